Source: an optimization exercise on an open RTL-to-GDS flow (aim: small area). Production flows keep margins and buffers that such runs may drop.
At most, simulation tests tie the RTL to the original design; equivalence was not proved.
Runs are listed by start time; runs that overlapped did not see each other's results, and the first one shown may already differ from the original design.
Not every run is shown, and edits may drop behaviour that the tests do not exercise.
No functional check of the RTL was part of run 8.
No activity file was given, so power comes from the tool's default toggle rates.

<file path="flow/config.mk">
export PLATFORM = sky130hd
export DESIGN_NAME = case2mod_new
export DESIGN_NICKNAME = case2mod_new
export VERILOG_FILES = /design/flow/design.v
export SDC_FILE = /design/flow/constraint.sdc
export NUM_CORES = 4
export LEC_CHECK = 0
export CAP_MARGIN = 20
export CORE_MARGIN = 2
export CORE_UTILIZATION = 40
export SLEW_MARGIN = 20
</file>
<file path="flow/constraint.sdc">
create_clock -name core_clock -period 10.0 [get_ports {clk}]
set_input_delay 2.0000 -clock core_clock [delete_from_list [all_inputs] [get_ports {clk}]]
set_output_delay 2.0000 -clock core_clock [all_outputs]
set_load 0.01 [all_outputs]
</file>
<file path="flow/design.v">
`timescale 1 ns / 1 ns
module node_aut
          (
           clk,
           reset,
           enb,
           inActive,
           Trest_def,
           Active,
           state,
           path_timer
          );
  input   clk;
  input   reset;
  input   enb;
  input   inActive;
  input   [15:0] Trest_def;   
  output  Active;
  output  [7:0] state;   
  output  [15:0] path_timer;   
  parameter [15:0] TRRP_def = 100;   
  parameter [15:0] TERP_defs = 200;   
  parameter [15:0] TERP_s = 200;   
  parameter [15:0] TRRP_s = 100;   
  parameter [15:0] Trest_s = 300;   
  parameter [15:0] Terp_min = 200;   
  parameter [15:0] Terp_max = 200;   
  parameter is_NodeAutomaton_IN_ERP = 2'd0, is_NodeAutomaton_IN_RRP = 2'd1, is_NodeAutomaton_IN_Rest = 2'd2;
  reg [1:0] is_NodeAutomaton;   
  reg [15:0] TERP_cur;   
  reg [15:0] TRRP_cur;   
  reg [15:0] Trest_cur;   
  reg [15:0] TERP_def;   
  reg  Active_reg;
  reg [7:0] state_reg;   
  reg [15:0] path_timer_reg;   
  reg [1:0] is_NodeAutomaton_next;   
  reg [15:0] TERP_cur_next;   
  reg [15:0] TRRP_cur_next;   
  reg [15:0] Trest_cur_next;   
  reg [15:0] TERP_def_next;   
  reg  Active_reg_next;
  reg [7:0] state_reg_next;   
  reg [15:0] path_timer_reg_next;   
  always @(posedge clk or posedge reset)
    begin : SimpleModeling_c4_suxpossEf4V4iz8hNpPGGHH_node_aut_process
      if (reset == 1'b1) begin
        state_reg <= 8'd0;
        Active_reg <= 1'b0;
        Trest_cur <= Trest_s;
        TERP_def <= TERP_defs;
        TERP_cur <= TERP_s;
        TRRP_cur <= TRRP_s;
        path_timer_reg <= 16'd0;
        is_NodeAutomaton <= is_NodeAutomaton_IN_Rest;
      end
      else begin
        if (enb) begin
          is_NodeAutomaton <= is_NodeAutomaton_next;
          TERP_cur <= TERP_cur_next;
          TRRP_cur <= TRRP_cur_next;
          Trest_cur <= Trest_cur_next;
          TERP_def <= TERP_def_next;
          Active_reg <= Active_reg_next;
          state_reg <= state_reg_next;
          path_timer_reg <= path_timer_reg_next;
        end
      end
    end
  always @(is_NodeAutomaton, TERP_cur, TRRP_cur, Trest_cur, inActive, Trest_def, TERP_def,
       Active_reg, state_reg, path_timer_reg) begin
    TERP_def_next = TERP_def;
    Active_reg_next = Active_reg;
    state_reg_next = state_reg;
    path_timer_reg_next = path_timer_reg;
    is_NodeAutomaton_next = is_NodeAutomaton;
    TERP_cur_next = TERP_cur;
    TRRP_cur_next = TRRP_cur;
    Trest_cur_next = Trest_cur;
    case ( is_NodeAutomaton)
      is_NodeAutomaton_IN_ERP :
        begin
          if (inActive) begin
            TERP_cur_next = Terp_min;
            TERP_def_next = Terp_min;
            path_timer_reg_next = 16'd3;
            Active_reg_next = 1'b0;
            is_NodeAutomaton_next = is_NodeAutomaton_IN_ERP;
          end
          else if ( ! inActive && (TERP_cur == 16'b0000000000000000)) begin
            TERP_cur_next = TERP_def;
            path_timer_reg_next = 16'd0;
            Active_reg_next = 1'b0;
            is_NodeAutomaton_next = is_NodeAutomaton_IN_RRP;
          end
          else begin
            TERP_cur_next = TERP_cur - 16'd1;
            path_timer_reg_next = 16'd0;
            Active_reg_next = 1'b0;
            state_reg_next = 8'd2;
          end
        end
      is_NodeAutomaton_IN_RRP :
        begin
          if (inActive) begin
            TERP_def_next = Terp_min;
            path_timer_reg_next = 16'd3;
            TERP_cur_next = Terp_min;
            TRRP_cur_next = TRRP_def;
            is_NodeAutomaton_next = is_NodeAutomaton_IN_ERP;
          end
          else if ( ! inActive && (TRRP_cur == 16'b0000000000000000)) begin
            TRRP_cur_next = TRRP_def;
            path_timer_reg_next = 16'd0;
            is_NodeAutomaton_next = is_NodeAutomaton_IN_Rest;
          end
          else begin
            TRRP_cur_next = TRRP_cur - 16'd1;
            state_reg_next = 8'd3;
          end
        end
      default :
        begin
          if ( ! inActive && (Trest_cur == 16'b0000000000000000)) begin
            Trest_cur_next = Trest_def;
            Active_reg_next = 1'b1;
            path_timer_reg_next = 16'd0;
            is_NodeAutomaton_next = is_NodeAutomaton_IN_ERP;
          end
          else if (inActive) begin
            Trest_cur_next = Trest_def;
            TERP_def_next = Terp_max;
            TERP_cur_next = Terp_max;
            path_timer_reg_next = 16'd1;
            is_NodeAutomaton_next = is_NodeAutomaton_IN_ERP;
          end
          else begin
            Trest_cur_next = Trest_cur - 16'd1;
            state_reg_next = 8'd1;
          end
        end
    endcase
  end
  assign Active = Active_reg_next;
  assign state = state_reg_next;
  assign path_timer = path_timer_reg_next;
endmodule   
`timescale 1 ns / 1 ns
module node_aut_block
          (
           clk,
           reset,
           enb,
           inActive,
           Trest_def,
           Active,
           state,
           path_timer
          );
  input   clk;
  input   reset;
  input   enb;
  input   inActive;
  input   [15:0] Trest_def;   
  output  Active;
  output  [7:0] state;   
  output  [15:0] path_timer;   
  parameter [15:0] TRRP_def = 100;   
  parameter [15:0] TERP_defs = 200;   
  parameter [15:0] TERP_s = 200;   
  parameter [15:0] TRRP_s = 100;   
  parameter [15:0] Trest_s = 9999;   
  parameter [15:0] Terp_min = 200;   
  parameter [15:0] Terp_max = 200;   
  parameter is_NodeAutomaton1_IN_ERP = 2'd0, is_NodeAutomaton1_IN_RRP = 2'd1, is_NodeAutomaton1_IN_Rest = 2'd2;
  reg [1:0] is_NodeAutomaton;   
  reg [15:0] TERP_cur;   
  reg [15:0] TRRP_cur;   
  reg [15:0] Trest_cur;   
  reg [15:0] TERP_def;   
  reg  Active_reg;
  reg [7:0] state_reg;   
  reg [15:0] path_timer_reg;   
  reg [1:0] is_NodeAutomaton_next;   
  reg [15:0] TERP_cur_next;   
  reg [15:0] TRRP_cur_next;   
  reg [15:0] Trest_cur_next;   
  reg [15:0] TERP_def_next;   
  reg  Active_reg_next;
  reg [7:0] state_reg_next;   
  reg [15:0] path_timer_reg_next;   
  always @(posedge clk or posedge reset)
    begin : SimpleModeling_c4_s1xDqgOO5UWpFPid2aCOBUB_node_aut_process
      if (reset == 1'b1) begin
        state_reg <= 8'd0;
        Active_reg <= 1'b0;
        Trest_cur <= Trest_s;
        TERP_def <= TERP_defs;
        TERP_cur <= TERP_s;
        TRRP_cur <= TRRP_s;
        path_timer_reg <= 16'd0;
        is_NodeAutomaton <= is_NodeAutomaton1_IN_Rest;
      end
      else begin
        if (enb) begin
          is_NodeAutomaton <= is_NodeAutomaton_next;
          TERP_cur <= TERP_cur_next;
          TRRP_cur <= TRRP_cur_next;
          Trest_cur <= Trest_cur_next;
          TERP_def <= TERP_def_next;
          Active_reg <= Active_reg_next;
          state_reg <= state_reg_next;
          path_timer_reg <= path_timer_reg_next;
        end
      end
    end
  always @(is_NodeAutomaton, TERP_cur, TRRP_cur, Trest_cur, inActive, Trest_def, TERP_def,
       Active_reg, state_reg, path_timer_reg) begin
    TERP_def_next = TERP_def;
    Active_reg_next = Active_reg;
    state_reg_next = state_reg;
    path_timer_reg_next = path_timer_reg;
    is_NodeAutomaton_next = is_NodeAutomaton;
    TERP_cur_next = TERP_cur;
    TRRP_cur_next = TRRP_cur;
    Trest_cur_next = Trest_cur;
    case ( is_NodeAutomaton)
      is_NodeAutomaton1_IN_ERP :
        begin
          if (inActive) begin
            TERP_cur_next = Terp_min;
            TERP_def_next = Terp_min;
            path_timer_reg_next = 16'd3;
            Active_reg_next = 1'b0;
            is_NodeAutomaton_next = is_NodeAutomaton1_IN_ERP;
          end
          else if ( ! inActive && (TERP_cur == 16'b0000000000000000)) begin
            TERP_cur_next = TERP_def;
            path_timer_reg_next = 16'd0;
            Active_reg_next = 1'b0;
            is_NodeAutomaton_next = is_NodeAutomaton1_IN_RRP;
          end
          else begin
            TERP_cur_next = TERP_cur - 16'd1;
            path_timer_reg_next = 16'd0;
            Active_reg_next = 1'b0;
            state_reg_next = 8'd2;
          end
        end
      is_NodeAutomaton1_IN_RRP :
        begin
          if (inActive) begin
            TERP_def_next = Terp_min;
            path_timer_reg_next = 16'd3;
            TERP_cur_next = Terp_min;
            TRRP_cur_next = TRRP_def;
            is_NodeAutomaton_next = is_NodeAutomaton1_IN_ERP;
          end
          else if ( ! inActive && (TRRP_cur == 16'b0000000000000000)) begin
            TRRP_cur_next = TRRP_def;
            path_timer_reg_next = 16'd0;
            is_NodeAutomaton_next = is_NodeAutomaton1_IN_Rest;
          end
          else begin
            TRRP_cur_next = TRRP_cur - 16'd1;
            state_reg_next = 8'd3;
          end
        end
      default :
        begin
          if ( ! inActive && (Trest_cur == 16'b0000000000000000)) begin
            Trest_cur_next = Trest_def;
            Active_reg_next = 1'b1;
            path_timer_reg_next = 16'd0;
            is_NodeAutomaton_next = is_NodeAutomaton1_IN_ERP;
          end
          else if (inActive) begin
            Trest_cur_next = Trest_def;
            TERP_def_next = Terp_max;
            TERP_cur_next = Terp_max;
            path_timer_reg_next = 16'd1;
            is_NodeAutomaton_next = is_NodeAutomaton1_IN_ERP;
          end
          else begin
            Trest_cur_next = Trest_cur - 16'd1;
            state_reg_next = 8'd1;
          end
        end
    endcase
  end
  assign Active = Active_reg_next;
  assign state = state_reg_next;
  assign path_timer = path_timer_reg_next;
endmodule   
`timescale 1 ns / 1 ns
module node_aut_block1
          (
           clk,
           reset,
           enb,
           inActive,
           Trest_def,
           Active,
           state,
           path_timer
          );
  input   clk;
  input   reset;
  input   enb;
  input   inActive;
  input   [15:0] Trest_def;   
  output  Active;
  output  [7:0] state;   
  output  [15:0] path_timer;   
  parameter [15:0] TRRP_def = 100;   
  parameter [15:0] TERP_defs = 250;   
  parameter [15:0] TERP_s = 250;   
  parameter [15:0] TRRP_s = 100;   
  parameter [15:0] Trest_s = 9999;   
  parameter [15:0] Terp_min = 250;   
  parameter [15:0] Terp_max = 250;   
  parameter is_NodeAutomaton2_IN_ERP = 2'd0, is_NodeAutomaton2_IN_RRP = 2'd1, is_NodeAutomaton2_IN_Rest = 2'd2;
  reg [1:0] is_NodeAutomaton;   
  reg [15:0] TERP_cur;   
  reg [15:0] TRRP_cur;   
  reg [15:0] Trest_cur;   
  reg [15:0] TERP_def;   
  reg  Active_reg;
  reg [7:0] state_reg;   
  reg [15:0] path_timer_reg;   
  reg [1:0] is_NodeAutomaton_next;   
  reg [15:0] TERP_cur_next;   
  reg [15:0] TRRP_cur_next;   
  reg [15:0] Trest_cur_next;   
  reg [15:0] TERP_def_next;   
  reg  Active_reg_next;
  reg [7:0] state_reg_next;   
  reg [15:0] path_timer_reg_next;   
  always @(posedge clk or posedge reset)
    begin : SimpleModeling_c4_szWf5iSuTCoRpi5BMejntzB_node_aut_process
      if (reset == 1'b1) begin
        state_reg <= 8'd0;
        Active_reg <= 1'b0;
        Trest_cur <= Trest_s;
        TERP_def <= TERP_defs;
        TERP_cur <= TERP_s;
        TRRP_cur <= TRRP_s;
        path_timer_reg <= 16'd0;
        is_NodeAutomaton <= is_NodeAutomaton2_IN_Rest;
      end
      else begin
        if (enb) begin
          is_NodeAutomaton <= is_NodeAutomaton_next;
          TERP_cur <= TERP_cur_next;
          TRRP_cur <= TRRP_cur_next;
          Trest_cur <= Trest_cur_next;
          TERP_def <= TERP_def_next;
          Active_reg <= Active_reg_next;
          state_reg <= state_reg_next;
          path_timer_reg <= path_timer_reg_next;
        end
      end
    end
  always @(is_NodeAutomaton, TERP_cur, TRRP_cur, Trest_cur, inActive, Trest_def, TERP_def,
       Active_reg, state_reg, path_timer_reg) begin
    TERP_def_next = TERP_def;
    Active_reg_next = Active_reg;
    state_reg_next = state_reg;
    path_timer_reg_next = path_timer_reg;
    is_NodeAutomaton_next = is_NodeAutomaton;
    TERP_cur_next = TERP_cur;
    TRRP_cur_next = TRRP_cur;
    Trest_cur_next = Trest_cur;
    case ( is_NodeAutomaton)
      is_NodeAutomaton2_IN_ERP :
        begin
          if (inActive) begin
            TERP_cur_next = Terp_min;
            TERP_def_next = Terp_min;
            path_timer_reg_next = 16'd3;
            Active_reg_next = 1'b0;
            is_NodeAutomaton_next = is_NodeAutomaton2_IN_ERP;
          end
          else if ( ! inActive && (TERP_cur == 16'b0000000000000000)) begin
            TERP_cur_next = TERP_def;
            path_timer_reg_next = 16'd0;
            Active_reg_next = 1'b0;
            is_NodeAutomaton_next = is_NodeAutomaton2_IN_RRP;
          end
          else begin
            TERP_cur_next = TERP_cur - 16'd1;
            path_timer_reg_next = 16'd0;
            Active_reg_next = 1'b0;
            state_reg_next = 8'd2;
          end
        end
      is_NodeAutomaton2_IN_RRP :
        begin
          if (inActive) begin
            TERP_def_next = Terp_min;
            path_timer_reg_next = 16'd3;
            TERP_cur_next = Terp_min;
            TRRP_cur_next = TRRP_def;
            is_NodeAutomaton_next = is_NodeAutomaton2_IN_ERP;
          end
          else if ( ! inActive && (TRRP_cur == 16'b0000000000000000)) begin
            TRRP_cur_next = TRRP_def;
            path_timer_reg_next = 16'd0;
            is_NodeAutomaton_next = is_NodeAutomaton2_IN_Rest;
          end
          else begin
            TRRP_cur_next = TRRP_cur - 16'd1;
            state_reg_next = 8'd3;
          end
        end
      default :
        begin
          if ( ! inActive && (Trest_cur == 16'b0000000000000000)) begin
            Trest_cur_next = Trest_def;
            Active_reg_next = 1'b1;
            path_timer_reg_next = 16'd0;
            is_NodeAutomaton_next = is_NodeAutomaton2_IN_ERP;
          end
          else if (inActive) begin
            Trest_cur_next = Trest_def;
            TERP_def_next = Terp_max;
            TERP_cur_next = Terp_max;
            path_timer_reg_next = 16'd1;
            is_NodeAutomaton_next = is_NodeAutomaton2_IN_ERP;
          end
          else begin
            Trest_cur_next = Trest_cur - 16'd1;
            state_reg_next = 8'd1;
          end
        end
    endcase
  end
  assign Active = Active_reg_next;
  assign state = state_reg_next;
  assign path_timer = path_timer_reg_next;
endmodule   
`timescale 1 ns / 1 ns
module node_aut_block2
          (
           clk,
           reset,
           enb,
           inActive,
           Trest_def,
           Active,
           state,
           path_timer
          );
  input   clk;
  input   reset;
  input   enb;
  input   inActive;
  input   [15:0] Trest_def;   
  output  Active;
  output  [7:0] state;   
  output  [15:0] path_timer;   
  parameter [15:0] TRRP_def = 100;   
  parameter [15:0] TERP_defs = 150;   
  parameter [15:0] TERP_s = 150;   
  parameter [15:0] TRRP_s = 100;   
  parameter [15:0] Trest_s = 9999;   
  parameter [15:0] Terp_min = 150;   
  parameter [15:0] Terp_max = 150;   
  parameter is_NodeAutomaton3_IN_ERP = 2'd0, is_NodeAutomaton3_IN_RRP = 2'd1, is_NodeAutomaton3_IN_Rest = 2'd2;
  reg [1:0] is_NodeAutomaton;   
  reg [15:0] TERP_cur;   
  reg [15:0] TRRP_cur;   
  reg [15:0] Trest_cur;   
  reg [15:0] TERP_def;   
  reg  Active_reg;
  reg [7:0] state_reg;   
  reg [15:0] path_timer_reg;   
  reg [1:0] is_NodeAutomaton_next;   
  reg [15:0] TERP_cur_next;   
  reg [15:0] TRRP_cur_next;   
  reg [15:0] Trest_cur_next;   
  reg [15:0] TERP_def_next;   
  reg  Active_reg_next;
  reg [7:0] state_reg_next;   
  reg [15:0] path_timer_reg_next;   
  always @(posedge clk or posedge reset)
    begin : SimpleModeling_c4_sesaJgFT16oseWqniFKQeBD_node_aut_process
      if (reset == 1'b1) begin
        state_reg <= 8'd0;
        Active_reg <= 1'b0;
        Trest_cur <= Trest_s;
        TERP_def <= TERP_defs;
        TERP_cur <= TERP_s;
        TRRP_cur <= TRRP_s;
        path_timer_reg <= 16'd0;
        is_NodeAutomaton <= is_NodeAutomaton3_IN_Rest;
      end
      else begin
        if (enb) begin
          is_NodeAutomaton <= is_NodeAutomaton_next;
          TERP_cur <= TERP_cur_next;
          TRRP_cur <= TRRP_cur_next;
          Trest_cur <= Trest_cur_next;
          TERP_def <= TERP_def_next;
          Active_reg <= Active_reg_next;
          state_reg <= state_reg_next;
          path_timer_reg <= path_timer_reg_next;
        end
      end
    end
  always @(is_NodeAutomaton, TERP_cur, TRRP_cur, Trest_cur, inActive, Trest_def, TERP_def,
       Active_reg, state_reg, path_timer_reg) begin
    TERP_def_next = TERP_def;
    Active_reg_next = Active_reg;
    state_reg_next = state_reg;
    path_timer_reg_next = path_timer_reg;
    is_NodeAutomaton_next = is_NodeAutomaton;
    TERP_cur_next = TERP_cur;
    TRRP_cur_next = TRRP_cur;
    Trest_cur_next = Trest_cur;
    case ( is_NodeAutomaton)
      is_NodeAutomaton3_IN_ERP :
        begin
          if (inActive) begin
            TERP_cur_next = Terp_min;
            TERP_def_next = Terp_min;
            path_timer_reg_next = 16'd3;
            Active_reg_next = 1'b0;
            is_NodeAutomaton_next = is_NodeAutomaton3_IN_ERP;
          end
          else if ( ! inActive && (TERP_cur == 16'b0000000000000000)) begin
            TERP_cur_next = TERP_def;
            path_timer_reg_next = 16'd0;
            Active_reg_next = 1'b0;
            is_NodeAutomaton_next = is_NodeAutomaton3_IN_RRP;
          end
          else begin
            TERP_cur_next = TERP_cur - 16'd1;
            path_timer_reg_next = 16'd0;
            Active_reg_next = 1'b0;
            state_reg_next = 8'd2;
          end
        end
      is_NodeAutomaton3_IN_RRP :
        begin
          if (inActive) begin
            TERP_def_next = Terp_min;
            path_timer_reg_next = 16'd3;
            TERP_cur_next = Terp_min;
            TRRP_cur_next = TRRP_def;
            is_NodeAutomaton_next = is_NodeAutomaton3_IN_ERP;
          end
          else if ( ! inActive && (TRRP_cur == 16'b0000000000000000)) begin
            TRRP_cur_next = TRRP_def;
            path_timer_reg_next = 16'd0;
            is_NodeAutomaton_next = is_NodeAutomaton3_IN_Rest;
          end
          else begin
            TRRP_cur_next = TRRP_cur - 16'd1;
            state_reg_next = 8'd3;
          end
        end
      default :
        begin
          if ( ! inActive && (Trest_cur == 16'b0000000000000000)) begin
            Trest_cur_next = Trest_def;
            Active_reg_next = 1'b1;
            path_timer_reg_next = 16'd0;
            is_NodeAutomaton_next = is_NodeAutomaton3_IN_ERP;
          end
          else if (inActive) begin
            Trest_cur_next = Trest_def;
            TERP_def_next = Terp_max;
            TERP_cur_next = Terp_max;
            path_timer_reg_next = 16'd1;
            is_NodeAutomaton_next = is_NodeAutomaton3_IN_ERP;
          end
          else begin
            Trest_cur_next = Trest_cur - 16'd1;
            state_reg_next = 8'd1;
          end
        end
    endcase
  end
  assign Active = Active_reg_next;
  assign state = state_reg_next;
  assign path_timer = path_timer_reg_next;
endmodule   
`timescale 1 ns / 1 ns
module path_aut
          (
           clk,
           reset,
           enb,
           inActive1,
           inActive2,
           forw_param,
           pathTimerEn,
           pathTimerEx,
           outActive1,
           outActive2,
           state
          );
  input   clk;
  input   reset;
  input   enb;
  input   inActive1;
  input   inActive2;
  input   [15:0] forw_param;   
  input   [15:0] pathTimerEn;   
  input   [15:0] pathTimerEx;   
  output  outActive1;
  output  outActive2;
  output  [7:0] state;   
  parameter [15:0] bck_param = 132;   
  parameter is_PathAutomaton_IN_AntegradeConduction = 3'd0, is_PathAutomaton_IN_Conflict = 3'd1, is_PathAutomaton_IN_Double = 3'd2, is_PathAutomaton_IN_Idle = 3'd3, is_PathAutomaton_IN_RetrogradeConduction = 3'd4;
  reg [2:0] is_PathAutomaton;   
  reg [15:0] forw_timer_cur;   
  reg [15:0] bck_timer_cur;   
  reg [15:0] bck_timer_def;   
  reg [15:0] forw_timer_def;   
  reg  idle_st;
  reg  outActive1_reg;
  reg  outActive2_reg;
  reg [7:0] state_reg;   
  reg [2:0] is_PathAutomaton_next;   
  reg [15:0] forw_timer_cur_next;   
  reg [15:0] bck_timer_cur_next;   
  reg [15:0] bck_timer_def_next;   
  reg [15:0] forw_timer_def_next;   
  reg  idle_st_next;
  reg  outActive1_reg_next;
  reg  outActive2_reg_next;
  reg [7:0] state_reg_next;   
  reg [15:0] forw_timer_cur_temp;   
  reg [15:0] bck_timer_cur_temp;   
  reg [15:0] bck_timer_def_temp;   
  reg [15:0] forw_timer_def_temp;   
  reg [31:0] mul_temp;   
  reg signed [31:0] cast;   
  reg [31:0] mul_temp_0;   
  reg signed [31:0] cast_0;   
  reg [31:0] mul_temp_1;   
  reg [31:0] mul_temp_2;   
  always @(posedge clk or posedge reset)
    begin : SimpleModeling_c5_syHRalblCJibqLyxg4M5rt_path_aut_process
      if (reset == 1'b1) begin
        forw_timer_cur <= 16'd0;
        bck_timer_cur <= 16'd0;
        bck_timer_def <= 16'd0;
        forw_timer_def <= 16'd0;
        state_reg <= 8'd0;
        outActive1_reg <= 1'b0;
        outActive2_reg <= 1'b0;
        is_PathAutomaton <= is_PathAutomaton_IN_Idle;
        idle_st <= 1'b1;
      end
      else begin
        if (enb) begin
          is_PathAutomaton <= is_PathAutomaton_next;
          forw_timer_cur <= forw_timer_cur_next;
          bck_timer_cur <= bck_timer_cur_next;
          bck_timer_def <= bck_timer_def_next;
          forw_timer_def <= forw_timer_def_next;
          idle_st <= idle_st_next;
          outActive1_reg <= outActive1_reg_next;
          outActive2_reg <= outActive2_reg_next;
          state_reg <= state_reg_next;
        end
      end
    end
  always @(is_PathAutomaton, forw_timer_cur, bck_timer_cur, inActive1, inActive2,
       bck_timer_def, forw_timer_def, forw_param, idle_st, pathTimerEn,
       pathTimerEx, outActive1_reg, outActive2_reg, state_reg) begin
    forw_timer_cur_temp = forw_timer_cur;
    bck_timer_cur_temp = bck_timer_cur;
    bck_timer_def_temp = bck_timer_def;
    forw_timer_def_temp = forw_timer_def;
    outActive1_reg_next = outActive1_reg;
    outActive2_reg_next = outActive2_reg;
    state_reg_next = state_reg;
    is_PathAutomaton_next = is_PathAutomaton;
    idle_st_next = idle_st;
    if ((pathTimerEn > 16'b0000000000000000) && idle_st) begin
      mul_temp = forw_param * pathTimerEn;
      cast = mul_temp;
      forw_timer_def_temp = cast[15:0];
      forw_timer_cur_temp = forw_timer_def_temp;
    end
    else if ((pathTimerEn > 16'b0000000000000000) &&  ! idle_st) begin
      mul_temp_0 = forw_param * pathTimerEn;
      cast_0 = mul_temp_0;
      forw_timer_def_temp = cast_0[15:0];
    end
    if ((pathTimerEx > 16'b0000000000000000) && idle_st) begin
      mul_temp_1 = bck_param * pathTimerEx;
      bck_timer_def_temp = mul_temp_1[15:0];
      bck_timer_cur_temp = bck_timer_def_temp;
    end
    else if ((pathTimerEx > 16'b0000000000000000) &&  ! idle_st) begin
      mul_temp_2 = bck_param * pathTimerEx;
      bck_timer_def_temp = mul_temp_2[15:0];
    end
    case ( is_PathAutomaton)
      is_PathAutomaton_IN_AntegradeConduction :
        begin
          if (inActive2) begin
            is_PathAutomaton_next = is_PathAutomaton_IN_Double;
          end
          else if ((forw_timer_cur_temp == 16'b0000000000000000) &&  ! inActive2) begin
            forw_timer_cur_temp = forw_timer_def_temp;
            outActive2_reg_next = 1'b1;
            is_PathAutomaton_next = is_PathAutomaton_IN_Conflict;
          end
          else begin
            forw_timer_cur_temp = forw_timer_cur_temp - 16'd1;
            outActive1_reg_next = 1'b0;
            idle_st_next = 1'b0;
            state_reg_next = 8'd2;
          end
        end
      is_PathAutomaton_IN_Conflict :
        begin
          outActive2_reg_next = 1'b0;
          outActive1_reg_next = 1'b0;
          is_PathAutomaton_next = is_PathAutomaton_IN_Idle;
          idle_st_next = 1'b1;
        end
      is_PathAutomaton_IN_Double :
        begin
          if (bck_timer_cur_temp == 16'b0000000000000000) begin
            bck_timer_cur_temp = bck_timer_def_temp;
            outActive1_reg_next = 1'b1;
            is_PathAutomaton_next = is_PathAutomaton_IN_AntegradeConduction;
          end
          else if ((forw_timer_cur_temp != 16'b0000000000000000) && (bck_timer_cur_temp != 16'b0000000000000000)) begin
            forw_timer_cur_temp = forw_timer_def_temp;
            bck_timer_cur_temp = bck_timer_def_temp;
            is_PathAutomaton_next = is_PathAutomaton_IN_Conflict;
          end
          else if (forw_timer_cur_temp == 16'b0000000000000000) begin
            forw_timer_cur_temp = forw_timer_def_temp;
            outActive2_reg_next = 1'b1;
            is_PathAutomaton_next = is_PathAutomaton_IN_RetrogradeConduction;
          end
          else begin
            forw_timer_cur_temp = forw_timer_cur_temp - 16'b0000000000000001;
            bck_timer_cur_temp = bck_timer_cur_temp - 16'b0000000000000001;
            state_reg_next = 8'd5;
          end
        end
      is_PathAutomaton_IN_Idle :
        begin
          if (inActive1) begin
            is_PathAutomaton_next = is_PathAutomaton_IN_AntegradeConduction;
          end
          else if (( ! inActive1) && inActive2) begin
            is_PathAutomaton_next = is_PathAutomaton_IN_RetrogradeConduction;
          end
          else begin
            state_reg_next = 8'd1;
          end
        end
      default :
        begin
          if ((bck_timer_cur_temp == 16'b0000000000000000) &&  ! inActive1) begin
            bck_timer_cur_temp = bck_timer_def_temp;
            outActive1_reg_next = 1'b1;
            is_PathAutomaton_next = is_PathAutomaton_IN_Conflict;
          end
          else if (inActive1) begin
            is_PathAutomaton_next = is_PathAutomaton_IN_Double;
          end
          else begin
            bck_timer_cur_temp = bck_timer_cur_temp - 16'd1;
            outActive2_reg_next = 1'b0;
            state_reg_next = 8'd3;
          end
        end
    endcase
    forw_timer_cur_next = forw_timer_cur_temp;
    bck_timer_cur_next = bck_timer_cur_temp;
    bck_timer_def_next = bck_timer_def_temp;
    forw_timer_def_next = forw_timer_def_temp;
  end
  assign outActive1 = outActive1_reg_next;
  assign outActive2 = outActive2_reg_next;
  assign state = state_reg_next;
endmodule   
`timescale 1 ns / 1 ns
module path_aut_block
          (
           clk,
           reset,
           enb,
           inActive1,
           inActive2,
           forw_param,
           pathTimerEn,
           pathTimerEx,
           outActive1,
           outActive2,
           state
          );
  input   clk;
  input   reset;
  input   enb;
  input   inActive1;
  input   inActive2;
  input   [15:0] forw_param;   
  input   [15:0] pathTimerEn;   
  input   [15:0] pathTimerEx;   
  output  outActive1;
  output  outActive2;
  output  [7:0] state;   
  parameter [15:0] bck_param = 144;   
  parameter is_PathAutomaton1_IN_AntegradeConduction = 3'd0, is_PathAutomaton1_IN_Conflict = 3'd1, is_PathAutomaton1_IN_Double = 3'd2, is_PathAutomaton1_IN_Idle = 3'd3, is_PathAutomaton1_IN_RetrogradeConduction = 3'd4;
  reg [2:0] is_PathAutomaton;   
  reg [15:0] forw_timer_cur;   
  reg [15:0] bck_timer_cur;   
  reg [15:0] bck_timer_def;   
  reg [15:0] forw_timer_def;   
  reg  idle_st;
  reg  outActive1_reg;
  reg  outActive2_reg;
  reg [7:0] state_reg;   
  reg [2:0] is_PathAutomaton_next;   
  reg [15:0] forw_timer_cur_next;   
  reg [15:0] bck_timer_cur_next;   
  reg [15:0] bck_timer_def_next;   
  reg [15:0] forw_timer_def_next;   
  reg  idle_st_next;
  reg  outActive1_reg_next;
  reg  outActive2_reg_next;
  reg [7:0] state_reg_next;   
  reg [15:0] forw_timer_cur_temp;   
  reg [15:0] bck_timer_cur_temp;   
  reg [15:0] bck_timer_def_temp;   
  reg [15:0] forw_timer_def_temp;   
  reg [31:0] mul_temp;   
  reg signed [31:0] cast;   
  reg [31:0] mul_temp_0;   
  reg signed [31:0] cast_0;   
  reg [31:0] mul_temp_1;   
  reg [31:0] mul_temp_2;   
  always @(posedge clk or posedge reset)
    begin : SimpleModeling_c5_slkWgeU7GiIrmZhMENsvtbC_path_aut_process
      if (reset == 1'b1) begin
        forw_timer_cur <= 16'd0;
        bck_timer_cur <= 16'd0;
        bck_timer_def <= 16'd0;
        forw_timer_def <= 16'd0;
        state_reg <= 8'd0;
        outActive1_reg <= 1'b0;
        outActive2_reg <= 1'b0;
        is_PathAutomaton <= is_PathAutomaton1_IN_Idle;
        idle_st <= 1'b1;
      end
      else begin
        if (enb) begin
          is_PathAutomaton <= is_PathAutomaton_next;
          forw_timer_cur <= forw_timer_cur_next;
          bck_timer_cur <= bck_timer_cur_next;
          bck_timer_def <= bck_timer_def_next;
          forw_timer_def <= forw_timer_def_next;
          idle_st <= idle_st_next;
          outActive1_reg <= outActive1_reg_next;
          outActive2_reg <= outActive2_reg_next;
          state_reg <= state_reg_next;
        end
      end
    end
  always @(is_PathAutomaton, forw_timer_cur, bck_timer_cur, inActive1, inActive2,
       bck_timer_def, forw_timer_def, forw_param, idle_st, pathTimerEn,
       pathTimerEx, outActive1_reg, outActive2_reg, state_reg) begin
    forw_timer_cur_temp = forw_timer_cur;
    bck_timer_cur_temp = bck_timer_cur;
    bck_timer_def_temp = bck_timer_def;
    forw_timer_def_temp = forw_timer_def;
    outActive1_reg_next = outActive1_reg;
    outActive2_reg_next = outActive2_reg;
    state_reg_next = state_reg;
    is_PathAutomaton_next = is_PathAutomaton;
    idle_st_next = idle_st;
    if ((pathTimerEn > 16'b0000000000000000) && idle_st) begin
      mul_temp = forw_param * pathTimerEn;
      cast = mul_temp;
      forw_timer_def_temp = cast[15:0];
      forw_timer_cur_temp = forw_timer_def_temp;
    end
    else if ((pathTimerEn > 16'b0000000000000000) &&  ! idle_st) begin
      mul_temp_0 = forw_param * pathTimerEn;
      cast_0 = mul_temp_0;
      forw_timer_def_temp = cast_0[15:0];
    end
    if ((pathTimerEx > 16'b0000000000000000) && idle_st) begin
      mul_temp_1 = bck_param * pathTimerEx;
      bck_timer_def_temp = mul_temp_1[15:0];
      bck_timer_cur_temp = bck_timer_def_temp;
    end
    else if ((pathTimerEx > 16'b0000000000000000) &&  ! idle_st) begin
      mul_temp_2 = bck_param * pathTimerEx;
      bck_timer_def_temp = mul_temp_2[15:0];
    end
    case ( is_PathAutomaton)
      is_PathAutomaton1_IN_AntegradeConduction :
        begin
          if (inActive2) begin
            is_PathAutomaton_next = is_PathAutomaton1_IN_Double;
          end
          else if ((forw_timer_cur_temp == 16'b0000000000000000) &&  ! inActive2) begin
            forw_timer_cur_temp = forw_timer_def_temp;
            outActive2_reg_next = 1'b1;
            is_PathAutomaton_next = is_PathAutomaton1_IN_Conflict;
          end
          else begin
            forw_timer_cur_temp = forw_timer_cur_temp - 16'd1;
            outActive1_reg_next = 1'b0;
            idle_st_next = 1'b0;
            state_reg_next = 8'd2;
          end
        end
      is_PathAutomaton1_IN_Conflict :
        begin
          outActive2_reg_next = 1'b0;
          outActive1_reg_next = 1'b0;
          is_PathAutomaton_next = is_PathAutomaton1_IN_Idle;
          idle_st_next = 1'b1;
        end
      is_PathAutomaton1_IN_Double :
        begin
          if (bck_timer_cur_temp == 16'b0000000000000000) begin
            bck_timer_cur_temp = bck_timer_def_temp;
            outActive1_reg_next = 1'b1;
            is_PathAutomaton_next = is_PathAutomaton1_IN_AntegradeConduction;
          end
          else if ((forw_timer_cur_temp != 16'b0000000000000000) && (bck_timer_cur_temp != 16'b0000000000000000)) begin
            forw_timer_cur_temp = forw_timer_def_temp;
            bck_timer_cur_temp = bck_timer_def_temp;
            is_PathAutomaton_next = is_PathAutomaton1_IN_Conflict;
          end
          else if (forw_timer_cur_temp == 16'b0000000000000000) begin
            forw_timer_cur_temp = forw_timer_def_temp;
            outActive2_reg_next = 1'b1;
            is_PathAutomaton_next = is_PathAutomaton1_IN_RetrogradeConduction;
          end
          else begin
            forw_timer_cur_temp = forw_timer_cur_temp - 16'b0000000000000001;
            bck_timer_cur_temp = bck_timer_cur_temp - 16'b0000000000000001;
            state_reg_next = 8'd5;
          end
        end
      is_PathAutomaton1_IN_Idle :
        begin
          if (inActive1) begin
            is_PathAutomaton_next = is_PathAutomaton1_IN_AntegradeConduction;
          end
          else if (( ! inActive1) && inActive2) begin
            is_PathAutomaton_next = is_PathAutomaton1_IN_RetrogradeConduction;
          end
          else begin
            state_reg_next = 8'd1;
          end
        end
      default :
        begin
          if ((bck_timer_cur_temp == 16'b0000000000000000) &&  ! inActive1) begin
            bck_timer_cur_temp = bck_timer_def_temp;
            outActive1_reg_next = 1'b1;
            is_PathAutomaton_next = is_PathAutomaton1_IN_Conflict;
          end
          else if (inActive1) begin
            is_PathAutomaton_next = is_PathAutomaton1_IN_Double;
          end
          else begin
            bck_timer_cur_temp = bck_timer_cur_temp - 16'd1;
            outActive2_reg_next = 1'b0;
            state_reg_next = 8'd3;
          end
        end
    endcase
    forw_timer_cur_next = forw_timer_cur_temp;
    bck_timer_cur_next = bck_timer_cur_temp;
    bck_timer_def_next = bck_timer_def_temp;
    forw_timer_def_next = forw_timer_def_temp;
  end
  assign outActive1 = outActive1_reg_next;
  assign outActive2 = outActive2_reg_next;
  assign state = state_reg_next;
endmodule   
`timescale 1 ns / 1 ns
module path_aut_block1
          (
           clk,
           reset,
           enb,
           inActive1,
           inActive2,
           forw_param,
           pathTimerEn,
           pathTimerEx,
           outActive1,
           outActive2,
           state
          );
  input   clk;
  input   reset;
  input   enb;
  input   inActive1;
  input   inActive2;
  input   [15:0] forw_param;   
  input   [15:0] pathTimerEn;   
  input   [15:0] pathTimerEx;   
  output  outActive1;
  output  outActive2;
  output  [7:0] state;   
  parameter [15:0] bck_param = 32767;   
  parameter is_PathAutomaton2_IN_AntegradeConduction = 3'd0, is_PathAutomaton2_IN_Conflict = 3'd1, is_PathAutomaton2_IN_Double = 3'd2, is_PathAutomaton2_IN_Idle = 3'd3, is_PathAutomaton2_IN_RetrogradeConduction = 3'd4;
  reg [2:0] is_PathAutomaton;   
  reg [15:0] forw_timer_cur;   
  reg [15:0] bck_timer_cur;   
  reg [15:0] bck_timer_def;   
  reg [15:0] forw_timer_def;   
  reg  idle_st;
  reg  outActive1_reg;
  reg  outActive2_reg;
  reg [7:0] state_reg;   
  reg [2:0] is_PathAutomaton_next;   
  reg [15:0] forw_timer_cur_next;   
  reg [15:0] bck_timer_cur_next;   
  reg [15:0] bck_timer_def_next;   
  reg [15:0] forw_timer_def_next;   
  reg  idle_st_next;
  reg  outActive1_reg_next;
  reg  outActive2_reg_next;
  reg [7:0] state_reg_next;   
  reg [15:0] forw_timer_cur_temp;   
  reg [15:0] bck_timer_cur_temp;   
  reg [15:0] bck_timer_def_temp;   
  reg [15:0] forw_timer_def_temp;   
  reg [31:0] mul_temp;   
  reg signed [31:0] cast;   
  reg [31:0] mul_temp_0;   
  reg signed [31:0] cast_0;   
  reg [31:0] mul_temp_1;   
  reg [31:0] mul_temp_2;   
  always @(posedge clk or posedge reset)
    begin : SimpleModeling_c5_sfdxFIRurZ8Vejj6LPq2lUG_path_aut_process
      if (reset == 1'b1) begin
        forw_timer_cur <= 16'd0;
        bck_timer_cur <= 16'd0;
        bck_timer_def <= 16'd0;
        forw_timer_def <= 16'd0;
        state_reg <= 8'd0;
        outActive1_reg <= 1'b0;
        outActive2_reg <= 1'b0;
        is_PathAutomaton <= is_PathAutomaton2_IN_Idle;
        idle_st <= 1'b1;
      end
      else begin
        if (enb) begin
          is_PathAutomaton <= is_PathAutomaton_next;
          forw_timer_cur <= forw_timer_cur_next;
          bck_timer_cur <= bck_timer_cur_next;
          bck_timer_def <= bck_timer_def_next;
          forw_timer_def <= forw_timer_def_next;
          idle_st <= idle_st_next;
          outActive1_reg <= outActive1_reg_next;
          outActive2_reg <= outActive2_reg_next;
          state_reg <= state_reg_next;
        end
      end
    end
  always @(is_PathAutomaton, forw_timer_cur, bck_timer_cur, inActive1, inActive2,
       bck_timer_def, forw_timer_def, forw_param, idle_st, pathTimerEn,
       pathTimerEx, outActive1_reg, outActive2_reg, state_reg) begin
    forw_timer_cur_temp = forw_timer_cur;
    bck_timer_cur_temp = bck_timer_cur;
    bck_timer_def_temp = bck_timer_def;
    forw_timer_def_temp = forw_timer_def;
    outActive1_reg_next = outActive1_reg;
    outActive2_reg_next = outActive2_reg;
    state_reg_next = state_reg;
    is_PathAutomaton_next = is_PathAutomaton;
    idle_st_next = idle_st;
    if ((pathTimerEn > 16'b0000000000000000) && idle_st) begin
      mul_temp = forw_param * pathTimerEn;
      cast = mul_temp;
      forw_timer_def_temp = cast[15:0];
      forw_timer_cur_temp = forw_timer_def_temp;
    end
    else if ((pathTimerEn > 16'b0000000000000000) &&  ! idle_st) begin
      mul_temp_0 = forw_param * pathTimerEn;
      cast_0 = mul_temp_0;
      forw_timer_def_temp = cast_0[15:0];
    end
    if ((pathTimerEx > 16'b0000000000000000) && idle_st) begin
      mul_temp_1 = bck_param * pathTimerEx;
      bck_timer_def_temp = mul_temp_1[15:0];
      bck_timer_cur_temp = bck_timer_def_temp;
    end
    else if ((pathTimerEx > 16'b0000000000000000) &&  ! idle_st) begin
      mul_temp_2 = bck_param * pathTimerEx;
      bck_timer_def_temp = mul_temp_2[15:0];
    end
    case ( is_PathAutomaton)
      is_PathAutomaton2_IN_AntegradeConduction :
        begin
          if (inActive2) begin
            is_PathAutomaton_next = is_PathAutomaton2_IN_Double;
          end
          else if ((forw_timer_cur_temp == 16'b0000000000000000) &&  ! inActive2) begin
            forw_timer_cur_temp = forw_timer_def_temp;
            outActive2_reg_next = 1'b1;
            is_PathAutomaton_next = is_PathAutomaton2_IN_Conflict;
          end
          else begin
            forw_timer_cur_temp = forw_timer_cur_temp - 16'd1;
            outActive1_reg_next = 1'b0;
            idle_st_next = 1'b0;
            state_reg_next = 8'd2;
          end
        end
      is_PathAutomaton2_IN_Conflict :
        begin
          outActive2_reg_next = 1'b0;
          outActive1_reg_next = 1'b0;
          is_PathAutomaton_next = is_PathAutomaton2_IN_Idle;
          idle_st_next = 1'b1;
        end
      is_PathAutomaton2_IN_Double :
        begin
          if (bck_timer_cur_temp == 16'b0000000000000000) begin
            bck_timer_cur_temp = bck_timer_def_temp;
            outActive1_reg_next = 1'b1;
            is_PathAutomaton_next = is_PathAutomaton2_IN_AntegradeConduction;
          end
          else if ((forw_timer_cur_temp != 16'b0000000000000000) && (bck_timer_cur_temp != 16'b0000000000000000)) begin
            forw_timer_cur_temp = forw_timer_def_temp;
            bck_timer_cur_temp = bck_timer_def_temp;
            is_PathAutomaton_next = is_PathAutomaton2_IN_Conflict;
          end
          else if (forw_timer_cur_temp == 16'b0000000000000000) begin
            forw_timer_cur_temp = forw_timer_def_temp;
            outActive2_reg_next = 1'b1;
            is_PathAutomaton_next = is_PathAutomaton2_IN_RetrogradeConduction;
          end
          else begin
            forw_timer_cur_temp = forw_timer_cur_temp - 16'b0000000000000001;
            bck_timer_cur_temp = bck_timer_cur_temp - 16'b0000000000000001;
            state_reg_next = 8'd5;
          end
        end
      is_PathAutomaton2_IN_Idle :
        begin
          if (inActive1) begin
            is_PathAutomaton_next = is_PathAutomaton2_IN_AntegradeConduction;
          end
          else if (( ! inActive1) && inActive2) begin
            is_PathAutomaton_next = is_PathAutomaton2_IN_RetrogradeConduction;
          end
          else begin
            state_reg_next = 8'd1;
          end
        end
      default :
        begin
          if ((bck_timer_cur_temp == 16'b0000000000000000) &&  ! inActive1) begin
            bck_timer_cur_temp = bck_timer_def_temp;
            outActive1_reg_next = 1'b1;
            is_PathAutomaton_next = is_PathAutomaton2_IN_Conflict;
          end
          else if (inActive1) begin
            is_PathAutomaton_next = is_PathAutomaton2_IN_Double;
          end
          else begin
            bck_timer_cur_temp = bck_timer_cur_temp - 16'd1;
            outActive2_reg_next = 1'b0;
            state_reg_next = 8'd3;
          end
        end
    endcase
    forw_timer_cur_next = forw_timer_cur_temp;
    bck_timer_cur_next = bck_timer_cur_temp;
    bck_timer_def_next = bck_timer_def_temp;
    forw_timer_def_next = forw_timer_def_temp;
  end
  assign outActive1 = outActive1_reg_next;
  assign outActive2 = outActive2_reg_next;
  assign state = state_reg_next;
endmodule   
`timescale 1 ns / 1 ns
module path_aut_block2
          (
           clk,
           reset,
           enb,
           inActive1,
           inActive2,
           forw_param,
           pathTimerEn,
           pathTimerEx,
           outActive1,
           outActive2,
           state
          );
  input   clk;
  input   reset;
  input   enb;
  input   inActive1;
  input   inActive2;
  input   [15:0] forw_param;   
  input   [15:0] pathTimerEn;   
  input   [15:0] pathTimerEx;   
  output  outActive1;
  output  outActive2;
  output  [7:0] state;   
  parameter is_PathAutomaton3_IN_AntegradeConduction = 3'd0, is_PathAutomaton3_IN_Conflict = 3'd1, is_PathAutomaton3_IN_Double = 3'd2, is_PathAutomaton3_IN_Idle = 3'd3, is_PathAutomaton3_IN_RetrogradeConduction = 3'd4;
  reg [2:0] is_PathAutomaton;   
  reg [15:0] forw_timer_cur;   
  reg [15:0] bck_timer_cur;   
  reg [15:0] bck_timer_def;   
  reg [15:0] forw_timer_def;   
  reg  idle_st;
  reg  outActive1_reg;
  reg  outActive2_reg;
  reg [7:0] state_reg;   
  reg [2:0] is_PathAutomaton_next;   
  reg [15:0] forw_timer_cur_next;   
  reg [15:0] bck_timer_cur_next;   
  reg [15:0] bck_timer_def_next;   
  reg [15:0] forw_timer_def_next;   
  reg  idle_st_next;
  reg  outActive1_reg_next;
  reg  outActive2_reg_next;
  reg [7:0] state_reg_next;   
  reg [15:0] forw_timer_cur_temp;   
  reg [15:0] bck_timer_cur_temp;   
  reg [15:0] bck_timer_def_temp;   
  reg [15:0] forw_timer_def_temp;   
  reg [31:0] mul_temp;   
  reg signed [31:0] cast;   
  reg [31:0] mul_temp_0;   
  reg signed [31:0] cast_0;   
  reg [31:0] cast_1;   
  reg [31:0] cast_2;   
  always @(posedge clk or posedge reset)
    begin : SimpleModeling_c5_sXXf9G8yBl4H718z1OLmKvG_path_aut_process
      if (reset == 1'b1) begin
        forw_timer_cur <= 16'd0;
        bck_timer_cur <= 16'd0;
        bck_timer_def <= 16'd0;
        forw_timer_def <= 16'd0;
        state_reg <= 8'd0;
        outActive1_reg <= 1'b0;
        outActive2_reg <= 1'b0;
        is_PathAutomaton <= is_PathAutomaton3_IN_Idle;
        idle_st <= 1'b1;
      end
      else begin
        if (enb) begin
          is_PathAutomaton <= is_PathAutomaton_next;
          forw_timer_cur <= forw_timer_cur_next;
          bck_timer_cur <= bck_timer_cur_next;
          bck_timer_def <= bck_timer_def_next;
          forw_timer_def <= forw_timer_def_next;
          idle_st <= idle_st_next;
          outActive1_reg <= outActive1_reg_next;
          outActive2_reg <= outActive2_reg_next;
          state_reg <= state_reg_next;
        end
      end
    end
  always @(is_PathAutomaton, forw_timer_cur, bck_timer_cur, inActive1, inActive2,
       bck_timer_def, forw_timer_def, forw_param, idle_st, pathTimerEn,
       pathTimerEx, outActive1_reg, outActive2_reg, state_reg) begin
    forw_timer_cur_temp = forw_timer_cur;
    bck_timer_cur_temp = bck_timer_cur;
    bck_timer_def_temp = bck_timer_def;
    forw_timer_def_temp = forw_timer_def;
    outActive1_reg_next = outActive1_reg;
    outActive2_reg_next = outActive2_reg;
    state_reg_next = state_reg;
    is_PathAutomaton_next = is_PathAutomaton;
    idle_st_next = idle_st;
    if ((pathTimerEn > 16'b0000000000000000) && idle_st) begin
      mul_temp = forw_param * pathTimerEn;
      cast = mul_temp;
      forw_timer_def_temp = cast[15:0];
      forw_timer_cur_temp = forw_timer_def_temp;
    end
    else if ((pathTimerEn > 16'b0000000000000000) &&  ! idle_st) begin
      mul_temp_0 = forw_param * pathTimerEn;
      cast_0 = mul_temp_0;
      forw_timer_def_temp = cast_0[15:0];
    end
    if ((pathTimerEx > 16'b0000000000000000) && idle_st) begin
      cast_1 = {12'b0, {pathTimerEx, 4'b0000}};
      bck_timer_def_temp = cast_1[15:0];
      bck_timer_cur_temp = bck_timer_def_temp;
    end
    else if ((pathTimerEx > 16'b0000000000000000) &&  ! idle_st) begin
      cast_2 = {12'b0, {pathTimerEx, 4'b0000}};
      bck_timer_def_temp = cast_2[15:0];
    end
    case ( is_PathAutomaton)
      is_PathAutomaton3_IN_AntegradeConduction :
        begin
          if (inActive2) begin
            is_PathAutomaton_next = is_PathAutomaton3_IN_Double;
          end
          else if ((forw_timer_cur_temp == 16'b0000000000000000) &&  ! inActive2) begin
            forw_timer_cur_temp = forw_timer_def_temp;
            outActive2_reg_next = 1'b1;
            is_PathAutomaton_next = is_PathAutomaton3_IN_Conflict;
          end
          else begin
            forw_timer_cur_temp = forw_timer_cur_temp - 16'd1;
            outActive1_reg_next = 1'b0;
            idle_st_next = 1'b0;
            state_reg_next = 8'd2;
          end
        end
      is_PathAutomaton3_IN_Conflict :
        begin
          outActive2_reg_next = 1'b0;
          outActive1_reg_next = 1'b0;
          is_PathAutomaton_next = is_PathAutomaton3_IN_Idle;
          idle_st_next = 1'b1;
        end
      is_PathAutomaton3_IN_Double :
        begin
          if (bck_timer_cur_temp == 16'b0000000000000000) begin
            bck_timer_cur_temp = bck_timer_def_temp;
            outActive1_reg_next = 1'b1;
            is_PathAutomaton_next = is_PathAutomaton3_IN_AntegradeConduction;
          end
          else if ((forw_timer_cur_temp != 16'b0000000000000000) && (bck_timer_cur_temp != 16'b0000000000000000)) begin
            forw_timer_cur_temp = forw_timer_def_temp;
            bck_timer_cur_temp = bck_timer_def_temp;
            is_PathAutomaton_next = is_PathAutomaton3_IN_Conflict;
          end
          else if (forw_timer_cur_temp == 16'b0000000000000000) begin
            forw_timer_cur_temp = forw_timer_def_temp;
            outActive2_reg_next = 1'b1;
            is_PathAutomaton_next = is_PathAutomaton3_IN_RetrogradeConduction;
          end
          else begin
            forw_timer_cur_temp = forw_timer_cur_temp - 16'b0000000000000001;
            bck_timer_cur_temp = bck_timer_cur_temp - 16'b0000000000000001;
            state_reg_next = 8'd5;
          end
        end
      is_PathAutomaton3_IN_Idle :
        begin
          if (inActive1) begin
            is_PathAutomaton_next = is_PathAutomaton3_IN_AntegradeConduction;
          end
          else if (( ! inActive1) && inActive2) begin
            is_PathAutomaton_next = is_PathAutomaton3_IN_RetrogradeConduction;
          end
          else begin
            state_reg_next = 8'd1;
          end
        end
      default :
        begin
          if ((bck_timer_cur_temp == 16'b0000000000000000) &&  ! inActive1) begin
            bck_timer_cur_temp = bck_timer_def_temp;
            outActive1_reg_next = 1'b1;
            is_PathAutomaton_next = is_PathAutomaton3_IN_Conflict;
          end
          else if (inActive1) begin
            is_PathAutomaton_next = is_PathAutomaton3_IN_Double;
          end
          else begin
            bck_timer_cur_temp = bck_timer_cur_temp - 16'd1;
            outActive2_reg_next = 1'b0;
            state_reg_next = 8'd3;
          end
        end
    endcase
    forw_timer_cur_next = forw_timer_cur_temp;
    bck_timer_cur_next = bck_timer_cur_temp;
    bck_timer_def_next = bck_timer_def_temp;
    forw_timer_def_next = forw_timer_def_temp;
  end
  assign outActive1 = outActive1_reg_next;
  assign outActive2 = outActive2_reg_next;
  assign state = state_reg_next;
endmodule   
`timescale 1 ns / 1 ns
module path_aut_block3
          (
           clk,
           reset,
           enb,
           inActive1,
           inActive2,
           forw_param,
           pathTimerEn,
           pathTimerEx,
           outActive1,
           outActive2,
           state
          );
  input   clk;
  input   reset;
  input   enb;
  input   inActive1;
  input   inActive2;
  input   [15:0] forw_param;   
  input   [15:0] pathTimerEn;   
  input   [15:0] pathTimerEx;   
  output  outActive1;
  output  outActive2;
  output  [7:0] state;   
  parameter [15:0] bck_param = 20;   
  parameter is_PathAutomaton4_IN_AntegradeConduction = 3'd0, is_PathAutomaton4_IN_Conflict = 3'd1, is_PathAutomaton4_IN_Double = 3'd2, is_PathAutomaton4_IN_Idle = 3'd3, is_PathAutomaton4_IN_RetrogradeConduction = 3'd4;
  reg [2:0] is_PathAutomaton;   
  reg [15:0] forw_timer_cur;   
  reg [15:0] bck_timer_cur;   
  reg [15:0] bck_timer_def;   
  reg [15:0] forw_timer_def;   
  reg  idle_st;
  reg  outActive1_reg;
  reg  outActive2_reg;
  reg [7:0] state_reg;   
  reg [2:0] is_PathAutomaton_next;   
  reg [15:0] forw_timer_cur_next;   
  reg [15:0] bck_timer_cur_next;   
  reg [15:0] bck_timer_def_next;   
  reg [15:0] forw_timer_def_next;   
  reg  idle_st_next;
  reg  outActive1_reg_next;
  reg  outActive2_reg_next;
  reg [7:0] state_reg_next;   
  reg [15:0] forw_timer_cur_temp;   
  reg [15:0] bck_timer_cur_temp;   
  reg [15:0] bck_timer_def_temp;   
  reg [15:0] forw_timer_def_temp;   
  reg [31:0] mul_temp;   
  reg signed [31:0] cast;   
  reg [31:0] mul_temp_0;   
  reg signed [31:0] cast_0;   
  reg [31:0] mul_temp_1;   
  reg [31:0] mul_temp_2;   
  always @(posedge clk or posedge reset)
    begin : SimpleModeling_c5_s8JQpq20GP7s0xCFAG0H17G_path_aut_process
      if (reset == 1'b1) begin
        forw_timer_cur <= 16'd0;
        bck_timer_cur <= 16'd0;
        bck_timer_def <= 16'd0;
        forw_timer_def <= 16'd0;
        state_reg <= 8'd0;
        outActive1_reg <= 1'b0;
        outActive2_reg <= 1'b0;
        is_PathAutomaton <= is_PathAutomaton4_IN_Idle;
        idle_st <= 1'b1;
      end
      else begin
        if (enb) begin
          is_PathAutomaton <= is_PathAutomaton_next;
          forw_timer_cur <= forw_timer_cur_next;
          bck_timer_cur <= bck_timer_cur_next;
          bck_timer_def <= bck_timer_def_next;
          forw_timer_def <= forw_timer_def_next;
          idle_st <= idle_st_next;
          outActive1_reg <= outActive1_reg_next;
          outActive2_reg <= outActive2_reg_next;
          state_reg <= state_reg_next;
        end
      end
    end
  always @(is_PathAutomaton, forw_timer_cur, bck_timer_cur, inActive1, inActive2,
       bck_timer_def, forw_timer_def, forw_param, idle_st, pathTimerEn,
       pathTimerEx, outActive1_reg, outActive2_reg, state_reg) begin
    forw_timer_cur_temp = forw_timer_cur;
    bck_timer_cur_temp = bck_timer_cur;
    bck_timer_def_temp = bck_timer_def;
    forw_timer_def_temp = forw_timer_def;
    outActive1_reg_next = outActive1_reg;
    outActive2_reg_next = outActive2_reg;
    state_reg_next = state_reg;
    is_PathAutomaton_next = is_PathAutomaton;
    idle_st_next = idle_st;
    if ((pathTimerEn > 16'b0000000000000000) && idle_st) begin
      mul_temp = forw_param * pathTimerEn;
      cast = mul_temp;
      forw_timer_def_temp = cast[15:0];
      forw_timer_cur_temp = forw_timer_def_temp;
    end
    else if ((pathTimerEn > 16'b0000000000000000) &&  ! idle_st) begin
      mul_temp_0 = forw_param * pathTimerEn;
      cast_0 = mul_temp_0;
      forw_timer_def_temp = cast_0[15:0];
    end
    if ((pathTimerEx > 16'b0000000000000000) && idle_st) begin
      mul_temp_1 = bck_param * pathTimerEx;
      bck_timer_def_temp = mul_temp_1[15:0];
      bck_timer_cur_temp = bck_timer_def_temp;
    end
    else if ((pathTimerEx > 16'b0000000000000000) &&  ! idle_st) begin
      mul_temp_2 = bck_param * pathTimerEx;
      bck_timer_def_temp = mul_temp_2[15:0];
    end
    case ( is_PathAutomaton)
      is_PathAutomaton4_IN_AntegradeConduction :
        begin
          if (inActive2) begin
            is_PathAutomaton_next = is_PathAutomaton4_IN_Double;
          end
          else if ((forw_timer_cur_temp == 16'b0000000000000000) &&  ! inActive2) begin
            forw_timer_cur_temp = forw_timer_def_temp;
            outActive2_reg_next = 1'b1;
            is_PathAutomaton_next = is_PathAutomaton4_IN_Conflict;
          end
          else begin
            forw_timer_cur_temp = forw_timer_cur_temp - 16'd1;
            outActive1_reg_next = 1'b0;
            idle_st_next = 1'b0;
            state_reg_next = 8'd2;
          end
        end
      is_PathAutomaton4_IN_Conflict :
        begin
          outActive2_reg_next = 1'b0;
          outActive1_reg_next = 1'b0;
          is_PathAutomaton_next = is_PathAutomaton4_IN_Idle;
          idle_st_next = 1'b1;
        end
      is_PathAutomaton4_IN_Double :
        begin
          if (bck_timer_cur_temp == 16'b0000000000000000) begin
            bck_timer_cur_temp = bck_timer_def_temp;
            outActive1_reg_next = 1'b1;
            is_PathAutomaton_next = is_PathAutomaton4_IN_AntegradeConduction;
          end
          else if ((forw_timer_cur_temp != 16'b0000000000000000) && (bck_timer_cur_temp != 16'b0000000000000000)) begin
            forw_timer_cur_temp = forw_timer_def_temp;
            bck_timer_cur_temp = bck_timer_def_temp;
            is_PathAutomaton_next = is_PathAutomaton4_IN_Conflict;
          end
          else if (forw_timer_cur_temp == 16'b0000000000000000) begin
            forw_timer_cur_temp = forw_timer_def_temp;
            outActive2_reg_next = 1'b1;
            is_PathAutomaton_next = is_PathAutomaton4_IN_RetrogradeConduction;
          end
          else begin
            forw_timer_cur_temp = forw_timer_cur_temp - 16'b0000000000000001;
            bck_timer_cur_temp = bck_timer_cur_temp - 16'b0000000000000001;
            state_reg_next = 8'd5;
          end
        end
      is_PathAutomaton4_IN_Idle :
        begin
          if (inActive1) begin
            is_PathAutomaton_next = is_PathAutomaton4_IN_AntegradeConduction;
          end
          else if (( ! inActive1) && inActive2) begin
            is_PathAutomaton_next = is_PathAutomaton4_IN_RetrogradeConduction;
          end
          else begin
            state_reg_next = 8'd1;
          end
        end
      default :
        begin
          if ((bck_timer_cur_temp == 16'b0000000000000000) &&  ! inActive1) begin
            bck_timer_cur_temp = bck_timer_def_temp;
            outActive1_reg_next = 1'b1;
            is_PathAutomaton_next = is_PathAutomaton4_IN_Conflict;
          end
          else if (inActive1) begin
            is_PathAutomaton_next = is_PathAutomaton4_IN_Double;
          end
          else begin
            bck_timer_cur_temp = bck_timer_cur_temp - 16'd1;
            outActive2_reg_next = 1'b0;
            state_reg_next = 8'd3;
          end
        end
    endcase
    forw_timer_cur_next = forw_timer_cur_temp;
    bck_timer_cur_next = bck_timer_cur_temp;
    bck_timer_def_next = bck_timer_def_temp;
    forw_timer_def_next = forw_timer_def_temp;
  end
  assign outActive1 = outActive1_reg_next;
  assign outActive2 = outActive2_reg_next;
  assign state = state_reg_next;
endmodule   
`timescale 1 ns / 1 ns
module path_aut_block4
          (
           clk,
           reset,
           enb,
           inActive1,
           inActive2,
           forw_param,
           pathTimerEn,
           pathTimerEx,
           outActive1,
           outActive2,
           state
          );
  input   clk;
  input   reset;
  input   enb;
  input   inActive1;
  input   inActive2;
  input   [15:0] forw_param;   
  input   [15:0] pathTimerEn;   
  input   [15:0] pathTimerEx;   
  output  outActive1;
  output  outActive2;
  output  [7:0] state;   
  parameter [15:0] bck_param = 36;   
  parameter is_PathAutomaton5_IN_AntegradeConduction = 3'd0, is_PathAutomaton5_IN_Conflict = 3'd1, is_PathAutomaton5_IN_Double = 3'd2, is_PathAutomaton5_IN_Idle = 3'd3, is_PathAutomaton5_IN_RetrogradeConduction = 3'd4;
  reg [2:0] is_PathAutomaton;   
  reg [15:0] forw_timer_cur;   
  reg [15:0] bck_timer_cur;   
  reg [15:0] bck_timer_def;   
  reg [15:0] forw_timer_def;   
  reg  idle_st;
  reg  outActive1_reg;
  reg  outActive2_reg;
  reg [7:0] state_reg;   
  reg [2:0] is_PathAutomaton_next;   
  reg [15:0] forw_timer_cur_next;   
  reg [15:0] bck_timer_cur_next;   
  reg [15:0] bck_timer_def_next;   
  reg [15:0] forw_timer_def_next;   
  reg  idle_st_next;
  reg  outActive1_reg_next;
  reg  outActive2_reg_next;
  reg [7:0] state_reg_next;   
  reg [15:0] forw_timer_cur_temp;   
  reg [15:0] bck_timer_cur_temp;   
  reg [15:0] bck_timer_def_temp;   
  reg [15:0] forw_timer_def_temp;   
  reg [31:0] mul_temp;   
  reg signed [31:0] cast;   
  reg [31:0] mul_temp_0;   
  reg signed [31:0] cast_0;   
  reg [31:0] mul_temp_1;   
  reg [31:0] mul_temp_2;   
  always @(posedge clk or posedge reset)
    begin : SimpleModeling_c5_sJoVFldQ2OZoACM6qDrrS6E_path_aut_process
      if (reset == 1'b1) begin
        forw_timer_cur <= 16'd0;
        bck_timer_cur <= 16'd0;
        bck_timer_def <= 16'd0;
        forw_timer_def <= 16'd0;
        state_reg <= 8'd0;
        outActive1_reg <= 1'b0;
        outActive2_reg <= 1'b0;
        is_PathAutomaton <= is_PathAutomaton5_IN_Idle;
        idle_st <= 1'b1;
      end
      else begin
        if (enb) begin
          is_PathAutomaton <= is_PathAutomaton_next;
          forw_timer_cur <= forw_timer_cur_next;
          bck_timer_cur <= bck_timer_cur_next;
          bck_timer_def <= bck_timer_def_next;
          forw_timer_def <= forw_timer_def_next;
          idle_st <= idle_st_next;
          outActive1_reg <= outActive1_reg_next;
          outActive2_reg <= outActive2_reg_next;
          state_reg <= state_reg_next;
        end
      end
    end
  always @(is_PathAutomaton, forw_timer_cur, bck_timer_cur, inActive1, inActive2,
       bck_timer_def, forw_timer_def, forw_param, idle_st, pathTimerEn,
       pathTimerEx, outActive1_reg, outActive2_reg, state_reg) begin
    forw_timer_cur_temp = forw_timer_cur;
    bck_timer_cur_temp = bck_timer_cur;
    bck_timer_def_temp = bck_timer_def;
    forw_timer_def_temp = forw_timer_def;
    outActive1_reg_next = outActive1_reg;
    outActive2_reg_next = outActive2_reg;
    state_reg_next = state_reg;
    is_PathAutomaton_next = is_PathAutomaton;
    idle_st_next = idle_st;
    if ((pathTimerEn > 16'b0000000000000000) && idle_st) begin
      mul_temp = forw_param * pathTimerEn;
      cast = mul_temp;
      forw_timer_def_temp = cast[15:0];
      forw_timer_cur_temp = forw_timer_def_temp;
    end
    else if ((pathTimerEn > 16'b0000000000000000) &&  ! idle_st) begin
      mul_temp_0 = forw_param * pathTimerEn;
      cast_0 = mul_temp_0;
      forw_timer_def_temp = cast_0[15:0];
    end
    if ((pathTimerEx > 16'b0000000000000000) && idle_st) begin
      mul_temp_1 = bck_param * pathTimerEx;
      bck_timer_def_temp = mul_temp_1[15:0];
      bck_timer_cur_temp = bck_timer_def_temp;
    end
    else if ((pathTimerEx > 16'b0000000000000000) &&  ! idle_st) begin
      mul_temp_2 = bck_param * pathTimerEx;
      bck_timer_def_temp = mul_temp_2[15:0];
    end
    case ( is_PathAutomaton)
      is_PathAutomaton5_IN_AntegradeConduction :
        begin
          if (inActive2) begin
            is_PathAutomaton_next = is_PathAutomaton5_IN_Double;
          end
          else if ((forw_timer_cur_temp == 16'b0000000000000000) &&  ! inActive2) begin
            forw_timer_cur_temp = forw_timer_def_temp;
            outActive2_reg_next = 1'b1;
            is_PathAutomaton_next = is_PathAutomaton5_IN_Conflict;
          end
          else begin
            forw_timer_cur_temp = forw_timer_cur_temp - 16'd1;
            outActive1_reg_next = 1'b0;
            idle_st_next = 1'b0;
            state_reg_next = 8'd2;
          end
        end
      is_PathAutomaton5_IN_Conflict :
        begin
          outActive2_reg_next = 1'b0;
          outActive1_reg_next = 1'b0;
          is_PathAutomaton_next = is_PathAutomaton5_IN_Idle;
          idle_st_next = 1'b1;
        end
      is_PathAutomaton5_IN_Double :
        begin
          if (bck_timer_cur_temp == 16'b0000000000000000) begin
            bck_timer_cur_temp = bck_timer_def_temp;
            outActive1_reg_next = 1'b1;
            is_PathAutomaton_next = is_PathAutomaton5_IN_AntegradeConduction;
          end
          else if ((forw_timer_cur_temp != 16'b0000000000000000) && (bck_timer_cur_temp != 16'b0000000000000000)) begin
            forw_timer_cur_temp = forw_timer_def_temp;
            bck_timer_cur_temp = bck_timer_def_temp;
            is_PathAutomaton_next = is_PathAutomaton5_IN_Conflict;
          end
          else if (forw_timer_cur_temp == 16'b0000000000000000) begin
            forw_timer_cur_temp = forw_timer_def_temp;
            outActive2_reg_next = 1'b1;
            is_PathAutomaton_next = is_PathAutomaton5_IN_RetrogradeConduction;
          end
          else begin
            forw_timer_cur_temp = forw_timer_cur_temp - 16'b0000000000000001;
            bck_timer_cur_temp = bck_timer_cur_temp - 16'b0000000000000001;
            state_reg_next = 8'd5;
          end
        end
      is_PathAutomaton5_IN_Idle :
        begin
          if (inActive1) begin
            is_PathAutomaton_next = is_PathAutomaton5_IN_AntegradeConduction;
          end
          else if (( ! inActive1) && inActive2) begin
            is_PathAutomaton_next = is_PathAutomaton5_IN_RetrogradeConduction;
          end
          else begin
            state_reg_next = 8'd1;
          end
        end
      default :
        begin
          if ((bck_timer_cur_temp == 16'b0000000000000000) &&  ! inActive1) begin
            bck_timer_cur_temp = bck_timer_def_temp;
            outActive1_reg_next = 1'b1;
            is_PathAutomaton_next = is_PathAutomaton5_IN_Conflict;
          end
          else if (inActive1) begin
            is_PathAutomaton_next = is_PathAutomaton5_IN_Double;
          end
          else begin
            bck_timer_cur_temp = bck_timer_cur_temp - 16'd1;
            outActive2_reg_next = 1'b0;
            state_reg_next = 8'd3;
          end
        end
    endcase
    forw_timer_cur_next = forw_timer_cur_temp;
    bck_timer_cur_next = bck_timer_cur_temp;
    bck_timer_def_next = bck_timer_def_temp;
    forw_timer_def_next = forw_timer_def_temp;
  end
  assign outActive1 = outActive1_reg_next;
  assign outActive2 = outActive2_reg_next;
  assign state = state_reg_next;
endmodule   
`timescale 1 ns / 1 ns
module path_aut_block5
          (
           clk,
           reset,
           enb,
           inActive1,
           inActive2,
           forw_param,
           pathTimerEn,
           pathTimerEx,
           outActive1,
           outActive2,
           state
          );
  input   clk;
  input   reset;
  input   enb;
  input   inActive1;
  input   inActive2;
  input   [15:0] forw_param;   
  input   [15:0] pathTimerEn;   
  input   [15:0] pathTimerEx;   
  output  outActive1;
  output  outActive2;
  output  [7:0] state;   
  parameter [15:0] bck_param = 38;   
  parameter is_PathAutomaton6_IN_AntegradeConduction = 3'd0, is_PathAutomaton6_IN_Conflict = 3'd1, is_PathAutomaton6_IN_Double = 3'd2, is_PathAutomaton6_IN_Idle = 3'd3, is_PathAutomaton6_IN_RetrogradeConduction = 3'd4;
  reg [2:0] is_PathAutomaton;   
  reg [15:0] forw_timer_cur;   
  reg [15:0] bck_timer_cur;   
  reg [15:0] bck_timer_def;   
  reg [15:0] forw_timer_def;   
  reg  idle_st;
  reg  outActive1_reg;
  reg  outActive2_reg;
  reg [7:0] state_reg;   
  reg [2:0] is_PathAutomaton_next;   
  reg [15:0] forw_timer_cur_next;   
  reg [15:0] bck_timer_cur_next;   
  reg [15:0] bck_timer_def_next;   
  reg [15:0] forw_timer_def_next;   
  reg  idle_st_next;
  reg  outActive1_reg_next;
  reg  outActive2_reg_next;
  reg [7:0] state_reg_next;   
  reg [15:0] forw_timer_cur_temp;   
  reg [15:0] bck_timer_cur_temp;   
  reg [15:0] bck_timer_def_temp;   
  reg [15:0] forw_timer_def_temp;   
  reg [31:0] mul_temp;   
  reg signed [31:0] cast;   
  reg [31:0] mul_temp_0;   
  reg signed [31:0] cast_0;   
  reg [31:0] mul_temp_1;   
  reg [31:0] mul_temp_2;   
  always @(posedge clk or posedge reset)
    begin : SimpleModeling_c5_sgWaDJNI37SeTljw87P4QPF_path_aut_process
      if (reset == 1'b1) begin
        forw_timer_cur <= 16'd0;
        bck_timer_cur <= 16'd0;
        bck_timer_def <= 16'd0;
        forw_timer_def <= 16'd0;
        state_reg <= 8'd0;
        outActive1_reg <= 1'b0;
        outActive2_reg <= 1'b0;
        is_PathAutomaton <= is_PathAutomaton6_IN_Idle;
        idle_st <= 1'b1;
      end
      else begin
        if (enb) begin
          is_PathAutomaton <= is_PathAutomaton_next;
          forw_timer_cur <= forw_timer_cur_next;
          bck_timer_cur <= bck_timer_cur_next;
          bck_timer_def <= bck_timer_def_next;
          forw_timer_def <= forw_timer_def_next;
          idle_st <= idle_st_next;
          outActive1_reg <= outActive1_reg_next;
          outActive2_reg <= outActive2_reg_next;
          state_reg <= state_reg_next;
        end
      end
    end
  always @(is_PathAutomaton, forw_timer_cur, bck_timer_cur, inActive1, inActive2,
       bck_timer_def, forw_timer_def, forw_param, idle_st, pathTimerEn,
       pathTimerEx, outActive1_reg, outActive2_reg, state_reg) begin
    forw_timer_cur_temp = forw_timer_cur;
    bck_timer_cur_temp = bck_timer_cur;
    bck_timer_def_temp = bck_timer_def;
    forw_timer_def_temp = forw_timer_def;
    outActive1_reg_next = outActive1_reg;
    outActive2_reg_next = outActive2_reg;
    state_reg_next = state_reg;
    is_PathAutomaton_next = is_PathAutomaton;
    idle_st_next = idle_st;
    if ((pathTimerEn > 16'b0000000000000000) && idle_st) begin
      mul_temp = forw_param * pathTimerEn;
      cast = mul_temp;
      forw_timer_def_temp = cast[15:0];
      forw_timer_cur_temp = forw_timer_def_temp;
    end
    else if ((pathTimerEn > 16'b0000000000000000) &&  ! idle_st) begin
      mul_temp_0 = forw_param * pathTimerEn;
      cast_0 = mul_temp_0;
      forw_timer_def_temp = cast_0[15:0];
    end
    if ((pathTimerEx > 16'b0000000000000000) && idle_st) begin
      mul_temp_1 = bck_param * pathTimerEx;
      bck_timer_def_temp = mul_temp_1[15:0];
      bck_timer_cur_temp = bck_timer_def_temp;
    end
    else if ((pathTimerEx > 16'b0000000000000000) &&  ! idle_st) begin
      mul_temp_2 = bck_param * pathTimerEx;
      bck_timer_def_temp = mul_temp_2[15:0];
    end
    case ( is_PathAutomaton)
      is_PathAutomaton6_IN_AntegradeConduction :
        begin
          if (inActive2) begin
            is_PathAutomaton_next = is_PathAutomaton6_IN_Double;
          end
          else if ((forw_timer_cur_temp == 16'b0000000000000000) &&  ! inActive2) begin
            forw_timer_cur_temp = forw_timer_def_temp;
            outActive2_reg_next = 1'b1;
            is_PathAutomaton_next = is_PathAutomaton6_IN_Conflict;
          end
          else begin
            forw_timer_cur_temp = forw_timer_cur_temp - 16'd1;
            outActive1_reg_next = 1'b0;
            idle_st_next = 1'b0;
            state_reg_next = 8'd2;
          end
        end
      is_PathAutomaton6_IN_Conflict :
        begin
          outActive2_reg_next = 1'b0;
          outActive1_reg_next = 1'b0;
          is_PathAutomaton_next = is_PathAutomaton6_IN_Idle;
          idle_st_next = 1'b1;
        end
      is_PathAutomaton6_IN_Double :
        begin
          if (bck_timer_cur_temp == 16'b0000000000000000) begin
            bck_timer_cur_temp = bck_timer_def_temp;
            outActive1_reg_next = 1'b1;
            is_PathAutomaton_next = is_PathAutomaton6_IN_AntegradeConduction;
          end
          else if ((forw_timer_cur_temp != 16'b0000000000000000) && (bck_timer_cur_temp != 16'b0000000000000000)) begin
            forw_timer_cur_temp = forw_timer_def_temp;
            bck_timer_cur_temp = bck_timer_def_temp;
            is_PathAutomaton_next = is_PathAutomaton6_IN_Conflict;
          end
          else if (forw_timer_cur_temp == 16'b0000000000000000) begin
            forw_timer_cur_temp = forw_timer_def_temp;
            outActive2_reg_next = 1'b1;
            is_PathAutomaton_next = is_PathAutomaton6_IN_RetrogradeConduction;
          end
          else begin
            forw_timer_cur_temp = forw_timer_cur_temp - 16'b0000000000000001;
            bck_timer_cur_temp = bck_timer_cur_temp - 16'b0000000000000001;
            state_reg_next = 8'd5;
          end
        end
      is_PathAutomaton6_IN_Idle :
        begin
          if (inActive1) begin
            is_PathAutomaton_next = is_PathAutomaton6_IN_AntegradeConduction;
          end
          else if (( ! inActive1) && inActive2) begin
            is_PathAutomaton_next = is_PathAutomaton6_IN_RetrogradeConduction;
          end
          else begin
            state_reg_next = 8'd1;
          end
        end
      default :
        begin
          if ((bck_timer_cur_temp == 16'b0000000000000000) &&  ! inActive1) begin
            bck_timer_cur_temp = bck_timer_def_temp;
            outActive1_reg_next = 1'b1;
            is_PathAutomaton_next = is_PathAutomaton6_IN_Conflict;
          end
          else if (inActive1) begin
            is_PathAutomaton_next = is_PathAutomaton6_IN_Double;
          end
          else begin
            bck_timer_cur_temp = bck_timer_cur_temp - 16'd1;
            outActive2_reg_next = 1'b0;
            state_reg_next = 8'd3;
          end
        end
    endcase
    forw_timer_cur_next = forw_timer_cur_temp;
    bck_timer_cur_next = bck_timer_cur_temp;
    bck_timer_def_next = bck_timer_def_temp;
    forw_timer_def_next = forw_timer_def_temp;
  end
  assign outActive1 = outActive1_reg_next;
  assign outActive2 = outActive2_reg_next;
  assign state = state_reg_next;
endmodule   
`timescale 1 ns / 1 ns
module NA1_SA
          (
           clk,
           reset,
           enb,
           inActive,
           Trest_def,
           Active,
           State,
           path_timer
          );
  input   clk;
  input   reset;
  input   enb;
  input   inActive;
  input   [15:0] Trest_def;   
  output  Active;
  output  [7:0] State;   
  output  [15:0] path_timer;   
  reg  activeMem_out1;
  wire Logical_Operator1_out1;
  wire Active_1;
  wire [7:0] state_1;   
  wire [15:0] path_timer_1;   
  reg  inActiveMem_out1;
  reg [15:0] path_timer_2;   
  assign Logical_Operator1_out1 = activeMem_out1 | inActive;
  node_aut   u_node_aut   (.clk(clk),
                           .reset(reset),
                           .enb(enb),
                           .inActive(Logical_Operator1_out1),
                           .Trest_def(Trest_def),   
                           .Active(Active_1),
                           .state(state_1),   
                           .path_timer(path_timer_1)   
                           );
  always @(posedge clk or posedge reset)
    begin : activeMem_process
      if (reset == 1'b1) begin
        activeMem_out1 <= 1'b0;
      end
      else begin
        if (enb) begin
          activeMem_out1 <= Active_1;
        end
      end
    end
  always @(posedge clk or posedge reset)
    begin : inActiveMem_process
      if (reset == 1'b1) begin
        inActiveMem_out1 <= 1'b0;
      end
      else begin
        if (enb) begin
          inActiveMem_out1 <= inActive;
        end
      end
    end
  assign Active = activeMem_out1 | inActiveMem_out1;
  assign State = state_1;
  always @(posedge clk or posedge reset)
    begin : pathMem_process
      if (reset == 1'b1) begin
        path_timer_2 <= 16'b0000000000000000;
      end
      else begin
        if (enb) begin
          path_timer_2 <= path_timer_1;
        end
      end
    end
  assign path_timer = path_timer_2;
endmodule   
`timescale 1 ns / 1 ns
module NA2_AV
          (
           clk,
           reset,
           enb,
           inActive,
           Trest_def,
           Active,
           State,
           path_timer
          );
  input   clk;
  input   reset;
  input   enb;
  input   inActive;
  input   [15:0] Trest_def;   
  output  Active;
  output  [7:0] State;   
  output  [15:0] path_timer;   
  reg  activeMem_out1;
  wire Logical_Operator1_out1;
  wire Active_1;
  wire [7:0] state_1;   
  wire [15:0] path_timer_1;   
  reg  inActiveMem_out1;
  reg [15:0] path_timer_2;   
  assign Logical_Operator1_out1 = activeMem_out1 | inActive;
  node_aut_block   u_node_aut   (.clk(clk),
                                 .reset(reset),
                                 .enb(enb),
                                 .inActive(Logical_Operator1_out1),
                                 .Trest_def(Trest_def),   
                                 .Active(Active_1),
                                 .state(state_1),   
                                 .path_timer(path_timer_1)   
                                 );
  always @(posedge clk or posedge reset)
    begin : activeMem_process
      if (reset == 1'b1) begin
        activeMem_out1 <= 1'b0;
      end
      else begin
        if (enb) begin
          activeMem_out1 <= Active_1;
        end
      end
    end
  always @(posedge clk or posedge reset)
    begin : inActiveMem_process
      if (reset == 1'b1) begin
        inActiveMem_out1 <= 1'b0;
      end
      else begin
        if (enb) begin
          inActiveMem_out1 <= inActive;
        end
      end
    end
  assign Active = activeMem_out1 | inActiveMem_out1;
  assign State = state_1;
  always @(posedge clk or posedge reset)
    begin : pathMem_process
      if (reset == 1'b1) begin
        path_timer_2 <= 16'b0000000000000000;
      end
      else begin
        if (enb) begin
          path_timer_2 <= path_timer_1;
        end
      end
    end
  assign path_timer = path_timer_2;
endmodule   
`timescale 1 ns / 1 ns
module NA3_RV
          (
           clk,
           reset,
           enb,
           inActive,
           Trest_def,
           Active,
           State,
           path_timer
          );
  input   clk;
  input   reset;
  input   enb;
  input   inActive;
  input   [15:0] Trest_def;   
  output  Active;
  output  [7:0] State;   
  output  [15:0] path_timer;   
  reg  activeMem_out1;
  wire Logical_Operator1_out1;
  wire Active_1;
  wire [7:0] state_1;   
  wire [15:0] path_timer_1;   
  reg  inActiveMem_out1;
  reg [15:0] path_timer_2;   
  assign Logical_Operator1_out1 = activeMem_out1 | inActive;
  node_aut_block1   u_node_aut   (.clk(clk),
                                  .reset(reset),
                                  .enb(enb),
                                  .inActive(Logical_Operator1_out1),
                                  .Trest_def(Trest_def),   
                                  .Active(Active_1),
                                  .state(state_1),   
                                  .path_timer(path_timer_1)   
                                  );
  always @(posedge clk or posedge reset)
    begin : activeMem_process
      if (reset == 1'b1) begin
        activeMem_out1 <= 1'b0;
      end
      else begin
        if (enb) begin
          activeMem_out1 <= Active_1;
        end
      end
    end
  always @(posedge clk or posedge reset)
    begin : inActiveMem_process
      if (reset == 1'b1) begin
        inActiveMem_out1 <= 1'b0;
      end
      else begin
        if (enb) begin
          inActiveMem_out1 <= inActive;
        end
      end
    end
  assign Active = activeMem_out1 | inActiveMem_out1;
  assign State = state_1;
  always @(posedge clk or posedge reset)
    begin : pathMem_process
      if (reset == 1'b1) begin
        path_timer_2 <= 16'b0000000000000000;
      end
      else begin
        if (enb) begin
          path_timer_2 <= path_timer_1;
        end
      end
    end
  assign path_timer = path_timer_2;
endmodule   
`timescale 1 ns / 1 ns
module NA4_F1
          (
           clk,
           reset,
           enb,
           inActive,
           Trest_def,
           Active,
           State,
           path_timer
          );
  input   clk;
  input   reset;
  input   enb;
  input   inActive;
  input   [15:0] Trest_def;   
  output  Active;
  output  [7:0] State;   
  output  [15:0] path_timer;   
  reg  activeMem_out1;
  wire Logical_Operator1_out1;
  wire node_aut_out1;
  wire [7:0] node_aut_out2;   
  wire [15:0] node_aut_out3;   
  reg  inActiveMem_out1;
  reg [15:0] path_timer_1;   
  assign Logical_Operator1_out1 = activeMem_out1 | inActive;
  node_aut_block1   u_node_aut   (.clk(clk),
                                  .reset(reset),
                                  .enb(enb),
                                  .inActive(Logical_Operator1_out1),
                                  .Trest_def(Trest_def),   
                                  .Active(node_aut_out1),
                                  .state(node_aut_out2),   
                                  .path_timer(node_aut_out3)   
                                  );
  always @(posedge clk or posedge reset)
    begin : activeMem_process
      if (reset == 1'b1) begin
        activeMem_out1 <= 1'b0;
      end
      else begin
        if (enb) begin
          activeMem_out1 <= node_aut_out1;
        end
      end
    end
  always @(posedge clk or posedge reset)
    begin : inActiveMem_process
      if (reset == 1'b1) begin
        inActiveMem_out1 <= 1'b0;
      end
      else begin
        if (enb) begin
          inActiveMem_out1 <= inActive;
        end
      end
    end
  assign Active = activeMem_out1 | inActiveMem_out1;
  assign State = node_aut_out2;
  always @(posedge clk or posedge reset)
    begin : pathMem_process
      if (reset == 1'b1) begin
        path_timer_1 <= 16'b0000000000000000;
      end
      else begin
        if (enb) begin
          path_timer_1 <= node_aut_out3;
        end
      end
    end
  assign path_timer = path_timer_1;
endmodule   
`timescale 1 ns / 1 ns
module NA5_F2
          (
           clk,
           reset,
           enb,
           inActive,
           Trest_def,
           Active,
           State,
           path_timer
          );
  input   clk;
  input   reset;
  input   enb;
  input   inActive;
  input   [15:0] Trest_def;   
  output  Active;
  output  [7:0] State;   
  output  [15:0] path_timer;   
  reg  activeMem_out1;
  wire Logical_Operator1_out1;
  wire node_aut_out1;
  wire [7:0] node_aut_out2;   
  wire [15:0] node_aut_out3;   
  reg  inActiveMem_out1;
  reg [15:0] path_timer_1;   
  assign Logical_Operator1_out1 = activeMem_out1 | inActive;
  node_aut_block1   u_node_aut   (.clk(clk),
                                  .reset(reset),
                                  .enb(enb),
                                  .inActive(Logical_Operator1_out1),
                                  .Trest_def(Trest_def),   
                                  .Active(node_aut_out1),
                                  .state(node_aut_out2),   
                                  .path_timer(node_aut_out3)   
                                  );
  always @(posedge clk or posedge reset)
    begin : activeMem_process
      if (reset == 1'b1) begin
        activeMem_out1 <= 1'b0;
      end
      else begin
        if (enb) begin
          activeMem_out1 <= node_aut_out1;
        end
      end
    end
  always @(posedge clk or posedge reset)
    begin : inActiveMem_process
      if (reset == 1'b1) begin
        inActiveMem_out1 <= 1'b0;
      end
      else begin
        if (enb) begin
          inActiveMem_out1 <= inActive;
        end
      end
    end
  assign Active = activeMem_out1 | inActiveMem_out1;
  assign State = node_aut_out2;
  always @(posedge clk or posedge reset)
    begin : pathMem_process
      if (reset == 1'b1) begin
        path_timer_1 <= 16'b0000000000000000;
      end
      else begin
        if (enb) begin
          path_timer_1 <= node_aut_out3;
        end
      end
    end
  assign path_timer = path_timer_1;
endmodule   
`timescale 1 ns / 1 ns
module NA6_S1
          (
           clk,
           reset,
           enb,
           inActive,
           Trest_def,
           Active,
           State,
           path_timer
          );
  input   clk;
  input   reset;
  input   enb;
  input   inActive;
  input   [15:0] Trest_def;   
  output  Active;
  output  [7:0] State;   
  output  [15:0] path_timer;   
  reg  activeMem_out1;
  wire Logical_Operator1_out1;
  wire Active_1;
  wire [7:0] state_1;   
  wire [15:0] path_timer_1;   
  reg  inActiveMem_out1;
  reg [15:0] path_timer_2;   
  assign Logical_Operator1_out1 = activeMem_out1 | inActive;
  node_aut_block2   u_node_aut   (.clk(clk),
                                  .reset(reset),
                                  .enb(enb),
                                  .inActive(Logical_Operator1_out1),
                                  .Trest_def(Trest_def),   
                                  .Active(Active_1),
                                  .state(state_1),   
                                  .path_timer(path_timer_1)   
                                  );
  always @(posedge clk or posedge reset)
    begin : activeMem_process
      if (reset == 1'b1) begin
        activeMem_out1 <= 1'b0;
      end
      else begin
        if (enb) begin
          activeMem_out1 <= Active_1;
        end
      end
    end
  always @(posedge clk or posedge reset)
    begin : inActiveMem_process
      if (reset == 1'b1) begin
        inActiveMem_out1 <= 1'b0;
      end
      else begin
        if (enb) begin
          inActiveMem_out1 <= inActive;
        end
      end
    end
  assign Active = activeMem_out1 | inActiveMem_out1;
  assign State = state_1;
  always @(posedge clk or posedge reset)
    begin : pathMem_process
      if (reset == 1'b1) begin
        path_timer_2 <= 16'b0000000000000000;
      end
      else begin
        if (enb) begin
          path_timer_2 <= path_timer_1;
        end
      end
    end
  assign path_timer = path_timer_2;
endmodule   
`timescale 1 ns / 1 ns
module NA7_S2
          (
           clk,
           reset,
           enb,
           inActive,
           Trest_def,
           Active,
           State,
           path_timer
          );
  input   clk;
  input   reset;
  input   enb;
  input   inActive;
  input   [15:0] Trest_def;   
  output  Active;
  output  [7:0] State;   
  output  [15:0] path_timer;   
  reg  activeMem_out1;
  wire Logical_Operator1_out1;
  wire node_aut_out1;
  wire [7:0] node_aut_out2;   
  wire [15:0] node_aut_out3;   
  reg  inActiveMem_out1;
  reg [15:0] path_timer_1;   
  assign Logical_Operator1_out1 = activeMem_out1 | inActive;
  node_aut_block2   u_node_aut   (.clk(clk),
                                  .reset(reset),
                                  .enb(enb),
                                  .inActive(Logical_Operator1_out1),
                                  .Trest_def(Trest_def),   
                                  .Active(node_aut_out1),
                                  .state(node_aut_out2),   
                                  .path_timer(node_aut_out3)   
                                  );
  always @(posedge clk or posedge reset)
    begin : activeMem_process
      if (reset == 1'b1) begin
        activeMem_out1 <= 1'b0;
      end
      else begin
        if (enb) begin
          activeMem_out1 <= node_aut_out1;
        end
      end
    end
  always @(posedge clk or posedge reset)
    begin : inActiveMem_process
      if (reset == 1'b1) begin
        inActiveMem_out1 <= 1'b0;
      end
      else begin
        if (enb) begin
          inActiveMem_out1 <= inActive;
        end
      end
    end
  assign Active = activeMem_out1 | inActiveMem_out1;
  assign State = node_aut_out2;
  always @(posedge clk or posedge reset)
    begin : pathMem_process
      if (reset == 1'b1) begin
        path_timer_1 <= 16'b0000000000000000;
      end
      else begin
        if (enb) begin
          path_timer_1 <= node_aut_out3;
        end
      end
    end
  assign path_timer = path_timer_1;
endmodule   
`timescale 1 ns / 1 ns
module PA1_1to2
          (
           clk,
           reset,
           enb,
           inActive1,
           inActive2,
           pathTimerEn,
           pathTimerEx,
           forw_param,
           outActive1,
           outActive2,
           state
          );
  input   clk;
  input   reset;
  input   enb;
  input   inActive1;
  input   inActive2;
  input   [15:0] pathTimerEn;   
  input   [15:0] pathTimerEx;   
  input   [15:0] forw_param;   
  output  outActive1;
  output  outActive2;
  output  [7:0] state;   
  path_aut   u_path_aut   (.clk(clk),
                           .reset(reset),
                           .enb(enb),
                           .inActive1(inActive1),
                           .inActive2(inActive2),
                           .forw_param(forw_param),   
                           .pathTimerEn(pathTimerEn),   
                           .pathTimerEx(pathTimerEx),   
                           .outActive1(outActive1),
                           .outActive2(outActive2),
                           .state(state)   
                           );
endmodule   
`timescale 1 ns / 1 ns
module PA2_2to3
          (
           clk,
           reset,
           enb,
           inActive1,
           inActive2,
           pathTimerEn,
           pathTimerEx,
           forw_param,
           outActive1,
           outActive2,
           state
          );
  input   clk;
  input   reset;
  input   enb;
  input   inActive1;
  input   inActive2;
  input   [15:0] pathTimerEn;   
  input   [15:0] pathTimerEx;   
  input   [15:0] forw_param;   
  output  outActive1;
  output  outActive2;
  output  [7:0] state;   
  path_aut_block   u_path_aut   (.clk(clk),
                                 .reset(reset),
                                 .enb(enb),
                                 .inActive1(inActive1),
                                 .inActive2(inActive2),
                                 .forw_param(forw_param),   
                                 .pathTimerEn(pathTimerEn),   
                                 .pathTimerEx(pathTimerEx),   
                                 .outActive1(outActive1),
                                 .outActive2(outActive2),
                                 .state(state)   
                                 );
endmodule   
`timescale 1 ns / 1 ns
module PA3_1to4
          (
           clk,
           reset,
           enb,
           inActive1,
           inActive2,
           pathTimerEn,
           pathTimerEx,
           forw_param,
           outActive1,
           outActive2,
           state
          );
  input   clk;
  input   reset;
  input   enb;
  input   inActive1;
  input   inActive2;
  input   [15:0] pathTimerEn;   
  input   [15:0] pathTimerEx;   
  input   [15:0] forw_param;   
  output  outActive1;
  output  outActive2;
  output  [7:0] state;   
  path_aut_block1   u_path_aut   (.clk(clk),
                                  .reset(reset),
                                  .enb(enb),
                                  .inActive1(inActive1),
                                  .inActive2(inActive2),
                                  .forw_param(forw_param),   
                                  .pathTimerEn(pathTimerEn),   
                                  .pathTimerEx(pathTimerEx),   
                                  .outActive1(outActive1),
                                  .outActive2(outActive2),
                                  .state(state)   
                                  );
endmodule   
`timescale 1 ns / 1 ns
module PA4_1to6
          (
           clk,
           reset,
           enb,
           inActive1,
           inActive2,
           pathTimerEn,
           pathTimerEx,
           forw_param,
           outActive1,
           outActive2,
           state
          );
  input   clk;
  input   reset;
  input   enb;
  input   inActive1;
  input   inActive2;
  input   [15:0] pathTimerEn;   
  input   [15:0] pathTimerEx;   
  input   [15:0] forw_param;   
  output  outActive1;
  output  outActive2;
  output  [7:0] state;   
  path_aut_block2   u_path_aut   (.clk(clk),
                                  .reset(reset),
                                  .enb(enb),
                                  .inActive1(inActive1),
                                  .inActive2(inActive2),
                                  .forw_param(forw_param),   
                                  .pathTimerEn(pathTimerEn),   
                                  .pathTimerEx(pathTimerEx),   
                                  .outActive1(outActive1),
                                  .outActive2(outActive2),
                                  .state(state)   
                                  );
endmodule   
`timescale 1 ns / 1 ns
module PA5_4to5
          (
           clk,
           reset,
           enb,
           inActive1,
           inActive2,
           pathTimerEn,
           pathTimerEx,
           forw_param,
           outActive1,
           outActive2,
           state
          );
  input   clk;
  input   reset;
  input   enb;
  input   inActive1;
  input   inActive2;
  input   [15:0] pathTimerEn;   
  input   [15:0] pathTimerEx;   
  input   [15:0] forw_param;   
  output  outActive1;
  output  outActive2;
  output  [7:0] state;   
  path_aut_block3   u_path_aut   (.clk(clk),
                                  .reset(reset),
                                  .enb(enb),
                                  .inActive1(inActive1),
                                  .inActive2(inActive2),
                                  .forw_param(forw_param),   
                                  .pathTimerEn(pathTimerEn),   
                                  .pathTimerEx(pathTimerEx),   
                                  .outActive1(outActive1),
                                  .outActive2(outActive2),
                                  .state(state)   
                                  );
endmodule   
`timescale 1 ns / 1 ns
module PA6_6to7
          (
           clk,
           reset,
           enb,
           inActive1,
           inActive2,
           pathTimerEn,
           pathTimerEx,
           forw_param,
           outActive1,
           outActive2,
           state
          );
  input   clk;
  input   reset;
  input   enb;
  input   inActive1;
  input   inActive2;
  input   [15:0] pathTimerEn;   
  input   [15:0] pathTimerEx;   
  input   [15:0] forw_param;   
  output  outActive1;
  output  outActive2;
  output  [7:0] state;   
  path_aut_block4   u_path_aut   (.clk(clk),
                                  .reset(reset),
                                  .enb(enb),
                                  .inActive1(inActive1),
                                  .inActive2(inActive2),
                                  .forw_param(forw_param),   
                                  .pathTimerEn(pathTimerEn),   
                                  .pathTimerEx(pathTimerEx),   
                                  .outActive1(outActive1),
                                  .outActive2(outActive2),
                                  .state(state)   
                                  );
endmodule   
`timescale 1 ns / 1 ns
module PA7_5to7
          (
           clk,
           reset,
           enb,
           inActive1,
           inActive2,
           pathTimerEn,
           pathTimerEx,
           forw_param,
           outActive1,
           outActive2,
           state
          );
  input   clk;
  input   reset;
  input   enb;
  input   inActive1;
  input   inActive2;
  input   [15:0] pathTimerEn;   
  input   [15:0] pathTimerEx;   
  input   [15:0] forw_param;   
  output  outActive1;
  output  outActive2;
  output  [7:0] state;   
  path_aut_block5   u_path_aut   (.clk(clk),
                                  .reset(reset),
                                  .enb(enb),
                                  .inActive1(inActive1),
                                  .inActive2(inActive2),
                                  .forw_param(forw_param),   
                                  .pathTimerEn(pathTimerEn),   
                                  .pathTimerEx(pathTimerEx),   
                                  .outActive1(outActive1),
                                  .outActive2(outActive2),
                                  .state(state)   
                                  );
endmodule   
`timescale 1 ns / 1 ns
module PAC
          (
           clk,
           reset,
           enb,
           st_en,
           count_def,
           act,
           PVC
          );
  input   clk;
  input   reset;
  input   enb;
  input   st_en;
  input   [15:0] count_def;   
  input   act;
  output  PVC;
  parameter is_SimpleModeling_c8_PVC_IN_Count = 2'd0, is_SimpleModeling_c8_PVC_IN_Wait = 2'd1, is_SimpleModeling_c8_PVC_IN_start = 2'd2;
  reg [1:0] is_SimpleModeling_c8_PVC;   
  reg [15:0] count;   
  reg  PVC_reg;
  reg [1:0] is_SimpleModeling_c8_PVC_next;   
  reg [15:0] count_next;   
  reg  PVC_reg_next;
  always @(posedge clk or posedge reset)
    begin : SimpleModeling_c8_PVC_process
      if (reset == 1'b1) begin
        count <= 16'd0;
        PVC_reg <= 1'b0;
        is_SimpleModeling_c8_PVC <= is_SimpleModeling_c8_PVC_IN_Wait;
      end
      else begin
        if (enb) begin
          is_SimpleModeling_c8_PVC <= is_SimpleModeling_c8_PVC_next;
          count <= count_next;
          PVC_reg <= PVC_reg_next;
        end
      end
    end
  always @(is_SimpleModeling_c8_PVC, st_en, count_def, act, count, PVC_reg) begin
    PVC_reg_next = PVC_reg;
    is_SimpleModeling_c8_PVC_next = is_SimpleModeling_c8_PVC;
    count_next = count;
    case ( is_SimpleModeling_c8_PVC)
      is_SimpleModeling_c8_PVC_IN_Count :
        begin
          if (count == 16'b0000000000000000) begin
            PVC_reg_next = 1'b1;
            is_SimpleModeling_c8_PVC_next = is_SimpleModeling_c8_PVC_IN_Wait;
          end
          else begin
            PVC_reg_next = 1'b0;
            count_next = count - 16'd1;
          end
        end
      is_SimpleModeling_c8_PVC_IN_Wait :
        begin
          if (st_en) begin
            is_SimpleModeling_c8_PVC_next = is_SimpleModeling_c8_PVC_IN_start;
          end
          else begin
            PVC_reg_next = 1'b0;
          end
        end
      default :
        begin
          if (act) begin
            count_next = count_def;
            is_SimpleModeling_c8_PVC_next = is_SimpleModeling_c8_PVC_IN_Count;
          end
          else begin
            PVC_reg_next = 1'b0;
          end
        end
    endcase
  end
  assign PVC = PVC_reg_next;
endmodule   
`timescale 1 ns / 1 ns
module case2mod_new
          (
           clk,
           reset,
           clk_enable,
           AP,
           VP,
           SArest,
           AVforw,
           PAC_en,
           PVC_en,
           ce_out,
           NA1Out,
           NA2Out,
           NA3Out,
           NA4Out,
           NA5Out,
           NA6Out,
           NA7Out
          );
  input   clk;
  input   reset;
  input   clk_enable;
  input   AP;
  input   VP;
  input   [15:0] SArest;   
  input   [15:0] AVforw;   
  input   PAC_en;
  input   PVC_en;
  output  ce_out;
  output  NA1Out;
  output  NA2Out;
  output  NA3Out;
  output  NA4Out;
  output  NA5Out;
  output  NA6Out;
  output  NA7Out;
  wire [15:0] PVC_count_out1;   
  wire [15:0] NA3_tRest_out1;   
  wire [15:0] NA2_tRest_out1;   
  wire [15:0] PA1_forw_out1;   
  wire [15:0] PA4_forw_out1;   
  wire [15:0] NA6_tRest_out1;   
  wire [15:0] PA6_forw_out1;   
  wire [15:0] NA7_tRest_out1;   
  wire [15:0] PA7_forw_out1;   
  wire [15:0] NA5_tRest_out1;   
  wire [15:0] PA5_forw_out1;   
  wire [15:0] NA4_tRest_out1;   
  wire [15:0] PA3_forw_out1;   
  wire [15:0] PAC_count_out1;   
  wire Active;
  wire Active_1;
  wire PVC;
  wire PVC_1;
  wire outActive1;
  wire outActive1_1;
  wire [15:0] path_timer;   
  wire [15:0] path_timer_1;   
  wire [15:0] path_timer_2;   
  wire [15:0] path_timer_3;   
  wire outActive2;
  wire outActive2_1;
  wire [15:0] path_timer_4;   
  wire [15:0] path_timer_5;   
  wire [15:0] path_timer_6;   
  wire outActive2_2;
  wire outActive2_3;
  wire [15:0] path_timer_7;   
  wire [15:0] path_timer_8;   
  wire [15:0] path_timer_9;   
  wire outActive2_4;
  wire outActive2_5;
  wire [15:0] path_timer_10;   
  wire [15:0] path_timer_11;   
  wire [15:0] path_timer_12;   
  wire Active_2;
  wire Active_3;
  wire [15:0] path_timer_13;   
  wire [15:0] path_timer_14;   
  wire Active_4;
  wire Active_5;
  wire Active_6;
  wire outActive2_6;
  wire [7:0] state;   
  wire outActive2_7;
  wire outActive1_2;
  wire outActive1_3;
  wire NA6_OR_out1;
  wire [7:0] state_1;   
  wire Active_7;
  wire outActive2_8;
  wire [7:0] state_2;   
  wire outActive2_9;
  wire NA7_OR_out1;
  wire [7:0] state_3;   
  wire Active_8;
  wire Active_9;
  wire Active_10;
  wire outActive1_4;
  wire [7:0] state_4;   
  wire outActive1_5;
  wire NA5_OR_out1;
  wire [7:0] state_5;   
  wire Active_11;
  wire Active_12;
  wire Active_13;
  wire outActive1_6;
  wire [7:0] state_6;   
  wire outActive1_7;
  wire NA4_OR_out1;
  wire [7:0] state_7;   
  wire Active_14;
  wire Active_15;
  wire outActive1_8;
  wire [7:0] state_8;   
  wire outActive1_9;
  wire [15:0] path_timer_15;   
  wire [15:0] path_timer_16;   
  wire [15:0] path_timer_17;   
  wire outActive2_10;
  wire outActive2_11;
  wire [15:0] path_timer_18;   
  wire [15:0] path_timer_19;   
  wire [15:0] path_timer_20;   
  wire Active_16;
  wire Active_17;
  wire PVC_out1;
  wire PVC_2;
  wire outActive2_12;
  wire outActive2_13;
  wire NA3_OR_out1;
  wire [7:0] state_9;   
  wire Active_18;
  wire Active_19;
  wire Active_20;
  wire outActive1_10;
  wire [7:0] state_10;   
  wire outActive1_11;
  wire NA2_OR_out1;
  wire [7:0] state_11;   
  wire Active_21;
  wire Active_22;
  wire outActive1_12;
  wire [7:0] state_12;   
  wire outActive1_13;
  wire NA1_OR_out1;
  wire [7:0] state_13;   
  wire Active_23;
  wire Active_24;
  wire Active_25;
  wire Active_26;
  wire Active_27;
  wire Active_28;
  wire Active_29;
  assign PVC_count_out1 = 16'b0000000110010000;
  assign NA3_tRest_out1 = 16'b0010011100001111;
  assign NA2_tRest_out1 = 16'b0010011100001111;
  assign PA1_forw_out1 = 16'b0000000000010110;
  assign PA4_forw_out1 = 16'b0000000000010000;
  assign NA6_tRest_out1 = 16'b0010011100001111;
  assign PA6_forw_out1 = 16'b0000000000100100;
  assign NA7_tRest_out1 = 16'b0010011100001111;
  assign PA7_forw_out1 = 16'b0000000000100110;
  assign NA5_tRest_out1 = 16'b0010011100001111;
  assign PA5_forw_out1 = 16'b0000000000010100;
  assign NA4_tRest_out1 = 16'b0010011100001111;
  assign PA3_forw_out1 = 16'b0000000000101111;
  assign PAC_count_out1 = 16'b0000000011010010;
  assign Active_1 = Active;
  PAC   u_PAC   (.clk(clk),
                 .reset(reset),
                 .enb(clk_enable),
                 .st_en(PAC_en),
                 .count_def(PAC_count_out1),   
                 .act(Active_1),
                 .PVC(PVC)
                 );
  assign PVC_1 = PVC;
  assign outActive1_1 = outActive1;
  assign path_timer_1 = path_timer;
  assign path_timer_3 = path_timer_2;
  assign outActive2_1 = outActive2;
  assign path_timer_5 = path_timer_4;
  assign path_timer_6 = path_timer;
  assign outActive2_3 = outActive2_2;
  assign path_timer_8 = path_timer_7;
  assign path_timer_9 = path_timer_4;
  assign outActive2_5 = outActive2_4;
  assign path_timer_10 = path_timer_7;
  assign path_timer_12 = path_timer_11;
  assign Active_3 = Active_2;
  assign path_timer_13 = path_timer_11;
  assign path_timer_14 = path_timer_2;
  assign Active_5 = Active_4;
  assign Active_6 = Active;
  PA4_1to6   u_PA4_1to6   (.clk(clk),
                           .reset(reset),
                           .enb(clk_enable),
                           .inActive1(Active_6),
                           .inActive2(Active_5),
                           .pathTimerEn(path_timer_14),   
                           .pathTimerEx(path_timer_13),   
                           .forw_param(PA4_forw_out1),   
                           .outActive1(outActive1),
                           .outActive2(outActive2_6),
                           .state(state)   
                           );
  assign outActive2_7 = outActive2_6;
  assign outActive1_3 = outActive1_2;
  assign NA6_OR_out1 = outActive1_3 | outActive2_7;
  NA6_S1   u_NA6_S1   (.clk(clk),
                       .reset(reset),
                       .enb(clk_enable),
                       .inActive(NA6_OR_out1),
                       .Trest_def(NA6_tRest_out1),   
                       .Active(Active_4),
                       .State(state_1),   
                       .path_timer(path_timer_11)   
                       );
  assign Active_7 = Active_4;
  PA6_6to7   u_PA6_6to7   (.clk(clk),
                           .reset(reset),
                           .enb(clk_enable),
                           .inActive1(Active_7),
                           .inActive2(Active_3),
                           .pathTimerEn(path_timer_12),   
                           .pathTimerEx(path_timer_10),   
                           .forw_param(PA6_forw_out1),   
                           .outActive1(outActive1_2),
                           .outActive2(outActive2_8),
                           .state(state_2)   
                           );
  assign outActive2_9 = outActive2_8;
  assign NA7_OR_out1 = outActive2_9 | outActive2_5;
  NA7_S2   u_NA7_S2   (.clk(clk),
                       .reset(reset),
                       .enb(clk_enable),
                       .inActive(NA7_OR_out1),
                       .Trest_def(NA7_tRest_out1),   
                       .Active(Active_2),
                       .State(state_3),   
                       .path_timer(path_timer_7)   
                       );
  assign Active_8 = Active_2;
  assign Active_10 = Active_9;
  PA7_5to7   u_PA7_5to7   (.clk(clk),
                           .reset(reset),
                           .enb(clk_enable),
                           .inActive1(Active_10),
                           .inActive2(Active_8),
                           .pathTimerEn(path_timer_9),   
                           .pathTimerEx(path_timer_8),   
                           .forw_param(PA7_forw_out1),   
                           .outActive1(outActive1_4),
                           .outActive2(outActive2_4),
                           .state(state_4)   
                           );
  assign outActive1_5 = outActive1_4;
  assign NA5_OR_out1 = outActive1_5 | outActive2_3;
  NA5_F2   u_NA5_F2   (.clk(clk),
                       .reset(reset),
                       .enb(clk_enable),
                       .inActive(NA5_OR_out1),
                       .Trest_def(NA5_tRest_out1),   
                       .Active(Active_9),
                       .State(state_5),   
                       .path_timer(path_timer_4)   
                       );
  assign Active_11 = Active_9;
  assign Active_13 = Active_12;
  PA5_4to5   u_PA5_4to5   (.clk(clk),
                           .reset(reset),
                           .enb(clk_enable),
                           .inActive1(Active_13),
                           .inActive2(Active_11),
                           .pathTimerEn(path_timer_6),   
                           .pathTimerEx(path_timer_5),   
                           .forw_param(PA5_forw_out1),   
                           .outActive1(outActive1_6),
                           .outActive2(outActive2_2),
                           .state(state_6)   
                           );
  assign outActive1_7 = outActive1_6;
  assign NA4_OR_out1 = outActive1_7 | outActive2_1;
  NA4_F1   u_NA4_F1   (.clk(clk),
                       .reset(reset),
                       .enb(clk_enable),
                       .inActive(NA4_OR_out1),
                       .Trest_def(NA4_tRest_out1),   
                       .Active(Active_12),
                       .State(state_7),   
                       .path_timer(path_timer)   
                       );
  assign Active_14 = Active_12;
  assign Active_15 = Active;
  PA3_1to4   u_PA3_1to4   (.clk(clk),
                           .reset(reset),
                           .enb(clk_enable),
                           .inActive1(Active_15),
                           .inActive2(Active_14),
                           .pathTimerEn(path_timer_3),   
                           .pathTimerEx(path_timer_1),   
                           .forw_param(PA3_forw_out1),   
                           .outActive1(outActive1_8),
                           .outActive2(outActive2),
                           .state(state_8)   
                           );
  assign outActive1_9 = outActive1_8;
  assign path_timer_16 = path_timer_15;
  assign path_timer_17 = path_timer_2;
  assign outActive2_11 = outActive2_10;
  assign path_timer_19 = path_timer_18;
  assign path_timer_20 = path_timer_15;
  assign Active_17 = Active_16;
  PAC   u_PVC   (.clk(clk),
                 .reset(reset),
                 .enb(clk_enable),
                 .st_en(PVC_en),
                 .count_def(PVC_count_out1),   
                 .act(Active_17),
                 .PVC(PVC_out1)
                 );
  assign PVC_2 = PVC_out1;
  assign outActive2_13 = outActive2_12;
  assign NA3_OR_out1 = PVC_2 | (outActive2_13 | VP);
  NA3_RV   u_NA3_RV   (.clk(clk),
                       .reset(reset),
                       .enb(clk_enable),
                       .inActive(NA3_OR_out1),
                       .Trest_def(NA3_tRest_out1),   
                       .Active(Active_16),
                       .State(state_9),   
                       .path_timer(path_timer_18)   
                       );
  assign Active_18 = Active_16;
  assign Active_20 = Active_19;
  PA2_2to3   u_PA2_2to3   (.clk(clk),
                           .reset(reset),
                           .enb(clk_enable),
                           .inActive1(Active_20),
                           .inActive2(Active_18),
                           .pathTimerEn(path_timer_20),   
                           .pathTimerEx(path_timer_19),   
                           .forw_param(AVforw),   
                           .outActive1(outActive1_10),
                           .outActive2(outActive2_12),
                           .state(state_10)   
                           );
  assign outActive1_11 = outActive1_10;
  assign NA2_OR_out1 = outActive1_11 | outActive2_11;
  NA2_AV   u_NA2_AV   (.clk(clk),
                       .reset(reset),
                       .enb(clk_enable),
                       .inActive(NA2_OR_out1),
                       .Trest_def(NA2_tRest_out1),   
                       .Active(Active_19),
                       .State(state_11),   
                       .path_timer(path_timer_15)   
                       );
  assign Active_21 = Active_19;
  assign Active_22 = Active;
  PA1_1to2   u_PA1_1to2   (.clk(clk),
                           .reset(reset),
                           .enb(clk_enable),
                           .inActive1(Active_22),
                           .inActive2(Active_21),
                           .pathTimerEn(path_timer_17),   
                           .pathTimerEx(path_timer_16),   
                           .forw_param(PA1_forw_out1),   
                           .outActive1(outActive1_12),
                           .outActive2(outActive2_10),
                           .state(state_12)   
                           );
  assign outActive1_13 = outActive1_12;
  assign NA1_OR_out1 = PVC_1 | (AP | (outActive1_1 | (outActive1_13 | outActive1_9)));
  NA1_SA   u_NA1_SA   (.clk(clk),
                       .reset(reset),
                       .enb(clk_enable),
                       .inActive(NA1_OR_out1),
                       .Trest_def(SArest),   
                       .Active(Active),
                       .State(state_13),   
                       .path_timer(path_timer_2)   
                       );
  assign Active_23 = Active;
  assign NA1Out = Active_23;
  assign Active_24 = Active_19;
  assign NA2Out = Active_24;
  assign Active_25 = Active_16;
  assign NA3Out = Active_25;
  assign Active_26 = Active_12;
  assign NA4Out = Active_26;
  assign Active_27 = Active_9;
  assign NA5Out = Active_27;
  assign Active_28 = Active_4;
  assign NA6Out = Active_28;
  assign Active_29 = Active_2;
  assign NA7Out = Active_29;
  assign ce_out = clk_enable;
endmodule   
</file>
<file path="flow/run.sh">
#!/bin/bash
# synth_recipe.tcl (not shown) runs the flow's synth.tcl, then flattens the netlist and writes it again
# the make line also repeats each setting of config.mk as NAME=value (left out here)
make -C /OpenROAD-flow-scripts/flow DESIGN_CONFIG=/design/flow/config.mk WORK_HOME=/design/flow/orfs CLKGATE_MAP_FILE= SYNTH_SCRIPT=/design/flow/synth_recipe.tcl finish
</file>
==> reports/metrics.csv, run 1 <==
metric;value;unit
avgSynthCellArea;8.209;um^2
ys_top_cells_by_area;dfrtp_1 (36%), dfstp_2 (6.5%), nand2_1 (6.2%);
start_util;40.14;%
max-cap-violations;0;
end_kind;flip-flop;
rsz0062_at_grt;no;
grt.overflow.total;0;
cts_tree;done;
area.growth.synth_to_final;11.07;%
dieArea;138400;um^2
grt_use_total;20.70;%
required;10.62;ns
cts_buffer_depth;3;
clk_latency;0.73;ns
ys_types;89;
grt_pass1_wl;243000;um
crit_buf_inv;3;
num_rows;135;
drc;0;
cts_resized;0;
r2r-start;u_NA1_SA.u_node_aut.path_timer_reg[0];
worst_slack;3.193;ns
start_kind;primary input;
antenna_cells;0;
multiInputGateArea;29490;um^2
critPathTopFamily;compound AO/OA/AOI/OAI gates;
tns;0;ns
slowest_stage;o21ai_1;
seq_area;22840;um^2
crit_fanout;14;
antenna_found_initial;0;
hold_viol;0;
cts_sinks;906;
fillers;13210;
synth_top_area_cell;dfrtp_1;
critPathLaunch;AVforw[3];
ys_seq_area_share;42.16;%
min_period;6.807;ns
synth_nets;6742;
pre_cts_ws;2.449;ns
hpwl;94590;um
maxSlewViolCount;0;
crit_type;in2reg;
mostFrequentLayoutCell;nand2_1;
cp_slowest_stage_delay;0.71;ns
grt_pass1_vias;46970;
timing.slew.headroom;21.87;%
drtPass1Iterations;6;
vias_per_cell;5.810;
layout-drive-gt1-share;7.802;%
h-tree-depth;3;
ys_warn_count;19;
grt_max_degree;167;
die_y;372.0;um
synth_ff_type;dfrtp_1;
total_leakage_power;25.33;nW
drt_iter0_markers;4212;
io_buffers;46;
netlist.area_leader.share;35.61;%
cp.arrival;7.43;ns
ant_nets;0;
clock-skew-final;0.04300;ns
place_congestion;0.8630;
die_w;372.0;um
wl_per_cell;17.21;um
synth-edff-count;0;
status;no timing/DRC/antenna violations;
worstMarginPinSlew;1.161;ns
most-common-layout-cells;nand2_1 (888), nor2_1 (783), dfrtp_1 (771), o21ai_0 (621), a21oi_1 (502);
clock.fmax;146.9;MHz
synth-seq-cells;906;
nets;6651;
clockRootBuffer;clkbuf_16;
vdd_drop_max;0.1820;mV
syn_area;54170;um^2
hp-start;u_PA3_1to4.u_path_aut.forw_timer_def[3];
vias;48700;
ios;47;
power_density;271.5;nW/um^2
cp_cell_sequence;clkdlybuf4s50_1, and2_1, ha_1, ha_1, inv_1, fa_1, nand2b_1, a21boi_0, nor3_1, o31a_1, and3_1, o2111a_1, buf_4, o21ai_1, nand2_1, o21ai_0, mux2_2;
cts_setup_buffers;0;
path_clk_slew;0.06;ns
min_path_type;reg2reg;
min_period_over_period;68.07;%
core_area;135000;um^2
synthArstFlopShare;100.0;%
cp_common_cell;ha_1;
wirelength;144300;um
cts_buffers;105;
holdBufCountCts;0;
synthCells;6599;
setup_violations;0;
[worst register-to-register path, stage by stage, from the launching register on]
cell and delay [ns]:
dfrtp_1 0.53, inv_1 0.27, ha_2 0.21, buf_4 0.44, nand2b_1 0.71, nand2_1 0.24, ha_1 0.28, inv_1 0.13
nor4_4 0.09, a31oi_1 0.17, o21ai_0 0.09, buf_4 0.18, a221oi_1 0.93, nand4b_1 0.76, or2_2 0.66, nand2b_1 0.27
o41ai_1 0.27
[layer usage]
metal	global-route usage [%]	wire length [um]
met1	29.42	68600
met3	2.665	6899
met4	6.041	3248
met2	32.90	65510
met5	0	0
[kinds of logic after synthesis]
kind of cell    after synthesis  synth area share [%]
compound gates             1923                 21.89
xor+xnor                    222                 3.615
fa+ha+maj                   104                 2.416
buf+inv                     492                 3.464
flops                       906                 42.16
mux                          76                 1.478
simple gates               2876                 24.98
[where the power goes]
part / switching, mW / internal, mW / leakage (nW)
combinational: 4.36 / 2.39 / 12.0
clock: 1.69 / 2.54 / 1.88
sequential: 0.884 / 4.48 / 11.5
total: 6.93 / 9.40 / 25.3
[Yosys cell counts (all sizes together), types with 32 or more instances]
library cell  number
a211oi            33
a21o              32
a21oi            502
a22o              43
a22oi             63
a31oi            107
and2             196
and3              43
buf               32
clkbuf           294
dfrtp            771
dfstp            135
ha               103
inv              162
mux2i             47
nand2            889
nand2b            77
nand3            164
nand4             45
nor2             787
nor2b             51
nor3             251
nor4             119
o211ai            43
o21a              32
o21ai            636
o22ai             71
o31ai             64
o41ai             32
or2               37
or3               99
or4               50
xnor2            142
xor2              79
[final cells by class]
type                    instances  area share [%]
clock inverters                70           1.585
multi-input cells            5201           49.02
repair buffers                128           1.928
inverters                     166           1.050
flip-flops and latches        906           37.96
well taps                    1781           3.704
clock buffers                 130           4.756
[worst paths after layout]
check	endpoint	slack, ns	cells after the start
worst max-delay path	u_NA2_AV.u_node_aut.path_timer_reg[0]	3.19	17
worst min-delay path	u_PA3_1to4.u_path_aut.forw_timer_def[3]	0.46	2
worst max register to register	u_NA1_SA.u_node_aut.TERP_cur[15]	3.66	16
worst min register to register	u_PA3_1to4.u_path_aut.forw_timer_def[3]	0.46	2
max in group asynchronous	u_NA6_S1.u_node_aut.TERP_cur[5]	6.41	4
min in group asynchronous	u_PA2_2to3.u_path_aut.forw_timer_def[3]	1.61	2
[stage by stage]
step | hold WS, ns | utilization (%) | std cells | power [mW] | cell area, um^2
final | 0.4568 | 44.58 | 8382 | 16.34 | 60170
after global placement | 0.4383 | 41.75 | 8181 | 11.94 | 56340
after floorplan | 0.4146 | - | 6599 | 10.24 | 54180
after global routing | 0.4606 | 44.58 | 8382 | 17.56 | 60170
after detailed placement | 0.4378 | 41.75 | 8181 | 12.04 | 56340
after CTS | 0.4516 | 44.57 | 8381 | 16.37 | 60160
==> inputs of run 2 (changes only) <==
==> flow/design.v (replaced) <==
module node_fix
  #(parameter W = 14,
    parameter [W-1:0] TERP = 200,
    parameter [W-1:0] TRRP = 100,
    parameter [W-1:0] TREST = 9999)
  (input  clk,
   input  reset,
   input  enb,
   input  inExt,
   output Active,
   output pt_nz,
   output pt_3);
  localparam [1:0] S_REST = 2'd0, S_ERP = 2'd1, S_RRP = 2'd2;
  reg activeMem, inActiveMem, pm_nz, pm_3;
  reg [1:0] st;
  reg [W-1:0] c;
  wire node_in = activeMem | inExt;
  wire rest = (st == S_REST);
  wire cz = (c == {W{1'b0}});
  wire fire = rest & ~node_in & cz;
  always @(posedge clk or posedge reset)
    if (reset) begin
      activeMem   <= 1'b0;
      inActiveMem <= 1'b0;
      pm_nz       <= 1'b0;
      pm_3        <= 1'b0;
      st          <= S_REST;
      c           <= TREST;
    end else if (enb) begin
      activeMem   <= fire;
      inActiveMem <= inExt;
      pm_nz       <= node_in;
      pm_3        <= node_in & ~rest;
      if (node_in) begin
        st <= S_ERP;
        c  <= TERP;
      end else if (cz) begin
        case (st)
          S_ERP:   begin st <= S_RRP;  c <= TRRP;  end
          S_RRP:   begin st <= S_REST; c <= TREST; end
          default: begin st <= S_ERP;  c <= TERP;  end
        endcase
      end else begin
        c <= c - 1'b1;
      end
    end
  assign Active = activeMem | inActiveMem;
  assign pt_nz  = pm_nz;
  assign pt_3   = pm_3;
endmodule
module node_sa
  #(parameter [7:0] TERP = 200,
    parameter [7:0] TRRP = 100,
    parameter [15:0] TREST_INIT = 300)
  (input  clk,
   input  reset,
   input  enb,
   input  inExt,
   input  [15:0] Trest_def,
   output Active,
   output pt_nz,
   output pt_3);
  localparam [1:0] S_REST = 2'd0, S_ERP = 2'd1, S_RRP = 2'd2;
  reg activeMem, inActiveMem, pm_nz, pm_3;
  reg [1:0] st;
  reg [15:0] r;
  reg [7:0] e;
  wire node_in = activeMem | inExt;
  wire rest = (st == S_REST);
  wire rz = (r == 16'd0);
  wire ez = (e == 8'd0);
  wire fire = rest & ~node_in & rz;
  always @(posedge clk or posedge reset)
    if (reset) begin
      activeMem   <= 1'b0;
      inActiveMem <= 1'b0;
      pm_nz       <= 1'b0;
      pm_3        <= 1'b0;
      st          <= S_REST;
      r           <= TREST_INIT;
      e           <= TERP;
    end else if (enb) begin
      activeMem   <= fire;
      inActiveMem <= inExt;
      pm_nz       <= node_in;
      pm_3        <= node_in & ~rest;
      case (st)
        S_ERP: begin
          if (node_in) e <= TERP;
          else if (ez) begin st <= S_RRP; e <= TRRP; end
          else e <= e - 1'b1;
        end
        S_RRP: begin
          if (node_in) begin st <= S_ERP; e <= TERP; end
          else if (ez) st <= S_REST;
          else e <= e - 1'b1;
        end
        default: begin
          if (node_in | rz) begin
            st <= S_ERP;
            e  <= TERP;
            r  <= Trest_def;
          end else begin
            r <= r - 1'b1;
          end
        end
      endcase
    end
  assign Active = activeMem | inActiveMem;
  assign pt_nz  = pm_nz;
  assign pt_3   = pm_3;
endmodule
module path_aut
  #(parameter VARF = 0,
    parameter FW = 16,
    parameter [FW-1:0] F1 = 0,    
    parameter [FW-1:0] F3 = 0,    
    parameter BW = 16,
    parameter [BW-1:0] B1 = 0,
    parameter [BW-1:0] B3 = 0)
  (input  clk,
   input  reset,
   input  enb,
   input  in1,
   input  in2,
   input  en_nz,
   input  en_3,
   input  ex_nz,
   input  ex_3,
   input  [15:0] forw,
   output out1,
   output out2);
  localparam [2:0] S_ANTE = 3'd0, S_CONF = 3'd1, S_DBL = 3'd2, S_IDLE = 3'd3, S_RETRO = 3'd4;
  reg [2:0] st;
  reg idle, o1, o2;
  reg [FW-1:0] fcur;
  reg [BW-1:0] bcur;
  reg [1:0] bdef_c;
  reg [2:0] st_n;
  reg idle_n, o1_n, o2_n;
  reg [FW-1:0] fcur_n;
  reg [BW-1:0] bcur_n;
  wire [FW-1:0] fnew;
  wire [FW-1:0] fdef;
  generate
    if (VARF) begin : g_varf
      reg [FW-1:0] fdef_r;
      wire [FW-1:0] f1 = forw[FW-1:0];
      assign fnew = en_3 ? (f1 + {f1[FW-2:0], 1'b0}) : f1;
      always @(posedge clk or posedge reset)
        if (reset) fdef_r <= {FW{1'b0}};
        else if (enb & en_nz) fdef_r <= fnew;
      assign fdef = fdef_r;
    end else begin : g_constf
      reg [1:0] fdef_c;
      assign fnew = en_3 ? F3 : F1;
      always @(posedge clk or posedge reset)
        if (reset) fdef_c <= 2'b00;
        else if (enb & en_nz) fdef_c <= {1'b1, en_3};
      assign fdef = fdef_c[1] ? (fdef_c[0] ? F3 : F1) : {FW{1'b0}};
    end
  endgenerate
  wire [BW-1:0] bnew = ex_3 ? B3 : B1;
  wire [BW-1:0] bdef = bdef_c[1] ? (bdef_c[0] ? B3 : B1) : {BW{1'b0}};
  wire [FW-1:0] fdef_t = en_nz ? fnew : fdef;
  wire [FW-1:0] fcur_t = (en_nz & idle) ? fnew : fcur;
  wire [BW-1:0] bdef_t = ex_nz ? bnew : bdef;
  wire [BW-1:0] bcur_t = (ex_nz & idle) ? bnew : bcur;
  wire fz = (fcur_t == {FW{1'b0}});
  wire bz = (bcur_t == {BW{1'b0}});
  always @* begin
    st_n   = st;
    idle_n = idle;
    o1_n   = o1;
    o2_n   = o2;
    fcur_n = fcur_t;
    bcur_n = bcur_t;
    case (st)
      S_ANTE: begin
        if (in2) st_n = S_DBL;
        else if (fz) begin
          fcur_n = fdef_t;
          o2_n   = 1'b1;
          st_n   = S_CONF;
        end else begin
          fcur_n = fcur_t - 1'b1;
          o1_n   = 1'b0;
          idle_n = 1'b0;
        end
      end
      S_CONF: begin
        o1_n   = 1'b0;
        o2_n   = 1'b0;
        st_n   = S_IDLE;
        idle_n = 1'b1;
      end
      S_DBL: begin
        if (bz) begin
          bcur_n = bdef_t;
          o1_n   = 1'b1;
          st_n   = S_ANTE;
        end else if (!fz) begin
          fcur_n = fdef_t;
          bcur_n = bdef_t;
          st_n   = S_CONF;
        end else begin
          fcur_n = fdef_t;
          o2_n   = 1'b1;
          st_n   = S_RETRO;
        end
      end
      S_IDLE: begin
        if (in1) st_n = S_ANTE;
        else if (in2) st_n = S_RETRO;
      end
      default: begin
        if (bz & !in1) begin
          bcur_n = bdef_t;
          o1_n   = 1'b1;
          st_n   = S_CONF;
        end else if (in1) st_n = S_DBL;
        else begin
          bcur_n = bcur_t - 1'b1;
          o2_n   = 1'b0;
        end
      end
    endcase
  end
  always @(posedge clk or posedge reset)
    if (reset) begin
      st     <= S_IDLE;
      idle   <= 1'b1;
      o1     <= 1'b0;
      o2     <= 1'b0;
      fcur   <= {FW{1'b0}};
      bcur   <= {BW{1'b0}};
      bdef_c <= 2'b00;
    end else if (enb) begin
      st     <= st_n;
      idle   <= idle_n;
      o1     <= o1_n;
      o2     <= o2_n;
      fcur   <= fcur_n;
      bcur   <= bcur_n;
      if (ex_nz) bdef_c <= {1'b1, ex_3};
    end
  assign out1 = o1_n;
  assign out2 = o2_n;
endmodule
module PAC
  #(parameter W = 9,
    parameter [W-1:0] DEF = 210)
  (input  clk,
   input  reset,
   input  enb,
   input  st_en,
   input  act,
   output PVC);
  localparam [1:0] S_COUNT = 2'd0, S_WAIT = 2'd1, S_START = 2'd2;
  reg [1:0] st;
  reg [W-1:0] count;
  reg pvc;
  reg pvc_n;
  always @* begin
    pvc_n = pvc;
    case (st)
      S_COUNT: pvc_n = (count == {W{1'b0}});
      S_WAIT:  if (!st_en) pvc_n = 1'b0;
      default: if (!act) pvc_n = 1'b0;
    endcase
  end
  always @(posedge clk or posedge reset)
    if (reset) begin
      st    <= S_WAIT;
      count <= {W{1'b0}};
      pvc   <= 1'b0;
    end else if (enb) begin
      pvc <= pvc_n;
      case (st)
        S_COUNT:
          if (count == {W{1'b0}}) st <= S_WAIT;
          else count <= count - 1'b1;
        S_WAIT:
          if (st_en) st <= S_START;
        default:
          if (act) begin
            count <= DEF;
            st    <= S_COUNT;
          end
      endcase
    end
  assign PVC = pvc_n;
endmodule
`timescale 1 ns / 1 ns
module case2mod_new
  (input  clk,
   input  reset,
   input  clk_enable,
   input  AP,
   input  VP,
   input  [15:0] SArest,
   input  [15:0] AVforw,
   input  PAC_en,
   input  PVC_en,
   output ce_out,
   output NA1Out,
   output NA2Out,
   output NA3Out,
   output NA4Out,
   output NA5Out,
   output NA6Out,
   output NA7Out);
  wire enb = clk_enable;
  wire a1, a2, a3, a4, a5, a6, a7;                  
  wire n1, n2, n3, n4, n5, n6, n7;                  
  wire t1, t2, t3, t4, t5, t6, t7;                  
  wire p1o1, p1o2, p2o1, p2o2, p3o1, p3o2, p4o1, p4o2;
  wire p5o1, p5o2, p6o1, p6o2, p7o1, p7o2;
  wire pac, pvc;
  PAC #(.W(8), .DEF(8'd210)) u_PAC
    (.clk(clk), .reset(reset), .enb(enb), .st_en(PAC_en), .act(a1), .PVC(pac));
  PAC #(.W(9), .DEF(9'd400)) u_PVC
    (.clk(clk), .reset(reset), .enb(enb), .st_en(PVC_en), .act(a3), .PVC(pvc));
  node_sa #(.TERP(8'd200), .TRRP(8'd100), .TREST_INIT(16'd300)) u_NA1
    (.clk(clk), .reset(reset), .enb(enb),
     .inExt(pac | AP | p4o1 | p1o1 | p3o1), .Trest_def(SArest),
     .Active(a1), .pt_nz(n1), .pt_3(t1));
  node_fix #(.W(14), .TERP(14'd200), .TRRP(14'd100), .TREST(14'd9999)) u_NA2
    (.clk(clk), .reset(reset), .enb(enb), .inExt(p2o1 | p1o2),
     .Active(a2), .pt_nz(n2), .pt_3(t2));
  node_fix #(.W(14), .TERP(14'd250), .TRRP(14'd100), .TREST(14'd9999)) u_NA3
    (.clk(clk), .reset(reset), .enb(enb), .inExt(pvc | p2o2 | VP),
     .Active(a3), .pt_nz(n3), .pt_3(t3));
  node_fix #(.W(14), .TERP(14'd250), .TRRP(14'd100), .TREST(14'd9999)) u_NA4
    (.clk(clk), .reset(reset), .enb(enb), .inExt(p5o1 | p3o2),
     .Active(a4), .pt_nz(n4), .pt_3(t4));
  node_fix #(.W(14), .TERP(14'd250), .TRRP(14'd100), .TREST(14'd9999)) u_NA5
    (.clk(clk), .reset(reset), .enb(enb), .inExt(p7o1 | p5o2),
     .Active(a5), .pt_nz(n5), .pt_3(t5));
  node_fix #(.W(14), .TERP(14'd150), .TRRP(14'd100), .TREST(14'd9999)) u_NA6
    (.clk(clk), .reset(reset), .enb(enb), .inExt(p6o1 | p4o2),
     .Active(a6), .pt_nz(n6), .pt_3(t6));
  node_fix #(.W(14), .TERP(14'd150), .TRRP(14'd100), .TREST(14'd9999)) u_NA7
    (.clk(clk), .reset(reset), .enb(enb), .inExt(p6o2 | p7o2),
     .Active(a7), .pt_nz(n7), .pt_3(t7));
  path_aut #(.FW(7), .F1(7'd22), .F3(7'd66), .BW(9), .B1(9'd132), .B3(9'd396)) u_PA1
    (.clk(clk), .reset(reset), .enb(enb), .in1(a1), .in2(a2),
     .en_nz(n1), .en_3(t1), .ex_nz(n2), .ex_3(t2), .forw(16'd0),
     .out1(p1o1), .out2(p1o2));
  path_aut #(.VARF(1), .FW(16), .BW(9), .B1(9'd144), .B3(9'd432)) u_PA2
    (.clk(clk), .reset(reset), .enb(enb), .in1(a2), .in2(a3),
     .en_nz(n2), .en_3(t2), .ex_nz(n3), .ex_3(t3), .forw(AVforw),
     .out1(p2o1), .out2(p2o2));
  path_aut #(.FW(8), .F1(8'd47), .F3(8'd141), .BW(15), .B1(15'd32767), .B3(15'd32765)) u_PA3
    (.clk(clk), .reset(reset), .enb(enb), .in1(a1), .in2(a4),
     .en_nz(n1), .en_3(t1), .ex_nz(n4), .ex_3(t4), .forw(16'd0),
     .out1(p3o1), .out2(p3o2));
  path_aut #(.FW(6), .F1(6'd16), .F3(6'd48), .BW(6), .B1(6'd16), .B3(6'd48)) u_PA4
    (.clk(clk), .reset(reset), .enb(enb), .in1(a1), .in2(a6),
     .en_nz(n1), .en_3(t1), .ex_nz(n6), .ex_3(t6), .forw(16'd0),
     .out1(p4o1), .out2(p4o2));
  path_aut #(.FW(6), .F1(6'd20), .F3(6'd60), .BW(6), .B1(6'd20), .B3(6'd60)) u_PA5
    (.clk(clk), .reset(reset), .enb(enb), .in1(a4), .in2(a5),
     .en_nz(n4), .en_3(t4), .ex_nz(n5), .ex_3(t5), .forw(16'd0),
     .out1(p5o1), .out2(p5o2));
  path_aut #(.FW(7), .F1(7'd36), .F3(7'd108), .BW(7), .B1(7'd36), .B3(7'd108)) u_PA6
    (.clk(clk), .reset(reset), .enb(enb), .in1(a6), .in2(a7),
     .en_nz(n6), .en_3(t6), .ex_nz(n7), .ex_3(t7), .forw(16'd0),
     .out1(p6o1), .out2(p6o2));
  path_aut #(.FW(7), .F1(7'd38), .F3(7'd114), .BW(7), .B1(7'd38), .B3(7'd114)) u_PA7
    (.clk(clk), .reset(reset), .enb(enb), .in1(a5), .in2(a7),
     .en_nz(n5), .en_3(t5), .ex_nz(n7), .ex_3(t7), .forw(16'd0),
     .out1(p7o1), .out2(p7o2));
  assign NA1Out = a1;
  assign NA2Out = a2;
  assign NA3Out = a3;
  assign NA4Out = a4;
  assign NA5Out = a5;
  assign NA6Out = a6;
  assign NA7Out = a7;
  assign ce_out = clk_enable;
endmodule
==> run 2 against run 1 <==
Against the previous run:
- still clean on timing, DRC and antenna
- maximum frequency increased by 12%
- wire length decreased by 53%
- area after synthesis decreased by 55%
- global-route usage increased by 0.35 points
- sequential power decreased by about 50%
- combinational power decreased by 52%
- cell area decreased by 55%
- hold slack improved by 0.023 ns
- sequential share of layout area decreased by 4.4 points
- clock-buffer cell count decreased by 66
- core utilization increased by 0.39 points
- critical path type unchanged
- largest cell class unchanged
==> reports/metrics.csv, run 2 <==
metric;value;unit;change
synth-seq-cells;361;;was 906
die_y;252.2;um;was 372.0 um
cts_tree;done;;unchanged
tns;0;ns;unchanged
synthArstFlopShare;100.0;%;unchanged
start_util;40.67;%;was 40.14%
drc;0;;unchanged
rsz0062_at_grt;no;;unchanged
hpwl;45760;um;was 94,590 um
critPathLaunch;AVforw[0];;was AVforw[3]
h-tree-depth;2;;was 3
hold_viol;0;;unchanged
internal_power;4.382;mW;was 9.405 mW
mostFrequentLayoutCell;nand2_1;;unchanged
cts_buffers;45;;was 105
final_area;27250;um^2;was 60,170 um^2
vias;23420;;was 48,700
ys_top_cells_by_area;dfrtp_1 (29%), dfstp_2 (8.3%), nand2_1 (6.4%);;was dfrtp_1 (36%), dfstp_2 (6.5%), nand2_1 (6.2%)
ys_seq_area_share;37.06;%;was 42.16%
grt.overflow.total;0;;unchanged
cts_buffer_depth;3;;unchanged
p_sw;3.279;mW;was 6.932 mW
clock-skew-final;0.02939;ns;was 0.04300 ns
ios;47;;unchanged
start_kind;primary input;;unchanged
ys_types;92;;was 89
end_kind;flip-flop;;unchanged
cts_setup_buffers;0;;unchanged
io_buffers;46;;unchanged
place_area;25660;um^2;was 56,340 um^2
vdd_drop_max;0.1486;mV;was 0.1820 mV
wl_per_cell;17.40;um;was 17.21 um
cp_slowest_stage_delay;0.66;ns;was 0.71 ns
total_leakage_power;10.81;nW;was 25.33 nW
clock_power_share;22.6;%;was 25.9%
swShare;42.80;%;was 42.43%
drtPass1Iterations;6;;unchanged
r2r_end;u_PA2.st[2];;was u_NA1_SA.u_node_aut.TERP_cur[15]
vias_per_cell;6.031;;was 5.810
maxSlewViolCount;0;;unchanged
worstHoldPathCells;2;;unchanged
crit_type;in2reg;;unchanged
power;7.662;mW;was 16.34 mW
synthCells;3116;;was 6,599
final_util;44.98;%;was 44.58%
reg2regPathDepth;12;;was 16
netlist.area_leader.share;28.74;%;was 35.61%
power_density;281.2;nW/um^2;was 271.5 nW/um^2
reg2reg_slack;5.26;ns;was 3.66 ns
holdBufCountCts;0;;unchanged
max-cap-violations;0;;unchanged
status;no timing/DRC/antenna violations;;unchanged
worstMarginPinSlew;1.019;ns;was 1.161 ns
die_w;252.2;um;was 372.0 um
area.growth.synth_to_final;10.59;%;was 11.07%
cp.arrival;6.57;ns;was 7.43 ns
core_area;60580;um^2;was 135,000 um^2
setup_violations;0;;unchanged
dieArea;63600;um^2;was 138,400 um^2
crit_fanout;14;;unchanged
syn_area;24640;um^2;was 54,170 um^2
min_period;6.098;ns;was 6.807 ns
synth_top_area_cell;dfrtp_1;;unchanged
antenna_found_initial;0;;unchanged
hp-start;u_PA2.g_varf.fdef_r[10];;was u_PA3_1to4.u_path_aut.forw_timer_def[3]
clock.fmax;164.0;MHz;was 146.9 MHz
grt_max_degree;133;;was 167
cp_cell_sequence;clkdlybuf4s50_1, ha_1, inv_1, fa_1, nor2b_1, o21a_1, nor4_1, nor3_1, nand4bb_1, a2111oi_4, and3_1, nor2_1, nor2_1, mux2_2;;was clkdlybuf4s50_1, and2_1, ha_1, ha_1, inv_1, fa_1, nand2b_1, a21boi_0, nor3_1, o31a_1, and3_1, o2111a_1, buf_4, o21ai_1, nand2_1, o21ai_0, mux2_2
synth_nets;3219;;was 6,742
nets;3168;;was 6,651
wirelength;67570;um;was 144,300 um
slowest_stage;and3_1;;was o21ai_1
grt_pass1_wl;114100;um;was 243,000 um
synth_common_cells;nand2_1 (418), nor2_1 (310), o21ai_0 (301), a21oi_1 (296), dfrtp_1 (283);;was nand2_1 (889), nor2_1 (785), dfrtp_1 (771), o21ai_0 (625), a21oi_1 (502)
antenna_cells;0;;unchanged
min_path_type;reg2reg;;unchanged
clockRootBuffer;clkbuf_16;;unchanged
cp_common_cell;nor2_1;;was ha_1
num_rows;90;;was 135
ant_nets;0;;unchanged
r2r-start;u_NA2.pm_nz;;was u_NA1_SA.u_node_aut.path_timer_reg[0]
timing.slew.headroom;31.57;%;was 21.87%
top_regs;u_NA1.r (16), u_PA2.fcur (16), u_PA2.g_varf.fdef_r (16);;
layout-drive-gt1-share;8.285;%;was 7.802%
avgSynthCellArea;7.907;um^2;was 8.209 um^2
cts_resized;0;;unchanged
yosysMostFrequentCell;nand2_1;;unchanged
path_clk_slew;0.06;ns;about the same
hold-path-endpoint;u_PA2.g_varf.fdef_r[10];;was u_PA3_1to4.u_path_aut.forw_timer_def[3]
combPwrFrac;42.4;%;was 41.3%
p_seq_share;35.0;%;was 32.8%
required;10.47;ns;was 10.62 ns
synth_ff_type;dfrtp_1;;unchanged
grt_use_total;21.05;%;was 20.70%
cts_sinks;361;;was 906
synth-edff-count;0;;unchanged
place_congestion;0.8831;;was 0.8630
clk_latency;0.59;ns;was 0.73 ns
min_period_over_period;60.98;%;was 68.07%
grt_pass1_vias;22690;;was 46,970
most-common-layout-cells;nand2_1 (418), nor2_1 (308), o21ai_0 (301), a21oi_1 (296), dfrtp_1 (283);;was nand2_1 (888), nor2_1 (783), dfrtp_1 (771), o21ai_0 (621), a21oi_1 (502)
ys_warn_count;13;;was 19
drt_iter0_markers;1795;;was 4,212
==> run 2: changes by cell type in the layout (fill, tap and decap cells not counted), sizes merged, moves of 55 or more <==
cell,previous run,this run
dfstp,135,78
inv,166,99
or3,99,44
nand2,889,418
o21ai,636,308
a21oi,502,296
and2,196,34
dfrtp,771,283
xnor2,142,37
nand3,164,89
clkbuf,130,64
nor2,787,311
nor3,251,108
nor4,119,31
==> run 2: logic make-up after synthesis <==
| family | count (synthesis) | synth area share (%) |
|---|---|---|
| adder cells (fa/ha/maj) | 64 | 3.281 |
| AO/OA/AOI/OAI | 1066 | 27.34 |
| flip-flops | 361 | 37.06 |
| XOR/XNOR | 62 | 2.204 |
| buffers and inverters | 277 | 4.352 |
| AND/OR/NAND/NOR | 1239 | 23.74 |
| multiplexers | 47 | 2.026 |
==> run 2: worst max-delay path by stage <==
stage / endpoint / slack [ns] / cells past startpoint
after global placement: u_PA2.st[2] / 3.48 / 14
after detailed placement: u_PA2.st[2] / 3.36 / 14
after global routing: u_PA2.st[2] / 3.61 / 14
after CTS: u_PA2.st[2] / 3.97 / 14
after floorplan: u_NA1.activeMem / 3.22 / 1
final: u_PA2.st[2] / 3.90 / 14
==> run 2: power by group through the flow <==
stage / clock (mW) / combinational [mW] / sequential (mW)
2_1_floorplan: 0 / 2.68 / 2.37
3_3_place_gp: 0 / 3.12 / 2.65
3_5_place_dp: 0 / 3.21 / 2.67
4_1_cts: 1.78 / 3.23 / 2.66
5_1_grt: 1.85 / 3.67 / 2.77
6_report: 1.73 / 3.25 / 2.68
==> run 2: layout make-up <==
type / count / area [um^2]
inverter: 101 / 385.4
timing repair buffer: 78 / 718.2
multi-input combinational: 2478 / 14450
sequential: 361 / 9131
clock buffer: 64 / 1340
fill: 5953 / 33340
tap: 782 / 978.4
clock inverter: 20 / 244.0
==> run 2: stage by stage <==
step,setup WS (ns),hold WS (ns),instances
floorplan,3.223,0.4422,3116
global placement,3.481,0.4611,3800
detailed placement,3.362,0.4665,3800
CTS,3.974,0.4809,3884
global route,3.611,0.4929,3884
finish,3.902,0.4802,3884
==> run 2: per-layer routing <==
metal / wire (um) / track usage, % / share of wire [%] / vias up
met1: 31570 / 29.01 / 47 / 11420
li1: - / - / - / 11320
met2: 31740 / 35.06 / 47 / 594
met5: 0 / 0 / 0 / -
met4: 1229 / 5.275 / 1.8 / 0
met3: 3030 / 2.636 / 4.5 / 97
==> run 2: worst max-delay path: cells and delay by family <==
family          cells  cell delay [ns]
fa+ha+maj           2             0.65
simple gates        7             2.26
buf+inv             2             0.65
mux                 1             0.35
compound gates      2             0.63
==> inputs of run 3 (changes only) <==
==> flow/design.v (replaced) <==
module node_fix
  #(parameter W = 14,
    parameter [W-1:0] TAP = 0,
    parameter [W-1:0] SZ = 0,
    parameter [W-1:0] SERP = 0,
    parameter [W-1:0] SRRP = 0,
    parameter [W-1:0] SREST = 0)
  (input  clk,
   input  reset,
   input  enb,
   input  inExt,
   output Active,
   output pt_nz,
   output pt_3);
  localparam [2:0] S_REST = 3'b000, S_RRP = 3'b010, S_ERP = 3'b001,
                   S_FIRE = 3'b011, S_ERPS = 3'b101, S_ERP1 = 3'b111;
  reg inActiveMem;
  reg [2:0] st;
  reg [W-1:0] c;
  wire activeMem = (st == S_FIRE);
  wire node_in = activeMem | inExt;
  wire rest = (st == S_REST);
  wire cz = (c == SZ);
  always @(posedge clk or posedge reset)
    if (reset) begin
      inActiveMem <= 1'b0;
      st          <= S_REST;
      c           <= SREST;
    end else if (enb) begin
      inActiveMem <= inExt;
      if (node_in) begin
        st <= rest ? S_ERPS : S_ERP1;
        c  <= SERP;
      end else if (cz) begin
        if (st[0]) begin
          st <= S_RRP;
          c  <= SRRP;
        end else if (st[1]) begin
          st <= S_REST;
          c  <= SREST;
        end else begin
          st <= S_FIRE;
          c  <= SERP;
        end
      end else begin
        if (st[0]) st <= S_ERP;
        c <= {c[W-2:0], ^(c & TAP)};
      end
    end
  assign Active = activeMem | inActiveMem;
  assign pt_nz  = st[2];
  assign pt_3   = st[1];
endmodule
module node_sa
  #(parameter [7:0] TAP = 0,
    parameter [7:0] SZ = 0,
    parameter [7:0] SERP = 0,
    parameter [7:0] SRRP = 0,
    parameter [15:0] TREST_INIT = 300)
  (input  clk,
   input  reset,
   input  enb,
   input  inExt,
   input  [15:0] Trest_def,
   output Active,
   output pt_nz,
   output pt_3);
  localparam [2:0] S_REST = 3'b000, S_RRP = 3'b010, S_ERP = 3'b001,
                   S_FIRE = 3'b011, S_ERPS = 3'b101, S_ERP1 = 3'b111;
  reg inActiveMem;
  reg [2:0] st;
  reg [15:0] r;
  reg [7:0] e;
  wire activeMem = (st == S_FIRE);
  wire node_in = activeMem | inExt;
  wire rest = (st == S_REST);
  wire rz = (r == 16'd0);
  wire ez = (e == SZ);
  always @(posedge clk or posedge reset)
    if (reset) begin
      inActiveMem <= 1'b0;
      st          <= S_REST;
      r           <= TREST_INIT;
      e           <= SERP;
    end else if (enb) begin
      inActiveMem <= inExt;
      if (rest) begin
        if (node_in | rz) begin
          st <= node_in ? S_ERPS : S_FIRE;
          e  <= SERP;
          r  <= Trest_def;
        end else begin
          r <= r - 1'b1;
        end
      end else if (node_in) begin
        st <= S_ERP1;
        e  <= SERP;
      end else if (ez) begin
        st <= st[0] ? S_RRP : S_REST;
        e  <= SRRP;
      end else begin
        if (st[0]) st <= S_ERP;
        e <= {e[6:0], ^(e & TAP)};
      end
    end
  assign Active = activeMem | inActiveMem;
  assign pt_nz  = st[2];
  assign pt_3   = st[1];
endmodule
module path_aut
  #(parameter VARF = 0,
    parameter FW = 16,
    parameter [FW-1:0] FTAP = 0,
    parameter [FW-1:0] FZ = 0,
    parameter [FW-1:0] F1 = 0,
    parameter [FW-1:0] F3 = 0,
    parameter BW = 16,
    parameter [BW-1:0] BTAP = 0,
    parameter [BW-1:0] BZ = 0,
    parameter [BW-1:0] B1 = 0,
    parameter [BW-1:0] B3 = 0)
  (input  clk,
   input  reset,
   input  enb,
   input  in1,
   input  in2,
   input  en_nz,
   input  en_3,
   input  ex_nz,
   input  ex_3,
   input  [15:0] forw,
   output out1,
   output out2);
  localparam [2:0] S_ANTE = 3'd0, S_CONF = 3'd1, S_DBL = 3'd2, S_IDLE = 3'd3, S_RETRO = 3'd4;
  reg [2:0] st;
  reg idle, o1, o2;
  reg [FW-1:0] fcur;
  reg [BW-1:0] bcur;
  reg [1:0] bdef_c;
  reg [2:0] st_n;
  reg idle_n, o1_n, o2_n;
  reg [FW-1:0] fcur_n;
  reg [BW-1:0] bcur_n;
  wire [FW-1:0] fnew;
  wire [FW-1:0] fdef;
  generate
    if (VARF) begin : g_varf
      reg [FW-1:0] fdef_r;
      wire [FW-1:0] f1 = forw[FW-1:0];
      assign fnew = en_3 ? (f1 + {f1[FW-2:0], 1'b0}) : f1;
      always @(posedge clk or posedge reset)
        if (reset) fdef_r <= {FW{1'b0}};
        else if (enb & en_nz) fdef_r <= fnew;
      assign fdef = fdef_r;
    end else begin : g_constf
      reg [1:0] fdef_c;
      assign fnew = en_3 ? F3 : F1;
      always @(posedge clk or posedge reset)
        if (reset) fdef_c <= 2'b00;
        else if (enb & en_nz) fdef_c <= {1'b1, en_3};
      assign fdef = fdef_c[1] ? (fdef_c[0] ? F3 : F1) : FZ;
    end
  endgenerate
  wire [BW-1:0] bnew = ex_3 ? B3 : B1;
  wire [BW-1:0] bdef = bdef_c[1] ? (bdef_c[0] ? B3 : B1) : BZ;
  wire [FW-1:0] fdef_t = en_nz ? fnew : fdef;
  wire [FW-1:0] fcur_t = (en_nz & idle) ? fnew : fcur;
  wire [BW-1:0] bdef_t = ex_nz ? bnew : bdef;
  wire [BW-1:0] bcur_t = (ex_nz & idle) ? bnew : bcur;
  wire fz = (fcur_t == FZ);
  wire bz = (bcur_t == BZ);
  wire [FW-1:0] fcur_dec = VARF ? fcur_t - 1'b1 : {fcur_t[FW-2:0], ^(fcur_t & FTAP)};
  wire [BW-1:0] bcur_dec = {bcur_t[BW-2:0], ^(bcur_t & BTAP)};
  always @* begin
    st_n   = st;
    idle_n = idle;
    o1_n   = o1;
    o2_n   = o2;
    fcur_n = fcur_t;
    bcur_n = bcur_t;
    case (st)
      S_ANTE: begin
        if (in2) st_n = S_DBL;
        else if (fz) begin
          fcur_n = fdef_t;
          o2_n   = 1'b1;
          st_n   = S_CONF;
        end else begin
          fcur_n = fcur_dec;
          o1_n   = 1'b0;
          idle_n = 1'b0;
        end
      end
      S_CONF: begin
        o1_n   = 1'b0;
        o2_n   = 1'b0;
        st_n   = S_IDLE;
        idle_n = 1'b1;
      end
      S_DBL: begin
        if (bz) begin
          bcur_n = bdef_t;
          o1_n   = 1'b1;
          st_n   = S_ANTE;
        end else if (!fz) begin
          fcur_n = fdef_t;
          bcur_n = bdef_t;
          st_n   = S_CONF;
        end else begin
          fcur_n = fdef_t;
          o2_n   = 1'b1;
          st_n   = S_RETRO;
        end
      end
      S_IDLE: begin
        if (in1) st_n = S_ANTE;
        else if (in2) st_n = S_RETRO;
      end
      default: begin
        if (bz & !in1) begin
          bcur_n = bdef_t;
          o1_n   = 1'b1;
          st_n   = S_CONF;
        end else if (in1) st_n = S_DBL;
        else begin
          bcur_n = bcur_dec;
          o2_n   = 1'b0;
        end
      end
    endcase
  end
  always @(posedge clk or posedge reset)
    if (reset) begin
      st     <= S_IDLE;
      idle   <= 1'b1;
      o1     <= 1'b0;
      o2     <= 1'b0;
      fcur   <= FZ;
      bcur   <= BZ;
      bdef_c <= 2'b00;
    end else if (enb) begin
      st     <= st_n;
      idle   <= idle_n;
      o1     <= o1_n;
      o2     <= o2_n;
      fcur   <= fcur_n;
      bcur   <= bcur_n;
      if (ex_nz) bdef_c <= {1'b1, ex_3};
    end
  assign out1 = o1_n;
  assign out2 = o2_n;
endmodule
module PAC
  #(parameter W = 9,
    parameter [W-1:0] TAP = 0,
    parameter [W-1:0] SZ = 0,
    parameter [W-1:0] SDEF = 0)
  (input  clk,
   input  reset,
   input  enb,
   input  st_en,
   input  act,
   output PVC);
  localparam [1:0] S_COUNT = 2'd0, S_WAIT = 2'd1, S_START = 2'd2;
  reg [1:0] st;
  reg [W-1:0] count;
  reg pvc;
  reg pvc_n;
  wire cz = (count == SZ);
  always @* begin
    pvc_n = pvc;
    case (st)
      S_COUNT: pvc_n = cz;
      S_WAIT:  if (!st_en) pvc_n = 1'b0;
      default: if (!act) pvc_n = 1'b0;
    endcase
  end
  always @(posedge clk or posedge reset)
    if (reset) begin
      st    <= S_WAIT;
      count <= SZ;
      pvc   <= 1'b0;
    end else if (enb) begin
      pvc <= pvc_n;
      case (st)
        S_COUNT:
          if (cz) st <= S_WAIT;
          else count <= {count[W-2:0], ^(count & TAP)};
        S_WAIT:
          if (st_en) st <= S_START;
        default:
          if (act) begin
            count <= SDEF;
            st    <= S_COUNT;
          end
      endcase
    end
  assign PVC = pvc_n;
endmodule
`timescale 1 ns / 1 ns
module case2mod_new
  (input  clk,
   input  reset,
   input  clk_enable,
   input  AP,
   input  VP,
   input  [15:0] SArest,
   input  [15:0] AVforw,
   input  PAC_en,
   input  PVC_en,
   output ce_out,
   output NA1Out,
   output NA2Out,
   output NA3Out,
   output NA4Out,
   output NA5Out,
   output NA6Out,
   output NA7Out);
  wire enb = clk_enable;
  wire a1, a2, a3, a4, a5, a6, a7;                  
  wire n1, n2, n3, n4, n5, n6, n7;                  
  wire t1, t2, t3, t4, t5, t6, t7;                  
  wire p1o1, p1o2, p2o1, p2o2, p3o1, p3o2, p4o1, p4o2;
  wire p5o1, p5o2, p6o1, p6o2, p7o1, p7o2;
  wire pac, pvc;
  PAC #(.W(8), .TAP(8'b10111000), .SZ(8'b11111111), .SDEF(8'b10111000)) u_PAC
    (.clk(clk), .reset(reset), .enb(enb), .st_en(PAC_en), .act(a1), .PVC(pac));
  PAC #(.W(9), .TAP(9'b100010000), .SZ(9'b111111111), .SDEF(9'b111000100)) u_PVC
    (.clk(clk), .reset(reset), .enb(enb), .st_en(PVC_en), .act(a3), .PVC(pvc));
  node_sa #(.TAP(8'b10111000), .SZ(8'b11111111), .SERP(8'b01100100), .SRRP(8'b00101101),
            .TREST_INIT(16'd300)) u_NA1
    (.clk(clk), .reset(reset), .enb(enb),
     .inExt(pac | AP | p4o1 | p1o1 | p3o1), .Trest_def(SArest),
     .Active(a1), .pt_nz(n1), .pt_3(t1));
  node_fix #(.W(14), .TAP(14'b10000000010101), .SZ(14'b11111111111111),
             .SERP(14'b10011010001000), .SRRP(14'b00001110001011), .SREST(14'b11011000010011)) u_NA2
    (.clk(clk), .reset(reset), .enb(enb), .inExt(p2o1 | p1o2),
     .Active(a2), .pt_nz(n2), .pt_3(t2));
  node_fix #(.W(14), .TAP(14'b10000000010101), .SZ(14'b11111111111111),
             .SERP(14'b01101110110011), .SRRP(14'b00001110001011), .SREST(14'b11011000010011)) u_NA3
    (.clk(clk), .reset(reset), .enb(enb), .inExt(pvc | p2o2 | VP),
     .Active(a3), .pt_nz(n3), .pt_3(t3));
  node_fix #(.W(14), .TAP(14'b10000000010101), .SZ(14'b11111111111111),
             .SERP(14'b01101110110011), .SRRP(14'b00001110001011), .SREST(14'b11011000010011)) u_NA4
    (.clk(clk), .reset(reset), .enb(enb), .inExt(p5o1 | p3o2),
     .Active(a4), .pt_nz(n4), .pt_3(t4));
  node_fix #(.W(14), .TAP(14'b10000000010101), .SZ(14'b11111111111111),
             .SERP(14'b01101110110011), .SRRP(14'b00001110001011), .SREST(14'b11011000010011)) u_NA5
    (.clk(clk), .reset(reset), .enb(enb), .inExt(p7o1 | p5o2),
     .Active(a5), .pt_nz(n5), .pt_3(t5));
  node_fix #(.W(14), .TAP(14'b10000000010101), .SZ(14'b11111111111111),
             .SERP(14'b11001111110001), .SRRP(14'b00001110001011), .SREST(14'b11011000010011)) u_NA6
    (.clk(clk), .reset(reset), .enb(enb), .inExt(p6o1 | p4o2),
     .Active(a6), .pt_nz(n6), .pt_3(t6));
  node_fix #(.W(14), .TAP(14'b10000000010101), .SZ(14'b11111111111111),
             .SERP(14'b11001111110001), .SRRP(14'b00001110001011), .SREST(14'b11011000010011)) u_NA7
    (.clk(clk), .reset(reset), .enb(enb), .inExt(p6o2 | p7o2),
     .Active(a7), .pt_nz(n7), .pt_3(t7));
  path_aut #(.FW(7), .FTAP(7'b1100000), .FZ(7'b1111111), .F1(7'b0101110), .F3(7'b0100001),
             .BW(9), .BTAP(9'b100010000), .BZ(9'b111111111), .B1(9'b111010101), .B3(9'b001001100)) u_PA1
    (.clk(clk), .reset(reset), .enb(enb), .in1(a1), .in2(a2),
     .en_nz(n1), .en_3(t1), .ex_nz(n2), .ex_3(t2), .forw(16'd0),
     .out1(p1o1), .out2(p1o2));
  path_aut #(.VARF(1), .FW(16), .FZ(16'd0),
             .BW(9), .BTAP(9'b100010000), .BZ(9'b111111111), .B1(9'b000101101), .B3(9'b110001010)) u_PA2
    (.clk(clk), .reset(reset), .enb(enb), .in1(a2), .in2(a3),
     .en_nz(n2), .en_3(t2), .ex_nz(n3), .ex_3(t3), .forw(AVforw),
     .out1(p2o1), .out2(p2o2));
  path_aut #(.FW(8), .FTAP(8'b10111000), .FZ(8'b11111111), .F1(8'b11001101), .F3(8'b11101011),
             .BW(16), .BTAP(16'b1101000000001000), .BZ(16'b1111111111111111), .B1(16'b0101010100010001), .B3(16'b0101010001000101)) u_PA3
    (.clk(clk), .reset(reset), .enb(enb), .in1(a1), .in2(a4),
     .en_nz(n1), .en_3(t1), .ex_nz(n4), .ex_3(t4), .forw(16'd0),
     .out1(p3o1), .out2(p3o2));
  path_aut #(.FW(6), .FTAP(6'b110000), .FZ(6'b111111), .F1(6'b011101), .F3(6'b011000),
             .BW(6), .BTAP(6'b110000), .BZ(6'b111111), .B1(6'b011101), .B3(6'b011000)) u_PA4
    (.clk(clk), .reset(reset), .enb(enb), .in1(a1), .in2(a6),
     .en_nz(n1), .en_3(t1), .ex_nz(n6), .ex_3(t6), .forw(16'd0),
     .out1(p4o1), .out2(p4o2));
  path_aut #(.FW(6), .FTAP(6'b110000), .FZ(6'b111111), .F1(6'b101101), .F3(6'b111000),
             .BW(6), .BTAP(6'b110000), .BZ(6'b111111), .B1(6'b101101), .B3(6'b111000)) u_PA5
    (.clk(clk), .reset(reset), .enb(enb), .in1(a4), .in2(a5),
     .en_nz(n4), .en_3(t4), .ex_nz(n5), .ex_3(t5), .forw(16'd0),
     .out1(p5o1), .out2(p5o2));
  path_aut #(.FW(7), .FTAP(7'b1100000), .FZ(7'b1111111), .F1(7'b1110110), .F3(7'b1100001),
             .BW(7), .BTAP(7'b1100000), .BZ(7'b1111111), .B1(7'b1110110), .B3(7'b1100001)) u_PA6
    (.clk(clk), .reset(reset), .enb(enb), .in1(a6), .in2(a7),
     .en_nz(n6), .en_3(t6), .ex_nz(n7), .ex_3(t7), .forw(16'd0),
     .out1(p6o1), .out2(p6o2));
  path_aut #(.FW(7), .FTAP(7'b1100000), .FZ(7'b1111111), .F1(7'b0111101), .F3(7'b1000001),
             .BW(7), .BTAP(7'b1100000), .BZ(7'b1111111), .B1(7'b0111101), .B3(7'b1000001)) u_PA7
    (.clk(clk), .reset(reset), .enb(enb), .in1(a5), .in2(a7),
     .en_nz(n5), .en_3(t5), .ex_nz(n7), .ex_3(t7), .forw(16'd0),
     .out1(p7o1), .out2(p7o2));
  assign NA1Out = a1;
  assign NA2Out = a2;
  assign NA3Out = a3;
  assign NA4Out = a4;
  assign NA5Out = a5;
  assign NA6Out = a6;
  assign NA7Out = a7;
  assign ce_out = clk_enable;
endmodule
==> run 3 against run 2 <==
Against the previous run:
- via count is 11% lower
- still clean
- sequential power is 6% higher
- largest cell class unchanged
- final cell count is 10% lower
- critical path type unchanged
==> reports/metrics.csv, run 3 <==
metric;value;unit;change
total_leakage_power;9.495;nW;was 10.81 nW
grt_use_total;20.04;%;was 21.05%
power_density;328.5;nW/um^2;was 281.2 nW/um^2
reg2regPathDepth;12;;unchanged
start_util;40.48;%;was 40.67%
max-cap-violations;0;;unchanged
instances_no_fill;3497;;was 3,884
synth-edff-count;0;;unchanged
synth_top_area_cell;dfstp_2;;was dfrtp_1
antenna_found_initial;0;;unchanged
synth-seq-cells;348;;was 361
nets;2779;;was 3,168
cts_resized;0;;unchanged
hold-path-endpoint;u_PVC.count[0];;was u_PA2.g_varf.fdef_r[10]
min_path_type;reg2reg;;unchanged
clk_latency;0.57;ns;was 0.59 ns
vias_per_cell;5.937;;was 6.031
worst_slack;3.503;ns;was 3.902 ns
netlist.area_leader.share;22.39;%;was 28.74%
fillers;5443;;was 5,953
syn_area;22300;um^2;was 24,640 um^2
critPathTopFamily;simple AND/OR/NAND/NOR gates;;unchanged
crit_type;in2reg;;unchanged
end_kind;flip-flop;;unchanged
clockRootBuffer;clkbuf_16;;unchanged
grt.overflow.total;0;;unchanged
synth_ff_type;dfstp_2;;was dfrtp_1
r2r_end;u_PA2.fcur[3];;was u_PA2.st[2]
cts_buffer_depth;3;;unchanged
dp.cells;3418;;was 3,800
place_congestion;0.8934;;was 0.8831
clock-skew-final;0.02235;ns;was 0.02939 ns
cts_tree;done;;unchanged
reg2reg_slack;4.98;ns;was 5.26 ns
start_kind;primary input;;unchanged
hpwl;38330;um;was 45,760 um
ys_seq_area_share;40.12;%;was 37.06%
synth_nets;2852;;was 3,219
area.growth.synth_to_final;11.18;%;was 10.59%
ant_nets;0;;unchanged
tns;0;ns;unchanged
maxSlewViolCount;0;;unchanged
pre_cts_ws;2.945;ns;was 3.362 ns
min_period_over_period;64.97;%;was 60.98%
setup_violations;0;;unchanged
ys_top_cells_by_area;dfstp_2 (22%), dfrtp_1 (18%), a21oi_1 (7.2%);;was dfrtp_1 (29%), dfstp_2 (8.3%), nand2_1 (6.4%)
wl_per_cell;16.65;um;was 17.40 um
clock.fmax;153.9;MHz;was 164.0 MHz
worstMarginPinSlew;1.018;ns;was 1.019 ns
rsz0062_at_grt;no;;unchanged
io_buffers;46;;unchanged
final_area;24790;um^2;was 27,250 um^2
cts_setup_buffers;0;;unchanged
mostFrequentLayoutCell;nand2_1;;unchanged
most-common-layout-cells;nand2_1 (367), a21oi_1 (323), nor2_1 (287), o21ai_0 (283), dfstp_2 (190);;was nand2_1 (418), nor2_1 (308), o21ai_0 (301), a21oi_1 (296), dfrtp_1 (283)
grt_pass1_vias;19580;;was 22,690
synth_common_cells;nand2_1 (367), a21oi_1 (323), nor2_1 (287), o21ai_0 (283), dfstp_2 (190);;was nand2_1 (418), nor2_1 (310), o21ai_0 (301), a21oi_1 (296), dfrtp_1 (283)
ys_warn_count;13;;unchanged
avgSynthCellArea;7.998;um^2;was 7.907 um^2
vias;20760;;was 23,420
min_period;6.497;ns;was 6.098 ns
ios;47;;unchanged
drtPass1Iterations;8;;was 6
hp-start;u_PVC.count[0];;was u_PA2.g_varf.fdef_r[10]
vdd_drop_max;0.1381;mV;was 0.1486 mV
grt_max_degree;204;;was 133
wirelength;58220;um;was 67,570 um
synthArstFlopShare;100.0;%;unchanged
synthCells;2788;;was 3,116
cts_buffers;43;;was 45
r2r-start;u_NA2.st[2];;was u_NA2.pm_nz
cts_sinks;348;;was 361
core_area;55090;um^2;was 60,580 um^2
crit_buf_inv;3;;was 2
status;no timing/DRC/antenna violations;;unchanged
cp_slowest_stage_delay;0.70;ns;was 0.66 ns
holdBufCountCts;0;;unchanged
yosysMostFrequentCell;nand2_1;;unchanged
drc;0;;unchanged
ys_types;88;;was 92
final_util;45.00;%;was 44.98%
antenna_cells;0;;unchanged
required;10.40;ns;was 10.47 ns
dieArea;57650;um^2;was 63,600 um^2
whs;0.4570;ns;was 0.4802 ns
h-tree-depth;2;;unchanged
power;8.144;mW;was 7.662 mW
die_y;240.1;um;was 252.2 um
die_w;240.1;um;was 252.2 um
drt_iter0_markers;2050;;was 1,795
timing.slew.headroom;31.99;%;was 31.57%
place_area;23190;um^2;was 25,660 um^2
hold_viol;0;;unchanged
grt_pass1_wl;97870;um;was 114,100 um
cp_cell_sequence;clkdlybuf4s50_1, ha_1, inv_1, fa_1, nand2b_1, a211oi_2, o311ai_0, nor2_1, nand4_2, or4_4, or2_1, nor3_2, buf_4, o31ai_1, a222oi_1, o22ai_1;;was clkdlybuf4s50_1, ha_1, inv_1, fa_1, nor2b_1, o21a_1, nor4_1, nor3_1, nand4bb_1, a2111oi_4, and3_1, nor2_1, nor2_1, mux2_2
cp.arrival;6.89;ns;was 6.57 ns
path_clk_slew;0.06;ns;about the same
num_rows;86;;was 90
worstHoldPathCells;2;;unchanged
slowest_stage;nor3_2;;was and3_1
crit_fanout;12;;was 14
layout-drive-gt1-share;12.37;%;was 8.285%
-- run 3: changes by cell type after synthesis, sizes merged, moves of 17 or more --
cell / delta
dfstp: +112
a21oi: +28
dfrtp: -125
or3: -22
o31ai: -17
ha: -39
nor3: -42
inv: -29
nand2: -51
o21ai: -20
nor2: -24
clkbuf: +18
-- run 3: per-layer routing --
layer  vias to the layer above  share of wire (%)  global-route usage, %  wire length, um
li1                      10070                  -                      -                -
met1                     10000                 48                  28.05            27680
met2                       604                 46                  32.26            26600
met3                        92                4.6                  2.216             2703
met4                         0                2.1                  6.682             1238
met5                         -                  0                      0                0
-- run 3: kinds of logic after synthesis --
kind of cell | after synthesis | synth area share, %
AO/OA/AOI/OAI | 1024 | 28.55
XOR/XNOR | 39 | 1.532
adder cells (fa/ha/maj) | 25 | 1.436
buffers and inverters | 261 | 4.545
flip-flops | 348 | 40.12
multiplexers | 42 | 1.969
AND/OR/NAND/NOR | 1049 | 21.84
-- run 3: layout make-up --
| class | instances | area, um^2 | area share, % |
|---|---|---|---|
| Clock buffer | 62 | 1310 | 5.284 |
| Clock inverter | 17 | 287.8 | 1.161 |
| Inverter | 70 | 266.5 | 1.075 |
| Multi-Input combinational cell | 2179 | 12340 | 49.77 |
| Sequential cell | 348 | 8946 | 36.09 |
| Tap cell | 748 | 935.9 | 3.775 |
| Timing Repair Buffer | 73 | 705.7 | 2.846 |
-- run 3: worst max-delay path by stage --
stage | startpoint | to | slack (ns) | cells past startpoint
final | AVforw[0] | u_PA2.fcur[3] | 3.50 | 16
after global routing | AVforw[0] | u_PA2.fcur[3] | 3.12 | 16
after CTS | AVforw[0] | u_PA2.fcur[3] | 3.54 | 16
after detailed placement | AVforw[0] | u_PA2.fcur[3] | 2.95 | 16
after global placement | AVforw[1] | u_PA2.fcur[3] | 2.98 | 16
after floorplan | reset | u_NA1.e[0] | 3.50 | 1
-- run 3: worst register-to-register path: stages, from the launching register on --
cell and delay, ns:
dfrtp_1 0.72, and2_1 0.80, mux2i_1 0.25, o311ai_0 0.14
nor2_1 0.30, nand4_2 0.18, or4_4 0.59, or2_1 0.27
nor3_2 0.70, buf_4 0.32, o31ai_1 0.11, a222oi_1 0.35
o22ai_1 0.13
-- run 3: where the power goes --
group	internal [mW]	total (mW)	switching (mW)
clock	1.11	1.75	0.632
combinational	1.39	3.57	2.18
sequential	2.17	2.83	0.655
==> inputs of run 4 (changes only) <==
--- a/flow/config.mk
+++ b/flow/config.mk
@@ -8,4 +8,5 @@
 export CAP_MARGIN = 20
 export CORE_MARGIN = 2
 export CORE_UTILIZATION = 40
+export CTS_BUF_LIST = sky130_fd_sc_hd__clkbuf_4
 export SLEW_MARGIN = 20
==> run 4 against run 3 <==
Against the previous run:
- first-iteration DRC count fell by 4.1%
- area after synthesis did not move
- sequential share of layout area rose by 0.46 points
- flip-flop and latch count did not move
- sequential power barely moved
- maximum frequency rose by 4.3%
- hold slack improved by 0.0012 ns
- non-clock buffer count did not move
- synthesized cell count did not move
- wire length rose by 1.1%
- die area did not move
- final cell count rose by 3.1%
- largest power group unchanged
==> reports/metrics.csv, run 4 <==
metric;value;unit;change
status;no timing/DRC/antenna violations;;unchanged
timing.slew.headroom;26.85;%;was 31.99%
start_kind;primary input;;unchanged
ys_seq_area_share;40.12;%;unchanged
setup_violations;0;;unchanged
cts_resized;0;;unchanged
min_period_over_period;62.29;%;was 64.97%
vdd_drop_max;0.1040;mV;was 0.1381 mV
power;7.749;mW;was 8.144 mW
min_path_type;reg2reg;;unchanged
path_clk_slew;0.07;ns;was 0.06 ns
clk_latency;0.83;ns;was 0.57 ns
crit_type;in2reg;;unchanged
die_w;240.1;um;unchanged
place_congestion;0.8934;;unchanged
total_leakage_power;9.475;nW;was 9.495 nW
avgSynthCellArea;7.998;um^2;unchanged
io_buffers;46;;unchanged
synth-seq-cells;348;;unchanged
fillers;5539;;was 5,443
worstMarginPinSlew;1.097;ns;was 1.018 ns
grt_use_total;20.36;%;was 20.04%
internal_power;4.257;mW;was 4.674 mW
critPathLaunch;AVforw[0];;unchanged
ant_nets;0;;unchanged
cts_buffers;99;;was 43
combPwrFrac;46.2;%;was 43.8%
core_area;55090;um^2;unchanged
tns;0;ns;unchanged
cts_tree;done;;unchanged
min_period;6.229;ns;was 6.497 ns
ys_types;88;;unchanged
synthCells;2788;;unchanged
slowest_stage;nor3_2;;unchanged
yosysMostFrequentCell;nand2_1;;unchanged
vias_per_cell;5.887;;was 5.937
swShare;45.06;%;was 42.60%
start_util;40.48;%;unchanged
ios;47;;unchanged
layout-drive-gt1-share;14.85;%;was 12.37%
hpwl;38330;um;unchanged
clock.fmax;160.5;MHz;was 153.9 MHz
synth-edff-count;0;;unchanged
wl_per_cell;16.34;um;was 16.65 um
syn_area;22300;um^2;unchanged
cp.arrival;6.90;ns;was 6.89 ns
grt_pass1_vias;20130;;was 19,580
seq_area;8946;um^2;unchanged
power_density;316.6;nW/um^2;was 328.5 nW/um^2
cts_setup_buffers;0;;unchanged
hp-start;u_PVC.count[0];;unchanged
mostFrequentLayoutCell;nand2_1;;unchanged
synth_top_area_cell;dfstp_2;;unchanged
vias;21220;;was 20,760
p_sw;3.491;mW;was 3.469 mW
clockRootBuffer;clkbuf_4;;was clkbuf_16
netlist.area_leader.share;22.39;%;unchanged
synth_ff_type;dfstp_2;;unchanged
rsz0062_at_grt;no;;unchanged
synth_nets;2852;;unchanged
cts_sinks;348;;unchanged
maxSlewViolCount;0;;unchanged
wirelength;58880;um;was 58,220 um
ys_warn_count;13;;unchanged
drt_iter0_markers;1966;;was 2,050
grt.overflow.total;0;;unchanged
clock_power_share;17.3;%;was 21.4%
nets;2835;;was 2,779
synthArstFlopShare;100.0;%;unchanged
synth_common_cells;nand2_1 (367), a21oi_1 (323), nor2_1 (287), o21ai_0 (283), dfstp_2 (190);;unchanged
multiInputGateArea;12340;um^2;unchanged
cp_slowest_stage_delay;0.71;ns;was 0.70 ns
p_seq_share;36.5;%;was 34.7%
clock-skew-final;0.04489;ns;was 0.02235 ns
h-tree-depth;3;;was 2
cp_cell_sequence;clkdlybuf4s50_1, ha_1, inv_1, fa_1, nand2b_1, a211oi_2, o311ai_0, nor2_1, nand4_2, or4_4, or2_1, nor3_2, buf_4, o31ai_1, a222oi_1, o22ai_1;;unchanged
crit_fanout;12;;unchanged
drtPass1Iterations;6;;was 8
ys_top_cells_by_area;dfstp_2 (22%), dfrtp_1 (18%), a21oi_1 (7.2%);;unchanged
cts_buffer_depth;3;;unchanged
required;10.67;ns;was 10.40 ns
num_rows;86;;unchanged
grt_max_degree;204;;unchanged
dieArea;57650;um^2;unchanged
max-cap-violations;0;;unchanged
hold_viol;0;;unchanged
die_y;240.1;um;unchanged
holdBufCountCts;0;;unchanged
most-common-layout-cells;nand2_1 (367), a21oi_1 (323), nor2_1 (287), o21ai_0 (283), dfstp_2 (190);;unchanged
area.growth.synth_to_final;9.763;%;was 11.18%
drc;0;;unchanged
r2r-start;u_NA2.st[2];;unchanged
end_kind;flip-flop;;unchanged
antenna_found_initial;1;;was 0
grt_pass1_wl;99080;um;was 97,870 um
-- run 4: changes by cell type in the layout (fill, tap and decap cells not counted), sizes merged --
cell,change
clkinvlp,-1
clkinv,+28
diode,+1
clkbuf,+84
inv,+2
bufinv,-7
-- run 4: final timing paths --
| kind | endpoint | slack [ns] | cells after the start |
|---|---|---|---|
| min in group asynchronous | u_NA1.r[4] | 1.64 | 3 |
| min | u_PVC.count[0] | 0.46 | 2 |
| max reg2reg | u_PA2.fcur[3] | 5.03 | 12 |
| max in group asynchronous | u_PA3.o1 | 6.66 | 4 |
| min reg2reg | u_PVC.count[0] | 0.46 | 2 |
| max | u_PA2.fcur[3] | 3.77 | 16 |
-- run 4: final cells by class --
class	count	share of cell area, %
multi-input combinational	2179	50.41
antenna	1	0.01022
inverter	70	1.089
clock inverter	39	0.7515
clock buffer	146	4.478
timing repair buffer	73	2.883
tap	748	3.824
sequential	348	36.55
-- run 4: power groups by stage --
stage / clock network (mW) / registers, mW / logic [mW]
CTS: 1.40 / 2.81 / 3.55
global placement: 0 / 2.81 / 3.47
global route: 1.48 / 2.92 / 4.05
floorplan: 0 / 2.49 / 2.97
detailed placement: 0 / 2.82 / 3.53
finish: 1.34 / 2.83 / 3.58
-- run 4: critical path: cells and delay by family --
| family | cells | cell delay, ns |
|---|---|---|
| AOI/OAI and AO/OA | 5 | 1.15 |
| and+or+nand+nor | 6 | 2.22 |
| buffers and inverters | 3 | 0.91 |
| adders and majority gates | 2 | 0.59 |
-- run 4: cell families (layout without fill, tap and decap cells) --
group	count (synthesis)	in the layout	share of synthesized area [%]
adders and majority gates	25	25	1.436
DFF	348	348	40.12
and+or+nand+nor	1049	1049	21.84
muxes	42	42	1.969
AOI/OAI and AO/OA	1024	1024	28.55
other	0	1	0
buffers and inverters	261	328	4.545
xor gates and xnor gates	39	39	1.532
-- run 4: layer usage --
| layer | vias to the layer above | global-route usage, % | routed length (um) | share of wire (%) |
|---|---|---|---|---|
| met1 | 10150 | 27.91 | 27520 | 47 |
| met3 | 112 | 3.249 | 3326 | 5.6 |
| li1 | 10250 | - | - | - |
| met5 | - | 0 | 0 | 0 |
| met4 | 0 | 7.943 | 1299 | 2.2 |
| met2 | 703 | 32.18 | 26740 | 45 |
-- run 4: per-stage QoR --
step | setup WS, ns | hold slack (ns) | utilization (%) | cells | cell area (um^2)
floorplan | 3.497 | 0.4348 | - | 2788 | 22300
global placement | 2.983 | 0.4432 | 42.09 | 3417 | 23190
detailed placement | 2.945 | 0.4528 | 42.10 | 3418 | 23190
CTS | 3.844 | 0.4632 | 44.42 | 3603 | 24470
global route | 3.425 | 0.4825 | 44.43 | 3604 | 24480
finish | 3.771 | 0.4582 | 44.43 | 3604 | 24480
==> inputs of run 5 (changes only) <==
==> flow/design.v (replaced) <==
module node_fix
  #(parameter W = 14,
    parameter [W-1:0] TAP = 0,
    parameter [W-1:0] SZ = 0,
    parameter [W-1:0] SERP = 0,
    parameter [W-1:0] SRRP = 0,
    parameter [W-1:0] SREST = 0)
  (input  clk,
   input  reset,
   input  enb,
   input  inExt,
   output Active,
   output pt_nz,
   output pt_3);
  localparam [2:0] S_REST = 3'b000, S_RRP = 3'b010, S_ERP = 3'b001,
                   S_FIRE = 3'b011, S_ERPS = 3'b101, S_ERP1 = 3'b111;
  reg inActiveMem;
  reg [2:0] st;
  reg [W-1:0] c;
  wire activeMem = (st == S_FIRE);
  wire node_in = activeMem | inExt;
  wire rest = (st == S_REST);
  wire cz = (c == SZ);
  always @(posedge clk or posedge reset)
    if (reset) begin
      inActiveMem <= 1'b0;
      st          <= S_REST;
      c           <= SREST;
    end else if (enb) begin
      inActiveMem <= inExt;
      if (node_in) begin
        st <= rest ? S_ERPS : S_ERP1;
        c  <= SERP;
      end else if (cz) begin
        if (st[0]) begin
          st <= S_RRP;
          c  <= SRRP;
        end else if (st[1]) begin
          st <= S_REST;
          c  <= SREST;
        end else begin
          st <= S_FIRE;
          c  <= SERP;
        end
      end else begin
        if (st[0]) st <= S_ERP;
        c <= {c[W-2:0], ^(c & TAP)};
      end
    end
  assign Active = activeMem | inActiveMem;
  assign pt_nz  = st[2];
  assign pt_3   = st[1];
endmodule
module node_sa
  #(parameter [7:0] TAP = 0,
    parameter [7:0] SZ = 0,
    parameter [7:0] SERP = 0,
    parameter [7:0] SRRP = 0,
    parameter [15:0] TREST_INIT = 300)
  (input  clk,
   input  reset,
   input  enb,
   input  inExt,
   input  [15:0] Trest_def,
   output Active,
   output pt_nz,
   output pt_3);
  localparam [2:0] S_REST = 3'b000, S_RRP = 3'b010, S_ERP = 3'b001,
                   S_FIRE = 3'b011, S_ERPS = 3'b101, S_ERP1 = 3'b111;
  reg inActiveMem;
  reg [2:0] st;
  reg [15:0] r;
  reg [7:0] e;
  wire activeMem = (st == S_FIRE);
  wire node_in = activeMem | inExt;
  wire rest = (st == S_REST);
  wire rz = (r == 16'd0);
  wire ez = (e == SZ);
  always @(posedge clk or posedge reset)
    if (reset) begin
      inActiveMem <= 1'b0;
      st          <= S_REST;
      r           <= TREST_INIT;
    end else if (enb) begin
      inActiveMem <= inExt;
      if (rest) begin
        if (node_in | rz) begin
          st <= node_in ? S_ERPS : S_FIRE;
          r  <= Trest_def;
        end else begin
          r <= r - 1'b1;
        end
      end else if (node_in) begin
        st <= S_ERP1;
      end else if (ez) begin
        st <= st[0] ? S_RRP : S_REST;
      end else begin
        if (st[0]) st <= S_ERP;
      end
    end
  always @(posedge clk)
    if (enb) begin
      if (rest | node_in) e <= SERP;
      else if (ez) e <= SRRP;
      else e <= {e[6:0], ^(e & TAP)};
    end
  assign Active = activeMem | inActiveMem;
  assign pt_nz  = st[2];
  assign pt_3   = st[1];
endmodule
module path_aut
  #(parameter VARF = 0,
    parameter FW = 16,
    parameter [FW-1:0] FTAP = 0,
    parameter [FW-1:0] FZ = 0,
    parameter [FW-1:0] F1 = 0,
    parameter [FW-1:0] F3 = 0,
    parameter BW = 16,
    parameter [BW-1:0] BTAP = 0,
    parameter [BW-1:0] BZ = 0,
    parameter [BW-1:0] B1 = 0,
    parameter [BW-1:0] B3 = 0)
  (input  clk,
   input  reset,
   input  enb,
   input  in1,
   input  in2,
   input  en_nz,
   input  en_3,
   input  ex_nz,
   input  ex_3,
   input  [15:0] forw,
   output out1,
   output out2);
  reg sA, sC, sD, sR;
  reg idle, o1, o2;
  reg [FW-1:0] fcur;
  reg [BW-1:0] bcur;
  reg bdef3;
  wire sI = ~(sA | sC | sD | sR);
  wire [FW-1:0] fnew;
  wire [FW-1:0] fdef;
  generate
    if (VARF) begin : g_varf
      reg [FW-1:0] fdef_r;
      wire [FW-1:0] f1 = forw[FW-1:0];
      assign fnew = en_3 ? (f1 + {f1[FW-2:0], 1'b0}) : f1;
      always @(posedge clk)
        if (enb & en_nz) fdef_r <= fnew;
      assign fdef = fdef_r;
    end else begin : g_constf
      reg fdef3;
      assign fnew = en_3 ? F3 : F1;
      always @(posedge clk)
        if (enb & en_nz) fdef3 <= en_3;
      assign fdef = fdef3 ? F3 : F1;
    end
  endgenerate
  wire [BW-1:0] bnew = ex_3 ? B3 : B1;
  wire [BW-1:0] bdef = bdef3 ? B3 : B1;
  wire [FW-1:0] fdef_t = en_nz ? fnew : fdef;
  wire [FW-1:0] fcur_t = (en_nz & idle) ? fnew : fcur;
  wire [BW-1:0] bdef_t = ex_nz ? bnew : bdef;
  wire [BW-1:0] bcur_t = (ex_nz & idle) ? bnew : bcur;
  wire fz = (fcur_t == FZ);
  wire bz = (bcur_t == BZ);
  wire [FW-1:0] fcur_dec = VARF ? fcur_t - 1'b1 : {fcur_t[FW-2:0], ^(fcur_t & FTAP)};
  wire [BW-1:0] bcur_dec = {bcur_t[BW-2:0], ^(bcur_t & BTAP)};
  wire a_run  = sA & ~in2 & ~fz;        
  wire a_out  = sA & ~in2 & fz;         
  wire a_dbl  = sA & in2;
  wire d_ante = sD & bz;                
  wire d_conf = sD & ~bz & ~fz;
  wire d_ret  = sD & ~bz & fz;          
  wire r_out  = sR & bz & ~in1;         
  wire r_dbl  = sR & in1;
  wire r_run  = sR & ~in1 & ~bz;        
  wire i_ante = sI & in1;
  wire i_ret  = sI & ~in1 & in2;
  wire sA_n = a_run | d_ante | i_ante;
  wire sC_n = a_out | d_conf | r_out;
  wire sD_n = a_dbl | r_dbl;
  wire sR_n = d_ret | i_ret | r_run;
  wire idle_n = sC | (idle & ~a_run);
  wire o1_n = d_ante | r_out | (o1 & ~sC & ~a_run);
  wire o2_n = a_out | d_ret | (o2 & ~sC & ~r_run);
  wire [FW-1:0] fcur_n = (sD & ~bz) ? fdef_t : ((sA & ~in2) ? fcur_dec : fcur_t);
  wire [BW-1:0] bcur_n = (d_ante | d_conf | r_out) ? bdef_t : (r_run ? bcur_dec : bcur_t);
  always @(posedge clk or posedge reset)
    if (reset) begin
      sA   <= 1'b0;
      sC   <= 1'b0;
      sD   <= 1'b0;
      sR   <= 1'b0;
      idle <= 1'b1;
      o1   <= 1'b0;
      o2   <= 1'b0;
      bcur <= BZ;
    end else if (enb) begin
      sA   <= sA_n;
      sC   <= sC_n;
      sD   <= sD_n;
      sR   <= sR_n;
      idle <= idle_n;
      o1   <= o1_n;
      o2   <= o2_n;
      bcur <= bcur_n;
    end
  always @(posedge clk)
    if (enb) begin
      fcur <= fcur_n;
      if (ex_nz) bdef3 <= ex_3;
    end
  assign out1 = o1_n;
  assign out2 = o2_n;
endmodule
module PAC
  #(parameter W = 9,
    parameter [W-1:0] TAP = 0,
    parameter [W-1:0] SZ = 0,
    parameter [W-1:0] SDEF = 0)
  (input  clk,
   input  reset,
   input  enb,
   input  st_en,
   input  act,
   output PVC);
  localparam [1:0] S_COUNT = 2'd0, S_WAIT = 2'd1, S_START = 2'd2;
  reg [1:0] st;
  reg [W-1:0] count;
  reg pvc;
  reg pvc_n;
  wire cz = (count == SZ);
  always @* begin
    pvc_n = pvc;
    case (st)
      S_COUNT: pvc_n = cz;
      S_WAIT:  if (!st_en) pvc_n = 1'b0;
      default: if (!act) pvc_n = 1'b0;
    endcase
  end
  always @(posedge clk or posedge reset)
    if (reset) begin
      st    <= S_WAIT;
      pvc   <= 1'b0;
    end else if (enb) begin
      pvc <= pvc_n;
      case (st)
        S_COUNT: if (cz) st <= S_WAIT;
        S_WAIT:  if (st_en) st <= S_START;
        default: if (act) st <= S_COUNT;
      endcase
    end
  always @(posedge clk)
    if (enb) begin
      if (st == S_COUNT) count <= {count[W-2:0], ^(count & TAP)};
      else count <= SDEF;
    end
  assign PVC = pvc_n;
endmodule
`timescale 1 ns / 1 ns
module case2mod_new
  (input  clk,
   input  reset,
   input  clk_enable,
   input  AP,
   input  VP,
   input  [15:0] SArest,
   input  [15:0] AVforw,
   input  PAC_en,
   input  PVC_en,
   output ce_out,
   output NA1Out,
   output NA2Out,
   output NA3Out,
   output NA4Out,
   output NA5Out,
   output NA6Out,
   output NA7Out);
  wire enb = clk_enable;
  wire a1, a2, a3, a4, a5, a6, a7;                  
  wire n1, n2, n3, n4, n5, n6, n7;                  
  wire t1, t2, t3, t4, t5, t6, t7;                  
  wire p1o1, p1o2, p2o1, p2o2, p3o1, p3o2, p4o1, p4o2;
  wire p5o1, p5o2, p6o1, p6o2, p7o1, p7o2;
  wire pac, pvc;
  PAC #(.W(8), .TAP(8'b10111000), .SZ(8'b11111111), .SDEF(8'b10111000)) u_PAC
    (.clk(clk), .reset(reset), .enb(enb), .st_en(PAC_en), .act(a1), .PVC(pac));
  PAC #(.W(9), .TAP(9'b100010000), .SZ(9'b111111111), .SDEF(9'b111000100)) u_PVC
    (.clk(clk), .reset(reset), .enb(enb), .st_en(PVC_en), .act(a3), .PVC(pvc));
  node_sa #(.TAP(8'b10111000), .SZ(8'b00000111), .SERP(8'b01000000), .SRRP(8'b01000100),
            .TREST_INIT(16'd300)) u_NA1
    (.clk(clk), .reset(reset), .enb(enb),
     .inExt(pac | AP | p4o1 | p1o1 | p3o1), .Trest_def(SArest),
     .Active(a1), .pt_nz(n1), .pt_3(t1));
  node_fix #(.W(14), .TAP(14'b10000000010101), .SZ(14'b00110110000110),
             .SERP(14'b11110111001100), .SRRP(14'b11110110101100), .SREST(14'b11100111011100)) u_NA2
    (.clk(clk), .reset(reset), .enb(enb), .inExt(p2o1 | p1o2),
     .Active(a2), .pt_nz(n2), .pt_3(t2));
  node_fix #(.W(14), .TAP(14'b10000000010101), .SZ(14'b10100010110111),
             .SERP(14'b00001101011010), .SRRP(14'b00001010011000), .SREST(14'b00001110011000)) u_NA3
    (.clk(clk), .reset(reset), .enb(enb), .inExt(pvc | p2o2 | VP),
     .Active(a3), .pt_nz(n3), .pt_3(t3));
  node_fix #(.W(14), .TAP(14'b10000000010101), .SZ(14'b10100010110111),
             .SERP(14'b00001101011010), .SRRP(14'b00001010011000), .SREST(14'b00001110011000)) u_NA4
    (.clk(clk), .reset(reset), .enb(enb), .inExt(p5o1 | p3o2),
     .Active(a4), .pt_nz(n4), .pt_3(t4));
  node_fix #(.W(14), .TAP(14'b10000000010101), .SZ(14'b10100010110111),
             .SERP(14'b00001101011010), .SRRP(14'b00001010011000), .SREST(14'b00001110011000)) u_NA5
    (.clk(clk), .reset(reset), .enb(enb), .inExt(p7o1 | p5o2),
     .Active(a5), .pt_nz(n5), .pt_3(t5));
  node_fix #(.W(14), .TAP(14'b10000000010101), .SZ(14'b11011001111111),
             .SERP(14'b01110010001011), .SRRP(14'b11110010000011), .SREST(14'b01100010001001)) u_NA6
    (.clk(clk), .reset(reset), .enb(enb), .inExt(p6o1 | p4o2),
     .Active(a6), .pt_nz(n6), .pt_3(t6));
  node_fix #(.W(14), .TAP(14'b10000000010101), .SZ(14'b11011001111111),
             .SERP(14'b01110010001011), .SRRP(14'b11110010000011), .SREST(14'b01100010001001)) u_NA7
    (.clk(clk), .reset(reset), .enb(enb), .inExt(p6o2 | p7o2),
     .Active(a7), .pt_nz(n7), .pt_3(t7));
  path_aut #(.FW(7), .FTAP(7'b1100000), .FZ(7'b0101110), .F1(7'b1010110), .F3(7'b0010110),
             .BW(9), .BTAP(9'b100010000), .BZ(9'b000110110), .B1(9'b101111011), .B3(9'b111111011)) u_PA1
    (.clk(clk), .reset(reset), .enb(enb), .in1(a1), .in2(a2),
     .en_nz(n1), .en_3(t1), .ex_nz(n2), .ex_3(t2), .forw(16'd0),
     .out1(p1o1), .out2(p1o2));
  path_aut #(.VARF(1), .FW(16), .FZ(16'd0),
             .BW(9), .BTAP(9'b100010000), .BZ(9'b010010011), .B1(9'b111111101), .B3(9'b111111100)) u_PA2
    (.clk(clk), .reset(reset), .enb(enb), .in1(a2), .in2(a3),
     .en_nz(n2), .en_3(t2), .ex_nz(n3), .ex_3(t3), .forw(AVforw),
     .out1(p2o1), .out2(p2o2));
  path_aut #(.FW(8), .FTAP(8'b10111000), .FZ(8'b00011000), .F1(8'b10010101), .F3(8'b00010101),
             .BW(16), .BTAP(16'b1101000000001000), .BZ(16'b0000010000000101), .B1(16'b0000000000011111), .B3(16'b0000000001111111)) u_PA3
    (.clk(clk), .reset(reset), .enb(enb), .in1(a1), .in2(a4),
     .en_nz(n1), .en_3(t1), .ex_nz(n4), .ex_3(t4), .forw(16'd0),
     .out1(p3o1), .out2(p3o2));
  path_aut #(.FW(6), .FTAP(6'b110000), .FZ(6'b001101), .F1(6'b001001), .F3(6'b000001),
             .BW(6), .BTAP(6'b110000), .BZ(6'b001101), .B1(6'b001001), .B3(6'b000001)) u_PA4
    (.clk(clk), .reset(reset), .enb(enb), .in1(a1), .in2(a6),
     .en_nz(n1), .en_3(t1), .ex_nz(n6), .ex_3(t6), .forw(16'd0),
     .out1(p4o1), .out2(p4o2));
  path_aut #(.FW(6), .FTAP(6'b110000), .FZ(6'b000011), .F1(6'b011010), .F3(6'b011000),
             .BW(6), .BTAP(6'b110000), .BZ(6'b010000), .B1(6'b100110), .B3(6'b000110)) u_PA5
    (.clk(clk), .reset(reset), .enb(enb), .in1(a4), .in2(a5),
     .en_nz(n4), .en_3(t4), .ex_nz(n5), .ex_3(t5), .forw(16'd0),
     .out1(p5o1), .out2(p5o2));
  path_aut #(.FW(7), .FTAP(7'b1100000), .FZ(7'b0010001), .F1(7'b0111111), .F3(7'b0011111),
             .BW(7), .BTAP(7'b1100000), .BZ(7'b0010001), .B1(7'b0111111), .B3(7'b0011111)) u_PA6
    (.clk(clk), .reset(reset), .enb(enb), .in1(a6), .in2(a7),
     .en_nz(n6), .en_3(t6), .ex_nz(n7), .ex_3(t7), .forw(16'd0),
     .out1(p6o1), .out2(p6o2));
  path_aut #(.FW(7), .FTAP(7'b1100000), .FZ(7'b0000001), .F1(7'b1000110), .F3(7'b1000010),
             .BW(7), .BTAP(7'b1100000), .BZ(7'b0000001), .B1(7'b1000110), .B3(7'b1000010)) u_PA7
    (.clk(clk), .reset(reset), .enb(enb), .in1(a5), .in2(a7),
     .en_nz(n5), .en_3(t5), .ex_nz(n7), .ex_3(t7), .forw(16'd0),
     .out1(p7o1), .out2(p7o2));
  assign NA1Out = a1;
  assign NA2Out = a2;
  assign NA3Out = a3;
  assign NA4Out = a4;
  assign NA5Out = a5;
  assign NA6Out = a6;
  assign NA7Out = a7;
  assign ce_out = clk_enable;
endmodule
==> flow/flow/run.sh (new file) <==
#!/bin/bash
# The standard layout, with clock tree synthesis given its own sink clustering
# and buffer, and no dummy loads.
set -euo pipefail
export CTS_ARGS="-sink_clustering_enable -repair_clock_nets -dont_use_dummy_load -buf_list sky130_fd_sc_hd__clkbuf_16 -sink_clustering_size 30 -sink_clustering_max_diameter 100"
bash standard.sh > standard.log 2>&1
==> flow/standard.sh (new file) <==
#!/bin/bash
# synth_recipe.tcl (not shown) runs the flow's synth.tcl, then flattens the netlist and writes it again
# the make line also repeats each setting of config.mk as NAME=value (left out here)
make -C /OpenROAD-flow-scripts/flow DESIGN_CONFIG=/design/flow/config.mk WORK_HOME=/design/flow/orfs CLKGATE_MAP_FILE= SYNTH_SCRIPT=/design/flow/synth_recipe.tcl "${@:-finish}"
--- a/flow/config.mk
+++ b/flow/config.mk
@@ -8,5 +8,4 @@
 export CAP_MARGIN = 20
 export CORE_MARGIN = 2
 export CORE_UTILIZATION = 40
-export CTS_BUF_LIST = sky130_fd_sc_hd__clkbuf_4
 export SLEW_MARGIN = 20
removed: flow/run.sh
==> run 5 against run 4 <==
Against the previous run:
- still clean on timing, DRC and antenna
- hold slack improved by 0.017 ns
- clock power fell by 42%
- combinational power fell by 61%
- clock skew fell by 0.00061 ns
- setup slack improved by 0.12 ns
- global-route usage fell by 3.5 points
- wire length fell by 29%
- critical path depth fell by 3
- core utilization fell by 0.87 points
- critical path type unchanged
- critical endpoint is now u_PA2.bcur[8]
- largest cell class is now sequential cells
==> reports/metrics.csv, run 5 <==
metric;value;unit;change
most-common-layout-cells;nand2_1 (232), a21oi_1 (223), nor2_1 (196), dfrtp_1 (178), o21ai_0 (117);;was nand2_1 (367), a21oi_1 (323), nor2_1 (287), o21ai_0 (283), dfstp_2 (190)
cp.arrival;6.53;ns;was 6.90 ns
synthCells;2009;;was 2,788
vdd_drop_max;0.1177;mV;was 0.1040 mV
ys_top_cells_by_area;dfrtp_1 (24%), edfxtp_1 (17%), dfstp_2 (9.1%);;was dfstp_2 (22%), dfrtp_1 (18%), a21oi_1 (7.2%)
r2r_end;u_PA2.bcur[8];;was u_PA2.fcur[3]
antenna_found_initial;1;;unchanged
cts_buffers;18;;was 99
wirelength;41720;um;was 58,880 um
ios;47;;unchanged
nets;2054;;was 2,835
worst_slack;3.891;ns;was 3.771 ns
drt_iter0_markers;1114;;was 1,966
clockRootBuffer;clkbuf_16;;was clkbuf_4
ant_nets;0;;unchanged
synth_adder_area_share;1.699;%;was 1.436%
final_util;43.56;%;was 44.43%
num_rows;79;;was 86
grt_use_total;16.82;%;was 20.36%
dieArea;48880;um^2;was 57,650 um^2
rsz0062_at_grt;no;;unchanged
clock.fmax;163.7;MHz;was 160.5 MHz
drtPass1Iterations;5;;was 6
setup_violations;0;;unchanged
crit_fanout;7;;was 12
reg2regPathDepth;10;;was 12
grt_pass1_vias;14460;;was 20,130
yosys-mux-area-fraction;2.582;%;was 1.969%
dp.cells;2577;;was 3,418
total_leakage_power;7.730;nW;was 9.475 nW
synth_compound_area_share;21.21;%;was 28.55%
io_buffers;46;;unchanged
power_density;212.8;nW/um^2;was 316.6 nW/um^2
ys_types;80;;was 88
place_area;19820;um^2;was 23,190 um^2
vias_per_cell;5.785;;was 5.887
synth_common_cells;nand2_1 (232), a21oi_1 (223), nor2_1 (196), dfrtp_1 (178), o21ai_0 (117);;was nand2_1 (367), a21oi_1 (323), nor2_1 (287), o21ai_0 (283), dfstp_2 (190)
reg2reg_slack;5.68;ns;was 5.03 ns
syn_area;18850;um^2;was 22,300 um^2
grt_max_degree;208;;was 204
synth-seq-cells;348;;unchanged
drc;0;;unchanged
wl_per_cell;16.08;um;was 16.34 um
clk_latency;0.54;ns;was 0.83 ns
synth_ff_type;dfrtp_1;;was dfstp_2
start_util;40.49;%;was 40.48%
start_kind;primary input;;unchanged
antenna_cells;0;;was 1
fillers;4439;;was 5,539
maxSlewViolCount;0;;unchanged
grt_pass1_wl;71640;um;was 99,080 um
r2r-start;u_NA2.st[1];;was u_NA2.st[2]
holdBufCountCts;0;;unchanged
tns;0;ns;unchanged
clock-skew-final;0.04428;ns;was 0.04489 ns
place_congestion;0.8415;;was 0.8934
grt.overflow.total;0;;unchanged
cp_slowest_stage_delay;0.68;ns;was 0.71 ns
hold_viol;0;;unchanged
ys_warn_count;13;;unchanged
synth_nets;2073;;was 2,852
worstHoldPathCells;2;;unchanged
mostFrequentLayoutCell;nand2_1;;unchanged
p_seq_share;49.6;%;was 36.5%
clock_power_share;17.9;%;was 17.3%
avgSynthCellArea;9.384;um^2;was 7.998 um^2
swShare;36.27;%;was 45.06%
synth_xor_area_share;2.137;%;was 1.532%
synthArstFlopShare;69.83;%;was 100.0%
ys_seq_area_share;49.41;%;was 40.12%
hpwl;27660;um;was 38,330 um
p_sw;1.566;mW;was 3.491 mW
min_period;6.109;ns;was 6.229 ns
area.growth.synth_to_final;7.573;%;was 9.763%
max-cap-violations;0;;unchanged
layout-drive-gt1-share;6.590;%;was 14.85%
status;no timing/DRC/antenna violations;;unchanged
slowest_stage;o31ai_1;;was nor3_2
die_y;221.1;um;was 240.1 um
yosysMostFrequentCell;nand2_1;;unchanged
min_path_type;reg2reg;;unchanged
cts_sinks;348;;unchanged
critPathTopFamily;compound AO/OA/AOI/OAI gates;;was simple AND/OR/NAND/NOR gates
pre_cts_ws;3.411;ns;was 2.945 ns
cts_buffer_depth;3;;unchanged
instances_no_fill;2595;;was 3,604
synth_top_family_by_area;compound AO/OA/AOI/OAI gates;;unchanged
hold-path-endpoint;u_PA4.bcur[2];;was u_PVC.count[0]
h-tree-depth;1;;was 3
cts_resized;0;;unchanged
path_clk_slew;0.10;ns;was 0.07 ns
cp_cell_sequence;clkdlybuf4s50_1, ha_1, inv_1, fa_1, nor2b_1, o31ai_1, mux2i_1, or4_4, a221o_1, or4b_4, nor3_1, a211oi_1, o32a_1;;was clkdlybuf4s50_1, ha_1, inv_1, fa_1, nand2b_1, a211oi_2, o311ai_0, nor2_1, nand4_2, or4_4, or2_1, nor3_2, buf_4, o31ai_1, a222oi_1, o22ai_1
crit_buf_inv;2;;was 3
timing.slew.headroom;35.71;%;was 26.85%
crit_type;in2reg;;unchanged
synth_top_area_cell;dfrtp_1;;was dfstp_2
hp-start;u_PA4.bcur[2];;was u_PVC.count[0]
cts_tree;done;;unchanged
final_area;20280;um^2;was 24,480 um^2
end_kind;flip-flop;;unchanged
vias;15010;;was 21,220
netlist.area_leader.share;23.63;%;was 22.39%
synth-simple-area-share;19.48;%;was 21.84%
combPwrFrac;32.5;%;was 46.2%
internal_power;2.750;mW;was 4.257 mW
synth-edff-count;105;;was 0
cts_setup_buffers;0;;unchanged
die_w;221.1;um;was 240.1 um
core_area;46560;um^2;was 55,090 um^2
min_period_over_period;61.09;%;was 62.29%
worstMarginPinSlew;0.9643;ns;was 1.097 ns
required;10.42;ns;was 10.67 ns
## run 5: cell types whose count changed after synthesis, moves of 30 or more
cell / change
clkbuf_1: -77
nand3_1: -34
edfxtp_1: +105
nor2_1: -91
nand2_1: -135
dfstp_2: -125
a21oi_1: -100
o21ai_0: -166
a31oi_1: -30
## run 5: cell families (layout without fill, tap and decap cells)
family | count (synthesis) | after routing
flops | 348 | 348
compound gates | 620 | 620
buf+inv | 170 | 149
xor+xnor | 46 | 46
simple gates | 753 | 753
mux | 47 | 47
fa+ha+maj | 25 | 25
## run 5: tightest hold or removal path: stages (launching register included)
cell	delay, ns
dfstp_2	0.39
nand2_1	0.05
nand2_1	0.04
## run 5: worst max path at each step
| stage | depth (start not counted) | start | slack, ns | to |
|---|---|---|---|---|
| finish | 13 | AVforw[0] | 3.89 | u_PA2.bcur[8] |
| global route | 14 | AVforw[0] | 3.57 | u_NA2.st[1] |
| CTS | 13 | AVforw[0] | 3.96 | u_PA2.bcur[8] |
| detailed placement | 13 | AVforw[0] | 3.41 | u_PA2.bcur[8] |
| global placement | 14 | AVforw[0] | 3.49 | u_NA2.st[1] |
| floorplan | 1 | reset | 1.43 | u_NA1.inActiveMem |
## run 5: per-layer routing
| layer | share of wire, % | global-route usage [%] | up-vias |
|---|---|---|---|
| met4 | 1.6 | 3.919 | 0 |
| met3 | 3.2 | 1.567 | 40 |
| met5 | 0 | 0 | - |
| met1 | 47 | 23.19 | 7367 |
| li1 | - | - | 7348 |
| met2 | 48 | 28.66 | 257 |
## run 5: power groups by stage
stage | Sequential [mW] | Clock [mW] | Combinational [mW]
after floorplan | 2.05 | 0 | 1.14
after global placement | 2.16 | 0 | 1.37
after detailed placement | 2.16 | 0 | 1.40
after CTS | 2.14 | 0.808 | 1.41
after global routing | 2.19 | 0.851 | 1.59
final | 2.14 | 0.774 | 1.40
## run 5: cell type report
class                   instances  area [um^2]  share of cell area (%)
flip-flops and latches        348         9315                   45.93
multi-input cells            1491         8885                   43.81
well taps                     607        759.5                   3.745
repair buffers                 63        605.6                   2.986
clock buffers                  18        450.4                   2.221
inverters                      68        264.0                   1.302
## run 5: metrics by stage
stage / hold slack [ns] / power (mW)
floorplan: 0.4231 / 3.197
global placement: 0.4600 / 3.529
detailed placement: 0.4620 / 3.567
CTS: 0.4760 / 4.356
global route: 0.4994 / 4.631
finish: 0.4754 / 4.316
==> inputs of run 6 (changes only) <==
==> flow/flow/run.sh (replaced) <==
#!/bin/bash
# The standard layout, with clock tree synthesis given its own sink clustering
# and buffer, and no dummy loads.
set -euo pipefail
export CTS_ARGS="-sink_clustering_enable -repair_clock_nets -dont_use_dummy_load -buf_list sky130_fd_sc_hd__clkbuf_8 -sink_clustering_size 16 -sink_clustering_max_diameter 80"
bash standard.sh > standard.log 2>&1
==> run 6 against run 5 <==
Against the previous run:
- hold slack worse by 0.00082 ns
- core utilization is 0.20 points lower
- synthesized cell count stayed put
- register-to-register slack hardly changed
- clock power is 11% lower
- die area stayed put
==> reports/metrics.csv, run 6 <==
metric;value;unit;change
grt_use_total;16.95;%;was 16.82%
seq_area;9315;um^2;unchanged
ant_nets;0;;unchanged
die_y;221.1;um;unchanged
multiInputGateArea;8885;um^2;unchanged
hpwl;27660;um;unchanged
reg2reg_slack;5.68;ns;about the same
ys_warn_count;13;;unchanged
r2r-start;u_NA2.st[1];;unchanged
netlist.area_leader.share;23.63;%;unchanged
end_kind;flip-flop;;unchanged
required;10.50;ns;was 10.42 ns
avgSynthCellArea;9.384;um^2;unchanged
syn_area;18850;um^2;unchanged
dieArea;48880;um^2;unchanged
p_seq_share;50.6;%;was 49.6%
place_congestion;0.8415;;unchanged
swShare;37.12;%;was 36.27%
max-cap-violations;0;;unchanged
status;no timing/DRC/antenna violations;;unchanged
grt_pass1_vias;14520;;was 14,460
total_leakage_power;7.695;nW;was 7.730 nW
cts_sinks;348;;unchanged
cts_buffer_depth;3;;unchanged
cts_buffers;26;;was 18
tns;0;ns;unchanged
die_w;221.1;um;unchanged
synth_nets;2073;;unchanged
grt_max_degree;208;;unchanged
h-tree-depth;1;;unchanged
vdd_drop_max;0.1007;mV;was 0.1177 mV
worstMarginPinSlew;0.9571;ns;was 0.9643 ns
clock-skew-final;0.05161;ns;was 0.04428 ns
wl_per_cell;16.10;um;was 16.08 um
synthArstFlopShare;69.83;%;unchanged
antenna_found_initial;1;;unchanged
cts_resized;0;;unchanged
holdBufCountCts;0;;unchanged
maxSlewViolCount;0;;unchanged
synth-seq-cells;348;;unchanged
path_clk_slew;0.10;ns;about the same
crit_path_end;u_PA2.bcur[8];;unchanged
mostFrequentLayoutCell;nand2_1;;unchanged
ios;47;;unchanged
cts_setup_buffers;0;;unchanged
p_sw;1.569;mW;was 1.566 mW
grt_pass1_wl;72220;um;was 71,640 um
antenna_cells;0;;unchanged
cp.arrival;6.53;ns;about the same
ys_top_cells_by_area;dfrtp_1 (24%), edfxtp_1 (17%), dfstp_2 (9.1%);;unchanged
area.growth.synth_to_final;7.082;%;was 7.573%
min_period;6.027;ns;was 6.109 ns
crit_fanout;7;;unchanged
yosysMostFrequentCell;nand2_1;;unchanged
cts_tree;done;;unchanged
synthCells;2009;;unchanged
wirelength;41920;um;was 41,720 um
clk_latency;0.62;ns;was 0.54 ns
start_util;40.49;%;unchanged
clock_power_share;16.2;%;was 17.9%
final_util;43.36;%;was 43.56%
r2r_end;u_PA2.bcur[8];;unchanged
nets;2062;;was 2,054
hold_viol;0;;unchanged
min_period_over_period;60.27;%;was 61.09%
io_buffers;46;;unchanged
instances_no_fill;2603;;was 2,595
setup_violations;0;;unchanged
synth-edff-count;105;;unchanged
drt_iter0_markers;1082;;was 1,114
critPathLaunch;AVforw[0];;unchanged
most-common-layout-cells;nand2_1 (232), a21oi_1 (223), nor2_1 (196), dfrtp_1 (178), o21ai_0 (117);;unchanged
whs;0.4746;ns;was 0.4754 ns
synth_ff_type;dfrtp_1;;unchanged
grt.overflow.total;0;;unchanged
timing.slew.headroom;35.60;%;was 35.71%
pre_cts_ws;3.411;ns;unchanged
start_kind;primary input;;unchanged
drtPass1Iterations;5;;unchanged
vias_per_cell;5.769;;was 5.785
vias;15020;;was 15,010
crit_type;in2reg;;unchanged
layout-drive-gt1-share;6.964;%;was 6.590%
dp.cells;2577;;unchanged
power_density;209.4;nW/um^2;was 212.8 nW/um^2
clock.fmax;165.9;MHz;was 163.7 MHz
clockRootBuffer;clkbuf_8;;was clkbuf_16
min_path_type;reg2reg;;unchanged
worst_slack;3.973;ns;was 3.891 ns
ys_seq_area_share;49.41;%;unchanged
rsz0062_at_grt;no;;unchanged
ys_types;80;;unchanged
synth_common_cells;nand2_1 (232), a21oi_1 (223), nor2_1 (196), dfrtp_1 (178), o21ai_0 (117);;unchanged
synth_top_area_cell;dfrtp_1;;unchanged
num_rows;79;;unchanged
internal_power;2.658;mW;was 2.750 mW
reg2regPathDepth;10;;unchanged
combPwrFrac;33.2;%;was 32.5%
fillers;4448;;was 4,439
drc;0;;unchanged
core_area;46560;um^2;unchanged
## run 6: cell type report
class	instances	area share (%)
sequential	348	46.14
multi-input combinational	1491	44.01
tap	607	3.762
timing repair buffer	63	3.000
clock buffer	26	1.773
inverter	68	1.308
## run 6: cells by family after synthesis
logic type               share of synthesized area (%)
AO/OA/AOI/OAI                                    21.21
XOR/XNOR                                         2.137
adder cells (fa/ha/maj)                          1.699
buffers and inverters                            3.484
flip-flops                                       49.41
multiplexers                                     2.582
AND/OR/NAND/NOR                                  19.48
## run 6: how the worst min path moves through the flow
stage | start | endpoint | slack (ns) | cells after the start
floorplan | u_NA3.st[1] | u_PA2.bdef3 | 0.42 | 0
global placement | u_PA4.bcur[2] | u_PA4.bcur[2] | 0.46 | 2
detailed placement | u_PA4.bcur[2] | u_PA4.bcur[2] | 0.46 | 2
CTS | u_PA4.bcur[2] | u_PA4.bcur[2] | 0.48 | 2
global route | u_PA4.bcur[2] | u_PA4.bcur[2] | 0.50 | 2
finish | u_PA4.bcur[2] | u_PA4.bcur[2] | 0.47 | 2
## run 6: power groups by stage
stage                     Sequential, mW  Combinational [mW]  Clock, mW
after floorplan                     2.05                1.14          0
after global routing                2.19                1.59      0.771
after CTS                           2.14                1.41      0.727
after global placement              2.16                1.37          0
final                               2.14                1.40      0.686
after detailed placement            2.16                1.40          0
## run 6: per-stage QoR
stage | cell area, um^2 | power (mW)
6_report | 20190 | 4.228
5_1_grt | 20190 | 4.550
4_1_cts | 20180 | 4.274
3_5_place_dp | 19820 | 3.567
3_3_place_gp | 19820 | 3.529
2_1_floorplan | 18850 | 3.197
## run 6: layer usage
metal	share of wire, %	up-vias	GRT usage (%)	routed length (um)
met5	0	-	0	0
met4	1.8	0	3.616	753
met3	3.3	49	1.978	1392
met2	48	267	28.75	19990
met1	47	7353	23.37	19780
li1	-	7347	-	-
## run 6: critical path, stage by stage
cell and delay, ns:
clkdlybuf4s50_1 0.47, ha_1 0.26, inv_1 0.08, fa_1 0.21
nor2b_1 0.08, o31ai_1 0.68, mux2i_1 0.20, or4_4 0.52
a221o_1 0.36, or4b_4 0.58, nor3_1 0.39, a211oi_1 0.29
o32a_1 0.39
==> inputs of run 7 (changes only) <==
==> flow/run.sh (new file) <==
#!/bin/bash
# synth_recipe.tcl (not shown) runs the flow's synth.tcl, then flattens the netlist and writes it again
# the make line also repeats each setting of config.mk as NAME=value (left out here)
make -C /OpenROAD-flow-scripts/flow DESIGN_CONFIG=/design/flow/config.mk WORK_HOME=/design/flow/orfs CLKGATE_MAP_FILE= SYNTH_SCRIPT=/design/flow/synth_recipe.tcl finish
--- a/flow/config.mk
+++ b/flow/config.mk
@@ -8,4 +8,7 @@
 export CAP_MARGIN = 20
 export CORE_MARGIN = 2
 export CORE_UTILIZATION = 40
+export CTS_BUF_LIST = sky130_fd_sc_hd__clkbuf_8
+export CTS_CLUSTER_DIAMETER = 80
+export CTS_CLUSTER_SIZE = 16
 export SLEW_MARGIN = 20
removed: flow/flow/run.sh
removed: flow/standard.sh
==> run 7 against run 6 <==
Against the previous run:
- synthesized cell count did not move
- non-clock buffer count did not move
- via count rose by 0.13%
- global-route usage barely moved
- total power rose by 2.0%
- cell area rose by 0.66%
- critical path depth did not move
==> reports/metrics.csv, run 7 <==
metric;value;unit;change
setup_violations;0;;unchanged
num_rows;79;;unchanged
grt_pass1_vias;14520;;about the same
ios;47;;unchanged
cts_tree;done;;unchanged
ys_warn_count;13;;unchanged
multiInputGateArea;8885;um^2;unchanged
area.growth.synth_to_final;7.792;%;was 7.082%
drc;0;;unchanged
synth_ff_type;dfrtp_1;;unchanged
status;no timing/DRC/antenna violations;;unchanged
synth_top_area_cell;dfrtp_1;;unchanged
vias_per_cell;5.730;;was 5.769
reg2regPathDepth;10;;unchanged
met1_length;19840;um;was 19,780 um
ys_top_cells_by_area;dfrtp_1 (24%), edfxtp_1 (17%), dfstp_2 (9.1%);;unchanged
top_layer;met4;;unchanged
nets;2062;;unchanged
syn_area;18850;um^2;unchanged
synth-seq-cells;348;;unchanged
dr_wl_met2;20080;um;was 19,990 um
r2r-start;u_NA2.st[1];;unchanged
synth_compound_area_share;21.21;%;unchanged
yosysMostFrequentCell;nand2_1;;unchanged
hp-start;u_PA4.bcur[2];;unchanged
start_kind;primary input;;unchanged
grt_max_degree;208;;unchanged
synthArstFlopShare;69.83;%;unchanged
required;10.50;ns;about the same
whs;0.4757;ns;was 0.4746 ns
synth_xor_area_share;2.137;%;unchanged
power_density;212.1;nW/um^2;was 209.4 nW/um^2
synthCells;2009;;unchanged
wl_per_cell;16.00;um;was 16.10 um
grt_use_total;16.99;%;was 16.95%
io_buffers;46;;unchanged
end_kind;flip-flop;;unchanged
min_period;6.023;ns;was 6.027 ns
pre_cts_ws;3.411;ns;unchanged
die_y;221.1;um;unchanged
wl_met3;1282;um;was 1392 um
antenna_cells;0;;unchanged
timing.slew.headroom;35.10;%;was 35.60%
grt_pass1_wl;72330;um;was 72,220 um
mostFrequentLayoutCell;nand2_1;;unchanged
crit_type;in2reg;;unchanged
avgSynthCellArea;9.384;um^2;unchanged
layout-drive-gt1-share;7.139;%;was 6.964%
synth_top_family_by_area;compound AO/OA/AOI/OAI gates;;unchanged
core_area;46560;um^2;unchanged
drtPass1Iterations;5;;unchanged
antenna_found_initial;1;;unchanged
tns;0;ns;unchanged
critPathLaunch;AVforw[0];;unchanged
ys_seq_area_share;49.41;%;unchanged
cts_buffer_depth;3;;unchanged
synth_common_cells;nand2_1 (232), a21oi_1 (223), nor2_1 (196), dfrtp_1 (178), o21ai_0 (117);;unchanged
drt_iter0_markers;1082;;unchanged
cts_resized;0;;unchanged
synth_nets;2073;;unchanged
worstHoldPathCells;2;;unchanged
r2r_end;u_PA2.bcur[8];;unchanged
most-common-layout-cells;nand2_1 (232), a21oi_1 (223), nor2_1 (196), dfrtp_1 (178), o21ai_0 (117);;unchanged
dieArea;48880;um^2;unchanged
worst_slack;3.977;ns;was 3.973 ns
yosys-mux-area-fraction;2.582;%;unchanged
cts_buffers;26;;unchanged
h-tree-depth;1;;unchanged
clock.fmax;166.0;MHz;was 165.9 MHz
cts_setup_buffers;0;;unchanged
hold_viol;0;;unchanged
clock-skew-final;0.03504;ns;was 0.05161 ns
ant_nets;0;;unchanged
max-cap-violations;0;;unchanged
synth-edff-count;105;;unchanged
place_congestion;0.8415;;unchanged
synth_adder_area_share;1.699;%;unchanged
seq_area;9315;um^2;unchanged
vias;15040;;was 15,020
die_w;221.1;um;unchanged
path_clk_slew;0.10;ns;about the same
crit_fanout;7;;unchanged
reg2reg_slack;5.68;ns;about the same
hold-path-endpoint;u_PA4.bcur[2];;unchanged
fillers;4453;;was 4,448
hpwl;27660;um;unchanged
cts_sinks;348;;unchanged
holdBufCountCts;0;;unchanged
min_period_over_period;60.23;%;was 60.27%
clockRootBuffer;clkbuf_8;;unchanged
synth-simple-area-share;19.48;%;unchanged
clk_latency;0.63;ns;was 0.62 ns
min_path_type;reg2reg;;unchanged
start_util;40.49;%;unchanged
netlist.area_leader.share;23.63;%;unchanged
maxSlewViolCount;0;;unchanged
total_leakage_power;7.819;nW;was 7.695 nW
grt.overflow.total;0;;unchanged
rsz0062_at_grt;no;;unchanged
worstMarginPinSlew;0.9647;ns;was 0.9571 ns
wirelength;41990;um;was 41,920 um
ys_types;80;;unchanged
cp.arrival;6.52;ns;was 6.53 ns
vdd_drop_max;0.1018;mV;was 0.1007 mV
[run 7: kinds of logic (layout without fill, tap and decap cells)]
kind of cell	count (synthesis)	count (layout)
adders and majority gates	25	25
and+or+nand+nor	753	753
xor gates and xnor gates	46	46
DFF	348	348
muxes	47	47
AOI/OAI and AO/OA	620	620
buffers and inverters	170	178
[run 7: metal layers]
layer / up-vias / global-route usage (%)
li1: 7376 / -
met1: 7364 / 23.46
met2: 250 / 28.72
met3: 45 / 1.925
met4: 0 / 3.789
met5: - / 0
[run 7: per-stage QoR]
step,util (%),power [mW],cell area [um^2],cells
5_1_grt,43.65,4.638,20320,2624
3_3_place_gp,42.58,3.529,19820,2577
4_1_cts,43.64,4.358,20320,2624
3_5_place_dp,42.58,3.567,19820,2577
6_report,43.65,4.310,20320,2624
2_1_floorplan,-,3.197,18850,2009
[run 7: power breakdown]
part | internal (mW) | total [mW] | switching, mW
Combinational | 0.567 | 1.40 | 0.834
Sequential | 1.86 | 2.14 | 0.281
Clock | 0.288 | 0.769 | 0.482
Total | 2.71 | 4.31 | 1.60
[run 7: critical path: stages]
cell             delay [ns]
clkdlybuf4s50_1        0.47
ha_1                   0.26
inv_1                  0.08
fa_1                   0.21
nor2b_1                0.08
o31ai_1                0.70
mux2i_1                0.20
or4_4                  0.52
a221o_1                0.36
or4b_4                 0.58
nor3_1                 0.38
a211oi_1               0.28
o32a_1                 0.38
[run 7: final cells by class]
cell class / count / share of cell area, %
tap: 607 / 3.737
clock inverter: 19 / 0.5234
sequential: 348 / 45.84
clock buffer: 28 / 1.896
inverter: 68 / 1.299
multi-input combinational: 1491 / 43.72
timing repair buffer: 63 / 2.980
[run 7: how the worst max path moves through the flow]
stage | endpoint | depth (start not counted) | slack, ns
final | u_PA2.bcur[8] | 13 | 3.98
after global routing | u_NA2.st[1] | 14 | 3.68
after CTS | u_PA2.bcur[8] | 13 | 4.08
after detailed placement | u_PA2.bcur[8] | 13 | 3.41
after global placement | u_NA2.st[1] | 14 | 3.49
after floorplan | u_NA1.inActiveMem | 1 | 1.43
==> inputs of run 8 (changes only) <==
--- a/flow/design.v
+++ b/flow/design.v
@@ -133,11 +133,12 @@
    output out1,
    output out2);
   reg sA, sC, sD, sR;
-  reg idle, o1, o2;
+  reg nidle, o1, o2;        
   reg [FW-1:0] fcur;
   reg [BW-1:0] bcur;
   reg bdef3;
   wire sI = ~(sA | sC | sD | sR);
+  wire idle = ~nidle;
   wire [FW-1:0] fnew;
   wire [FW-1:0] fdef;
   generate
@@ -181,7 +182,7 @@
   wire sC_n = a_out | d_conf | r_out;
   wire sD_n = a_dbl | r_dbl;
   wire sR_n = d_ret | i_ret | r_run;
-  wire idle_n = sC | (idle & ~a_run);
+  wire nidle_n = ~sC & (nidle | a_run);
   wire o1_n = d_ante | r_out | (o1 & ~sC & ~a_run);
   wire o2_n = a_out | d_ret | (o2 & ~sC & ~r_run);
   wire [FW-1:0] fcur_n = (sD & ~bz) ? fdef_t : ((sA & ~in2) ? fcur_dec : fcur_t);
@@ -192,7 +193,7 @@
       sC   <= 1'b0;
       sD   <= 1'b0;
       sR   <= 1'b0;
-      idle <= 1'b1;
+      nidle <= 1'b0;
       o1   <= 1'b0;
       o2   <= 1'b0;
       bcur <= BZ;
@@ -201,7 +202,7 @@
       sC   <= sC_n;
       sD   <= sD_n;
       sR   <= sR_n;
-      idle <= idle_n;
+      nidle <= nidle_n;
       o1   <= o1_n;
       o2   <= o2_n;
       bcur <= bcur_n;
@@ -225,7 +226,7 @@
    input  st_en,
    input  act,
    output PVC);
-  localparam [1:0] S_COUNT = 2'd0, S_WAIT = 2'd1, S_START = 2'd2;
+  localparam [1:0] S_WAIT = 2'd0, S_COUNT = 2'd1, S_START = 2'd2;
   reg [1:0] st;
   reg [W-1:0] count;
   reg pvc;
==> flow/flow/run.sh (new file) <==
#!/bin/bash
# Own layout flow: the standard flow (standard.sh), with three changes:
#  1. after the standard synthesis, its combinational logic is mapped again
#     by ABC for area (flow/remap.abc); the flip-flops are kept as they are
#     (same instances, names and cells), and the new netlist is proved
#     equivalent to the standard one before it is used (else the standard
#     netlist is kept);
#  2. clock tree synthesis uses clkbuf_8 sink clusters and no dummy loads;
#  3. ports are buffered with buf_1 (every port still gets its own buffer).
# Each tool's output goes to a log file of its own in this folder.
set -euo pipefail
W=$(pwd)
K=$W/flow
R=$W/orfs/results/${FLOW_PLATFORM}/case2mod_new/base
LIB=$FLOW_HOME/platforms/${FLOW_PLATFORM}/lib/sky130_fd_sc_hd__tt_025C_1v80.lib
YOSYS=$(command -v yosys || echo "$FLOW_HOME/../tools/install/yosys/bin/yosys")

export CTS_ARGS="-sink_clustering_enable -repair_clock_nets -dont_use_dummy_load -buf_list sky130_fd_sc_hd__clkbuf_8 -sink_clustering_size 16 -sink_clustering_max_diameter 80"
export BUFFER_PORTS_ARGS="-buffer_cell sky130_fd_sc_hd__buf_1"

bash standard.sh synth > standard_synth.log 2>&1
cp "$R/1_2_yosys.v" "$W/std_netlist.v"

SEQ=$(tr '\n' ' ' < "$K/seq.txt")
DU=$(sed 's/^/-dont_use /' "$K/dont_use.txt" | tr '\n' ' ')
TOP=${FLOW_TOP}

cat > "$W/remap.ys" <<EOS
read_liberty -ignore_miss_func $LIB
blackbox $SEQ
read_verilog $W/std_netlist.v
hierarchy -check -top $TOP
flatten
opt_clean
abc -liberty $LIB -script $K/remap.abc $DU
opt_clean -purge
hilomap -singleton -hicell sky130_fd_sc_hd__conb_1 HI -locell sky130_fd_sc_hd__conb_1 LO
splitnets
opt_clean -purge
insbuf -buf sky130_fd_sc_hd__buf_4 A X
opt_clean -purge
stat -liberty $LIB
select -assert-none t:\$_*
write_verilog -noattr -nohex -nodec $W/remapped.v
EOS

# Equivalence of the two netlists: both read with the flip-flops as black
# boxes, every flip-flop instance turned into ports named after it (so the
# proof pairs flip-flops by instance name), then a SAT proof of the miter.
for x in gold gate; do
  if [[ $x == gold ]]; then f=$W/std_netlist.v; else f=$W/remapped.v; fi
  cat > "$W/eq_$x.ys" <<EOS
read_liberty -ignore_miss_func $LIB
blackbox $SEQ
read_verilog $f
hierarchy -check -top $TOP
flatten
delete t:\$scopeinfo
expose -evert -sep __ t:sky130_fd_sc_hd__*
opt_clean -purge
rename $TOP $x
write_verilog -noattr $W/eq_$x.v
EOS
done
cat > "$W/eq_miter.ys" <<EOS
read_liberty -ignore_miss_func $LIB
read_verilog $W/eq_gold.v $W/eq_gate.v
flatten
miter -equiv -flatten -make_assert gold gate miter
hierarchy -top miter
sat -verify -prove-asserts miter
EOS

use_remap=0
if timeout 1200 "$YOSYS" -s "$W/remap.ys" > "$W/remap.log" 2>&1; then
  if timeout 600 "$YOSYS" -s "$W/eq_gold.ys" > "$W/eq_gold.log" 2>&1 &&
     timeout 600 "$YOSYS" -s "$W/eq_gate.ys" > "$W/eq_gate.log" 2>&1 &&
     timeout 1200 "$YOSYS" -s "$W/eq_miter.ys" > "$W/eq_miter.log" 2>&1; then
    use_remap=1
  fi
fi
echo "use_remap=$use_remap" > "$W/remap_result.txt"
if [[ $use_remap == 1 ]]; then
  cp "$W/remapped.v" "$R/1_2_yosys.v"
  rm -f "$R/1_synth.odb" "$R/1_synth.sdc"
fi

bash standard.sh > standard.log 2>&1
==> flow/flow/dont_use.txt (new file) <==
sky130_fd_sc_hd__fill_1
sky130_fd_sc_hd__fill_2
sky130_fd_sc_hd__fill_4
sky130_fd_sc_hd__fill_8
sky130_fd_sc_hd__lpflow_bleeder_1
sky130_fd_sc_hd__lpflow_clkbufkapwr_1
sky130_fd_sc_hd__lpflow_clkbufkapwr_16
sky130_fd_sc_hd__lpflow_clkbufkapwr_2
sky130_fd_sc_hd__lpflow_clkbufkapwr_4
sky130_fd_sc_hd__lpflow_clkbufkapwr_8
sky130_fd_sc_hd__lpflow_clkinvkapwr_1
sky130_fd_sc_hd__lpflow_clkinvkapwr_16
sky130_fd_sc_hd__lpflow_clkinvkapwr_2
sky130_fd_sc_hd__lpflow_clkinvkapwr_4
sky130_fd_sc_hd__lpflow_clkinvkapwr_8
sky130_fd_sc_hd__lpflow_decapkapwr_12
sky130_fd_sc_hd__lpflow_decapkapwr_3
sky130_fd_sc_hd__lpflow_decapkapwr_4
sky130_fd_sc_hd__lpflow_decapkapwr_6
sky130_fd_sc_hd__lpflow_decapkapwr_8
sky130_fd_sc_hd__lpflow_inputiso0n_1
sky130_fd_sc_hd__lpflow_inputiso0p_1
sky130_fd_sc_hd__lpflow_inputiso1n_1
sky130_fd_sc_hd__lpflow_inputiso1p_1
sky130_fd_sc_hd__lpflow_inputisolatch_1
sky130_fd_sc_hd__lpflow_isobufsrc_1
sky130_fd_sc_hd__lpflow_isobufsrc_16
sky130_fd_sc_hd__lpflow_isobufsrc_2
sky130_fd_sc_hd__lpflow_isobufsrc_4
sky130_fd_sc_hd__lpflow_isobufsrc_8
sky130_fd_sc_hd__lpflow_isobufsrckapwr_16
sky130_fd_sc_hd__lpflow_lsbuf_lh_hl_isowell_tap_1
sky130_fd_sc_hd__lpflow_lsbuf_lh_hl_isowell_tap_2
sky130_fd_sc_hd__lpflow_lsbuf_lh_hl_isowell_tap_4
sky130_fd_sc_hd__lpflow_lsbuf_lh_isowell_4
sky130_fd_sc_hd__lpflow_lsbuf_lh_isowell_tap_1
sky130_fd_sc_hd__lpflow_lsbuf_lh_isowell_tap_2
sky130_fd_sc_hd__lpflow_lsbuf_lh_isowell_tap_4
sky130_fd_sc_hd__probe_p_8
sky130_fd_sc_hd__probec_p_8
==> flow/flow/remap.abc (new file) <==
strash
&get -n
&deepsyn -T 60
&put
dch -f
amap
topo
==> flow/flow/seq.txt (new file) <==
sky130_fd_sc_hd__dfbbn_1
sky130_fd_sc_hd__dfbbn_2
sky130_fd_sc_hd__dfbbp_1
sky130_fd_sc_hd__dfrbp_1
sky130_fd_sc_hd__dfrbp_2
sky130_fd_sc_hd__dfrtn_1
sky130_fd_sc_hd__dfrtp_1
sky130_fd_sc_hd__dfrtp_2
sky130_fd_sc_hd__dfrtp_4
sky130_fd_sc_hd__dfsbp_1
sky130_fd_sc_hd__dfsbp_2
sky130_fd_sc_hd__dfstp_1
sky130_fd_sc_hd__dfstp_2
sky130_fd_sc_hd__dfstp_4
sky130_fd_sc_hd__dfxbp_1
sky130_fd_sc_hd__dfxbp_2
sky130_fd_sc_hd__dfxtp_1
sky130_fd_sc_hd__dfxtp_2
sky130_fd_sc_hd__dfxtp_4
sky130_fd_sc_hd__dlclkp_1
sky130_fd_sc_hd__dlclkp_2
sky130_fd_sc_hd__dlclkp_4
sky130_fd_sc_hd__dlrbn_1
sky130_fd_sc_hd__dlrbn_2
sky130_fd_sc_hd__dlrbp_1
sky130_fd_sc_hd__dlrbp_2
sky130_fd_sc_hd__dlrtn_1
sky130_fd_sc_hd__dlrtn_2
sky130_fd_sc_hd__dlrtn_4
sky130_fd_sc_hd__dlrtp_1
sky130_fd_sc_hd__dlrtp_2
sky130_fd_sc_hd__dlrtp_4
sky130_fd_sc_hd__dlxbn_1
sky130_fd_sc_hd__dlxbn_2
sky130_fd_sc_hd__dlxbp_1
sky130_fd_sc_hd__dlxtn_1
sky130_fd_sc_hd__dlxtn_2
sky130_fd_sc_hd__dlxtn_4
sky130_fd_sc_hd__dlxtp_1
sky130_fd_sc_hd__edfxbp_1
sky130_fd_sc_hd__edfxtp_1
sky130_fd_sc_hd__lpflow_inputisolatch_1
sky130_fd_sc_hd__sdfbbn_1
sky130_fd_sc_hd__sdfbbn_2
sky130_fd_sc_hd__sdfbbp_1
sky130_fd_sc_hd__sdfrbp_1
sky130_fd_sc_hd__sdfrbp_2
sky130_fd_sc_hd__sdfrtn_1
sky130_fd_sc_hd__sdfrtp_1
sky130_fd_sc_hd__sdfrtp_2
sky130_fd_sc_hd__sdfrtp_4
sky130_fd_sc_hd__sdfsbp_1
sky130_fd_sc_hd__sdfsbp_2
sky130_fd_sc_hd__sdfstp_1
sky130_fd_sc_hd__sdfstp_2
sky130_fd_sc_hd__sdfstp_4
sky130_fd_sc_hd__sdfxbp_1
sky130_fd_sc_hd__sdfxbp_2
sky130_fd_sc_hd__sdfxtp_1
sky130_fd_sc_hd__sdfxtp_2
sky130_fd_sc_hd__sdfxtp_4
sky130_fd_sc_hd__sdlclkp_1
sky130_fd_sc_hd__sdlclkp_2
sky130_fd_sc_hd__sdlclkp_4
sky130_fd_sc_hd__sedfxbp_1
sky130_fd_sc_hd__sedfxbp_2
sky130_fd_sc_hd__sedfxtp_1
sky130_fd_sc_hd__sedfxtp_2
sky130_fd_sc_hd__sedfxtp_4
==> flow/standard.sh (new file) <==
#!/bin/bash
# synth_recipe.tcl (not shown) runs the flow's synth.tcl, then flattens the netlist and writes it again
# the make line also repeats each setting of config.mk as NAME=value (left out here)
make -C /OpenROAD-flow-scripts/flow DESIGN_CONFIG=/design/flow/config.mk WORK_HOME=/design/flow/orfs CLKGATE_MAP_FILE= SYNTH_SCRIPT=/design/flow/synth_recipe.tcl "${@:-finish}"
--- a/flow/config.mk
+++ b/flow/config.mk
@@ -8,7 +8,4 @@
 export CAP_MARGIN = 20
 export CORE_MARGIN = 2
 export CORE_UTILIZATION = 40
-export CTS_BUF_LIST = sky130_fd_sc_hd__clkbuf_8
-export CTS_CLUSTER_DIAMETER = 80
-export CTS_CLUSTER_SIZE = 16
 export SLEW_MARGIN = 20
removed: flow/run.sh
==> run 8 against run 7 <==
Against the previous run:
- hold slack gained 0.0059 ns
- synthesized cell count shrank 9.9%
- combinational power is essentially flat
- critical path depth grew 15
- clock power shrank 12%
==> reports/metrics.csv, run 8 <==
metric;value;unit;change
status;no timing/DRC/antenna violations;;unchanged
place_congestion;0.8304;;was 0.8415
rsz0062_at_grt;no;;unchanged
nets;1936;;was 2,062
cp_slowest_stage_delay;0.41;ns;was 0.70 ns
most-common-layout-cells;nor2_1 (292), clkinv_1 (289), dfrtp_1 (187), o21ai_0 (141), nand2_1 (132);;was nand2_1 (232), a21oi_1 (223), nor2_1 (196), dfrtp_1 (178), o21ai_0 (117)
layout-drive-gt1-share;5.172;%;was 7.139%
vias_per_cell;5.509;;was 5.730
grt.overflow.total;0;;unchanged
holdBufCountCts;0;;unchanged
min_period_over_period;59.26;%;was 60.23%
dieArea;43630;um^2;was 48,880 um^2
end_kind;flip-flop;;unchanged
max-cap-violations;0;;unchanged
clockRootBuffer;clkbuf_8;;unchanged
clock-skew-final;0.05975;ns;was 0.03504 ns
cts_buffers;26;;unchanged
timing.slew.headroom;35.33;%;was 35.10%
cp_common_cell;nor2_1;;
hold_viol;0;;unchanged
start_kind;primary input;;unchanged
clock.fmax;168.7;MHz;was 166.0 MHz
clk_latency;0.62;ns;was 0.63 ns
dp.cells;2408;;was 2,577
final_area;18100;um^2;was 20,320 um^2
area.growth.synth_to_final;7.803;%;was 7.792%
worstMarginPinSlew;0.9664;ns;was 0.9647 ns
syn_area;16790;um^2;was 18,850 um^2
met2_usage;27.54;%;was 28.72%
cts_buffer_depth;3;;unchanged
die_w;208.9;um;was 221.1 um
synthCells;1811;;was 2,009
grt_util_met3;2.465;%;was 1.925%
mostFrequentLayoutCell;nor2_1;;was nand2_1
cts_tree;done;;unchanged
power_density;233.0;nW/um^2;was 212.1 nW/um^2
busiest_layer;met2;;unchanged
crit_fanout;8;;was 7
crit_type;in2reg;;unchanged
instances_no_fill;2435;;was 2,624
crit_buf_inv;5;;was 2
setup_violations;0;;unchanged
ant_nets;0;;unchanged
cp.arrival;6.43;ns;was 6.52 ns
min_path_type;reg2reg;;unchanged
grt_use_met1;23.72;%;was 23.46%
io_buffers;46;;unchanged
grt_max_degree;143;;was 208
grt_use_total;16.95;%;was 16.99%
ios;47;;unchanged
drc;0;;unchanged
total_leakage_power;6.349;nW;was 7.819 nW
die_y;208.9;um;was 221.1 um
antenna_found_initial;1;;unchanged
grt_pass1_vias;13240;;was 14,520
drtPass1Iterations;5;;unchanged
maxSlewViolCount;0;;unchanged
start_util;40.30;%;was 40.49%
place_area;17740;um^2;was 19,820 um^2
grt_pass1_wl;63200;um;was 72,330 um
path_clk_slew;0.10;ns;about the same
min_period;5.926;ns;was 6.023 ns
cts_setup_buffers;0;;unchanged
hpwl;25480;um;was 27,660 um
power;4.218;mW;was 4.310 mW
critPathTopFamily;simple AND/OR/NAND/NOR gates;;was compound AO/OA/AOI/OAI gates
num_rows;75;;was 79
wl_per_cell;15.05;um;was 16.00 um
synth_nets;1850;;was 2,073
h-tree-depth;1;;unchanged
wirelength;36650;um;was 41,990 um
required;10.50;ns;about the same
drt_iter0_markers;864;;was 1,082
vias;13410;;was 15,040
cts_sinks;348;;unchanged
core_area;41670;um^2;was 46,560 um^2
vdd_drop_max;0.09952;mV;was 0.1018 mV
slowest_stage;nor2_1;;was o31ai_1
cts_resized;0;;unchanged
tns;0;ns;unchanged
ys_warn_count;13;;unchanged
avgSynthCellArea;9.271;um^2;was 9.384 um^2
==> run 8: final timing paths <==
| path | from | endpoint | cells after the start | slack [ns] |
|---|---|---|---|---|
| max | AVforw[2] | u_NA2.c[0] | 28 | 4.07 |
| min | u_NA2.c[0] | u_NA2.c[0] | 1 | 0.48 |
| max reg2reg | u_NA2.st[2] | u_NA1.r[9] | 21 | 4.58 |
| min reg2reg | u_NA2.c[0] | u_NA2.c[0] | 1 | 0.48 |
| max in group asynchronous | reset | u_NA7.c[2] | 3 | 7.01 |
| min in group asynchronous | reset | u_NA3.c[6] | 2 | 1.62 |
==> run 8: power breakdown <==
group	internal, mW	switching, mW	leakage (nW)
combinational	0.487	0.881	2.37
clock	0.233	0.446	0.187
sequential	1.92	0.247	3.80
==> run 8: routing by layer <==
layer | up-vias | wire (um)
li1 | 6686 | -
met5 | - | 0
met1 | 6447 | 17670
met4 | 0 | 814
met2 | 221 | 16720
met3 | 60 | 1449
==> run 8: through the flow <==
step	hold WS (ns)	setup WS, ns	utilization, %
floorplan	0.4433	3.618	-
global placement	0.4629	3.570	42.58
CTS	0.4859	4.131	43.44
finish	0.4815	4.074	43.44
global route	0.4995	3.437	43.44
detailed placement	0.4692	3.481	42.58
==> run 8: area by class of cell <==
| class | count | area (um^2) |
|---|---|---|
| diodes | 1 | 2.502 |
| inverters | 291 | 1101 |
| repair buffers | 59 | 274.0 |
| well taps | 539 | 674.4 |
| fillers | 4100 | 23570 |
| clock buffers | 26 | 357.8 |
| multi-input cells | 1171 | 6386 |
| flip-flops and latches | 348 | 9304 |
==> inputs of run 9 (changes only) <==
--- a/flow/design.v
+++ b/flow/design.v
@@ -9,12 +9,12 @@
    input  reset,
    input  enb,
    input  inExt,
+   input  inMem,
    output Active,
    output pt_nz,
    output pt_3);
   localparam [2:0] S_REST = 3'b000, S_RRP = 3'b010, S_ERP = 3'b001,
                    S_FIRE = 3'b011, S_ERPS = 3'b101, S_ERP1 = 3'b111;
-  reg inActiveMem;
   reg [2:0] st;
   reg [W-1:0] c;
   wire activeMem = (st == S_FIRE);
@@ -23,11 +23,9 @@
   wire cz = (c == SZ);
   always @(posedge clk or posedge reset)
     if (reset) begin
-      inActiveMem <= 1'b0;
       st          <= S_REST;
       c           <= SREST;
     end else if (enb) begin
-      inActiveMem <= inExt;
       if (node_in) begin
         st <= rest ? S_ERPS : S_ERP1;
         c  <= SERP;
@@ -47,7 +45,7 @@
         c <= {c[W-2:0], ^(c & TAP)};
       end
     end
-  assign Active = activeMem | inActiveMem;
+  assign Active = activeMem | inMem;
   assign pt_nz  = st[2];
   assign pt_3   = st[1];
 endmodule
@@ -61,13 +59,13 @@
    input  reset,
    input  enb,
    input  inExt,
+   input  inMem,
    input  [15:0] Trest_def,
    output Active,
    output pt_nz,
    output pt_3);
   localparam [2:0] S_REST = 3'b000, S_RRP = 3'b010, S_ERP = 3'b001,
                    S_FIRE = 3'b011, S_ERPS = 3'b101, S_ERP1 = 3'b111;
-  reg inActiveMem;
   reg [2:0] st;
   reg [15:0] r;
   reg [7:0] e;
@@ -78,11 +76,9 @@
   wire ez = (e == SZ);
   always @(posedge clk or posedge reset)
     if (reset) begin
-      inActiveMem <= 1'b0;
       st          <= S_REST;
       r           <= TREST_INIT;
     end else if (enb) begin
-      inActiveMem <= inExt;
       if (rest) begin
         if (node_in | rz) begin
           st <= node_in ? S_ERPS : S_FIRE;
@@ -104,7 +100,7 @@
       else if (ez) e <= SRRP;
       else e <= {e[6:0], ^(e & TAP)};
     end
-  assign Active = activeMem | inActiveMem;
+  assign Active = activeMem | inMem;
   assign pt_nz  = st[2];
   assign pt_3   = st[1];
 endmodule
@@ -131,7 +127,9 @@
    input  ex_3,
    input  [15:0] forw,
    output out1,
-   output out2);
+   output out2,
+   output out1_q,    
+   output out2_q);
   reg sA, sC, sD, sR;
   reg nidle, o1, o2;        
   reg [FW-1:0] fcur;
@@ -214,6 +212,8 @@
     end
   assign out1 = o1_n;
   assign out2 = o2_n;
+  assign out1_q = o1;
+  assign out2_q = o2;
 endmodule
 module PAC
   #(parameter W = 9,
@@ -225,7 +225,8 @@
    input  enb,
    input  st_en,
    input  act,
-   output PVC);
+   output PVC,
+   output PVC_q);
   localparam [1:0] S_WAIT = 2'd0, S_COUNT = 2'd1, S_START = 2'd2;
   reg [1:0] st;
   reg [W-1:0] count;
@@ -258,6 +259,7 @@
       else count <= SDEF;
     end
   assign PVC = pvc_n;
+  assign PVC_q = pvc;
 endmodule
 `timescale 1 ns / 1 ns
 module case2mod_new
@@ -285,74 +287,86 @@
   wire p1o1, p1o2, p2o1, p2o2, p3o1, p3o2, p4o1, p4o2;
   wire p5o1, p5o2, p6o1, p6o2, p7o1, p7o2;
   wire pac, pvc;
+  wire p1q1, p1q2, p2q1, p2q2, p3q1, p3q2, p4q1, p4q2;    
+  wire p5q1, p5q2, p6q1, p6q2, p7q1, p7q2;
+  wire pacq, pvcq;
+  reg APq, VPq;
+  always @(posedge clk or posedge reset)
+    if (reset) begin
+      APq <= 1'b0;
+      VPq <= 1'b0;
+    end else if (enb) begin
+      APq <= AP;
+      VPq <= VP;
+    end
   PAC #(.W(8), .TAP(8'b10111000), .SZ(8'b11111111), .SDEF(8'b10111000)) u_PAC
-    (.clk(clk), .reset(reset), .enb(enb), .st_en(PAC_en), .act(a1), .PVC(pac));
+    (.clk(clk), .reset(reset), .enb(enb), .st_en(PAC_en), .act(a1), .PVC(pac), .PVC_q(pacq));
   PAC #(.W(9), .TAP(9'b100010000), .SZ(9'b111111111), .SDEF(9'b111000100)) u_PVC
-    (.clk(clk), .reset(reset), .enb(enb), .st_en(PVC_en), .act(a3), .PVC(pvc));
+    (.clk(clk), .reset(reset), .enb(enb), .st_en(PVC_en), .act(a3), .PVC(pvc), .PVC_q(pvcq));
   node_sa #(.TAP(8'b10111000), .SZ(8'b00000111), .SERP(8'b01000000), .SRRP(8'b01000100),
             .TREST_INIT(16'd300)) u_NA1
     (.clk(clk), .reset(reset), .enb(enb),
-     .inExt(pac | AP | p4o1 | p1o1 | p3o1), .Trest_def(SArest),
+     .inExt(pac | AP | p4o1 | p1o1 | p3o1), .inMem(pacq | APq | p4q1 | p1q1 | p3q1), .Trest_def(SArest),
      .Active(a1), .pt_nz(n1), .pt_3(t1));
   node_fix #(.W(14), .TAP(14'b10000000010101), .SZ(14'b00110110000110),
              .SERP(14'b11110111001100), .SRRP(14'b11110110101100), .SREST(14'b11100111011100)) u_NA2
-    (.clk(clk), .reset(reset), .enb(enb), .inExt(p2o1 | p1o2),
+    (.clk(clk), .reset(reset), .enb(enb), .inExt(p2o1 | p1o2), .inMem(p2q1 | p1q2),
      .Active(a2), .pt_nz(n2), .pt_3(t2));
   node_fix #(.W(14), .TAP(14'b10000000010101), .SZ(14'b10100010110111),
              .SERP(14'b00001101011010), .SRRP(14'b00001010011000), .SREST(14'b00001110011000)) u_NA3
-    (.clk(clk), .reset(reset), .enb(enb), .inExt(pvc | p2o2 | VP),
+    (.clk(clk), .reset(reset), .enb(enb), .inExt(pvc | p2o2 | VP), .inMem(pvcq | p2q2 | VPq),
      .Active(a3), .pt_nz(n3), .pt_3(t3));
   node_fix #(.W(14), .TAP(14'b10000000010101), .SZ(14'b10100010110111),
              .SERP(14'b00001101011010), .SRRP(14'b00001010011000), .SREST(14'b00001110011000)) u_NA4
-    (.clk(clk), .reset(reset), .enb(enb), .inExt(p5o1 | p3o2),
+    (.clk(clk), .reset(reset), .enb(enb), .inExt(p5o1 | p3o2), .inMem(p5q1 | p3q2),
      .Active(a4), .pt_nz(n4), .pt_3(t4));
   node_fix #(.W(14), .TAP(14'b10000000010101), .SZ(14'b10100010110111),
              .SERP(14'b00001101011010), .SRRP(14'b00001010011000), .SREST(14'b00001110011000)) u_NA5
-    (.clk(clk), .reset(reset), .enb(enb), .inExt(p7o1 | p5o2),
+    (.clk(clk), .reset(reset), .enb(enb), .inExt(p7o1 | p5o2), .inMem(p7q1 | p5q2),
      .Active(a5), .pt_nz(n5), .pt_3(t5));
   node_fix #(.W(14), .TAP(14'b10000000010101), .SZ(14'b11011001111111),
              .SERP(14'b01110010001011), .SRRP(14'b11110010000011), .SREST(14'b01100010001001)) u_NA6
-    (.clk(clk), .reset(reset), .enb(enb), .inExt(p6o1 | p4o2),
+    (.clk(clk), .reset(reset), .enb(enb), .inExt(p6o1 | p4o2), .inMem(p6q1 | p4q2),
      .Active(a6), .pt_nz(n6), .pt_3(t6));
   node_fix #(.W(14), .TAP(14'b10000000010101), .SZ(14'b11011001111111),
              .SERP(14'b01110010001011), .SRRP(14'b11110010000011), .SREST(14'b01100010001001)) u_NA7
-    (.clk(clk), .reset(reset), .enb(enb), .inExt(p6o2 | p7o2),
+    (.clk(clk), .reset(reset), .enb(enb), .inExt(p6o2 | p7o2), .inMem(p6q2 | p7q2),
      .Active(a7), .pt_nz(n7), .pt_3(t7));
   path_aut #(.FW(7), .FTAP(7'b1100000), .FZ(7'b0101110), .F1(7'b1010110), .F3(7'b0010110),
              .BW(9), .BTAP(9'b100010000), .BZ(9'b000110110), .B1(9'b101111011), .B3(9'b111111011)) u_PA1
     (.clk(clk), .reset(reset), .enb(enb), .in1(a1), .in2(a2),
      .en_nz(n1), .en_3(t1), .ex_nz(n2), .ex_3(t2), .forw(16'd0),
-     .out1(p1o1), .out2(p1o2));
+     .out1(p1o1), .out2(p1o2), .out1_q(p1q1), .out2_q(p1q2));
   path_aut #(.VARF(1), .FW(16), .FZ(16'd0),
              .BW(9), .BTAP(9'b100010000), .BZ(9'b010010011), .B1(9'b111111101), .B3(9'b111111100)) u_PA2
     (.clk(clk), .reset(reset), .enb(enb), .in1(a2), .in2(a3),
      .en_nz(n2), .en_3(t2), .ex_nz(n3), .ex_3(t3), .forw(AVforw),
-     .out1(p2o1), .out2(p2o2));
+     .out1(p2o1), .out2(p2o2), .out1_q(p2q1), .out2_q(p2q2));
   path_aut #(.FW(8), .FTAP(8'b10111000), .FZ(8'b00011000), .F1(8'b10010101), .F3(8'b00010101),
              .BW(16), .BTAP(16'b1101000000001000), .BZ(16'b0000010000000101), .B1(16'b0000000000011111), .B3(16'b0000000001111111)) u_PA3
     (.clk(clk), .reset(reset), .enb(enb), .in1(a1), .in2(a4),
      .en_nz(n1), .en_3(t1), .ex_nz(n4), .ex_3(t4), .forw(16'd0),
-     .out1(p3o1), .out2(p3o2));
+     .out1(p3o1), .out2(p3o2), .out1_q(p3q1), .out2_q(p3q2));
   path_aut #(.FW(6), .FTAP(6'b110000), .FZ(6'b001101), .F1(6'b001001), .F3(6'b000001),
              .BW(6), .BTAP(6'b110000), .BZ(6'b001101), .B1(6'b001001), .B3(6'b000001)) u_PA4
     (.clk(clk), .reset(reset), .enb(enb), .in1(a1), .in2(a6),
      .en_nz(n1), .en_3(t1), .ex_nz(n6), .ex_3(t6), .forw(16'd0),
-     .out1(p4o1), .out2(p4o2));
+     .out1(p4o1), .out2(p4o2), .out1_q(p4q1), .out2_q(p4q2));
   path_aut #(.FW(6), .FTAP(6'b110000), .FZ(6'b000011), .F1(6'b011010), .F3(6'b011000),
              .BW(6), .BTAP(6'b110000), .BZ(6'b010000), .B1(6'b100110), .B3(6'b000110)) u_PA5
     (.clk(clk), .reset(reset), .enb(enb), .in1(a4), .in2(a5),
      .en_nz(n4), .en_3(t4), .ex_nz(n5), .ex_3(t5), .forw(16'd0),
-     .out1(p5o1), .out2(p5o2));
+     .out1(p5o1), .out2(p5o2), .out1_q(p5q1), .out2_q(p5q2));
   path_aut #(.FW(7), .FTAP(7'b1100000), .FZ(7'b0010001), .F1(7'b0111111), .F3(7'b0011111),
              .BW(7), .BTAP(7'b1100000), .BZ(7'b0010001), .B1(7'b0111111), .B3(7'b0011111)) u_PA6
     (.clk(clk), .reset(reset), .enb(enb), .in1(a6), .in2(a7),
      .en_nz(n6), .en_3(t6), .ex_nz(n7), .ex_3(t7), .forw(16'd0),
-     .out1(p6o1), .out2(p6o2));
+     .out1(p6o1), .out2(p6o2), .out1_q(p6q1), .out2_q(p6q2));
   path_aut #(.FW(7), .FTAP(7'b1100000), .FZ(7'b0000001), .F1(7'b1000110), .F3(7'b1000010),
              .BW(7), .BTAP(7'b1100000), .BZ(7'b0000001), .B1(7'b1000110), .B3(7'b1000010)) u_PA7
     (.clk(clk), .reset(reset), .enb(enb), .in1(a5), .in2(a7),
      .en_nz(n5), .en_3(t5), .ex_nz(n7), .ex_3(t7), .forw(16'd0),
-     .out1(p7o1), .out2(p7o2));
+     .out1(p7o1), .out2(p7o2), .out1_q(p7q1), .out2_q(p7q2));
   assign NA1Out = a1;
   assign NA2Out = a2;
   assign NA3Out = a3;
==> flow/flow/remap.abc (replaced) <==
strash
&get -n
&deepsyn -T 60
&put
dch -f
amap -F 5 -A 5
topo
==> run 9 against run 8 <==
Against the previous run:
- cell area down 1.9%
- synthesized cell count down 2.2%
- core utilization up 0.13 points
- clock skew up 0.029 ns
- flip-flop and latch count down 5
- largest cell class unchanged
==> reports/metrics.csv, run 9 <==
metric;value;unit;change
vdd_drop_max;0.09010;mV;was 0.09952 mV
nets;1894;;was 1,936
crit_fanout;10;;was 8
io_buffers;46;;unchanged
cts_sinks;343;;was 348
max-cap-violations;0;;unchanged
rsz0062_at_grt;no;;unchanged
holdBufCountCts;0;;unchanged
avgSynthCellArea;9.297;um^2;was 9.271 um^2
die_w;206.9;um;was 208.9 um
ios;47;;unchanged
drtPass1Iterations;5;;unchanged
grt_pass1_vias;12660;;was 13,240
hpwl;24330;um;was 25,480 um
required;10.50;ns;about the same
grt_max_degree;142;;was 143
cp.arrival;6.89;ns;was 6.43 ns
start_util;40.41;%;was 40.30%
total_leakage_power;6.225;nW;was 6.349 nW
setup_violations;0;;unchanged
antenna_cells;0;;was 1
drc;0;;unchanged
grt.overflow.total;0;;unchanged
path_clk_slew;0.10;ns;about the same
end_kind;flip-flop;;unchanged
cts_setup_buffers;0;;unchanged
grt_use_total;17.09;%;was 16.95%
wirelength;35850;um;was 36,650 um
syn_area;16460;um^2;was 16,790 um^2
start_kind;primary input;;unchanged
maxSlewViolCount;0;;unchanged
min_period_over_period;63.87;%;was 59.26%
clk_latency;0.61;ns;was 0.62 ns
vias;13190;;was 13,410
clockRootBuffer;clkbuf_8;;unchanged
power_density;244.4;nW/um^2;was 233.0 nW/um^2
r2r_end;u_NA2.c[10];;was u_NA1.r[9]
cts_buffers;26;;unchanged
r2r-start;u_NA2.st[2];;unchanged
antenna_found_initial;0;;was 1
layout-drive-gt1-share;5.181;%;was 5.172%
min_path_type;reg2reg;;unchanged
dieArea;42800;um^2;was 43,630 um^2
ys_warn_count;14;;was 13
num_rows;74;;was 75
vias_per_cell;5.532;;was 5.509
timing.slew.headroom;34.83;%;was 35.33%
ant_nets;0;;unchanged
most-common-layout-cells;clkinv_1 (318), nor2_1 (259), dfrtp_1 (182), o21ai_0 (142), o22ai_1 (111);;was nor2_1 (292), clkinv_1 (289), dfrtp_1 (187), o21ai_0 (141), nand2_1 (132)
min_period;6.387;ns;was 5.926 ns
worstMarginPinSlew;0.9775;ns;was 0.9664 ns
cts_resized;0;;unchanged
die_y;206.9;um;was 208.9 um
status;no timing/DRC/antenna violations;;unchanged
wl_per_cell;15.03;um;was 15.05 um
tns;0;ns;unchanged
critPathLaunch;AVforw[1];;was AVforw[2]
drt_iter0_markers;1026;;was 864
mostFrequentLayoutCell;clkinv_1;;was nor2_1
synth_nets;1810;;was 1,850
h-tree-depth;1;;unchanged
crit_path_end;u_NA2.c[10];;was u_NA2.c[0]
pre_cts_ws;3.058;ns;was 3.481 ns
clock-skew-final;0.08908;ns;was 0.05975 ns
cts_buffer_depth;3;;unchanged
hold_viol;0;;unchanged
final_util;43.57;%;was 43.44%
crit_type;in2reg;;unchanged
synthCells;1771;;was 1,811
place_congestion;0.8222;;was 0.8304
area.growth.synth_to_final;7.804;%;was 7.803%
core_area;40740;um^2;was 41,670 um^2
worst_slack;3.613;ns;was 4.074 ns
clock.fmax;156.6;MHz;was 168.7 MHz
grt_pass1_wl;61240;um;was 63,200 um
cts_tree;done;;unchanged
reg2regPathDepth;17;;was 21
reg2reg_slack;4.21;ns;was 4.58 ns
-- run 9: worst min-delay path by stage --
stage | from | end | slack [ns] | depth (start not counted)
floorplan | u_NA7.c[12] | u_NA7.c[12] | 0.45 | 2
global placement | u_NA2.c[8] | u_NA2.c[8] | 0.46 | 2
detailed placement | u_NA2.c[8] | u_NA2.c[8] | 0.46 | 2
CTS | u_NA4.c[9] | u_NA4.c[10] | 0.48 | 2
global route | u_NA2.c[8] | u_NA2.c[8] | 0.49 | 2
finish | u_NA4.c[9] | u_NA4.c[10] | 0.47 | 2
-- run 9: through the flow --
step                area [um^2]  cells  power [mW]  hold WS [ns]
global route              17750   2385       4.687        0.4929
floorplan                 16460   1771       3.270        0.4507
detailed placement        17390   2359       3.693        0.4646
global placement          17390   2359       3.659        0.4578
CTS                       17750   2385       4.376        0.4759
finish                    17750   2385       4.337        0.4687
-- run 9: metal layers --
layer  global-route usage [%]  wire length, um  vias up
li1                         -                -     6565
met1                    24.85            17460     6361
met2                    27.29            16370      235
met3                    2.214             1520       33
met4                    3.850              493        0
met5                        0                0        -
-- run 9: final cells by class --
type                       count  area, um^2
clock buffer                  26       357.8
tap                          532       665.6
sequential                   343        9179
fill                        3988       22990
timing repair buffer          57       259.0
inverter                     320        1211
multi-input combinational   1107        6077
-- run 9: report_power, final --
group	internal (mW)	leakage, nW	switching [mW]	total, mW
registers	1.92	3.78	0.256	2.17
clock network	0.233	0.187	0.438	0.671
logic	0.542	2.26	0.953	1.49
-- run 9: critical path: stages --
cell and delay [ns]:
buf_1 0.12, clkinv_1 0.15, o21ai_0 0.25, nor2b_1 0.20, nor2_1 0.07, nor2_1 0.13, nor2_1 0.07, nor2_1 0.12
nor2_1 0.07, nor2_1 0.13, nor2_1 0.08, nor3_1 0.24, a21oi_1 0.19, nor3_1 0.15, a21oi_1 0.10, or4_1 0.45
nor4bb_1 0.63, nor2_1 0.16, a211oi_1 0.30, o32ai_1 0.15, nor4_1 0.42, nand2_1 0.35, o22ai_1 0.25, o21ai_0 0.10
==> inputs of run 10 (changes only) <==
--- a/flow/design.v
+++ b/flow/design.v
@@ -4,7 +4,8 @@
     parameter [W-1:0] SZ = 0,
     parameter [W-1:0] SERP = 0,
     parameter [W-1:0] SRRP = 0,
-    parameter [W-1:0] SREST = 0)
+    parameter [W-1:0] SREST = 0,
+    parameter [W-1:0] MASK = 0)    
   (input  clk,
    input  reset,
    input  enb,
@@ -16,7 +17,9 @@
   localparam [2:0] S_REST = 3'b000, S_RRP = 3'b010, S_ERP = 3'b001,
                    S_FIRE = 3'b011, S_ERPS = 3'b101, S_ERP1 = 3'b111;
   reg [2:0] st;
-  reg [W-1:0] c;
+  reg [W-1:0] cm;                   
+  wire [W-1:0] c = cm ^ MASK;
+  reg [W-1:0] c_n;
   wire activeMem = (st == S_FIRE);
   wire node_in = activeMem | inExt;
   wire rest = (st == S_REST);
@@ -24,27 +27,27 @@
   always @(posedge clk or posedge reset)
     if (reset) begin
       st          <= S_REST;
-      c           <= SREST;
+      cm          <= SREST ^ MASK;
     end else if (enb) begin
+      cm <= c_n ^ MASK;
       if (node_in) begin
         st <= rest ? S_ERPS : S_ERP1;
-        c  <= SERP;
       end else if (cz) begin
-        if (st[0]) begin
-          st <= S_RRP;
-          c  <= SRRP;
-        end else if (st[1]) begin
-          st <= S_REST;
-          c  <= SREST;
-        end else begin
-          st <= S_FIRE;
-          c  <= SERP;
-        end
+        if (st[0]) st <= S_RRP;
+        else if (st[1]) st <= S_REST;
+        else st <= S_FIRE;
       end else begin
         if (st[0]) st <= S_ERP;
-        c <= {c[W-2:0], ^(c & TAP)};
       end
     end
+  always @* begin
+    if (node_in) c_n = SERP;
+    else if (cz) begin
+      if (st[0]) c_n = SRRP;
+      else if (st[1]) c_n = SREST;
+      else c_n = SERP;
+    end else c_n = {c[W-2:0], ^(c & TAP)};
+  end
   assign Active = activeMem | inMem;
   assign pt_nz  = st[2];
   assign pt_3   = st[1];
@@ -94,12 +97,10 @@
         if (st[0]) st <= S_ERP;
       end
     end
-  always @(posedge clk)
-    if (enb) begin
-      if (rest | node_in) e <= SERP;
-      else if (ez) e <= SRRP;
-      else e <= {e[6:0], ^(e & TAP)};
-    end
+  wire [7:0] e_n = (rest | node_in) ? SERP : (ez ? SRRP : {e[6:0], ^(e & TAP)});
+  always @(posedge clk or posedge reset)
+    if (reset) e <= 8'd0;
+    else e <= e ^ ((e ^ e_n) & {8{enb}});
   assign Active = activeMem | inMem;
   assign pt_nz  = st[2];
   assign pt_3   = st[1];
@@ -144,14 +145,18 @@
       reg [FW-1:0] fdef_r;
       wire [FW-1:0] f1 = forw[FW-1:0];
       assign fnew = en_3 ? (f1 + {f1[FW-2:0], 1'b0}) : f1;
-      always @(posedge clk)
-        if (enb & en_nz) fdef_r <= fnew;
+      wire we = enb & en_nz;
+      always @(posedge clk or posedge reset)
+        if (reset) fdef_r <= {FW{1'b0}};
+        else fdef_r <= fdef_r ^ ((fdef_r ^ fnew) & {FW{we}});
       assign fdef = fdef_r;
     end else begin : g_constf
       reg fdef3;
       assign fnew = en_3 ? F3 : F1;
-      always @(posedge clk)
-        if (enb & en_nz) fdef3 <= en_3;
+      wire we = enb & en_nz;
+      always @(posedge clk or posedge reset)
+        if (reset) fdef3 <= 1'b0;
+        else fdef3 <= fdef3 ^ ((fdef3 ^ en_3) & we);
       assign fdef = fdef3 ? F3 : F1;
     end
   endgenerate
@@ -205,11 +210,15 @@
       o2   <= o2_n;
       bcur <= bcur_n;
     end
-  always @(posedge clk)
-    if (enb) begin
-      fcur <= fcur_n;
-      if (ex_nz) bdef3 <= ex_3;
-    end
+  wire bwe = enb & ex_nz;
+  always @(posedge clk or posedge reset)
+    if (reset) begin
+      fcur <= {FW{1'b0}};
+      bdef3 <= 1'b0;
+    end else begin
+    fcur  <= fcur ^ ((fcur ^ fcur_n) & {FW{enb}});
+    bdef3 <= bdef3 ^ ((bdef3 ^ ex_3) & bwe);
+  end
   assign out1 = o1_n;
   assign out2 = o2_n;
   assign out1_q = o1;
@@ -253,11 +262,10 @@
         default: if (act) st <= S_COUNT;
       endcase
     end
-  always @(posedge clk)
-    if (enb) begin
-      if (st == S_COUNT) count <= {count[W-2:0], ^(count & TAP)};
-      else count <= SDEF;
-    end
+  wire [W-1:0] count_n = (st == S_COUNT) ? {count[W-2:0], ^(count & TAP)} : SDEF;
+  always @(posedge clk or posedge reset)
+    if (reset) count <= {W{1'b0}};
+    else count <= count ^ ((count ^ count_n) & {W{enb}});
   assign PVC = pvc_n;
   assign PVC_q = pvc;
 endmodule
@@ -309,27 +317,33 @@
      .inExt(pac | AP | p4o1 | p1o1 | p3o1), .inMem(pacq | APq | p4q1 | p1q1 | p3q1), .Trest_def(SArest),
      .Active(a1), .pt_nz(n1), .pt_3(t1));
   node_fix #(.W(14), .TAP(14'b10000000010101), .SZ(14'b00110110000110),
-             .SERP(14'b11110111001100), .SRRP(14'b11110110101100), .SREST(14'b11100111011100)) u_NA2
+             .SERP(14'b11110111001100), .SRRP(14'b11110110101100), .SREST(14'b11100111011100),
+             .MASK(14'b10101010101010)) u_NA2
     (.clk(clk), .reset(reset), .enb(enb), .inExt(p2o1 | p1o2), .inMem(p2q1 | p1q2),
      .Active(a2), .pt_nz(n2), .pt_3(t2));
   node_fix #(.W(14), .TAP(14'b10000000010101), .SZ(14'b10100010110111),
-             .SERP(14'b00001101011010), .SRRP(14'b00001010011000), .SREST(14'b00001110011000)) u_NA3
+             .SERP(14'b00001101011010), .SRRP(14'b00001010011000), .SREST(14'b00001110011000),
+             .MASK(14'b10101010101010)) u_NA3
     (.clk(clk), .reset(reset), .enb(enb), .inExt(pvc | p2o2 | VP), .inMem(pvcq | p2q2 | VPq),
      .Active(a3), .pt_nz(n3), .pt_3(t3));
   node_fix #(.W(14), .TAP(14'b10000000010101), .SZ(14'b10100010110111),
-             .SERP(14'b00001101011010), .SRRP(14'b00001010011000), .SREST(14'b00001110011000)) u_NA4
+             .SERP(14'b00001101011010), .SRRP(14'b00001010011000), .SREST(14'b00001110011000),
+             .MASK(14'b10101010101010)) u_NA4
     (.clk(clk), .reset(reset), .enb(enb), .inExt(p5o1 | p3o2), .inMem(p5q1 | p3q2),
      .Active(a4), .pt_nz(n4), .pt_3(t4));
   node_fix #(.W(14), .TAP(14'b10000000010101), .SZ(14'b10100010110111),
-             .SERP(14'b00001101011010), .SRRP(14'b00001010011000), .SREST(14'b00001110011000)) u_NA5
+             .SERP(14'b00001101011010), .SRRP(14'b00001010011000), .SREST(14'b00001110011000),
+             .MASK(14'b10101010101010)) u_NA5
     (.clk(clk), .reset(reset), .enb(enb), .inExt(p7o1 | p5o2), .inMem(p7q1 | p5q2),
      .Active(a5), .pt_nz(n5), .pt_3(t5));
   node_fix #(.W(14), .TAP(14'b10000000010101), .SZ(14'b11011001111111),
-             .SERP(14'b01110010001011), .SRRP(14'b11110010000011), .SREST(14'b01100010001001)) u_NA6
+             .SERP(14'b01110010001011), .SRRP(14'b11110010000011), .SREST(14'b01100010001001),
+             .MASK(14'b10101010101010)) u_NA6
     (.clk(clk), .reset(reset), .enb(enb), .inExt(p6o1 | p4o2), .inMem(p6q1 | p4q2),
      .Active(a6), .pt_nz(n6), .pt_3(t6));
   node_fix #(.W(14), .TAP(14'b10000000010101), .SZ(14'b11011001111111),
-             .SERP(14'b01110010001011), .SRRP(14'b11110010000011), .SREST(14'b01100010001001)) u_NA7
+             .SERP(14'b01110010001011), .SRRP(14'b11110010000011), .SREST(14'b01100010001001),
+             .MASK(14'b10101010101010)) u_NA7
     (.clk(clk), .reset(reset), .enb(enb), .inExt(p6o2 | p7o2), .inMem(p6q2 | p7q2),
      .Active(a7), .pt_nz(n7), .pt_3(t7));
   path_aut #(.FW(7), .FTAP(7'b1100000), .FZ(7'b0101110), .F1(7'b1010110), .F3(7'b0010110),
==> run 10 against run 9 <==
Against the previous run:
- still clean on timing, DRC and antenna
- global-route usage up 1.2 points
- combinational power grew 9%
- wire length up 4.0%
- maximum frequency grew 12%
- critical path type unchanged
- critical endpoint is now u_NA3.st[1]
- largest power group unchanged
- highest routed layer unchanged
==> reports/metrics.csv, run 10 <==
metric;value;unit;change
status;no timing/DRC/antenna violations;;unchanged
start_util;40.69;%;was 40.41%
holdBufCountCts;0;;unchanged
nets;1916;;was 1,894
reg2regPathDepth;22;;was 17
most-common-layout-cells;dfrtp_1 (283), clkinv_1 (283), nor2_1 (228), o21ai_0 (136);;was clkinv_1 (318), nor2_1 (259), dfrtp_1 (182), o21ai_0 (142), o22ai_1 (111)
drt_iter0_markers;930;;was 1,026
die_y;205.5;um;was 206.9 um
place_area;17180;um^2;was 17,390 um^2
cts_tree;done;;unchanged
dieArea;42230;um^2;was 42,800 um^2
start_kind;primary input;;unchanged
grt_use_total;18.24;%;was 17.09%
vias_per_cell;5.615;;was 5.532
worstMarginPinSlew;1.034;ns;was 0.9775 ns
end_kind;flip-flop;;unchanged
path_clk_slew;0.10;ns;about the same
antenna_found_initial;0;;unchanged
layout-drive-gt1-share;5.493;%;was 5.181%
r2r-start;u_NA2.st[2];;unchanged
ios;47;;unchanged
grt_use_met1;25.98;%;was 24.85%
hpwl;25670;um;was 24,330 um
r2r_end;u_NA3.st[1];;was u_NA2.c[10]
vdd_drop_max;0.1324;mV;was 0.09010 mV
crit_type;in2reg;;unchanged
instances_no_fill;2400;;was 2,385
power_density;256.2;nW/um^2;was 244.4 nW/um^2
worst_slack;4.292;ns;was 3.613 ns
die_w;205.5;um;was 206.9 um
cp.arrival;6.22;ns;was 6.89 ns
tns;0;ns;unchanged
critPathLaunch;AVforw[0];;was AVforw[1]
place_congestion;0.8646;;was 0.8222
min_period_over_period;57.08;%;was 63.87%
grt_util_met3;2.582;%;was 2.214%
num_rows;73;;was 74
maxSlewViolCount;0;;unchanged
power;4.494;mW;was 4.337 mW
wirelength;37290;um;was 35,850 um
cts_buffer_depth;3;;unchanged
core_area;39910;um^2;was 40,740 um^2
crit_fanout;4;;was 10
setup_violations;0;;unchanged
clk_latency;0.60;ns;was 0.61 ns
grt_max_degree;76;;was 142
synth_nets;1829;;was 1,810
met2_usage;29.68;%;was 27.29%
timing.slew.headroom;30.83;%;was 34.83%
vias;13480;;was 13,190
grt_pass1_vias;13280;;was 12,660
ys_warn_count;14;;unchanged
h-tree-depth;1;;unchanged
crit_path_end;u_NA3.st[1];;was u_NA2.c[10]
busiest_layer;met2;;unchanged
ant_nets;0;;unchanged
max-cap-violations;0;;unchanged
final_util;43.94;%;was 43.57%
reg2reg_slack;4.70;ns;was 4.21 ns
synthCells;1790;;was 1,771
pre_cts_ws;3.740;ns;was 3.058 ns
drc;0;;unchanged
grt.overflow.total;0;;unchanged
drtPass1Iterations;5;;unchanged
hold_viol;0;;unchanged
area.growth.synth_to_final;7.997;%;was 7.804%
whs;0.4393;ns;was 0.4687 ns
required;10.51;ns;was 10.50 ns
grt_pass1_wl;64780;um;was 61,240 um
antenna_cells;0;;unchanged
cts_resized;0;;unchanged
clockRootBuffer;clkbuf_8;;unchanged
io_buffers;46;;unchanged
cts_setup_buffers;0;;unchanged
cts_buffers;26;;unchanged
min_path_type;reg2reg;;unchanged
avgSynthCellArea;9.073;um^2;was 9.297 um^2
clock-skew-final;0.03608;ns;was 0.08908 ns
dp.cells;2374;;was 2,359
cts_sinks;343;;unchanged
min_period;5.708;ns;was 6.387 ns
clock.fmax;175.2;MHz;was 156.6 MHz
rsz0062_at_grt;no;;unchanged
total_leakage_power;6.553;nW;was 6.225 nW
wl_per_cell;15.54;um;was 15.03 um
syn_area;16240;um^2;was 16,460 um^2
final_area;17540;um^2;was 17,750 um^2
[run 10: per-layer routing]
layer / up-vias / part of all wire [%]
li1: 6681 / -
met1: 6551 / 49
met2: 203 / 46
met3: 41 / 3.5
met4: 0 / 1.7
met5: - / 0
[run 10: layout make-up]
cell class                 instances  area, um^2
tap                              525       656.9
multi-input combinational       1161        6505
timing repair buffer              60       281.5
inverter                         285        1080
clock buffer                      26       357.8
fill                            3886       22380
sequential                       343        8658
[run 10: how the worst min path moves through the flow]
| stage | start | endpoint | slack (ns) | cells after the start |
|---|---|---|---|---|
| final | u_NA2.cm[7] | u_NA2.cm[8] | 0.44 | 1 |
| after CTS | u_NA2.cm[7] | u_NA2.cm[8] | 0.44 | 1 |
| after global placement | u_NA2.cm[7] | u_NA2.cm[8] | 0.42 | 1 |
| after detailed placement | u_NA2.cm[7] | u_NA2.cm[8] | 0.42 | 1 |
| after floorplan | u_NA2.cm[7] | u_NA2.cm[8] | 0.39 | 1 |
| after global routing | u_NA2.cm[7] | u_NA2.cm[8] | 0.46 | 1 |
[run 10: report_power, final]
group          internal [mW]  total (mW)  switching, mW  leakage, nW
sequential              1.87        2.19          0.314         3.99
clock                  0.233       0.673          0.440        0.187
combinational          0.602        1.63           1.03         2.38
[run 10: critical path: stages]
cell	delay [ns]
buf_1	0.18
clkinv_1	0.19
o21ai_0	0.26
nor2b_1	0.20
nor2_1	0.08
nor3_1	0.19
o21ai_0	0.16
o22ai_1	0.22
clkinv_1	0.13
or4_1	0.52
or4_1	0.55
nor3_1	0.34
nand2_1	0.15
nor2_1	0.22
nor2_1	0.10
nand3_1	0.16
clkinv_1	0.13
nor2_1	0.14
clkinv_1	0.12
o21ai_0	0.16
==> inputs of run 11 (changes only) <==
--- a/flow/flow/run.sh
+++ b/flow/flow/run.sh
@@ -15,7 +15,7 @@
 LIB=$FLOW_HOME/platforms/${FLOW_PLATFORM}/lib/sky130_fd_sc_hd__tt_025C_1v80.lib
 YOSYS=$(command -v yosys || echo "$FLOW_HOME/../tools/install/yosys/bin/yosys")
 
-export CTS_ARGS="-sink_clustering_enable -repair_clock_nets -dont_use_dummy_load -buf_list sky130_fd_sc_hd__clkbuf_8 -sink_clustering_size 16 -sink_clustering_max_diameter 80"
+export CTS_ARGS="-sink_clustering_enable -repair_clock_nets -dont_use_dummy_load -buf_list sky130_fd_sc_hd__clkbuf_8 -sink_clustering_size 24 -sink_clustering_max_diameter 60"
 export BUFFER_PORTS_ARGS="-buffer_cell sky130_fd_sc_hd__buf_1"
 
 bash standard.sh synth > standard_synth.log 2>&1
==> run 11 against run 10 <==
Against the previous run:
- critical endpoint unchanged
- maximum frequency decreased by 2.7%
- via count increased by 0.88%
- core utilization increased by 0.39 points
- sequential share of layout area decreased by 0.43 points
==> reports/metrics.csv, run 11 <==
metric;value;unit;change
combPwrFrac;34.8;%;was 36.3%
internal_power;2.762;mW;was 2.709 mW
status;no timing/DRC/antenna violations;;unchanged
grt.overflow.total;0;;unchanged
power_density;254.7;nW/um^2;was 256.2 nW/um^2
critPathLaunch;AVforw[1];;was AVforw[0]
vias;13600;;was 13,480
met2_usage;28.64;%;was 29.68%
clockRootBuffer;clkbuf_8;;unchanged
die_y;205.6;um;was 205.5 um
wirelength;36810;um;was 37,290 um
drc;0;;unchanged
rsz0062_at_grt;no;;unchanged
area.growth.synth_to_final;8.785;%;was 7.997%
swShare;38.71;%;was 39.71%
maxSlewViolCount;0;;unchanged
grt_max_degree;124;;was 76
seq_area;8658;um^2;unchanged
path_clk_slew;0.09;ns;was 0.10 ns
cts_resized;0;;unchanged
start_kind;primary input;;unchanged
holdBufCountCts;0;;unchanged
worst_slack;4.132;ns;was 4.292 ns
timing.slew.headroom;30.95;%;was 30.83%
hp-start;u_NA2.cm[7];;unchanged
instances_no_fill;2426;;was 2,400
cts_tree;done;;unchanged
required;10.47;ns;was 10.51 ns
clock_power_share;16.9;%;was 15.0%
clock.fmax;170.4;MHz;was 175.2 MHz
cts_setup_buffers;0;;unchanged
cts_sinks;343;;unchanged
hold_viol;0;;unchanged
crit_type;in2reg;;unchanged
clk_latency;0.60;ns;about the same
grt_use_met1;25.55;%;was 25.98%
layout-drive-gt1-share;5.892;%;was 5.493%
antenna_found_initial;0;;unchanged
mostFrequentLayoutCell;clkinv_1;;
clock-skew-final;0.06631;ns;was 0.03608 ns
avgSynthCellArea;9.001;um^2;was 9.073 um^2
max-cap-violations;0;;unchanged
min_path_type;reg2reg;;unchanged
start_util;40.75;%;was 40.69%
cp.arrival;6.33;ns;was 6.22 ns
most-common-layout-cells;clkinv_1 (303), dfrtp_1 (283), nor2_1 (247), o22ai_1 (131), o21ai_0 (127);;was dfrtp_1 (283), clkinv_1 (283), nor2_1 (228), o21ai_0 (136)
p_sw;1.745;mW;was 1.785 mW
drt_iter0_markers;936;;was 930
hpwl;25230;um;was 25,670 um
ys_warn_count;14;;unchanged
wl_per_cell;15.17;um;was 15.54 um
h-tree-depth;2;;was 1
io_buffers;46;;unchanged
pre_cts_ws;3.607;ns;was 3.740 ns
r2r-start;u_NA3.st[0];;was u_NA2.st[2]
worstMarginPinSlew;1.032;ns;was 1.034 ns
syn_area;16260;um^2;was 16,240 um^2
grt_pass1_vias;13200;;was 13,280
busiest_layer;met2;;unchanged
p_seq_share;48.4;%;was 48.7%
drtPass1Iterations;6;;was 5
cts_buffers;34;;was 26
setup_violations;0;;unchanged
grt_use_total;18.10;%;was 18.24%
dieArea;42290;um^2;was 42,230 um^2
tns;0;ns;unchanged
vdd_drop_max;0.1023;mV;was 0.1324 mV
grt_pass1_wl;64050;um;was 64,780 um
place_congestion;0.8438;;was 0.8646
crit_fanout;9;;was 4
ant_nets;0;;unchanged
fillers;3923;;was 3,886
synthCells;1807;;was 1,790
min_period_over_period;58.68;%;was 57.08%
cts_buffer_depth;3;;unchanged
grt_util_met3;3.310;%;was 2.582%
min_period;5.868;ns;was 5.708 ns
num_rows;73;;unchanged
die_w;205.6;um;was 205.5 um
dp.cells;2392;;was 2,374
nets;1942;;was 1,916
ios;47;;unchanged
end_kind;flip-flop;;unchanged
total_leakage_power;6.684;nW;was 6.553 nW
core_area;39910;um^2;unchanged
synth_nets;1846;;was 1,829
multiInputGateArea;6454;um^2;was 6505 um^2
antenna_cells;0;;unchanged
vias_per_cell;5.604;;was 5.615
==> run 11: worst max-delay path, stage by stage <==
cell      delay, ns
buf_1          0.14
clkinv_1       0.16
o21ai_0        0.23
nor2b_1        0.19
nor2_1         0.07
nor2_1         0.13
nor2_1         0.08
nor2_1         0.12
nor2_1         0.07
nor2_1         0.12
nor2_1         0.07
nor2_1         0.12
nor2_1         0.07
nor3_1         0.18
nor2_1         0.07
a21oi_1        0.16
nor2_1         0.06
a21oi_1        0.21
nor4b_1        0.73
clkinv_1       0.27
nor2_1         0.25
nor4_1         0.08
buf_4          0.17
nand2_1        0.25
a21oi_1        0.14
nand2_1        0.09
o221ai_1       0.10
==> run 11: worst paths after layout <==
check / cells past startpoint / slack, ns / end
hold / removal: 1 / 0.43 / u_NA2.cm[8]
hold reg to reg: 1 / 0.43 / u_NA2.cm[8]
min in group asynchronous: 2 / 1.53 / u_PA7.bcur[1]
setup / recovery: 27 / 4.13 / u_NA3.st[1]
setup reg to reg: 29 / 4.90 / u_NA3.st[1]
max in group asynchronous: 4 / 6.49 / asynchronous set/reset pin
==> run 11: through the flow <==
stage	total power, mW	cell area [um^2]	hold slack [ns]	utilization (%)
finish	4.507	17690	0.4288	44.33
global placement	3.735	17230	0.4118	43.16
detailed placement	3.772	17230	0.4143	43.16
global route	4.891	17690	0.4539	44.33
floorplan	3.342	16260	0.3907	-
CTS	4.558	17690	0.4307	44.33
==> run 11: metal layers <==
metal,vias to the layer above,routed length (um)
li1,6735,-
met1,6582,17910
met2,231,16680
met3,47,1589
met4,0,628
met5,-,0
==> run 11: power by group through the flow <==
stage,logic (mW),clock network (mW),registers [mW]
floorplan,1.22,0,2.12
global placement,1.54,0,2.20
detailed placement,1.57,0,2.20
CTS,1.57,0.803,2.18
global route,1.79,0.852,2.25
finish,1.57,0.760,2.18
==> run 11: final cells by class <==
| cell class | count | share of cell area (%) |
|---|---|---|
| flip-flops and latches | 343 | 48.94 |
| well taps | 525 | 3.713 |
| repair buffers | 61 | 1.704 |
| inverters | 305 | 6.527 |
| clock buffers | 34 | 2.645 |
| multi-input cells | 1158 | 36.48 |
==> inputs of run 12 (changes only) <==
--- a/flow/flow/run.sh
+++ b/flow/flow/run.sh
@@ -15,7 +15,7 @@
 LIB=$FLOW_HOME/platforms/${FLOW_PLATFORM}/lib/sky130_fd_sc_hd__tt_025C_1v80.lib
 YOSYS=$(command -v yosys || echo "$FLOW_HOME/../tools/install/yosys/bin/yosys")
 
-export CTS_ARGS="-sink_clustering_enable -repair_clock_nets -dont_use_dummy_load -buf_list sky130_fd_sc_hd__clkbuf_8 -sink_clustering_size 24 -sink_clustering_max_diameter 60"
+export CTS_ARGS="-sink_clustering_enable -repair_clock_nets -dont_use_dummy_load -buf_list sky130_fd_sc_hd__clkbuf_4 -sink_clustering_size 10 -sink_clustering_max_diameter 50"
 export BUFFER_PORTS_ARGS="-buffer_cell sky130_fd_sc_hd__buf_1"
 
 bash standard.sh synth > standard_synth.log 2>&1
@@ -25,14 +25,18 @@
 DU=$(sed 's/^/-dont_use /' "$K/dont_use.txt" | tr '\n' ' ')
 TOP=${FLOW_TOP}
 
-cat > "$W/remap.ys" <<EOS
+# The remap is run with four ABC random seeds in parallel; the smallest
+# result that is proved equivalent is used.
+for S in 0 1 2 3; do
+  sed "s/-S 0/-S $S/" "$K/remap.abc" > "$W/remap_$S.abc"
+  cat > "$W/remap_$S.ys" <<EOS
 read_liberty -ignore_miss_func $LIB
 blackbox $SEQ
 read_verilog $W/std_netlist.v
 hierarchy -check -top $TOP
 flatten
 opt_clean
-abc -liberty $LIB -script $K/remap.abc $DU
+abc -liberty $LIB -script $W/remap_$S.abc $DU
 opt_clean -purge
 hilomap -singleton -hicell sky130_fd_sc_hd__conb_1 HI -locell sky130_fd_sc_hd__conb_1 LO
 splitnets
@@ -41,8 +45,19 @@
 opt_clean -purge
 stat -liberty $LIB
 select -assert-none t:\$_*
-write_verilog -noattr -nohex -nodec $W/remapped.v
+write_verilog -noattr -nohex -nodec $W/remapped_$S.v
 EOS
+  (timeout 1200 "$YOSYS" -s "$W/remap_$S.ys" > "$W/remap_$S.log" 2>&1 || rm -f "$W/remapped_$S.v") &
+done
+wait
+: > "$W/remap_areas.txt"
+for S in 0 1 2 3; do
+  if [[ -f "$W/remapped_$S.v" ]]; then
+    area=$(grep "Chip area" "$W/remap_$S.log" | tail -1 | awk '{print $NF}')
+    echo "$area $S" >> "$W/remap_areas.txt"
+  fi
+done
+sort -g "$W/remap_areas.txt" -o "$W/remap_areas.txt"
 
 # Equivalence of the two netlists: both read with the flip-flops as black
 # boxes, every flip-flop instance turned into ports named after it (so the
@@ -72,13 +87,16 @@
 EOS
 
 use_remap=0
-if timeout 1200 "$YOSYS" -s "$W/remap.ys" > "$W/remap.log" 2>&1; then
+while read -r area S; do
+  cp "$W/remapped_$S.v" "$W/remapped.v"
   if timeout 600 "$YOSYS" -s "$W/eq_gold.ys" > "$W/eq_gold.log" 2>&1 &&
      timeout 600 "$YOSYS" -s "$W/eq_gate.ys" > "$W/eq_gate.log" 2>&1 &&
      timeout 1200 "$YOSYS" -s "$W/eq_miter.ys" > "$W/eq_miter.log" 2>&1; then
     use_remap=1
+    echo "seed=$S area=$area" > "$W/remap_choice.txt"
+    break
   fi
-fi
+done < "$W/remap_areas.txt"
 echo "use_remap=$use_remap" > "$W/remap_result.txt"
 if [[ $use_remap == 1 ]]; then
   cp "$W/remapped.v" "$R/1_2_yosys.v"
==> flow/flow/remap.abc (replaced) <==
strash
&get -n
&deepsyn -T 60 -S 0
&put
dch -f
amap -F 5 -A 5
topo
==> run 12 against run 11 <==
Against the previous run:
- cell area decreased by 1.0%
- global-route usage increased by 0.70 points
- core utilization decreased by 0.44 points
- final cell count decreased by 0.70%
==> reports/metrics.csv, run 12 <==
metric;value;unit;change
status;no timing/DRC/antenna violations;;unchanged
place_congestion;0.8724;;was 0.8438
synthCells;1785;;was 1,807
avgSynthCellArea;9.107;um^2;was 9.001 um^2
grt.overflow.total;0;;unchanged
ys_warn_count;14;;unchanged
wl_per_cell;15.69;um;was 15.17 um
reg2regPathDepth;12;;was 29
grt_use_total;18.81;%;was 18.10%
combPwrFrac;35.0;%;was 34.8%
synth_nets;1824;;was 1,846
final_area;17520;um^2;was 17,690 um^2
tns;0;ns;unchanged
antenna_found_initial;2;;was 0
p_seq_share;50.0;%;was 48.4%
clockRootBuffer;clkbuf_4;;was clkbuf_8
io_buffers;46;;unchanged
final_util;43.89;%;was 44.33%
swShare;39.74;%;was 38.71%
die_w;205.6;um;about the same
rsz0062_at_grt;no;;unchanged
mostFrequentLayoutCell;dfrtp_1;;was clkinv_1
area.growth.synth_to_final;7.759;%;was 8.785%
clock.fmax;173.8;MHz;was 170.4 MHz
worstMarginPinSlew;0.9968;ns;was 1.032 ns
drc;0;;unchanged
p_sw;1.753;mW;was 1.745 mW
num_rows;73;;unchanged
maxSlewViolCount;0;;unchanged
hold_viol;0;;unchanged
clock-skew-final;0.04679;ns;was 0.06631 ns
nets;1924;;was 1,942
min_period_over_period;57.55;%;was 58.68%
required;10.67;ns;was 10.47 ns
dieArea;42270;um^2;was 42,290 um^2
drt_iter0_markers;880;;was 936
vdd_drop_max;0.1091;mV;was 0.1023 mV
reg2reg_slack;5.13;ns;was 4.90 ns
cp_common_cell;nor2_1;;unchanged
ant_nets;0;;unchanged
cp_slowest_stage_delay;0.62;ns;was 0.73 ns
cts_tree;done;;unchanged
hpwl;25590;um;was 25,230 um
cts_resized;0;;unchanged
max-cap-violations;0;;unchanged
drtPass1Iterations;5;;was 6
grt_pass1_wl;65980;um;was 64,050 um
internal_power;2.658;mW;was 2.762 mW
cts_buffer_depth;3;;unchanged
most-common-layout-cells;dfrtp_1 (283), clkinv_1 (282), nor2_1 (229), o21ai_0 (150), nand2_1 (123);;was clkinv_1 (303), dfrtp_1 (283), nor2_1 (247), o22ai_1 (131), o21ai_0 (127)
vias;13580;;was 13,600
min_period;5.755;ns;was 5.868 ns
vias_per_cell;5.636;;was 5.604
cts_sinks;343;;unchanged
start_kind;primary input;;unchanged
worstHoldPathCells;1;;unchanged
slowest_stage;nor4b_1;;unchanged
core_area;39910;um^2;unchanged
syn_area;16260;um^2;about the same
min_path_type;reg2reg;;unchanged
power_density;251.8;nW/um^2;was 254.7 nW/um^2
cts_setup_buffers;0;;unchanged
cts_buffers;45;;was 34
start_util;40.73;%;was 40.75%
place_area;17180;um^2;was 17,230 um^2
setup_violations;0;;unchanged
ios;47;;unchanged
cp.arrival;6.43;ns;was 6.33 ns
wirelength;37790;um;was 36,810 um
crit_fanout;6;;was 9
die_y;205.6;um;about the same
end_kind;flip-flop;;unchanged
holdBufCountCts;0;;unchanged
timing.slew.headroom;33.55;%;was 30.95%
crit_type;in2reg;;unchanged
whs;0.4363;ns;was 0.4288 ns
grt_pass1_vias;13620;;was 13,200
clk_latency;0.77;ns;was 0.60 ns
h-tree-depth;2;;unchanged
grt_max_degree;127;;was 124
total_leakage_power;6.507;nW;was 6.684 nW
path_clk_slew;0.11;ns;was 0.09 ns
clock_power_share;15.0;%;was 16.9%
layout-drive-gt1-share;6.160;%;was 5.892%
## run 12: worst paths after layout
check                              start                          to
setup / recovery               AVforw[1]                 u_NA2.cm[9]
hold / removal              u_NA3.cm[12]                u_NA3.cm[13]
setup reg to reg           u_PA3.bcur[6]                 u_NA1.r[15]
hold reg to reg             u_NA3.cm[12]                u_NA3.cm[13]
max in group asynchronous          reset  asynchronous set/reset pin
min in group asynchronous          reset                 u_NA5.cm[6]
## run 12: layer usage
metal	track usage, %	up-vias	share of wire (%)
met3	3.009	65	4.5
met2	30.24	269	46
met1	26.07	6488	48
li1	-	6752	-
met5	0	-	0.034
met4	5.884	2	2.0
## run 12: worst max-delay path, delay by kind of cell
family          cells  cell delay [ns]
compound gates      6             0.80
simple gates       18             2.76
buf+inv             4             0.88
## run 12: stage by stage
step                power (mW)  setup slack [ns]  std cells
finish                   4.411             4.245       2409
global route             4.808             3.733       2409
CTS                      4.461             4.413       2408
detailed placement       3.774             3.565       2363
global placement         3.739             3.642       2363
floorplan                3.342             1.702       1785
## run 12: layout make-up
cell class                 count  area (um^2)
timing repair buffer          54        261.5
multi-input combinational   1157         6524
antenna                        1        2.502
clock buffer                  45        337.8
tap                          525        656.9
fill                        3892        22400
sequential                   343         8658
inverter                     284         1076
## run 12: power by group through the flow
stage | Clock (mW) | Sequential, mW | Combinational, mW
final | 0.662 | 2.21 | 1.54
after global routing | 0.751 | 2.28 | 1.78
after CTS | 0.708 | 2.21 | 1.55
after detailed placement | 0 | 2.23 | 1.54
after global placement | 0 | 2.22 | 1.51
after floorplan | 0 | 2.14 | 1.20
==> inputs of run 13 (changes only) <==
--- a/flow/flow/run.sh
+++ b/flow/flow/run.sh
@@ -15,7 +15,7 @@
 LIB=$FLOW_HOME/platforms/${FLOW_PLATFORM}/lib/sky130_fd_sc_hd__tt_025C_1v80.lib
 YOSYS=$(command -v yosys || echo "$FLOW_HOME/../tools/install/yosys/bin/yosys")
 
-export CTS_ARGS="-sink_clustering_enable -repair_clock_nets -dont_use_dummy_load -buf_list sky130_fd_sc_hd__clkbuf_4 -sink_clustering_size 10 -sink_clustering_max_diameter 50"
+export CTS_ARGS="-sink_clustering_enable -repair_clock_nets -dont_use_dummy_load -buf_list {sky130_fd_sc_hd__clkbuf_4 sky130_fd_sc_hd__clkbuf_8} -sink_clustering_size 12 -sink_clustering_max_diameter 60"
 export BUFFER_PORTS_ARGS="-buffer_cell sky130_fd_sc_hd__buf_1"
 
 bash standard.sh synth > standard_synth.log 2>&1
==> run 13 against run 12 <==
Against the previous run:
- still clean
- global-route usage decreased by 0.13 points
- wire length decreased by 0.51%
- first-iteration DRC count decreased by 1.4%
- sequential share of layout area decreased by 0.59 points
- register-to-register slack got worse by 0.02 ns
- die area unchanged
- non-clock buffer count increased by 1
- combinational power about the same
- critical path type unchanged
==> reports/metrics.csv, run 13 <==
metric;value;unit;change
status;no timing/DRC/antenna violations;;unchanged
dp.cells;2363;;unchanged
grt_pass1_wl;65630;um;was 65,980 um
hold_viol;0;;unchanged
worstHoldPathCells;1;;unchanged
synthCells;1785;;unchanged
core_area;39910;um^2;unchanged
rsz0062_at_grt;no;;unchanged
antenna_cells;0;;was 1
clockRootBuffer;clkbuf_8;;was clkbuf_4
grt_use_total;18.67;%;was 18.81%
vdd_drop_max;0.1127;mV;was 0.1091 mV
cts_sinks;343;;unchanged
start_kind;primary input;;unchanged
nets;1918;;was 1,924
pre_cts_ws;3.565;ns;unchanged
critPathLaunch;AVforw[1];;unchanged
cts_tree;done;;unchanged
critPathTopFamily;simple AND/OR/NAND/NOR gates;;unchanged
place_congestion;0.8724;;unchanged
antenna_found_initial;0;;was 2
hold-path-endpoint;u_NA3.cm[13];;unchanged
end_kind;flip-flop;;unchanged
fillers;3871;;was 3,892
vias_per_cell;5.627;;was 5.636
instances_no_fill;2402;;was 2,409
vias;13520;;was 13,580
timing.slew.headroom;35.85;%;was 33.55%
grt_util_met3;2.677;%;was 3.009%
total_leakage_power;6.586;nW;was 6.507 nW
r2r_end;u_NA1.r[15];;unchanged
cts_resized;0;;unchanged
r2r-start;u_PA3.bcur[6];;unchanged
hp-start;u_NA3.cm[12];;unchanged
multiInputGateArea;6524;um^2;unchanged
ys_warn_count;14;;unchanged
max-cap-violations;0;;unchanged
ant_nets;0;;unchanged
power_density;257.0;nW/um^2;was 251.8 nW/um^2
crit_type;in2reg;;unchanged
drc;0;;unchanged
min_period;5.909;ns;was 5.755 ns
dieArea;42270;um^2;unchanged
crit_buf_inv;4;;unchanged
crit_fanout;6;;unchanged
clock.fmax;169.2;MHz;was 173.8 MHz
reg2reg_slack;5.11;ns;was 5.13 ns
syn_area;16260;um^2;unchanged
cts_buffers;38;;was 45
mostFrequentLayoutCell;dfrtp_1;;unchanged
worstMarginPinSlew;0.9548;ns;was 0.9968 ns
cp_common_cell;nor2_1;;unchanged
clk_latency;0.61;ns;was 0.77 ns
hpwl;25590;um;unchanged
seq_area;8658;um^2;unchanged
clock-skew-final;0.09253;ns;was 0.04679 ns
grt.overflow.total;0;;unchanged
start_util;40.73;%;unchanged
most-common-layout-cells;dfrtp_1 (283), clkinv_1 (282), nor2_1 (229), o21ai_0 (150), nand2_1 (123);;unchanged
reg2regPathDepth;12;;unchanged
layout-drive-gt1-share;5.860;%;was 6.160%
slowest_stage;nor4b_1;;unchanged
io_buffers;46;;unchanged
synth_nets;1824;;unchanged
met2_usage;29.97;%;was 30.24%
final_util;44.41;%;was 43.89%
cp.arrival;6.45;ns;was 6.43 ns
min_period_over_period;59.09;%;was 57.55%
h-tree-depth;2;;unchanged
cts_buffer_depth;3;;unchanged
grt_pass1_vias;13540;;was 13,620
cp_slowest_stage_delay;0.63;ns;was 0.62 ns
setup_violations;0;;unchanged
die_w;205.6;um;unchanged
num_rows;73;;unchanged
maxSlewViolCount;0;;unchanged
grt_max_degree;127;;unchanged
die_y;205.6;um;unchanged
tns;0;ns;unchanged
grt_use_met1;26.23;%;was 26.07%
path_clk_slew;0.08;ns;was 0.11 ns
required;10.54;ns;was 10.67 ns
area.growth.synth_to_final;9.052;%;was 7.759%
wl_per_cell;15.65;um;was 15.69 um
holdBufCountCts;0;;unchanged
cts_setup_buffers;0;;unchanged
min_path_type;reg2reg;;unchanged
drtPass1Iterations;5;;unchanged
worst_slack;4.091;ns;was 4.245 ns
wirelength;37600;um;was 37,790 um
drt_iter0_markers;868;;was 880
power;4.556;mW;was 4.411 mW
ios;47;;unchanged
busiest_layer;met2;;unchanged
avgSynthCellArea;9.107;um^2;unchanged
[run 13: final cells by class]
type / instances / share of cell area [%]
sequential: 343 / 48.84
multi-input combinational: 1157 / 36.80
inverter: 284 / 6.070
tap: 525 / 3.706
clock buffer: 38 / 2.950
timing repair buffer: 55 / 1.630
[run 13: how the worst max path moves through the flow]
stage	end	slack [ns]	cells after the start
final	u_NA2.cm[9]	4.09	28
after global routing	u_NA2.cm[9]	3.56	28
after CTS	u_NA2.cm[9]	4.22	28
after detailed placement	u_NA2.cm[9]	3.57	28
after global placement	u_NA2.cm[9]	3.64	28
after floorplan	APq	1.70	1
[run 13: power breakdown]
part           leakage (nW)  internal [mW]  total (mW)  switching (mW)
registers              3.99           1.88        2.21           0.330
logic                  2.32          0.577        1.55           0.968
clock network         0.273          0.339       0.803           0.464
total                  6.59           2.79        4.56            1.76
[run 13: through the flow]
| step | cell area [um^2] | hold slack, ns |
|---|---|---|
| 3_3_place_gp | 17180 | 0.4141 |
| 2_1_floorplan | 16260 | 0.3965 |
| 4_1_cts | 17700 | 0.4332 |
| 3_5_place_dp | 17180 | 0.4207 |
| 5_1_grt | 17730 | 0.4474 |
| 6_report | 17730 | 0.4298 |
[run 13: metal layers]
layer  up-vias  wire (um)  part of all wire, %
li1       6719          -                    -
met4         0        696                  1.9
met1      6509      18230                   48
met5         -          0                    0
met3        54       1413                  3.8
met2       234      17270                   46
==> inputs of run 14 (changes only) <==
--- a/flow/design.v
+++ b/flow/design.v
@@ -70,7 +70,8 @@
   localparam [2:0] S_REST = 3'b000, S_RRP = 3'b010, S_ERP = 3'b001,
                    S_FIRE = 3'b011, S_ERPS = 3'b101, S_ERP1 = 3'b111;
   reg [2:0] st;
-  reg [15:0] r;
+  reg [15:0] rm;            
+  wire [15:0] r = rm ^ TREST_INIT;
   reg [7:0] e;
   wire activeMem = (st == S_FIRE);
   wire node_in = activeMem | inExt;
@@ -80,14 +81,14 @@
   always @(posedge clk or posedge reset)
     if (reset) begin
       st          <= S_REST;
-      r           <= TREST_INIT;
+      rm          <= 16'd0;
     end else if (enb) begin
       if (rest) begin
         if (node_in | rz) begin
           st <= node_in ? S_ERPS : S_FIRE;
-          r  <= Trest_def;
+          rm <= Trest_def ^ TREST_INIT;
         end else begin
-          r <= r - 1'b1;
+          rm <= (r - 1'b1) ^ TREST_INIT;
         end
       end else if (node_in) begin
         st <= S_ERP1;
@@ -134,7 +135,8 @@
   reg sA, sC, sD, sR;
   reg nidle, o1, o2;        
   reg [FW-1:0] fcur;
-  reg [BW-1:0] bcur;
+  reg [BW-1:0] bcm;         
+  wire [BW-1:0] bcur = bcm ^ BZ;
   reg bdef3;
   wire sI = ~(sA | sC | sD | sR);
   wire idle = ~nidle;
@@ -199,7 +201,7 @@
       nidle <= 1'b0;
       o1   <= 1'b0;
       o2   <= 1'b0;
-      bcur <= BZ;
+      bcm  <= {BW{1'b0}};
     end else if (enb) begin
       sA   <= sA_n;
       sC   <= sC_n;
@@ -208,7 +210,7 @@
       nidle <= nidle_n;
       o1   <= o1_n;
       o2   <= o2_n;
-      bcur <= bcur_n;
+      bcm  <= bcur_n ^ BZ;
     end
   wire bwe = enb & ex_nz;
   always @(posedge clk or posedge reset)
@@ -318,32 +320,32 @@
      .Active(a1), .pt_nz(n1), .pt_3(t1));
   node_fix #(.W(14), .TAP(14'b10000000010101), .SZ(14'b00110110000110),
              .SERP(14'b11110111001100), .SRRP(14'b11110110101100), .SREST(14'b11100111011100),
-             .MASK(14'b10101010101010)) u_NA2
+             .MASK(14'b11100111011100)) u_NA2
     (.clk(clk), .reset(reset), .enb(enb), .inExt(p2o1 | p1o2), .inMem(p2q1 | p1q2),
      .Active(a2), .pt_nz(n2), .pt_3(t2));
   node_fix #(.W(14), .TAP(14'b10000000010101), .SZ(14'b10100010110111),
              .SERP(14'b00001101011010), .SRRP(14'b00001010011000), .SREST(14'b00001110011000),
-             .MASK(14'b10101010101010)) u_NA3
+             .MASK(14'b00001110011000)) u_NA3
     (.clk(clk), .reset(reset), .enb(enb), .inExt(pvc | p2o2 | VP), .inMem(pvcq | p2q2 | VPq),
      .Active(a3), .pt_nz(n3), .pt_3(t3));
   node_fix #(.W(14), .TAP(14'b10000000010101), .SZ(14'b10100010110111),
              .SERP(14'b00001101011010), .SRRP(14'b00001010011000), .SREST(14'b00001110011000),
-             .MASK(14'b10101010101010)) u_NA4
+             .MASK(14'b00001110011000)) u_NA4
     (.clk(clk), .reset(reset), .enb(enb), .inExt(p5o1 | p3o2), .inMem(p5q1 | p3q2),
      .Active(a4), .pt_nz(n4), .pt_3(t4));
   node_fix #(.W(14), .TAP(14'b10000000010101), .SZ(14'b10100010110111),
              .SERP(14'b00001101011010), .SRRP(14'b00001010011000), .SREST(14'b00001110011000),
-             .MASK(14'b10101010101010)) u_NA5
+             .MASK(14'b00001110011000)) u_NA5
     (.clk(clk), .reset(reset), .enb(enb), .inExt(p7o1 | p5o2), .inMem(p7q1 | p5q2),
      .Active(a5), .pt_nz(n5), .pt_3(t5));
   node_fix #(.W(14), .TAP(14'b10000000010101), .SZ(14'b11011001111111),
              .SERP(14'b01110010001011), .SRRP(14'b11110010000011), .SREST(14'b01100010001001),
-             .MASK(14'b10101010101010)) u_NA6
+             .MASK(14'b01100010001001)) u_NA6
     (.clk(clk), .reset(reset), .enb(enb), .inExt(p6o1 | p4o2), .inMem(p6q1 | p4q2),
      .Active(a6), .pt_nz(n6), .pt_3(t6));
   node_fix #(.W(14), .TAP(14'b10000000010101), .SZ(14'b11011001111111),
              .SERP(14'b01110010001011), .SRRP(14'b11110010000011), .SREST(14'b01100010001001),
-             .MASK(14'b10101010101010)) u_NA7
+             .MASK(14'b01100010001001)) u_NA7
     (.clk(clk), .reset(reset), .enb(enb), .inExt(p6o2 | p7o2), .inMem(p6q2 | p7q2),
      .Active(a7), .pt_nz(n7), .pt_3(t7));
   path_aut #(.FW(7), .FTAP(7'b1100000), .FZ(7'b0101110), .F1(7'b1010110), .F3(7'b0010110),
--- a/flow/flow/run.sh
+++ b/flow/flow/run.sh
@@ -15,7 +15,7 @@
 LIB=$FLOW_HOME/platforms/${FLOW_PLATFORM}/lib/sky130_fd_sc_hd__tt_025C_1v80.lib
 YOSYS=$(command -v yosys || echo "$FLOW_HOME/../tools/install/yosys/bin/yosys")
 
-export CTS_ARGS="-sink_clustering_enable -repair_clock_nets -dont_use_dummy_load -buf_list {sky130_fd_sc_hd__clkbuf_4 sky130_fd_sc_hd__clkbuf_8} -sink_clustering_size 12 -sink_clustering_max_diameter 60"
+export CTS_ARGS="-sink_clustering_enable -repair_clock_nets -dont_use_dummy_load -buf_list sky130_fd_sc_hd__clkbuf_8 -sink_clustering_size 16 -sink_clustering_max_diameter 80"
 export BUFFER_PORTS_ARGS="-buffer_cell sky130_fd_sc_hd__buf_1"
 
 bash standard.sh synth > standard_synth.log 2>&1
==> run 14 against run 13 <==
Against the previous run:
- final cell count grew 0.79%
- still clean
- core utilization down 0.64 points
- critical path depth shrank 3
==> reports/metrics.csv, run 14 <==
metric;value;unit;change
cts_buffer_depth;3;;unchanged
maxSlewViolCount;0;;unchanged
wl_per_cell;15.23;um;was 15.65 um
antenna_found_initial;0;;unchanged
drt_iter0_markers;893;;was 868
instances_no_fill;2421;;was 2,402
swShare;39.79;%;was 38.69%
holdBufCountCts;0;;unchanged
fillers;3896;;was 3,871
power;4.279;mW;was 4.556 mW
synth_nets;1853;;was 1,824
layout-drive-gt1-share;2.110;%;was 5.860%
total_leakage_power;6.571;nW;was 6.586 nW
vias;13470;;was 13,520
hold_viol;0;;unchanged
syn_area;16090;um^2;was 16,260 um^2
die_w;204.6;um;was 205.6 um
ys_warn_count;14;;unchanged
num_rows;73;;unchanged
max-cap-violations;0;;unchanged
seq_area;8583;um^2;was 8658 um^2
vias_per_cell;5.565;;was 5.627
internal_power;2.576;mW;was 2.794 mW
mostFrequentLayoutCell;dfrtp_1;;unchanged
combPwrFrac;35.4;%;was 33.9%
grt.overflow.total;0;;unchanged
start_kind;primary input;;unchanged
wirelength;36880;um;was 37,600 um
path_clk_slew;0.10;ns;was 0.08 ns
core_area;39730;um^2;was 39,910 um^2
min_period;5.742;ns;was 5.909 ns
cts_tree;done;;unchanged
clockRootBuffer;clkbuf_8;;unchanged
dieArea;41860;um^2;was 42,270 um^2
min_path_type;reg2reg;;unchanged
multiInputGateArea;6306;um^2;was 6524 um^2
h-tree-depth;1;;was 2
place_area;17030;um^2;was 17,180 um^2
grt_use_total;18.15;%;was 18.67%
die_y;204.6;um;was 205.6 um
rsz0062_at_grt;no;;unchanged
whs;0.4553;ns;was 0.4298 ns
dp.cells;2395;;was 2,363
drc;0;;unchanged
status;no timing/DRC/antenna violations;;unchanged
crit_fanout;27;;was 6
grt_pass1_wl;64170;um;was 65,630 um
cp.arrival;6.22;ns;was 6.45 ns
start_util;40.51;%;was 40.73%
end_kind;flip-flop;;unchanged
antenna_cells;0;;unchanged
ant_nets;0;;unchanged
p_sw;1.702;mW;was 1.763 mW
nets;1937;;was 1,918
cts_resized;0;;unchanged
grt_pass1_vias;13320;;was 13,540
timing.slew.headroom;38.73;%;was 35.85%
vdd_drop_max;0.08983;mV;was 0.1127 mV
worstMarginPinSlew;0.9157;ns;was 0.9548 ns
clock.fmax;174.1;MHz;was 169.2 MHz
synthCells;1814;;was 1,785
ios;47;;unchanged
avgSynthCellArea;8.872;um^2;was 9.107 um^2
setup_violations;0;;unchanged
area.growth.synth_to_final;8.054;%;was 9.052%
cts_sinks;343;;unchanged
clock-skew-final;0.04646;ns;was 0.09253 ns
power_density;246.0;nW/um^2;was 257.0 nW/um^2
p_seq_share;48.8;%;was 48.5%
drtPass1Iterations;5;;unchanged
most-common-layout-cells;dfrtp_1 (343), clkinv_1 (317), nor2_1 (237), o22ai_1 (164), o21ai_0 (132);;was dfrtp_1 (283), clkinv_1 (282), nor2_1 (229), o21ai_0 (150), nand2_1 (123)
final_area;17390;um^2;was 17,730 um^2
grt_max_degree;120;;was 127
clk_latency;0.61;ns;about the same
required;10.48;ns;was 10.54 ns
tns;0;ns;unchanged
cts_setup_buffers;0;;unchanged
min_period_over_period;57.42;%;was 59.09%
hpwl;25450;um;was 25,590 um
cts_buffers;26;;was 38
place_congestion;0.8295;;was 0.8724
clock_power_share;15.8;%;was 17.6%
io_buffers;46;;unchanged
crit_type;in2reg;;unchanged
==> run 14: cell count changes in the layout (fill, tap and decap cells not counted), moves of 12 or more <==
cell and change:
dfrtp_1 +60, dfstp_2 -60, o22ai_1 +53, o22a_1 -37, clkinv_1 +35, a21oi_1 +19, o21ai_0 -18, clkbuf_8 -12
nand3_1 -12
==> run 14: routing by layer <==
metal	GRT usage [%]	up-vias	share of wire [%]
li1	-	6706	-
met4	5.409	0	2.1
met3	2.259	58	3.8
met2	29.43	238	45
met1	25.46	6471	49
met5	0	-	0
==> run 14: stage by stage <==
stage	setup slack, ns	utilization (%)
floorplan	1.635	-
global placement	3.672	42.85
detailed placement	3.581	42.85
CTS	4.244	43.75
global route	3.525	43.77
finish	4.258	43.77
==> run 14: worst paths after layout <==
path / depth (start not counted) / endpoint / slack [ns] / from
max: 25 / u_NA1.rm[0] / 4.26 / clk_enable
min: 1 / u_PA4.nidle / 0.46 / u_PA4.sC
max reg2reg: 12 / u_NA1.rm[3] / 4.66 / u_NA2.st[1]
min reg2reg: 1 / u_PA4.nidle / 0.46 / u_PA4.sC
max in group asynchronous: 3 / asynchronous set/reset pin / 7.03 / reset
min in group asynchronous: 2 / u_NA6.cm[3] / 1.61 / reset
==> run 14: final cells by class <==
class	instances	area share, %
Clock buffer	26	2.058
Sequential cell	343	49.36
Timing Repair Buffer	57	1.604
Tap cell	525	3.777
Inverter	319	6.943
Multi-Input combinational cell	1151	36.26
==> run 14: power by group through the flow <==
stage	combinational, mW	sequential [mW]	clock [mW]
global route	1.74	2.15	0.755
global placement	1.49	2.11	0
detailed placement	1.51	2.11	0
floorplan	1.17	2.04	0
finish	1.51	2.09	0.675
CTS	1.52	2.09	0.704
==> run 14: worst max-delay path, stage by stage <==
cell and delay, ns:
clkbuf_4 0.35, nand4_1 0.25, nor2_1 0.19, clkinv_1 0.10
nor2_1 0.15, and2_0 0.21, nand2_1 0.10, nor2_1 0.17
nand2_1 0.11, nor2_1 0.14, clkinv_1 0.10, nor2_1 0.16
nand2_1 0.12, nor2_1 0.15, clkinv_1 0.10, nor2_1 0.14
clkinv_1 0.09, nor2_1 0.13, clkinv_1 0.10, nor2_1 0.20
nand2_1 0.11, nor2_1 0.16, o21ai_0 0.29, clkinv_1 0.43
o21ai_0 0.17
==> inputs of run 15 (changes only) <==
--- a/flow/config.mk
+++ b/flow/config.mk
@@ -7,5 +7,5 @@
 export LEC_CHECK = 0
 export CAP_MARGIN = 20
 export CORE_MARGIN = 2
-export CORE_UTILIZATION = 40
+export CORE_UTILIZATION = 65
 export SLEW_MARGIN = 20
==> run 15 against run 14 <==
Against the previous run:
- maximum frequency grew 1.9%
- sequential share of layout area grew 0.83 points
- first-iteration DRC count grew 41%
==> reports/metrics.csv, run 15 <==
metric;value;unit;change
die_y;161.4;um;was 204.6 um
most-common-layout-cells;dfrtp_1 (343), clkinv_1 (317), nor2_1 (237), o22ai_1 (164), o21ai_0 (132);;unchanged
io_buffers;46;;unchanged
clock_power_share;15.2;%;was 15.8%
r2r_end;u_NA3.cm[7];;was u_NA1.rm[3]
max-cap-violations;0;;unchanged
vdd_drop_max;0.1585;mV;was 0.08983 mV
core_area;24320;um^2;was 39,730 um^2
whs;0.4579;ns;was 0.4553 ns
antenna_found_initial;1;;was 0
mostFrequentLayoutCell;dfrtp_1;;unchanged
layout-drive-gt1-share;1.851;%;was 2.110%
power;4.262;mW;was 4.279 mW
path_clk_slew;0.10;ns;about the same
start_util;66.18;%;was 40.51%
internal_power;2.565;mW;was 2.576 mW
instances_no_fill;2216;;was 2,421
place_area;16760;um^2;was 17,030 um^2
r2r-start;u_NA2.st[2];;was u_NA2.st[1]
synth_nets;1853;;unchanged
timing.slew.headroom;33.12;%;was 38.73%
combPwrFrac;35.8;%;was 35.4%
grt_pass1_vias;13130;;was 13,320
reg2regPathDepth;15;;was 12
critPathLaunch;clk_enable;;unchanged
grt_use_total;27.67;%;was 18.15%
drt_iter0_markers;1260;;was 893
final_area;17100;um^2;was 17,390 um^2
clockRootBuffer;clkbuf_8;;unchanged
status;no timing/DRC/antenna violations;;unchanged
min_period_over_period;56.37;%;was 57.42%
wl_per_cell;16.00;um;was 15.23 um
cp_slowest_stage_delay;0.43;ns;about the same
place_congestion;0.8421;;was 0.8295
reg2reg_slack;4.50;ns;was 4.66 ns
drc;0;;unchanged
crit_type;in2reg;;unchanged
slowest_stage;clkinv_1;;unchanged
maxSlewViolCount;0;;unchanged
dieArea;26040;um^2;was 41,860 um^2
crit_fanout;23;;was 27
tns;0;ns;unchanged
syn_area;16090;um^2;unchanged
hold_viol;0;;unchanged
nets;1932;;was 1,937
start_kind;primary input;;unchanged
setup_violations;0;;unchanged
power_density;249.2;nW/um^2;was 246.0 nW/um^2
avgSynthCellArea;8.872;um^2;unchanged
p_sw;1.696;mW;was 1.702 mW
cts_buffers;25;;was 26
ios;47;;unchanged
rsz0062_at_grt;no;;unchanged
vias;13690;;was 13,470
min_path_type;reg2reg;;unchanged
final_util;70.32;%;was 43.77%
cts_resized;0;;unchanged
holdBufCountCts;0;;unchanged
synthCells;1814;;unchanged
clock-skew-final;0.04359;ns;was 0.04646 ns
wirelength;35460;um;was 36,880 um
h-tree-depth;1;;unchanged
end_kind;flip-flop;;unchanged
swShare;39.80;%;was 39.79%
die_w;161.4;um;was 204.6 um
grt_pass1_wl;61000;um;was 64,170 um
hpwl;24160;um;was 25,450 um
clock.fmax;177.4;MHz;was 174.1 MHz
ys_warn_count;14;;unchanged
worst_slack;4.363;ns;was 4.258 ns
cts_setup_buffers;0;;unchanged
drtPass1Iterations;5;;unchanged
grt_max_degree;179;;was 120
pre_cts_ws;3.728;ns;was 3.581 ns
ant_nets;0;;unchanged
grt.overflow.total;0;;unchanged
cts_tree;done;;unchanged
cp_common_cell;nor2_1;;unchanged
clk_latency;0.57;ns;was 0.61 ns
p_seq_share;49.1;%;was 48.8%
cts_buffer_depth;3;;unchanged
cp.arrival;6.08;ns;was 6.22 ns
total_leakage_power;6.546;nW;was 6.571 nW
area.growth.synth_to_final;6.266;%;was 8.054%
worstMarginPinSlew;0.9941;ns;was 0.9157 ns
dp.cells;2190;;was 2,395
num_rows;57;;was 73
vias_per_cell;6.177;;was 5.565
crit_path_end;u_NA1.rm[12];;was u_NA1.rm[0]
min_period;5.637;ns;was 5.742 ns
required;10.45;ns;was 10.48 ns
cts_sinks;343;;unchanged
[run 15: layer usage]
| metal | global-route usage [%] | part of all wire [%] | vias to the layer above |
|---|---|---|---|
| met3 | 2.825 | 4.8 | 62 |
| met5 | 0 | 0 | - |
| met4 | 7.792 | 2.4 | 0 |
| met1 | 40.11 | 46 | 6551 |
| met2 | 45.16 | 46 | 391 |
| li1 | - | - | 6684 |
[run 15: final cells by class]
type	count	area [um^2]
Antenna cell	1	2.502
Clock buffer	25	344.1
Fill cell	1937	7217
Inverter	319	1207
Multi-Input combinational cell	1151	6306
Sequential cell	343	8583
Tap cell	324	405.4
Timing Repair Buffer	53	254.0
[run 15: critical path: cells and delay by family]
| kind | cells | cell delay (ns) |
|---|---|---|
| buf+inv | 7 | 1.17 |
| compound gates | 2 | 0.45 |
| simple gates | 16 | 2.44 |
[run 15: how the worst min path moves through the flow]
stage,from,to,slack (ns),cells after the start
floorplan,u_PA3.sC,u_PA3.nidle,0.43,1
global placement,u_PA3.sC,u_PA3.nidle,0.44,1
detailed placement,u_PA3.sC,u_PA3.nidle,0.45,1
CTS,u_PA6.bcm[3],u_PA6.bcm[4],0.46,1
global route,u_PA6.bcm[3],u_PA6.bcm[4],0.48,1
finish,u_PA3.sC,u_PA3.nidle,0.46,1
[run 15: power by group through the flow]
stage	clock network (mW)	registers [mW]	logic (mW)
floorplan	0	2.04	1.17
detailed placement	0	2.11	1.51
global route	0.712	2.14	1.73
CTS	0.662	2.09	1.51
finish	0.646	2.09	1.52
global placement	0	2.10	1.46
==> inputs of run 16 (changes only) <==
--- a/flow/design.v
+++ b/flow/design.v
@@ -132,13 +132,17 @@
    output out2,
    output out1_q,    
    output out2_q);
-  reg sA, sC, sD, sR;
+  reg [2:0] st;
+  wire sA = (st == 3'b001);
+  wire sR = (st == 3'b010);
+  wire sD = (st == 3'b011);
+  wire sC = st[2];
   reg nidle, o1, o2;        
   reg [FW-1:0] fcur;
   reg [BW-1:0] bcm;         
   wire [BW-1:0] bcur = bcm ^ BZ;
   reg bdef3;
-  wire sI = ~(sA | sC | sD | sR);
+  wire sI = (st == 3'b000);
   wire idle = ~nidle;
   wire [FW-1:0] fnew;
   wire [FW-1:0] fdef;
@@ -194,19 +198,13 @@
   wire [BW-1:0] bcur_n = (d_ante | d_conf | r_out) ? bdef_t : (r_run ? bcur_dec : bcur_t);
   always @(posedge clk or posedge reset)
     if (reset) begin
-      sA   <= 1'b0;
-      sC   <= 1'b0;
-      sD   <= 1'b0;
-      sR   <= 1'b0;
+      st   <= 3'b000;
       nidle <= 1'b0;
       o1   <= 1'b0;
       o2   <= 1'b0;
       bcm  <= {BW{1'b0}};
     end else if (enb) begin
-      sA   <= sA_n;
-      sC   <= sC_n;
-      sD   <= sD_n;
-      sR   <= sR_n;
+      st   <= {sC_n, sR_n | sD_n, sA_n | sD_n};
       nidle <= nidle_n;
       o1   <= o1_n;
       o2   <= o2_n;
==> run 16 against run 15 <==
Against the previous run:
- hold slack gained 0.010 ns
- synthesized cell count is 2.3% lower
- first-iteration DRC count down 6.6%
- wire length down 5.0%
- critical endpoint is now u_NA1.rm[15]
==> reports/metrics.csv, run 16 <==
metric;value;unit;change
vias;13160;;was 13,690
timing.slew.headroom;32.43;%;was 33.12%
slowest_stage;nor4_1;;was clkinv_1
dieArea;25540;um^2;was 26,040 um^2
clk_latency;0.56;ns;was 0.57 ns
antenna_found_initial;0;;was 1
cp_common_cell;nor2_1;;unchanged
cts_sinks;336;;was 343
status;no timing/DRC/antenna violations;;unchanged
drt_iter0_markers;1177;;was 1,260
clock-skew-final;0.009147;ns;was 0.04359 ns
hold_viol;0;;unchanged
drtPass1Iterations;6;;was 5
clock.fmax;188.0;MHz;was 177.4 MHz
h-tree-depth;1;;unchanged
start_kind;primary input;;unchanged
maxSlewViolCount;0;;unchanged
io_buffers;46;;unchanged
power_density;246.2;nW/um^2;was 249.2 nW/um^2
total_leakage_power;6.429;nW;was 6.546 nW
antenna_cells;0;;was 1
cp.arrival;5.78;ns;was 6.08 ns
whs;0.4680;ns;was 0.4579 ns
min_path_type;reg2reg;;unchanged
min_period;5.320;ns;was 5.637 ns
core_area;24110;um^2;was 24,320 um^2
crit_type;in2reg;;unchanged
grt_pass1_vias;12480;;was 13,130
rsz0062_at_grt;no;;unchanged
holdBufCountCts;0;;unchanged
required;10.46;ns;was 10.45 ns
drc;0;;unchanged
setup_violations;0;;unchanged
ys_warn_count;14;;unchanged
end_kind;flip-flop;;unchanged
max-cap-violations;0;;unchanged
worstMarginPinSlew;1.014;ns;was 0.9941 ns
num_rows;57;;unchanged
syn_area;15780;um^2;was 16,090 um^2
cts_buffer_depth;3;;unchanged
cp_slowest_stage_delay;0.38;ns;was 0.43 ns
most-common-layout-cells;dfrtp_1 (336), clkinv_1 (301), nor2_1 (226), o22ai_1 (151), o21ai_0 (147);;was dfrtp_1 (343), clkinv_1 (317), nor2_1 (237), o22ai_1 (164), o21ai_0 (132)
ios;47;;unchanged
die_y;159.8;um;was 161.4 um
cts_buffers;24;;was 25
synth_nets;1811;;was 1,853
critPathTopFamily;simple AND/OR/NAND/NOR gates;;unchanged
die_w;159.8;um;was 161.4 um
path_clk_slew;0.10;ns;about the same
min_period_over_period;53.20;%;was 56.37%
vdd_drop_max;0.1747;mV;was 0.1585 mV
cp_cell_sequence;clkbuf_4, inv_4, nor4_1, clkinv_1, nor2_1, and3_1, nand2_1, nor2_1, nand2_1, nor2_1, clkinv_1, nor2_1, nand2_1, nor2_1, clkinv_1, nor2_1, clkinv_1, nor2_1, clkinv_1, nor3_1, a21oi_1, a22o_1;;
wirelength;33690;um;was 35,460 um
wl_per_cell;15.49;um;was 16.00 um
grt_pass1_wl;58550;um;was 61,000 um
tns;0;ns;unchanged
cts_resized;0;;unchanged
hpwl;23200;um;was 24,160 um
crit_buf_inv;7;;unchanged
clockRootBuffer;clkbuf_8;;unchanged
ant_nets;0;;unchanged
synthCells;1772;;was 1,814
start_util;65.46;%;was 66.18%
grt.overflow.total;0;;unchanged
area.growth.synth_to_final;6.589;%;was 6.266%
mostFrequentLayoutCell;dfrtp_1;;unchanged
cts_setup_buffers;0;;unchanged
cts_tree;done;;unchanged
nets;1892;;was 1,932
avgSynthCellArea;8.905;um^2;was 8.872 um^2
grt_use_total;26.79;%;was 27.67%
crit_fanout;21;;was 23
place_congestion;0.9051;;was 0.8421
layout-drive-gt1-share;2.053;%;was 1.851%
vias_per_cell;6.051;;was 6.177
grt_max_degree;190;;was 179
-- run 16: layout make-up --
| cell class | count | area [um^2] |
|---|---|---|
| Tap cell | 324 | 405.4 |
| Multi-Input combinational cell | 1132 | 6231 |
| Timing Repair Buffer | 56 | 296.5 |
| Fill cell | 1953 | 7287 |
| Clock buffer | 24 | 330.3 |
| Inverter | 303 | 1147 |
| Sequential cell | 336 | 8408 |
-- run 16: routing by layer --
layer,up-vias,track usage (%),wire length [um]
met4,0,6.757,679
met3,51,3.481,1642
met5,-,0,0
met2,313,41.97,15110
li1,6540,-,-
met1,6258,40.27,16260
-- run 16: path summary, 6_finish.rpt --
check | start | slack (ns) | depth (start not counted) | endpoint
max | clk_enable | 4.68 | 22 | u_NA1.rm[15]
min | u_PA3.bcm[9] | 0.47 | 1 | u_PA3.bcm[10]
max in group asynchronous | reset | 7.27 | 3 | u_NA4.cm[12]
max reg2reg | u_NA1.st[1] | 5.88 | 15 | u_NA1.rm[13]
min reg2reg | u_PA3.bcm[9] | 0.47 | 1 | u_PA3.bcm[10]
min in group asynchronous | reset | 1.45 | 2 | u_PA6.bcm[0]
-- run 16: worst register-to-register path, stage by stage (launching register included) --
cell and delay (ns):
dfrtp_1 0.46, clkinv_1 0.17, nor3_1 0.10, nor4_1 0.66
buf_4 0.28, nor2_1 0.07, clkinv_1 0.06, nand3_1 0.07
nor2_1 0.25, a31oi_1 0.15, o211ai_1 0.23, a311oi_1 0.12
nor2_1 0.57, buf_4 0.31, clkinv_1 0.26, o32a_1 0.25
-- run 16: power breakdown --
part	switching, mW	internal [mW]	leakage [nW]
clock network	0.412	0.216	0.173
logic	0.926	0.532	2.23
registers	0.295	1.76	4.03
total	1.63	2.51	6.43
-- run 16: stage by stage --
stage	cells	area [um^2]	util (%)	setup WS [ns]	power, mW
final	2175	16820	69.77	4.680	4.140
after global routing	2175	16820	69.77	4.112	4.463
after CTS	2174	16790	69.66	4.716	4.145
after detailed placement	2150	16460	68.29	4.139	3.522
after global placement	2150	16460	68.27	4.403	3.469
after floorplan	1772	15780	-	1.769	3.129
==> inputs of run 17 (changes only) <==
--- a/flow/flow/run.sh
+++ b/flow/flow/run.sh
@@ -15,7 +15,7 @@
 LIB=$FLOW_HOME/platforms/${FLOW_PLATFORM}/lib/sky130_fd_sc_hd__tt_025C_1v80.lib
 YOSYS=$(command -v yosys || echo "$FLOW_HOME/../tools/install/yosys/bin/yosys")
 
-export CTS_ARGS="-sink_clustering_enable -repair_clock_nets -dont_use_dummy_load -buf_list sky130_fd_sc_hd__clkbuf_8 -sink_clustering_size 16 -sink_clustering_max_diameter 80"
+export CTS_ARGS="-sink_clustering_enable -repair_clock_nets -dont_use_dummy_load -buf_list sky130_fd_sc_hd__clkbuf_4 -sink_clustering_size 10 -sink_clustering_max_diameter 50"
 export BUFFER_PORTS_ARGS="-buffer_cell sky130_fd_sc_hd__buf_1"
 
 bash standard.sh synth > standard_synth.log 2>&1
@@ -25,9 +25,9 @@
 DU=$(sed 's/^/-dont_use /' "$K/dont_use.txt" | tr '\n' ' ')
 TOP=${FLOW_TOP}
 
-# The remap is run with four ABC random seeds in parallel; the smallest
-# result that is proved equivalent is used.
-for S in 0 1 2 3; do
+# The remap is run with eight ABC random seeds, four at a time; the
+# smallest result that is proved equivalent is used.
+for S in 0 1 2 3 4 5 6 7; do
   sed "s/-S 0/-S $S/" "$K/remap.abc" > "$W/remap_$S.abc"
   cat > "$W/remap_$S.ys" <<EOS
 read_liberty -ignore_miss_func $LIB
@@ -48,10 +48,11 @@
 write_verilog -noattr -nohex -nodec $W/remapped_$S.v
 EOS
   (timeout 1200 "$YOSYS" -s "$W/remap_$S.ys" > "$W/remap_$S.log" 2>&1 || rm -f "$W/remapped_$S.v") &
+  if [[ $S == 3 ]]; then wait; fi
 done
 wait
 : > "$W/remap_areas.txt"
-for S in 0 1 2 3; do
+for S in 0 1 2 3 4 5 6 7; do
   if [[ -f "$W/remapped_$S.v" ]]; then
     area=$(grep "Chip area" "$W/remap_$S.log" | tail -1 | awk '{print $NF}')
     echo "$area $S" >> "$W/remap_areas.txt"
==> run 17 against run 16 <==
Against the previous run:
- still clean on timing, DRC and antenna
- area after synthesis is the same
- synthesized cell count is the same
- wire length grew 0.84%
- total power shrank 0.26%
- cell area shrank 0.12%
- critical path depth is the same
- global-route usage grew 0.50 points
==> reports/metrics.csv, run 17 <==
metric;value;unit;change
cts_resized;0;;unchanged
ys_warn_count;14;;unchanged
clock-skew-final;0.03583;ns;was 0.009147 ns
die_w;159.8;um;unchanged
place_area;16460;um^2;unchanged
cp.arrival;5.81;ns;was 5.78 ns
h-tree-depth;2;;was 1
required;10.55;ns;was 10.46 ns
min_period_over_period;52.64;%;was 53.20%
p_sw;1.649;mW;was 1.633 mW
dr_wl_met2;15080;um;was 15,110 um
cp_cell_sequence;clkbuf_4, inv_4, nor4_1, clkinv_1, nor2_1, and3_1, nand2_1, nor2_1, nand2_1, nor2_1, clkinv_1, nor2_1, nand2_1, nor2_1, clkinv_1, nor2_1, clkinv_1, nor2_1, clkinv_1, nor3_1, a21oi_1, a22o_1;;unchanged
drt_iter0_markers;1049;;was 1,177
worstMarginPinSlew;1.015;ns;was 1.014 ns
synthCells;1772;;unchanged
tns;0;ns;unchanged
grt_use_total;27.29;%;was 26.79%
clk_latency;0.68;ns;was 0.56 ns
reg2reg_slack;5.92;ns;was 5.88 ns
wl_per_cell;15.49;um;about the same
cp_common_cell;nor2_1;;unchanged
cts_tree;done;;unchanged
power_density;245.8;nW/um^2;was 246.2 nW/um^2
reg2regPathDepth;15;;unchanged
timing.slew.headroom;32.30;%;was 32.43%
wirelength;33970;um;was 33,690 um
whs;0.4745;ns;was 0.4680 ns
place_congestion;0.9051;;unchanged
syn_area;15780;um^2;unchanged
area.growth.synth_to_final;6.463;%;was 6.589%
rsz0062_at_grt;no;;unchanged
setup_violations;0;;unchanged
mostFrequentLayoutCell;dfrtp_1;;unchanged
crit_fanout;21;;unchanged
clockRootBuffer;clkbuf_4;;was clkbuf_8
start_util;65.46;%;unchanged
cts_buffers;41;;was 24
cts_sinks;336;;unchanged
internal_power;2.480;mW;was 2.507 mW
cp_slowest_stage_delay;0.40;ns;was 0.38 ns
most-common-layout-cells;dfrtp_1 (336), clkinv_1 (301), nor2_1 (226), o22ai_1 (151), o21ai_0 (147);;unchanged
min_period;5.264;ns;was 5.320 ns
slowest_stage;nor4_1;;unchanged
vias_per_cell;6.047;;was 6.051
die_y;159.8;um;unchanged
path_clk_slew;0.10;ns;about the same
start_kind;primary input;;unchanged
grt_pass1_wl;59150;um;was 58,550 um
antenna_found_initial;2;;was 0
hold_viol;0;;unchanged
combPwrFrac;35.3;%;was 35.2%
top_layer;met5;;was met4
drc;0;;unchanged
status;no timing/DRC/antenna violations;;unchanged
clock.fmax;190.0;MHz;was 188.0 MHz
dieArea;25540;um^2;unchanged
max-cap-violations;0;;unchanged
ant_nets;0;;unchanged
grt_max_degree;190;;unchanged
io_buffers;46;;unchanged
cts_buffer_depth;3;;unchanged
worstHoldPathCells;2;;was 1
maxSlewViolCount;0;;unchanged
grt.overflow.total;0;;unchanged
layout-drive-gt1-share;2.944;%;was 2.053%
core_area;24110;um^2;unchanged
end_kind;flip-flop;;unchanged
cts_setup_buffers;0;;unchanged
r2r-start;u_NA1.st[1];;unchanged
wl_met3;1784;um;was 1642 um
clock_power_share;15.0;%;was 15.2%
met1_length;16300;um;was 16,260 um
swShare;39.94;%;was 39.45%
vias;13260;;was 13,160
holdBufCountCts;0;;unchanged
ios;47;;unchanged
drtPass1Iterations;5;;was 6
p_seq_share;49.7;%;was 49.6%
total_leakage_power;6.445;nW;was 6.429 nW
nets;1909;;was 1,892
vdd_drop_max;0.1377;mV;was 0.1747 mV
crit_buf_inv;7;;unchanged
final_area;16800;um^2;was 16,820 um^2
synth_nets;1811;;unchanged
min_path_type;reg2reg;;unchanged
final_util;69.69;%;was 69.77%
r2r_end;u_NA1.rm[13];;unchanged
hpwl;23200;um;unchanged
critPathTopFamily;simple AND/OR/NAND/NOR gates;;unchanged
grt_pass1_vias;12600;;was 12,480
num_rows;57;;unchanged
avgSynthCellArea;8.905;um^2;unchanged
crit_type;in2reg;;unchanged
==> run 17: changes by cell type in the layout (fill, tap and decap cells not counted), sizes merged <==
cell | previous run | this run
clkbuf | 25 | 42
diode | 0 | 1
==> run 17: metal layers <==
| metal | vias to the layer above | global-route usage, % |
|---|---|---|
| met4 | 2 | 7.862 |
| met1 | 6256 | 40.54 |
| met2 | 349 | 42.15 |
| li1 | 6584 | - |
| met3 | 71 | 4.442 |
| met5 | - | 0 |
==> run 17: worst max-delay path by stage <==
stage / from / endpoint / slack, ns / cells past startpoint
2_1_floorplan: reset / APq / 1.77 / 1
3_3_place_gp: clk_enable / u_NA1.rm[15] / 4.40 / 22
3_5_place_dp: clk_enable / u_NA1.rm[15] / 4.14 / 22
4_1_cts: clk_enable / u_NA1.rm[15] / 4.87 / 22
5_1_grt: clk_enable / u_NA1.rm[14] / 4.26 / 23
6_report: clk_enable / u_NA1.rm[15] / 4.74 / 22
==> run 17: worst min-delay path, cell delays in order (launching register included) <==
cell	delay, ns
dfrtp_1	0.33
nand2_1	0.05
nand2_1	0.07
==> run 17: power by group through the flow <==
stage               logic (mW)  registers [mW]  clock network, mW
floorplan                 1.12            2.01                  0
global placement          1.40            2.07                  0
detailed placement        1.44            2.08                  0
CTS                       1.45            2.05              0.638
global route              1.66            2.11              0.693
finish                    1.46            2.05              0.619
==> run 17: stage by stage <==
step           std cells  setup WS [ns]  total power, mW
3_5_place_dp        2150          4.139            3.522
5_1_grt             2193          4.262            4.465
4_1_cts             2191          4.867            4.139
6_report            2193          4.736            4.130
2_1_floorplan       1772          1.769            3.129
3_3_place_gp        2150          4.403            3.469
==> run 17: final cells by class <==
| type | instances | area (um^2) |
|---|---|---|
| fillers | 1963 | 7307 |
| multi-input cells | 1132 | 6231 |
| repair buffers | 56 | 296.5 |
| clock buffers | 41 | 307.8 |
| well taps | 324 | 405.4 |
| diodes | 1 | 2.502 |
| flip-flops and latches | 336 | 8408 |
| inverters | 303 | 1147 |
==> inputs of run 18 (changes only) <==
--- a/flow/flow/run.sh
+++ b/flow/flow/run.sh
@@ -15,7 +15,7 @@
 LIB=$FLOW_HOME/platforms/${FLOW_PLATFORM}/lib/sky130_fd_sc_hd__tt_025C_1v80.lib
 YOSYS=$(command -v yosys || echo "$FLOW_HOME/../tools/install/yosys/bin/yosys")
 
-export CTS_ARGS="-sink_clustering_enable -repair_clock_nets -dont_use_dummy_load -buf_list sky130_fd_sc_hd__clkbuf_4 -sink_clustering_size 10 -sink_clustering_max_diameter 50"
+export CTS_ARGS="-sink_clustering_enable -repair_clock_nets -dont_use_dummy_load -buf_list sky130_fd_sc_hd__clkbuf_8 -sink_clustering_size 16 -sink_clustering_max_diameter 80"
 export BUFFER_PORTS_ARGS="-buffer_cell sky130_fd_sc_hd__buf_1"
 
 bash standard.sh synth > standard_synth.log 2>&1
==> run 18 against run 17 <==
Against the previous run:
- still clean on timing, DRC and antenna
- combinational power about the same
- clock power is 1% higher
- critical path depth did not move
- sequential power about the same
==> reports/metrics.csv, run 18 <==
metric;value;unit;change
synth_nets;1811;;unchanged
grt_pass1_vias;12480;;was 12,600
io_buffers;46;;unchanged
min_period_over_period;53.20;%;was 52.64%
fillers;1953;;was 1,963
cts_buffers;24;;was 41
required;10.46;ns;was 10.55 ns
swShare;39.45;%;was 39.94%
drt_iter0_markers;1177;;was 1,049
timing.slew.headroom;32.43;%;was 32.30%
core_area;24110;um^2;unchanged
synthCells;1772;;unchanged
clk_latency;0.56;ns;was 0.68 ns
whs;0.4680;ns;was 0.4745 ns
mostFrequentLayoutCell;dfrtp_1;;unchanged
hpwl;23200;um;unchanged
antenna_cells;0;;was 1
ys_warn_count;14;;unchanged
vias;13160;;was 13,260
ios;47;;unchanged
combPwrFrac;35.2;%;was 35.3%
vdd_drop_max;0.1747;mV;was 0.1377 mV
slowest_stage;nor4_1;;unchanged
grt_pass1_wl;58550;um;was 59,150 um
cp_slowest_stage_delay;0.38;ns;was 0.40 ns
setup_violations;0;;unchanged
clock-skew-final;0.009147;ns;was 0.03583 ns
crit_type;in2reg;;unchanged
grt_use_total;26.79;%;was 27.29%
cp_common_cell;nor2_1;;unchanged
die_w;159.8;um;unchanged
wl_per_cell;15.49;um;about the same
p_sw;1.633;mW;was 1.649 mW
cts_sinks;336;;unchanged
num_rows;57;;unchanged
dieArea;25540;um^2;unchanged
antenna_found_initial;0;;was 2
total_leakage_power;6.429;nW;was 6.445 nW
clock_power_share;15.2;%;was 15.0%
maxSlewViolCount;0;;unchanged
grt.overflow.total;0;;unchanged
end_kind;flip-flop;;unchanged
min_path_type;reg2reg;;unchanged
rsz0062_at_grt;no;;unchanged
ant_nets;0;;unchanged
dp.cells;2150;;unchanged
internal_power;2.507;mW;was 2.480 mW
layout-drive-gt1-share;2.053;%;was 2.944%
tns;0;ns;unchanged
p_seq_share;49.6;%;was 49.7%
syn_area;15780;um^2;unchanged
area.growth.synth_to_final;6.589;%;was 6.463%
cp.arrival;5.78;ns;was 5.81 ns
cp_cell_sequence;clkbuf_4, inv_4, nor4_1, clkinv_1, nor2_1, and3_1, nand2_1, nor2_1, nand2_1, nor2_1, clkinv_1, nor2_1, nand2_1, nor2_1, clkinv_1, nor2_1, clkinv_1, nor2_1, clkinv_1, nor3_1, a21oi_1, a22o_1;;unchanged
cts_setup_buffers;0;;unchanged
avgSynthCellArea;8.905;um^2;unchanged
place_congestion;0.9051;;unchanged
start_kind;primary input;;unchanged
crit_buf_inv;7;;unchanged
clockRootBuffer;clkbuf_8;;was clkbuf_4
wirelength;33690;um;was 33,970 um
crit_fanout;21;;unchanged
worstMarginPinSlew;1.014;ns;was 1.015 ns
drtPass1Iterations;6;;was 5
clock.fmax;188.0;MHz;was 190.0 MHz
max-cap-violations;0;;unchanged
cts_resized;0;;unchanged
instances_no_fill;2175;;was 2,193
cts_tree;done;;unchanged
hold_viol;0;;unchanged
power_density;246.2;nW/um^2;was 245.8 nW/um^2
start_util;65.46;%;unchanged
holdBufCountCts;0;;unchanged
grt_max_degree;190;;unchanged
min_period;5.320;ns;was 5.264 ns
die_y;159.8;um;unchanged
critPathTopFamily;simple AND/OR/NAND/NOR gates;;unchanged
drc;0;;unchanged
most-common-layout-cells;dfrtp_1 (336), clkinv_1 (301), nor2_1 (226), o22ai_1 (151), o21ai_0 (147);;unchanged
vias_per_cell;6.051;;was 6.047
nets;1892;;was 1,909
status;no timing/DRC/antenna violations;;unchanged
h-tree-depth;1;;was 2
path_clk_slew;0.10;ns;about the same
cts_buffer_depth;3;;unchanged
==> run 18: layer usage <==
layer  wire length, um  global-route usage (%)
met3              1642                   3.481
met4               679                   6.757
met2             15110                   41.97
met5                 0                       0
met1             16260                   40.27
==> run 18: final timing paths <==
check	start	end	slack (ns)	cells after the start
min reg2reg	u_PA3.bcm[9]	u_PA3.bcm[10]	0.47	1
max in group asynchronous	reset	u_NA4.cm[12]	7.27	3
min in group asynchronous	reset	u_PA6.bcm[0]	1.45	2
max	clk_enable	u_NA1.rm[15]	4.68	22
min	u_PA3.bcm[9]	u_PA3.bcm[10]	0.47	1
max reg2reg	u_NA1.st[1]	u_NA1.rm[13]	5.88	15
==> run 18: final cells by class <==
cell class              count  area (um^2)  area share, %
inverters                 303         1147          6.822
repair buffers             56        296.5          1.763
multi-input cells        1132         6231          37.05
well taps                 324        405.4          2.410
clock buffers              24        330.3          1.964
flip-flops and latches    336         8408          49.99
==> run 18: worst register-to-register path, delay by kind of cell (launching register included) <==
| kind | cells | cell delay (ns) |
|---|---|---|
| buffers and inverters | 5 | 1.08 |
| and+or+nand+nor | 6 | 1.72 |
| DFF | 1 | 0.46 |
| AOI/OAI and AO/OA | 4 | 0.75 |
==> run 18: through the flow <==
| step | util [%] | instance area, um^2 | setup WS (ns) | power, mW |
|---|---|---|---|---|
| after global placement | 68.27 | 16460 | 4.403 | 3.469 |
| after detailed placement | 68.29 | 16460 | 4.139 | 3.522 |
| after global routing | 69.77 | 16820 | 4.112 | 4.463 |
| final | 69.77 | 16820 | 4.680 | 4.140 |
| after floorplan | - | 15780 | 1.769 | 3.129 |
| after CTS | 69.66 | 16790 | 4.716 | 4.145 |
==> run 18: power by group through the flow <==
stage / clock network [mW] / logic (mW) / registers (mW)
after detailed placement: 0 / 1.44 / 2.08
final: 0.628 / 1.46 / 2.05
after global placement: 0 / 1.40 / 2.07
after CTS: 0.644 / 1.45 / 2.05
after floorplan: 0 / 1.12 / 2.01
after global routing: 0.692 / 1.66 / 2.11
==> inputs of run 19 (changes only) <==
--- a/flow/config.mk
+++ b/flow/config.mk
@@ -7,5 +7,5 @@
 export LEC_CHECK = 0
 export CAP_MARGIN = 20
 export CORE_MARGIN = 2
-export CORE_UTILIZATION = 65
+export CORE_UTILIZATION = 80
 export SLEW_MARGIN = 20
==> run 19 against run 18 <==
Against the previous run:
- still clean
- total power grew 1.3%
- final cell count is 2.8% lower
- maximum frequency shrank 12%
- critical path type unchanged
- highest routed layer unchanged
==> reports/metrics.csv, run 19 <==
metric;value;unit;change
h-tree-depth;1;;unchanged
vias;14000;;was 13,160
fillers;1114;;was 1,953
cp_slowest_stage_delay;0.50;ns;was 0.38 ns
start_util;81.34;%;was 65.46%
clock.fmax;164.6;MHz;was 188.0 MHz
cts_setup_buffers;0;;unchanged
crit_type;in2reg;;unchanged
grt_pass1_wl;61290;um;was 58,550 um
required;10.46;ns;about the same
grt_use_total;35.87;%;was 26.79%
holdBufCountCts;0;;unchanged
avgSynthCellArea;8.905;um^2;unchanged
cts_buffers;24;;unchanged
clk_latency;0.57;ns;was 0.56 ns
dp.cells;2091;;was 2,150
cp_cell_sequence;clkbuf_4, inv_4, nor4_1, clkinv_1, nor2_1, and3_1, nand2_1, nor2_1, nand2_1, nor2_1, clkinv_1, nor2_1, nand2_1, nor2_1, clkinv_1, nor2_1, clkinv_1, nor2_1, clkinv_1, nor3_1, a21oi_1, a22o_1;;unchanged
min_path_type;reg2reg;;unchanged
ys_warn_count;14;;unchanged
min_period_over_period;60.75;%;was 53.20%
maxSlewViolCount;0;;unchanged
end_kind;flip-flop;;unchanged
hpwl;25520;um;was 23,200 um
worstMarginPinSlew;1.036;ns;was 1.014 ns
cts_tree;done;;unchanged
path_clk_slew;0.10;ns;about the same
status;no timing/DRC/antenna violations;;unchanged
vias_per_cell;6.621;;was 6.051
io_buffers;46;;unchanged
core_area;19400;um^2;was 24,110 um^2
die_w;144.4;um;was 159.8 um
final_area;16700;um^2;was 16,820 um^2
setup_violations;0;;unchanged
grt.overflow.total;0;;unchanged
clockRootBuffer;clkbuf_8;;unchanged
hold_viol;0;;unchanged
cp_common_cell;nor2_1;;unchanged
total_leakage_power;6.411;nW;was 6.429 nW
most-common-layout-cells;dfrtp_1 (336), clkinv_1 (301), nor2_1 (226), o22ai_1 (151), o21ai_0 (146);;was dfrtp_1 (336), clkinv_1 (301), nor2_1 (226), o22ai_1 (151), o21ai_0 (147)
ios;47;;unchanged
area.growth.synth_to_final;5.860;%;was 6.589%
cts_sinks;336;;unchanged
max-cap-violations;0;;unchanged
nets;1891;;was 1,892
syn_area;15780;um^2;unchanged
ant_nets;0;;unchanged
multiInputGateArea;6230;um^2;was 6231 um^2
num_rows;51;;was 57
drt_iter0_markers;1177;;unchanged
wl_per_cell;17.31;um;was 15.49 um
place_area;16370;um^2;was 16,460 um^2
layout-drive-gt1-share;2.000;%;was 2.053%
vdd_drop_max;0.1899;mV;was 0.1747 mV
power;4.195;mW;was 4.140 mW
antenna_found_initial;0;;unchanged
synthCells;1772;;unchanged
min_period;6.075;ns;was 5.320 ns
crit_fanout;71;;was 21
mostFrequentLayoutCell;dfrtp_1;;unchanged
slowest_stage;clkbuf_4;;was nor4_1
dieArea;20860;um^2;was 25,540 um^2
power_density;251.1;nW/um^2;was 246.2 nW/um^2
tns;0;ns;unchanged
die_y;144.4;um;was 159.8 um
timing.slew.headroom;30.95;%;was 32.43%
rsz0062_at_grt;no;;unchanged
grt_pass1_vias;13360;;was 12,480
whs;0.4781;ns;was 0.4680 ns
place_congestion;0.9415;;was 0.9051
clock-skew-final;0.03072;ns;was 0.009147 ns
instances_no_fill;2115;;was 2,175
cts_buffer_depth;3;;unchanged
grt_max_degree;149;;was 190
drtPass1Iterations;8;;was 6
wirelength;36620;um;was 33,690 um
drc;0;;unchanged
cp.arrival;6.54;ns;was 5.78 ns
seq_area;8408;um^2;unchanged
cts_resized;0;;unchanged
antenna_cells;0;;unchanged
start_kind;primary input;;unchanged
synth_nets;1811;;unchanged
run 19: cell count changes in the layout (fill, tap and decap cells not counted):
cell | previous run | this run
o21ai_2 | 0 | 1
buf_16 | 1 | 0
buf_4 | 7 | 8
nor3_1 | 67 | 68
o21ai_0 | 147 | 146
buf_12 | 2 | 1
nor3_2 | 1 | 0
run 19: through the flow:
step / util [%] / setup slack, ns
2_1_floorplan: - / 1.769
3_3_place_gp: 84.38 / 3.819
3_5_place_dp: 84.38 / 3.432
4_1_cts: 86.09 / 4.023
5_1_grt: 86.11 / 3.428
6_report: 86.11 / 3.925
run 19: layer usage:
metal | track usage, % | up-vias | routed length, um
li1 | - | 6539 | -
met1 | 48.95 | 6773 | 15340
met2 | 60.84 | 599 | 18110
met3 | 4.967 | 92 | 2322
met4 | 10.83 | 0 | 839
met5 | 0 | - | 0
run 19: worst paths after layout:
check / startpoint / slack, ns / to / cells past startpoint
max: clk_enable / 3.92 / u_NA1.rm[15] / 22
min: u_PA3.bcm[9] / 0.48 / u_PA3.bcm[10] / 1
max reg2reg: u_NA1.st[1] / 5.91 / u_NA1.rm[14] / 14
min reg2reg: u_PA3.bcm[9] / 0.48 / u_PA3.bcm[10] / 1
max in group asynchronous: reset / 7.06 / u_PA2.bcm[4] / 3
min in group asynchronous: reset / 1.62 / u_PA7.bcm[1] / 2
run 19: report_power, final:
part | switching (mW) | internal (mW) | leakage (nW)
Clock | 0.410 | 0.216 | 0.173
Combinational | 0.967 | 0.529 | 2.21
Sequential | 0.313 | 1.76 | 4.03
Total | 1.69 | 2.51 | 6.41
run 19: area by class of cell:
cell class / count / area share, %
clock buffer: 24 / 1.978
inverter: 303 / 6.869
multi-input combinational: 1132 / 37.30
sequential: 336 / 50.34
tap: 265 / 1.985
timing repair buffer: 55 / 1.536
run 19: worst max-delay path, delay by kind of cell:
kind / cells / cell delay, ns
buffers and inverters: 7 / 1.57
AO/OA/AOI/OAI: 2 / 0.35
AND/OR/NAND/NOR: 13 / 2.59

==> port drivers added, routing unchanged <==
In the flow no input, the clock included, has a driving cell. The finished layouts below were timed again as built, in two steps. Step 1 sets driving cells, clkbuf_16 on the clock port and buf_2 on the other inputs (assumed; they add their load-dependent delay and slew). Step 2 also shifts input and output timing later by t, the mid clock arrival at the registers, as if the neighbouring blocks saw the same clock. a / b / c = no drivers / after step 1 / after step 2; a / b = the first two.
| run | t (ns) | setup WS [ns] | worst setup path after step 2 | clock arrival spread, ns |
|---|---|---|---|---|
| run 1 | 0.794 | 3.193 / 3.248 / 2.453 | input to register | 0.051 / 0.051 |
| run 2 | 0.631 | 3.902 / 3.935 / 3.303 | input to register | 0.030 / 0.029 |
| run 3 | 0.614 | 3.503 / 3.539 / 2.925 | input to register | 0.024 / 0.024 |
| run 4 | 0.855 | 3.771 / 3.801 / 2.946 | input to register | 0.049 / 0.048 |
| run 5 | 0.574 | 3.891 / 3.925 / 3.351 | input to register | 0.045 / 0.045 |
| run 6 | 0.645 | 3.973 / 4.000 / 3.354 | input to register | 0.055 / 0.055 |
| run 7 | 0.665 | 3.977 / 4.003 / 3.339 | input to register | 0.041 / 0.041 |
| run 8 | 0.641 | 4.074 / 4.103 / 3.462 | input to register | 0.060 / 0.061 |
| run 9 | 0.619 | 3.613 / 3.638 / 3.019 | input to register | 0.091 / 0.091 |
| run 10 | 0.632 | 4.292 / 4.315 / 3.683 | input to register | 0.036 / 0.036 |
| run 11 | 0.617 | 4.132 / 4.144 / 3.528 | input to register | 0.067 / 0.067 |
| run 12 | 0.784 | 4.245 / 4.268 / 3.484 | input to register | 0.058 / 0.058 |
| run 13 | 0.606 | 4.091 / 4.115 / 3.509 | input to register | 0.095 / 0.096 |
| run 14 | 0.634 | 4.258 / 4.281 / 3.647 | input to register | 0.057 / 0.056 |
| run 15 | 0.601 | 4.363 / 4.387 / 3.786 | input to register | 0.050 / 0.049 |
| run 16 | 0.606 | 4.680 / 4.703 / 4.097 | input to register | 0.010 / 0.010 |
| run 17 | 0.704 | 4.736 / 4.758 / 4.054 | input to register | 0.036 / 0.036 |
| run 18 | 0.606 | 4.680 / 4.703 / 4.097 | input to register | 0.010 / 0.010 |
| run 19 | 0.595 | 3.925 / 3.945 / 3.349 | input to register | 0.032 / 0.033 |
After both steps setup and hold are still met in every run listed. For run 4, which loses most, drivers alone change the setup slack by +0.030 ns; drivers and shift together by -0.825 ns.
